Context: an optimization exercise on an open-source flow, tuned for small area and a short achievable clock period. The choices shown serve that exercise and are no tape-out recipe. At most, simulation tests tie the RTL to the original design; equivalence was not proved. The runs stand in the order in which they began. Some may have run side by side, so a run need not build on the results above it, and the first need not be the original design. Some runs may be left out. An edit can pass the tests and still lose a function that they never use. No functional check of the RTL was part of runs 9 to 13, 22, 25 and 28. Power figures rest on the tool's default switching activity, not on a simulated workload. No driver is modelled on the clock port, so clocking that relies on it looks cheaper here than on a real chip.

===== config.mk =====
export PLATFORM = sky130hd
export DESIGN_NAME = top
export DESIGN_NICKNAME = top
export VERILOG_FILES = /design/flow/design.v
export SDC_FILE = /design/flow/constraint.sdc
export NUM_CORES = 4
export LEC_CHECK = 0
export CAP_MARGIN = 20
export CORE_MARGIN = 2
export CORE_UTILIZATION = 40
export PLACE_DENSITY = 0.6
export SLEW_MARGIN = 20

===== constraint.sdc =====
create_clock -name core_clock -period 5.0 [get_ports {clk}]
set_input_delay 1.0000 -clock core_clock [delete_from_list [all_inputs] [get_ports {clk}]]
set_output_delay 1.0000 -clock core_clock [all_outputs]
set_load 0.01 [all_outputs]

===== design.v =====
module PE
#(parameter DATA_WIDTH=8)
(
    clk,
    rst_n,
    en_din,
    en_win,
    data_in,
    weights_in,
    data_out,
    ready
);
input clk,rst_n;
input en_din,en_win;
input [DATA_WIDTH-1:0] data_in,weights_in;
output [2*DATA_WIDTH-1:0] data_out;   
output ready;  
wire en;
assign en = en_din & en_win;
reg [4:0] cnt;
always@(posedge clk or negedge rst_n)
begin
    if(!rst_n)
        cnt <= 'd0;
    else if(en)
    begin
        if(cnt == 27)  
            cnt <= 'd0;
        else 
            cnt <= cnt + 1'b1;
    end
    else
        cnt <= 'd0;
end
reg [2*DATA_WIDTH-1:0] sum;
always@(posedge clk or negedge rst_n)
begin
    if(!rst_n)
        sum <= 'd0;
    else if(en)
        begin
            if(cnt == 27)  
                sum <= 'd0; 
            else
                sum <= data_in * weights_in + sum;
        end
end
reg ready;
reg [2*DATA_WIDTH-1:0] data_out;
always@(posedge clk or negedge rst_n)
begin
    if(!rst_n)
    begin
        ready <= 1'b0;
        data_out <= 'd0;
    end
    else if(cnt == 27)
    begin
        ready <= 1'b1;
        data_out <= sum;
    end
    else
        ready <= 1'b0;        
end
endmodule
module input_bus
#(parameter BUS_WIDTH=8)  
(
    clk,
    rst_n,
    data,
    en,              
    data_l0,
    data_l1,
    data_l2,
    en_l0,
    en_l1,
    en_l2
);
input clk,rst_n; 
input en;                            
input [BUS_WIDTH-1:0] data;          
output en_l0,en_l1,en_l2;                            
output [BUS_WIDTH-1:0] data_l0,data_l1,data_l2;      
reg en_l0,en_l1,en_l2;
reg [BUS_WIDTH-1:0] data_l0,data_l1,data_l2;
always@(posedge clk or negedge rst_n)
begin
    if(!rst_n)
    begin
        en_l0 <= 1'b0;
        en_l1 <= 1'b0;
        en_l2 <= 1'b0;
        data_l0 <= 'd0;
        data_l1 <= 'd0;
        data_l2 <= 'd0;
    end
    else
    begin
        en_l0 <= en;
        en_l1 <= en_l0;
        en_l2 <= en_l1;
        data_l0 <= data;
        data_l1 <= data_l0;
        data_l2 <= data_l1;
    end
end
endmodule
module obuffer
#(
parameter DATA_WIDTH=8,  
parameter MEM_DATA_WIDTH=9,    
parameter MEM_ADDR_WIDTH=4    
)  
(
    clk,
    rst_n,
    p0_ready,
    p1_ready,
    p2_ready,
    p0_din,
    p1_din,
    p2_din,
    empty,
    full,
    rd_en,
    data_rdout,
    errout
);
input clk,rst_n;
input p0_ready,p1_ready,p2_ready;
input [2*DATA_WIDTH-1:0] p0_din,p1_din,p2_din;
input rd_en;
output empty,full;
output [2*DATA_WIDTH-1:0] data_rdout;
output errout;  
reg [2*DATA_WIDTH-1:0] mem[MEM_DATA_WIDTH-1:0];
reg [MEM_ADDR_WIDTH:0] wr_ptr, rd_ptr;
wire [MEM_ADDR_WIDTH-1:0] wr_addr,rd_addr;
assign wr_addr[MEM_ADDR_WIDTH-1:0] = wr_ptr[MEM_ADDR_WIDTH-1:0];
assign rd_addr[MEM_ADDR_WIDTH-1:0] = rd_ptr[MEM_ADDR_WIDTH-1:0];
always@(posedge clk or negedge rst_n)
begin
    if(!rst_n)
        wr_ptr <= 'd0;
    else if(!full & (p0_ready | p1_ready | p2_ready))
    begin
        if(wr_ptr[MEM_ADDR_WIDTH-1:0] == MEM_DATA_WIDTH-1)
            wr_ptr <= {~wr_ptr[MEM_ADDR_WIDTH],4'b0000};
        else 
            wr_ptr <= wr_ptr + 1'b1;
    end
end
always@(posedge clk or negedge rst_n)
begin
    if(!rst_n)
        rd_ptr <= 'd0;
    else if(!empty & rd_en)
    begin
        if(rd_ptr[MEM_ADDR_WIDTH-1:0] == MEM_DATA_WIDTH-1)
            rd_ptr <= {~rd_ptr[MEM_ADDR_WIDTH],4'b0000};
        else 
            rd_ptr <= rd_ptr + 1'b1;
    end
end
reg errout;
always@(posedge clk or negedge rst_n)
begin
    if(!rst_n)
        errout <= 1'b0;
    else if(!full & (p0_ready | p1_ready | p2_ready))
    begin
        case({p0_ready,p1_ready,p2_ready})
        3'b000:
            mem[wr_addr] <= mem[wr_addr];
        3'b100:
            mem[wr_addr] <= p0_din;
        3'b010:
            mem[wr_addr] <= p1_din;
        3'b001:
            mem[wr_addr] <= p2_din;
        default:
            errout <= 1'b1;
        endcase
    end
end
reg [2*DATA_WIDTH-1:0] data_rdout;
always@(posedge clk or negedge rst_n)
begin
    if(!rst_n)
        data_rdout <= 'd0;
    else if(!empty & rd_en)
        data_rdout <= mem[rd_addr];
end
assign full = (wr_ptr=={~rd_ptr[MEM_ADDR_WIDTH],rd_ptr[MEM_ADDR_WIDTH-1:0]});
assign empty = (wr_ptr==rd_ptr);
endmodule
module top(
    clk,
    rst_n,
    ifm0,
    ifm1,
    ifm2,
    ifm0_en,
    ifm1_en,
    ifm2_en,
    w0,
    w1,
    w2,
    w0_en,
    w1_en,
    w2_en,
    obf0_rd_en,
    obf1_rd_en,
    obf2_rd_en,
    obf0_empty,
    obf1_empty,
    obf2_empty,
    obf0_full,
    obf1_full,
    obf2_full,
    obf0_err,
    obf1_err,
    obf2_err,
    obf0_out,
    obf1_out,
    obf2_out
);
parameter DATA_WIDTH=8;
input clk,rst_n;
input ifm0_en,ifm1_en,ifm2_en;
input w0_en,w1_en,w2_en;
input [DATA_WIDTH-1:0] ifm0,ifm1,ifm2;
input [DATA_WIDTH-1:0] w0,w1,w2;
input obf0_rd_en,obf1_rd_en,obf2_rd_en;
output obf0_empty,obf1_empty,obf2_empty;
output obf0_full,obf1_full,obf2_full;
output obf0_err,obf1_err,obf2_err;
output [2*DATA_WIDTH-1:0] obf0_out,obf1_out,obf2_out;
wire [DATA_WIDTH-1:0] ifm0_l0,ifm0_l1,ifm0_l2;
wire ifm0_en0,ifm0_en1,ifm0_en2;
input_bus ifm_bus0(
    .clk(clk),
    .rst_n(rst_n),
    .data(ifm0),
    .en(ifm0_en),             
    .data_l0(ifm0_l0),
    .data_l1(ifm0_l1),
    .data_l2(ifm0_l2),
    .en_l0(ifm0_en0),
    .en_l1(ifm0_en1),
    .en_l2(ifm0_en2)
);
wire [DATA_WIDTH-1:0] ifm1_l0,ifm1_l1,ifm1_l2;
wire ifm1_en0,ifm1_en1,ifm1_en2;
input_bus ifm_bus1(
    .clk(clk),
    .rst_n(rst_n),
    .data(ifm1),
    .en(ifm1_en),             
    .data_l0(ifm1_l0),
    .data_l1(ifm1_l1),
    .data_l2(ifm1_l2),
    .en_l0(ifm1_en0),
    .en_l1(ifm1_en1),
    .en_l2(ifm1_en2)
);
wire [DATA_WIDTH-1:0] ifm2_l0,ifm2_l1,ifm2_l2;
wire ifm2_en0,ifm2_en1,ifm2_en2;
input_bus ifm_bus2(
    .clk(clk),
    .rst_n(rst_n),
    .data(ifm2),
    .en(ifm2_en),             
    .data_l0(ifm2_l0),
    .data_l1(ifm2_l1),
    .data_l2(ifm2_l2),
    .en_l0(ifm2_en0),
    .en_l1(ifm2_en1),
    .en_l2(ifm2_en2)
);
wire [DATA_WIDTH-1:0] w0_l0,w0_l1,w0_l2;
wire w0_en0,w0_en1,w0_en2;
input_bus w_bus0(
    .clk(clk),
    .rst_n(rst_n),
    .data(w0),
    .en(w0_en),             
    .data_l0(w0_l0),
    .data_l1(w0_l1),
    .data_l2(w0_l2),
    .en_l0(w0_en0),
    .en_l1(w0_en1),
    .en_l2(w0_en2)
);
wire [DATA_WIDTH-1:0] w1_l0,w1_l1,w1_l2;
wire w1_en0,w1_en1,w1_en2;
input_bus w_bus1(
    .clk(clk),
    .rst_n(rst_n),
    .data(w1),
    .en(w1_en),             
    .data_l0(w1_l0),
    .data_l1(w1_l1),
    .data_l2(w1_l2),
    .en_l0(w1_en0),
    .en_l1(w1_en1),
    .en_l2(w1_en2)
);
wire [DATA_WIDTH-1:0] w2_l0,w2_l1,w2_l2;
wire w2_en0,w2_en1,w2_en2;
input_bus w_bus2(
    .clk(clk),
    .rst_n(rst_n),
    .data(w2),
    .en(w2_en),             
    .data_l0(w2_l0),
    .data_l1(w2_l1),
    .data_l2(w2_l2),
    .en_l0(w2_en0),
    .en_l1(w2_en1),
    .en_l2(w2_en2)
);
wire [2*DATA_WIDTH-1:0] pe00_out,pe01_out,pe02_out,pe10_out,pe11_out,pe12_out,pe20_out,pe21_out,pe22_out;
wire pe00_rdy,pe01_rdy,pe02_rdy,pe10_rdy,pe11_rdy,pe12_rdy,pe20_rdy,pe21_rdy,pe22_rdy;
PE pe00(
    .clk(clk),
    .rst_n(rst_n),
    .en_din(ifm0_en0),
    .en_win(w0_en0),
    .data_in(ifm0_l0),
    .weights_in(w0_l0),
    .data_out(pe00_out),
    .ready(pe00_rdy)
);
PE pe01(
    .clk(clk),
    .rst_n(rst_n),
    .en_din(ifm0_en1),
    .en_win(w1_en0),
    .data_in(ifm0_l1),
    .weights_in(w1_l0),
    .data_out(pe01_out),
    .ready(pe01_rdy)
);
PE pe02(
    .clk(clk),
    .rst_n(rst_n),
    .en_din(ifm0_en2),
    .en_win(w2_en0),
    .data_in(ifm0_l2),
    .weights_in(w2_l0),
    .data_out(pe02_out),
    .ready(pe02_rdy)
);
PE pe10(
    .clk(clk),
    .rst_n(rst_n),
    .en_din(ifm1_en0),
    .en_win(w0_en1),
    .data_in(ifm1_l0),
    .weights_in(w0_l1),
    .data_out(pe10_out),
    .ready(pe10_rdy)
);
PE pe11(
    .clk(clk),
    .rst_n(rst_n),
    .en_din(ifm1_en1),
    .en_win(w1_en1),
    .data_in(ifm1_l1),
    .weights_in(w1_l1),
    .data_out(pe11_out),
    .ready(pe11_rdy)
);
PE pe12(
    .clk(clk),
    .rst_n(rst_n),
    .en_din(ifm1_en2),
    .en_win(w2_en1),
    .data_in(ifm1_l2),
    .weights_in(w2_l1),
    .data_out(pe12_out),
    .ready(pe12_rdy)
);
PE pe20(
    .clk(clk),
    .rst_n(rst_n),
    .en_din(ifm2_en0),
    .en_win(w0_en2),
    .data_in(ifm2_l0),
    .weights_in(w0_l2),
    .data_out(pe20_out),
    .ready(pe20_rdy)
);
PE pe21(
    .clk(clk),
    .rst_n(rst_n),
    .en_din(ifm2_en1),
    .en_win(w1_en2),
    .data_in(ifm2_l1),
    .weights_in(w1_l2),
    .data_out(pe21_out),
    .ready(pe21_rdy)
);
PE pe22(
    .clk(clk),
    .rst_n(rst_n),
    .en_din(ifm2_en2),
    .en_win(w2_en2),
    .data_in(ifm2_l2),
    .weights_in(w2_l2),
    .data_out(pe22_out),
    .ready(pe22_rdy)
);
obuffer obf0(
    .clk(clk),
    .rst_n(rst_n),
    .p0_ready(pe00_rdy),
    .p1_ready(pe10_rdy),
    .p2_ready(pe20_rdy),
    .p0_din(pe00_out),
    .p1_din(pe10_out),
    .p2_din(pe20_out),
    .empty(obf0_empty),
    .full(obf0_full),
    .rd_en(obf0_rd_en),
    .data_rdout(obf0_out),
    .errout(obf0_err)
);
obuffer obf1(
    .clk(clk),
    .rst_n(rst_n),
    .p0_ready(pe01_rdy),
    .p1_ready(pe11_rdy),
    .p2_ready(pe21_rdy),
    .p0_din(pe01_out),
    .p1_din(pe11_out),
    .p2_din(pe21_out),
    .empty(obf1_empty),
    .full(obf1_full),
    .rd_en(obf1_rd_en),
    .data_rdout(obf1_out),
    .errout(obf1_err)
);
obuffer obf2(
    .clk(clk),
    .rst_n(rst_n),
    .p0_ready(pe02_rdy),
    .p1_ready(pe12_rdy),
    .p2_ready(pe22_rdy),
    .p0_din(pe02_out),
    .p1_din(pe12_out),
    .p2_din(pe22_out),
    .empty(obf2_empty),
    .full(obf2_full),
    .rd_en(obf2_rd_en),
    .data_rdout(obf2_out),
    .errout(obf2_err)
);
endmodule

===== run.sh =====
#!/bin/bash
# synth_recipe.tcl (not shown) runs the flow's synth.tcl, then flattens the netlist and writes it again
# the make line also repeats each setting of config.mk as NAME=value (left out here)
make -C /OpenROAD-flow-scripts/flow DESIGN_CONFIG=/design/flow/config.mk WORK_HOME=/design/flow/orfs CLKGATE_MAP_FILE= SYNTH_SCRIPT=/design/flow/synth_recipe.tcl finish

==> results.cfg, run 1 <==
[clock_tree]
clk_pin_slew_ns = 0.06
htree_levels = 3
cts_buffers = 113
hold_buffers = 0
clockBufferDepth = 3
cts_root_buffer = clkbuf_16
cts_setup_buffers = 0
cts_tree = yes
cts_resized = 0
insertion_delay_ns = 0.76
cts.sinks = 1017

[global_routing]
grt_pass1_vias = 46400
antenna_found_initial = 4
track_usage = 0.214
grt_max_degree = 144
grt_pass1_wl_mm = 272
overflow = 0

[route]
routed-via-count = 45600
drt-pass1-iter-count = 9
wl_per_cell_um = 20.8
dr.first_iter.drc_count = 4235
vias_per_cell = 5.48
drc = 0
ant_nets = 0
wl_mm = 173

[power]
p_per_area_nw_per_um2 = 497
irDropWorstVdd_mv = 0.351
p_leak_nw = 30.8

[floorplan]
start_util = 0.401
die_x_um = 402
coreArea_um2 = 158000
die_h_um = 402
dieArea_um2 = 161000
num_io_pins = 116
rows = 146

[timing]
slew-limit-headroom = 0.293
drv_slew = 0
rsz0062_at_grt = false
worst_slew_pin_slew_ns = 1.06
final-hold-violation-count = 0
timing.fmax_mhz = 211
setup_violations = 0
timing.final.crit_share = 0.946
finClkSkew_ns = 0.0632
period_needed_ns = 4.73
setup_tns_ns = 0

[yosys]
yosysTopAreaCell = dfrtp_1
yosys-top-cells-area = dfrtp_1 23%, edfxtp_1 20%, fa_1 14%
synth_top_area_share = 0.231
syn-num-nets = 6927
synth_most_common_cell = inv_1
postSynthCellCount = 6070
avgSynthCellArea_um2 = 10.4
synthDistinctLibCells = 80
synth_commonest_cells = 921 x inv_1, 912 x nand2_1, 585 x dfrtp_1
ys.warnings.count = 4
ys.flop_type = dfrtp_1
netlist_area_um2 = 63300
synthArstFlopShare = 0.575
synth_edf_count = 432
synth-seq-area-share = 0.436
synth-seq-cells = 1017

[layout]
largest_registers = obf0.mem: 144 flops, obf1.mem: 144 flops, obf2.mem: 144 flops
syn_to_final_growth_pct = 11.8
final_cells = 8329
final_nets = 7012
final_layout_size_suffix_gt1_frac = 0.0590
fillerInstances = 14900
design_area_um2 = 70800

[placed_design]
dpl-instance-area_um2 = 67000
place.gp.congestion = 0.864
dp_hpwl_mm = 122
portBuffers = 115
dp_cells = 8111

[critical_path]
critical_path.endpoint_type = flop
startpoint_type = flop
cp.arrival_ns = 5.39
critPathKind = flop to flop
cp_max_fo = 9
required_ns = 5.66

[job]
drv_cap = 0

[worst_hold_path]
min_path_type = input port to asynchronous set/reset pin

[outcome]
status = no timing/DRC/antenna violations
-- area by class of cell --
cell class	instances	area [um^2]	share of cell area
diodes	5	12.5	0.000177
multi-input cells	3867	31200	0.441
inverters	923	3460	0.0490
repair buffers	233	2070	0.0293
clock inverters	44	480	0.00679
clock buffers	168	3310	0.0467
flip-flops and latches	1017	27600	0.390
well taps	2072	2590	0.0366
-- through the flow --
step	hold slack, ns	setup slack [ns]	total power, mW	util
2_1_floorplan	0.352	0.623	23.2	-
3_3_place_gp	0.387	0.272	26.7	0.424
3_5_place_dp	0.400	0.257	26.9	0.424
4_1_cts	0.0904	0.237	35.5	0.448
5_1_grt	0.123	0.0180	38.6	0.448
6_report	0.144	0.270	35.2	0.448
-- layout by cell type (no fill, tap or decap), types with 14 or more instances in the layout --
cell type,synthesis,final
xnor2_1,72,72
clkinv_2,0,19
dfrtp_1,585,585
o21a_1,23,23
nor3_1,38,38
and2_1,328,328
a21oi_1,162,161
nor2_1,200,200
nor2b_1,38,38
a31oi_1,32,32
a32o_1,14,14
a221oi_1,76,76
a21o_1,60,60
ha_1,348,340
xor2_1,43,43
clkbuf_16,0,116
o221ai_1,36,36
a222oi_1,108,108
mux2i_1,18,18
clkbuf_8,0,21
mux2_2,30,30
clkbuf_1,208,31
or2_2,14,14
edfxtp_1,432,432
nand2_1,912,912
o41ai_1,21,21
o21ai_0,296,295
a22oi_1,151,151
nand4b_1,16,16
nand3_1,59,59
fa_1,450,450
inv_1,921,921
a211oi_1,46,46
clkdlybuf4s50_1,0,114
a22o_1,26,26
o31ai_1,45,45
buf_4,2,115
and3_1,35,35
-- worst paths after layout --
check / start / to / slack (ns) / cells past startpoint
min in group core_clock: w_bus0.en_l1 / w_bus0.en_l2 / 0.41 / 0
setup / recovery: ifm_bus0.data_l0[7] / pe00.sum[14] / 0.27 / 15
setup reg to reg: ifm_bus0.data_l0[7] / pe00.sum[14] / 0.27 / 15
max in group asynchronous: rst_n / w_bus2.en_l0 / 2.84 / 3
hold reg to reg: w_bus0.en_l1 / w_bus0.en_l2 / 0.41 / 0
hold / removal: rst_n / obf0.data_rdout[6] / 0.14 / 1
-- cells by family (layout without fill, tap and decap cells) --
group / after synthesis / count (layout) / share of synthesized area
AOI/OAI and AO/OA: 1201 / 1201 / 0.134
xor gates and xnor gates: 115 / 115 / 0.0159
adders and majority gates: 798 / 798 / 0.211
buffers and inverters: 1186 / 1368 / 0.0712
DFF: 1017 / 1017 / 0.436
muxes: 48 / 48 / 0.00818
other: 0 / 5 / 0
and+or+nand+nor: 1705 / 1705 / 0.124
-- critical path, cell delays in order, from the launching register on --
cell and delay, ns:
dfrtp_1 0.63, nand2_1 0.15, fa_1 0.55, inv_1 0.05
fa_1 0.49, fa_1 0.49, inv_1 0.05, fa_1 0.47
inv_1 0.04, ha_1 0.37, a21o_1 0.23, a21o_1 0.17
a21o_1 0.18, a221o_1 0.38, a211o_1 0.30, o211ai_1 0.09
-- per-layer routing --
layer	wire length, um	global-route usage
met4	4590	0.0664
met5	11	0
met1	75600	0.300
met2	81100	0.347
met3	11500	0.0293
-- power breakdown --
part	leakage, nW	internal [mW]	total, mW	switching, mW
clock	1.85	4.85	8.43	3.57
combinational	19.0	7.30	16.8	9.48
sequential	9.97	9.31	9.98	0.667
==> run 2: changes to the inputs <==
==> design.v (replaced) <==
module PE
#(parameter DATA_WIDTH=8, parameter EARLY=0)
(
    input clk,
    input rst_n,
    input en,                                    
    input [DATA_WIDTH-1:0] data_in,
    input [DATA_WIDTH-1:0] weights_in,
    output reg [2*DATA_WIDTH-1:0] sum,
    output reg ready
);
reg [4:0] cnt;
wire c27 = (cnt == 5'd27);
always @(posedge clk or negedge rst_n)
begin
    if (!rst_n)
        cnt <= 5'd0;
    else if (en & ~c27)
        cnt <= cnt + 1'b1;
    else
        cnt <= 5'd0;
end
always @(posedge clk or negedge rst_n)
begin
    if (!rst_n)
        ready <= 1'b0;
    else
        ready <= c27;
end
reg [2*DATA_WIDTH-1:0] P;
always @(posedge clk)
    P <= data_in * weights_in;
wire take = en & ~c27;
wire acc;
generate
if (EARLY) begin : g_early
    assign acc = take;
end else begin : g_lag
    reg v;
    always @(posedge clk or negedge rst_n)
    begin
        if (!rst_n)
            v <= 1'b0;
        else
            v <= take;
    end
    assign acc = v;
end
endgenerate
always @(posedge clk or negedge rst_n)
begin
    if (!rst_n)
        sum <= 'd0;
    else
        sum <= (ready ? {2*DATA_WIDTH{1'b0}} : sum) + (acc ? P : {2*DATA_WIDTH{1'b0}});
end
endmodule
module input_bus
#(parameter BUS_WIDTH=8, parameter TAPS=3)
(
    input clk,
    input rst_n,
    input en,
    input [BUS_WIDTH-1:0] data,
    output reg [2:0] en_l,
    output [3*BUS_WIDTH-1:0] data_l
);
always @(posedge clk or negedge rst_n)
begin
    if (!rst_n)
        en_l <= 3'b000;
    else
        en_l <= {en_l[1:0], en};
end
reg [BUS_WIDTH-1:0] d0, d1;
wire [BUS_WIDTH-1:0] d2;
always @(posedge clk)
begin
    d0 <= data;
    d1 <= d0;
end
generate
if (TAPS > 2) begin : g_t2
    reg [BUS_WIDTH-1:0] d2r;
    always @(posedge clk)
        d2r <= d1;
    assign d2 = d2r;
end else begin : g_not2
    assign d2 = {BUS_WIDTH{1'b0}};
end
endgenerate
assign data_l = {d2, d1, d0};
endmodule
module obuffer
#(parameter DATA_WIDTH=8)
(
    input clk,
    input rst_n,
    input p0_ready,
    input p1_ready,
    input p2_ready,
    input [2*DATA_WIDTH-1:0] p0_din,
    input [2*DATA_WIDTH-1:0] p1_din,
    input [2*DATA_WIDTH-1:0] p2_din,
    output reg empty,
    output reg full,
    input rd_en,
    output reg [2*DATA_WIDTH-1:0] data_rdout,
    output reg errout
);
reg [2*DATA_WIDTH-1:0] mem [0:8];
reg [3:0] wr_addr, rd_addr, count;
wire any = p0_ready | p1_ready | p2_ready;
wire two = (p0_ready & p1_ready) | (p0_ready & p2_ready) | (p1_ready & p2_ready);
wire wr = any & ~full;
wire rd = rd_en & ~empty;
wire [2*DATA_WIDTH-1:0] wdata = ({2*DATA_WIDTH{p0_ready}} & p0_din)
                              | ({2*DATA_WIDTH{p1_ready}} & p1_din)
                              | ({2*DATA_WIDTH{p2_ready}} & p2_din);
always @(posedge clk)
    if (wr & ~two)
        mem[wr_addr] <= wdata;
always @(posedge clk or negedge rst_n)
begin
    if (!rst_n) begin
        wr_addr <= 4'd0;
        rd_addr <= 4'd0;
        count <= 4'd0;
        empty <= 1'b1;
        full <= 1'b0;
        errout <= 1'b0;
        data_rdout <= 'd0;
    end else begin
        if (wr)
            wr_addr <= (wr_addr == 4'd8) ? 4'd0 : wr_addr + 1'b1;
        if (rd) begin
            rd_addr <= (rd_addr == 4'd8) ? 4'd0 : rd_addr + 1'b1;
            data_rdout <= mem[rd_addr];
        end
        if (wr & two)
            errout <= 1'b1;
        if (wr & ~rd) begin
            count <= count + 1'b1;
            empty <= 1'b0;
            full <= (count == 4'd8);
        end else if (rd & ~wr) begin
            count <= count - 1'b1;
            empty <= (count == 4'd1);
            full <= 1'b0;
        end
    end
end
endmodule
module top(
    clk,
    rst_n,
    ifm0,
    ifm1,
    ifm2,
    ifm0_en,
    ifm1_en,
    ifm2_en,
    w0,
    w1,
    w2,
    w0_en,
    w1_en,
    w2_en,
    obf0_rd_en,
    obf1_rd_en,
    obf2_rd_en,
    obf0_empty,
    obf1_empty,
    obf2_empty,
    obf0_full,
    obf1_full,
    obf2_full,
    obf0_err,
    obf1_err,
    obf2_err,
    obf0_out,
    obf1_out,
    obf2_out
);
parameter DATA_WIDTH=8;
input clk,rst_n;
input ifm0_en,ifm1_en,ifm2_en;
input w0_en,w1_en,w2_en;
input [DATA_WIDTH-1:0] ifm0,ifm1,ifm2;
input [DATA_WIDTH-1:0] w0,w1,w2;
input obf0_rd_en,obf1_rd_en,obf2_rd_en;
output obf0_empty,obf1_empty,obf2_empty;
output obf0_full,obf1_full,obf2_full;
output obf0_err,obf1_err,obf2_err;
output [2*DATA_WIDTH-1:0] obf0_out,obf1_out,obf2_out;
localparam DW = DATA_WIDTH;
wire [2:0] fen [0:2];
wire [2:0] wen [0:2];
wire [3*DW-1:0] fd [0:2];
wire [3*DW-1:0] wd [0:2];
wire [DW-1:0] ifm_in [0:2];
wire [DW-1:0] w_in [0:2];
wire ifm_en_in [0:2];
wire w_en_in [0:2];
assign ifm_in[0] = ifm0; assign ifm_in[1] = ifm1; assign ifm_in[2] = ifm2;
assign w_in[0] = w0; assign w_in[1] = w1; assign w_in[2] = w2;
assign ifm_en_in[0] = ifm0_en; assign ifm_en_in[1] = ifm1_en; assign ifm_en_in[2] = ifm2_en;
assign w_en_in[0] = w0_en; assign w_en_in[1] = w1_en; assign w_en_in[2] = w2_en;
genvar i, j;
generate
for (i = 0; i < 3; i = i + 1) begin : g_bus
    input_bus #(.BUS_WIDTH(DW), .TAPS(i == 0 ? 3 : 2)) ifm_bus (
        .clk(clk), .rst_n(rst_n), .en(ifm_en_in[i]), .data(ifm_in[i]),
        .en_l(fen[i]), .data_l(fd[i]));
    input_bus #(.BUS_WIDTH(DW), .TAPS(i == 0 ? 3 : 2)) w_bus (
        .clk(clk), .rst_n(rst_n), .en(w_en_in[i]), .data(w_in[i]),
        .en_l(wen[i]), .data_l(wd[i]));
end
endgenerate
wire [2*DW-1:0] pe_sum [0:8];
wire [8:0] pe_rdy;
generate
for (i = 0; i < 3; i = i + 1) begin : g_row
    for (j = 0; j < 3; j = j + 1) begin : g_col
        localparam E = (i > 0) && (j > 0);
        localparam JA = E ? j - 1 : j;
        localparam IB = E ? i - 1 : i;
        PE #(.DATA_WIDTH(DW), .EARLY(E)) pe (
            .clk(clk),
            .rst_n(rst_n),
            .en(fen[i][j] & wen[j][i]),
            .data_in(fd[i][JA*DW +: DW]),
            .weights_in(wd[j][IB*DW +: DW]),
            .sum(pe_sum[3*i+j]),
            .ready(pe_rdy[3*i+j])
        );
    end
end
endgenerate
obuffer #(.DATA_WIDTH(DW)) obf0(
    .clk(clk), .rst_n(rst_n),
    .p0_ready(pe_rdy[0]), .p1_ready(pe_rdy[3]), .p2_ready(pe_rdy[6]),
    .p0_din(pe_sum[0]), .p1_din(pe_sum[3]), .p2_din(pe_sum[6]),
    .empty(obf0_empty), .full(obf0_full), .rd_en(obf0_rd_en),
    .data_rdout(obf0_out), .errout(obf0_err)
);
obuffer #(.DATA_WIDTH(DW)) obf1(
    .clk(clk), .rst_n(rst_n),
    .p0_ready(pe_rdy[1]), .p1_ready(pe_rdy[4]), .p2_ready(pe_rdy[7]),
    .p0_din(pe_sum[1]), .p1_din(pe_sum[4]), .p2_din(pe_sum[7]),
    .empty(obf1_empty), .full(obf1_full), .rd_en(obf1_rd_en),
    .data_rdout(obf1_out), .errout(obf1_err)
);
obuffer #(.DATA_WIDTH(DW)) obf2(
    .clk(clk), .rst_n(rst_n),
    .p0_ready(pe_rdy[2]), .p1_ready(pe_rdy[5]), .p2_ready(pe_rdy[8]),
    .p0_din(pe_sum[2]), .p1_din(pe_sum[5]), .p2_din(pe_sum[8]),
    .empty(obf2_empty), .full(obf2_full), .rd_en(obf2_rd_en),
    .data_rdout(obf2_out), .errout(obf2_err)
);
endmodule
==> run 2 against run 1 <==
  * Via count decreased by 17%
  * Worst setup slack improved by 0.19 ns
  * Worst hold slack improved by 0.054 ns
  * Highest routed layer unchanged
==> results.cfg, run 2 <==
[outcome]
status = no timing/DRC/antenna violations

[clock_tree]
cts_buffers = 113
cts_resized = 0
clockBufferDepth = 3
hold_buffers = 0
cts_setup_buffers = 0
clk_pin_slew_ns = 0.06
cts_root_buffer = clkbuf_16
insertion_delay_ns = 0.75
htree_levels = 3
cts.sinks = 1002
cts_tree = yes

[power]
p_leak_nw = 29.8
power_mw = 31.0
irDropWorstVdd_mv = 0.304
p_per_area_nw_per_um2 = 462

[critical_path]
crit_chain = and2_1 > fa_1 > fa_1 > fa_1 > inv_1 > fa_1 > inv_1 > ha_1 > or2_2 > a21oi_1 > a21oi_1 > a211oi_1 > a21oi_1 > xnor2_1
startpoint_type = flop
critical_path.endpoint_type = flop
max_stage_delay_ns = 0.69
critPathKind = flop to flop
cp-startpoint = g_bus[1].w_bus.d0[3]
cp_max_fo = 17
required_ns = 5.60
r2r_start = g_bus[1].w_bus.d0[3]
crit_buf_inv = 2
cp_common_cell = fa_1
cp.arrival_ns = 5.14
critPathSlowestCell = dfxtp_1
crit_family = adder cells

[layout]
final_cell_mix = 618 x inv_1, 618 x and2_1, 501 x ha_1
fillerInstances = 13600
final_layout_size_suffix_gt1_frac = 0.0668
postLayoutCoreUtil = 0.454
design_area_um2 = 67000
final_nets = 6329
syn_to_final_growth_pct = 12.5
final_cells = 7468

[yosys]
syn-num-nets = 6183
ys.flop_type = edfxtp_1
synth_commonest_cells = 618 x and2_1, 618 x inv_1, 501 x ha_1
synth-seq-cells = 1002
yosysTopAreaCell = edfxtp_1
avgSynthCellArea_um2 = 11.3
synth-seq-area-share = 0.436
postSynthCellCount = 5290
ys.warnings.count = 6
synth_top_area_share = 0.218
synthDistinctLibCells = 68
synth_edf_count = 432
synthArstFlopShare = 0.313
yosys-top-cells-area = edfxtp_1 22%, dfrtp_1 13%, fa_1 11%
netlist_area_um2 = 59500

[timing]
timing.fmax_mhz = 220
timing.final.crit_share = 0.908
slew-limit-headroom = 0.279
final-hold-violation-count = 0
setup_ws_ns = 0.462
setup_tns_ns = 0
setup_violations = 0
hold_ws_ns = 0.197
finClkSkew_ns = 0.0708
drv_slew = 0
period_needed_ns = 4.54
rsz0062_at_grt = false
worst_slew_pin_slew_ns = 1.08

[floorplan]
die_x_um = 390
dieArea_um2 = 152000
start_util = 0.403
rows = 141
coreArea_um2 = 148000
num_io_pins = 116
die_h_um = 390

[global_routing]
track_usage = 0.178
overflow = 0
grt_pass1_vias = 39400
grt_pass1_wl_mm = 215
antenna_found_initial = 10
grt_max_degree = 73

[job]
drv_cap = 0

[placed_design]
dpl-instance-area_um2 = 63000
place_ws_ns = 0.451
place.gp.congestion = 0.843
portBuffers = 115
dp_cells = 7250
dp_hpwl_mm = 94.9

[worst_hold_path]
min_path_type = input port to asynchronous set/reset pin

[route]
routed-via-count = 37900
vias_per_cell = 5.07
drt-pass1-iter-count = 9
dr.first_iter.drc_count = 2151
wl_mm = 133
ant_nets = 0
drc = 0
wl_per_cell_um = 17.8
[run 2: changes by cell type in the layout (fill, tap and decap cells not counted), moves of 161 or more]
cell     before  now
ha_1        340  501
nand2_1     912  389
and2_1      328  618
inv_1       921  618
dfrtp_1     585  305
dfxtp_1       0  256
[run 2: layout make-up]
cell class                 count  area (um^2)  area share
antenna                        1         2.50   0.0000374
clock buffer                 159         3240      0.0484
clock inverter                57          708      0.0106
inverter                     624         2340      0.0350
multi-input combinational   3527        30700       0.458
sequential                  1002        26000       0.388
tap                         1930         2410      0.0360
timing repair buffer         168         1600      0.0239
[run 2: kinds of logic after synthesis]
kind of cell,synth area share
compound gates,0.0759
xor+xnor,0.0358
fa+ha+maj,0.218
buf+inv,0.0482
flops,0.436
mux,0.0386
simple gates,0.148
[run 2: where the power goes]
part	leakage (nW)	total (mW)	internal [mW]	switching, mW
logic	17.6	11.2	5.21	5.94
registers	10.2	11.2	9.95	1.22
clock network	1.92	8.65	5.08	3.57
[run 2: worst reg2reg max path, stage by stage, from the launching register on]
cell and delay, ns:
dfxtp_1 0.69, and2_1 0.24, fa_1 0.45, fa_1 0.53, fa_1 0.51, inv_1 0.05
fa_1 0.47, inv_1 0.04, ha_1 0.31, or2_2 0.32, a21oi_1 0.14, a21oi_1 0.07
a211oi_1 0.34, a21oi_1 0.14, xnor2_1 0.13
[run 2: path summary, 6_finish.rpt]
check | end | cells past startpoint | slack [ns]
setup / recovery | g_row[1].g_col[1].pe.P[15] | 14 | 0.46
max in group asynchronous | obf0.rd_addr[0] | 2 | 3.67
hold reg to reg | g_bus[1].w_bus.en_l[1] | 0 | 0.38
min in group core_clock | g_bus[1].w_bus.en_l[1] | 0 | 0.38
hold / removal | obf1.rd_addr[3] | 1 | 0.20
setup reg to reg | g_row[1].g_col[1].pe.P[15] | 14 | 0.46
[run 2: routing by layer]
metal,global-route usage,wire [um],vias up
met1,0.242,60900,18800
met2,0.297,62900,668
li1,-,-,18200
met3,0.0273,6070,167
met4,0.0489,2990,4
met5,0,26,-
==> run 3: changes to the inputs <==
--- a/design.v
+++ b/design.v
@@ -1,58 +1,199 @@
 module PE
-#(parameter DATA_WIDTH=8, parameter EARLY=0)
+#(parameter DATA_WIDTH=8)
 (
     input clk,
     input rst_n,
-    input en,                                    
-    input [DATA_WIDTH-1:0] data_in,
-    input [DATA_WIDTH-1:0] weights_in,
-    output reg [2*DATA_WIDTH-1:0] sum,
+    input en,                        
+    input en_next,                   
+    input [7:0] data_in,
+    input [7:0] weights_in,
+    output reg [15:0] S,
+    output reg [15:0] C,
     output reg ready
 );
 reg [4:0] cnt;
 wire c27 = (cnt == 5'd27);
-always @(posedge clk or negedge rst_n)
+always @(posedge clk)
 begin
-    if (!rst_n)
-        cnt <= 5'd0;
-    else if (en & ~c27)
+    if (en & ~c27)
         cnt <= cnt + 1'b1;
     else
         cnt <= 5'd0;
 end
+reg take, clr;
 always @(posedge clk or negedge rst_n)
 begin
-    if (!rst_n)
+    if (!rst_n) begin
         ready <= 1'b0;
-    else
+        take <= 1'b0;
+        clr <= 1'b1;
+    end else begin
         ready <= c27;
+        clr <= c27;
+        take <= en_next & ~(en & (cnt == 5'd26));
+    end
 end
-reg [2*DATA_WIDTH-1:0] P;
-always @(posedge clk)
-    P <= data_in * weights_in;
-wire take = en & ~c27;
-wire acc;
+wire [63:0] pp;
+genvar gi, gj;
 generate
-if (EARLY) begin : g_early
-    assign acc = take;
-end else begin : g_lag
-    reg v;
-    always @(posedge clk or negedge rst_n)
-    begin
-        if (!rst_n)
-            v <= 1'b0;
-        else
-            v <= take;
+for (gi = 0; gi < 8; gi = gi + 1) begin : g_pp
+    for (gj = 0; gj < 8; gj = gj + 1) begin : g_ppj
+        assign pp[gi*8+gj] = data_in[gi] & weights_in[gj] & take;
     end
-    assign acc = v;
 end
 endgenerate
-always @(posedge clk or negedge rst_n)
+wire [15:0] s0 = clr ? 16'd0 : S;
+wire [15:0] c0 = clr ? 16'd0 : C;
+wire t1 = pp[7] ^ pp[14];
+wire t2 = pp[7] & pp[14];
+wire t3 = pp[15] ^ pp[22];
+wire t4 = pp[15] & pp[22];
+wire t5 = pp[4] ^ pp[11];
+wire t6 = pp[4] & pp[11];
+wire t7 = pp[5] ^ pp[12] ^ pp[19];
+wire t8 = (pp[5] & pp[12]) | (pp[5] & pp[19]) | (pp[12] & pp[19]);
+wire t9 = pp[26] ^ pp[33];
+wire t10 = pp[26] & pp[33];
+wire t11 = pp[6] ^ pp[13] ^ pp[20];
+wire t12 = (pp[6] & pp[13]) | (pp[6] & pp[20]) | (pp[13] & pp[20]);
+wire t13 = pp[27] ^ pp[34] ^ pp[41];
+wire t14 = (pp[27] & pp[34]) | (pp[27] & pp[41]) | (pp[34] & pp[41]);
+wire t15 = pp[48] ^ s0[6];
+wire t16 = pp[48] & s0[6];
+wire t17 = t1 ^ pp[21] ^ pp[28];
+wire t18 = (t1 & pp[21]) | (t1 & pp[28]) | (pp[21] & pp[28]);
+wire t19 = pp[35] ^ pp[42] ^ pp[49];
+wire t20 = (pp[35] & pp[42]) | (pp[35] & pp[49]) | (pp[42] & pp[49]);
+wire t21 = pp[56] ^ s0[7] ^ c0[7];
+wire t22 = (pp[56] & s0[7]) | (pp[56] & c0[7]) | (s0[7] & c0[7]);
+wire t23 = t3 ^ pp[29] ^ pp[36];
+wire t24 = (t3 & pp[29]) | (t3 & pp[36]) | (pp[29] & pp[36]);
+wire t25 = pp[43] ^ pp[50] ^ pp[57];
+wire t26 = (pp[43] & pp[50]) | (pp[43] & pp[57]) | (pp[50] & pp[57]);
+wire t27 = s0[8] ^ c0[8] ^ t2;
+wire t28 = (s0[8] & c0[8]) | (s0[8] & t2) | (c0[8] & t2);
+wire t29 = pp[23] ^ pp[30] ^ pp[37];
+wire t30 = (pp[23] & pp[30]) | (pp[23] & pp[37]) | (pp[30] & pp[37]);
+wire t31 = pp[44] ^ pp[51] ^ pp[58];
+wire t32 = (pp[44] & pp[51]) | (pp[44] & pp[58]) | (pp[51] & pp[58]);
+wire t33 = s0[9] ^ c0[9] ^ t4;
+wire t34 = (s0[9] & c0[9]) | (s0[9] & t4) | (c0[9] & t4);
+wire t35 = pp[31] ^ pp[38] ^ pp[45];
+wire t36 = (pp[31] & pp[38]) | (pp[31] & pp[45]) | (pp[38] & pp[45]);
+wire t37 = pp[52] ^ pp[59] ^ s0[10];
+wire t38 = (pp[52] & pp[59]) | (pp[52] & s0[10]) | (pp[59] & s0[10]);
+wire t39 = pp[39] ^ pp[46] ^ pp[53];
+wire t40 = (pp[39] & pp[46]) | (pp[39] & pp[53]) | (pp[46] & pp[53]);
+wire t41 = pp[2] ^ pp[9];
+wire t42 = pp[2] & pp[9];
+wire t43 = pp[3] ^ pp[10] ^ pp[17];
+wire t44 = (pp[3] & pp[10]) | (pp[3] & pp[17]) | (pp[10] & pp[17]);
+wire t45 = pp[24] ^ s0[3];
+wire t46 = pp[24] & s0[3];
+wire t47 = t5 ^ pp[18] ^ pp[25];
+wire t48 = (t5 & pp[18]) | (t5 & pp[25]) | (pp[18] & pp[25]);
+wire t49 = pp[32] ^ s0[4] ^ c0[4];
+wire t50 = (pp[32] & s0[4]) | (pp[32] & c0[4]) | (s0[4] & c0[4]);
+wire t51 = t7 ^ t9 ^ pp[40];
+wire t52 = (t7 & t9) | (t7 & pp[40]) | (t9 & pp[40]);
+wire t53 = s0[5] ^ c0[5] ^ t6;
+wire t54 = (s0[5] & c0[5]) | (s0[5] & t6) | (c0[5] & t6);
+wire t55 = t11 ^ t13 ^ t15;
+wire t56 = (t11 & t13) | (t11 & t15) | (t13 & t15);
+wire t57 = c0[6] ^ t8 ^ t10;
+wire t58 = (c0[6] & t8) | (c0[6] & t10) | (t8 & t10);
+wire t59 = t17 ^ t19 ^ t21;
+wire t60 = (t17 & t19) | (t17 & t21) | (t19 & t21);
+wire t61 = t12 ^ t14 ^ t16;
+wire t62 = (t12 & t14) | (t12 & t16) | (t14 & t16);
+wire t63 = t23 ^ t25 ^ t27;
+wire t64 = (t23 & t25) | (t23 & t27) | (t25 & t27);
+wire t65 = t18 ^ t20 ^ t22;
+wire t66 = (t18 & t20) | (t18 & t22) | (t20 & t22);
+wire t67 = t29 ^ t31 ^ t33;
+wire t68 = (t29 & t31) | (t29 & t33) | (t31 & t33);
+wire t69 = t24 ^ t26 ^ t28;
+wire t70 = (t24 & t26) | (t24 & t28) | (t26 & t28);
+wire t71 = t35 ^ t37 ^ c0[10];
+wire t72 = (t35 & t37) | (t35 & c0[10]) | (t37 & c0[10]);
+wire t73 = t30 ^ t32 ^ t34;
+wire t74 = (t30 & t32) | (t30 & t34) | (t32 & t34);
+wire t75 = t39 ^ pp[60] ^ s0[11];
+wire t76 = (t39 & pp[60]) | (t39 & s0[11]) | (pp[60] & s0[11]);
+wire t77 = c0[11] ^ t36 ^ t38;
+wire t78 = (c0[11] & t36) | (c0[11] & t38) | (t36 & t38);
+wire t79 = pp[47] ^ pp[54] ^ pp[61];
+wire t80 = (pp[47] & pp[54]) | (pp[47] & pp[61]) | (pp[54] & pp[61]);
+wire t81 = s0[12] ^ c0[12] ^ t40;
+wire t82 = (s0[12] & c0[12]) | (s0[12] & t40) | (c0[12] & t40);
+wire t83 = pp[55] ^ pp[62] ^ s0[13];
+wire t84 = (pp[55] & pp[62]) | (pp[55] & s0[13]) | (pp[62] & s0[13]);
+wire t85 = pp[1] ^ pp[8];
+wire t86 = pp[1] & pp[8];
+wire t87 = t41 ^ pp[16] ^ s0[2];
+wire t88 = (t41 & pp[16]) | (t41 & s0[2]) | (pp[16] & s0[2]);
+wire t89 = t43 ^ t45 ^ c0[3];
+wire t90 = (t43 & t45) | (t43 & c0[3]) | (t45 & c0[3]);
+wire t91 = t47 ^ t49 ^ t44;
+wire t92 = (t47 & t49) | (t47 & t44) | (t49 & t44);
+wire t93 = t51 ^ t53 ^ t48;
+wire t94 = (t51 & t53) | (t51 & t48) | (t53 & t48);
+wire t95 = t55 ^ t57 ^ t52;
+wire t96 = (t55 & t57) | (t55 & t52) | (t57 & t52);
+wire t97 = t59 ^ t61 ^ t56;
+wire t98 = (t59 & t61) | (t59 & t56) | (t61 & t56);
+wire t99 = t63 ^ t65 ^ t60;
+wire t100 = (t63 & t65) | (t63 & t60) | (t65 & t60);
+wire t101 = t67 ^ t69 ^ t64;
+wire t102 = (t67 & t69) | (t67 & t64) | (t69 & t64);
+wire t103 = t71 ^ t73 ^ t68;
+wire t104 = (t71 & t73) | (t71 & t68) | (t73 & t68);
+wire t105 = t75 ^ t77 ^ t72;
+wire t106 = (t75 & t77) | (t75 & t72) | (t77 & t72);
+wire t107 = t79 ^ t81 ^ t76;
+wire t108 = (t79 & t81) | (t79 & t76) | (t81 & t76);
+wire t109 = t83 ^ c0[13] ^ t80;
+wire t110 = (t83 & c0[13]) | (t83 & t80) | (c0[13] & t80);
+wire t111 = pp[63] ^ s0[14] ^ c0[14];
+wire t112 = (pp[63] & s0[14]) | (pp[63] & c0[14]) | (s0[14] & c0[14]);
+wire t113 = pp[0] ^ s0[0];
+wire t114 = pp[0] & s0[0];
+wire t115 = t85 ^ s0[1] ^ c0[1];
+wire t116 = (t85 & s0[1]) | (t85 & c0[1]) | (s0[1] & c0[1]);
+wire t117 = t87 ^ c0[2] ^ t86;
+wire t118 = (t87 & c0[2]) | (t87 & t86) | (c0[2] & t86);
+wire t119 = t89 ^ t42 ^ t88;
+wire t120 = (t89 & t42) | (t89 & t88) | (t42 & t88);
+wire t121 = t91 ^ t46 ^ t90;
+wire t122 = (t91 & t46) | (t91 & t90) | (t46 & t90);
+wire t123 = t93 ^ t50 ^ t92;
+wire t124 = (t93 & t50) | (t93 & t92) | (t50 & t92);
+wire t125 = t95 ^ t54 ^ t94;
+wire t126 = (t95 & t54) | (t95 & t94) | (t54 & t94);
+wire t127 = t97 ^ t58 ^ t96;
+wire t128 = (t97 & t58) | (t97 & t96) | (t58 & t96);
+wire t129 = t99 ^ t62 ^ t98;
+wire t130 = (t99 & t62) | (t99 & t98) | (t62 & t98);
+wire t131 = t101 ^ t66 ^ t100;
+wire t132 = (t101 & t66) | (t101 & t100) | (t66 & t100);
+wire t133 = t103 ^ t70 ^ t102;
+wire t134 = (t103 & t70) | (t103 & t102) | (t70 & t102);
+wire t135 = t105 ^ t74 ^ t104;
+wire t136 = (t105 & t74) | (t105 & t104) | (t74 & t104);
+wire t137 = t107 ^ t78 ^ t106;
+wire t138 = (t107 & t78) | (t107 & t106) | (t78 & t106);
+wire t139 = t109 ^ t82 ^ t108;
+wire t140 = (t109 & t82) | (t109 & t108) | (t82 & t108);
+wire t141 = t111 ^ t84 ^ t110;
+wire t142 = (t111 & t84) | (t111 & t110) | (t84 & t110);
+wire t143 = s0[15] ^ c0[15] ^ t112;
+wire t144 = (s0[15] & c0[15]) | (s0[15] & t112) | (c0[15] & t112);
+wire [15:0] s_n = {t143, t141, t139, t137, t135, t133, t131, t129, t127, t125, t123, t121, t119, t117, t115, t113};
+wire [15:0] c_n = {t142, t140, t138, t136, t134, t132, t130, t128, t126, t124, t122, t120, t118, t116, t114, c0[0]};
+always @(posedge clk)
 begin
-    if (!rst_n)
-        sum <= 'd0;
-    else
-        sum <= (ready ? {2*DATA_WIDTH{1'b0}} : sum) + (acc ? P : {2*DATA_WIDTH{1'b0}});
+    S <= s_n;
+    C <= c_n;
 end
 endmodule
 module input_bus
@@ -99,9 +240,12 @@
     input p0_ready,
     input p1_ready,
     input p2_ready,
-    input [2*DATA_WIDTH-1:0] p0_din,
-    input [2*DATA_WIDTH-1:0] p1_din,
-    input [2*DATA_WIDTH-1:0] p2_din,
+    input [2*DATA_WIDTH-1:0] p0_s,
+    input [2*DATA_WIDTH-1:0] p0_c,
+    input [2*DATA_WIDTH-1:0] p1_s,
+    input [2*DATA_WIDTH-1:0] p1_c,
+    input [2*DATA_WIDTH-1:0] p2_s,
+    input [2*DATA_WIDTH-1:0] p2_c,
     output reg empty,
     output reg full,
     input rd_en,
@@ -114,9 +258,17 @@
 wire two = (p0_ready & p1_ready) | (p0_ready & p2_ready) | (p1_ready & p2_ready);
 wire wr = any & ~full;
 wire rd = rd_en & ~empty;
-wire [2*DATA_WIDTH-1:0] wdata = ({2*DATA_WIDTH{p0_ready}} & p0_din)
-                              | ({2*DATA_WIDTH{p1_ready}} & p1_din)
-                              | ({2*DATA_WIDTH{p2_ready}} & p2_din);
+wire [3:0] count_inc = count + 1'b1;
+wire [3:0] count_dec = count - 1'b1;
+wire count_is8 = (count == 4'd8);
+wire count_is1 = (count == 4'd1);
+wire [2*DATA_WIDTH-1:0] ws = ({2*DATA_WIDTH{p0_ready}} & p0_s)
+                           | ({2*DATA_WIDTH{p1_ready}} & p1_s)
+                           | ({2*DATA_WIDTH{p2_ready}} & p2_s);
+wire [2*DATA_WIDTH-1:0] wc = ({2*DATA_WIDTH{p0_ready}} & p0_c)
+                           | ({2*DATA_WIDTH{p1_ready}} & p1_c)
+                           | ({2*DATA_WIDTH{p2_ready}} & p2_c);
+wire [2*DATA_WIDTH-1:0] wdata = ws + wc;
 always @(posedge clk)
     if (wr & ~two)
         mem[wr_addr] <= wdata;
@@ -140,12 +292,12 @@
         if (wr & two)
             errout <= 1'b1;
         if (wr & ~rd) begin
-            count <= count + 1'b1;
+            count <= count_inc;
             empty <= 1'b0;
-            full <= (count == 4'd8);
+            full <= count_is8;
         end else if (rd & ~wr) begin
-            count <= count - 1'b1;
-            empty <= (count == 4'd1);
+            count <= count_dec;
+            empty <= count_is1;
             full <= 1'b0;
         end
     end
@@ -209,29 +361,31 @@
 genvar i, j;
 generate
 for (i = 0; i < 3; i = i + 1) begin : g_bus
-    input_bus #(.BUS_WIDTH(DW), .TAPS(i == 0 ? 3 : 2)) ifm_bus (
+    input_bus #(.BUS_WIDTH(DW), .TAPS(3)) ifm_bus (
         .clk(clk), .rst_n(rst_n), .en(ifm_en_in[i]), .data(ifm_in[i]),
         .en_l(fen[i]), .data_l(fd[i]));
-    input_bus #(.BUS_WIDTH(DW), .TAPS(i == 0 ? 3 : 2)) w_bus (
+    input_bus #(.BUS_WIDTH(DW), .TAPS(3)) w_bus (
         .clk(clk), .rst_n(rst_n), .en(w_en_in[i]), .data(w_in[i]),
         .en_l(wen[i]), .data_l(wd[i]));
 end
 endgenerate
-wire [2*DW-1:0] pe_sum [0:8];
+wire [2*DW-1:0] pe_s [0:8];
+wire [2*DW-1:0] pe_c [0:8];
 wire [8:0] pe_rdy;
 generate
 for (i = 0; i < 3; i = i + 1) begin : g_row
     for (j = 0; j < 3; j = j + 1) begin : g_col
-        localparam E = (i > 0) && (j > 0);
-        localparam JA = E ? j - 1 : j;
-        localparam IB = E ? i - 1 : i;
-        PE #(.DATA_WIDTH(DW), .EARLY(E)) pe (
+        wire fn = (j == 0) ? ifm_en_in[i] : fen[i][(j == 0 ? 0 : j - 1)];
+        wire wn = (i == 0) ? w_en_in[j] : wen[j][(i == 0 ? 0 : i - 1)];
+        PE #(.DATA_WIDTH(DW)) pe (
             .clk(clk),
             .rst_n(rst_n),
             .en(fen[i][j] & wen[j][i]),
-            .data_in(fd[i][JA*DW +: DW]),
-            .weights_in(wd[j][IB*DW +: DW]),
-            .sum(pe_sum[3*i+j]),
+            .en_next(fn & wn),
+            .data_in(fd[i][j*DW +: DW]),
+            .weights_in(wd[j][i*DW +: DW]),
+            .S(pe_s[3*i+j]),
+            .C(pe_c[3*i+j]),
             .ready(pe_rdy[3*i+j])
         );
     end
@@ -240,21 +394,24 @@
 obuffer #(.DATA_WIDTH(DW)) obf0(
     .clk(clk), .rst_n(rst_n),
     .p0_ready(pe_rdy[0]), .p1_ready(pe_rdy[3]), .p2_ready(pe_rdy[6]),
-    .p0_din(pe_sum[0]), .p1_din(pe_sum[3]), .p2_din(pe_sum[6]),
+    .p0_s(pe_s[0]), .p0_c(pe_c[0]), .p1_s(pe_s[3]), .p1_c(pe_c[3]),
+    .p2_s(pe_s[6]), .p2_c(pe_c[6]),
     .empty(obf0_empty), .full(obf0_full), .rd_en(obf0_rd_en),
     .data_rdout(obf0_out), .errout(obf0_err)
 );
 obuffer #(.DATA_WIDTH(DW)) obf1(
     .clk(clk), .rst_n(rst_n),
     .p0_ready(pe_rdy[1]), .p1_ready(pe_rdy[4]), .p2_ready(pe_rdy[7]),
-    .p0_din(pe_sum[1]), .p1_din(pe_sum[4]), .p2_din(pe_sum[7]),
+    .p0_s(pe_s[1]), .p0_c(pe_c[1]), .p1_s(pe_s[4]), .p1_c(pe_c[4]),
+    .p2_s(pe_s[7]), .p2_c(pe_c[7]),
     .empty(obf1_empty), .full(obf1_full), .rd_en(obf1_rd_en),
     .data_rdout(obf1_out), .errout(obf1_err)
 );
 obuffer #(.DATA_WIDTH(DW)) obf2(
     .clk(clk), .rst_n(rst_n),
     .p0_ready(pe_rdy[2]), .p1_ready(pe_rdy[5]), .p2_ready(pe_rdy[8]),
-    .p0_din(pe_sum[2]), .p1_din(pe_sum[5]), .p2_din(pe_sum[8]),
+    .p0_s(pe_s[2]), .p0_c(pe_c[2]), .p1_s(pe_s[5]), .p1_c(pe_c[5]),
+    .p2_s(pe_s[8]), .p2_c(pe_c[8]),
     .empty(obf2_empty), .full(obf2_full), .rd_en(obf2_rd_en),
     .data_rdout(obf2_out), .errout(obf2_err)
 );
==> run 3 against run 2 <==
  * Still clean on timing, DRC and antenna
  * Sequential share of layout area grew 2.9 points
  * Largest cell class unchanged
  * Critical path depth is 4 lower
  * Synthesized cell count decreased by 15%
  * Synthesized area shrank 7.5%
  * Highest routed layer unchanged
==> results.cfg, run 3 <==
[outcome]
status = no timing/DRC/antenna violations

[timing]
period_needed_ns = 3.84
hold_ws_ns = 0.175
setup_ws_ns = 1.16
timing.fmax_mhz = 260
timing.final.crit_share = 0.768
rsz0062_at_grt = false
setup_violations = 0
slew-limit-headroom = 0.256
setup_tns_ns = 0
finClkSkew_ns = 0.0538
final-hold-violation-count = 0
worst_slew_pin_slew_ns = 1.12
drv_slew = 0

[global_routing]
grt_max_degree = 56
grt_pass1_wl_mm = 211
grt_pass1_vias = 35800
antenna_found_initial = 1
overflow = 0
track_usage = 0.193

[route]
dr.first_iter.drc_count = 2827
ant_nets = 0
vias_per_cell = 5.19
wl_mm = 132
drc = 0
wl_per_cell_um = 20.4
drt-pass1-iter-count = 9
routed-via-count = 33500

[clock_tree]
hold_buffers = 0
cts_buffers = 111
cts_tree = yes
cts_root_buffer = clkbuf_16
cts_resized = 0
clockBufferDepth = 3
htree_levels = 3
insertion_delay_ns = 0.74
cts_setup_buffers = 0
clk_pin_slew_ns = 0.06
cts.sinks = 1038

[floorplan]
num_io_pins = 116
die_x_um = 375
dieArea_um2 = 141000
rows = 136
start_util = 0.402
die_h_um = 375
coreArea_um2 = 137000

[yosys]
synth-seq-area-share = 0.469
ys.warnings.count = 4
syn-num-nets = 5271
synth_top_area_share = 0.236
synth_most_common_cell = inv_1
yosys-top-cells-area = edfxtp_1 24%, fa_1 20%, dfxtp_1 17%
synthArstFlopShare = 0.133
avgSynthCellArea_um2 = 12.3
ys.flop_type = dfxtp_1
synth-seq-cells = 1038
postSynthCellCount = 4477
synth_commonest_cells = 617 x inv_1, 561 x fa_1, 468 x dfxtp_1
synth_edf_count = 432
netlist_area_um2 = 55000
synthDistinctLibCells = 64
yosysTopAreaCell = edfxtp_1

[placed_design]
place_ws_ns = 1.16
dp_hpwl_mm = 93.9
place.gp.congestion = 0.885
portBuffers = 115

[layout]
antennaDiodeCount = 0
postLayoutCoreUtil = 0.452
final_cell_mix = 617 x inv_1, 561 x fa_1, 468 x dfxtp_1
syn_to_final_growth_pct = 12.5
final_nets = 5359
final_common_cell = inv_1
final_layout_size_suffix_gt1_frac = 0.0772

[power]
p_per_area_nw_per_um2 = 446
p_leak_nw = 26.9
irDropWorstVdd_mv = 0.324

[job]
drv_cap = 0

[worst_hold_path]
min_path_type = input port to asynchronous set/reset pin

[critical_path]
startpoint_type = flop
critical_path.endpoint_type = flop
cp.arrival_ns = 4.23
required_ns = 5.39
cp_max_fo = 26
critPathKind = flop to flop
run 3: cell types whose count changed in the layout (fill, tap and decap cells not counted), moves of 63 or more:
| cell | change |
|---|---|
| fa_1 | +228 |
| a21oi_1 | -110 |
| nand2_1 | -117 |
| and3_1 | +311 |
| dfrtp_1 | -183 |
| nand3_1 | +150 |
| dfxtp_1 | +212 |
| nor2_1 | -63 |
| and2_1 | -591 |
| xnor2_1 | -126 |
| nand2b_1 | +107 |
| ha_1 | -327 |
run 3: kinds of logic after synthesis:
| logic type | Yosys count | share of synthesized area |
|---|---|---|
| simple gates | 1278 | 0.125 |
| buf+inv | 805 | 0.0558 |
| xor+xnor | 94 | 0.0150 |
| compound gates | 422 | 0.0510 |
| fa+ha+maj | 735 | 0.244 |
| mux | 105 | 0.0411 |
| flops | 1038 | 0.469 |
run 3: cell type report:
cell class	instances	area, um^2
Tap cell	1794	2240
Multi-Input combinational cell	2634	26200
Clock buffer	142	3000
Inverter	623	2340
Clock inverter	67	846
Sequential cell	1038	25800
Timing Repair Buffer	157	1480
Fill cell	12400	75100
run 3: through the flow:
| step | total power, mW | instance area, um^2 | cells |
|---|---|---|---|
| 2_1_floorplan | 16.6 | 55000 | 4477 |
| 3_3_place_gp | 19.0 | 58100 | 6246 |
| 3_5_place_dp | 19.3 | 58100 | 6246 |
| 4_1_cts | 28.0 | 61900 | 6455 |
| 5_1_grt | 29.7 | 61900 | 6455 |
| 6_report | 27.6 | 61900 | 6455 |
run 3: worst paths after layout:
check                                           start                    endpoint  slack (ns)  depth (start not counted)
max                        g_row[0].g_col[1].pe.ready             obf1.mem[8][14]        1.16                         10
min                                             rst_n  g_row[0].g_col[2].pe.ready        0.18                          1
max reg2reg                g_row[0].g_col[1].pe.ready             obf1.mem[8][14]        1.16                         10
min reg2reg                    g_bus[2].w_bus.en_l[1]      g_bus[2].w_bus.en_l[2]        0.43                          0
max in group asynchronous                       rst_n             obf0.rd_addr[0]        3.74                          2
min in group core_clock        g_bus[2].w_bus.en_l[1]      g_bus[2].w_bus.en_l[2]        0.43                          0
run 3: worst max-delay path: stages, from the launching register on:
cell,delay [ns]
dfrtp_1,0.50
buf_4,0.29
a222oi_1,0.50
inv_1,0.09
ha_1,0.26
a211oi_1,0.33
o21ai_1,0.16
a31o_2,0.27
a2111oi_0,0.41
a21oi_1,0.10
xor2_1,0.58
run 3: power breakdown:
group	switching (mW)	total (mW)	internal, mW
registers	1.57	11.7	10.2
clock network	3.55	8.56	5.01
logic	4.00	7.33	3.32
run 3: per-layer routing:
metal / part of all wire / vias to the layer above / wire (um) / global-route usage
met4: 0.035 / 2 / 4600 / 0.0673
met5: 0.000076 / - / 10 / 0
met1: 0.42 / 17100 / 54900 / 0.251
met2: 0.50 / 891 / 65900 / 0.331
li1: - / 15300 / - / -
met3: 0.047 / 237 / 6250 / 0.0268
==> run 4: changes to the inputs <==
--- a/config.mk
+++ b/config.mk
@@ -9,4 +9,5 @@
 export CORE_MARGIN = 2
 export CORE_UTILIZATION = 40
 export PLACE_DENSITY = 0.6
+export SETUP_SLACK_MARGIN = 2.0
 export SLEW_MARGIN = 20
==> run 4 against run 3 <==
  * Highest routed layer is now met4
  * Global-route usage rose by 0.36 points
  * Largest cell class unchanged
  * Cell area increased by 7.4%
  * Flip-flop and latch count unchanged
  * Synthesized cell count unchanged
  * Via count rose by 4.0%
  * First-iteration DRC count up 3.9%
  * Clock power is essentially flat
  * Critical path depth down 1
  * Register-to-register slack improved by 0.65 ns
  * Clock skew up 0.014 ns
  * Still clean on timing, DRC and antenna
  * Synthesized area unchanged
==> results.cfg, run 4 <==
[timing]
setup_violations = 0
period_needed_ns = 3.19
final-hold-violation-count = 0
drv_slew = 0
rsz0062_at_grt = true
timing.fmax_mhz = 313
slew-limit-headroom = 0.265
worst_slew_pin_slew_ns = 1.10
timing.final.crit_share = 0.639
setup_tns_ns = 0
finClkSkew_ns = 0.0677

[layout]
design_area_um2 = 66500
final_cells = 6632
multi_input_area_um2 = 28300
syn_to_final_growth_pct = 20.7
final_cell_mix = 543 x inv_1, 432 x edfxtp_1, 417 x fa_1
fillerInstances = 11900
final_common_cell = inv_1
final_nets = 5529
final-seq-area_um2 = 26000
final_layout_size_suffix_gt1_frac = 0.219

[placed_design]
portBuffers = 115
dp_hpwl_mm = 91.7
dp_cells = 6241
dpl-instance-area_um2 = 58100
place.gp.congestion = 0.860

[critical_path]
startpoint_type = flop
cp-startpoint = g_row[0].g_col[1].pe.take
required_ns = 5.59
cp_max_fo = 6
critical_path.endpoint_type = flop
cp.arrival_ns = 3.78
r2r_start = g_row[0].g_col[1].pe.take
critPathKind = flop to flop

[power]
power_mw = 28.0
p_per_area_nw_per_um2 = 422
p_leak_nw = 27.9
irDropWorstVdd_mv = 0.291

[floorplan]
die_h_um = 375
start_util = 0.402
coreArea_um2 = 137000
die_x_um = 375
rows = 136
dieArea_um2 = 141000
num_io_pins = 116

[route]
drt-pass1-iter-count = 9
ant_nets = 0
routed-via-count = 34800
wl_mm = 137
vias_per_cell = 5.25
drc = 0
wl_per_cell_um = 20.7
dr.first_iter.drc_count = 2937

[yosys]
synth_commonest_cells = 617 x inv_1, 561 x fa_1, 468 x dfxtp_1
yosys-top-cells-area = edfxtp_1 24%, fa_1 20%, dfxtp_1 17%
ys.flop_type = dfxtp_1
netlist_area_um2 = 55000
synth_edf_count = 432
syn-num-nets = 5271
synth-seq-area-share = 0.469
synthDistinctLibCells = 64
synth_top_area_share = 0.236
synth_most_common_cell = inv_1
synthArstFlopShare = 0.133
yosysTopAreaCell = edfxtp_1
avgSynthCellArea_um2 = 12.3
ys.warnings.count = 4
synth-seq-cells = 1038
postSynthCellCount = 4477

[global_routing]
track_usage = 0.197
grt_pass1_wl_mm = 215
overflow = 0
top_usage_layer = met2
antenna_found_initial = 10
met1_usage = 0.274
met3_usage = 0.0283
grt_max_degree = 103
grt_pass1_vias = 36600
grt_util_met2 = 0.321

[outcome]
status = no timing/DRC/antenna violations

[clock_tree]
clk_pin_slew_ns = 0.06
cts.sinks = 1038
cts_buffers = 113
insertion_delay_ns = 0.75
cts_tree = yes
clockBufferDepth = 3
htree_levels = 3
cts_root_buffer = clkbuf_16

[job]
drv_cap = 0

[worst_hold_path]
min_path_type = input port to asynchronous set/reset pin
run 4: cell counts after synthesis:
No cell type changed its count.
run 4: cell type report:
| cell class | count | area share |
|---|---|---|
| Tap cell | 1794 | 0.0338 |
| Antenna cell | 3 | 0.000113 |
| Sequential cell | 1038 | 0.391 |
| Clock inverter | 59 | 0.0105 |
| Inverter | 623 | 0.0352 |
| Timing Repair Buffer | 322 | 0.0554 |
| Clock buffer | 156 | 0.0480 |
| Multi-Input combinational cell | 2637 | 0.426 |
run 4: path summary, 6_finish.rpt:
| check | end | slack (ns) | cells past startpoint |
|---|---|---|---|
| min reg2reg | g_bus[2].w_bus.d1[2] | 0.37 | 0 |
| min in group core_clock | g_bus[2].w_bus.d1[2] | 0.37 | 0 |
| min | obf1.data_rdout[5] | 0.15 | 1 |
| max | g_row[0].g_col[1].pe.S[7] | 1.81 | 9 |
| max in group asynchronous | g_row[1].g_col[0].pe.take | 3.65 | 2 |
| max reg2reg | g_row[0].g_col[1].pe.S[7] | 1.81 | 9 |
run 4: stage by stage:
stage               utilization  hold WS, ns  setup slack [ns]
global route              0.485        0.161              1.75
global placement          0.424        0.409              1.40
floorplan                     -        0.348              1.92
CTS                       0.470        0.130              1.84
detailed placement        0.424        0.410              1.27
finish                    0.485        0.155              1.81
run 4: per-layer routing:
metal / wire length, um / up-vias
li1: - / 15600
met1: 59700 / 17900
met2: 66200 / 1082
met3: 8380 / 194
met4: 3150 / 0
met5: 0 / -
run 4: worst max-delay path: stages (launching register included):
cell	delay [ns]
dfrtp_2	0.46
buf_12	0.16
and3_4	0.17
ha_4	0.26
inv_2	0.04
fa_1	0.48
inv_2	0.04
fa_1	0.46
fa_1	0.53
fa_2	0.43
run 4: cells by family (layout without fill, tap and decap cells):
group	after synthesis	count (layout)	share of synthesized area
xor gates and xnor gates	94	97	0.0150
and+or+nand+nor	1278	1278	0.125
other	0	3	0
adders and majority gates	735	735	0.244
buffers and inverters	805	1160	0.0558
AOI/OAI and AO/OA	422	422	0.0510
muxes	105	105	0.0411
DFF	1038	1038	0.469
run 4: report_power, final:
part	internal, mW	switching, mW	leakage (nW)
clock	5.02	3.57	1.88
sequential	10.2	1.45	9.33
combinational	3.62	4.20	16.7
total	18.8	9.22	27.9
run 4: repair_timing:
| item | 4_1_cts | 5_1_grt |
|---|---|---|
| setup buffers | 96 | 52 |
| pin swaps | 116 | 173 |
| gates cloned | 15 | 10 |
| endpoints found under the setup margin | 562 | 395 |
| resized for setup | 351 | 373 |
| hold buffers | 0 | 0 |
==> run 5: changes to the inputs <==
==> design.v (replaced) <==
module PE
#(parameter DATA_WIDTH=8, parameter EARLY=0)
(
    input clk,
    input rst_n,
    input en0,                       
    input en1,                       
    input en2,                       
    input [7:0] data_in,
    input [7:0] weights_in,
    output reg [15:0] S,
    output reg [15:0] C,
    output reg ready
);
reg [4:0] cnt;
wire c27 = (cnt == 5'd27);
always @(posedge clk)
begin
    if (en0 & ~c27)
        cnt <= cnt + 1'b1;
    else
        cnt <= 5'd0;
end
wire take_next;
generate
if (EARLY) begin : g_early
    assign take_next = en2 & ~(en1 & en0 & (cnt == 5'd25));
end else begin : g_lag
    assign take_next = en1 & ~(en0 & (cnt == 5'd26));
end
endgenerate
reg take, clr;
always @(posedge clk or negedge rst_n)
begin
    if (!rst_n) begin
        ready <= 1'b0;
        take <= 1'b0;
        clr <= 1'b1;
    end else begin
        ready <= c27;
        clr <= c27;
        take <= take_next;
    end
end
wire [7:0] ag = data_in & {8{take}};
wire [63:0] pp;
genvar gi, gj;
generate
for (gi = 0; gi < 8; gi = gi + 1) begin : g_pp
    for (gj = 0; gj < 8; gj = gj + 1) begin : g_ppj
        assign pp[gi*8+gj] = ag[gi] & weights_in[gj];
    end
end
endgenerate
wire u1 = pp[6] ^ pp[13];
wire u2 = pp[6] & pp[13];
wire u3 = pp[7] ^ pp[14] ^ pp[21];
wire u4 = (pp[7] & pp[14]) | (pp[7] & pp[21]) | (pp[14] & pp[21]);
wire u5 = pp[28] ^ pp[35];
wire u6 = pp[28] & pp[35];
wire u7 = pp[15] ^ pp[22] ^ pp[29];
wire u8 = (pp[15] & pp[22]) | (pp[15] & pp[29]) | (pp[22] & pp[29]);
wire u9 = pp[36] ^ pp[43];
wire u10 = pp[36] & pp[43];
wire u11 = pp[23] ^ pp[30] ^ pp[37];
wire u12 = (pp[23] & pp[30]) | (pp[23] & pp[37]) | (pp[30] & pp[37]);
wire u13 = pp[4] ^ pp[11];
wire u14 = pp[4] & pp[11];
wire u15 = pp[5] ^ pp[12] ^ pp[19];
wire u16 = (pp[5] & pp[12]) | (pp[5] & pp[19]) | (pp[12] & pp[19]);
wire u17 = pp[26] ^ pp[33];
wire u18 = pp[26] & pp[33];
wire u19 = u1 ^ pp[20] ^ pp[27];
wire u20 = (u1 & pp[20]) | (u1 & pp[27]) | (pp[20] & pp[27]);
wire u21 = pp[34] ^ pp[41] ^ pp[48];
wire u22 = (pp[34] & pp[41]) | (pp[34] & pp[48]) | (pp[41] & pp[48]);
wire u23 = u3 ^ u5 ^ pp[42];
wire u24 = (u3 & u5) | (u3 & pp[42]) | (u5 & pp[42]);
wire u25 = pp[49] ^ pp[56] ^ u2;
wire u26 = (pp[49] & pp[56]) | (pp[49] & u2) | (pp[56] & u2);
wire u27 = u7 ^ u9 ^ pp[50];
wire u28 = (u7 & u9) | (u7 & pp[50]) | (u9 & pp[50]);
wire u29 = pp[57] ^ u4 ^ u6;
wire u30 = (pp[57] & u4) | (pp[57] & u6) | (u4 & u6);
wire u31 = u11 ^ pp[44] ^ pp[51];
wire u32 = (u11 & pp[44]) | (u11 & pp[51]) | (pp[44] & pp[51]);
wire u33 = pp[58] ^ u8 ^ u10;
wire u34 = (pp[58] & u8) | (pp[58] & u10) | (u8 & u10);
wire u35 = pp[31] ^ pp[38] ^ pp[45];
wire u36 = (pp[31] & pp[38]) | (pp[31] & pp[45]) | (pp[38] & pp[45]);
wire u37 = pp[52] ^ pp[59] ^ u12;
wire u38 = (pp[52] & pp[59]) | (pp[52] & u12) | (pp[59] & u12);
wire u39 = pp[39] ^ pp[46] ^ pp[53];
wire u40 = (pp[39] & pp[46]) | (pp[39] & pp[53]) | (pp[46] & pp[53]);
wire u41 = pp[3] ^ pp[10];
wire u42 = pp[3] & pp[10];
wire u43 = u13 ^ pp[18] ^ pp[25];
wire u44 = (u13 & pp[18]) | (u13 & pp[25]) | (pp[18] & pp[25]);
wire u45 = u15 ^ u17 ^ pp[40];
wire u46 = (u15 & u17) | (u15 & pp[40]) | (u17 & pp[40]);
wire u47 = u19 ^ u21 ^ u16;
wire u48 = (u19 & u21) | (u19 & u16) | (u21 & u16);
wire u49 = u23 ^ u25 ^ u20;
wire u50 = (u23 & u25) | (u23 & u20) | (u25 & u20);
wire u51 = u27 ^ u29 ^ u24;
wire u52 = (u27 & u29) | (u27 & u24) | (u29 & u24);
wire u53 = u31 ^ u33 ^ u28;
wire u54 = (u31 & u33) | (u31 & u28) | (u33 & u28);
wire u55 = u35 ^ u37 ^ u32;
wire u56 = (u35 & u37) | (u35 & u32) | (u37 & u32);
wire u57 = u39 ^ pp[60] ^ u36;
wire u58 = (u39 & pp[60]) | (u39 & u36) | (pp[60] & u36);
wire u59 = pp[47] ^ pp[54] ^ pp[61];
wire u60 = (pp[47] & pp[54]) | (pp[47] & pp[61]) | (pp[54] & pp[61]);
wire [39:0] m_n;
assign m_n[0] = pp[0];
assign m_n[1] = pp[1];
assign m_n[2] = pp[8];
assign m_n[3] = pp[2];
assign m_n[4] = pp[9];
assign m_n[5] = pp[16];
assign m_n[6] = u41;
assign m_n[7] = pp[17];
assign m_n[8] = pp[24];
assign m_n[9] = u43;
assign m_n[10] = pp[32];
assign m_n[11] = u42;
assign m_n[12] = u45;
assign m_n[13] = u14;
assign m_n[14] = u44;
assign m_n[15] = u47;
assign m_n[16] = u18;
assign m_n[17] = u46;
assign m_n[18] = u49;
assign m_n[19] = u22;
assign m_n[20] = u48;
assign m_n[21] = u51;
assign m_n[22] = u26;
assign m_n[23] = u50;
assign m_n[24] = u53;
assign m_n[25] = u30;
assign m_n[26] = u52;
assign m_n[27] = u55;
assign m_n[28] = u34;
assign m_n[29] = u54;
assign m_n[30] = u57;
assign m_n[31] = u38;
assign m_n[32] = u56;
assign m_n[33] = u59;
assign m_n[34] = u40;
assign m_n[35] = u58;
assign m_n[36] = pp[55];
assign m_n[37] = pp[62];
assign m_n[38] = u60;
assign m_n[39] = pp[63];
reg [39:0] M;
always @(posedge clk)
    M <= m_n;
wire [15:0] s0 = clr ? 16'd0 : S;
wire [15:0] c0 = clr ? 16'd0 : C;
wire t1 = M[3] ^ M[4];
wire t2 = M[3] & M[4];
wire t3 = M[6] ^ M[7] ^ M[8];
wire t4 = (M[6] & M[7]) | (M[6] & M[8]) | (M[7] & M[8]);
wire t5 = M[9] ^ M[10] ^ M[11];
wire t6 = (M[9] & M[10]) | (M[9] & M[11]) | (M[10] & M[11]);
wire t7 = M[12] ^ M[13] ^ M[14];
wire t8 = (M[12] & M[13]) | (M[12] & M[14]) | (M[13] & M[14]);
wire t9 = M[15] ^ M[16] ^ M[17];
wire t10 = (M[15] & M[16]) | (M[15] & M[17]) | (M[16] & M[17]);
wire t11 = M[18] ^ M[19] ^ M[20];
wire t12 = (M[18] & M[19]) | (M[18] & M[20]) | (M[19] & M[20]);
wire t13 = M[21] ^ M[22] ^ M[23];
wire t14 = (M[21] & M[22]) | (M[21] & M[23]) | (M[22] & M[23]);
wire t15 = M[24] ^ M[25] ^ M[26];
wire t16 = (M[24] & M[25]) | (M[24] & M[26]) | (M[25] & M[26]);
wire t17 = M[27] ^ M[28] ^ M[29];
wire t18 = (M[27] & M[28]) | (M[27] & M[29]) | (M[28] & M[29]);
wire t19 = M[30] ^ M[31] ^ M[32];
wire t20 = (M[30] & M[31]) | (M[30] & M[32]) | (M[31] & M[32]);
wire t21 = M[33] ^ M[34] ^ M[35];
wire t22 = (M[33] & M[34]) | (M[33] & M[35]) | (M[34] & M[35]);
wire t23 = M[36] ^ M[37] ^ M[38];
wire t24 = (M[36] & M[37]) | (M[36] & M[38]) | (M[37] & M[38]);
wire t25 = M[1] ^ M[2];
wire t26 = M[1] & M[2];
wire t27 = t1 ^ M[5] ^ s0[2];
wire t28 = (t1 & M[5]) | (t1 & s0[2]) | (M[5] & s0[2]);
wire t29 = t3 ^ s0[3] ^ c0[3];
wire t30 = (t3 & s0[3]) | (t3 & c0[3]) | (s0[3] & c0[3]);
wire t31 = t5 ^ s0[4] ^ c0[4];
wire t32 = (t5 & s0[4]) | (t5 & c0[4]) | (s0[4] & c0[4]);
wire t33 = t7 ^ s0[5] ^ c0[5];
wire t34 = (t7 & s0[5]) | (t7 & c0[5]) | (s0[5] & c0[5]);
wire t35 = t9 ^ s0[6] ^ c0[6];
wire t36 = (t9 & s0[6]) | (t9 & c0[6]) | (s0[6] & c0[6]);
wire t37 = t11 ^ s0[7] ^ c0[7];
wire t38 = (t11 & s0[7]) | (t11 & c0[7]) | (s0[7] & c0[7]);
wire t39 = t13 ^ s0[8] ^ c0[8];
wire t40 = (t13 & s0[8]) | (t13 & c0[8]) | (s0[8] & c0[8]);
wire t41 = t15 ^ s0[9] ^ c0[9];
wire t42 = (t15 & s0[9]) | (t15 & c0[9]) | (s0[9] & c0[9]);
wire t43 = t17 ^ s0[10] ^ c0[10];
wire t44 = (t17 & s0[10]) | (t17 & c0[10]) | (s0[10] & c0[10]);
wire t45 = t19 ^ s0[11] ^ c0[11];
wire t46 = (t19 & s0[11]) | (t19 & c0[11]) | (s0[11] & c0[11]);
wire t47 = t21 ^ s0[12] ^ c0[12];
wire t48 = (t21 & s0[12]) | (t21 & c0[12]) | (s0[12] & c0[12]);
wire t49 = t23 ^ s0[13] ^ c0[13];
wire t50 = (t23 & s0[13]) | (t23 & c0[13]) | (s0[13] & c0[13]);
wire t51 = M[39] ^ s0[14] ^ c0[14];
wire t52 = (M[39] & s0[14]) | (M[39] & c0[14]) | (s0[14] & c0[14]);
wire t53 = M[0] ^ s0[0];
wire t54 = M[0] & s0[0];
wire t55 = t25 ^ s0[1] ^ c0[1];
wire t56 = (t25 & s0[1]) | (t25 & c0[1]) | (s0[1] & c0[1]);
wire t57 = t27 ^ c0[2] ^ t26;
wire t58 = (t27 & c0[2]) | (t27 & t26) | (c0[2] & t26);
wire t59 = t29 ^ t2 ^ t28;
wire t60 = (t29 & t2) | (t29 & t28) | (t2 & t28);
wire t61 = t31 ^ t4 ^ t30;
wire t62 = (t31 & t4) | (t31 & t30) | (t4 & t30);
wire t63 = t33 ^ t6 ^ t32;
wire t64 = (t33 & t6) | (t33 & t32) | (t6 & t32);
wire t65 = t35 ^ t8 ^ t34;
wire t66 = (t35 & t8) | (t35 & t34) | (t8 & t34);
wire t67 = t37 ^ t10 ^ t36;
wire t68 = (t37 & t10) | (t37 & t36) | (t10 & t36);
wire t69 = t39 ^ t12 ^ t38;
wire t70 = (t39 & t12) | (t39 & t38) | (t12 & t38);
wire t71 = t41 ^ t14 ^ t40;
wire t72 = (t41 & t14) | (t41 & t40) | (t14 & t40);
wire t73 = t43 ^ t16 ^ t42;
wire t74 = (t43 & t16) | (t43 & t42) | (t16 & t42);
wire t75 = t45 ^ t18 ^ t44;
wire t76 = (t45 & t18) | (t45 & t44) | (t18 & t44);
wire t77 = t47 ^ t20 ^ t46;
wire t78 = (t47 & t20) | (t47 & t46) | (t20 & t46);
wire t79 = t49 ^ t22 ^ t48;
wire t80 = (t49 & t22) | (t49 & t48) | (t22 & t48);
wire t81 = t51 ^ t24 ^ t50;
wire t82 = (t51 & t24) | (t51 & t50) | (t24 & t50);
wire t83 = s0[15] ^ c0[15] ^ t52;
wire t84 = (s0[15] & c0[15]) | (s0[15] & t52) | (c0[15] & t52);
wire [15:0] s_n = {t83, t81, t79, t77, t75, t73, t71, t69, t67, t65, t63, t61, t59, t57, t55, t53};
wire [15:0] c_n = {t82, t80, t78, t76, t74, t72, t70, t68, t66, t64, t62, t60, t58, t56, t54, c0[0]};
always @(posedge clk)
begin
    S <= s_n;
    C <= c_n;
end
endmodule
module input_bus
#(parameter BUS_WIDTH=8, parameter TAPS=3)
(
    input clk,
    input rst_n,
    input en,
    input [BUS_WIDTH-1:0] data,
    output reg [2:0] en_l,
    output [3*BUS_WIDTH-1:0] data_l
);
always @(posedge clk or negedge rst_n)
begin
    if (!rst_n)
        en_l <= 3'b000;
    else
        en_l <= {en_l[1:0], en};
end
reg [BUS_WIDTH-1:0] d0, d1;
wire [BUS_WIDTH-1:0] d2;
always @(posedge clk)
begin
    d0 <= data;
    d1 <= d0;
end
generate
if (TAPS > 2) begin : g_t2
    reg [BUS_WIDTH-1:0] d2r;
    always @(posedge clk)
        d2r <= d1;
    assign d2 = d2r;
end else begin : g_not2
    assign d2 = {BUS_WIDTH{1'b0}};
end
endgenerate
assign data_l = {d2, d1, d0};
endmodule
module obuffer
#(parameter DATA_WIDTH=8)
(
    input clk,
    input rst_n,
    input p0_ready,
    input p1_ready,
    input p2_ready,
    input [2*DATA_WIDTH-1:0] p0_s,
    input [2*DATA_WIDTH-1:0] p0_c,
    input [2*DATA_WIDTH-1:0] p1_s,
    input [2*DATA_WIDTH-1:0] p1_c,
    input [2*DATA_WIDTH-1:0] p2_s,
    input [2*DATA_WIDTH-1:0] p2_c,
    output reg empty,
    output reg full,
    input rd_en,
    output reg [2*DATA_WIDTH-1:0] data_rdout,
    output reg errout
);
localparam DW2 = 2*DATA_WIDTH;
reg [DW2-1:0] mem [0:8];
reg [3:0] wr_addr, rd_addr, count;
wire any = p0_ready | p1_ready | p2_ready;
wire two = (p0_ready & p1_ready) | (p0_ready & p2_ready) | (p1_ready & p2_ready);
wire wr = any & ~full;
wire rd = rd_en & ~empty;
reg [DW2-1:0] ps, pc;
reg [3:0] pend_addr;
reg pend;
always @(posedge clk)
begin
    ps <= ({DW2{p0_ready}} & p0_s) | ({DW2{p1_ready}} & p1_s) | ({DW2{p2_ready}} & p2_s);
    pc <= ({DW2{p0_ready}} & p0_c) | ({DW2{p1_ready}} & p1_c) | ({DW2{p2_ready}} & p2_c);
    pend_addr <= wr_addr;
end
wire [DW2-1:0] pdata = ps + pc;
always @(posedge clk)
    if (pend)
        mem[pend_addr] <= pdata;
wire [DW2-1:0] rdata = (pend && (pend_addr == rd_addr)) ? pdata : mem[rd_addr];
wire [3:0] count_inc = count + 1'b1;
wire [3:0] count_dec = count - 1'b1;
wire [3:0] count_n = wr ? count_inc : count;
wire [3:0] count_r = empty ? count_n : (wr ? count : count_dec);
wire empty_n = wr ? 1'b0 : empty;
wire empty_r = empty ? empty_n : (wr ? 1'b0 : (count == 4'd1));
wire full_n = wr ? (count == 4'd8) : full;
wire full_r = empty ? full_n : 1'b0;
always @(posedge clk or negedge rst_n)
begin
    if (!rst_n) begin
        wr_addr <= 4'd0;
        rd_addr <= 4'd0;
        count <= 4'd0;
        empty <= 1'b1;
        full <= 1'b0;
        errout <= 1'b0;
        pend <= 1'b0;
        data_rdout <= 'd0;
    end else begin
        pend <= wr & ~two;
        if (wr)
            wr_addr <= (wr_addr == 4'd8) ? 4'd0 : wr_addr + 1'b1;
        if (rd) begin
            rd_addr <= (rd_addr == 4'd8) ? 4'd0 : rd_addr + 1'b1;
            data_rdout <= rdata;
        end
        if (wr & two)
            errout <= 1'b1;
        count <= rd_en ? count_r : count_n;
        empty <= rd_en ? empty_r : empty_n;
        full <= rd_en ? full_r : full_n;
    end
end
endmodule
module top(
    clk,
    rst_n,
    ifm0,
    ifm1,
    ifm2,
    ifm0_en,
    ifm1_en,
    ifm2_en,
    w0,
    w1,
    w2,
    w0_en,
    w1_en,
    w2_en,
    obf0_rd_en,
    obf1_rd_en,
    obf2_rd_en,
    obf0_empty,
    obf1_empty,
    obf2_empty,
    obf0_full,
    obf1_full,
    obf2_full,
    obf0_err,
    obf1_err,
    obf2_err,
    obf0_out,
    obf1_out,
    obf2_out
);
parameter DATA_WIDTH=8;
input clk,rst_n;
input ifm0_en,ifm1_en,ifm2_en;
input w0_en,w1_en,w2_en;
input [DATA_WIDTH-1:0] ifm0,ifm1,ifm2;
input [DATA_WIDTH-1:0] w0,w1,w2;
input obf0_rd_en,obf1_rd_en,obf2_rd_en;
output obf0_empty,obf1_empty,obf2_empty;
output obf0_full,obf1_full,obf2_full;
output obf0_err,obf1_err,obf2_err;
output [2*DATA_WIDTH-1:0] obf0_out,obf1_out,obf2_out;
localparam DW = DATA_WIDTH;
wire [2:0] fen [0:2];
wire [2:0] wen [0:2];
wire [3*DW-1:0] fd [0:2];
wire [3*DW-1:0] wd [0:2];
wire [DW-1:0] ifm_in [0:2];
wire [DW-1:0] w_in [0:2];
wire ifm_en_in [0:2];
wire w_en_in [0:2];
assign ifm_in[0] = ifm0; assign ifm_in[1] = ifm1; assign ifm_in[2] = ifm2;
assign w_in[0] = w0; assign w_in[1] = w1; assign w_in[2] = w2;
assign ifm_en_in[0] = ifm0_en; assign ifm_en_in[1] = ifm1_en; assign ifm_en_in[2] = ifm2_en;
assign w_en_in[0] = w0_en; assign w_en_in[1] = w1_en; assign w_en_in[2] = w2_en;
wire [3:0] fe [0:2];
wire [3:0] we [0:2];
genvar i, j;
generate
for (i = 0; i < 3; i = i + 1) begin : g_bus
    input_bus #(.BUS_WIDTH(DW), .TAPS(i == 0 ? 3 : 2)) ifm_bus (
        .clk(clk), .rst_n(rst_n), .en(ifm_en_in[i]), .data(ifm_in[i]),
        .en_l(fen[i]), .data_l(fd[i]));
    input_bus #(.BUS_WIDTH(DW), .TAPS(i == 0 ? 3 : 2)) w_bus (
        .clk(clk), .rst_n(rst_n), .en(w_en_in[i]), .data(w_in[i]),
        .en_l(wen[i]), .data_l(wd[i]));
    assign fe[i] = {fen[i], ifm_en_in[i]};
    assign we[i] = {wen[i], w_en_in[i]};
end
endgenerate
wire [2*DW-1:0] pe_s [0:8];
wire [2*DW-1:0] pe_c [0:8];
wire [8:0] pe_rdy;
generate
for (i = 0; i < 3; i = i + 1) begin : g_row
    for (j = 0; j < 3; j = j + 1) begin : g_col
        localparam E = (i > 0) && (j > 0);
        localparam JA = E ? j - 1 : j;
        localparam IB = E ? i - 1 : i;
        PE #(.DATA_WIDTH(DW), .EARLY(E)) pe (
            .clk(clk),
            .rst_n(rst_n),
            .en0(fe[i][j+1] & we[j][i+1]),
            .en1(fe[i][j] & we[j][i]),
            .en2(fe[i][E ? j-1 : 0] & we[j][E ? i-1 : 0]),
            .data_in(fd[i][JA*DW +: DW]),
            .weights_in(wd[j][IB*DW +: DW]),
            .S(pe_s[3*i+j]),
            .C(pe_c[3*i+j]),
            .ready(pe_rdy[3*i+j])
        );
    end
end
endgenerate
obuffer #(.DATA_WIDTH(DW)) obf0(
    .clk(clk), .rst_n(rst_n),
    .p0_ready(pe_rdy[0]), .p1_ready(pe_rdy[3]), .p2_ready(pe_rdy[6]),
    .p0_s(pe_s[0]), .p0_c(pe_c[0]), .p1_s(pe_s[3]), .p1_c(pe_c[3]),
    .p2_s(pe_s[6]), .p2_c(pe_c[6]),
    .empty(obf0_empty), .full(obf0_full), .rd_en(obf0_rd_en),
    .data_rdout(obf0_out), .errout(obf0_err)
);
obuffer #(.DATA_WIDTH(DW)) obf1(
    .clk(clk), .rst_n(rst_n),
    .p0_ready(pe_rdy[1]), .p1_ready(pe_rdy[4]), .p2_ready(pe_rdy[7]),
    .p0_s(pe_s[1]), .p0_c(pe_c[1]), .p1_s(pe_s[4]), .p1_c(pe_c[4]),
    .p2_s(pe_s[7]), .p2_c(pe_c[7]),
    .empty(obf1_empty), .full(obf1_full), .rd_en(obf1_rd_en),
    .data_rdout(obf1_out), .errout(obf1_err)
);
obuffer #(.DATA_WIDTH(DW)) obf2(
    .clk(clk), .rst_n(rst_n),
    .p0_ready(pe_rdy[2]), .p1_ready(pe_rdy[5]), .p2_ready(pe_rdy[8]),
    .p0_s(pe_s[2]), .p0_c(pe_c[2]), .p1_s(pe_s[5]), .p1_c(pe_c[5]),
    .p2_s(pe_s[8]), .p2_c(pe_c[8]),
    .empty(obf2_empty), .full(obf2_full), .rd_en(obf2_rd_en),
    .data_rdout(obf2_out), .errout(obf2_err)
);
endmodule
--- a/config.mk
+++ b/config.mk
@@ -9,5 +9,4 @@
 export CORE_MARGIN = 2
 export CORE_UTILIZATION = 40
 export PLACE_DENSITY = 0.6
-export SETUP_SLACK_MARGIN = 2.0
 export SLEW_MARGIN = 20
==> run 5 against run 4 <==
  * Wire length rose by 6.5%
  * Clock power rose by 37%
  * Count of clock-buffer cells in the layout rose by 69
  * Cell area rose by 11%
  * Non-clock buffer count fell by 140
  * Critical path type unchanged
==> results.cfg, run 5 <==
[outcome]
status = no timing/DRC/antenna violations

[layout]
final_nets = 6007
final_layout_size_suffix_gt1_frac = 0.0901
final_common_cell = dfxtp_1
fillerInstances = 14400
multi_input_area_um2 = 26800
final-seq-area_um2 = 34600
final_cell_mix = 901 x dfxtp_1, 715 x inv_1, 561 x fa_1
largest_reg_flops = 360
top_register = g_row.g_col.pe.M
syn_to_final_growth_pct = 14.0

[floorplan]
die_h_um = 406
dieArea_um2 = 165000
die_x_um = 406
rows = 147
num_io_pins = 116
coreArea_um2 = 161000
start_util = 0.403

[critical_path]
startpoint_type = flop
required_ns = 5.67
cp_max_fo = 36
r2r_setup_slack_ns = 1.86
critPathKind = flop to flop
critical_path.endpoint_type = flop
rr_worst_depth = 6
r2r_start = g_row[2].g_col[0].pe.take
reg2reg_to = g_row[2].g_col[0].pe.M[18]
cp.arrival_ns = 3.81

[route]
drt-pass1-iter-count = 9
wl_per_cell_um = 19.5
dr.first_iter.drc_count = 3473
wl_mm = 146
ant_nets = 0
vias_per_cell = 5.01
routed-via-count = 37600
drc = 0

[timing]
timing.final.crit_share = 0.627
period_needed_ns = 3.14
worst_slew_pin_slew_ns = 1.08
setup_tns_ns = 0
rsz0062_at_grt = false
slew-limit-headroom = 0.277
finClkSkew_ns = 0.0318
final-hold-violation-count = 0
drv_slew = 0
hold_ws_ns = 0.248
timing.fmax_mhz = 319
setup_violations = 0

[yosys]
yosys-top-cells-area = dfxtp_1 28%, edfxtp_1 20%, fa_1 17%
synthDistinctLibCells = 70
yosysTopAreaCell = dfxtp_1
ys.warnings.count = 6
synth_most_common_cell = dfxtp_1
avgSynthCellArea_um2 = 12.7
ys.flop_type = dfxtp_1
synth_top_area_share = 0.279
synthArstFlopShare = 0.0957
netlist_area_um2 = 64800
synth-seq-area-share = 0.534
postSynthCellCount = 5098
synth_edf_count = 432
synth_commonest_cells = 901 x dfxtp_1, 715 x inv_1, 561 x fa_1
syn-num-nets = 5880
synth-seq-cells = 1474

[placed_design]
dp_hpwl_mm = 100
portBuffers = 115
place.gp.congestion = 0.826

[clock_tree]
insertion_delay_ns = 0.80
cts_setup_buffers = 0
clockBufferDepth = 3
cts_resized = 0
htree_levels = 4
cts_root_buffer = clkbuf_16
cts.sinks = 1474
cts_buffers = 158
hold_buffers = 0
cts_tree = yes
clk_pin_slew_ns = 0.06

[global_routing]
overflow = 0
grt_pass1_wl_mm = 230
antenna_found_initial = 5
track_usage = 0.182
grt_pass1_vias = 39400
grt_max_degree = 75

[power]
p_per_area_nw_per_um2 = 447
p_leak_nw = 32.5
irDropWorstVdd_mv = 0.374

[worst_hold_path]
min_path_type = input port to asynchronous set/reset pin

[job]
drv_cap = 0
[run 5: changes by cell type after synthesis, moves of 35 or more]
| cell | change |
|---|---|
| dfxtp_1 | +433 |
| nor2_1 | +99 |
| inv_1 | +98 |
| nand2b_1 | +89 |
| nor2b_1 | -80 |
| nand2_1 | -48 |
| mux2i_1 | +44 |
| and3_1 | -35 |
[run 5: logic make-up (layout without fill, tap and decap cells)]
group	after synthesis	count (layout)	share of synthesized area
multiplexers	150	150	0.0419
other	0	3	0
AO/OA/AOI/OAI	391	391	0.0429
AND/OR/NAND/NOR	1330	1330	0.109
XOR/XNOR	100	100	0.0135
buffers and inverters	930	1184	0.0543
adder cells (fa/ha/maj)	723	723	0.205
flip-flops	1474	1474	0.534
[run 5: layer usage]
metal / vias to the layer above / track usage / part of all wire / wire [um]
met5: - / 0 / 0 / 0
met4: 0 / 0.0613 / 0.027 / 4020
met3: 227 / 0.0309 / 0.057 / 8400
met2: 1068 / 0.290 / 0.47 / 68500
met1: 19200 / 0.253 / 0.45 / 65500
li1: 17200 / - / - / -
[run 5: final cells by class]
type                    instances  share of cell area
clock buffers                 225              0.0622
repair buffers                182              0.0225
diodes                          3            0.000102
inverters                     715              0.0364
clock inverters                62              0.0106
multi-input cells            2694               0.363
well taps                    2160              0.0366
flip-flops and latches       1474               0.468
[run 5: worst max path at each step]
stage / startpoint / to / slack (ns) / cells past startpoint
after detailed placement: obf2_rd_en / obf2.count[3] / 1.90 / 6
after CTS: g_row[2].g_col[0].pe.take / g_row[2].g_col[0].pe.M[18] / 1.90 / 6
after floorplan: g_row[2].g_col[1].pe.take / g_row[2].g_col[1].pe.M[21] / 2.36 / 7
final: g_row[2].g_col[0].pe.take / g_row[2].g_col[0].pe.M[18] / 1.86 / 6
after global routing: g_row[2].g_col[0].pe.take / g_row[2].g_col[0].pe.M[18] / 1.66 / 6
after global placement: g_row[2].g_col[0].pe.take / g_row[2].g_col[0].pe.M[18] / 1.96 / 6
[run 5: where the power goes]
part	leakage, nW	internal, mW	switching [mW]	total [mW]
clock network	2.63	6.84	4.98	11.8
logic	17.1	2.68	3.29	5.97
registers	12.8	13.8	1.42	15.2
total	32.5	23.3	9.70	33.0
[run 5: worst max-delay path: stages (launching register included)]
cell and delay, ns:
dfrtp_1 0.92, buf_4 0.35, nand3_1 0.13, fa_1 0.57
inv_1 0.06, fa_1 0.50, fa_1 0.48
[run 5: stage by stage]
stage | area [um^2] | utilization | total power, mW | setup slack [ns] | std cells
floorplan | 64800 | - | 19.2 | 2.36 | 5098
global placement | 68400 | 0.426 | 21.2 | 1.96 | 7224
detailed placement | 68400 | 0.426 | 21.5 | 1.90 | 7224
CTS | 73800 | 0.459 | 33.5 | 1.90 | 7511
global route | 73800 | 0.459 | 35.0 | 1.66 | 7513
finish | 73800 | 0.459 | 33.0 | 1.86 | 7515
==> run 6: changes to the inputs <==
--- a/config.mk
+++ b/config.mk
@@ -9,4 +9,5 @@
 export CORE_MARGIN = 2
 export CORE_UTILIZATION = 40
 export PLACE_DENSITY = 0.6
+export SETUP_SLACK_MARGIN = 2.4
 export SLEW_MARGIN = 20
==> run 6 against run 5 <==
  * Register-to-register slack gained 0.55 ns
  * Clock power grew 4%
  * Wire length grew 1.2%
  * Flip-flop and latch count is the same
  * Still clean on timing, DRC and antenna
  * Combinational power is essentially flat
  * Die area is the same
  * Power grew 1.5%
  * Via count grew 0.95%
  * Clock skew grew 0.022 ns
  * Worst setup slack gained 0.55 ns
  * Sequential power is essentially flat
==> results.cfg, run 6 <==
[yosys]
yosysTopAreaCell = dfxtp_1
yosys-top-cells-area = dfxtp_1 28%, edfxtp_1 20%, fa_1 17%
ys.flop_type = dfxtp_1
synth_top_area_share = 0.279
synth-seq-cells = 1474
synth_commonest_cells = 901 x dfxtp_1, 715 x inv_1, 561 x fa_1
postSynthCellCount = 5098
synth-seq-area-share = 0.534
synthDistinctLibCells = 70
ys.warnings.count = 6
netlist_area_um2 = 64800
avgSynthCellArea_um2 = 12.7
synth_most_common_cell = dfxtp_1
synthArstFlopShare = 0.0957
synth_edf_count = 432
syn-num-nets = 5880

[worst_hold_path]
min_path_type = input port to asynchronous set/reset pin

[layout]
final_common_cell = dfxtp_1
postLayoutCoreUtil = 0.467
final-seq-area_um2 = 34600
final_nets = 6065
fillerInstances = 14400
final_layout_size_suffix_gt1_frac = 0.119
multi_input_area_um2 = 27200
final_cells = 7583
final_cell_mix = 879 x dfxtp_1, 715 x inv_1, 559 x fa_1
largest_reg_flops = 360
top_register = g_row.g_col.pe.M
design_area_um2 = 75000
syn_to_final_growth_pct = 15.8

[floorplan]
dieArea_um2 = 165000
start_util = 0.403
coreArea_um2 = 161000
die_x_um = 406
num_io_pins = 116
die_h_um = 406
rows = 147

[critical_path]
rr_worst_depth = 10
r2r_setup_slack_ns = 2.42
required_ns = 5.71
cp_max_fo = 3
setup.worst_path.end = obf2.data_rdout[13]
critPathKind = flop to flop
critical_path.endpoint_type = flop
cp-startpoint = obf2.ps[1]
reg2reg_to = obf2.data_rdout[13]
r2r_start = obf2.ps[1]
cp.arrival_ns = 3.30
startpoint_type = flop

[timing]
worst_slew_pin_slew_ns = 1.07
setup_tns_ns = 0
setup_violations = 0
final-hold-violation-count = 0
drv_slew = 0
rsz0062_at_grt = true
period_needed_ns = 2.58
slew-limit-headroom = 0.283
setup_ws_ns = 2.42
timing.fmax_mhz = 387
finClkSkew_ns = 0.0542
timing.final.crit_share = 0.516

[placed_design]
portBuffers = 115
place_ws_ns = 1.88
dpl-instance-area_um2 = 68400
dp_hpwl_mm = 101
place.gp.congestion = 0.829
dp_cells = 7223

[clock_tree]
cts_tree = yes
cts_buffers = 160
insertion_delay_ns = 0.82
cts.sinks = 1474
hold_buffers = 0
clk_pin_slew_ns = 0.06
cts_root_buffer = clkbuf_16
htree_levels = 4
clockBufferDepth = 3

[global_routing]
grt_max_degree = 75
grt_pass1_vias = 39700
grt_pass1_wl_mm = 233
overflow = 0
antenna_found_initial = 5
track_usage = 0.183

[route]
drc = 0
wl_mm = 148
drt-pass1-iter-count = 9
dr.first_iter.drc_count = 3295
vias_per_cell = 5.01
routed-via-count = 38000
wl_per_cell_um = 19.5
ant_nets = 0

[job]
drv_cap = 0

[power]
seqPwrFrac = 0.453
p_switching_mw = 9.89
p_clk_frac = 0.368
switching_share = 0.295
p_per_area_nw_per_um2 = 446
pwr-share-comb = 0.179
irDropWorstVdd_mv = 0.281
p_leak_nw = 33.2
p_int_mw = 23.6

[outcome]
status = no timing/DRC/antenna violations
[run 6: cell types whose count changed in the layout (fill, tap and decap cells not counted), sizes merged, moves of 7 or more]
cell,previous run,this run
dlygate4sd2,0,45
clkinvlp,2,13
clkbuf,226,219
clkdlybuf4s15,0,8
bufinv,7,14
buf,67,122
clkdlybuf4s50,114,57
[run 6: through the flow]
step	total power, mW	hold WS, ns
final	33.5	0.130
after global routing	35.6	0.171
after CTS	33.9	0.143
after detailed placement	21.5	0.386
after global placement	21.2	0.377
after floorplan	19.2	0.359
[run 6: kinds of logic after synthesis]
group / synth area share
XOR/XNOR: 0.0135
flip-flops: 0.534
adder cells (fa/ha/maj): 0.205
AND/OR/NAND/NOR: 0.109
buffers and inverters: 0.0543
multiplexers: 0.0419
AO/OA/AOI/OAI: 0.0429
[run 6: worst max-delay path: stages (launching register included)]
cell	delay (ns)
dfxtp_2	0.32
ha_4	0.16
fa_2	0.34
a211oi_2	0.21
o21bai_2	0.13
a311o_2	0.41
buf_6	0.13
a21o_1	0.17
a21oi_4	0.20
xnor2_4	0.11
a221o_1	0.30
[run 6: worst min path at each step]
stage / endpoint / slack (ns) / depth (start not counted)
final: obf1.count[0] / 0.13 / 1
after global routing: obf1.count[0] / 0.17 / 1
after CTS: obf1.count[0] / 0.14 / 1
after detailed placement: g_bus[1].w_bus.en_l[2] / 0.39 / 0
after global placement: g_bus[1].w_bus.en_l[2] / 0.38 / 0
after floorplan: g_bus[0].ifm_bus.d1[2] / 0.36 / 0
[run 6: power by group through the flow]
| stage | clock (mW) | sequential (mW) | combinational, mW |
|---|---|---|---|
| floorplan | 0 | 14.7 | 4.49 |
| global placement | 0 | 15.5 | 5.77 |
| detailed placement | 0 | 15.5 | 6.03 |
| CTS | 12.6 | 15.2 | 6.08 |
| global route | 13.1 | 15.3 | 7.12 |
| finish | 12.3 | 15.2 | 5.99 |
[run 6: per-layer routing]
layer | wire length (um) | share of wire | track usage
met1 | 66300 | 0.45 | 0.255
met2 | 69700 | 0.47 | 0.294
met3 | 8580 | 0.058 | 0.0319
met4 | 3580 | 0.024 | 0.0538
met5 | 0 | 0 | 0
[run 6: final cells by class]
class | count | share of cell area
clock buffers | 214 | 0.0600
multi-input cells | 2695 | 0.362
diodes | 1 | 0.0000334
well taps | 2160 | 0.0360
clock inverters | 87 | 0.0153
flip-flops and latches | 1474 | 0.462
inverters | 715 | 0.0358
repair buffers | 237 | 0.0289
[run 6: what timing repair did]
item | 4_1_cts | 5_1_grt
gates resized for setup | 158 | 49
hold endpoints to repair | 0 | 0
pin swaps | 12 | 17
buffers inserted | 35 | 19
gates cloned | 1 | 3
setup endpoints to repair | 304 | 152
==> run 7: changes to the inputs <==
--- a/config.mk
+++ b/config.mk
@@ -8,6 +8,7 @@
 export CAP_MARGIN = 20
 export CORE_MARGIN = 2
 export CORE_UTILIZATION = 40
+export CTS_BUF_LIST = sky130_fd_sc_hd__clkbuf_8
 export PLACE_DENSITY = 0.6
 export SETUP_SLACK_MARGIN = 2.4
 export SLEW_MARGIN = 20
==> run 7 against run 6 <==
  * Clock skew is 0.012 ns higher
  * Count of clock-buffer cells in the layout is 91 higher
  * Flip-flop and latch count stayed put
  * Synthesized cell count stayed put
  * First-iteration DRC count is 0.94% higher
  * Worst hold slack better by 0.27 ns
  * Power is 3.3% lower
  * Highest routed layer unchanged
  * Critical path depth is 1 lower
==> results.cfg, run 7 <==
[route]
ant_nets = 0
wl_mm = 149
drt-pass1-iter-count = 8
wl_per_cell_um = 19.2
routed-via-count = 38600
drc = 0
dr.first_iter.drc_count = 3326
vias_per_cell = 4.97

[global_routing]
grt_max_degree = 75
track_usage = 0.185
overflow = 0
grt_pass1_vias = 40600
antenna_found_initial = 6
grt_pass1_wl_mm = 234

[floorplan]
rows = 147
die_h_um = 406
num_io_pins = 116
start_util = 0.403
coreArea_um2 = 161000
dieArea_um2 = 165000
die_x_um = 406

[yosys]
ys.warnings.count = 6
yosys-top-cells-area = dfxtp_1 28%, edfxtp_1 20%, fa_1 17%
synth_edf_count = 432
synth-seq-cells = 1474
syn-num-nets = 5880
synthDistinctLibCells = 70
synth_most_common_cell = dfxtp_1
ys.flop_type = dfxtp_1
synth_top_area_share = 0.279
netlist_area_um2 = 64800
yosysTopAreaCell = dfxtp_1
synthArstFlopShare = 0.0957
avgSynthCellArea_um2 = 12.7
synth_commonest_cells = 901 x dfxtp_1, 715 x inv_1, 561 x fa_1
synth-seq-area-share = 0.534
postSynthCellCount = 5098

[timing]
worst_slew_pin_slew_ns = 1.06
final-hold-violation-count = 0
rsz0062_at_grt = true
period_needed_ns = 2.66
timing.fmax_mhz = 375
setup_tns_ns = 0
timing.final.crit_share = 0.533
drv_slew = 0
finClkSkew_ns = 0.0664
setup_violations = 0
slew-limit-headroom = 0.291

[placed_design]
dp_hpwl_mm = 101
place.gp.congestion = 0.829
portBuffers = 115
dp_cells = 7223

[critical_path]
cp.arrival_ns = 3.51
required_ns = 5.85
rr_worst_depth = 9
critical_path.endpoint_type = flop
critPathKind = flop to flop
startpoint_type = flop
cp_max_fo = 10

[clock_tree]
clockBufferDepth = 3
cts_tree = yes
htree_levels = 4
cts.sinks = 1474
insertion_delay_ns = 0.98
clk_pin_slew_ns = 0.07
cts_root_buffer = clkbuf_8
cts_buffers = 239

[layout]
final_cells = 7767
final_nets = 6172
syn_to_final_growth_pct = 15.3
largest_reg_flops = 360
final_layout_size_suffix_gt1_frac = 0.150
postLayoutCoreUtil = 0.464
final_cell_mix = 875 x dfxtp_1, 769 x inv_1, 560 x fa_1
final_common_cell = dfxtp_1
top_register = g_row.g_col.pe.M

[worst_hold_path]
hold_depth = 0
min_path_type = flop to flop

[outcome]
status = no timing/DRC/antenna violations

[power]
p_per_area_nw_per_um2 = 434
irDropWorstVdd_mv = 0.268
p_leak_nw = 33.4

[job]
drv_cap = 0
[run 7: cell counts after synthesis]
No cell type changed its count.
[run 7: final timing paths]
| path | startpoint | to | slack, ns |
|---|---|---|---|
| max in group asynchronous | rst_n | g_row[0].g_col[0].pe.take | 3.39 |
| worst min register to register | g_bus[1].w_bus.en_l[1] | g_bus[1].w_bus.en_l[2] | 0.40 |
| worst min-delay path | g_bus[1].w_bus.en_l[1] | g_bus[1].w_bus.en_l[2] | 0.40 |
| min in group asynchronous | rst_n | obf1.count[0] | 0.54 |
| worst max register to register | obf1.pc[7] | obf1.data_rdout[14] | 2.34 |
| worst max-delay path | obf1.pc[7] | obf1.data_rdout[14] | 2.34 |
[run 7: what timing repair did]
| action | CTS | global route |
|---|---|---|
| cloned | 1 | 2 |
| pin swaps | 11 | 9 |
| hold buffers | 1 | 0 |
| setup buffers | 55 | 26 |
| endpoints found under the hold margin | 12 | 0 |
| setup endpoints to repair | 300 | 169 |
| resized for setup | 328 | 49 |
[run 7: area by class of cell]
type / count / area [um^2]
repair buffers: 265 / 2260
clock buffers: 305 / 4200
diodes: 2 / 5.00
multi-input cells: 2695 / 27100
fillers: 14500 / 86100
well taps: 2160 / 2700
inverters: 715 / 2680
flip-flops and latches: 1474 / 34600
clock inverters: 151 / 1040
[run 7: layer usage]
metal,share of wire,up-vias,track usage,wire length [um]
met2,0.47,1148,0.297,70200
met4,0.023,0,0.0568,3450
met1,0.45,19600,0.254,66600
met5,0,-,0,0
li1,-,17600,-,-
met3,0.061,226,0.0347,9100
[run 7: where the power goes]
part	internal [mW]	leakage, nW	total [mW]	switching, mW
registers	13.8	12.8	15.2	1.38
logic	2.75	17.7	6.16	3.41
clock network	6.03	2.95	11.1	5.04
total	22.6	33.4	32.4	9.82
[run 7: kinds of logic after synthesis]
kind of cell               after synthesis  synth area share
adders and majority gates              723             0.205
and+or+nand+nor                       1330             0.109
muxes                                  150            0.0419
DFF                                   1474             0.534
xor gates and xnor gates               100            0.0135
AOI/OAI and AO/OA                      391            0.0429
buffers and inverters                  930            0.0543
[run 7: stage by stage]
stage	total power, mW	hold WS, ns	cell area [um^2]	setup WS, ns
2_1_floorplan	19.2	0.359	64800	2.40
3_3_place_gp	21.2	0.377	68400	1.96
3_5_place_dp	21.5	0.386	68400	1.88
4_1_cts	32.8	0.367	74200	2.12
5_1_grt	34.5	0.409	74700	2.26
6_report	32.4	0.396	74700	2.34
[run 7: worst max-delay path, cell delays in order, from the launching register on]
cell and delay (ns):
dfxtp_1 0.31, ha_1 0.37, a21o_1 0.26, a21oi_1 0.21
nor2b_1 0.07, a311oi_1 0.39, o21ai_0 0.25, xor2_2 0.19
buf_4 0.19, a221o_1 0.32
==> run 8: changes to the inputs <==
--- a/config.mk
+++ b/config.mk
@@ -8,7 +8,8 @@
 export CAP_MARGIN = 20
 export CORE_MARGIN = 2
 export CORE_UTILIZATION = 40
-export CTS_BUF_LIST = sky130_fd_sc_hd__clkbuf_8
+export CTS_CLUSTER_DIAMETER = 100
+export CTS_CLUSTER_SIZE = 30
 export PLACE_DENSITY = 0.6
 export SETUP_SLACK_MARGIN = 2.4
 export SLEW_MARGIN = 20
==> run 8 against run 7 <==
  * Largest cell class unchanged
  * Clock power fell by 43%
  * Via count down 3.9%
  * Power shrank 15%
  * Clock skew shrank 0.017 ns
  * Largest power group unchanged
  * Critical path type unchanged
  * Final cell count decreased by 4.8%
  * Cell area down 4.5%
==> results.cfg, run 8 <==
[yosys]
synthXorXnorAreaFrac = 0.0135
synth-seq-cells = 1474
yosysTopAreaCell = dfxtp_1
synth_commonest_cells = 901 x dfxtp_1, 715 x inv_1, 561 x fa_1
synthSimpleGateAreaFrac = 0.109
avgSynthCellArea_um2 = 12.7
synth_most_common_cell = dfxtp_1
ys.flop_type = dfxtp_1
ys.warnings.count = 6
postSynthCellCount = 5098
synth_compound_area_frac = 0.0429
synth_top_area_share = 0.279
synthDistinctLibCells = 70
netlist_area_um2 = 64800
synth-seq-area-share = 0.534
syn-num-nets = 5880
synth_fa_ha_area_frac = 0.205
synth_top_family_by_area = adder cells
yosys-top-cells-area = dfxtp_1 28%, edfxtp_1 20%, fa_1 17%
muxShareOfSynthArea = 0.0419
synth_edf_count = 432
synthArstFlopShare = 0.0957

[power]
power_mw = 27.5
p_per_area_nw_per_um2 = 385
irDropWorstVdd_mv = 0.323
switching_share = 0.313
p_int_mw = 18.9
seqPwrFrac = 0.552
pwr-share-comb = 0.218
p_clk_frac = 0.230
p_switching_mw = 8.60
p_leak_nw = 31.4

[layout]
syn_to_final_growth_pct = 10.1
antennaDiodeCount = 0
top_register = g_row.g_col.pe.M
final_common_cell = dfxtp_1
largest_reg_flops = 360
final_cell_mix = 876 x dfxtp_1, 715 x inv_1, 560 x fa_1
final_layout_size_suffix_gt1_frac = 0.0869
postLayoutCoreUtil = 0.444
final_nets = 5972

[floorplan]
die_x_um = 406
coreArea_um2 = 161000
num_io_pins = 116
dieArea_um2 = 165000
start_util = 0.403
die_h_um = 406
rows = 147

[timing]
setup_violations = 0
drv_slew = 0
final-hold-violation-count = 0
setup_tns_ns = 0
period_needed_ns = 2.59
finClkSkew_ns = 0.0493
hold_ws_ns = 0.185
timing.fmax_mhz = 386
worst_slew_pin_slew_ns = 1.04
slew-limit-headroom = 0.307
rsz0062_at_grt = true
timing.final.crit_share = 0.518

[critical_path]
rr_worst_depth = 10
r2r_setup_slack_ns = 2.41
cp_max_fo = 3
r2r_start = obf2.ps[1]
cp.arrival_ns = 3.21
crit_family = compound AO/OA/AOI/OAI gates
reg2reg_to = obf2.data_rdout[13]
required_ns = 5.62
startpoint_type = flop
max_stage_delay_ns = 0.41
critical_path.endpoint_type = flop
critPathSlowestCell = a311o_2
critPathKind = flop to flop
crit_chain = ha_4 > fa_2 > a211oi_2 > o21bai_2 > a311o_2 > buf_6 > a21o_1 > a21oi_4 > xnor2_4 > a221o_1
crit_buf_inv = 1

[route]
wl_mm = 145
drc = 0
dr.first_iter.drc_count = 3229
ant_nets = 0
vias_per_cell = 5.01
drt-pass1-iter-count = 9
routed-via-count = 37100
wl_per_cell_um = 19.6

[job]
drv_cap = 0

[clock_tree]
cts_root_buffer = clkbuf_16
htree_levels = 2
clk_pin_slew_ns = 0.11
cts.sinks = 1474
clockBufferDepth = 3
cts_tree = yes
insertion_delay_ns = 0.75
hold_buffers = 0
cts_buffers = 60

[global_routing]
track_usage = 0.179
grt_pass1_vias = 38700
grt_max_degree = 75
antenna_found_initial = 3
overflow = 0
grt_pass1_wl_mm = 228

[placed_design]
place.gp.congestion = 0.829
portBuffers = 115
dp_hpwl_mm = 101

[outcome]
status = no timing/DRC/antenna violations

[worst_hold_path]
min_path_type = input port to asynchronous set/reset pin
## run 8: worst max path at each step
stage	start	end	slack, ns	depth (start not counted)
3_3_place_gp	g_row[0].g_col[1].pe.take	g_row[0].g_col[1].pe.M[18]	1.96	6
6_report	obf2.ps[1]	obf2.data_rdout[13]	2.41	10
5_1_grt	obf1.pc[4]	obf1.data_rdout[10]	2.29	8
3_5_place_dp	obf1.pc[1]	obf1.mem[5][13]	1.88	9
4_1_cts	obf2.ps[1]	obf2.data_rdout[13]	2.33	10
2_1_floorplan	g_row[2].g_col[2].pe.take	g_row[2].g_col[2].pe.M[18]	2.40	7
## run 8: per-layer routing
layer / wire length, um / up-vias / global-route usage
met5: 0 / - / 0
met4: 2960 / 0 / 0.0410
met3: 7530 / 155 / 0.0233
met2: 68900 / 907 / 0.293
met1: 65700 / 19000 / 0.253
li1: - / 17000 / -
## run 8: per-stage QoR
step	area [um^2]	std cells	setup slack [ns]
6_report	71300	7395	2.41
3_3_place_gp	68400	7223	1.96
2_1_floorplan	64800	5098	2.40
4_1_cts	70800	7368	2.33
3_5_place_dp	68400	7223	1.88
5_1_grt	71300	7395	2.29
## run 8: cells by family (layout without fill, tap and decap cells)
kind of cell	Yosys count	after routing
flip-flops	1474	1474
adder cells (fa/ha/maj)	723	723
AO/OA/AOI/OAI	391	391
AND/OR/NAND/NOR	1330	1331
buffers and inverters	930	1066
multiplexers	150	150
XOR/XNOR	100	100
## run 8: area by class of cell
class                      count  area [um^2]
fill                       14700        89400
clock buffer                  90         1660
sequential                  1474        34600
multi-input combinational   2695        27100
timing repair buffer         244         2230
inverter                     715         2680
tap                         2160         2700
clock inverter                17          260
## run 8: power groups by stage
stage                     clock (mW)  combinational, mW  sequential, mW
final                           6.32               5.98            15.2
after global routing            6.93               7.14            15.3
after CTS                       6.55               6.07            15.2
after detailed placement           0               6.03            15.5
after global placement             0               5.77            15.5
after floorplan                    0               4.49            14.7
## run 8: worst register-to-register path, stage by stage, from the launching register on
cell and delay, ns:
dfxtp_2 0.34, ha_4 0.16, fa_2 0.34, a211oi_2 0.21, o21bai_2 0.13, a311o_2 0.41
buf_6 0.13, a21o_1 0.17, a21oi_4 0.20, xnor2_4 0.11, a221o_1 0.30
## run 8: what timing repair did
| item | in CTS | in global routing |
|---|---|---|
| endpoints found under the setup margin | 303 | 158 |
| setup buffers | 37 | 23 |
| resized for setup | 142 | 46 |
| pin swaps | 11 | 12 |
| gates cloned | 1 | 3 |
==> run 9: changes to the inputs <==
--- a/design.v
+++ b/design.v
@@ -6,8 +6,8 @@
     input en0,                       
     input en1,                       
     input en2,                       
-    input [7:0] data_in,
-    input [7:0] weights_in,
+    input [7:0] data_src,            
+    input [7:0] weights_in,          
     output reg [15:0] S,
     output reg [15:0] C,
     output reg ready
@@ -29,20 +29,20 @@
     assign take_next = en1 & ~(en0 & (cnt == 5'd26));
 end
 endgenerate
-reg take, clr;
+reg [7:0] ag;
+reg clr;
 always @(posedge clk or negedge rst_n)
 begin
     if (!rst_n) begin
         ready <= 1'b0;
-        take <= 1'b0;
         clr <= 1'b1;
+        ag <= 8'd0;
     end else begin
         ready <= c27;
         clr <= c27;
-        take <= take_next;
+        ag <= data_src & {8{take_next}};
     end
 end
-wire [7:0] ag = data_in & {8{take}};
 wire [63:0] pp;
 genvar gi, gj;
 generate
@@ -251,14 +251,14 @@
 end
 endmodule
 module input_bus
-#(parameter BUS_WIDTH=8, parameter TAPS=3)
+#(parameter BUS_WIDTH=8, parameter DTAPS=3)
 (
     input clk,
     input rst_n,
     input en,
     input [BUS_WIDTH-1:0] data,
     output reg [2:0] en_l,
-    output [3*BUS_WIDTH-1:0] data_l
+    output [DTAPS*BUS_WIDTH-1:0] data_l
 );
 always @(posedge clk or negedge rst_n)
 begin
@@ -267,24 +267,17 @@
     else
         en_l <= {en_l[1:0], en};
 end
-reg [BUS_WIDTH-1:0] d0, d1;
-wire [BUS_WIDTH-1:0] d2;
-always @(posedge clk)
-begin
-    d0 <= data;
-    d1 <= d0;
-end
+reg [DTAPS*BUS_WIDTH-1:0] d;
 generate
-if (TAPS > 2) begin : g_t2
-    reg [BUS_WIDTH-1:0] d2r;
+if (DTAPS > 1) begin : g_chain
     always @(posedge clk)
-        d2r <= d1;
-    assign d2 = d2r;
-end else begin : g_not2
-    assign d2 = {BUS_WIDTH{1'b0}};
+        d <= {d[(DTAPS-1)*BUS_WIDTH-1:0], data};
+end else begin : g_one
+    always @(posedge clk)
+        d <= data;
 end
 endgenerate
-assign data_l = {d2, d1, d0};
+assign data_l = d;
 endmodule
 module obuffer
 #(parameter DATA_WIDTH=8)
@@ -313,16 +306,21 @@
 wire two = (p0_ready & p1_ready) | (p0_ready & p2_ready) | (p1_ready & p2_ready);
 wire wr = any & ~full;
 wire rd = rd_en & ~empty;
-reg [DW2-1:0] ps, pc;
+wire [DW2-1:0] ss = ({DW2{p0_ready}} & p0_s) | ({DW2{p1_ready}} & p1_s) | ({DW2{p2_ready}} & p2_s);
+wire [DW2-1:0] cc = ({DW2{p0_ready}} & p0_c) | ({DW2{p1_ready}} & p1_c) | ({DW2{p2_ready}} & p2_c);
+reg [DATA_WIDTH:0] plo;
+reg [DATA_WIDTH-1:0] phs, phc;
 reg [3:0] pend_addr;
 reg pend;
 always @(posedge clk)
 begin
-    ps <= ({DW2{p0_ready}} & p0_s) | ({DW2{p1_ready}} & p1_s) | ({DW2{p2_ready}} & p2_s);
-    pc <= ({DW2{p0_ready}} & p0_c) | ({DW2{p1_ready}} & p1_c) | ({DW2{p2_ready}} & p2_c);
+    plo <= ss[DATA_WIDTH-1:0] + cc[DATA_WIDTH-1:0];
+    phs <= ss[DW2-1:DATA_WIDTH];
+    phc <= cc[DW2-1:DATA_WIDTH];
     pend_addr <= wr_addr;
 end
-wire [DW2-1:0] pdata = ps + pc;
+wire [DATA_WIDTH-1:0] phi = phs + phc + plo[DATA_WIDTH];
+wire [DW2-1:0] pdata = {phi, plo[DATA_WIDTH-1:0]};
 always @(posedge clk)
     if (pend)
         mem[pend_addr] <= pdata;
@@ -407,8 +405,6 @@
 localparam DW = DATA_WIDTH;
 wire [2:0] fen [0:2];
 wire [2:0] wen [0:2];
-wire [3*DW-1:0] fd [0:2];
-wire [3*DW-1:0] wd [0:2];
 wire [DW-1:0] ifm_in [0:2];
 wire [DW-1:0] w_in [0:2];
 wire ifm_en_in [0:2];
@@ -419,17 +415,28 @@
 assign w_en_in[0] = w0_en; assign w_en_in[1] = w1_en; assign w_en_in[2] = w2_en;
 wire [3:0] fe [0:2];
 wire [3:0] we [0:2];
+wire [3*DW-1:0] fdx [0:2];
+wire [4*DW-1:0] wd [0:2];
 genvar i, j;
 generate
 for (i = 0; i < 3; i = i + 1) begin : g_bus
-    input_bus #(.BUS_WIDTH(DW), .TAPS(i == 0 ? 3 : 2)) ifm_bus (
+    wire [(i == 0 ? 2 : 1)*DW-1:0] fd;
+    wire [3*DW-1:0] wdt;
+    input_bus #(.BUS_WIDTH(DW), .DTAPS(i == 0 ? 2 : 1)) ifm_bus (
         .clk(clk), .rst_n(rst_n), .en(ifm_en_in[i]), .data(ifm_in[i]),
-        .en_l(fen[i]), .data_l(fd[i]));
-    input_bus #(.BUS_WIDTH(DW), .TAPS(i == 0 ? 3 : 2)) w_bus (
+        .en_l(fen[i]), .data_l(fd));
+    input_bus #(.BUS_WIDTH(DW), .DTAPS(i == 0 ? 3 : 2)) w_bus (
         .clk(clk), .rst_n(rst_n), .en(w_en_in[i]), .data(w_in[i]),
-        .en_l(wen[i]), .data_l(wd[i]));
+        .en_l(wen[i]), .data_l(wdt[(i == 0 ? 3 : 2)*DW-1:0]));
+    if (i != 0) begin : g_pad
+        assign wdt[3*DW-1:2*DW] = {DW{1'b0}};
+        assign fdx[i] = {{DW{1'b0}}, fd, ifm_in[i]};
+    end else begin : g_nopad
+        assign fdx[i] = {fd, ifm_in[i]};
+    end
     assign fe[i] = {fen[i], ifm_en_in[i]};
     assign we[i] = {wen[i], w_en_in[i]};
+    assign wd[i] = {wdt, w_in[i]};
 end
 endgenerate
 wire [2*DW-1:0] pe_s [0:8];
@@ -439,16 +446,17 @@
 for (i = 0; i < 3; i = i + 1) begin : g_row
     for (j = 0; j < 3; j = j + 1) begin : g_col
         localparam E = (i > 0) && (j > 0);
-        localparam JA = E ? j - 1 : j;
-        localparam IB = E ? i - 1 : i;
+        wire e0 = fe[i][j+1] & we[j][i+1];
+        wire e1 = fe[i][j] & we[j][i];
+        wire e2 = fe[i][E ? j-1 : 0] & we[j][E ? i-1 : 0];
         PE #(.DATA_WIDTH(DW), .EARLY(E)) pe (
             .clk(clk),
             .rst_n(rst_n),
-            .en0(fe[i][j+1] & we[j][i+1]),
-            .en1(fe[i][j] & we[j][i]),
-            .en2(fe[i][E ? j-1 : 0] & we[j][E ? i-1 : 0]),
-            .data_in(fd[i][JA*DW +: DW]),
-            .weights_in(wd[j][IB*DW +: DW]),
+            .en0(e0),
+            .en1(e1),
+            .en2(e2),
+            .data_src(fdx[i][(E ? j-1 : j)*DW +: DW]),
+            .weights_in(wd[j][(E ? i : i+1)*DW +: DW]),
             .S(pe_s[3*i+j]),
             .C(pe_c[3*i+j]),
             .ready(pe_rdy[3*i+j])
--- a/config.mk
+++ b/config.mk
@@ -8,8 +8,8 @@
 export CAP_MARGIN = 20
 export CORE_MARGIN = 2
 export CORE_UTILIZATION = 40
-export CTS_CLUSTER_DIAMETER = 100
-export CTS_CLUSTER_SIZE = 30
+export CTS_CLUSTER_DIAMETER = 80
+export CTS_CLUSTER_SIZE = 20
 export PLACE_DENSITY = 0.6
-export SETUP_SLACK_MARGIN = 2.4
+export SETUP_SLACK_MARGIN = 2.8
 export SLEW_MARGIN = 20
==> run 9 against run 8 <==
  * Worst hold slack improved by 0.088 ns
  * Die area rose by 1.1%
  * First-iteration DRC count fell by 23%
  * Global-route usage fell by 0.39 points
  * Synthesized cell count fell by 1.5%
  * Critical endpoint is now obf0_empty
==> results.cfg, run 9 <==
[critical_path]
crit_family = flip-flops
critical_path.endpoint_type = primary output
cp_max_fo = 2
crit_chain = buf_6
critPathKind = flop to primary output
cp.arrival_ns = 1.38
crit_buf_inv = 1
required_ns = 4.00
critPathSlowestCell = dfstp_2
startpoint_type = flop
max_stage_delay_ns = 0.55

[yosys]
postSynthCellCount = 5023
netlist_area_um2 = 65500
synthDistinctLibCells = 65
synth_edf_count = 432
synth-seq-area-share = 0.539
synth_commonest_cells = 859 x dfxtp_1, 708 x inv_1, 567 x fa_1
syn-num-nets = 5808
synth_most_common_cell = dfxtp_1
synth-seq-cells = 1495
synthArstFlopShare = 0.136
yosysTopAreaCell = dfxtp_1
avgSynthCellArea_um2 = 13.0
ys.warnings.count = 7
ys.flop_type = dfxtp_1
yosys-top-cells-area = dfxtp_1 26%, edfxtp_1 20%, fa_1 17%
synth_top_area_share = 0.263

[layout]
syn_to_final_growth_pct = 15.1
largest_reg_flops = 360
postLayoutCoreUtil = 0.464
final_nets = 6159
final_layout_size_suffix_gt1_frac = 0.173
top_register = g_row.g_col.pe.M
final_common_cell = dfxtp_1
fillerInstances = 14600
final_cell_mix = 817 x dfxtp_1, 674 x inv_1, 539 x fa_1

[timing]
timing.fmax_mhz = 421
period_needed_ns = 2.38
final-hold-violation-count = 0
slew-limit-headroom = 0.205
setup_tns_ns = 0
timing.final.crit_share = 0.475
finClkSkew_ns = 0.0463
setup_violations = 0
rsz0062_at_grt = true
worst_slew_pin_slew_ns = 1.19
drv_slew = 0

[clock_tree]
cts_buffers = 97
clockBufferDepth = 3
cts_root_buffer = clkbuf_16
cts.sinks = 1495
htree_levels = 3
clk_pin_slew_ns = 0.09
hold_buffers = 0
insertion_delay_ns = 0.73
cts_tree = yes

[floorplan]
rows = 148
dieArea_um2 = 167000
num_io_pins = 116
start_util = 0.403
coreArea_um2 = 163000
die_x_um = 409
die_h_um = 409

[global_routing]
track_usage = 0.175
grt_pass1_vias = 39000
antenna_found_initial = 9
grt_max_degree = 91
overflow = 0
grt_pass1_wl_mm = 227

[route]
dr.first_iter.drc_count = 2484
drt-pass1-iter-count = 9
wl_mm = 145
routed-via-count = 36700
wl_per_cell_um = 19.0
ant_nets = 0
drc = 0
vias_per_cell = 4.81

[outcome]
status = no timing/DRC/antenna violations

[job]
drv_cap = 0

[power]
irDropWorstVdd_mv = 0.244
p_leak_nw = 32.1
p_per_area_nw_per_um2 = 400

[placed_design]
dp_hpwl_mm = 98.7
portBuffers = 115
place.gp.congestion = 0.808

[worst_hold_path]
min_path_type = input port to asynchronous set/reset pin
[run 9: cell types whose count changed after synthesis, sizes merged, moves of 39 or more]
cell    change
buf        +39
nand3     -156
clkbuf    -106
and2      +422
dfrtp      +63
and3      -322
dfxtp      -42
nand2      +68
[run 9: layout make-up]
type	instances	area, um^2	share of cell area
clock buffer	142	2750	0.0365
clock inverter	38	453	0.00601
inverter	708	2660	0.0353
timing repair buffer	400	3610	0.0479
tap	2175	2720	0.0361
multi-input combinational	2672	27600	0.367
sequential	1495	35500	0.471
antenna	5	12.5	0.000166
[run 9: worst paths after layout]
path / start / endpoint / slack (ns) / cells after the start
min in group core_clock: g_bus[0].ifm_bus.d[2] / g_bus[0].ifm_bus.d[10] / 0.35 / 0
worst max-delay path: obf0.empty / obf0_empty / 2.62 / 1
worst max register to register: g_row[1].g_col[1].pe.ready / obf1.plo[7] / 2.62 / 11
worst min-delay path: rst_n / obf2.data_rdout[11] / 0.27 / 1
max in group asynchronous: rst_n / g_row[0].g_col[0].pe.ag[1] / 3.61 / 2
worst min register to register: g_bus[0].ifm_bus.d[2] / g_bus[0].ifm_bus.d[10] / 0.35 / 0
[run 9: layer usage]
metal	global-route usage	vias up	wire, um
met2	0.289	738	70300
li1	-	16900	-
met1	0.235	18800	63900
met4	0.0572	4	4490
met3	0.0264	224	6000
met5	0	-	27
[run 9: stage by stage]
stage | cell area (um^2) | cells | hold WS (ns) | power, mW | setup slack, ns
2_1_floorplan | 65700 | 5023 | 0.323 | 19.7 | 2.45
3_3_place_gp | 69200 | 7214 | 0.369 | 21.5 | 2.26
3_5_place_dp | 69200 | 7214 | 0.368 | 21.8 | 2.17
4_1_cts | 74000 | 7538 | 0.272 | 30.3 | 2.56
5_1_grt | 75400 | 7635 | 0.295 | 32.2 | 2.50
6_report | 75400 | 7635 | 0.273 | 30.2 | 2.62
[run 9: repair_timing]
item,4_1_cts,5_1_grt
setup buffers,141,89
endpoints found under the hold margin,0,0
gates resized for setup,429,172
pin swaps,54,101
endpoints found under the setup margin,378,317
gates cloned,3,2
[run 9: power breakdown]
| group | switching (mW) | internal [mW] | total (mW) |
|---|---|---|---|
| logic | 3.55 | 2.91 | 6.47 |
| registers | 1.26 | 14.0 | 15.2 |
| clock network | 4.38 | 4.09 | 8.47 |
| total | 9.19 | 21.0 | 30.2 |
[run 9: cells by family after synthesis]
logic type,count (synthesis),share of synthesized area
simple gates,1340,0.110
buf+inv,856,0.0522
mux,135,0.0391
compound gates,376,0.0428
flops,1495,0.539
fa+ha+maj,726,0.204
xor+xnor,95,0.0127
==> run 10: changes to the inputs <==
--- a/config.mk
+++ b/config.mk
@@ -8,8 +8,8 @@
 export CAP_MARGIN = 20
 export CORE_MARGIN = 2
 export CORE_UTILIZATION = 40
-export CTS_CLUSTER_DIAMETER = 80
-export CTS_CLUSTER_SIZE = 20
+export CTS_CLUSTER_DIAMETER = 100
+export CTS_CLUSTER_SIZE = 30
 export PLACE_DENSITY = 0.6
 export SETUP_SLACK_MARGIN = 2.8
 export SLEW_MARGIN = 20
==> run 10 against run 9 <==
  * First-iteration DRC count fell by 4.2%
  * Cell area fell by 2.0%
  * Still clean on timing, DRC and antenna
  * Clock skew rose by 0.0018 ns
  * Clock power fell by 27%
  * Flip-flop and latch count did not move
  * Highest routed layer unchanged
  * Final cell count fell by 0.96%
  * Synthesized cell count did not move
  * Global-route usage fell by 0.24 points
  * Maximum frequency fell by 0.69%
==> results.cfg, run 10 <==
[yosys]
avgSynthCellArea_um2 = 13.0
synth_most_common_cell = dfxtp_1
syn-num-nets = 5808
synth-seq-area-share = 0.539
postSynthCellCount = 5023
synth-seq-cells = 1495
synth_top_area_share = 0.263
synthDistinctLibCells = 65
netlist_area_um2 = 65500
yosys-top-cells-area = dfxtp_1 26%, edfxtp_1 20%, fa_1 17%
ys.warnings.count = 7
synth_edf_count = 432
ys.flop_type = dfxtp_1
synthArstFlopShare = 0.136
synth_commonest_cells = 859 x dfxtp_1, 708 x inv_1, 567 x fa_1
yosysTopAreaCell = dfxtp_1

[power]
pwr-share-comb = 0.231
p_int_mw = 19.2
p_leak_nw = 31.4
p_switching_mw = 8.62
p_clk_frac = 0.221
power_mw = 27.8
irDropWorstVdd_mv = 0.298
seqPwrFrac = 0.547
switching_share = 0.310
p_per_area_nw_per_um2 = 376

[global_routing]
track_usage = 0.172
overflow = 0
grt_pass1_vias = 38500
grt_pass1_wl_mm = 225
grt_max_degree = 91
antenna_found_initial = 9

[layout]
postLayoutCoreUtil = 0.454
final_cell_mix = 815 x dfxtp_1, 677 x inv_1, 546 x fa_1
final_common_cell = dfxtp_1
final_nets = 6121
fillerInstances = 14800
syn_to_final_growth_pct = 12.9
final_layout_size_suffix_gt1_frac = 0.160
largest_reg_flops = 360
final_cells = 7562
top_register = g_row.g_col.pe.M

[clock_tree]
htree_levels = 2
clk_pin_slew_ns = 0.12
cts_buffers = 58
insertion_delay_ns = 0.74
cts_root_buffer = clkbuf_16
hold_buffers = 0
cts_tree = yes
cts.sinks = 1495
clockBufferDepth = 3

[critical_path]
critPathSlowestCell = dfstp_2
max_stage_delay_ns = 0.56
startpoint_type = flop
cp_max_fo = 2
crit_buf_inv = 1
required_ns = 4.00
critPathKind = flop to primary output
cp.arrival_ns = 1.39
critical_path.endpoint_type = primary output
crit_chain = buf_6
crit_family = flip-flops

[route]
wl_per_cell_um = 18.9
dr.first_iter.drc_count = 2380
wl_mm = 143
routed-via-count = 36500
drc = 0
drt-pass1-iter-count = 7
vias_per_cell = 4.83
ant_nets = 0

[floorplan]
die_h_um = 409
die_x_um = 409
dieArea_um2 = 167000
coreArea_um2 = 163000
num_io_pins = 116
rows = 148
start_util = 0.403

[timing]
timing.final.crit_share = 0.479
drv_slew = 0
setup_violations = 0
final-hold-violation-count = 0
setup_tns_ns = 0
finClkSkew_ns = 0.0481
timing.fmax_mhz = 418
rsz0062_at_grt = true
worst_slew_pin_slew_ns = 1.15
period_needed_ns = 2.39
slew-limit-headroom = 0.231
setup_ws_ns = 2.61

[placed_design]
dp_cells = 7214
place_ws_ns = 2.17
dp_hpwl_mm = 98.7
place.gp.congestion = 0.808
portBuffers = 115

[outcome]
status = no timing/DRC/antenna violations

[worst_hold_path]
min_path_type = input port to asynchronous set/reset pin

[job]
drv_cap = 0
==> run 10: cell counts after synthesis <==
Identical to the previous run, type by type.
==> run 10: worst paths after layout <==
kind,start,to,slack [ns],cells past startpoint
worst max-delay path,obf0.empty,obf0_empty,2.61,1
worst min-delay path,rst_n,obf2.data_rdout[11],0.21,1
worst max register to register,g_row[1].g_col[1].pe.ready,obf1.plo[7],2.65,11
worst min register to register,g_bus[0].ifm_bus.d[2],g_bus[0].ifm_bus.d[10],0.38,0
max in group asynchronous,rst_n,g_row[0].g_col[0].pe.ag[1],3.59,2
min in group core_clock,g_bus[0].ifm_bus.d[2],g_bus[0].ifm_bus.d[10],0.38,0
==> run 10: timing repair <==
item,in CTS,in global routing
resized for setup,432,157
gates cloned,4,1
endpoints found under the setup margin,399,319
pin swaps,57,99
setup buffers,144,87
==> run 10: kinds of logic after synthesis <==
family / after synthesis / synth area share
compound gates: 376 / 0.0428
xor+xnor: 95 / 0.0127
fa+ha+maj: 726 / 0.204
buf+inv: 856 / 0.0522
flops: 1495 / 0.539
mux: 135 / 0.0391
simple gates: 1340 / 0.110
==> run 10: per-stage QoR <==
stage | hold WS, ns | cell area, um^2
after floorplan | 0.323 | 65700
after global placement | 0.369 | 69200
after detailed placement | 0.368 | 69200
after CTS | 0.279 | 72700
after global routing | 0.269 | 73900
final | 0.214 | 73900
==> run 10: layer usage <==
| layer | up-vias | share of wire | global-route usage |
|---|---|---|---|
| met1 | 18800 | 0.44 | 0.234 |
| met3 | 168 | 0.040 | 0.0206 |
| li1 | 16800 | - | - |
| met2 | 707 | 0.49 | 0.290 |
| met5 | - | 0.00024 | 0 |
| met4 | 4 | 0.027 | 0.0503 |
==> run 10: layout make-up <==
| class | count | area [um^2] | share of cell area |
|---|---|---|---|
| clock buffers | 93 | 1590 | 0.0216 |
| repair buffers | 400 | 3590 | 0.0486 |
| multi-input cells | 2673 | 27600 | 0.373 |
| clock inverters | 13 | 204 | 0.00276 |
| diodes | 5 | 12.5 | 0.000169 |
| well taps | 2175 | 2720 | 0.0368 |
| inverters | 708 | 2660 | 0.0360 |
| flip-flops and latches | 1495 | 35500 | 0.481 |
==> run 10: power by group through the flow <==
stage	combinational, mW	clock [mW]	sequential, mW
floorplan	4.73	0	14.9
global placement	5.92	0	15.6
detailed placement	6.19	0	15.6
CTS	6.36	6.38	15.3
global route	7.60	6.78	15.4
finish	6.42	6.15	15.2
==> run 11: changes to the inputs <==
--- a/design.v
+++ b/design.v
@@ -301,7 +301,8 @@
 );
 localparam DW2 = 2*DATA_WIDTH;
 reg [DW2-1:0] mem [0:8];
-reg [3:0] wr_addr, rd_addr, count;
+reg [3:0] wr_addr, count;
+reg [8:0] rd_oh;                     
 wire any = p0_ready | p1_ready | p2_ready;
 wire two = (p0_ready & p1_ready) | (p0_ready & p2_ready) | (p1_ready & p2_ready);
 wire wr = any & ~full;
@@ -324,7 +325,15 @@
 always @(posedge clk)
     if (pend)
         mem[pend_addr] <= pdata;
-wire [DW2-1:0] rdata = (pend && (pend_addr == rd_addr)) ? pdata : mem[rd_addr];
+wire hit = pend & rd_oh[pend_addr];
+reg [DW2-1:0] rmem;
+integer k;
+always @(*) begin
+    rmem = {DW2{1'b0}};
+    for (k = 0; k < 9; k = k + 1)
+        rmem = rmem | ({DW2{rd_oh[k]}} & mem[k]);
+end
+wire [DW2-1:0] rdata = hit ? pdata : rmem;
 wire [3:0] count_inc = count + 1'b1;
 wire [3:0] count_dec = count - 1'b1;
 wire [3:0] count_n = wr ? count_inc : count;
@@ -337,7 +346,7 @@
 begin
     if (!rst_n) begin
         wr_addr <= 4'd0;
-        rd_addr <= 4'd0;
+        rd_oh <= 9'd1;
         count <= 4'd0;
         empty <= 1'b1;
         full <= 1'b0;
@@ -349,7 +358,7 @@
         if (wr)
             wr_addr <= (wr_addr == 4'd8) ? 4'd0 : wr_addr + 1'b1;
         if (rd) begin
-            rd_addr <= (rd_addr == 4'd8) ? 4'd0 : rd_addr + 1'b1;
+            rd_oh <= {rd_oh[7:0], rd_oh[8]};
             data_rdout <= rdata;
         end
         if (wr & two)
==> run 11 against run 10 <==
  * Worst setup slack got worse by 0.027 ns
  * Largest cell class unchanged
  * Clock power rose by 2%
  * First-iteration DRC count rose by 23%
  * Final cell count fell by 0.49%
  * Still clean on timing, DRC and antenna
  * Non-clock buffer count fell by 57
  * Die area fell by 1.1%
  * Largest power group unchanged
  * Sequential power fell by 3%
  * Clock skew rose by 0.010 ns
  * Highest routed layer unchanged
  * Core utilization fell by 0.23 points
  * Wire length rose by 1.8%
==> results.cfg, run 11 <==
[route]
dr.first_iter.drc_count = 2937
wl_per_cell_um = 19.3
routed-via-count = 36800
drt-pass1-iter-count = 8
drc = 0
wl_mm = 145
vias_per_cell = 4.89
ant_nets = 0

[yosys]
ys.warnings.count = 7
netlist_area_um2 = 64700
synth-seq-cells = 1510
synth_commonest_cells = 859 x dfxtp_1, 677 x inv_1, 567 x fa_1
avgSynthCellArea_um2 = 12.8
synth_most_common_cell = dfxtp_1
synth-seq-area-share = 0.551
syn-num-nets = 5855
yosysTopAreaCell = dfxtp_1
synthArstFlopShare = 0.145
postSynthCellCount = 5076
synth_edf_count = 432
synth_top_area_share = 0.266
yosys-top-cells-area = dfxtp_1 27%, edfxtp_1 20%, fa_1 18%
ys.flop_type = dfxtp_1
synthDistinctLibCells = 65

[global_routing]
grt_max_degree = 104
grt_pass1_vias = 38400
grt_pass1_wl_mm = 227
overflow = 0
track_usage = 0.178
antenna_found_initial = 12

[layout]
final_cell_mix = 815 x dfxtp_1, 658 x inv_1, 551 x fa_1
largest_reg_flops = 360
final_common_cell = dfxtp_1
final_cells = 7525
syn_to_final_growth_pct = 12.2
final_nets = 6097
top_register = g_row.g_col.pe.M
final_layout_size_suffix_gt1_frac = 0.126

[worst_hold_path]
min_path_type = input port to asynchronous set/reset pin

[critical_path]
crit_chain = buf_6
r2r_start = g_row[1].g_col[1].pe.ready
critPathSlowestCell = dfstp_2
rr_worst_depth = 10
max_stage_delay_ns = 0.58
cp_max_fo = 2
crit_buf_inv = 1
crit_family = flip-flops
critPathKind = flop to primary output
reg2reg_to = obf1.plo[7]
critical_path.endpoint_type = primary output
cp.arrival_ns = 1.42
required_ns = 4.00
startpoint_type = flop
r2r_setup_slack_ns = 2.67

[clock_tree]
insertion_delay_ns = 0.73
htree_levels = 2
clockBufferDepth = 3
cts_buffers = 60
cts.sinks = 1510
clk_pin_slew_ns = 0.11
cts_root_buffer = clkbuf_16
hold_buffers = 0
cts_tree = yes

[power]
power_mw = 25.4
p_per_area_nw_per_um2 = 350
p_leak_nw = 31.6
irDropWorstVdd_mv = 0.278

[timing]
period_needed_ns = 2.42
rsz0062_at_grt = true
timing.fmax_mhz = 413
setup_tns_ns = 0
setup_violations = 0
finClkSkew_ns = 0.0584
final-hold-violation-count = 0
drv_slew = 0
worst_slew_pin_slew_ns = 1.10
slew-limit-headroom = 0.268
timing.final.crit_share = 0.484

[placed_design]
place.gp.congestion = 0.808
portBuffers = 115
dp_cells = 7225
dp_hpwl_mm = 99.6

[floorplan]
coreArea_um2 = 161000
die_h_um = 406
dieArea_um2 = 165000
start_util = 0.403
rows = 147
die_x_um = 406
num_io_pins = 116

[outcome]
status = no timing/DRC/antenna violations

[job]
drv_cap = 0
## run 11: cell count changes after synthesis, moves of 31 or more
cell      delta
a221oi_1    +48
a22o_1      +39
clkbuf_1    +44
a22oi_1     +52
mux4_2      -91
nor2_1      -52
a222oi_1    +48
nand2_1     +84
inv_1       -31
## run 11: worst register-to-register path: cells and delay by family, from the launching register on
family	cells	cell delay, ns
AO/OA/AOI/OAI	5	0.86
XOR/XNOR	1	0.15
flip-flops	1	0.45
adder cells (fa/ha/maj)	2	0.56
buffers and inverters	2	0.24
## run 11: what timing repair did
action	CTS	global route
pin swaps	33	100
buffers inserted	102	82
resized for setup	417	175
endpoints found under the setup margin	298	290
cloned	5	1
endpoints found under the hold margin	0	0
## run 11: area by class of cell
| type | instances | area [um^2] |
|---|---|---|
| fillers | 14500 | 88000 |
| flip-flops and latches | 1510 | 35900 |
| multi-input cells | 2726 | 26500 |
| repair buffers | 343 | 3110 |
| well taps | 2160 | 2700 |
| inverters | 677 | 2540 |
| clock buffers | 91 | 1640 |
| clock inverters | 14 | 208 |
| diodes | 4 | 10.0 |
## run 11: per-stage QoR
stage / hold WS, ns / area, um^2 / setup WS [ns] / util
final: 0.219 / 72600 / 2.58 / 0.452
after CTS: 0.218 / 71300 / 2.53 / 0.444
after detailed placement: 0.391 / 68300 / 2.00 / 0.425
after global placement: 0.385 / 68300 / 1.97 / 0.425
after global routing: 0.226 / 72600 / 2.51 / 0.452
after floorplan: 0.323 / 64900 / 2.62 / -
## run 11: per-layer routing
metal / share of wire / global-route usage
met1: 0.45 / 0.248
met2: 0.48 / 0.298
met3: 0.051 / 0.0212
met4: 0.021 / 0.0380
met5: 0.000089 / 0
## run 11: power breakdown
part           internal (mW)  leakage (nW)  switching, mW
sequential              13.9          13.5          0.977
clock                   2.40         0.892           3.86
combinational           1.86          17.2           2.49
total                   18.1          31.6           7.32
## run 11: how the worst max path moves through the flow
stage / startpoint / end / depth (start not counted)
global route: obf0.empty / obf0_empty / 1
CTS: obf0.empty / obf0_empty / 1
global placement: obf1_rd_en / obf1.count[3] / 5
finish: obf0.empty / obf0_empty / 1
floorplan: g_row[1].g_col[0].pe.ready / obf0.plo[7] / 11
detailed placement: obf1_rd_en / obf1.count[3] / 5
## run 11: logic make-up (layout without fill, tap and decap cells)
family | count (synthesis) | after routing | synth area share
DFF | 1510 | 1510 | 0.551
and+or+nand+nor | 1393 | 1394 | 0.115
buffers and inverters | 842 | 1125 | 0.0504
adders and majority gates | 720 | 720 | 0.205
AOI/OAI and AO/OA | 477 | 477 | 0.0586
xor gates and xnor gates | 87 | 88 | 0.0118
muxes | 47 | 47 | 0.00854
other | 0 | 4 | 0
==> run 12: changes to the inputs <==
--- a/config.mk
+++ b/config.mk
@@ -7,9 +7,9 @@
 export LEC_CHECK = 0
 export CAP_MARGIN = 20
 export CORE_MARGIN = 2
-export CORE_UTILIZATION = 40
+export CORE_UTILIZATION = 55
 export CTS_CLUSTER_DIAMETER = 100
 export CTS_CLUSTER_SIZE = 30
-export PLACE_DENSITY = 0.6
+export PLACE_DENSITY = 0.75
 export SETUP_SLACK_MARGIN = 2.8
 export SLEW_MARGIN = 20
==> run 12 against run 11 <==
  * Still clean on timing, DRC and antenna
  * Largest cell class unchanged
  * Synthesized area stayed put
  * Non-clock buffer count up 7
  * Critical endpoint is now obf0.plo[7]
  * Die area fell by 27%
  * Largest power group unchanged
==> results.cfg, run 12 <==
[outcome]
status = no timing/DRC/antenna violations

[global_routing]
grt_pass1_wl_mm = 222
antenna_found_initial = 11
overflow = 0
track_usage = 0.237
grt_max_degree = 88
grt_pass1_vias = 39100

[layout]
postLayoutCoreUtil = 0.614
final_layout_size_suffix_gt1_frac = 0.125
top_register = g_row.g_col.pe.M
final_common_cell = dfxtp_1
largest_reg_flops = 360
final_nets = 6103
syn_to_final_growth_pct = 10.6
design_area_um2 = 71600
final_cell_mix = 813 x dfxtp_1, 663 x inv_1, 553 x fa_1

[timing]
slew-limit-headroom = 0.274
timing.final.crit_share = 0.483
finClkSkew_ns = 0.0390
setup_tns_ns = 0
drv_slew = 0
period_needed_ns = 2.41
setup_violations = 0
rsz0062_at_grt = true
timing.fmax_mhz = 414
worst_slew_pin_slew_ns = 1.09
hold_ws_ns = 0.266
final-hold-violation-count = 0

[power]
p_per_area_nw_per_um2 = 353
p_leak_nw = 31.6
irDropWorstVdd_mv = 0.294

[floorplan]
coreArea_um2 = 117000
start_util = 0.556
die_h_um = 347
rows = 125
dieArea_um2 = 120000
die_x_um = 347
num_io_pins = 116

[yosys]
yosys-top-cells-area = dfxtp_1 27%, edfxtp_1 20%, fa_1 18%
yosysTopAreaCell = dfxtp_1
avgSynthCellArea_um2 = 12.8
synth_commonest_cells = 859 x dfxtp_1, 677 x inv_1, 567 x fa_1
synth_most_common_cell = dfxtp_1
ys.flop_type = dfxtp_1
syn-num-nets = 5855
netlist_area_um2 = 64700
postSynthCellCount = 5076
synthDistinctLibCells = 65
synthArstFlopShare = 0.145
synth-seq-area-share = 0.551
synth_top_area_share = 0.266
synth_edf_count = 432
ys.warnings.count = 7
synth-seq-cells = 1510

[critical_path]
rr_worst_depth = 10
r2r_start = g_row[1].g_col[0].pe.ready
required_ns = 5.66
critical_path.endpoint_type = flop
cp_max_fo = 14
r2r_setup_slack_ns = 2.59
cp.arrival_ns = 3.08
startpoint_type = flop
reg2reg_to = obf0.plo[7]
critPathKind = flop to flop

[placed_design]
portBuffers = 115
place.gp.congestion = 0.835
dp_hpwl_mm = 95.4
dpl-instance-area_um2 = 67500

[worst_hold_path]
min_path_type = input port to asynchronous set/reset pin

[route]
vias_per_cell = 5.46
routed-via-count = 37600
ant_nets = 0
drt-pass1-iter-count = 9
dr.first_iter.drc_count = 3909
wl_mm = 142
drc = 0
wl_per_cell_um = 20.6

[clock_tree]
cts_buffers = 58
hold_buffers = 0
clockBufferDepth = 3
htree_levels = 2
cts_tree = yes
insertion_delay_ns = 0.74
clk_pin_slew_ns = 0.11
cts_root_buffer = clkbuf_16
cts.sinks = 1510

[job]
drv_cap = 0
[run 12: cell counts after synthesis]
Identical to the previous run, type by type.
[run 12: how the worst max path moves through the flow]
| stage | cells after the start | from | slack (ns) | to |
|---|---|---|---|---|
| after floorplan | 11 | g_row[1].g_col[0].pe.ready | 2.62 | obf0.plo[7] |
| after global placement | 5 | obf1_rd_en | 2.03 | obf1.count[3] |
| after detailed placement | 5 | obf1_rd_en | 1.99 | obf1.count[2] |
| after CTS | 1 | obf0.empty | 2.54 | obf0_empty |
| after global routing | 10 | g_row[0].g_col[1].pe.ready | 2.49 | obf1.plo[7] |
| final | 10 | g_row[1].g_col[0].pe.ready | 2.59 | obf0.plo[7] |
[run 12: metrics by stage]
stage	power [mW]	worst slack [ns]	instances
after floorplan	17.9	2.62	5076
after global placement	19.1	2.03	6589
after detailed placement	19.5	1.99	6589
after CTS	25.5	2.54	6812
after global routing	26.9	2.49	6891
final	25.3	2.59	6895
[run 12: critical path, cell delays in order (launching register included)]
cell and delay, ns:
dfrtp_1 0.43, buf_12 0.15, buf_4 0.21, a222oi_1 0.36
inv_1 0.15, ha_4 0.28, a21o_1 0.19, a21oi_2 0.15
o21bai_1 0.12, a21oi_2 0.17, xnor2_1 0.14
[run 12: kinds of logic (layout without fill, tap and decap cells)]
logic type               Yosys count  in the layout  share of synthesized area
adder cells (fa/ha/maj)          720            720                      0.205
buffers and inverters            842           1130                     0.0504
flip-flops                      1510           1510                      0.551
AND/OR/NAND/NOR                 1393           1395                      0.115
other                              0              4                          0
AO/OA/AOI/OAI                    477            477                     0.0586
multiplexers                      47             47                    0.00854
XOR/XNOR                          87             88                     0.0118
[run 12: cell type report]
class                           count  area, um^2
Inverter                          677        2540
Fill cell                        8632       44900
Multi-Input combinational cell   2727       26500
Clock inverter                      9         128
Sequential cell                  1510       35900
Timing Repair Buffer              350        3010
Tap cell                         1524        1910
Clock buffer                       94        1610
Antenna cell                        4        10.0
[run 12: routing by layer]
metal,global-route usage,routed length (um),vias up
met5,0,0,-
met4,0.0560,3010,0
met3,0.0266,9210,203
met2,0.391,68500,1199
met1,0.339,61000,19300
li1,-,-,17000
[run 12: timing repair]
action                     in CTS  in global routing
gates resized for setup       414                160
pin swaps                      49                 78
cloned                          6                  3
buffers inserted              114                 75
setup endpoints to repair     313                270
[run 12: power breakdown]
group	leakage [nW]	total [mW]	switching, mW	internal (mW)
registers	13.5	14.9	1.07	13.9
clock network	0.830	6.02	3.73	2.29
logic	17.2	4.35	2.50	1.85
total	31.6	25.3	7.30	18.0
==> run 13: changes to the inputs <==
==> flow/run.sh (new file) <==
#!/bin/bash
# Layout flow: the standard flow (standard.sh), with two changes:
#  - the port buffers start as buf_2 (repair may still resize them),
#  - clock tree synthesis inserts no dummy loads.
# standard.sh's output goes to standard.log in the work folder; ORFS keeps
# each step's full log under orfs/logs/.
cp standard.sh standard_sh.txt
export BUFFER_PORTS_ARGS="-buffer_cell sky130_fd_sc_hd__buf_2"
export CTS_ARGS="-sink_clustering_enable -repair_clock_nets -sink_clustering_size 30 -sink_clustering_max_diameter 100 -dont_use_dummy_load"
bash standard.sh > standard.log 2>&1
==> standard.sh (new file) <==
#!/bin/bash
# synth_recipe.tcl (not shown) runs the flow's synth.tcl, then flattens the netlist and writes it again
# the make line also repeats each setting of config.mk as NAME=value (left out here)
make -C /OpenROAD-flow-scripts/flow DESIGN_CONFIG=/design/flow/config.mk WORK_HOME=/design/flow/orfs CLKGATE_MAP_FILE= SYNTH_SCRIPT=/design/flow/synth_recipe.tcl "${@:-finish}"
--- a/config.mk
+++ b/config.mk
@@ -7,9 +7,9 @@
 export LEC_CHECK = 0
 export CAP_MARGIN = 20
 export CORE_MARGIN = 2
-export CORE_UTILIZATION = 55
+export CORE_UTILIZATION = 40
 export CTS_CLUSTER_DIAMETER = 100
 export CTS_CLUSTER_SIZE = 30
-export PLACE_DENSITY = 0.75
+export PLACE_DENSITY = 0.6
 export SETUP_SLACK_MARGIN = 2.8
 export SLEW_MARGIN = 20
removed: run.sh
==> run 13 against run 12 <==
  * Clock power fell by 5.1%
  * Synthesized cell count did not move
  * Sequential power barely moved
  * Critical path type is now flop to primary output
==> results.cfg, run 13 <==
[timing]
setup_violations = 0
setup_tns_ns = 0
rsz0062_at_grt = true
timing.fmax_mhz = 415
finClkSkew_ns = 0.0853
worst_slew_pin_slew_ns = 1.06
final-hold-violation-count = 0
slew-limit-headroom = 0.293
drv_slew = 0
timing.final.crit_share = 0.482
setup_ws_ns = 2.59
period_needed_ns = 2.41
hold_ws_ns = 0.326

[route]
routed-via-count = 36700
dr.first_iter.drc_count = 2775
drc = 0
wl_mm = 148
ant_nets = 0
wl_per_cell_um = 19.7
vias_per_cell = 4.90
drt-pass1-iter-count = 9

[critical_path]
cp.arrival_ns = 1.41
crit_family = flip-flops
required_ns = 4.00
cp_max_fo = 2
critPathKind = flop to primary output
startpoint_type = flop
crit_buf_inv = 1
r2r_setup_slack_ns = 2.66
max_stage_delay_ns = 0.57
critical_path.endpoint_type = primary output
crit_chain = buf_6
critPathSlowestCell = dfstp_2

[clock_tree]
cts_root_buffer = clkbuf_16
cts.sinks = 1510
clk_pin_slew_ns = 0.11
htree_levels = 2
insertion_delay_ns = 0.74
cts_buffers = 58
hold_buffers = 0
clockBufferDepth = 3
cts_tree = yes

[yosys]
synth_commonest_cells = 859 x dfxtp_1, 677 x inv_1, 567 x fa_1
synth-seq-cells = 1510
avgSynthCellArea_um2 = 12.8
synth-seq-area-share = 0.551
syn-num-nets = 5855
netlist_area_um2 = 64700
yosys-top-cells-area = dfxtp_1 27%, edfxtp_1 20%, fa_1 18%
postSynthCellCount = 5076
synthArstFlopShare = 0.145
yosysTopAreaCell = dfxtp_1
ys.warnings.count = 7
synth_edf_count = 432
synthDistinctLibCells = 65
synth_top_area_share = 0.266
ys.flop_type = dfxtp_1
synth_most_common_cell = dfxtp_1

[layout]
syn_to_final_growth_pct = 11.2
final_cell_mix = 810 x dfxtp_1, 654 x inv_1, 549 x fa_1
final_common_cell = dfxtp_1
final_layout_size_suffix_gt1_frac = 0.136
final_nets = 6105
fillerInstances = 14500
largest_reg_flops = 360
top_register = g_row.g_col.pe.M

[worst_hold_path]
min_path_type = input port to asynchronous set/reset pin

[power]
power_mw = 24.9
p_leak_nw = 31.5
p_per_area_nw_per_um2 = 346
irDropWorstVdd_mv = 0.296

[floorplan]
dieArea_um2 = 165000
num_io_pins = 116
die_h_um = 406
start_util = 0.403
coreArea_um2 = 161000
die_x_um = 406
rows = 147

[outcome]
status = no timing/DRC/antenna violations

[placed_design]
dp_hpwl_mm = 101
place.gp.congestion = 0.822
portBuffers = 115
place_ws_ns = 2.14

[global_routing]
grt_pass1_wl_mm = 228
grt_max_degree = 87
grt_pass1_vias = 38500
antenna_found_initial = 16
track_usage = 0.180
overflow = 0

[job]
drv_cap = 0
-- run 13: changes by cell type in the layout (fill, tap and decap cells not counted), sizes merged --
| cell | change |
|---|---|
| clkinv | -2 |
| clkbuf | -33 |
| inv | -7 |
| buf | +55 |
| o311ai | +1 |
| clkdlybuf4s50 | -57 |
| diode | +2 |
-- run 13: per-layer routing --
| metal | part of all wire | global-route usage | vias to the layer above |
|---|---|---|---|
| met1 | 0.44 | 0.247 | 18700 |
| li1 | - | - | 17000 |
| met2 | 0.48 | 0.301 | 878 |
| met3 | 0.055 | 0.0274 | 150 |
| met5 | 0.00016 | 0 | - |
| met4 | 0.021 | 0.0388 | 4 |
-- run 13: worst paths after layout --
path                                             from  cells after the start                        to
max in group asynchronous                       rst_n                      2  g_row[1].g_col[2].pe.clr
min                                             rst_n                      1        obf1.data_rdout[0]
min reg2reg                           obf1.wr_addr[2]                      0         obf1.pend_addr[2]
min in group core_clock                         w0[1]                      1       g_bus[0].w_bus.d[1]
max reg2reg                g_row[0].g_col[1].pe.ready                      9               obf1.plo[7]
max                                        obf0.empty                      1                obf0_empty
-- run 13: metrics by stage --
stage,util,std cells,cell area (um^2)
after floorplan,-,5076,64900
after global placement,0.422,7223,67700
after CTS,0.440,7396,70700
after detailed placement,0.422,7223,67700
final,0.448,7490,72000
after global routing,0.448,7484,72000
-- run 13: final cells by class --
type | count | area (um^2) | share of cell area
flip-flops and latches | 1510 | 35900 | 0.499
multi-input cells | 2728 | 26500 | 0.368
repair buffers | 351 | 2870 | 0.0399
well taps | 2160 | 2700 | 0.0376
inverters | 677 | 2540 | 0.0353
clock buffers | 58 | 1450 | 0.0202
diodes | 6 | 15.0 | 0.000209
-- run 13: timing repair --
item,CTS,global route
endpoints found under the setup margin,344,292
gates cloned,5,4
gates resized for setup,185,176
pin swaps,31,86
setup buffers,110,83
-- run 13: power breakdown --
group,total (mW),switching [mW],internal [mW]
combinational,4.32,2.49,1.83
clock,5.71,3.63,2.08
sequential,14.9,1.03,13.9
total,24.9,7.14,17.8
-- run 13: kinds of logic after synthesis --
logic type               synth area share
AND/OR/NAND/NOR                     0.115
XOR/XNOR                           0.0118
multiplexers                      0.00854
adder cells (fa/ha/maj)             0.205
AO/OA/AOI/OAI                      0.0586
flip-flops                          0.551
buffers and inverters              0.0504
==> run 14: changes to the inputs <==
--- a/design.v
+++ b/design.v
@@ -293,7 +293,7 @@
     input [2*DATA_WIDTH-1:0] p1_c,
     input [2*DATA_WIDTH-1:0] p2_s,
     input [2*DATA_WIDTH-1:0] p2_c,
-    output reg empty,
+    output empty,
     output reg full,
     input rd_en,
     output reg [2*DATA_WIDTH-1:0] data_rdout,
@@ -302,6 +302,8 @@
 localparam DW2 = 2*DATA_WIDTH;
 reg [DW2-1:0] mem [0:8];
 reg [3:0] wr_addr, count;
+reg ne;
+assign empty = ~ne;
 reg [8:0] rd_oh;                     
 wire any = p0_ready | p1_ready | p2_ready;
 wire two = (p0_ready & p1_ready) | (p0_ready & p2_ready) | (p1_ready & p2_ready);
@@ -348,7 +350,7 @@
         wr_addr <= 4'd0;
         rd_oh <= 9'd1;
         count <= 4'd0;
-        empty <= 1'b1;
+        ne <= 1'b0;
         full <= 1'b0;
         errout <= 1'b0;
         pend <= 1'b0;
@@ -364,7 +366,7 @@
         if (wr & two)
             errout <= 1'b1;
         count <= rd_en ? count_r : count_n;
-        empty <= rd_en ? empty_r : empty_n;
+        ne <= ~(rd_en ? empty_r : empty_n);
         full <= rd_en ? full_r : full_n;
     end
 end
==> run.sh (new file) <==
#!/bin/bash
# synth_recipe.tcl (not shown) runs the flow's synth.tcl, then flattens the netlist and writes it again
# the make line also repeats each setting of config.mk as NAME=value (left out here)
make -C /OpenROAD-flow-scripts/flow DESIGN_CONFIG=/design/flow/config.mk WORK_HOME=/design/flow/orfs CLKGATE_MAP_FILE= SYNTH_SCRIPT=/design/flow/synth_recipe.tcl finish
--- a/config.mk
+++ b/config.mk
@@ -11,5 +11,5 @@
 export CTS_CLUSTER_DIAMETER = 100
 export CTS_CLUSTER_SIZE = 30
 export PLACE_DENSITY = 0.6
-export SETUP_SLACK_MARGIN = 2.8
+export SETUP_SLACK_MARGIN = 3.0
 export SLEW_MARGIN = 20
removed: flow/run.sh
removed: standard.sh
==> run 14 against run 13 <==
  * Cell area is 5.4% higher
  * Core utilization is 2.5 points higher
  * Die area is 0.20% lower
  * Clock power is 6.1% higher
  * Critical endpoint is now g_row[0].g_col[2].pe.M[24]
==> results.cfg, run 14 <==
[outcome]
status = no timing/DRC/antenna violations

[timing]
final-hold-violation-count = 0
slew-limit-headroom = 0.352
worst_slew_pin_slew_ns = 0.971
setup_ws_ns = 2.65
timing.fmax_mhz = 426
setup_violations = 0
period_needed_ns = 2.35
drv_slew = 0
finClkSkew_ns = 0.0630
rsz0062_at_grt = true
setup_tns_ns = 0
timing.final.crit_share = 0.469

[yosys]
netlist_area_um2 = 64600
synth_edf_count = 432
synth-seq-area-share = 0.552
ys.warnings.count = 7
postSynthCellCount = 5027
ys.flop_type = dfxtp_1
avgSynthCellArea_um2 = 12.9
synth_top_area_share = 0.266
yosys-top-cells-area = dfxtp_1 27%, edfxtp_1 20%, fa_1 18%
synth_most_common_cell = dfxtp_1
synth-seq-cells = 1510
syn-num-nets = 5806
yosysTopAreaCell = dfxtp_1
synth_commonest_cells = 859 x dfxtp_1, 682 x inv_1, 567 x fa_1
synthArstFlopShare = 0.145
synthDistinctLibCells = 65

[critical_path]
crit_family = adder cells
reg2reg_to = g_row[0].g_col[2].pe.M[24]
r2r_start = g_row[0].g_col[2].pe.ag[4]
critical_path.endpoint_type = flop
cp_max_fo = 2
required_ns = 5.64
crit_chain = and2_4 > fa_2 > inv_2 > fa_2 > inv_2 > fa_2
crit_buf_inv = 2
rr_worst_depth = 6
cp.arrival_ns = 2.98
critPathSlowestCell = fa_2
max_stage_delay_ns = 0.56
r2r_setup_slack_ns = 2.65
cp_common_cell = fa_2
critPathKind = flop to flop
startpoint_type = flop

[layout]
fillerInstances = 14200
postLayoutCoreUtil = 0.473
largest_reg_flops = 360
final-seq-area_um2 = 36100
final_nets = 6199
final_layout_size_suffix_gt1_frac = 0.237
multi_input_area_um2 = 27900
final_cell_mix = 698 x dfxtp_1, 559 x inv_1, 471 x fa_1
final_cells = 7626
top_register = g_row.g_col.pe.M
final_common_cell = dfxtp_1
syn_to_final_growth_pct = 17.5

[clock_tree]
htree_levels = 2
cts_buffers = 58
cts_root_buffer = clkbuf_16
cts_tree = yes
clk_pin_slew_ns = 0.11
hold_buffers = 0
clockBufferDepth = 3
cts.sinks = 1510
insertion_delay_ns = 0.74

[route]
dr.first_iter.drc_count = 3025
wl_per_cell_um = 20.2
ant_nets = 0
routed-via-count = 37900
wl_mm = 154
drc = 0
drt-pass1-iter-count = 7
vias_per_cell = 4.96

[power]
p_clk_frac = 0.236
p_switching_mw = 7.44
switching_share = 0.290
p_per_area_nw_per_um2 = 338
p_leak_nw = 32.5
pwr-share-comb = 0.179
p_int_mw = 18.2
irDropWorstVdd_mv = 0.246
seqPwrFrac = 0.585

[placed_design]
dp_hpwl_mm = 102
dp_cells = 7185
place.gp.congestion = 0.826
portBuffers = 115
place_ws_ns = 1.92

[global_routing]
grt_max_degree = 91
track_usage = 0.187
overflow = 0
antenna_found_initial = 11
grt_pass1_wl_mm = 237
grt_pass1_vias = 39500

[floorplan]
die_h_um = 406
coreArea_um2 = 160000
start_util = 0.403
dieArea_um2 = 165000
die_x_um = 406
num_io_pins = 116
rows = 147

[worst_hold_path]
min_path_type = input port to asynchronous set/reset pin

[job]
drv_cap = 0
==> run 14: cell types whose count changed in the layout (fill, tap and decap cells not counted), moves of 78 or more <==
cell | before | now
dfxtp_1 | 810 | 698
dfxtp_2 | 30 | 142
inv_2 | 23 | 124
inv_1 | 654 | 559
nand2_1 | 364 | 283
fa_1 | 549 | 471
fa_2 | 18 | 96
==> run 14: logic make-up after synthesis <==
| family | Yosys count | synth area share |
|---|---|---|
| buf+inv | 845 | 0.0497 |
| flops | 1510 | 0.552 |
| simple gates | 1326 | 0.112 |
| xor+xnor | 82 | 0.0111 |
| compound gates | 489 | 0.0601 |
| fa+ha+maj | 720 | 0.205 |
| mux | 55 | 0.00990 |
==> run 14: power groups by stage <==
stage          logic, mW  clock network, mW  registers (mW)
3_3_place_gp        3.99                  0            15.2
4_1_cts             4.45               6.26            14.9
5_1_grt             5.51               6.68            15.1
6_report            4.59               6.06            15.0
2_1_floorplan       3.21                  0            14.6
3_5_place_dp        4.27                  0            15.1
==> run 14: cell type report <==
type | count | area share
inverter | 682 | 0.0337
tap | 2160 | 0.0356
antenna | 4 | 0.000132
clock inverter | 7 | 0.00142
clock buffer | 95 | 0.0212
sequential | 1510 | 0.476
multi-input combinational | 2677 | 0.368
timing repair buffer | 491 | 0.0644
==> run 14: per-stage QoR <==
step | total power, mW | hold slack (ns) | cell area [um^2]
final | 25.7 | 0.314 | 75900
after global routing | 27.3 | 0.343 | 75900
after CTS | 25.6 | 0.291 | 73800
after detailed placement | 19.4 | 0.417 | 68500
after global placement | 19.2 | 0.416 | 68500
after floorplan | 17.9 | 0.323 | 65200
==> run 14: what timing repair did <==
| action | 4_1_cts | 5_1_grt |
|---|---|---|
| pin swaps | 181 | 190 |
| cloned | 12 | 5 |
| setup endpoints to repair | 587 | 467 |
| buffers inserted | 235 | 83 |
| hold endpoints to repair | 0 | 0 |
| resized for setup | 781 | 393 |
==> run 14: worst max path at each step <==
stage | start | end | slack (ns) | cells after the start
5_1_grt | g_row[0].g_col[1].pe.ready | obf1.plo[7] | 2.55 | 10
3_3_place_gp | obf2.rd_oh[3] | obf2.data_rdout[8] | 2.00 | 6
3_5_place_dp | obf0.rd_oh[1] | obf0.data_rdout[8] | 1.92 | 6
6_report | g_row[0].g_col[2].pe.ag[4] | g_row[0].g_col[2].pe.M[24] | 2.65 | 6
4_1_cts | obf0.data_rdout[11] | obf0_out[11] | 2.60 | 1
2_1_floorplan | g_row[1].g_col[0].pe.ready | obf0.plo[7] | 2.75 | 11
==> run 14: routing by layer <==
metal / GRT usage / up-vias / wire length, um
li1: - / 17200 / -
met1: 0.265 / 19500 / 68600
met2: 0.307 / 949 / 73500
met3: 0.0228 / 172 / 8200
met4: 0.0447 / 2 / 3540
met5: 0 / - / 12
==> run 15: changes to the inputs <==
==> flow/run.sh (new file) <==
#!/bin/bash
# Layout flow: the standard flow (standard.sh), with two changes:
#  - the port buffers start as buf_2 (repair may still resize them),
#  - clock tree synthesis inserts no dummy loads.
# standard.sh's output goes to standard.log in the work folder; ORFS keeps
# each step's full log under orfs/logs/.
cp standard.sh standard_sh.txt
export BUFFER_PORTS_ARGS="-buffer_cell sky130_fd_sc_hd__buf_2"
export CTS_ARGS="-sink_clustering_enable -repair_clock_nets -sink_clustering_size 30 -sink_clustering_max_diameter 100 -dont_use_dummy_load"
bash standard.sh > standard.log 2>&1
==> standard.sh (new file) <==
#!/bin/bash
# synth_recipe.tcl (not shown) runs the flow's synth.tcl, then flattens the netlist and writes it again
# the make line also repeats each setting of config.mk as NAME=value (left out here)
make -C /OpenROAD-flow-scripts/flow DESIGN_CONFIG=/design/flow/config.mk WORK_HOME=/design/flow/orfs CLKGATE_MAP_FILE= SYNTH_SCRIPT=/design/flow/synth_recipe.tcl "${@:-finish}"
--- a/config.mk
+++ b/config.mk
@@ -11,5 +11,5 @@
 export CTS_CLUSTER_DIAMETER = 100
 export CTS_CLUSTER_SIZE = 30
 export PLACE_DENSITY = 0.6
-export SETUP_SLACK_MARGIN = 3.0
+export SETUP_SLACK_MARGIN = 2.6
 export SLEW_MARGIN = 20
removed: run.sh
==> run 15 against run 14 <==
  * Highest routed layer unchanged
  * Synthesized cell count unchanged
  * Synthesized area unchanged
  * Critical path depth up 4
  * Worst hold slack worse by 0.13 ns
  * Combinational power down about 10%
  * Critical endpoint is now obf2.plo[7]
  * Still clean on timing, DRC and antenna
==> results.cfg, run 15 <==
[layout]
final_layout_size_suffix_gt1_frac = 0.0867
final_nets = 5913
largest_reg_flops = 360
final_cells = 7295
fillerInstances = 14800
final_common_cell = dfxtp_1
syn_to_final_growth_pct = 8.50
top_register = g_row.g_col.pe.M
final_cell_mix = 840 x dfxtp_1, 679 x inv_1, 563 x fa_1
final-seq-area_um2 = 35800
multi_input_area_um2 = 26000

[clock_tree]
cts_buffers = 59
htree_levels = 2
insertion_delay_ns = 0.75
cts.sinks = 1510
cts_tree = yes
cts_root_buffer = clkbuf_16
clk_pin_slew_ns = 0.11
hold_buffers = 0
clockBufferDepth = 3

[route]
routed-via-count = 36100
wl_per_cell_um = 19.6
wl_mm = 143
dr.first_iter.drc_count = 3300
drc = 0
ant_nets = 0
vias_per_cell = 4.95
drt-pass1-iter-count = 8

[power]
p_per_area_nw_per_um2 = 353
p_leak_nw = 30.5
irDropWorstVdd_mv = 0.270

[placed_design]
place.gp.congestion = 0.809
dp_hpwl_mm = 101
portBuffers = 115
dp_cells = 7181

[yosys]
avgSynthCellArea_um2 = 12.9
yosysTopAreaCell = dfxtp_1
synth_edf_count = 432
synth_top_area_share = 0.266
syn-num-nets = 5806
synth_most_common_cell = dfxtp_1
synth-seq-cells = 1510
synth-seq-area-share = 0.552
synthDistinctLibCells = 65
synth_commonest_cells = 859 x dfxtp_1, 682 x inv_1, 567 x fa_1
ys.flop_type = dfxtp_1
postSynthCellCount = 5027
netlist_area_um2 = 64600
yosys-top-cells-area = dfxtp_1 27%, edfxtp_1 20%, fa_1 18%
synthArstFlopShare = 0.145
ys.warnings.count = 7

[job]
drv_cap = 0

[critical_path]
cp-startpoint = g_row[1].g_col[2].pe.ready
required_ns = 5.68
cp_max_fo = 16
critPathKind = flop to flop
rr_worst_depth = 10
r2r_setup_slack_ns = 2.61
reg2reg_to = obf2.plo[7]
cp.arrival_ns = 3.07
critical_path.endpoint_type = flop
setup.worst_path.end = obf2.plo[7]
startpoint_type = flop
r2r_start = g_row[1].g_col[2].pe.ready

[floorplan]
dieArea_um2 = 165000
num_io_pins = 116
die_h_um = 406
die_x_um = 406
rows = 147
coreArea_um2 = 160000
start_util = 0.403

[timing]
final-hold-violation-count = 0
setup_tns_ns = 0
finClkSkew_ns = 0.168
slew-limit-headroom = 0.290
timing.final.crit_share = 0.478
setup_violations = 0
timing.fmax_mhz = 418
drv_slew = 0
rsz0062_at_grt = true
period_needed_ns = 2.39
worst_slew_pin_slew_ns = 1.07

[global_routing]
antenna_found_initial = 14
grt_pass1_vias = 37900
track_usage = 0.176
grt_pass1_wl_mm = 225
grt_max_degree = 88
overflow = 0

[worst_hold_path]
min_path_type = input port to asynchronous set/reset pin

[outcome]
status = no timing/DRC/antenna violations
run 15: cell counts after synthesis:
No cell type changed its count.
run 15: logic make-up after synthesis:
family	after synthesis	synth area share
flip-flops	1510	0.552
AND/OR/NAND/NOR	1326	0.112
buffers and inverters	845	0.0497
adder cells (fa/ha/maj)	720	0.205
AO/OA/AOI/OAI	489	0.0601
XOR/XNOR	82	0.0111
multiplexers	55	0.00990
run 15: metal layers:
layer	part of all wire	track usage
met4	0.016	0.0324
met1	0.47	0.257
met2	0.47	0.283
met3	0.049	0.0207
met5	0.00021	0
run 15: critical path, cell delays in order, from the launching register on:
cell,delay (ns)
dfrtp_2,0.45
buf_12,0.16
a222oi_1,0.32
inv_1,0.13
ha_4,0.18
fa_2,0.34
a21o_1,0.17
a21oi_2,0.15
o21bai_1,0.08
a21oi_1,0.18
xnor2_1,0.14
run 15: power by group:
part | leakage [nW] | internal [mW] | switching, mW
Sequential | 13.6 | 13.9 | 1.07
Clock | 0.727 | 2.12 | 3.60
Combinational | 16.2 | 1.73 | 2.38
run 15: metrics by stage:
step	instance area (um^2)	worst slack, ns	hold slack [ns]	power, mW	util
after floorplan	64700	2.60	0.323	17.8	-
after global placement	67700	2.00	0.395	19.1	0.422
after detailed placement	67700	1.88	0.393	19.3	0.422
after CTS	69600	2.58	0.181	25.1	0.434
after global routing	70100	2.45	0.204	26.5	0.437
final	70100	2.61	0.183	24.7	0.437
run 15: cell type report:
| type | count | share of cell area |
|---|---|---|
| Antenna cell | 3 | 0.000107 |
| Tap cell | 2160 | 0.0386 |
| Clock buffer | 59 | 0.0211 |
| Multi-Input combinational cell | 2673 | 0.372 |
| Timing Repair Buffer | 208 | 0.0219 |
| Sequential cell | 1510 | 0.510 |
| Inverter | 682 | 0.0365 |
run 15: worst min path at each step:
stage / startpoint / endpoint / slack, ns / cells after the start
final: rst_n / obf2.data_rdout[9] / 0.18 / 1
after global routing: rst_n / obf2.data_rdout[5] / 0.20 / 1
after CTS: rst_n / obf2.data_rdout[9] / 0.18 / 1
after detailed placement: g_bus[2].ifm_bus.en_l[1] / g_bus[2].ifm_bus.en_l[2] / 0.39 / 0
after global placement: g_bus[2].ifm_bus.en_l[1] / g_bus[2].ifm_bus.en_l[2] / 0.40 / 0
after floorplan: g_bus[0].ifm_bus.d[2] / g_bus[0].ifm_bus.d[10] / 0.32 / 0
run 15: timing repair:
action	in CTS	in global routing
resized for setup	74	66
pin swaps	15	17
setup buffers	23	23
gates cloned	3	3
endpoints found under the setup margin	164	116
==> run 16: changes to the inputs <==
--- a/config.mk
+++ b/config.mk
@@ -11,5 +11,5 @@
 export CTS_CLUSTER_DIAMETER = 100
 export CTS_CLUSTER_SIZE = 30
 export PLACE_DENSITY = 0.6
-export SETUP_SLACK_MARGIN = 2.6
+export SETUP_SLACK_MARGIN = 2.8
 export SLEW_MARGIN = 20
==> run 16 against run 15 <==
  * Synthesized area did not move
  * Clock skew decreased by 0.080 ns
  * Power up 0.55%
  * Non-clock buffer count increased by 171
  * Core utilization is 1.3 points higher
  * Sequential power about the same
  * Register-to-register slack improved by 0.02 ns
  * Count of clock-buffer cells in the layout is the same
  * Critical path depth fell by 4
  * Flip-flop and latch count stayed put
  * Global-route usage rose by 0.44 points
==> results.cfg, run 16 <==
[outcome]
status = no timing/DRC/antenna violations

[global_routing]
overflow = 0
grt_max_degree = 101
grt_pass1_wl_mm = 229
track_usage = 0.180
grt_pass1_vias = 38300
antenna_found_initial = 15

[critical_path]
critical_path.endpoint_type = flop
cp_common_cell = fa_2
cp.arrival_ns = 2.95
crit_family = adder cells
startpoint_type = flop
crit_cells = 6
cp_max_fo = 2
crit_buf_inv = 2
critPathSlowestCell = fa_1
critPathKind = flop to flop
rr_worst_depth = 6
required_ns = 5.58
crit_chain = and2_4 > fa_1 > inv_1 > fa_2 > inv_2 > fa_2
max_stage_delay_ns = 0.53

[yosys]
ys.warnings.count = 7
synth_top_area_share = 0.266
synth_most_common_cell = dfxtp_1
synthDistinctLibCells = 65
ys.flop_type = dfxtp_1
synth-seq-cells = 1510
avgSynthCellArea_um2 = 12.9
synthArstFlopShare = 0.145
netlist_area_um2 = 64600
syn-num-nets = 5806
synth_edf_count = 432
synth-seq-area-share = 0.552
yosys-top-cells-area = dfxtp_1 27%, edfxtp_1 20%, fa_1 18%
synth_commonest_cells = 859 x dfxtp_1, 682 x inv_1, 567 x fa_1
postSynthCellCount = 5027
yosysTopAreaCell = dfxtp_1

[floorplan]
rows = 147
start_util = 0.403
dieArea_um2 = 165000
die_h_um = 406
num_io_pins = 116
die_x_um = 406
coreArea_um2 = 160000

[timing]
setup_ws_ns = 2.63
rsz0062_at_grt = true
finClkSkew_ns = 0.0882
setup_violations = 0
slew-limit-headroom = 0.291
worst_slew_pin_slew_ns = 1.06
drv_slew = 0
timing.fmax_mhz = 422
period_needed_ns = 2.37
timing.final.crit_share = 0.474
final-hold-violation-count = 0
hold_ws_ns = 0.272
setup_tns_ns = 0

[layout]
final_layout_size_suffix_gt1_frac = 0.142
top_register = g_row.g_col.pe.M
syn_to_final_growth_pct = 11.8
largest_reg_flops = 360
final_cell_mix = 815 x dfxtp_1, 665 x inv_1, 550 x fa_1
design_area_um2 = 72200
final_common_cell = dfxtp_1
final_nets = 6088
final_cells = 7469

[clock_tree]
htree_levels = 2
clk_pin_slew_ns = 0.11
cts.sinks = 1510
cts_buffers = 59
insertion_delay_ns = 0.72
cts_tree = yes
clockBufferDepth = 3
cts_root_buffer = clkbuf_16

[route]
routed-via-count = 37000
drt-pass1-iter-count = 6
vias_per_cell = 4.96
wl_per_cell_um = 19.7
ant_nets = 0
wl_mm = 147
drc = 0
dr.first_iter.drc_count = 3060

[placed_design]
portBuffers = 115
place_ws_ns = 1.92
place.gp.congestion = 0.828
dp_hpwl_mm = 99.9
dp_cells = 7181
dpl-instance-area_um2 = 67700

[job]
drv_cap = 0

[power]
p_per_area_nw_per_um2 = 344
irDropWorstVdd_mv = 0.304
p_leak_nw = 31.5

[worst_hold_path]
min_path_type = input port to asynchronous set/reset pin
run 16: cell count changes in the layout (fill, tap and decap cells not counted), sizes merged:
cell,previous run,this run
diode,3,2
buf,203,370
bufbuf,2,6
xnor2,54,56
o2111ai,2,3
or3,5,6
run 16: where the power goes:
part / total (mW) / internal, mW / leakage [nW] / switching (mW)
clock: 5.74 / 2.12 / 0.727 / 3.62
sequential: 14.9 / 13.9 / 13.5 / 1.05
combinational: 4.24 / 1.80 / 17.2 / 2.44
total: 24.9 / 17.8 / 31.5 / 7.11
run 16: layout make-up:
type	instances	area, um^2
multi-input cells	2677	26400
flip-flops and latches	1510	35900
well taps	2160	2700
clock buffers	59	1480
inverters	682	2560
repair buffers	379	3170
fillers	14500	88100
diodes	2	5.00
run 16: logic make-up after synthesis:
group	synth area share
muxes	0.00990
buffers and inverters	0.0497
AOI/OAI and AO/OA	0.0601
xor gates and xnor gates	0.0111
DFF	0.552
and+or+nand+nor	0.112
adders and majority gates	0.205
run 16: metal layers:
metal,GRT usage,vias to the layer above,share of wire
met4,0.0410,0,0.021
met5,0,-,0
met2,0.292,898,0.47
li1,-,16900,-
met3,0.0224,151,0.057
met1,0.259,19000,0.45
run 16: worst paths after layout:
path	from	to	slack (ns)
worst max-delay path	g_row[1].g_col[0].pe.ag[4]	g_row[1].g_col[0].pe.M[24]	2.63
worst min-delay path	rst_n	obf2.rd_oh[8]	0.27
worst max register to register	g_row[1].g_col[0].pe.ag[4]	g_row[1].g_col[0].pe.M[24]	2.63
worst min register to register	g_bus[1].ifm_bus.d[5]	g_row[1].g_col[2].pe.ag[5]	0.40
max in group asynchronous	rst_n	obf1.rd_oh[4]	3.58
min in group core_clock	w0[1]	g_bus[0].w_bus.d[1]	0.37
run 16: through the flow:
stage           util  power (mW)
2_1_floorplan      -        17.8
3_3_place_gp   0.422        19.1
3_5_place_dp   0.422        19.4
4_1_cts        0.443        25.2
5_1_grt        0.450        26.5
6_report       0.450        24.9
run 16: worst register-to-register path: stages (launching register included):
cell and delay [ns]:
dfrtp_2 0.47, and2_4 0.16, fa_1 0.53, inv_1 0.05, fa_2 0.53, inv_2 0.04, fa_2 0.50
run 16: timing repair:
action | in CTS | in global routing
gates cloned | 12 | 3
hold buffers | 0 | 0
buffers inserted | 126 | 86
hold endpoints to repair | 0 | 0
pin swaps | 45 | 84
endpoints found under the setup margin | 323 | 270
gates resized for setup | 221 | 154
==> run 17: changes to the inputs <==
--- a/config.mk
+++ b/config.mk
@@ -5,6 +5,7 @@
 export SDC_FILE = /design/flow/constraint.sdc
 export NUM_CORES = 4
 export LEC_CHECK = 0
+export ABC_AREA = 1
 export CAP_MARGIN = 20
 export CORE_MARGIN = 2
 export CORE_UTILIZATION = 40
==> run 17 against run 16 <==
  * Synthesized cell count grew 30%
  * Register-to-register slack gained 0.04 ns
  * Worst setup slack better by 0.0053 ns
  * Sequential power rose by 7%
  * Wire length is 5.2% higher
  * Cell area is 1.2% higher
  * Final cell count grew 19%
  * Count of clock-buffer cells in the layout is 2 higher
  * Combinational power rose by 91%
  * Flip-flop and latch count did not move
==> results.cfg, run 17 <==
[clock_tree]
clk_pin_slew_ns = 0.11
cts_buffers = 61
cts_root_buffer = clkbuf_16
clockBufferDepth = 3
htree_levels = 2
cts_tree = yes
cts.sinks = 1510
insertion_delay_ns = 0.74

[floorplan]
die_x_um = 412
die_h_um = 412
dieArea_um2 = 170000
rows = 149
coreArea_um2 = 165000
num_io_pins = 116
start_util = 0.404

[yosys]
synth-seq-cells = 1510
postSynthCellCount = 6547
synth_edf_count = 432
yosys-top-cells-area = dfxtp_1 26%, edfxtp_1 19%, fa_1 17%
synth-seq-area-share = 0.535
synth_most_common_cell = nand2_1
synth_commonest_cells = 1883 x nand2_1, 1238 x inv_1, 859 x dfxtp_1
avgSynthCellArea_um2 = 10.2
synthDistinctLibCells = 46
ys.warnings.count = 7
synthArstFlopShare = 0.145
ys.flop_type = dfxtp_1
synth_top_area_share = 0.258
syn-num-nets = 7326
netlist_area_um2 = 66700
yosysTopAreaCell = dfxtp_1

[critical_path]
r2r_start = g_row[1].g_col[0].pe.ag[4]
cp.arrival_ns = 1.36
crit_buf_inv = 1
crit_chain = buf_2
critPathSlowestCell = dfrtp_1
max_stage_delay_ns = 0.46
r2r_setup_slack_ns = 2.67
startpoint_type = flop
crit_family = flip-flops
required_ns = 4.00
cp_max_fo = 2
critPathKind = flop to primary output
critical_path.endpoint_type = primary output
reg2reg_to = g_row[1].g_col[0].pe.M[24]
rr_worst_depth = 7

[route]
drt-pass1-iter-count = 5
wl_mm = 154
drc = 0
vias_per_cell = 4.66
dr.first_iter.drc_count = 3098
routed-via-count = 41400
ant_nets = 0
wl_per_cell_um = 17.4

[global_routing]
grt_pass1_vias = 42200
grt_pass1_wl_mm = 242
overflow = 0
antenna_found_initial = 15
track_usage = 0.183
grt_max_degree = 88

[outcome]
status = no timing/DRC/antenna violations

[timing]
setup_ws_ns = 2.64
finClkSkew_ns = 0.0920
timing.fmax_mhz = 423
worst_slew_pin_slew_ns = 0.968
rsz0062_at_grt = true
hold_ws_ns = 0.274
slew-limit-headroom = 0.354
setup_violations = 0
period_needed_ns = 2.36
setup_tns_ns = 0
final-hold-violation-count = 0
drv_slew = 0
timing.final.crit_share = 0.473

[layout]
largest_reg_flops = 360
final_common_cell = nand2_1
final_layout_size_suffix_gt1_frac = 0.104
top_register = g_row.g_col.pe.M
final_cells = 8889
syn_to_final_growth_pct = 9.65
fillerInstances = 15700
final_nets = 7479
final_cell_mix = 1856 x nand2_1, 1194 x inv_1, 821 x dfxtp_1

[worst_hold_path]
min_path_type = input port to asynchronous set/reset pin

[placed_design]
place.gp.congestion = 0.862
dp_cells = 8616
dp_hpwl_mm = 108
portBuffers = 115
place_ws_ns = 2.04

[power]
irDropWorstVdd_mv = 0.261
p_leak_nw = 34.9
p_per_area_nw_per_um2 = 409

[job]
drv_cap = 0
-- run 17: cell count changes in the layout (fill, tap and decap cells not counted), sizes merged, moves of 40 or more --
cell and delta:
a222oi -141, inv +551, nand3 +298, nand2b -229, xnor2 -46, nor2b -54, a221oi -49, and2 -453
nor2 +98, a22oi -63, nand2 +1567, nor3 +40
-- run 17: kinds of logic (layout without fill, tap and decap cells) --
kind of cell | count (synthesis) | after routing | synth area share
compound gates | 155 | 155 | 0.0136
flops | 1510 | 1510 | 0.535
buf+inv | 1521 | 1671 | 0.0877
fa+ha+maj | 720 | 720 | 0.199
other cells | 0 | 2 | 0
xor+xnor | 63 | 63 | 0.00828
simple gates | 2578 | 2579 | 0.156
-- run 17: layout make-up --
cell class / instances / area, um^2 / area share
tap: 2189 / 2740 / 0.0375
inverter: 1245 / 4720 / 0.0646
timing repair buffer: 349 / 2560 / 0.0351
sequential: 1510 / 35900 / 0.491
multi-input combinational: 3517 / 25500 / 0.349
timing repair inverter: 16 / 120 / 0.00164
clock buffer: 61 / 1530 / 0.0209
antenna: 2 / 5.00 / 0.0000685
-- run 17: per-layer routing --
layer / vias up / global-route usage / wire length [um]
li1: 19800 / - / -
met1: 20400 / 0.253 / 69400
met2: 937 / 0.306 / 73600
met3: 212 / 0.0212 / 7250
met4: 6 / 0.0483 / 4230
met5: - / 0 / 32
-- run 17: report_power, final --
part / total, mW / leakage (nW) / switching [mW] / internal (mW)
logic: 8.09 / 21.3 / 4.69 / 3.40
clock network: 5.82 / 0.752 / 3.64 / 2.18
registers: 16.0 / 12.8 / 1.81 / 14.2
-- run 17: how the worst max path moves through the flow --
stage,slack (ns),cells after the start,end,startpoint
floorplan,2.61,3,obf0.mem[2][0],obf0.pend
global placement,2.06,6,obf0.data_rdout[6],obf0_rd_en
detailed placement,2.04,6,obf0.data_rdout[6],obf0_rd_en
CTS,2.57,1,obf2_out[6],obf2.data_rdout[6]
global route,2.60,1,obf0_out[6],obf0.data_rdout[6]
finish,2.64,1,obf2_out[9],obf2.data_rdout[9]
-- run 17: what timing repair did --
| action | in CTS | in global routing |
|---|---|---|
| cloned | 13 | 4 |
| hold buffers | 0 | 0 |
| buffers inserted | 105 | 88 |
| setup endpoints to repair | 456 | 325 |
| gates resized for setup | 186 | 131 |
| endpoints found under the hold margin | 0 | 0 |
| pin swaps | 3 | 36 |
-- run 17: stage by stage --
stage / total power [mW] / area [um^2] / util
6_report: 29.9 / 73100 / 0.443
5_1_grt: 32.2 / 73100 / 0.443
4_1_cts: 30.1 / 72000 / 0.436
3_5_place_dp: 24.1 / 69200 / 0.419
3_3_place_gp: 23.8 / 69200 / 0.419
2_1_floorplan: 21.3 / 67000 / -
==> run 18: changes to the inputs <==
--- a/config.mk
+++ b/config.mk
@@ -5,12 +5,11 @@
 export SDC_FILE = /design/flow/constraint.sdc
 export NUM_CORES = 4
 export LEC_CHECK = 0
-export ABC_AREA = 1
 export CAP_MARGIN = 20
 export CORE_MARGIN = 2
 export CORE_UTILIZATION = 40
 export CTS_CLUSTER_DIAMETER = 100
 export CTS_CLUSTER_SIZE = 30
 export PLACE_DENSITY = 0.6
-export SETUP_SLACK_MARGIN = 2.8
+export SETUP_SLACK_MARGIN = 2.5
 export SLEW_MARGIN = 20
==> run 18 against run 17 <==
  * Wire length decreased by 7.9%
  * Power decreased by 17%
  * Global-route usage decreased by 0.83 points
  * Critical path depth rose by 3
  * Final cell count down 18%
  * Sequential share of layout area up 2.1 points
  * Critical path type is now flop to flop
  * Critical endpoint is now obf0.data_rdout[13]
==> results.cfg, run 18 <==
[placed_design]
dpl-instance-area_um2 = 67700
place.gp.congestion = 0.821
dp_hpwl_mm = 101
portBuffers = 115
place_ws_ns = 1.95
dp_cells = 7185

[power]
p_per_area_nw_per_um2 = 355
irDropWorstVdd_mv = 0.247
power_mw = 24.7
p_leak_nw = 30.4

[layout]
final_nets = 5890
final_layout_size_suffix_gt1_frac = 0.0705
largest_reg_flops = 360
final_cell_mix = 852 x dfxtp_1, 682 x inv_1, 563 x fa_1
final_cells = 7271
top_register = g_row.g_col.pe.M
fillerInstances = 14900
multi_input_area_um2 = 26000
final-seq-area_um2 = 35700
syn_to_final_growth_pct = 7.89
final_common_cell = dfxtp_1
design_area_um2 = 69700

[route]
vias_per_cell = 4.97
wl_per_cell_um = 19.6
routed-via-count = 36100
wl_mm = 142
dr.first_iter.drc_count = 3184
ant_nets = 0
drc = 0
drt-pass1-iter-count = 7

[global_routing]
grt_pass1_wl_mm = 223
overflow = 0
grt_pass1_vias = 38000
antenna_found_initial = 17
grt_max_degree = 111
track_usage = 0.175

[yosys]
synthArstFlopShare = 0.145
synth-seq-cells = 1510
syn-num-nets = 5806
avgSynthCellArea_um2 = 12.9
postSynthCellCount = 5027
synth-seq-area-share = 0.552
synthDistinctLibCells = 65
synth_commonest_cells = 859 x dfxtp_1, 682 x inv_1, 567 x fa_1
ys.flop_type = dfxtp_1
synth_top_area_share = 0.266
synth_most_common_cell = dfxtp_1
yosysTopAreaCell = dfxtp_1
netlist_area_um2 = 64600
synth_edf_count = 432
ys.warnings.count = 7
yosys-top-cells-area = dfxtp_1 27%, edfxtp_1 20%, fa_1 18%

[critical_path]
max_stage_delay_ns = 0.94
critPathKind = flop to flop
crit_chain = nand4_1 > o21a_1 > a2111oi_1 > o21ai_0
cp-startpoint = obf0.rd_oh[8]
cp_max_fo = 19
required_ns = 5.57
r2r_start = obf0.rd_oh[8]
critical_path.endpoint_type = flop
cp.arrival_ns = 3.09
critPathSlowestCell = dfrtp_1
rr_worst_depth = 4
startpoint_type = flop

[timing]
rsz0062_at_grt = true
drv_slew = 0
finClkSkew_ns = 0.0706
timing.final.crit_share = 0.503
timing.fmax_mhz = 398
setup_violations = 0
final-hold-violation-count = 0
setup_tns_ns = 0
period_needed_ns = 2.52
slew-limit-headroom = 0.284
worst_slew_pin_slew_ns = 1.07
setup_ws_ns = 2.48

[clock_tree]
htree_levels = 2
cts.sinks = 1510
cts_buffers = 58
clockBufferDepth = 3
cts_root_buffer = clkbuf_16
cts_tree = yes
clk_pin_slew_ns = 0.11
hold_buffers = 0
insertion_delay_ns = 0.72

[floorplan]
rows = 147
start_util = 0.403
num_io_pins = 116
dieArea_um2 = 165000
coreArea_um2 = 160000
die_x_um = 406
die_h_um = 406

[job]
drv_cap = 0

[worst_hold_path]
min_path_type = input port to asynchronous set/reset pin

[outcome]
status = no timing/DRC/antenna violations
==> run 18: changes by cell type in the layout (fill, tap and decap cells not counted), sizes merged, moves of 63 or more <==
cell / previous run / this run
nand3: 374 / 76
and2: 2 / 455
buf: 348 / 182
nand2: 1887 / 320
nand2b: 0 / 229
nor2: 202 / 104
a222oi: 0 / 141
a22oi: 3 / 66
inv: 1233 / 682
==> run 18: worst paths after layout <==
path / end / slack [ns]
min: obf2.data_rdout[4] / 0.24
max reg2reg: obf0.data_rdout[13] / 2.48
max in group asynchronous: obf0.full / 3.52
min in group core_clock: g_bus[2].w_bus.d[4] / 0.39
min reg2reg: g_bus[0].ifm_bus.d[10] / 0.41
max: obf0.data_rdout[13] / 2.48
==> run 18: final cells by class <==
type                    instances  share of cell area
multi-input cells            2673               0.373
well taps                    2160              0.0388
diodes                          2           0.0000718
repair buffers                186              0.0187
clock buffers                  58              0.0208
inverters                     682              0.0367
flip-flops and latches       1510               0.512
==> run 18: power breakdown <==
part | switching [mW] | internal, mW | total [mW]
clock | 3.59 | 2.08 | 5.67
sequential | 1.08 | 13.8 | 14.9
combinational | 2.39 | 1.73 | 4.12
total | 7.05 | 17.7 | 24.7
==> run 18: kinds of logic after synthesis <==
| family | synth area share |
|---|---|
| AOI/OAI and AO/OA | 0.0601 |
| xor gates and xnor gates | 0.0111 |
| adders and majority gates | 0.205 |
| buffers and inverters | 0.0497 |
| DFF | 0.552 |
| muxes | 0.00990 |
| and+or+nand+nor | 0.112 |
==> run 18: repair_timing <==
| action | in CTS | in global routing |
|---|---|---|
| gates resized for setup | 36 | 35 |
| gates cloned | 1 | 4 |
| buffers inserted | 4 | 17 |
| pin swaps | 7 | 18 |
| setup endpoints to repair | 88 | 73 |
==> run 18: critical path, delay by kind of cell, from the launching register on <==
family,cells,cell delay (ns)
flip-flops,1,0.94
AO/OA/AOI/OAI,3,0.89
AND/OR/NAND/NOR,1,0.55
==> run 18: stage by stage <==
stage	util	hold slack, ns
finish	0.435	0.242
global route	0.435	0.241
CTS	0.432	0.208
detailed placement	0.422	0.398
global placement	0.422	0.395
floorplan	-	0.323
==> run 18: per-layer routing <==
metal	routed length, um	track usage	part of all wire	vias to the layer above
li1	-	-	-	16500
met4	3090	0.0395	0.022	4
met2	65100	0.279	0.46	899
met1	65600	0.253	0.46	18500
met3	8540	0.0248	0.060	160
met5	26	0	0.00018	-
==> run 19: changes to the inputs <==
==> flow/run.sh (replaced) <==
#!/bin/bash
# Layout flow: the standard flow (standard.sh), with two changes:
#  - the port buffers start as buf_2 (repair may still resize them),
#  - clock tree synthesis inserts no dummy loads and uses clkbuf_8 below
#    its root buffer.
# standard.sh's output goes to standard.log in the work folder; ORFS keeps
# each step's full log under orfs/logs/.
cp standard.sh standard_sh.txt
export BUFFER_PORTS_ARGS="-buffer_cell sky130_fd_sc_hd__buf_2"
export CTS_ARGS="-sink_clustering_enable -repair_clock_nets -root_buf sky130_fd_sc_hd__clkbuf_16 -buf_list sky130_fd_sc_hd__clkbuf_8 -sink_clustering_size 20 -sink_clustering_max_diameter 80 -dont_use_dummy_load"
bash standard.sh > standard.log 2>&1
--- a/config.mk
+++ b/config.mk
@@ -11,5 +11,5 @@
 export CTS_CLUSTER_DIAMETER = 100
 export CTS_CLUSTER_SIZE = 30
 export PLACE_DENSITY = 0.6
-export SETUP_SLACK_MARGIN = 2.5
+export SETUP_SLACK_MARGIN = 2.6
 export SLEW_MARGIN = 20
==> run 19 against run 18 <==
  * Synthesized area unchanged
  * Wire length up 1.2%
  * Clock power down 3%
  * Highest routed layer is now met4
  * Worst setup slack better by 0.11 ns
  * Largest power group unchanged
  * Maximum frequency up 4.7%
  * Still clean
  * Cell area up 0.70%
  * Final cell count up 1.1%
  * Flip-flop and latch count unchanged
  * Core utilization up 0.31 points
==> results.cfg, run 19 <==
[layout]
largest_reg_flops = 360
fillerInstances = 14800
final_nets = 5966
final_cells = 7349
final_cell_mix = 837 x dfxtp_1, 680 x inv_1, 562 x fa_1
final_layout_size_suffix_gt1_frac = 0.0974
design_area_um2 = 70200
top_register = g_row.g_col.pe.M
syn_to_final_growth_pct = 8.65
final_common_cell = dfxtp_1

[critical_path]
r2r_setup_slack_ns = 2.60
required_ns = 5.58
setup.worst_path.end = obf1.plo[7]
startpoint_type = flop
r2r_start = g_row[0].g_col[1].pe.ready
critical_path.endpoint_type = flop
cp-startpoint = g_row[0].g_col[1].pe.ready
cp_max_fo = 6
cp.arrival_ns = 2.98
rr_worst_depth = 9
critPathKind = flop to flop
reg2reg_to = obf1.plo[7]

[power]
irDropWorstVdd_mv = 0.222
p_per_area_nw_per_um2 = 350
p_leak_nw = 30.6

[yosys]
postSynthCellCount = 5027
syn-num-nets = 5806
ys.warnings.count = 7
synth_most_common_cell = dfxtp_1
synthArstFlopShare = 0.145
synthDistinctLibCells = 65
synth_top_area_share = 0.266
yosysTopAreaCell = dfxtp_1
synth_commonest_cells = 859 x dfxtp_1, 682 x inv_1, 567 x fa_1
avgSynthCellArea_um2 = 12.9
synth-seq-cells = 1510
synth-seq-area-share = 0.552
yosys-top-cells-area = dfxtp_1 27%, edfxtp_1 20%, fa_1 18%
ys.flop_type = dfxtp_1
netlist_area_um2 = 64600
synth_edf_count = 432

[floorplan]
die_h_um = 406
coreArea_um2 = 160000
num_io_pins = 116
die_x_um = 406
dieArea_um2 = 165000
rows = 147
start_util = 0.403

[outcome]
status = no timing/DRC/antenna violations

[clock_tree]
cts_root_buffer = clkbuf_16
clk_pin_slew_ns = 0.11
insertion_delay_ns = 0.69
cts_buffers = 93
hold_buffers = 0
cts_tree = yes
htree_levels = 3
cts.sinks = 1510
clockBufferDepth = 3

[timing]
hold_ws_ns = 0.265
setup_violations = 0
period_needed_ns = 2.40
slew-limit-headroom = 0.279
worst_slew_pin_slew_ns = 1.08
final-hold-violation-count = 0
timing.fmax_mhz = 416
finClkSkew_ns = 0.0869
rsz0062_at_grt = true
setup_tns_ns = 0
timing.final.crit_share = 0.481
drv_slew = 0

[route]
drt-pass1-iter-count = 9
wl_per_cell_um = 19.6
dr.first_iter.drc_count = 2930
wl_mm = 144
routed-via-count = 36400
vias_per_cell = 4.95
drc = 0
ant_nets = 0

[placed_design]
dpl-instance-area_um2 = 67700
dp_cells = 7181
portBuffers = 115
place.gp.congestion = 0.809
dp_hpwl_mm = 101

[job]
drv_cap = 0

[global_routing]
antenna_found_initial = 15
overflow = 0
grt_pass1_wl_mm = 226
track_usage = 0.178
grt_max_degree = 88
grt_pass1_vias = 38300

[worst_hold_path]
min_path_type = input port to asynchronous set/reset pin
[run 19: cell counts after synthesis]
No cell type changed its count.
[run 19: how the worst min path moves through the flow]
stage / end / slack, ns / cells after the start
global placement: g_bus[2].ifm_bus.en_l[2] / 0.40 / 0
detailed placement: g_bus[2].ifm_bus.en_l[2] / 0.39 / 0
finish: obf2.rd_oh[8] / 0.27 / 1
floorplan: g_bus[0].ifm_bus.d[10] / 0.32 / 0
global route: obf2.wr_addr[2] / 0.26 / 1
CTS: obf2.wr_addr[0] / 0.23 / 1
[run 19: cells by family after synthesis]
logic type,after synthesis,synth area share
adder cells (fa/ha/maj),720,0.205
XOR/XNOR,82,0.0111
flip-flops,1510,0.552
AO/OA/AOI/OAI,489,0.0601
buffers and inverters,845,0.0497
multiplexers,55,0.00990
AND/OR/NAND/NOR,1326,0.112
[run 19: worst max-delay path: stages, from the launching register on]
cell and delay, ns:
dfrtp_4 0.53, buf_4 0.15, a222oi_1 0.32, inv_1 0.14, fa_2 0.41, a21o_1 0.17
a21oi_2 0.18, o21bai_1 0.12, a21oi_2 0.15, xnor2_1 0.13
[run 19: power breakdown]
part / switching (mW) / total, mW / internal (mW)
clock network: 3.67 / 5.52 / 1.85
registers: 1.07 / 14.9 / 13.9
logic: 2.38 / 4.11 / 1.73
[run 19: cell type report]
cell class / instances / area (um^2) / share of cell area
diodes: 4 / 10.0 / 0.000143
inverters: 682 / 2560 / 0.0365
multi-input cells: 2673 / 26000 / 0.371
flip-flops and latches: 1510 / 35800 / 0.510
repair buffers: 227 / 1700 / 0.0242
clock buffers: 93 / 1380 / 0.0197
well taps: 2160 / 2700 / 0.0385
[run 19: timing repair]
action	4_1_cts	5_1_grt
gates resized for setup	68	79
gates cloned	4	3
setup endpoints to repair	160	126
pin swaps	16	27
setup buffers	21	43
[run 19: stage by stage]
stage | setup WS, ns | total power, mW | util
2_1_floorplan | 2.60 | 17.8 | -
3_3_place_gp | 2.00 | 19.1 | 0.422
3_5_place_dp | 1.88 | 19.3 | 0.422
4_1_cts | 2.60 | 24.9 | 0.434
5_1_grt | 2.41 | 26.3 | 0.438
6_report | 2.60 | 24.6 | 0.438
[run 19: routing by layer]
| layer | vias to the layer above | global-route usage | routed length, um |
|---|---|---|---|
| met4 | 0 | 0.0458 | 3520 |
| met3 | 192 | 0.0266 | 7940 |
| met5 | - | 0 | 0 |
| met1 | 18700 | 0.257 | 66200 |
| li1 | 16700 | - | - |
| met2 | 852 | 0.282 | 66300 |
==> run 20: changes to the inputs <==
==> flow/run.sh (replaced) <==
#!/bin/bash
# Layout flow: the standard flow (standard.sh), with two changes:
#  - the port buffers start as buf_2 (repair may still resize them),
#  - clock tree synthesis inserts no dummy loads.
# standard.sh's output goes to standard.log in the work folder; ORFS keeps
# each step's full log under orfs/logs/.
cp standard.sh standard_sh.txt
export BUFFER_PORTS_ARGS="-buffer_cell sky130_fd_sc_hd__buf_2"
export CTS_ARGS="-sink_clustering_enable -repair_clock_nets -sink_clustering_size 30 -sink_clustering_max_diameter 100 -dont_use_dummy_load"
bash standard.sh > standard.log 2>&1
--- a/config.mk
+++ b/config.mk
@@ -11,5 +11,5 @@
 export CTS_CLUSTER_DIAMETER = 100
 export CTS_CLUSTER_SIZE = 30
 export PLACE_DENSITY = 0.6
-export SETUP_SLACK_MARGIN = 2.6
+export SETUP_SLACK_MARGIN = 2.7
 export SLEW_MARGIN = 20
==> run 20 against run 19 <==
  * Combinational power is 2% higher
  * Count of clock-buffer cells in the layout down 34
  * First-iteration DRC count is 5.5% higher
  * Cell area grew 1.7%
  * Power increased by 1.3%
  * Non-clock buffer count grew 99
  * Global-route usage is 0.11 points higher
  * Final cell count rose by 0.88%
  * Synthesized area unchanged
  * Worst hold slack worse by 0.018 ns
==> results.cfg, run 20 <==
[clock_tree]
clockBufferDepth = 3
htree_levels = 2
cts_root_buffer = clkbuf_16
cts.sinks = 1510
clk_pin_slew_ns = 0.11
insertion_delay_ns = 0.73
cts_tree = yes
cts_buffers = 59

[yosys]
syn-num-nets = 5806
synth-seq-area-share = 0.552
synthDistinctLibCells = 65
netlist_area_um2 = 64600
yosys-top-cells-area = dfxtp_1 27%, edfxtp_1 20%, fa_1 18%
synthArstFlopShare = 0.145
synth_most_common_cell = dfxtp_1
synth_edf_count = 432
ys.warnings.count = 7
ys.flop_type = dfxtp_1
avgSynthCellArea_um2 = 12.9
synth_commonest_cells = 859 x dfxtp_1, 682 x inv_1, 567 x fa_1
synth_top_area_share = 0.266
synth-seq-cells = 1510
yosysTopAreaCell = dfxtp_1
postSynthCellCount = 5027

[route]
routed-via-count = 36800
drc = 0
wl_per_cell_um = 19.6
drt-pass1-iter-count = 10
dr.first_iter.drc_count = 3090
wl_mm = 146
ant_nets = 0
vias_per_cell = 4.97

[global_routing]
grt_pass1_wl_mm = 228
overflow = 0
antenna_found_initial = 12
track_usage = 0.179
grt_pass1_vias = 38900
grt_max_degree = 91

[timing]
setup_ws_ns = 2.65
setup_tns_ns = 0
rsz0062_at_grt = true
final-hold-violation-count = 0
drv_slew = 0
timing.final.crit_share = 0.469
timing.fmax_mhz = 426
period_needed_ns = 2.35
setup_violations = 0
slew-limit-headroom = 0.288
finClkSkew_ns = 0.105
worst_slew_pin_slew_ns = 1.07
hold_ws_ns = 0.247

[layout]
syn_to_final_growth_pct = 10.5
top_register = g_row.g_col.pe.M
largest_reg_flops = 360
final_layout_size_suffix_gt1_frac = 0.119
postLayoutCoreUtil = 0.445
final_nets = 6033
final_cell_mix = 831 x dfxtp_1, 671 x inv_1, 559 x fa_1
final_common_cell = dfxtp_1

[placed_design]
place_ws_ns = 1.98
place.gp.congestion = 0.804
dp_hpwl_mm = 101
portBuffers = 115

[floorplan]
start_util = 0.403
die_x_um = 406
rows = 147
dieArea_um2 = 165000
num_io_pins = 116
coreArea_um2 = 160000
die_h_um = 406

[job]
drv_cap = 0

[outcome]
status = no timing/DRC/antenna violations

[power]
p_leak_nw = 31.1
power_mw = 24.9
irDropWorstVdd_mv = 0.265
p_per_area_nw_per_um2 = 349

[critical_path]
critPathKind = flop to primary output
required_ns = 4.00
crit_family = flip-flops
cp.arrival_ns = 1.35
crit_chain = buf_2
startpoint_type = flop
crit_buf_inv = 1
critPathSlowestCell = dfrtp_1
critical_path.endpoint_type = primary output
cp_max_fo = 2
max_stage_delay_ns = 0.44

[worst_hold_path]
min_path_type = input port to asynchronous set/reset pin
==> run 20: metrics by stage <==
step / instance area (um^2) / std cells
final: 71400 / 7414
after global routing: 71400 / 7412
after CTS: 70400 / 7333
after detailed placement: 67700 / 7181
after global placement: 67700 / 7181
after floorplan: 64800 / 5027
==> run 20: kinds of logic (layout without fill, tap and decap cells) <==
logic type / count (synthesis) / in the layout / share of synthesized area
flops: 1510 / 1510 / 0.552
xor+xnor: 82 / 82 / 0.0111
other cells: 0 / 2 / 0
mux: 55 / 55 / 0.00990
simple gates: 1326 / 1327 / 0.112
fa+ha+maj: 720 / 720 / 0.205
compound gates: 489 / 491 / 0.0601
buf+inv: 845 / 1067 / 0.0497
==> run 20: report_power, final <==
part / total (mW) / switching [mW] / internal (mW)
sequential: 14.9 / 1.06 / 13.9
clock: 5.76 / 3.64 / 2.12
combinational: 4.21 / 2.42 / 1.79
total: 24.9 / 7.12 / 17.8
==> run 20: worst paths after layout <==
path | start | end | slack [ns] | depth (start not counted)
setup / recovery | obf2.data_rdout[15] | obf2_out[15] | 2.65 | 1
hold reg to reg | g_bus[0].ifm_bus.d[5] | g_bus[0].ifm_bus.d[13] | 0.42 | 0
hold / removal | rst_n | obf2.data_rdout[4] | 0.25 | 1
min in group core_clock | w0[1] | g_bus[0].w_bus.d[1] | 0.37 | 1
max in group asynchronous | rst_n | g_row[0].g_col[0].pe.ag[2] | 3.63 | 2
setup reg to reg | g_row[0].g_col[1].pe.ready | obf1.plo[7] | 2.66 | 10
==> run 20: area by class of cell <==
class / instances / area [um^2]
sequential: 1510 / 35900
inverter: 682 / 2560
multi-input combinational: 2675 / 26200
antenna: 2 / 5.00
clock buffer: 59 / 1480
tap: 2160 / 2700
timing repair buffer: 326 / 2580
fill: 14700 / 89000
==> run 20: metal layers <==
layer  track usage  up-vias  part of all wire
met4        0.0355        2             0.019
met3        0.0233      150             0.048
met2         0.295      787              0.47
met1         0.255    19100              0.46
met5             0        -           0.00014
li1              -    16800                 -
==> run 20: timing repair <==
action,4_1_cts,5_1_grt
gates cloned,4,2
buffers inserted,89,77
pin swaps,31,55
hold buffers,0,0
endpoints found under the setup margin,245,206
gates resized for setup,158,112
hold endpoints to repair,0,0
==> run 20: worst register-to-register path, stage by stage (launching register included) <==
cell and delay (ns):
dfrtp_2 0.45, buf_12 0.15, a222oi_1 0.30, inv_1 0.08, ha_2 0.20, fa_2 0.35, a21o_1 0.22, a21oi_4 0.16
o21bai_1 0.09, a21oi_2 0.14, xnor2_1 0.12
==> run 21: changes to the inputs <==
--- a/config.mk
+++ b/config.mk
@@ -13,3 +13,4 @@
 export PLACE_DENSITY = 0.6
 export SETUP_SLACK_MARGIN = 2.7
 export SLEW_MARGIN = 20
+export TNS_END_PERCENT = 30
==> run 21 against run 20 <==
  * Flip-flop and latch count did not move
  * Combinational power fell by 2%
  * Register-to-register slack got worse by 0.05 ns
  * Cell area fell by 1.2%
  * Core utilization fell by 0.52 points
  * Sequential share of layout area rose by 0.50 points
  * Synthesized area did not move
  * Worst hold slack got worse by 0.092 ns
  * Die area did not move
  * Critical path depth rose by 5
  * First-iteration DRC count fell by 7.8%
  * Clock skew rose by 0.0014 ns
  * Critical endpoint is now g_row[1].g_col[1].pe.M[24]
  * Highest routed layer unchanged
==> results.cfg, run 21 <==
[outcome]
status = no timing/DRC/antenna violations

[timing]
timing.final.crit_share = 0.478
drv_slew = 0
rsz0062_at_grt = true
setup_tns_ns = 0
slew-limit-headroom = 0.279
final-hold-violation-count = 0
timing.fmax_mhz = 419
hold_ws_ns = 0.155
finClkSkew_ns = 0.106
setup_violations = 0
worst_slew_pin_slew_ns = 1.08
period_needed_ns = 2.39

[yosys]
synth_commonest_cells = 859 x dfxtp_1, 682 x inv_1, 567 x fa_1
postSynthCellCount = 5027
ys.warnings.count = 7
avgSynthCellArea_um2 = 12.9
synth_most_common_cell = dfxtp_1
yosys-top-cells-area = dfxtp_1 27%, edfxtp_1 20%, fa_1 18%
synthArstFlopShare = 0.145
synth_top_area_share = 0.266
synthDistinctLibCells = 65
yosysTopAreaCell = dfxtp_1
synth-seq-area-share = 0.552
syn-num-nets = 5806
synth_edf_count = 432
netlist_area_um2 = 64600
ys.flop_type = dfxtp_1
synth-seq-cells = 1510

[worst_hold_path]
min_path_type = input port to asynchronous set/reset pin

[clock_tree]
insertion_delay_ns = 0.71
cts_buffers = 59
cts_root_buffer = clkbuf_16
cts_tree = yes
cts.sinks = 1510
clockBufferDepth = 3
clk_pin_slew_ns = 0.11
htree_levels = 2

[route]
ant_nets = 0
drc = 0
routed-via-count = 36200
wl_mm = 143
wl_per_cell_um = 19.5
drt-pass1-iter-count = 6
vias_per_cell = 4.95
dr.first_iter.drc_count = 2848

[layout]
syn_to_final_growth_pct = 9.19
final_nets = 5946
largest_reg_flops = 360
multi_input_area_um2 = 26100
final_cell_mix = 835 x dfxtp_1, 672 x inv_1, 558 x fa_1
final_layout_size_suffix_gt1_frac = 0.0984
fillerInstances = 14700
final_common_cell = dfxtp_1
top_register = g_row.g_col.pe.M
final-seq-area_um2 = 35800

[placed_design]
place.gp.congestion = 0.801
portBuffers = 115
dp_hpwl_mm = 101

[floorplan]
num_io_pins = 116
start_util = 0.403
die_x_um = 406
die_h_um = 406
coreArea_um2 = 160000
rows = 147
dieArea_um2 = 165000

[global_routing]
grt_max_degree = 62
grt_pass1_vias = 38200
grt_pass1_wl_mm = 226
antenna_found_initial = 12
track_usage = 0.176
overflow = 0

[critical_path]
startpoint_type = flop
required_ns = 5.64
cp.arrival_ns = 3.03
cp_max_fo = 7
critical_path.endpoint_type = flop
critPathKind = flop to flop
r2r_setup_slack_ns = 2.61

[power]
irDropWorstVdd_mv = 0.293
p_per_area_nw_per_um2 = 351
p_leak_nw = 30.7

[job]
drv_cap = 0
## run 21: cell counts after synthesis
Identical to the previous run, type by type.
## run 21: power breakdown
| part | leakage (nW) | switching, mW | internal (mW) |
|---|---|---|---|
| logic | 16.4 | 2.39 | 1.75 |
| registers | 13.6 | 1.05 | 13.9 |
| clock network | 0.727 | 3.61 | 2.12 |
| total | 30.7 | 7.04 | 17.7 |
## run 21: layout make-up
| type | count | area share |
|---|---|---|
| clock buffer | 59 | 0.0209 |
| tap | 2160 | 0.0383 |
| inverter | 682 | 0.0363 |
| timing repair buffer | 240 | 0.0266 |
| sequential | 1510 | 0.508 |
| multi-input combinational | 2674 | 0.370 |
| antenna | 3 | 0.000106 |
## run 21: cells by family (layout without fill, tap and decap cells)
logic type,after synthesis,count (layout),share of synthesized area
other,0,3,0
buffers and inverters,845,981,0.0497
and+or+nand+nor,1326,1327,0.112
muxes,55,55,0.00990
xor gates and xnor gates,82,82,0.0111
adders and majority gates,720,720,0.205
AOI/OAI and AO/OA,489,490,0.0601
DFF,1510,1510,0.552
## run 21: layer usage
metal / up-vias / track usage / wire, um
met5: - / 0 / 48
met4: 6 / 0.0374 / 2850
met3: 150 / 0.0209 / 6770
met2: 746 / 0.284 / 65900
met1: 18700 / 0.257 / 67500
li1: 16600 / - / -
## run 21: timing repair
action | CTS | global route
setup buffers | 14 | 56
endpoints found under the hold margin | 0 | 0
endpoints found under the setup margin | 228 | 251
gates resized for setup | 67 | 129
hold buffers | 0 | 0
pin swaps | 10 | 55
gates cloned | 3 | 7
## run 21: path summary, 6_finish.rpt
kind,start,end,cells after the start
max,g_row[1].g_col[1].pe.ag[4],g_row[1].g_col[1].pe.M[24],6
min,rst_n,obf2.data_rdout[4],1
max reg2reg,g_row[1].g_col[1].pe.ag[4],g_row[1].g_col[1].pe.M[24],6
min reg2reg,g_bus[0].ifm_bus.d[4],g_bus[0].ifm_bus.d[12],0
max in group asynchronous,rst_n,obf1.full,2
min in group core_clock,w0[7],g_bus[0].w_bus.d[7],1
## run 21: worst max-delay path, stage by stage (launching register included)
cell,delay (ns)
dfrtp_2,0.51
and2_4,0.17
fa_1,0.54
inv_2,0.04
fa_1,0.47
inv_1,0.05
fa_2,0.51
## run 21: per-stage QoR
stage               utilization  area (um^2)  setup WS, ns  instances  power [mW]
finish                    0.440        70500          2.61       7328        24.8
CTS                       0.434        69600          2.46       7261        25.1
detailed placement        0.422        67700          2.16       7185        19.3
global route              0.440        70500          2.50       7325        26.5
floorplan                     -        64700          2.59       5027        17.8
global placement          0.422        67700          1.91       7185        19.1
==> run 22: changes to the inputs <==
--- a/design.v
+++ b/design.v
@@ -6,6 +6,7 @@
     input en0,                       
     input en1,                       
     input en2,                       
+    input after_reset,               
     input [7:0] data_src,            
     input [7:0] weights_in,          
     output reg [15:0] S,
@@ -30,19 +31,16 @@
 end
 endgenerate
 reg [7:0] ag;
-reg clr;
+always @(posedge clk)
+    ag <= data_src & {8{take_next}};
 always @(posedge clk or negedge rst_n)
 begin
-    if (!rst_n) begin
+    if (!rst_n)
         ready <= 1'b0;
-        clr <= 1'b1;
-        ag <= 8'd0;
-    end else begin
+    else
         ready <= c27;
-        clr <= c27;
-        ag <= data_src & {8{take_next}};
-    end
 end
+wire clr = ready | after_reset;
 wire [63:0] pp;
 genvar gi, gj;
 generate
@@ -311,19 +309,20 @@
 wire rd = rd_en & ~empty;
 wire [DW2-1:0] ss = ({DW2{p0_ready}} & p0_s) | ({DW2{p1_ready}} & p1_s) | ({DW2{p2_ready}} & p2_s);
 wire [DW2-1:0] cc = ({DW2{p0_ready}} & p0_c) | ({DW2{p1_ready}} & p1_c) | ({DW2{p2_ready}} & p2_c);
-reg [DATA_WIDTH:0] plo;
-reg [DATA_WIDTH-1:0] phs, phc;
+localparam LO = 6;                   
+reg [LO:0] plo;
+reg [DW2-LO-1:0] phs, phc;
 reg [3:0] pend_addr;
 reg pend;
 always @(posedge clk)
 begin
-    plo <= ss[DATA_WIDTH-1:0] + cc[DATA_WIDTH-1:0];
-    phs <= ss[DW2-1:DATA_WIDTH];
-    phc <= cc[DW2-1:DATA_WIDTH];
+    plo <= ss[LO-1:0] + cc[LO-1:0];
+    phs <= ss[DW2-1:LO];
+    phc <= cc[DW2-1:LO];
     pend_addr <= wr_addr;
 end
-wire [DATA_WIDTH-1:0] phi = phs + phc + plo[DATA_WIDTH];
-wire [DW2-1:0] pdata = {phi, plo[DATA_WIDTH-1:0]};
+wire [DW2-LO-1:0] phi = phs + phc + plo[LO];
+wire [DW2-1:0] pdata = {phi, plo[LO-1:0]};
 always @(posedge clk)
     if (pend)
         mem[pend_addr] <= pdata;
@@ -450,6 +449,14 @@
     assign wd[i] = {wdt, w_in[i]};
 end
 endgenerate
+reg [2:0] rst_hold;
+always @(posedge clk or negedge rst_n)
+begin
+    if (!rst_n)
+        rst_hold <= 3'b111;
+    else
+        rst_hold <= {rst_hold[1:0], 1'b0};
+end
 wire [2*DW-1:0] pe_s [0:8];
 wire [2*DW-1:0] pe_c [0:8];
 wire [8:0] pe_rdy;
@@ -466,6 +473,7 @@
             .en0(e0),
             .en1(e1),
             .en2(e2),
+            .after_reset(rst_hold[2]),
             .data_src(fdx[i][(E ? j-1 : j)*DW +: DW]),
             .weights_in(wd[j][(E ? i : i+1)*DW +: DW]),
             .S(pe_s[3*i+j]),
--- a/config.mk
+++ b/config.mk
@@ -13,4 +13,3 @@
 export PLACE_DENSITY = 0.6
 export SETUP_SLACK_MARGIN = 2.7
 export SLEW_MARGIN = 20
-export TNS_END_PERCENT = 30
==> run 22 against run 21 <==
  * Critical endpoint is now g_row[0].g_col[1].pe.S[3]
  * Synthesized area is 1.3% lower
  * Synthesized cell count decreased by 0.42%
  * Maximum frequency shrank 3.6%
  * Worst setup slack got worse by 0.088 ns
  * Final cell count increased by 0.15%
  * Flip-flop and latch count did not move
  * Largest power group unchanged
  * Global-route usage increased by 0.21 points
  * Clock skew down 0.014 ns
  * Still clean
  * Register-to-register slack got worse by 0.09 ns
  * Combinational power decreased by 44%
  * Power fell by 10%
  * Die area decreased by 1.3%
==> results.cfg, run 22 <==
[route]
wl_per_cell_um = 19.8
ant_nets = 0
wl_mm = 145
drt-pass1-iter-count = 11
dr.first_iter.drc_count = 3164
drc = 0
routed-via-count = 36900
vias_per_cell = 5.03

[global_routing]
antenna_found_initial = 12
top_usage_layer = met2
met1_usage = 0.250
overflow = 0
track_usage = 0.178
grt_pass1_vias = 38300
grt_pass1_wl_mm = 226
met3_usage = 0.0216
grt_max_degree = 77
grt_util_met2 = 0.299

[layout]
final_layout_size_suffix_gt1_frac = 0.153
postLayoutCoreUtil = 0.452
fillerInstances = 14100
largest_reg_flops = 360
final_nets = 6042
final_common_cell = dfxtp_1
top_register = g_row.g_col.pe.M
syn_to_final_growth_pct = 12.3
final-seq-area_um2 = 35500
final_cell_mix = 864 x dfxtp_1, 655 x inv_1, 528 x fa_1
multi_input_area_um2 = 26400

[floorplan]
die_x_um = 403
rows = 146
num_io_pins = 116
dieArea_um2 = 163000
die_h_um = 403
start_util = 0.403
coreArea_um2 = 158000

[yosys]
postSynthCellCount = 5006
synthDistinctLibCells = 70
synth-seq-area-share = 0.553
synth_top_area_share = 0.294
yosysTopAreaCell = dfxtp_1
synthArstFlopShare = 0.0934
synth-seq-cells = 1510
ys.warnings.count = 7
netlist_area_um2 = 63800
syn-num-nets = 5785
synth_edf_count = 432
avgSynthCellArea_um2 = 12.7
synth_commonest_cells = 937 x dfxtp_1, 684 x inv_1, 567 x fa_1
synth_most_common_cell = dfxtp_1
ys.flop_type = dfxtp_1
yosys-top-cells-area = dfxtp_1 29%, edfxtp_1 20%, fa_1 18%

[power]
p_leak_nw = 31.2
p_per_area_nw_per_um2 = 310
irDropWorstVdd_mv = 0.251

[timing]
worst_slew_pin_slew_ns = 1.12
timing.fmax_mhz = 404
final-hold-violation-count = 0
timing.final.crit_share = 0.495
finClkSkew_ns = 0.0921
drv_slew = 0
period_needed_ns = 2.48
rsz0062_at_grt = true
setup_tns_ns = 0
slew-limit-headroom = 0.252
setup_violations = 0

[critical_path]
required_ns = 5.64
cp_common_cell = inv_1
max_stage_delay_ns = 0.75
crit_buf_inv = 4
critPathKind = flop to flop
cp_max_fo = 8
startpoint_type = flop
crit_family = adder cells
critical_path.endpoint_type = flop
cp.arrival_ns = 3.11
crit_chain = buf_12 > buf_4 > nor2_4 > and2_4 > fa_1 > inv_1 > fa_2 > inv_1
critPathSlowestCell = dfstp_4

[clock_tree]
htree_levels = 2
cts_tree = yes
clk_pin_slew_ns = 0.11
clockBufferDepth = 3
cts.sinks = 1510
cts_buffers = 60
hold_buffers = 0
insertion_delay_ns = 0.73
cts_root_buffer = clkbuf_16

[placed_design]
portBuffers = 115
dp_hpwl_mm = 101
place.gp.congestion = 0.832

[worst_hold_path]
min_path_type = input port to asynchronous set/reset pin

[outcome]
status = no timing/DRC/antenna violations

[job]
drv_cap = 0
==> run 22: cell types whose count changed after synthesis, moves of 21 or more <==
cell / previous run / this run
nor2b_1: 54 / 8
and2_1: 455 / 516
nand2_1: 320 / 498
dfrtp_1: 207 / 135
nand2b_1: 229 / 12
o21ai_0: 66 / 41
dfxtp_1: 859 / 937
nand4_1: 7 / 28
mux2i_1: 29 / 6
==> run 22: worst paths after layout <==
kind / start / endpoint / slack [ns] / depth (start not counted)
max in group asynchronous: rst_n / g_row[1].g_col[0].pe.ready / 3.55 / 2
hold reg to reg: rst_hold[0] / rst_hold[1] / 0.36 / 0
hold / removal: rst_n / obf1.rd_oh[6] / 0.32 / 1
setup reg to reg: rst_hold[2] / g_row[0].g_col[1].pe.S[3] / 2.52 / 8
min in group core_clock: rst_hold[0] / rst_hold[1] / 0.36 / 0
setup / recovery: rst_hold[2] / g_row[0].g_col[1].pe.S[3] / 2.52 / 8
==> run 22: metal layers <==
layer  up-vias  wire, um  share of wire
li1      16900         -              -
met1     19000     64600           0.45
met2       927     70000           0.48
met3       171      7630          0.053
met4         2      2970          0.020
met5         -        13       0.000090
==> run 22: cells by family after synthesis <==
family          share of synthesized area
compound gates                     0.0634
simple gates                        0.103
mux                               0.00883
other cells                     0.0000588
xor+xnor                           0.0122
buf+inv                            0.0510
flops                               0.553
fa+ha+maj                           0.208
==> run 22: cell type report <==
type,count,share of cell area
timing repair buffer,353,0.0428
antenna,6,0.000210
sequential,1510,0.495
inverter,684,0.0359
tap,2072,0.0362
clock buffer,60,0.0210
multi-input combinational,2654,0.369
==> run 22: where the power goes <==
part	internal (mW)	switching (mW)	leakage (nW)
logic	0.970	1.34	17.2
clock network	2.15	3.63	0.739
registers	13.3	0.780	13.3
total	16.4	5.75	31.2
==> run 22: through the flow <==
step	cells	setup slack, ns	power (mW)	cell area (um^2)	hold WS (ns)
floorplan	5006	2.71	15.6	63900	0.323
global placement	7078	2.11	16.3	66800	0.344
detailed placement	7078	1.97	16.5	66800	0.347
CTS	7245	2.52	22.3	70000	0.308
global route	7335	2.48	23.3	71600	0.322
finish	7339	2.52	22.2	71600	0.320
==> run 22: what timing repair did <==
item | in CTS | in global routing
cloned | 10 | 7
buffers inserted | 97 | 81
pin swaps | 53 | 100
endpoints found under the setup margin | 608 | 427
gates resized for setup | 230 | 245
==> run 23: changes to the inputs <==
--- a/design.v
+++ b/design.v
@@ -6,7 +6,6 @@
     input en0,                       
     input en1,                       
     input en2,                       
-    input after_reset,               
     input [7:0] data_src,            
     input [7:0] weights_in,          
     output reg [15:0] S,
@@ -31,16 +30,19 @@
 end
 endgenerate
 reg [7:0] ag;
-always @(posedge clk)
-    ag <= data_src & {8{take_next}};
+reg clr;
 always @(posedge clk or negedge rst_n)
 begin
-    if (!rst_n)
+    if (!rst_n) begin
         ready <= 1'b0;
-    else
+        clr <= 1'b1;
+        ag <= 8'd0;
+    end else begin
         ready <= c27;
+        clr <= c27;
+        ag <= data_src & {8{take_next}};
+    end
 end
-wire clr = ready | after_reset;
 wire [63:0] pp;
 genvar gi, gj;
 generate
@@ -449,14 +451,6 @@
     assign wd[i] = {wdt, w_in[i]};
 end
 endgenerate
-reg [2:0] rst_hold;
-always @(posedge clk or negedge rst_n)
-begin
-    if (!rst_n)
-        rst_hold <= 3'b111;
-    else
-        rst_hold <= {rst_hold[1:0], 1'b0};
-end
 wire [2*DW-1:0] pe_s [0:8];
 wire [2*DW-1:0] pe_c [0:8];
 wire [8:0] pe_rdy;
@@ -473,7 +467,6 @@
             .en0(e0),
             .en1(e1),
             .en2(e2),
-            .after_reset(rst_hold[2]),
             .data_src(fdx[i][(E ? j-1 : j)*DW +: DW]),
             .weights_in(wd[j][(E ? i : i+1)*DW +: DW]),
             .S(pe_s[3*i+j]),
==> run 23 against run 22 <==
  * Still clean
  * Worst hold slack worse by 0.15 ns
  * Critical path depth is 2 higher
  * Die area is 0.23% lower
  * Core utilization is 1.1 points lower
  * Register-to-register slack better by 0.14 ns
==> results.cfg, run 23 <==
[route]
wl_mm = 142
ant_nets = 0
routed-via-count = 35500
wl_per_cell_um = 20.2
vias_per_cell = 5.05
dr.first_iter.drc_count = 2974
drc = 0
drt-pass1-iter-count = 8

[critical_path]
critical_path.endpoint_type = flop
required_ns = 5.62
r2r_setup_slack_ns = 2.66
critPathSlowestCell = fa_2
crit_chain = inv_2 > fa_2 > fa_2 > nor2b_2 > o31a_1 > o21a_1 > nor2_2 > xnor2_2 > buf_6 > a311o_1
startpoint_type = flop
max_stage_delay_ns = 0.40
cp_max_fo = 5
critPathKind = flop to flop
cp_common_cell = fa_2
cp.arrival_ns = 2.96

[floorplan]
start_util = 0.402
dieArea_um2 = 162000
num_io_pins = 116
die_h_um = 403
rows = 146
die_x_um = 403
coreArea_um2 = 158000

[timing]
period_needed_ns = 2.34
final-hold-violation-count = 0
drv_slew = 0
timing.final.crit_share = 0.467
slew-limit-headroom = 0.293
finClkSkew_ns = 0.113
timing.fmax_mhz = 428
worst_slew_pin_slew_ns = 1.06
setup_tns_ns = 0
rsz0062_at_grt = true
setup_violations = 0

[power]
irDropWorstVdd_mv = 0.274
p_per_area_nw_per_um2 = 357
power_mw = 24.9
p_leak_nw = 29.3

[yosys]
yosys-top-cells-area = dfxtp_1 27%, edfxtp_1 20%, fa_1 18%
ys.flop_type = dfxtp_1
yosysTopAreaCell = dfxtp_1
synthXorXnorAreaFrac = 0.0123
synthArstFlopShare = 0.144
synthDistinctLibCells = 71
synth_fa_ha_area_frac = 0.209
synth_edf_count = 432
synth_top_area_share = 0.272
synth_most_common_cell = dfxtp_1
ys.warnings.count = 7
netlist_area_um2 = 63600
synth_top_family_by_area = adder cells
synth-seq-cells = 1516
postSynthCellCount = 4771
syn-num-nets = 5550
synth_commonest_cells = 865 x dfxtp_1, 567 x fa_1, 432 x edfxtp_1
synth-seq-area-share = 0.562
avgSynthCellArea_um2 = 13.3
synthSimpleGateAreaFrac = 0.111
muxShareOfSynthArea = 0.00814
synth_compound_area_frac = 0.0624

[layout]
largest_reg_flops = 360
final_common_cell = dfxtp_1
final_nets = 5723
top_register = g_row.g_col.pe.M
final_cell_mix = 835 x dfxtp_1, 558 x fa_1, 432 x edfxtp_1
syn_to_final_growth_pct = 9.72
final_layout_size_suffix_gt1_frac = 0.112
fillerInstances = 14400

[clock_tree]
clockBufferDepth = 3
cts_tree = yes
hold_buffers = 0
clk_pin_slew_ns = 0.11
cts_root_buffer = clkbuf_16
cts_buffers = 60
cts.sinks = 1516
insertion_delay_ns = 0.72
htree_levels = 2

[global_routing]
antenna_found_initial = 13
overflow = 0
grt_max_degree = 79
grt_pass1_vias = 37100
grt_pass1_wl_mm = 220
track_usage = 0.174

[placed_design]
dp_hpwl_mm = 97.7
place.gp.congestion = 0.827
portBuffers = 115

[outcome]
status = no timing/DRC/antenna violations

[job]
drv_cap = 0

[worst_hold_path]
min_path_type = input port to asynchronous set/reset pin
## run 23: cell types whose count changed after synthesis, sizes merged, moves of 72 or more
cell   before  now
dfrtp     135  207
nand2     498  350
nor2b       8  236
inv       684  421
and2      516  426
dfxtp     937  865
## run 23: kinds of logic after synthesis
| kind of cell | Yosys count |
|---|---|
| flip-flops | 1516 |
| AND/OR/NAND/NOR | 1318 |
| adder cells (fa/ha/maj) | 720 |
| AO/OA/AOI/OAI | 501 |
| buffers and inverters | 583 |
| multiplexers | 44 |
| XOR/XNOR | 89 |
## run 23: worst paths after layout
kind | start | end | cells past startpoint
min | rst_n | obf2.rd_oh[2] | 1
min reg2reg | g_bus[1].ifm_bus.en_l[1] | g_bus[1].ifm_bus.en_l[2] | 0
max in group asynchronous | rst_n | obf1.rd_oh[3] | 2
max | obf2.phc[0] | obf2.data_rdout[12] | 10
max reg2reg | obf2.phc[0] | obf2.data_rdout[12] | 10
min in group core_clock | w0[0] | g_bus[0].w_bus.d[0] | 1
## run 23: critical path: cells and delay by family (launching register included)
kind,cells,cell delay [ns]
AOI/OAI and AO/OA,3,0.60
adders and majority gates,2,0.78
DFF,1,0.34
xor gates and xnor gates,1,0.15
buffers and inverters,2,0.17
and+or+nand+nor,2,0.19
## run 23: report_power, final
part           total, mW  internal [mW]  switching, mW
logic               4.21           2.02           2.20
registers           14.9           13.9          0.983
clock network       5.78           2.15           3.63
total               24.9           18.1           6.81
## run 23: area by class of cell
type                       count  area, um^2  share of cell area
tap                         2072        2590              0.0371
timing repair buffer         268        2010              0.0288
inverter                     421        1580              0.0226
multi-input combinational   2677       26200               0.375
clock buffer                  60        1500              0.0215
sequential                  1516       36000               0.515
antenna                        6        15.0            0.000215
## run 23: stage by stage
stage	cells	instance area (um^2)	hold WS (ns)	worst slack (ns)	utilization
after floorplan	4771	63700	0.323	2.45	-
after global placement	6847	66700	0.409	2.25	0.421
after detailed placement	6847	66700	0.411	2.18	0.421
after CTS	6946	68800	0.174	2.52	0.435
after global routing	7015	69800	0.181	2.55	0.441
final	7020	69800	0.172	2.66	0.441
## run 23: metal layers
layer  vias up  part of all wire  track usage
met5         -           0.00041            0
met4         8             0.024       0.0446
met3       158             0.053       0.0240
met2       815              0.47        0.279
met1     18300              0.46        0.250
li1      16200                 -            -
## run 23: what timing repair did
item                                    CTS  global route
resized for setup                       119           106
buffers inserted                         36            62
hold endpoints to repair                  0             0
endpoints found under the setup margin  360           235
pin swaps                                14            36
gates cloned                              3             5
==> run 24: changes to the inputs <==
--- a/config.mk
+++ b/config.mk
@@ -11,5 +11,5 @@
 export CTS_CLUSTER_DIAMETER = 100
 export CTS_CLUSTER_SIZE = 30
 export PLACE_DENSITY = 0.6
-export SETUP_SLACK_MARGIN = 2.7
+export SETUP_SLACK_MARGIN = 2.8
 export SLEW_MARGIN = 20
==> run 24 against run 23 <==
  * Sequential power about the same
  * Synthesized area unchanged
  * Largest power group unchanged
  * Non-clock buffer count rose by 107
  * Sequential share of layout area is 1.0 points lower
  * Still clean
  * Count of clock-buffer cells in the layout unchanged
  * Register-to-register slack improved by 0.03 ns
  * Worst setup slack got worse by 0.0044 ns
  * Worst hold slack lost 0.0068 ns
  * Clock skew is 0.028 ns lower
  * Final cell count grew 1.5%
  * Die area unchanged
  * Global-route usage up 0.20 points
==> results.cfg, run 24 <==
[floorplan]
die_h_um = 403
num_io_pins = 116
start_util = 0.402
rows = 146
coreArea_um2 = 158000
die_x_um = 403
dieArea_um2 = 162000

[timing]
worst_slew_pin_slew_ns = 1.14
timing.fmax_mhz = 427
setup_ws_ns = 2.66
hold_ws_ns = 0.166
setup_violations = 0
slew-limit-headroom = 0.234
setup_tns_ns = 0
period_needed_ns = 2.34
rsz0062_at_grt = true
timing.final.crit_share = 0.468
finClkSkew_ns = 0.0849
drv_slew = 0
final-hold-violation-count = 0

[global_routing]
antenna_found_initial = 12
grt_pass1_wl_mm = 223
overflow = 0
grt_max_degree = 81
track_usage = 0.176
grt_pass1_vias = 37700

[clock_tree]
hold_buffers = 0
cts.sinks = 1516
insertion_delay_ns = 0.73
cts_buffers = 60
clk_pin_slew_ns = 0.11
htree_levels = 2
clockBufferDepth = 3
cts_tree = yes
cts_root_buffer = clkbuf_16

[critical_path]
cp.arrival_ns = 1.34
max_stage_delay_ns = 0.45
crit_chain = buf_2
critical_path.endpoint_type = primary output
crit_buf_inv = 1
required_ns = 4.00
crit_family = flip-flops
r2r_setup_slack_ns = 2.69
startpoint_type = flop
cp_max_fo = 2
critPathSlowestCell = dfrtp_1
critPathKind = flop to primary output

[layout]
final_nets = 5834
design_area_um2 = 71400
fillerInstances = 14200
postLayoutCoreUtil = 0.451
final_cells = 7127
largest_reg_flops = 360
final_cell_mix = 828 x dfxtp_1, 549 x fa_1, 432 x edfxtp_1
final_layout_size_suffix_gt1_frac = 0.147
top_register = g_row.g_col.pe.M
final_common_cell = dfxtp_1
syn_to_final_growth_pct = 12.2

[route]
vias_per_cell = 5.04
routed-via-count = 36000
ant_nets = 0
dr.first_iter.drc_count = 2873
drt-pass1-iter-count = 8
drc = 0
wl_per_cell_um = 20.2
wl_mm = 144

[yosys]
yosys-top-cells-area = dfxtp_1 27%, edfxtp_1 20%, fa_1 18%
synth_top_area_share = 0.272
synth-seq-cells = 1516
synth_most_common_cell = dfxtp_1
ys.warnings.count = 7
synth-seq-area-share = 0.562
netlist_area_um2 = 63600
postSynthCellCount = 4771
ys.flop_type = dfxtp_1
synth_commonest_cells = 865 x dfxtp_1, 567 x fa_1, 432 x edfxtp_1
yosysTopAreaCell = dfxtp_1
syn-num-nets = 5550
synthArstFlopShare = 0.144
avgSynthCellArea_um2 = 13.3
synthDistinctLibCells = 71
synth_edf_count = 432

[power]
irDropWorstVdd_mv = 0.293
p_per_area_nw_per_um2 = 350
power_mw = 25.0
p_leak_nw = 30.0

[placed_design]
place.gp.congestion = 0.794
place_ws_ns = 2.18
dp_hpwl_mm = 97.2
dp_cells = 6847
dpl-instance-area_um2 = 66700
portBuffers = 115

[job]
drv_cap = 0

[worst_hold_path]
min_path_type = input port to asynchronous set/reset pin

[outcome]
status = no timing/DRC/antenna violations
[run 24: cell count changes in the layout (fill, tap and decap cells not counted), sizes merged]
cell and delta:
a211o +1, buf +105, clkbuf +2, diode -4
xnor2 +3
[run 24: per-layer routing]
layer  share of wire  up-vias  GRT usage
met4           0.021        0     0.0371
met2            0.47      802      0.288
met3           0.047      151     0.0180
met1            0.46    18600      0.255
met5               0        -          0
li1                -    16400          -
[run 24: cell families (layout without fill, tap and decap cells)]
| kind of cell | Yosys count | count (layout) | share of synthesized area |
|---|---|---|---|
| fa+ha+maj | 720 | 720 | 0.209 |
| other cells | 0 | 2 | 0 |
| buf+inv | 583 | 856 | 0.0352 |
| simple gates | 1318 | 1318 | 0.111 |
| compound gates | 501 | 504 | 0.0624 |
| mux | 44 | 44 | 0.00814 |
| xor+xnor | 89 | 95 | 0.0123 |
| flops | 1516 | 1516 | 0.562 |
[run 24: repair_timing]
action,CTS,global route
pin swaps,42,95
setup buffers,105,103
resized for setup,202,192
cloned,7,3
endpoints found under the setup margin,446,366
[run 24: area by class of cell]
cell class	instances	area, um^2	area share
Antenna cell	2	5.00	0.0000701
Clock buffer	60	1500	0.0210
Inverter	421	1580	0.0221
Multi-Input combinational cell	2681	26700	0.374
Sequential cell	1516	36000	0.505
Tap cell	2072	2590	0.0363
Timing Repair Buffer	375	2980	0.0417
[run 24: final timing paths]
path | from | endpoint | cells after the start
worst max-delay path | obf2.data_rdout[11] | obf2_out[11] | 1
worst min-delay path | rst_n | obf2.data_rdout[2] | 1
worst max register to register | obf2.plo[6] | obf2.data_rdout[12] | 10
worst min register to register | g_bus[2].ifm_bus.d[6] | g_row[2].g_col[2].pe.ag[6] | 1
max in group asynchronous | rst_n | obf1.rd_oh[7] | 2
min in group core_clock | w0[0] | g_bus[0].w_bus.d[0] | 1
[run 24: where the power goes]
| group | leakage (nW) | switching [mW] | internal [mW] |
|---|---|---|---|
| combinational | 16.1 | 2.24 | 2.08 |
| sequential | 13.2 | 0.958 | 13.9 |
| clock | 0.739 | 3.63 | 2.15 |
| total | 30.0 | 6.83 | 18.2 |
==> run 25: changes to the inputs <==
--- a/design.v
+++ b/design.v
@@ -311,7 +311,7 @@
 wire rd = rd_en & ~empty;
 wire [DW2-1:0] ss = ({DW2{p0_ready}} & p0_s) | ({DW2{p1_ready}} & p1_s) | ({DW2{p2_ready}} & p2_s);
 wire [DW2-1:0] cc = ({DW2{p0_ready}} & p0_c) | ({DW2{p1_ready}} & p1_c) | ({DW2{p2_ready}} & p2_c);
-localparam LO = 6;                   
+localparam LO = 7;                   
 reg [LO:0] plo;
 reg [DW2-LO-1:0] phs, phc;
 reg [3:0] pend_addr;
--- a/config.mk
+++ b/config.mk
@@ -11,5 +11,5 @@
 export CTS_CLUSTER_DIAMETER = 100
 export CTS_CLUSTER_SIZE = 30
 export PLACE_DENSITY = 0.6
-export SETUP_SLACK_MARGIN = 2.8
+export SETUP_SLACK_MARGIN = 2.6
 export SLEW_MARGIN = 20
==> run 25 against run 24 <==
  * Still clean
  * Non-clock buffer count decreased by 182
  * Sequential share of layout area increased by 1.7 points
  * Cell area decreased by 3.8%
  * Flip-flop and latch count decreased by 3
  * Worst setup slack got worse by 0.049 ns
  * Register-to-register slack got worse by 0.08 ns
  * Clock power about the same
  * Core utilization decreased by 1.7 points
  * Worst hold slack improved by 0.15 ns
  * Critical path depth increased by 3
  * Largest cell class unchanged
  * Largest power group unchanged
==> results.cfg, run 25 <==
[outcome]
status = no timing/DRC/antenna violations

[yosys]
yosys-top-cells-area = dfxtp_1 27%, edfxtp_1 20%, fa_1 18%
synthDistinctLibCells = 65
synthArstFlopShare = 0.145
ys.warnings.count = 7
yosysTopAreaCell = dfxtp_1
synth-seq-cells = 1513
syn-num-nets = 5519
synth_commonest_cells = 862 x dfxtp_1, 567 x fa_1, 432 x edfxtp_1
postSynthCellCount = 4740
avgSynthCellArea_um2 = 13.4
netlist_area_um2 = 63500
synth_edf_count = 432
synth_top_area_share = 0.272
synth_most_common_cell = dfxtp_1
synth-seq-area-share = 0.562
ys.flop_type = dfxtp_1

[clock_tree]
insertion_delay_ns = 0.73
cts.sinks = 1513
cts_buffers = 60
cts_root_buffer = clkbuf_16
htree_levels = 2
hold_buffers = 0
clockBufferDepth = 3
clk_pin_slew_ns = 0.11
cts_tree = yes

[placed_design]
place.gp.congestion = 0.821
dp_hpwl_mm = 98.4
dp_cells = 6807
portBuffers = 115

[floorplan]
rows = 146
die_x_um = 403
die_h_um = 403
dieArea_um2 = 162000
num_io_pins = 116
start_util = 0.402
coreArea_um2 = 158000

[timing]
setup_tns_ns = 0
drv_slew = 0
final-hold-violation-count = 0
timing.fmax_mhz = 419
rsz0062_at_grt = true
slew-limit-headroom = 0.279
finClkSkew_ns = 0.100
hold_ws_ns = 0.313
setup_violations = 0
worst_slew_pin_slew_ns = 1.08
period_needed_ns = 2.39
timing.final.crit_share = 0.478

[layout]
largest_reg_flops = 360
final_nets = 5611
multi_input_area_um2 = 25900
final_layout_size_suffix_gt1_frac = 0.0878
final-seq-area_um2 = 35800
syn_to_final_growth_pct = 8.12
final_cells = 6904
top_register = g_row.g_col.pe.M
fillerInstances = 14300
final_common_cell = dfxtp_1
final_cell_mix = 843 x dfxtp_1, 561 x fa_1, 432 x edfxtp_1

[global_routing]
grt_pass1_vias = 36400
antenna_found_initial = 10
overflow = 0
track_usage = 0.174
grt_max_degree = 83
grt_pass1_wl_mm = 220

[route]
wl_met2_mm = 65.3
vias_per_cell = 5.07
routed-via-count = 35000
wl_met3_mm = 7.84
wl_mm = 141
wl_per_cell_um = 20.4
dr.first_iter.drc_count = 2868
drc = 0
top_layer = met5
ant_nets = 0
wl_met1_mm = 64.8
drt-pass1-iter-count = 7

[critical_path]
startpoint_type = flop
cp_max_fo = 16
max_stage_delay_ns = 0.70
rr_worst_depth = 4
critical_path.endpoint_type = flop
required_ns = 5.63
cp.arrival_ns = 3.02
critPathSlowestCell = o41a_2
crit_chain = mux4_2 > and3b_1 > o41a_2 > o311ai_2
critPathKind = flop to flop

[power]
p_per_area_nw_per_um2 = 363
power_mw = 24.9
irDropWorstVdd_mv = 0.290
p_leak_nw = 28.8

[worst_hold_path]
min_path_type = input port to asynchronous set/reset pin

[job]
drv_cap = 0
## run 25: through the flow
| step | util | setup WS, ns | instance area (um^2) |
|---|---|---|---|
| after floorplan | - | 2.56 | 63500 |
| after global placement | 0.421 | 2.22 | 66500 |
| after detailed placement | 0.421 | 2.15 | 66500 |
| after CTS | 0.432 | 2.53 | 68200 |
| after global routing | 0.435 | 2.55 | 68700 |
| final | 0.435 | 2.61 | 68700 |
## run 25: kinds of logic (layout without fill, tap and decap cells)
group | after synthesis | count (layout) | synth area share
DFF | 1513 | 1513 | 0.562
and+or+nand+nor | 1292 | 1292 | 0.109
adders and majority gates | 720 | 720 | 0.209
buffers and inverters | 594 | 681 | 0.0356
AOI/OAI and AO/OA | 487 | 489 | 0.0635
xor gates and xnor gates | 92 | 93 | 0.0127
muxes | 42 | 42 | 0.00786
other | 0 | 2 | 0
## run 25: area by class of cell
class	instances	area share
multi-input combinational	2636	0.377
inverter	428	0.0234
timing repair buffer	193	0.0185
antenna	2	0.0000729
tap	2072	0.0377
clock buffer	60	0.0219
sequential	1513	0.521
## run 25: worst max-delay path, delay by kind of cell (launching register included)
kind	cells	cell delay [ns]
muxes	1	0.47
AOI/OAI and AO/OA	2	1.02
DFF	1	0.52
and+or+nand+nor	1	0.27
## run 25: worst paths after layout
kind                                         endpoint  slack, ns                startpoint
setup / recovery                  obf0.data_rdout[12]       2.61             obf0.rd_oh[7]
hold / removal                          obf2.rd_oh[1]       0.31                     rst_n
setup reg to reg                  obf0.data_rdout[12]       2.61             obf0.rd_oh[7]
hold reg to reg              g_bus[1].ifm_bus.en_l[2]       0.43  g_bus[1].ifm_bus.en_l[1]
max in group asynchronous  g_row[0].g_col[0].pe.ag[1]       3.59                     rst_n
min in group core_clock           g_bus[0].w_bus.d[1]       0.36                     w0[1]
## run 25: power by group
part	switching [mW]	internal [mW]
clock	3.62	2.15
combinational	2.19	2.01
sequential	1.05	13.9
## run 25: repair_timing
| item | in CTS | in global routing |
|---|---|---|
| setup buffers | 7 | 23 |
| pin swaps | 3 | 22 |
| cloned | 0 | 3 |
| resized for setup | 53 | 65 |
| endpoints found under the hold margin | 0 | 0 |
| endpoints found under the setup margin | 174 | 95 |
## run 25: routing by layer
layer	vias up	track usage
met5	-	0
met4	4	0.0380
met3	136	0.0215
met2	847	0.280
met1	18100	0.254
li1	15900	-
==> run 26: changes to the inputs <==
--- a/design.v
+++ b/design.v
@@ -311,7 +311,7 @@
 wire rd = rd_en & ~empty;
 wire [DW2-1:0] ss = ({DW2{p0_ready}} & p0_s) | ({DW2{p1_ready}} & p1_s) | ({DW2{p2_ready}} & p2_s);
 wire [DW2-1:0] cc = ({DW2{p0_ready}} & p0_c) | ({DW2{p1_ready}} & p1_c) | ({DW2{p2_ready}} & p2_c);
-localparam LO = 7;                   
+localparam LO = 6;                   
 reg [LO:0] plo;
 reg [DW2-LO-1:0] phs, phc;
 reg [3:0] pend_addr;
--- a/config.mk
+++ b/config.mk
@@ -11,5 +11,5 @@
 export CTS_CLUSTER_DIAMETER = 100
 export CTS_CLUSTER_SIZE = 30
 export PLACE_DENSITY = 0.6
-export SETUP_SLACK_MARGIN = 2.6
+export SETUP_SLACK_MARGIN = 2.5
 export SLEW_MARGIN = 20
==> run 26 against run 25 <==
  * Non-clock buffer count shrank 10
  * Power decreased by 0.35%
  * Register-to-register slack got worse by 0.15 ns
  * Clock power decreased by 0.7%
==> results.cfg, run 26 <==
[outcome]
status = no timing/DRC/antenna violations

[critical_path]
cp_max_fo = 5
max_stage_delay_ns = 0.47
critPathSlowestCell = fa_1
cp.arrival_ns = 3.21
reg2reg_to = obf0.data_rdout[14]
startpoint_type = flop
r2r_setup_slack_ns = 2.46
crit_chain = fa_1 > fa_1 > a211oi_2 > o21ai_0 > a31oi_2 > buf_4 > xnor2_2 > nand3_1 > nand3_1
critPathKind = flop to flop
required_ns = 5.67
rr_worst_depth = 9
critical_path.endpoint_type = flop
r2r_start = obf0.phc[0]

[clock_tree]
htree_levels = 2
cts_buffers = 59
cts_root_buffer = clkbuf_16
hold_buffers = 0
clockBufferDepth = 3
insertion_delay_ns = 0.72
cts_tree = yes
clk_pin_slew_ns = 0.11
cts.sinks = 1516

[global_routing]
antenna_found_initial = 15
overflow = 0
grt_pass1_wl_mm = 222
grt_pass1_vias = 37100
grt_max_degree = 84
track_usage = 0.175

[placed_design]
place_ws_ns = 2.19
dp_hpwl_mm = 98.0
portBuffers = 115
dp_cells = 6854
place.gp.congestion = 0.827
dpl-instance-area_um2 = 66700

[yosys]
synth_commonest_cells = 865 x dfxtp_1, 567 x fa_1, 432 x edfxtp_1
syn-num-nets = 5550
yosys-top-cells-area = dfxtp_1 27%, edfxtp_1 20%, fa_1 18%
yosysTopAreaCell = dfxtp_1
postSynthCellCount = 4771
synthDistinctLibCells = 71
synthArstFlopShare = 0.144
netlist_area_um2 = 63600
synth-seq-area-share = 0.562
ys.flop_type = dfxtp_1
avgSynthCellArea_um2 = 13.3
ys.warnings.count = 7
synth_edf_count = 432
synth-seq-cells = 1516
synth_most_common_cell = dfxtp_1
synth_top_area_share = 0.272

[floorplan]
coreArea_um2 = 158000
dieArea_um2 = 162000
die_x_um = 403
rows = 146
num_io_pins = 116
start_util = 0.402
die_h_um = 403

[route]
ant_nets = 0
routed-via-count = 35100
drc = 0
drt-pass1-iter-count = 8
vias_per_cell = 5.07
wl_mm = 140
dr.first_iter.drc_count = 2955
wl_per_cell_um = 20.1

[layout]
final_nets = 5634
final_layout_size_suffix_gt1_frac = 0.0748
postLayoutCoreUtil = 0.433
syn_to_final_growth_pct = 7.72
final-seq-area_um2 = 35800
final_cell_mix = 854 x dfxtp_1, 564 x fa_1, 432 x edfxtp_1
final_cells = 6928
multi_input_area_um2 = 25900
top_register = g_row.g_col.pe.M
fillerInstances = 14400
largest_reg_flops = 360
final_common_cell = dfxtp_1
design_area_um2 = 68500

[timing]
timing.fmax_mhz = 394
hold_ws_ns = 0.252
finClkSkew_ns = 0.100
setup_violations = 0
setup_ws_ns = 2.46
period_needed_ns = 2.54
rsz0062_at_grt = true
final-hold-violation-count = 0
setup_tns_ns = 0
timing.final.crit_share = 0.507
worst_slew_pin_slew_ns = 1.04
drv_slew = 0
slew-limit-headroom = 0.302

[worst_hold_path]
min_path_type = input port to asynchronous set/reset pin

[job]
drv_cap = 0

[power]
irDropWorstVdd_mv = 0.241
p_leak_nw = 28.8
p_per_area_nw_per_um2 = 362
power_mw = 24.8
[run 26: per-layer routing]
layer	wire length [um]	global-route usage
met1	65300	0.258
met2	64900	0.282
met3	6940	0.0195
met4	2430	0.0325
met5	21	0
[run 26: what timing repair did]
| item | 4_1_cts | 5_1_grt |
|---|---|---|
| pin swaps | 0 | 15 |
| endpoints found under the setup margin | 91 | 152 |
| buffers inserted | 0 | 10 |
| resized for setup | 17 | 44 |
| cloned | 0 | 2 |
[run 26: cells by family (layout without fill, tap and decap cells)]
| family | after synthesis | in the layout | share of synthesized area |
|---|---|---|---|
| compound gates | 501 | 501 | 0.0624 |
| xor+xnor | 89 | 91 | 0.0123 |
| other cells | 0 | 3 | 0 |
| flops | 1516 | 1516 | 0.562 |
| buf+inv | 583 | 663 | 0.0352 |
| simple gates | 1318 | 1318 | 0.111 |
| fa+ha+maj | 720 | 720 | 0.209 |
| mux | 44 | 44 | 0.00814 |
[run 26: power breakdown]
group / total (mW) / internal [mW] / switching (mW)
combinational: 4.16 / 1.98 / 2.18
sequential: 14.9 / 13.9 / 1.01
clock: 5.73 / 2.12 / 3.62
[run 26: cell type report]
cell class              count  share of cell area
diodes                      3            0.000110
clock buffers              59              0.0215
inverters                 421              0.0231
multi-input cells        2674               0.378
flip-flops and latches   1516               0.523
well taps                2072              0.0378
repair buffers            183              0.0164
[run 26: worst max-delay path: cells and delay by family, from the launching register on]
kind	cells	cell delay, ns
flip-flops	1	0.33
buffers and inverters	1	0.18
XOR/XNOR	1	0.19
AO/OA/AOI/OAI	3	0.61
AND/OR/NAND/NOR	2	0.23
adder cells (fa/ha/maj)	2	0.94
[run 26: worst max-delay path by stage]
stage	start	endpoint	slack [ns]
2_1_floorplan	obf1.pend_addr[1]	obf1.mem[0][0]	2.45
5_1_grt	obf0.phc[0]	obf0.data_rdout[14]	2.41
4_1_cts	obf1.phc[0]	obf1.data_rdout[12]	2.49
3_5_place_dp	obf0.rd_oh[7]	obf0.data_rdout[10]	2.19
3_3_place_gp	obf0.rd_oh[7]	obf0.data_rdout[14]	2.26
6_report	obf0.phc[0]	obf0.data_rdout[14]	2.46
==> run 27: changes to the inputs <==
--- a/config.mk
+++ b/config.mk
@@ -11,5 +11,5 @@
 export CTS_CLUSTER_DIAMETER = 100
 export CTS_CLUSTER_SIZE = 30
 export PLACE_DENSITY = 0.6
-export SETUP_SLACK_MARGIN = 2.5
+export SETUP_SLACK_MARGIN = 2.6
 export SLEW_MARGIN = 20
==> run 27 against run 26 <==
  * Register-to-register slack better by 0.21 ns
  * Critical path type unchanged
  * Final cell count hardly changed
  * Largest cell class unchanged
  * Still clean on timing, DRC and antenna
  * Synthesized area stayed put
  * Largest power group unchanged
==> results.cfg, run 27 <==
[route]
routed-via-count = 34900
dr.first_iter.drc_count = 2803
drc = 0
wl_mm = 139
vias_per_cell = 5.03
drt-pass1-iter-count = 9
ant_nets = 0
wl_per_cell_um = 20.0

[clock_tree]
clk_pin_slew_ns = 0.11
htree_levels = 2
cts.sinks = 1516
insertion_delay_ns = 0.73
cts_tree = yes
cts_root_buffer = clkbuf_16
cts_buffers = 59
hold_buffers = 0
clockBufferDepth = 3

[power]
pwr-share-comb = 0.168
p_per_area_nw_per_um2 = 361
seqPwrFrac = 0.601
irDropWorstVdd_mv = 0.265
switching_share = 0.273
p_switching_mw = 6.78
p_leak_nw = 28.8
p_int_mw = 18.0
p_clk_frac = 0.231

[global_routing]
track_usage = 0.173
grt_pass1_wl_mm = 220
antenna_found_initial = 12
grt_max_degree = 83
overflow = 0
grt_pass1_vias = 37000

[timing]
final-hold-violation-count = 0
hold_ws_ns = 0.191
worst_slew_pin_slew_ns = 1.07
slew-limit-headroom = 0.285
timing.fmax_mhz = 429
rsz0062_at_grt = true
drv_slew = 0
setup_tns_ns = 0
finClkSkew_ns = 0.100
setup_violations = 0
timing.final.crit_share = 0.466
period_needed_ns = 2.33

[layout]
final_cells = 6929
final_layout_size_suffix_gt1_frac = 0.0862
final_cell_mix = 845 x dfxtp_1, 560 x fa_1, 432 x edfxtp_1
final_nets = 5633
top_register = g_row.g_col.pe.M
largest_reg_flops = 360
final_common_cell = dfxtp_1
syn_to_final_growth_pct = 7.95

[floorplan]
die_x_um = 403
die_h_um = 403
coreArea_um2 = 158000
start_util = 0.402
rows = 146
num_io_pins = 116
dieArea_um2 = 162000

[yosys]
synthArstFlopShare = 0.144
synthDistinctLibCells = 71
ys.warnings.count = 7
avgSynthCellArea_um2 = 13.3
synth_commonest_cells = 865 x dfxtp_1, 567 x fa_1, 432 x edfxtp_1
netlist_area_um2 = 63600
synth-seq-cells = 1516
ys.flop_type = dfxtp_1
synth_most_common_cell = dfxtp_1
syn-num-nets = 5550
yosys-top-cells-area = dfxtp_1 27%, edfxtp_1 20%, fa_1 18%
yosysTopAreaCell = dfxtp_1
synth_top_area_share = 0.272
synth-seq-area-share = 0.562
postSynthCellCount = 4771
synth_edf_count = 432

[critical_path]
cp-startpoint = obf0.phc[0]
critPathSlowestCell = fa_2
max_stage_delay_ns = 0.41
rr_worst_depth = 7
r2r_setup_slack_ns = 2.67
cp.arrival_ns = 2.83
reg2reg_to = obf0.mem[1][14]
critPathKind = flop to flop
crit_chain = fa_2 > fa_2 > a211oi_2 > o21ai_1 > a31oi_2 > xnor2_2 > buf_4
r2r_start = obf0.phc[0]
required_ns = 5.50
cp_max_fo = 8
startpoint_type = flop
critical_path.endpoint_type = flop
cp_common_cell = fa_2
setup.worst_path.end = obf0.mem[1][14]

[placed_design]
place.gp.congestion = 0.824
dp_cells = 6842
dp_hpwl_mm = 97.9
portBuffers = 115

[job]
drv_cap = 0

[worst_hold_path]
min_path_type = input port to asynchronous set/reset pin

[outcome]
status = no timing/DRC/antenna violations
run 27: timing repair:
item	in CTS	in global routing
gates resized for setup	44	79
endpoints found under the hold margin	0	0
pin swaps	4	22
endpoints found under the setup margin	155	191
buffers inserted	5	17
gates cloned	1	0
run 27: critical path, delay by kind of cell (launching register included):
kind | cells | cell delay (ns)
adder cells (fa/ha/maj) | 2 | 0.81
AO/OA/AOI/OAI | 3 | 0.59
flip-flops | 1 | 0.34
XOR/XNOR | 1 | 0.18
buffers and inverters | 1 | 0.17
run 27: through the flow:
stage	total power, mW	setup slack, ns	utilization	instance area [um^2]
CTS	25.2	2.56	0.432	68300
floorplan	18.0	2.45	-	63700
detailed placement	19.4	2.23	0.421	66600
global route	26.4	2.52	0.434	68700
finish	24.8	2.67	0.434	68700
global placement	19.2	2.26	0.421	66600
run 27: routing by layer:
layer  vias to the layer above  track usage  part of all wire
li1                      16000            -                 -
met1                     18000        0.251              0.46
met2                       718        0.283              0.47
met3                       133       0.0189             0.044
met4                         6       0.0317             0.017
met5                         -            0           0.00024
run 27: cells by family after synthesis:
kind of cell             synth area share
XOR/XNOR                           0.0123
multiplexers                      0.00814
AND/OR/NAND/NOR                     0.111
adder cells (fa/ha/maj)             0.209
buffers and inverters              0.0352
flip-flops                          0.562
AO/OA/AOI/OAI                      0.0624
run 27: worst min-delay path by stage:
stage                        startpoint                        to  cells past startpoint
6_report                          rst_n        obf2.data_rdout[4]                      1
3_5_place_dp   g_bus[2].ifm_bus.en_l[1]  g_bus[2].ifm_bus.en_l[2]                      0
2_1_floorplan     g_bus[0].ifm_bus.d[2]    g_bus[0].ifm_bus.d[10]                      0
3_3_place_gp   g_bus[2].ifm_bus.en_l[1]  g_bus[2].ifm_bus.en_l[2]                      0
4_1_cts                           rst_n        obf2.data_rdout[4]                      1
5_1_grt                           rst_n        obf2.data_rdout[4]                      1
run 27: power groups by stage:
| stage | logic (mW) | registers, mW | clock network [mW] |
|---|---|---|---|
| floorplan | 3.28 | 14.7 | 0 |
| global placement | 4.00 | 15.2 | 0 |
| detailed placement | 4.22 | 15.2 | 0 |
| CTS | 4.27 | 14.9 | 5.96 |
| global route | 5.02 | 15.1 | 6.35 |
| finish | 4.17 | 14.9 | 5.73 |
run 27: cell type report:
type / count / area, um^2
clock buffers: 59 / 1480
flip-flops and latches: 1516 / 35900
repair buffers: 183 / 1140
diodes: 5 / 12.5
fillers: 14500 / 89500
inverters: 421 / 1580
multi-input cells: 2673 / 26000
well taps: 2072 / 2590
==> run 28: changes to the inputs <==
--- a/design.v
+++ b/design.v
@@ -6,6 +6,7 @@
     input en0,                       
     input en1,                       
     input en2,                       
+    input after_reset,               
     input [7:0] data_src,            
     input [7:0] weights_in,          
     output reg [15:0] S,
@@ -30,19 +31,16 @@
 end
 endgenerate
 reg [7:0] ag;
-reg clr;
+always @(posedge clk)
+    ag <= data_src & {8{take_next}};
 always @(posedge clk or negedge rst_n)
 begin
-    if (!rst_n) begin
+    if (!rst_n)
         ready <= 1'b0;
-        clr <= 1'b1;
-        ag <= 8'd0;
-    end else begin
+    else
         ready <= c27;
-        clr <= c27;
-        ag <= data_src & {8{take_next}};
-    end
 end
+wire clr = ready | after_reset;
 wire [63:0] pp;
 genvar gi, gj;
 generate
@@ -451,6 +449,14 @@
     assign wd[i] = {wdt, w_in[i]};
 end
 endgenerate
+reg [2:0] rst_hold;
+always @(posedge clk or negedge rst_n)
+begin
+    if (!rst_n)
+        rst_hold <= 3'b111;
+    else
+        rst_hold <= {rst_hold[1:0], 1'b0};
+end
 wire [2*DW-1:0] pe_s [0:8];
 wire [2*DW-1:0] pe_c [0:8];
 wire [8:0] pe_rdy;
@@ -467,6 +473,7 @@
             .en0(e0),
             .en1(e1),
             .en2(e2),
+            .after_reset(rst_hold[2]),
             .data_src(fdx[i][(E ? j-1 : j)*DW +: DW]),
             .weights_in(wd[j][(E ? i : i+1)*DW +: DW]),
             .S(pe_s[3*i+j]),
==> run 28 against run 27 <==
  * Clock power barely moved
  * Sequential power down 5%
  * Global-route usage is 1.0 points higher
  * Wire length grew 6.8%
  * Core utilization grew 1.1 points
==> results.cfg, run 28 <==
[layout]
largest_reg_flops = 360
final_layout_size_suffix_gt1_frac = 0.119
final_nets = 5973
postLayoutCoreUtil = 0.445
final_cell_mix = 891 x dfxtp_1, 669 x inv_1, 558 x fa_1
syn_to_final_growth_pct = 10.5
final_common_cell = dfxtp_1
top_register = g_row.g_col.pe.M
final_cells = 7266

[yosys]
yosysTopAreaCell = dfxtp_1
avgSynthCellArea_um2 = 12.7
postSynthCellCount = 5006
synth_most_common_cell = dfxtp_1
synth-seq-area-share = 0.553
synth_edf_count = 432
synth_top_area_share = 0.294
synth_top_family_by_area = adder cells
synth_compound_area_frac = 0.0634
synth-seq-cells = 1510
syn-num-nets = 5785
synthXorXnorAreaFrac = 0.0122
ys.warnings.count = 7
ys.flop_type = dfxtp_1
muxShareOfSynthArea = 0.00883
yosys-top-cells-area = dfxtp_1 29%, edfxtp_1 20%, fa_1 18%
synthArstFlopShare = 0.0934
netlist_area_um2 = 63800
synthSimpleGateAreaFrac = 0.103
synth_commonest_cells = 937 x dfxtp_1, 684 x inv_1, 567 x fa_1
synth_fa_ha_area_frac = 0.208
synthDistinctLibCells = 70

[worst_hold_path]
min_path_type = flop to flop
min_from = g_bus[0].ifm_bus.d[4]

[floorplan]
start_util = 0.403
num_io_pins = 116
die_x_um = 403
rows = 146
coreArea_um2 = 158000
die_h_um = 403
dieArea_um2 = 163000

[critical_path]
r2r_start = rst_hold[2]
cp.arrival_ns = 3.07
critPathKind = flop to flop
critPathSlowestCell = dfstp_4
crit_chain = buf_12 > buf_12 > buf_6 > nor2_4 > buf_6 > and2_4 > fa_1 > fa_2
required_ns = 5.60
cp-startpoint = rst_hold[2]
r2r_setup_slack_ns = 2.53
max_stage_delay_ns = 0.73
cp_max_fo = 6
startpoint_type = flop
critical_path.endpoint_type = flop

[global_routing]
overflow = 0
track_usage = 0.183
grt_max_degree = 92
grt_pass1_wl_mm = 231
grt_pass1_vias = 38900
antenna_found_initial = 5

[timing]
period_needed_ns = 2.47
final-hold-violation-count = 0
worst_slew_pin_slew_ns = 1.12
timing.fmax_mhz = 405
timing.final.crit_share = 0.494
drv_slew = 0
rsz0062_at_grt = true
finClkSkew_ns = 0.0829
setup_tns_ns = 0
slew-limit-headroom = 0.253
setup_violations = 0

[clock_tree]
cts_root_buffer = clkbuf_16
cts_tree = yes
insertion_delay_ns = 0.70
clk_pin_slew_ns = 0.11
htree_levels = 2
cts.sinks = 1510
clockBufferDepth = 3
cts_buffers = 58

[route]
wl_per_cell_um = 20.4
ant_nets = 0
routed-via-count = 36700
wl_mm = 148
dr.first_iter.drc_count = 2887
drc = 0
vias_per_cell = 5.05
drt-pass1-iter-count = 9

[job]
drv_cap = 0

[placed_design]
portBuffers = 115
place.gp.congestion = 0.815
dp_hpwl_mm = 102
dp_cells = 7090

[power]
p_per_area_nw_per_um2 = 312
switching_share = 0.257
irDropWorstVdd_mv = 0.284
seqPwrFrac = 0.640
p_clk_frac = 0.259
p_switching_mw = 5.65
p_int_mw = 16.3
p_leak_nw = 30.7
power_mw = 22.0
pwr-share-comb = 0.101

[outcome]
status = no timing/DRC/antenna violations
run 28: cells by family after synthesis:
| kind of cell | Yosys count |
|---|---|
| muxes | 44 |
| AOI/OAI and AO/OA | 494 |
| DFF | 1510 |
| buffers and inverters | 851 |
| other | 1 |
| and+or+nand+nor | 1297 |
| adders and majority gates | 720 |
| xor gates and xnor gates | 89 |
run 28: what timing repair did:
action / 4_1_cts / 5_1_grt
hold buffers: 0 / 0
endpoints found under the setup margin: 425 / 194
pin swaps: 35 / 84
buffers inserted: 53 / 47
gates cloned: 10 / 6
gates resized for setup: 125 / 171
run 28: metrics by stage:
step	setup slack [ns]	hold WS (ns)	area, um^2
final	2.53	0.353	70400
after CTS	2.51	0.306	69400
after global placement	1.91	0.334	66900
after detailed placement	1.82	0.332	66900
after floorplan	2.57	0.323	63800
after global routing	2.48	0.327	70400
run 28: power groups by stage:
stage          combinational (mW)  sequential, mW  clock, mW
5_1_grt                      2.66            14.2       6.30
4_1_cts                      2.22            14.1       5.89
6_report                     2.22            14.1       5.70
3_5_place_dp                 2.12            14.3          0
3_3_place_gp                 1.97            14.3          0
2_1_floorplan                1.59            14.0          0
run 28: final cells by class:
class | count | area (um^2)
multi-input combinational | 2653 | 26000
sequential | 1510 | 35400
fill | 14300 | 87900
antenna | 2 | 5.00
clock buffer | 58 | 1450
tap | 2072 | 2590
timing repair buffer | 287 | 2410
inverter | 684 | 2570
run 28: worst max-delay path, delay by kind of cell, from the launching register on:
family | cells | cell delay [ns]
fa+ha+maj | 2 | 0.92
simple gates | 2 | 0.17
buf+inv | 4 | 0.53
flops | 1 | 0.73
run 28: layer usage:
metal	track usage	part of all wire	up-vias
li1	-	-	16700
met1	0.241	0.43	18900
met2	0.324	0.50	857
met3	0.0180	0.043	167
met4	0.0492	0.027	0
met5	0	0	-
run 28: worst paths after layout:
path	endpoint	depth (start not counted)
max reg2reg	g_row[2].g_col[0].pe.S[2]	8
min reg2reg	g_bus[0].ifm_bus.d[12]	0
min	g_bus[0].ifm_bus.d[12]	0
max	g_row[2].g_col[0].pe.S[2]	8
min in group asynchronous	obf1.full	1
max in group asynchronous	obf0.ne	2
==> run 29: changes to the inputs <==
--- a/design.v
+++ b/design.v
@@ -6,7 +6,6 @@
     input en0,                       
     input en1,                       
     input en2,                       
-    input after_reset,               
     input [7:0] data_src,            
     input [7:0] weights_in,          
     output reg [15:0] S,
@@ -31,16 +30,19 @@
 end
 endgenerate
 reg [7:0] ag;
-always @(posedge clk)
-    ag <= data_src & {8{take_next}};
+reg clr;
 always @(posedge clk or negedge rst_n)
 begin
-    if (!rst_n)
+    if (!rst_n) begin
         ready <= 1'b0;
-    else
+        clr <= 1'b1;
+        ag <= 8'd0;
+    end else begin
         ready <= c27;
+        clr <= c27;
+        ag <= data_src & {8{take_next}};
+    end
 end
-wire clr = ready | after_reset;
 wire [63:0] pp;
 genvar gi, gj;
 generate
@@ -449,14 +451,6 @@
     assign wd[i] = {wdt, w_in[i]};
 end
 endgenerate
-reg [2:0] rst_hold;
-always @(posedge clk or negedge rst_n)
-begin
-    if (!rst_n)
-        rst_hold <= 3'b111;
-    else
-        rst_hold <= {rst_hold[1:0], 1'b0};
-end
 wire [2*DW-1:0] pe_s [0:8];
 wire [2*DW-1:0] pe_c [0:8];
 wire [8:0] pe_rdy;
@@ -473,7 +467,6 @@
             .en0(e0),
             .en1(e1),
             .en2(e2),
-            .after_reset(rst_hold[2]),
             .data_src(fdx[i][(E ? j-1 : j)*DW +: DW]),
             .weights_in(wd[j][(E ? i : i+1)*DW +: DW]),
             .S(pe_s[3*i+j]),
--- a/config.mk
+++ b/config.mk
@@ -10,6 +10,7 @@
 export CORE_UTILIZATION = 40
 export CTS_CLUSTER_DIAMETER = 100
 export CTS_CLUSTER_SIZE = 30
+export GPL_ROUTABILITY_DRIVEN = 0
 export PLACE_DENSITY = 0.6
 export SETUP_SLACK_MARGIN = 2.6
 export SLEW_MARGIN = 20
==> run 29 against run 28 <==
  * Still clean
  * Via count is 4.9% lower
  * Global-route usage decreased by 1.0 points
  * Maximum frequency grew 5.8%
==> results.cfg, run 29 <==
[outcome]
status = no timing/DRC/antenna violations

[clock_tree]
clockBufferDepth = 3
cts_root_buffer = clkbuf_16
hold_buffers = 0
insertion_delay_ns = 0.73
cts.sinks = 1516
clk_pin_slew_ns = 0.11
cts_buffers = 59
cts_tree = yes
htree_levels = 2

[power]
irDropWorstVdd_mv = 0.265
p_per_area_nw_per_um2 = 361
p_leak_nw = 28.8

[critical_path]
critical_path.endpoint_type = flop
startpoint_type = flop
reg2reg_to = obf0.mem[1][14]
rr_worst_depth = 7
critPathKind = flop to flop
required_ns = 5.50
r2r_setup_slack_ns = 2.67
r2r_start = obf0.phc[0]
cp.arrival_ns = 2.83
cp_max_fo = 8

[timing]
final-hold-violation-count = 0
slew-limit-headroom = 0.285
timing.final.crit_share = 0.466
finClkSkew_ns = 0.100
setup_tns_ns = 0
drv_slew = 0
period_needed_ns = 2.33
rsz0062_at_grt = true
worst_slew_pin_slew_ns = 1.07
setup_violations = 0
timing.fmax_mhz = 429
hold_ws_ns = 0.191

[layout]
top_register = g_row.g_col.pe.M
final_cell_mix = 845 x dfxtp_1, 560 x fa_1, 432 x edfxtp_1
syn_to_final_growth_pct = 7.95
final_nets = 5633
final_layout_size_suffix_gt1_frac = 0.0862
final_common_cell = dfxtp_1
largest_reg_flops = 360
fillerInstances = 14500

[floorplan]
die_x_um = 403
start_util = 0.402
num_io_pins = 116
coreArea_um2 = 158000
die_h_um = 403
dieArea_um2 = 162000
rows = 146

[route]
ant_nets = 0
routed-via-count = 34900
drt-pass1-iter-count = 9
drc = 0
dr.first_iter.drc_count = 2803
wl_per_cell_um = 20.0
vias_per_cell = 5.03
wl_mm = 139

[yosys]
synth-seq-cells = 1516
avgSynthCellArea_um2 = 13.3
synth-seq-area-share = 0.562
yosys-top-cells-area = dfxtp_1 27%, edfxtp_1 20%, fa_1 18%
ys.warnings.count = 7
postSynthCellCount = 4771
ys.flop_type = dfxtp_1
synth_commonest_cells = 865 x dfxtp_1, 567 x fa_1, 432 x edfxtp_1
synthArstFlopShare = 0.144
yosysTopAreaCell = dfxtp_1
synthDistinctLibCells = 71
synth_edf_count = 432
netlist_area_um2 = 63600
syn-num-nets = 5550
synth_most_common_cell = dfxtp_1
synth_top_area_share = 0.272

[global_routing]
grt_pass1_vias = 37000
antenna_found_initial = 12
grt_max_degree = 83
track_usage = 0.173
grt_pass1_wl_mm = 220
overflow = 0

[placed_design]
dp_hpwl_mm = 97.9
portBuffers = 115

[worst_hold_path]
min_path_type = input port to asynchronous set/reset pin

[job]
drv_cap = 0
run 29: changes by cell type in the layout (fill, tap and decap cells not counted), sizes merged, moves of 24 or more:
cell	delta
inv	-263
nor2b	+228
nand2	-148
buf	-97
and2	-90
dfrtp	+72
dfxtp	-72
nand2b	+40
nand4	-24
run 29: where the power goes:
| group | internal, mW | switching, mW |
|---|---|---|
| Sequential | 13.9 | 0.996 |
| Combinational | 1.99 | 2.17 |
| Clock | 2.12 | 3.61 |
| Total | 18.0 | 6.78 |
run 29: per-stage QoR:
stage	std cells	utilization	instance area [um^2]	setup WS (ns)	power (mW)
floorplan	4771	-	63700	2.45	18.0
global placement	6842	0.421	66600	2.26	19.2
detailed placement	6842	0.421	66600	2.23	19.4
CTS	6907	0.432	68300	2.56	25.2
global route	6924	0.434	68700	2.52	26.4
finish	6929	0.434	68700	2.67	24.8
run 29: timing repair:
| item | in CTS | in global routing |
|---|---|---|
| gates resized for setup | 44 | 79 |
| gates cloned | 1 | 0 |
| pin swaps | 4 | 22 |
| buffers inserted | 5 | 17 |
| endpoints found under the setup margin | 155 | 191 |
run 29: worst max path at each step:
stage | startpoint | end
after floorplan | obf1.pend_addr[1] | obf1.mem[0][0]
after global placement | obf0.rd_oh[7] | obf0.data_rdout[14]
after detailed placement | obf0.rd_oh[7] | obf0.data_rdout[14]
after CTS | obf0.phc[0] | obf0.data_rdout[15]
after global routing | obf0.phc[0] | obf0.data_rdout[12]
final | obf0.phc[0] | obf0.mem[1][14]
run 29: worst max-delay path, cell delays in order, from the launching register on:
cell      delay [ns]
dfxtp_1         0.34
fa_2            0.41
fa_2            0.40
a211oi_2        0.25
o21ai_1         0.11
a31oi_2         0.23
xnor2_2         0.18
buf_4           0.17
run 29: cell type report:
cell class	count	area, um^2	area share
tap	2072	2590	0.0377
clock buffer	59	1480	0.0215
sequential	1516	35900	0.522
inverter	421	1580	0.0230
antenna	5	12.5	0.000182
multi-input combinational	2673	26000	0.379
timing repair buffer	183	1140	0.0166
run 29: cells by family (layout without fill, tap and decap cells):
family | Yosys count | after routing | share of synthesized area
adders and majority gates | 720 | 720 | 0.209
DFF | 1516 | 1516 | 0.562
buffers and inverters | 583 | 663 | 0.0352
and+or+nand+nor | 1318 | 1318 | 0.111
other | 0 | 5 | 0
AOI/OAI and AO/OA | 501 | 501 | 0.0624
muxes | 44 | 44 | 0.00814
xor gates and xnor gates | 89 | 90 | 0.0123
run 29: metal layers:
metal / part of all wire / track usage / up-vias
li1: - / - / 16000
met1: 0.46 / 0.251 / 18000
met2: 0.47 / 0.283 / 718
met3: 0.044 / 0.0189 / 133
met4: 0.017 / 0.0317 / 6
met5: 0.00024 / 0 / -
==> run 30: changes to the inputs <==
--- a/config.mk
+++ b/config.mk
@@ -10,7 +10,6 @@
 export CORE_UTILIZATION = 40
 export CTS_CLUSTER_DIAMETER = 100
 export CTS_CLUSTER_SIZE = 30
-export GPL_ROUTABILITY_DRIVEN = 0
-export PLACE_DENSITY = 0.6
+export PLACE_DENSITY = 0.65
 export SETUP_SLACK_MARGIN = 2.6
 export SLEW_MARGIN = 20
==> run 30 against run 29 <==
  * Cell area about the same
  * Final cell count about the same
  * Worst setup slack lost 0.027 ns
  * Worst hold slack better by 0.12 ns
  * Core utilization barely moved
  * Combinational power grew 1%
  * Die area did not move
  * Global-route usage shrank 0.22 points
  * Count of clock-buffer cells in the layout unchanged
  * Non-clock buffer count is 7 lower
  * First-iteration DRC count is 8.7% higher
  * Largest power group unchanged
  * Critical path type unchanged
==> results.cfg, run 30 <==
[outcome]
status = no timing/DRC/antenna violations

[clock_tree]
cts.sinks = 1516
cts_root_buffer = clkbuf_16
clk_pin_slew_ns = 0.11
htree_levels = 2
cts_tree = yes
cts_buffers = 59
clockBufferDepth = 3
insertion_delay_ns = 0.73

[yosys]
synthArstFlopShare = 0.144
ys.warnings.count = 7
synth-seq-cells = 1516
synth-seq-area-share = 0.562
synthDistinctLibCells = 71
postSynthCellCount = 4771
synth_edf_count = 432
yosys-top-cells-area = dfxtp_1 27%, edfxtp_1 20%, fa_1 18%
avgSynthCellArea_um2 = 13.3
netlist_area_um2 = 63600
synth_top_area_share = 0.272
yosysTopAreaCell = dfxtp_1
syn-num-nets = 5550
synth_most_common_cell = dfxtp_1
synth_commonest_cells = 865 x dfxtp_1, 567 x fa_1, 432 x edfxtp_1
ys.flop_type = dfxtp_1

[global_routing]
grt_pass1_vias = 36900
grt_pass1_wl_mm = 216
antenna_found_initial = 14
grt_max_degree = 93
overflow = 0
track_usage = 0.171

[power]
power_mw = 24.8
irDropWorstVdd_mv = 0.298
p_leak_nw = 28.7
p_per_area_nw_per_um2 = 362

[floorplan]
coreArea_um2 = 158000
die_h_um = 403
die_x_um = 403
dieArea_um2 = 162000
rows = 146
num_io_pins = 116
start_util = 0.402

[timing]
finClkSkew_ns = 0.110
final-hold-violation-count = 0
setup_tns_ns = 0
setup_violations = 0
slew-limit-headroom = 0.282
timing.fmax_mhz = 424
period_needed_ns = 2.36
drv_slew = 0
worst_slew_pin_slew_ns = 1.07
timing.final.crit_share = 0.472
rsz0062_at_grt = true

[placed_design]
portBuffers = 115
dp_hpwl_mm = 96.1
place.gp.congestion = 0.834

[layout]
syn_to_final_growth_pct = 7.89
final_common_cell = dfxtp_1
fillerInstances = 14200
multi_input_area_um2 = 26000
final_nets = 5628
final_layout_size_suffix_gt1_frac = 0.0811
final_cell_mix = 846 x dfxtp_1, 560 x fa_1, 432 x edfxtp_1
largest_reg_flops = 360
top_register = g_row.g_col.pe.M
final-seq-area_um2 = 35900

[critical_path]
critPathKind = flop to flop
startpoint_type = flop
cp_max_fo = 5
cp.arrival_ns = 3.04
critical_path.endpoint_type = flop
required_ns = 5.68

[route]
routed-via-count = 35200
wl_per_cell_um = 19.7
drc = 0
dr.first_iter.drc_count = 3046
wl_mm = 137
vias_per_cell = 5.08
drt-pass1-iter-count = 10
ant_nets = 0

[worst_hold_path]
min_path_type = input port to asynchronous set/reset pin

[job]
drv_cap = 0
## run 30: where the power goes
part,total (mW),switching [mW],internal (mW)
Sequential,14.9,0.964,13.9
Clock,5.70,3.58,2.12
Combinational,4.23,2.21,2.02
Total,24.8,6.76,18.1
## run 30: final cells by class
cell class                      count  area share
Sequential cell                  1516       0.523
Multi-Input combinational cell   2675       0.379
Tap cell                         2072      0.0378
Inverter                          421      0.0230
Clock buffer                       59      0.0215
Timing Repair Buffer              176      0.0164
Antenna cell                        7    0.000255
## run 30: cell families after synthesis
group	share of synthesized area
adder cells (fa/ha/maj)	0.209
multiplexers	0.00814
AO/OA/AOI/OAI	0.0624
flip-flops	0.562
XOR/XNOR	0.0123
AND/OR/NAND/NOR	0.111
buffers and inverters	0.0352
## run 30: routing by layer
metal | global-route usage | routed length [um] | vias to the layer above
li1 | - | - | 16000
met1 | 0.248 | 61600 | 18100
met2 | 0.273 | 63500 | 884
met3 | 0.0216 | 8300 | 158
met4 | 0.0419 | 3230 | 2
met5 | 0 | 11 | -
## run 30: worst paths after layout
check,startpoint,to,slack (ns),cells past startpoint
setup / recovery,obf0.plo[6],obf0.data_rdout[14],2.64,9
hold / removal,rst_n,obf2.data_rdout[6],0.31,1
setup reg to reg,obf0.plo[6],obf0.data_rdout[14],2.64,9
hold reg to reg,g_bus[1].ifm_bus.d[0],g_row[1].g_col[2].pe.ag[0],0.38,1
max in group asynchronous,rst_n,g_row[0].g_col[0].pe.clr,3.59,2
min in group core_clock,w0[3],g_bus[0].w_bus.d[3],0.36,1
## run 30: timing repair
| action | in CTS | in global routing |
|---|---|---|
| hold endpoints to repair | 0 | 0 |
| gates resized for setup | 47 | 65 |
| endpoints found under the setup margin | 130 | 167 |
| pin swaps | 8 | 21 |
| hold buffers | 0 | 0 |
| buffers inserted | 6 | 9 |
| gates cloned | 3 | 1 |
## run 30: stage by stage
| step | std cells | area [um^2] | utilization | hold slack, ns | setup WS, ns |
|---|---|---|---|---|---|
| after floorplan | 4771 | 63700 | - | 0.323 | 2.45 |
| after global placement | 6838 | 66600 | 0.421 | 0.406 | 2.30 |
| after detailed placement | 6839 | 66600 | 0.421 | 0.405 | 2.22 |
| after CTS | 6907 | 68300 | 0.432 | 0.291 | 2.57 |
| after global routing | 6920 | 68600 | 0.434 | 0.315 | 2.54 |
| final | 6926 | 68600 | 0.434 | 0.307 | 2.64 |
## run 30: worst max-delay path, stage by stage, from the launching register on
cell      delay (ns)
dfxtp_2         0.34
fa_2            0.41
fa_2            0.40
a211oi_2        0.28
o21ai_1         0.12
a31oi_2         0.23
buf_6           0.16
xnor2_4         0.16
nand3_2         0.11
nand3_2         0.09
==> run 31: changes to the inputs <==
--- a/config.mk
+++ b/config.mk
@@ -7,9 +7,9 @@
 export LEC_CHECK = 0
 export CAP_MARGIN = 20
 export CORE_MARGIN = 2
-export CORE_UTILIZATION = 40
+export CORE_UTILIZATION = 45
 export CTS_CLUSTER_DIAMETER = 100
 export CTS_CLUSTER_SIZE = 30
-export PLACE_DENSITY = 0.65
+export PLACE_DENSITY = 0.6
 export SETUP_SLACK_MARGIN = 2.6
 export SLEW_MARGIN = 20
==> run 31 against run 30 <==
  * Still clean
  * Register-to-register slack lost 0.02 ns
  * Worst setup slack worse by 0.016 ns
  * Sequential power about the same
  * Combinational power fell by 0.9%
  * Global-route usage increased by 2.2 points
  * Die area shrank 11%
  * Critical path depth shrank 1
  * Power up 0.16%
  * Synthesized cell count stayed put
  * First-iteration DRC count down 1.3%
  * Final cell count shrank 2.7%
  * Via count about the same
==> results.cfg, run 31 <==
[layout]
final_common_cell = dfxtp_1
final_layout_size_suffix_gt1_frac = 0.0844
largest_reg_flops = 360
syn_to_final_growth_pct = 7.65
top_register = g_row.g_col.pe.M
final_cell_mix = 845 x dfxtp_1, 561 x fa_1, 432 x edfxtp_1
design_area_um2 = 68500
final_nets = 5638

[floorplan]
die_x_um = 380
die_h_um = 380
dieArea_um2 = 144000
coreArea_um2 = 140000
num_io_pins = 116
rows = 137
start_util = 0.455

[timing]
finClkSkew_ns = 0.0583
final-hold-violation-count = 0
drv_slew = 0
timing.fmax_mhz = 421
setup_ws_ns = 2.63
period_needed_ns = 2.37
slew-limit-headroom = 0.298
timing.final.crit_share = 0.475
rsz0062_at_grt = true
setup_violations = 0
worst_slew_pin_slew_ns = 1.05
hold_ws_ns = 0.321
setup_tns_ns = 0

[global_routing]
grt_pass1_wl_mm = 217
grt_max_degree = 102
antenna_found_initial = 10
overflow = 0
grt_pass1_vias = 36600
track_usage = 0.193

[route]
vias_per_cell = 5.22
wl_per_cell_um = 20.4
wl_mm = 138
routed-via-count = 35200
drt-pass1-iter-count = 9
drc = 0
ant_nets = 0
dr.first_iter.drc_count = 3005

[critical_path]
max_stage_delay_ns = 0.42
crit_chain = fa_2 > fa_2 > a211oi_2 > o21ai_1 > a21oi_2 > xnor2_4 > a21oi_1 > o21ai_0
rr_worst_depth = 8
crit_family = compound AO/OA/AOI/OAI gates
crit_buf_inv = 0
startpoint_type = flop
r2r_start = obf0.plo[6]
cp_common_cell = fa_2
r2r_setup_slack_ns = 2.63
required_ns = 5.66
critPathSlowestCell = fa_2
setup.worst_path.end = obf0.data_rdout[12]
cp_max_fo = 5
critPathKind = flop to flop
reg2reg_to = obf0.data_rdout[12]
crit_cells = 8
cp.arrival_ns = 3.03
cp-startpoint = obf0.plo[6]
critical_path.endpoint_type = flop

[power]
seqPwrFrac = 0.602
p_clk_frac = 0.229
switching_share = 0.274
irDropWorstVdd_mv = 0.273
p_per_area_nw_per_um2 = 363
p_leak_nw = 28.8
p_int_mw = 18.0
power_mw = 24.9
pwr-share-comb = 0.169
p_switching_mw = 6.82

[clock_tree]
cts_buffers = 59
cts_tree = yes
clk_pin_slew_ns = 0.11
clockBufferDepth = 3
cts.sinks = 1516
cts_root_buffer = clkbuf_16
htree_levels = 2
insertion_delay_ns = 0.71

[worst_hold_path]
min_path_type = input port to asynchronous set/reset pin

[yosys]
ys.flop_type = dfxtp_1
yosysTopAreaCell = dfxtp_1
netlist_area_um2 = 63600
avgSynthCellArea_um2 = 13.3
yosys-top-cells-area = dfxtp_1 27%, edfxtp_1 20%, fa_1 18%
synthDistinctLibCells = 71
synth_compound_area_frac = 0.0624
synth_edf_count = 432
synth_top_area_share = 0.272
syn-num-nets = 5550
synth-seq-cells = 1516
synth_commonest_cells = 865 x dfxtp_1, 567 x fa_1, 432 x edfxtp_1
synthSimpleGateAreaFrac = 0.111
postSynthCellCount = 4771
muxShareOfSynthArea = 0.00814
synth_fa_ha_area_frac = 0.209
synth_most_common_cell = dfxtp_1
ys.warnings.count = 7
synth_top_family_by_area = adder cells
synthXorXnorAreaFrac = 0.0123
synth-seq-area-share = 0.562
synthArstFlopShare = 0.144

[placed_design]
portBuffers = 115
place.gp.congestion = 0.792
dp_hpwl_mm = 97.0
dpl-instance-area_um2 = 66400
place_ws_ns = 2.21

[outcome]
status = no timing/DRC/antenna violations

[job]
drv_cap = 0
==> run 31: cell counts after synthesis <==
Identical to the previous run, type by type.
==> run 31: worst reg2reg max path, delay by kind of cell (launching register included) <==
kind	cells	cell delay (ns)
compound gates	5	0.92
fa+ha+maj	2	0.83
flops	1	0.34
xor+xnor	1	0.21
==> run 31: worst min-delay path by stage <==
| stage | start | end | cells after the start |
|---|---|---|---|
| floorplan | g_bus[0].ifm_bus.d[2] | g_bus[0].ifm_bus.d[10] | 0 |
| global placement | g_bus[0].w_bus.en_l[0] | g_bus[0].w_bus.en_l[1] | 0 |
| detailed placement | g_bus[0].w_bus.en_l[0] | g_bus[0].w_bus.en_l[1] | 0 |
| CTS | w0[7] | g_bus[0].w_bus.d[7] | 1 |
| global route | w0[7] | g_bus[0].w_bus.d[7] | 1 |
| finish | rst_n | obf2.rd_oh[1] | 1 |
==> run 31: kinds of logic after synthesis <==
family                     count (synthesis)
buffers and inverters                    583
adders and majority gates                720
AOI/OAI and AO/OA                        501
muxes                                     44
DFF                                     1516
xor gates and xnor gates                  89
and+or+nand+nor                         1318
==> run 31: layout make-up <==
cell class | count | area [um^2]
clock buffers | 59 | 1480
flip-flops and latches | 1516 | 35900
repair buffers | 186 | 1160
diodes | 3 | 7.51
fillers | 12300 | 71400
multi-input cells | 2675 | 26000
well taps | 1876 | 2350
inverters | 421 | 1580
==> run 31: repair_timing <==
action                     4_1_cts  5_1_grt
hold buffers                     0        0
gates cloned                     2        1
buffers inserted                 4       10
resized for setup               39       83
pin swaps                        7       16
setup endpoints to repair      123      173
==> run 31: power groups by stage <==
stage                     Combinational, mW  Clock, mW  Sequential (mW)
final                                  4.19       5.70             15.0
after global routing                   5.04       6.30             15.1
after CTS                              4.32       5.92             15.0
after detailed placement               4.28          0             15.2
after global placement                 4.00          0             15.2
after floorplan                        3.28          0             14.7
==> run 31: stage by stage <==
stage	instances	util
floorplan	4771	-
global placement	6657	0.475
detailed placement	6657	0.475
CTS	6722	0.487
global route	6733	0.490
finish	6736	0.490
==> run 31: layer usage <==
layer | GRT usage | up-vias | part of all wire
li1 | - | 16000 | -
met1 | 0.287 | 18200 | 0.47
met2 | 0.301 | 834 | 0.45
met3 | 0.0286 | 142 | 0.059
met4 | 0.0428 | 4 | 0.020
met5 | 0 | - | 0.00017

-- separate check: timing with driven ports --
In the flow no input, the clock included, has a driving cell. The finished layouts below were timed again as built, in two steps.
Step 1, drivers: a clkbuf_16 drives clk and a buf_2 each remaining input, both assumed.
Step 2, shift: input delay + t, output delay - t, t = (earliest + latest rising clock arrival at the registers) / 2. This alone moves slack from input paths to output paths.
Slacks: ideal ports / drivers / drivers and shift; pairs: ideal ports / drivers.
| run | t, ns | setup slack, ns | worst register clock-pin slew, ns | pins driven straight from the clock port |
|---|---|---|---|---|
| run 1 | 0.809 | 0.270 / 0.270 / 0.270 | 0.07 / 0.07 | 1 |
| run 2 | 0.799 | 0.462 / 0.462 / 0.462 | 0.07 / 0.07 | 1 |
| run 3 | 0.790 | 1.160 / 1.160 / 1.160 | 0.07 / 0.07 | 1 |
| run 4 | 0.802 | 1.807 / 1.807 / 1.468 | 0.07 / 0.07 | 1 |
| run 5 | 0.863 | 1.864 / 1.864 / 1.864 | 0.06 / 0.06 | 1 |
| run 6 | 0.881 | 2.418 / 2.385 / 1.998 | 0.06 / 0.06 | 1 |
| run 7 | 1.018 | 2.337 / 2.298 / 1.964 | 0.07 / 0.07 | 1 |
| run 8 | 0.800 | 2.409 / 2.404 / 1.999 | 0.12 / 0.12 | 1 |
| run 9 | 0.787 | 2.623 / 2.545 / 2.263 | 0.09 / 0.09 | 1 |
| run 10 | 0.794 | 2.606 / 2.528 / 2.286 | 0.12 / 0.12 | 1 |
| run 11 | 0.781 | 2.579 / 2.501 / 2.265 | 0.12 / 0.12 | 1 |
| run 12 | 0.795 | 2.587 / 2.513 / 2.220 | 0.12 / 0.12 | 1 |
| run 13 | 0.773 | 2.592 / 2.513 / 2.600 | 0.12 / 0.12 | 1 |
| run 14 | 0.782 | 2.654 / 2.599 / 2.311 | 0.12 / 0.12 | 1 |
| run 15 | 0.746 | 2.610 / 2.567 / 2.607 | 0.12 / 0.12 | 1 |
| run 16 | 0.751 | 2.631 / 2.584 / 2.467 | 0.12 / 0.12 | 1 |
| run 17 | 0.762 | 2.636 / 2.561 / 2.494 | 0.12 / 0.12 | 1 |
| run 18 | 0.764 | 2.485 / 2.485 / 2.400 | 0.12 / 0.12 | 1 |
| run 19 | 0.736 | 2.597 / 2.597 / 2.525 | 0.12 / 0.12 | 1 |
| run 20 | 0.757 | 2.655 / 2.580 / 2.404 | 0.12 / 0.12 | 1 |
| run 21 | 0.746 | 2.612 / 2.561 / 2.483 | 0.12 / 0.12 | 1 |
| run 22 | 0.760 | 2.523 / 2.523 / 2.314 | 0.12 / 0.12 | 1 |
| run 23 | 0.748 | 2.664 / 2.592 / 2.494 | 0.12 / 0.12 | 1 |
| run 24 | 0.762 | 2.660 / 2.585 / 2.554 | 0.12 / 0.12 | 1 |
| run 25 | 0.753 | 2.611 / 2.591 / 2.229 | 0.12 / 0.12 | 1 |
| run 26 | 0.766 | 2.463 / 2.463 / 2.463 | 0.12 / 0.12 | 1 |
| run 27 | 0.758 | 2.669 / 2.594 / 2.470 | 0.12 / 0.12 | 1 |
| run 28 | 0.763 | 2.532 / 2.514 / 2.311 | 0.12 / 0.12 | 1 |
| run 29 | 0.758 | 2.669 / 2.594 / 2.470 | 0.12 / 0.12 | 1 |
| run 30 | 0.754 | 2.641 / 2.577 / 2.438 | 0.12 / 0.12 | 1 |
| run 31 | 0.771 | 2.625 / 2.599 / 2.535 | 0.12 / 0.12 | 1 |
After both steps setup and hold are still met in every run listed. For run 6, which loses most, drivers alone change the setup slack by -0.033 ns; drivers and shift together by -0.420 ns.
